What follows belongs to an exercise in optimizing a design on an open flow for small area; a production flow would make more cautious choices. At most, simulation tests tie the RTL to the original design; equivalence was not proved. Runs are listed by start time; runs that overlapped did not see each other's results, and the first one shown may already differ from the original design. Not every run is shown, and edits may drop behaviour that the tests do not exercise. Function not checked in runs 1, 4 to 7 and 11: the RTL went through the layout flow alone. No driver is modelled on the clock port, so clocking that relies on it looks cheaper here than on a real chip.

**design/flow/design.v**
```verilog
module init_lites (
   input             clk8,
   input             reset8,
   input             frame_busy,
   input      [3:0]  cmd_inst,
   input      [27:0] cmd_data,
   input      [7:0]  sizeplus1,
   output reg        init_done,
   output reg [25:0] init_data,
   output reg        init_go
);
   localparam INITINIT  = 3'd0;
   localparam STARTINIT = 3'd1;
   localparam LOOPINIT  = 3'd2;
   localparam INCINIT   = 3'd3;
   localparam DONEINIT  = 3'd4;
   localparam ENDINIT   = 3'd5;
   reg [2:0] initsm;
   reg [5:0] low_addr;
   always @(posedge clk8) begin
      if (reset8) begin
         init_done <= 1'b0;
         init_data <= 26'd0;
         init_go   <= 1'b0;
         low_addr  <= 6'd0;
         initsm    <= INITINIT;
      end else begin
         case (initsm)
            INITINIT: begin
               init_done <= 1'b0;
               init_data <= 26'd0;
               init_go   <= 1'b0;
               low_addr  <= 6'd0;
               initsm    <= STARTINIT;  
            end
            STARTINIT: begin
               init_data <= {low_addr, 20'd0};
               init_go   <= 1'b1;
               if (frame_busy)
                  initsm <= LOOPINIT;
            end
            LOOPINIT: begin
               init_go <= 1'b0;
               if (!frame_busy && low_addr == sizeplus1[5:0])
                  initsm <= DONEINIT;
               else if (!frame_busy)  
                  initsm <= INCINIT;
            end
            INCINIT: begin
               low_addr <= low_addr + 6'd1;
               initsm   <= STARTINIT;
            end
            DONEINIT: begin
               init_done <= 1'b1;
               initsm    <= ENDINIT;
            end
            ENDINIT: begin  
               init_done <= 1'b0;
               init_data <= 26'd0;
               init_go   <= 1'b0;
               low_addr  <= 6'd0;
               if (cmd_inst == 4'h0)  
                  initsm <= INITINIT;
            end
            default:
               initsm <= INITINIT;
         endcase
      end
   end
endmodule
module pause (
   input             clk8,
   input             reset8,
   input             ce1,
   input      [3:0]  cmd_inst,
   input      [27:0] cmd_data,
   output reg        pause_done
);
   localparam INIT  = 2'd0;
   localparam DELAY = 2'd1;
   localparam START = 2'd2;
   localparam DONE  = 2'd3;
   reg [1:0]  pausesm;
   reg        cnt5en;
   reg        cnt5done;
   reg [8:0]  cnt5ms;
   reg [7:0]  cnt_main;
   reg        calc_randnum;
   reg [11:0] random;
   wire       feedback = ~(random[10] ^ random[9]);
   always @(posedge clk8) begin
      if (reset8) begin
         cnt_main     <= 8'h00;
         pause_done   <= 1'b0;
         cnt5en       <= 1'b0;
         calc_randnum <= 1'b0;
         pausesm      <= INIT;
      end else begin
         case (pausesm)
            INIT: begin
               pause_done <= 1'b0;
               if (cmd_inst == 4'h1) begin
                  pausesm <= DELAY;
                  if (cmd_data[27:20] == 8'h00) begin
                     cnt_main     <= {2'b00, random[5:0]};
                     calc_randnum <= 1'b1;
                  end else
                     cnt_main <= cmd_data[27:20];
               end
            end
            DELAY: begin
               calc_randnum <= 1'b0;
               if (cnt_main == 8'h00)
                  pausesm <= DONE;  
               else if (!cnt5done)
                  cnt5en <= 1'b1;
               else begin
                  cnt5en  <= 1'b0;
                  pausesm <= START;
               end
            end
            START: begin
               cnt_main <= cnt_main - 8'd1;
               pausesm  <= DELAY;  
            end
            DONE: begin
               pause_done <= 1'b1;
               pausesm    <= INIT;
            end
         endcase
      end
   end
   always @(posedge clk8) begin
      if (reset8) begin
         cnt5ms   <= 9'd0;
         cnt5done <= 1'b0;
      end else begin
         cnt5done <= 1'b0;
         if (ce1 && cnt5en) begin
            if (cnt5ms == 9'h1FF) begin
               cnt5ms   <= 9'd0;
               cnt5done <= 1'b1;
            end else
               cnt5ms <= cnt5ms + 9'd1;
         end
      end
   end
   always @(posedge clk8) begin
      if (reset8)
         random <= 12'h563;  
      else if (calc_randnum)
         random <= {random[10:0], feedback};
   end
endmodule
module star_sw (
   input            clk8,
   input            ce1,
   input            reset8,
   input            psh_butt,
   output     [1:0] disp_addr,
   output reg       chng_disp
);
   localparam INIT   = 2'd0;
   localparam S_HI   = 2'd1;
   localparam S_CHNG = 2'd2;
   localparam S_LO   = 2'd3;
   reg [1:0]  mainsm;
   reg        cnt_en;
   reg [1:0]  addr;
   reg        done_cnt;
   reg [14:0] low_cnt;
   assign disp_addr = addr;
   always @(posedge clk8) begin
      if (reset8) begin
         cnt_en    <= 1'b0;
         chng_disp <= 1'b0;
         addr      <= 2'b00;
         mainsm    <= INIT;
      end else begin
         case (mainsm)
            INIT: begin
               cnt_en    <= 1'b0;
               chng_disp <= 1'b0;
               if (psh_butt)
                  mainsm <= S_HI;
            end
            S_HI: begin
               if (psh_butt)
                  mainsm <= S_CHNG;
               else
                  mainsm <= INIT;
            end
            S_CHNG: begin
               addr      <= addr + 2'd1;
               chng_disp <= 1'b1;
               mainsm    <= S_LO;
            end
            S_LO: begin
               if (done_cnt)
                  mainsm <= INIT;
               cnt_en <= 1'b1;
            end
         endcase
      end
   end
   always @(posedge clk8) begin
      if (reset8) begin
         low_cnt  <= 15'd0;
         done_cnt <= 1'b0;
      end else begin
         if (cnt_en && !psh_butt) begin
            if (ce1)
               low_cnt <= low_cnt + 15'd1;
         end else
            low_cnt <= 15'd0;
         done_cnt <= low_cnt[14];
      end
   end
endmodule
module chase (
   input            clk8,
   input            reset8,
   input      [3:0] cmd_inst,
   input     [27:0] cmd_data,
   input            prog_busy,
   input            fading,
   output     [5:0] offset,
   output     [7:0] neo_size,
   output     [7:0] sizeplus1,
   output           chase_done
);
   localparam [7:0] TOTAL_LITES  = 8'd24;
   localparam [7:0] TOTAL_MINUS1 = 8'd23;
   localparam INIT  = 2'd0;
   localparam JUMP  = 2'd1;
   localparam START = 2'd2;
   localparam DONE  = 2'd3;
   reg [1:0] chasesm;
   reg       cnt_up;
   reg       cnt_clear;
   reg       cnt_en;
   reg       jump_en;
   reg       ch_done;
   reg [7:0] count;
   reg [7:0] step;
   reg [7:0] size;
   reg [7:0] leap;
   assign offset     = count[5:0];
   assign sizeplus1  = TOTAL_LITES;
   assign neo_size   = TOTAL_MINUS1;
   assign chase_done = ch_done;
   always @(posedge clk8) begin
      if (reset8) begin
         jump_en   <= 1'b0;
         cnt_en    <= 1'b0;
         ch_done   <= 1'b0;
         cnt_up    <= 1'b1;
         cnt_clear <= 1'b1;
         chasesm   <= INIT;
      end else begin
         case (chasesm)
            INIT: begin
               ch_done   <= 1'b0;
               cnt_up    <= cmd_data[12];
               cnt_clear <= cmd_data[13];
               if (cmd_inst == 4'h5)
                  chasesm <= JUMP;
            end
            JUMP: begin
               jump_en <= 1'b1;
               chasesm <= START;
            end
            START: begin
               jump_en <= 1'b0;
               cnt_en  <= 1'b1;
               chasesm <= DONE;
            end
            DONE: begin
               cnt_en  <= 1'b0;
               ch_done <= 1'b1;
               chasesm <= INIT;
            end
         endcase
      end
   end
   always @(posedge clk8) begin
      if (!reset8 && chasesm == INIT)
         step <= cmd_data[27:20];
   end
   always @(posedge clk8) begin
      if (reset8 || prog_busy) begin
         size <= 8'h00;
         leap <= 8'h00;
      end else if (jump_en) begin
         if (step == 8'h00) begin
            size <= 8'h01;
            leap <= count + 8'd1;
         end else begin
            size <= step;
            leap <= count + step;
         end
      end
   end
   always @(posedge clk8) begin
      if (reset8 || prog_busy)
         count <= 8'h00;
      else if (cnt_en) begin
         if (cnt_clear)
            count <= 8'h00;
         else if (fading)
            count <= count;
         else if (cnt_up) begin
            if (leap > TOTAL_MINUS1)
               count <= leap - TOTAL_LITES;
            else
               count <= leap;
         end else begin
            if (count >= size)
               count <= count - size;
            else
               count <= TOTAL_LITES - leap;
         end
      end
   end
endmodule
module rainbow (
   input             clk8,
   input             reset8,
   input      [3:0]  cmd_inst,
   input      [27:0] cmd_data,
   input             prog_busy,
   output            rbow_en,
   output     [11:0] rbow_data,
   output reg        rbow_done
);
   localparam INIT  = 2'd0;
   localparam START = 2'd1;
   localparam DONE  = 2'd2;
   localparam [3:0] cnt_max = 4'hE;
   localparam [3:0] cnt_min = 4'h1;
   reg [1:0] rbowsm;
   reg       cnt_on;
   reg       cnt_en;
   reg       main_en;
   reg       red_en, grn_en, blu_en;
   reg       red_en_lat, grn_en_lat, blu_en_lat;
   reg       red_cnt_up, grn_cnt_up, blu_cnt_up;
   reg [3:0] red_cnt, grn_cnt, blu_cnt;
   assign rbow_en   = main_en;
   assign rbow_data = {blu_cnt, grn_cnt, red_cnt};
   always @(posedge clk8 or posedge reset8) begin
      if (reset8) begin
         cnt_en    <= 1'b0;
         main_en   <= 1'b0;
         cnt_on    <= 1'b0;
         rbow_done <= 1'b0;
         rbowsm    <= INIT;
      end else begin
         case (rbowsm)
            INIT: begin
               rbow_done <= 1'b0;
               cnt_on    <= cmd_data[12];
               if (cmd_inst == 4'hB)
                  rbowsm <= START;
               if (prog_busy)
                  main_en <= 1'b0;
            end
            START: begin
               main_en <= cnt_on;
               cnt_en  <= 1'b1;
               rbowsm  <= DONE;
            end
            DONE: begin
               cnt_en    <= 1'b0;
               rbow_done <= 1'b1;
               rbowsm    <= INIT;
            end
            default:
               rbowsm <= INIT;
         endcase
      end
   end
   always @(posedge clk8 or posedge reset8) begin
      if (reset8) begin
         red_cnt    <= 4'hF;
         red_cnt_up <= 1'b0;
         red_en_lat <= 1'b1;
         grn_en     <= 1'b1;
      end else if (!main_en || prog_busy) begin
         red_cnt    <= 4'hF;
         red_cnt_up <= 1'b0;
         red_en_lat <= 1'b1;
         grn_en     <= 1'b1;
      end else if (cnt_en && (red_en || red_en_lat)) begin
         if (red_cnt >= cnt_max)
            red_cnt_up <= 1'b0;
         else if (red_cnt <= cnt_min)
            red_cnt_up <= 1'b1;
         if (red_cnt_up)
            red_cnt <= red_cnt + 4'd1;
         else
            red_cnt <= red_cnt - 4'd1;
         if (red_en)
            red_en_lat <= 1'b1;
         else if (red_cnt == 4'h1 && !red_cnt_up)
            red_en_lat <= 1'b0;
         grn_en <= (red_cnt == cnt_max && red_cnt_up);
      end
   end
   always @(posedge clk8 or posedge reset8) begin
      if (reset8) begin
         grn_cnt    <= 4'h0;
         grn_cnt_up <= 1'b1;
         grn_en_lat <= 1'b0;
         blu_en     <= 1'b0;
      end else if (!main_en || prog_busy) begin
         grn_cnt    <= 4'h0;
         grn_cnt_up <= 1'b1;
         grn_en_lat <= 1'b0;
         blu_en     <= 1'b0;
      end else if (cnt_en && (grn_en || grn_en_lat)) begin
         if (grn_cnt >= cnt_max)
            grn_cnt_up <= 1'b0;
         else if (grn_cnt <= cnt_min)
            grn_cnt_up <= 1'b1;
         if (grn_cnt_up)
            grn_cnt <= grn_cnt + 4'd1;
         else
            grn_cnt <= grn_cnt - 4'd1;
         if (grn_en)
            grn_en_lat <= 1'b1;
         else if (grn_cnt == 4'h1 && !grn_cnt_up)
            grn_en_lat <= 1'b0;
         blu_en <= (grn_cnt == cnt_max && grn_cnt_up);
      end
   end
   always @(posedge clk8 or posedge reset8) begin
      if (reset8) begin
         blu_cnt    <= 4'h0;
         blu_cnt_up <= 1'b1;
         blu_en_lat <= 1'b0;
         red_en     <= 1'b0;
      end else if (!main_en || prog_busy) begin
         blu_cnt    <= 4'h0;
         blu_cnt_up <= 1'b1;
         blu_en_lat <= 1'b0;
         red_en     <= 1'b0;
      end else if (cnt_en && (blu_en || blu_en_lat)) begin
         if (blu_cnt >= cnt_max)
            blu_cnt_up <= 1'b0;
         else if (blu_cnt <= cnt_min)
            blu_cnt_up <= 1'b1;
         if (blu_cnt_up)
            blu_cnt <= blu_cnt + 4'd1;
         else
            blu_cnt <= blu_cnt - 4'd1;
         if (blu_en)
            blu_en_lat <= 1'b1;
         else if (blu_cnt == 4'h1 && !blu_cnt_up)
            blu_en_lat <= 1'b0;
         red_en <= (blu_cnt == cnt_max && blu_cnt_up);
      end
   end
endmodule
module fade (
   input             clk8,
   input             reset8,
   input      [3:0]  cmd_inst,
   input      [27:0] cmd_data,
   input             prog_busy,
   output reg        fading,
   output            fade_en,
   output     [7:0]  fade_data,
   output reg        fade_done
);
   localparam INIT  = 2'd0;
   localparam START = 2'd1;
   localparam DONE  = 2'd2;
   reg [1:0] fadesm;
   reg       cnt_on;
   reg       cnt_up;
   reg       cnt_updly;
   reg       cnt_en;
   reg       cnt_dly;
   reg       main_en;
   reg [7:0] count;
   reg [1:0] cnt_by;
   reg [1:0] cnt_lolim;
   reg [1:0] cnt_uplim;
   reg [7:0] incr2;
   reg [7:0] loestlim;
   reg [7:0] lolim;
   reg [7:0] uplim;
   reg [7:0] cnt_max;
   reg [7:0] cnt_min;
   assign fade_en   = main_en;
   assign fade_data = count;
   always @(posedge clk8 or posedge reset8) begin
      if (reset8) begin
         cnt_en    <= 1'b0;
         main_en   <= 1'b0;
         cnt_on    <= 1'b0;
         fade_done <= 1'b0;
         fadesm    <= INIT;
         cnt_by    <= 2'b00;
         cnt_uplim <= 2'b00;
         cnt_lolim <= 2'b00;
      end else begin
         case (fadesm)
            INIT: begin
               fade_done <= 1'b0;
               cnt_on    <= cmd_data[12];
               cnt_by    <= cmd_data[21:20];
               cnt_uplim <= cmd_data[23:22];
               cnt_lolim <= cmd_data[25:24];
               if (cmd_inst == 4'h7)
                  fadesm <= START;
               if (prog_busy)
                  main_en <= 1'b0;
            end
            START: begin
               main_en <= cnt_on;
               cnt_en  <= 1'b1;
               fadesm  <= DONE;
            end
            DONE: begin
               cnt_en    <= 1'b0;
               fade_done <= 1'b1;
               fadesm    <= INIT;
            end
            default:
               fadesm <= INIT;
         endcase
      end
   end
   always @(posedge clk8 or posedge reset8) begin
      if (reset8) begin
         count     <= 8'h00;
         cnt_up    <= 1'b1;
         cnt_updly <= 1'b1;
      end else begin
         cnt_updly <= cnt_up;
         if (!main_en || prog_busy || (incr2 != cnt_min)) begin
            count  <= 8'h00;
            cnt_up <= 1'b1;
         end else if (cnt_en) begin
            if (count >= cnt_max)
               cnt_up <= 1'b0;
            else if (count <= cnt_min || count <= lolim)
               cnt_up <= 1'b1;
            if (cnt_up)
               count <= count + incr2;
            else
               count <= count - incr2;
         end
      end
   end
   always @(posedge clk8 or posedge reset8) begin
      if (reset8)
         fading <= 1'b0;
      else if (!main_en || prog_busy || count == loestlim || (!cnt_updly && cnt_up))
         fading <= 1'b0;
      else
         fading <= 1'b1;
   end
   always @(posedge clk8 or posedge reset8) begin
      if (reset8)
         uplim <= 8'hC0;
      else if (cnt_en) begin
         case (cnt_uplim)
            2'b00: uplim <= 8'hC0;
            2'b01: uplim <= 8'h80;
            2'b10: uplim <= 8'h60;
            2'b11: uplim <= 8'h40;
         endcase
      end
   end
   always @(posedge clk8 or posedge reset8) begin
      if (reset8) begin
         incr2   <= 8'h01;
         cnt_max <= 8'hBF;
         cnt_min <= 8'h01;
      end else if (cnt_en) begin
         case (cnt_by)
            2'b00: incr2 <= 8'h01;
            2'b01: incr2 <= 8'h02;
            2'b10: incr2 <= 8'h04;
            2'b11: incr2 <= 8'h08;
         endcase
         cnt_max <= uplim - incr2;
         cnt_min <= incr2;
      end
   end
   always @(posedge clk8 or posedge reset8) begin
      if (reset8) begin
         lolim    <= 8'h01;
         loestlim <= 8'h00;
      end else begin
         if (cnt_en) begin
            case (cnt_lolim)
               2'b00: lolim <= 8'h01;
               2'b01: lolim <= 8'h04;
               2'b10: lolim <= 8'h08;
               2'b11: lolim <= 8'h10;
            endcase
         end
         if (cnt_dly)
            loestlim <= lolim - incr2;
      end
   end
   always @(posedge clk8) begin
      if (!reset8)
         cnt_dly <= cnt_en;
   end
endmodule
module set_lites (
   input             clk8,
   input             reset8,
   input             frame_busy,
   input      [3:0]  cmd_inst,
   input      [27:0] cmd_data,
   input      [5:0]  offset,
   input      [7:0]  sizeplus1,
   input             fade_en,
   input      [7:0]  fade_data,
   input             fading,
   input             rbow_en,
   input      [11:0] rbow_data,
   output            set_done,
   output     [25:0] set_data,
   output reg        set_go
);
   localparam S_INIT    = 4'd0;
   localparam S_START   = 4'd1;
   localparam S_ADDRLIM = 4'd2;
   localparam S_NUM     = 4'd3;
   localparam S_DLY1    = 4'd4;
   localparam S_COLOR   = 4'd5;
   localparam S_DLY2    = 4'd6;
   localparam S_SEL     = 4'd7;
   localparam S_GO      = 4'd8;
   localparam S_WAIT    = 4'd9;
   localparam S_END     = 4'd10;
   localparam P_INIT  = 2'd0;
   localparam P_WE    = 2'd1;
   localparam P_PAUSE = 2'd2;
   localparam P_MEM   = 2'd3;
   reg [3:0]  setsm;
   reg [7:0]  address;
   reg [7:0]  addrsum;
   wire [7:0] offset_int = {2'b00, offset};
   reg [5:0]  rand_addr;
   reg [7:0]  briteness;
   reg [11:0] color_lat;
   reg        set_path;
   reg [11:0] color;
   reg        calc_randnum;
   reg        calc_color;
   reg        calc_sel;
   reg        calc_addr;
   reg        addr64;
   reg        col_done;
   reg        random_en;
   reg [11:0] random;
   reg [11:0] nx_color;
   wire       feedback = ~(random[10] ^ random[9]);
   reg [1:0]  palsm;
   reg [3:0]  pal_addr;
   reg [11:0] pal_out;
   reg [11:0] pal_color;
   reg        pal_done;
   reg        pal_we;
   reg [191:0] palette;
   assign set_data[25:20] = addr64 ? rand_addr : addrsum[5:0];
   assign set_data[19:12] = fade_en ? fade_data : briteness;
   assign set_data[11:0]  = rbow_en ? rbow_data : (set_path ? color_lat : color);
   assign set_done = col_done | pal_done;
   always @(posedge clk8 or posedge reset8) begin
      if (reset8) begin
         col_done     <= 1'b0;
         set_go       <= 1'b0;
         address      <= 8'd0;
         briteness    <= 8'd0;
         color_lat    <= 12'd0;
         set_path     <= 1'b0;
         addrsum      <= 8'd0;
         calc_randnum <= 1'b0;
         calc_color   <= 1'b0;
         calc_sel     <= 1'b0;
         calc_addr    <= 1'b0;
         addr64       <= 1'b0;
         setsm        <= S_INIT;
      end else begin
         case (setsm)
            S_INIT: begin
               col_done  <= 1'b0;
               set_go    <= 1'b0;
               addr64    <= cmd_data[26];
               address   <= {2'b00, cmd_data[25:20]};
               briteness <= cmd_data[19:12];
               color_lat <= cmd_data[11:0];
               if (cmd_inst == 4'h3) begin
                  set_path <= 1'b0;
                  setsm    <= S_START;
               end else if (cmd_inst == 4'h4) begin
                  set_path <= 1'b1;  
                  setsm    <= S_START;
               end
            end
            S_START: begin
               addrsum <= address + offset_int;  
               setsm   <= S_ADDRLIM;
            end
            S_ADDRLIM: begin
               if (!set_path && (color_lat[0] || addr64))
                  setsm <= S_NUM;  
               else if (!set_path && !color_lat[0])
                  setsm <= S_SEL;  
               else
                  setsm <= S_GO;   
               if (addrsum >= sizeplus1)
                  addrsum <= addrsum - sizeplus1;
            end
            S_NUM: begin
               if (random_en)
                  calc_randnum <= 1'b1;
               setsm <= S_DLY1;
            end
            S_DLY1: begin
               calc_randnum <= 1'b0;
               setsm        <= S_COLOR;
            end
            S_COLOR: begin
               calc_color <= 1'b1;
               setsm      <= S_DLY2;
            end
            S_DLY2: begin
               calc_color <= 1'b0;
               setsm      <= S_SEL;
            end
            S_SEL: begin
               if (color_lat[0])
                  calc_sel <= 1'b1;
               if (addr64)
                  calc_addr <= 1'b1;
               setsm <= S_GO;
            end
            S_GO: begin
               calc_sel  <= 1'b0;
               calc_addr <= 1'b0;
               set_go    <= 1'b1;
               if (frame_busy)
                  setsm <= S_WAIT;
            end
            S_WAIT: begin
               set_go <= 1'b0;
               if (!frame_busy)
                  setsm <= S_END;
            end
            S_END: begin
               col_done <= 1'b1;
               setsm    <= S_INIT;
            end
            default:
               setsm <= S_INIT;
         endcase
      end
   end
   always @(posedge clk8 or posedge reset8) begin
      if (reset8)
         random_en <= 1'b1;
      else if (!fade_en)
         random_en <= 1'b1;  
      else if (calc_randnum)
         random_en <= 1'b0;  
      else if (!fading)
         random_en <= 1'b1;
      else
         random_en <= 1'b0;
   end
   always @(posedge clk8 or posedge reset8) begin
      if (reset8)
         random <= 12'h563;  
      else if (calc_randnum)
         random <= {random[10:0], feedback};
   end
   always @(posedge clk8 or posedge reset8) begin
      if (reset8)
         nx_color <= 12'h37C;
      else if (calc_color)
         nx_color <= pal_out;
   end
   always @(posedge clk8 or posedge reset8) begin
      if (reset8)
         color <= 12'd0;
      else if (calc_sel)
         color <= nx_color;  
   end
   always @(posedge clk8 or posedge reset8) begin
      if (reset8)
         rand_addr <= 6'd0;
      else if (calc_addr) begin
         if (random[9:4] <= sizeplus1[5:0])
            rand_addr <= random[9:4];
         else if (!random[6])
            rand_addr <= {3'b000, random[11:9]};
         else if (!random[5])
            rand_addr <= {3'b010, random[11:9]};
         else
            rand_addr <= {3'b001, random[11:9]};
      end
   end
   always @(posedge clk8 or posedge reset8) begin
      if (reset8) begin
         pal_done  <= 1'b0;
         pal_addr  <= 4'd0;
         pal_color <= 12'd0;
         pal_we    <= 1'b0;
         palsm     <= P_INIT;
      end else begin
         case (palsm)
            P_INIT: begin
               pal_done  <= 1'b0;
               pal_addr  <= cmd_data[23:20];
               pal_color <= cmd_data[11:0];
               pal_we    <= 1'b0;
               if (cmd_inst == 4'h9)
                  palsm <= P_WE;
            end
            P_WE: begin
               pal_we <= 1'b1;
               palsm  <= P_PAUSE;
            end
            P_PAUSE: begin
               pal_we <= 1'b0;
               palsm  <= P_MEM;
            end
            P_MEM: begin
               pal_done <= 1'b1;
               palsm    <= P_INIT;
            end
         endcase
      end
   end
   localparam [191:0] PAL_INIT = {
      12'hF0C, 12'hF00, 12'h33F, 12'hCCC, 12'h0F0, 12'h0CF, 12'h03F, 12'h00F,
      12'hF0C, 12'hF00, 12'hCF0, 12'h3F0, 12'h0F0, 12'h0CF, 12'h03F, 12'h00F};
   always @(posedge clk8 or posedge reset8) begin
      if (reset8) begin
         pal_out <= 12'd0;
         palette <= PAL_INIT;
      end else begin
         pal_out <= palette[random[3:0]*12 +: 12];
         if (pal_we)
            palette[pal_addr*12 +: 12] <= pal_color;
      end
   end
endmodule
module L2RnR2L(clk8,reset8,frame_busy,cmd_inst,cmd_data,neo_size,sizeplus1,
   l2r_data,l2r_done,l2r_go);
   input clk8;
   input reset8;
   input frame_busy;
   input [3:0] cmd_inst;
   input [27:0] cmd_data;
   input [7:0] neo_size;
   input [7:0] sizeplus1;
   output l2r_done;
   output [25:0] l2r_data;
   output l2r_go;
   reg l2r_done;
   reg [25:0] l2r_data;
   reg l2r_go;
   reg [25:0] data_buf;
   reg [3:0] rite_blu;
   reg [3:0] rite_grn;
   reg [3:0] rite_red;
   reg [3:0] left_blu;
   reg [3:0] left_grn;
   reg [3:0] left_red;
   reg [4:0] mix_blu_int;
   reg [4:0] mix_grn_int;
   reg [4:0] mix_red_int;
   reg [3:0] nx_rite_blu;
   reg [3:0] nx_rite_grn;
   reg [3:0] nx_rite_red;
   reg [3:0] nx_left_blu;
   reg [3:0] nx_left_grn;
   reg [3:0] nx_left_red;
   reg [3:0] mix_blu;
   reg [3:0] mix_grn;
   reg [3:0] mix_red;
   wire [3:0] nx_mix_blu;
   wire [3:0] nx_mix_grn;
   wire [3:0] nx_mix_red;
   reg [2:0] num_lites;
   reg [4:0] address;
   reg [11:0] random;
   reg [3:0] mainsm;
   reg calc_start;
   reg calc_addr;
   reg calc_lim;
   reg do_compare;
   reg sel_color;
   reg [3:0] iteraysm;
   reg [4:0] num_lite_less1;
   reg [4:0] inner_rite_lite;
   reg [4:0] inner_rite_lim;
   reg [4:0] iteray;
   reg iteray_up;
   reg iteray_en;
   reg iteray_done;
   reg [2:0] colorsm;
   reg calc_randnum;
   reg calc_color;
   reg calc_mix;
   wire feedback = random[10] ~^ random[9];  
   reg [4:0] left_addr_lo;
   reg [4:0] left_addr_hi;
   reg [4:0] rite_addr_lo;
   reg [4:0] rite_addr_hi;
   reg left_cmp_lo;
   reg left_cmp_hi;
   reg rite_cmp_lo;
   reg rite_cmp_hi;
   reg [1:0] cmp;
   wire [1:0] cmp_int;
	reg [7:0] brite;	 
	reg [7:0] briter;	 
   localparam black = 4'h0;
   localparam s_init  = 4'b0000;
   localparam s_start = 4'b0001;
   localparam s_addr  = 4'b0011;
   localparam s_lim   = 4'b0010;
   localparam s_cmp   = 4'b0110;
   localparam s_color = 4'b0111;
   localparam s_go    = 4'b0101;
   localparam s_busy  = 4'b0100;
   localparam s_done  = 4'b1100;
   localparam s_cmd   = 4'b1001;
   localparam i_init  = 4'b0000;
   localparam i_start = 4'b0001;
   localparam i_addr  = 4'b0011;
   localparam i_loop  = 4'b0111;
   localparam i_iter  = 4'b1111;
   localparam i_next  = 4'b1011;
   localparam i_pause = 4'b0110;
   localparam c_init  = 3'b000;
   localparam c_num   = 3'b001;
   localparam c_color = 3'b011;
   localparam c_mix   = 3'b010;
   localparam c_wait  = 3'b110;
   localparam zero  = 2'b00;
   localparam seven = 2'b01;
   localparam eight = 2'b10;
   localparam fs    = 2'b11;
   localparam cmp_black = 2'b00;
   localparam cmp_rite  = 2'b01;
   localparam cmp_left  = 2'b10;
   localparam cmp_mix   = 2'b11;
   always @ (posedge clk8 or posedge reset8)
   begin
      if (reset8)
         begin
            l2r_done   <= 1'b0;
            l2r_go     <= 1'b0;
            num_lites  <= 3'b000;
				brite		  <= 8'h08;
            calc_start <= 1'b0;
            calc_addr  <= 1'b0;
            calc_lim   <= 1'b0;
            do_compare <= 1'b0;
            sel_color  <= 1'b0;
            mainsm     <= s_init;
         end
      else
         case (mainsm)
            s_init:
               begin
                  num_lites <= cmd_data[22:20];
						brite 	 <= cmd_data[19:12];
                  if (cmd_inst == 4'h6)
                     mainsm <= s_start;
               end
            s_start:
               begin
                  calc_start <= 1'b1;  
                  mainsm     <= s_addr;
               end
            s_addr:
               begin
                  calc_start <= 1'b0;
                  mainsm     <= s_lim;
               end
            s_lim:
               begin
                  calc_lim   <= 1'b1;
                  mainsm     <= s_cmp;
               end
            s_cmp:
               begin
                  calc_lim   <= 1'b0;
                  do_compare <= 1'b1;
                  mainsm     <= s_color;
               end
            s_color:
               begin
                  do_compare <= 1'b0;
                  sel_color  <= 1'b1;
                  mainsm     <= s_go;
               end
            s_go:
               begin
                  sel_color  <= 1'b0;
                  l2r_go     <= 1'b1;
                  if (frame_busy == 1)
                     mainsm <= s_busy;
               end
            s_busy:
               begin
                  l2r_go <= 1'b0;
                  if (frame_busy == 0)
                     mainsm <= s_done;
               end
            s_done:
               begin
                  calc_addr <= 1'b1;
                  l2r_done  <= 1'b1;
                  mainsm    <= s_cmd;
               end
            s_cmd:
               begin
                  calc_addr <= 1'b0;
                  l2r_done  <= 1'b0;
                  num_lites <= cmd_data[22:20];
						brite 	 <= cmd_data[19:12];
                  if (cmd_inst == 4'h6)
                     mainsm <= s_start;
               end
            default:
               begin
                  l2r_go <= 1'b0;
                  mainsm <= s_cmd;
               end
         endcase
   end
   always @ (posedge clk8 or posedge reset8)
   begin
      if (reset8)
         address <= 5'b00000;
      else
         if (calc_addr)
            begin
               if (address == neo_size[4:0])  
                  address <= 5'b00000;  
               else
                  address <= address + 1'b1;
            end
   end
   always @ (posedge clk8 or posedge reset8)
   begin
      if (reset8)
         begin
            left_addr_lo <= 5'b00000;
            left_addr_hi <= 5'b00000;
            rite_addr_lo <= 5'b00000;
            rite_addr_hi <= 5'b00000;
         end
      else
         if (calc_lim)
            begin
               left_addr_lo <= iteray;
               left_addr_hi <= num_lites + iteray;  
               rite_addr_lo <= inner_rite_lim - iteray;  
               rite_addr_hi <= neo_size[4:0] - iteray;  
            end
   end
   always @ (posedge clk8 or posedge reset8)
   begin
      if (reset8)
         begin
            left_cmp_lo <= 1'b0;
            left_cmp_hi <= 1'b0;
            rite_cmp_lo <= 1'b0;
            rite_cmp_hi <= 1'b0;
         end
      else
         if (do_compare)
            begin
               begin
                  if (address >= left_addr_lo)
                     left_cmp_lo <= 1'b1;
                  else
                     left_cmp_lo <= 1'b0;
               end
               begin
                  if (address <= left_addr_hi)
                     left_cmp_hi <= 1'b1;
                  else
                     left_cmp_hi <= 1'b0;
               end
               begin
                  if (address >= rite_addr_lo)
                     rite_cmp_lo <= 1'b1;
                  else
                     rite_cmp_lo <= 1'b0;
               end
               begin
                  if (address <= rite_addr_hi)
                     rite_cmp_hi <= 1'b1;
                  else
                     rite_cmp_hi <= 1'b0;
               end
            end
   end
   assign cmp_int = {left_cmp_lo & left_cmp_hi, rite_cmp_lo & rite_cmp_hi};
   always @ (cmp_int)
   begin
      cmp <= cmp_int;
   end
	always @ (posedge clk8 or posedge reset8)
   begin
      if (reset8)
         briter <= 8'h0C; 
		else
			begin
				if (calc_start)
					briter <= brite + {1'b0, brite[7:1]};
			end
	end
   always @ (posedge clk8 or posedge reset8)
   begin
      if (reset8)
         begin
            num_lite_less1  <= 5'b00000;
            inner_rite_lite <= 5'b00000;
            inner_rite_lim  <= 5'b00000;
            iteray_en       <= 1'b0;
            iteray_done     <= 1'b0;
            iteraysm        <= i_init;
         end
      else
         case (iteraysm)
            i_init:
               begin
                  iteray_en       <= 1'b0;
                  iteray_done     <= 1'b0;
                  if (sel_color)
                     iteraysm     <= i_start;
               end
            i_start:
               begin
                  num_lite_less1  <= num_lites - 3'b001;
                  inner_rite_lite <= sizeplus1[4:0] - num_lites; 
                  inner_rite_lim  <= neo_size[4:0] - num_lites; 
                  iteraysm        <= i_addr;
               end
            i_addr:
               begin
                  if (address[4:3] == 2'b01)
                     iteraysm <= i_loop;
               end
            i_loop:
               begin
                  if (iteray_up == 1'b0 && iteray == 5'b00000)
                     iteraysm <= i_pause;  
                  else
                     iteraysm <= i_iter;  
               end
            i_iter:
               begin
                  iteray_en <= 1'b1;
                  iteraysm  <= i_next;
               end
            i_next:
               begin
                  iteray_en <= 1'b0;
                  if (address[4] == 1'b1)
                     iteraysm <= i_addr;  
               end
            i_pause:
               begin
                  iteray_done <= 1'b1;
                  if (address == neo_size[4:0] && calc_addr == 1'b1)
                     iteraysm <= i_init;  
               end
            default:
               begin
                  iteraysm <= i_init;
               end
         endcase
   end
   always @ (posedge clk8 or posedge reset8)
   begin
      if (reset8)
         begin
            iteray    <= 5'b00000;
            iteray_up <= 1'b1;
         end
      else
         begin
            begin
               if (iteray_en == 1'b1 && iteray == inner_rite_lite)
                  iteray_up <= 1'b0;
               else if (iteray_done == 1'b1)
                  iteray_up <= 1'b1;
            end
            if (iteray_en)
               begin
                  if (iteray_up == 1'b1 && iteray < inner_rite_lite)
                     iteray <= iteray + 1'b1;
                  else
                     iteray <= iteray - 1'b1;
               end
         end
   end
   always @ (posedge clk8 or posedge reset8)
   begin
      if (reset8)
         begin
            calc_randnum <= 1'b0;
            calc_color   <= 1'b0;
            calc_mix     <= 1'b0;
            colorsm      <= c_init;
         end
      else
         case (colorsm)
            c_init:
               begin
                  calc_randnum <= 1'b0;
                  calc_color   <= 1'b0;
                  calc_mix     <= 1'b0;
                  if (address[4] == 1'b1)
                     colorsm <= c_num;
               end
            c_num:
               begin
                  calc_randnum <= 1'b1;
                  colorsm      <= c_color;
               end
            c_color:
               begin
                  calc_randnum <= 1'b0;
                  calc_color   <= 1'b1;
                  colorsm      <= c_mix;
               end
            c_mix:
               begin
                  calc_color   <= 1'b0;
                  calc_mix     <= 1'b1;
                  colorsm      <= c_wait;
               end
            c_wait:
               begin
                  calc_mix     <= 1'b0;
                  if (address[4] == 1'b0)
                     colorsm <= c_init;
               end
            default:
               colorsm <= c_init;
         endcase
   end
   always @ (posedge clk8 or posedge reset8)
   begin
      if (reset8)
         random <= 12'h563;  
      else
         begin
            if (calc_randnum)
               random <= {random[10:0], feedback};  
         end
   end
   always @ (posedge clk8 or posedge reset8)
   begin
      if (reset8)
         begin
            nx_rite_blu <= 4'h0;
            nx_rite_grn <= 4'h0;
            nx_rite_red <= 4'h0;
            nx_left_blu <= 4'h0;
            nx_left_grn <= 4'h0;
            nx_left_red <= 4'h0;
         end
      else
         begin
            if (calc_color)
               begin
                  case (random[11:10])
                     3'b00:
                        begin
                           nx_rite_blu <= 4'h0;
                           nx_rite_grn <= 4'h0;
                           nx_rite_red <= 4'hF;
                           nx_left_blu <= 4'h0;
                           nx_left_grn <= 4'h8;
                           nx_left_red <= 4'h0;
                        end
                     3'b01:
                        begin
                           nx_rite_blu <= 4'h0;
                           nx_rite_grn <= 4'h0;
                           nx_rite_red <= 4'hF;
                           nx_left_blu <= 4'h8; 
                           nx_left_grn <= 4'h0;
                           nx_left_red <= 4'h0;
                        end
                     3'b10:
                        begin
                           nx_rite_blu <= 4'h8;
                           nx_rite_grn <= 4'h0;
                           nx_rite_red <= 4'hF;
                           nx_left_blu <= 4'h0;
                           nx_left_grn <= 4'h8;
                           nx_left_red <= 4'hF;
                        end
                     3'b11:
                        begin
                           nx_rite_blu <= 4'h0;
                           nx_rite_grn <= 4'hF;
                           nx_rite_red <= 4'h0;
                           nx_left_blu <= 4'h8;
                           nx_left_grn <= 4'h0;
                           nx_left_red <= 4'h0;
                        end
                  endcase
               end
         end
   end
   always @ (posedge clk8 or posedge reset8)
   begin
      if (reset8)
         begin
            mix_blu_int <= 5'b00000;
            mix_grn_int <= 5'b00000;
            mix_red_int <= 5'b00000;
         end
      else
         if (calc_mix)
            begin
               mix_blu_int <= nx_rite_blu + nx_left_blu;
               mix_grn_int <= nx_rite_grn + nx_left_grn;
               mix_red_int <= nx_rite_red + nx_left_red;
            end
   end
   assign nx_mix_blu = mix_blu_int[4] ? 4'hF : mix_blu_int[3:0];
   assign nx_mix_grn = mix_grn_int[4] ? 4'hF : mix_grn_int[3:0];
   assign nx_mix_red = mix_red_int[4] ? 4'hF : mix_red_int[3:0];
   always @ (posedge clk8 or posedge reset8)
   begin
      if (reset8)
         begin
            rite_blu <= 4'h0;
            rite_grn <= 4'hF;
            rite_red <= 4'h0;
            left_blu <= 4'h0;
            left_grn <= 4'h0;
            left_red <= 4'hF;
            mix_blu  <= 4'h0;
            mix_grn  <= 4'hF;
            mix_red  <= 4'hF;
         end
      else
         begin
            if (iteray_done == 1'b1)
               begin
                  rite_blu <= nx_rite_blu;
                  rite_grn <= nx_rite_grn;
                  rite_red <= nx_rite_red;
                  left_blu <= nx_left_blu;
                  left_grn <= nx_left_grn;
                  left_red <= nx_left_red;
                  mix_blu  <= nx_mix_blu;
                  mix_grn  <= nx_mix_grn;
                  mix_red  <= nx_mix_red;
               end
         end
   end  
   always @ (posedge clk8 or posedge reset8)
   begin
      if (reset8)
         begin
            l2r_data <= 26'h0000000;
         end
      else
         begin
            if (sel_color)
               begin
                  case (cmp)
                     cmp_black:
                        begin
                           l2r_data <= {1'b0, address, brite, black, black, black};
                        end
                     cmp_rite:
                        begin
                           l2r_data <= {1'b0, address, brite, rite_blu, rite_grn, rite_red};
                        end
                     cmp_left:
                        begin
                           l2r_data <= {1'b0, address, brite, left_blu, left_grn, left_red};
                        end
                     cmp_mix:
                        begin
                           l2r_data <= {1'b0, address, briter, mix_blu, mix_grn, mix_red};
                        end
                  endcase
               end
         end
   end
endmodule            
module tasks2do (
   input             clk8,
   input             reset8,
   input             ce1,
   input      [3:0]  cmd_inst,
   input      [27:0] cmd_data,
   input             timeout_done,
   input             prog_busy,
   input             frame_busy,
   input             neo_busy,
   input             disp_sel_n,
   output reg        frame_start,
   output reg [25:0] frame_data,
   output reg        shared_done,
   output     [7:0]  neo_size,
   output     [1:0]  disp_addr,
   output            chng_disp
);
   wire        init_done, init_go;
   wire [25:0] init_data;
   wire        set_done, set_go;
   wire [25:0] set_data;
   wire [5:0]  offset;
   wire        chase_done;
   wire        pause_done;
   wire        l2r_done, l2r_go;
   wire [25:0] l2r_data;
   wire        fading, fade_en, fade_done;
   wire [7:0]  fade_data;
   wire        rbow_en, rbow_done;
   wire [11:0] rbow_data;
   wire [7:0]  neo_size_int;
   wire [7:0]  sizeplus1;
   reg         f_start_int;
   reg  [7:0]  latch_start;
   wire dual_busy = frame_busy | neo_busy;
   wire psh_butt  = ~disp_sel_n;
   assign neo_size = neo_size_int;
   init_lites init_0 (
      .clk8(clk8), .reset8(reset8), .frame_busy(dual_busy),
      .cmd_inst(cmd_inst), .cmd_data(cmd_data), .sizeplus1(sizeplus1),
      .init_done(init_done), .init_data(init_data), .init_go(init_go));
   set_lites set_lites_0 (
      .clk8(clk8), .reset8(reset8), .frame_busy(dual_busy),
      .cmd_inst(cmd_inst), .cmd_data(cmd_data), .offset(offset),
      .sizeplus1(sizeplus1), .fade_en(fade_en), .fade_data(fade_data),
      .fading(fading), .rbow_en(rbow_en), .rbow_data(rbow_data),
      .set_done(set_done), .set_data(set_data), .set_go(set_go));
   chase chase_0 (
      .clk8(clk8), .reset8(reset8), .cmd_inst(cmd_inst), .cmd_data(cmd_data),
      .prog_busy(prog_busy), .fading(fading), .offset(offset),
      .neo_size(neo_size_int), .sizeplus1(sizeplus1), .chase_done(chase_done));
   pause pause_0 (
      .clk8(clk8), .reset8(reset8), .ce1(ce1), .cmd_inst(cmd_inst),
      .cmd_data(cmd_data), .pause_done(pause_done));
   L2RnR2L l2r_0 (
      .clk8(clk8), .reset8(reset8), .frame_busy(dual_busy),
      .cmd_inst(cmd_inst), .cmd_data(cmd_data), .neo_size(neo_size_int),
      .sizeplus1(sizeplus1), .l2r_done(l2r_done), .l2r_data(l2r_data),
      .l2r_go(l2r_go));
   fade fade_0 (
      .clk8(clk8), .reset8(reset8), .cmd_inst(cmd_inst), .cmd_data(cmd_data),
      .prog_busy(prog_busy), .fading(fading), .fade_en(fade_en),
      .fade_data(fade_data), .fade_done(fade_done));
   rainbow rainbow_0 (
      .clk8(clk8), .reset8(reset8), .cmd_inst(cmd_inst), .cmd_data(cmd_data),
      .prog_busy(prog_busy), .rbow_en(rbow_en), .rbow_data(rbow_data),
      .rbow_done(rbow_done));
   star_sw neo_sw_0 (
      .clk8(clk8), .ce1(ce1), .reset8(reset8), .psh_butt(psh_butt),
      .disp_addr(disp_addr), .chng_disp(chng_disp));
   always @(posedge clk8) begin
      if (reset8) begin
         frame_start <= 1'b0;
         f_start_int <= 1'b0;
         shared_done <= 1'b0;
         latch_start <= 8'd0;
      end else begin
         frame_start <= f_start_int;
         if (init_go || set_go || l2r_go) begin
            f_start_int <= 1'b1;
            latch_start <= {5'b00000, l2r_go, set_go, init_go};
         end else if (init_done || set_done || chase_done || pause_done ||
                      l2r_done || fade_done || timeout_done || rbow_done) begin
            shared_done <= 1'b1;
            latch_start <= 8'd0;
         end else begin
            f_start_int <= 1'b0;
            shared_done <= 1'b0;
         end
      end
   end
   always @(posedge clk8) begin
      if (reset8)
         frame_data <= 26'd0;
      else begin
         case (latch_start)
            8'b00000001: frame_data <= init_data;
            8'b00000010: frame_data <= set_data;
            8'b00000100: frame_data <= l2r_data;
            default:     frame_data <= 26'd0;
         endcase
      end
   end
endmodule
```
**design/flow/run.sh**
```bash
#!/bin/bash
# synth_recipe.tcl (not shown) runs the flow's synth.tcl, then flattens the netlist and writes it again
# the make line also repeats each setting of config.mk as NAME=value (left out here)
make -C /OpenROAD-flow-scripts/flow DESIGN_CONFIG=/design/flow/config.mk WORK_HOME=/design/flow/orfs CLKGATE_MAP_FILE= SYNTH_SCRIPT=/design/flow/synth_recipe.tcl finish
```
**design/flow/config.mk**
```make
export PLATFORM = sky130hd
export DESIGN_NAME = tasks2do
export DESIGN_NICKNAME = tasks2do
export VERILOG_FILES = /design/flow/design.v
export SDC_FILE = /design/flow/constraint.sdc
export NUM_CORES = 4
export LEC_CHECK = 0
export CAP_MARGIN = 20
export CORE_MARGIN = 2
export CORE_UTILIZATION = 40
export SLEW_MARGIN = 20
```
**design/flow/constraint.sdc**
```tcl
create_clock -name core_clock -period 10.0 [get_ports {clk8}]
set_input_delay 2.0000 -clock core_clock [delete_from_list [all_inputs] [get_ports {clk8}]]
set_output_delay 2.0000 -clock core_clock [all_outputs]
set_load 0.01 [all_outputs]
```
==> metrics.yaml, run 1 <==
synthesis:
  synthTopCellsByCount: "396 x dfrtp_1, 288 x nor2_1, 264 x nand2_1, 191 x a21oi_1, 171 x inv_1"
  async_flop_share_pct: 78.6
  netlist_instances: 3250
  yosysMostFrequentCell: "dfrtp_1"
  synth_seq_area_share_pct: 48.1
  synth_top_area_cell: "dfrtp_1"
  synth_edf_count: 9
  synth_ff_type: "dfrtp_1"
  netlist_area_mm2: 0.0343
  synth_top_cell_area_share_pct: 28.9
  yosysWarnings: 9
  ys_types: 96
  syn_area_per_cell_um2: 10.6
  synth_top_cells_by_area: "dfrtp_1 29%, dfstp_2 10%, dfxtp_1 7.9%"
  ys_ff_latch: 678
routing:
  routed_wl_um: 93600
  routedWlPerCell_um: 21.0
  antenna_left: 0
  routed_via_density: 5.64
  first_pass_iters: 5
  first_iter_violations: 2106
  vias: 25200
  drc: 0
placed_design:
  placed_cells: 4316
  dp_slack_ns: 4.60
  io_buffer_count: 70
  dp.final_hpwl_um: 65900
  place_congestion: 0.957
  post_dp_cell_area_mm2: 0.0360
finish:
  layout.nets: 3449
  fillers: 7951
  area_delta_synth_final_pct: 12.8
  finish.instance_area_mm2: 0.0387
  drive_gt1_share_pct: 16.2
  fin_cells: 4458
grt:
  grt_first_pass_wirelength_um: 146000
  gr-total-overflow: 0
  use_met3_pct: 4.05
  grt_max_degree: 176
  grt_use_total_pct: 21.1
  grt.busiest_layer: "met2"
  use_met1_pct: 29.0
  grt_util_met2_pct: 33.0
  antenna_found_initial: 4
  first_global_vias: 24400
sta:
  final.setup.worst_slack_ns: 4.50
  period_needed_ns: 5.50
  final-setup-viol-count: 0
  slew_violations: 0
  setup_tns_ns: 0
  skew_ns: 0.0298
  slew-limit-headroom_pct: 22.2
  fmax_ghz: 0.182
  hold_violations: 0
  period_share_pct: 55.0
  grt_setup_unrepaired: "false"
  worstMarginPinSlew_ns: 1.16
clocking:
  cts_tree: "done"
  insertion_delay_ns: 0.63
  path_clk_slew_ns: 0.06
  cts_buffer_depth: 3
  cts.sinks: 678
  cts_hold_buf: 0
  cts_max_level: 3
  clockRootBuffer: "clkbuf_16"
  cts_buffers: 75
  post_cts_resized: 0
  cts_setup_buffers: 0
worst_setup_path:
  critical_path_class: "flip-flop to flip-flop"
  r2r-start: "set_lites_0.pal_addr[0]"
  crit_path_end_kind: "flip-flop"
  startpoint: "set_lites_0.pal_addr[0]"
  worst_ep_required_time_ns: 10.51
  critPathArrivalTime_ns: 6.02
  crit_fanout: 40
  worst_setup_path_start_kind: "flip-flop"
floorplanning:
  start_util_pct: 40.3
  die_area_mm2: 0.0881
  core_area_mm2: 0.0850
  num_rows: 107
  die_y_um: 297
  num_io_pins: 79
  die_x_um: 297
flow_run:
  maxCapViolations: 0
min_path:
  hp-start: "fade_0.cnt_up"
  hp-class: "flip-flop to flip-flop"
run_status:
  outcome: "finished clean"
[cell usage in the layout (no fill, tap or decap), types with 69 or more instances in the layout]
master and instances:
a21oi_1 191, inv_1 170, dfstp_2 136, a22o_1 114
o21ai_0 140, clkdlybuf4s50_1 69, clkbuf_16 77, ha_1 150
mux2_2 137, dfxtp_1 136, dfrtp_1 396, mux2i_1 97
nor2_1 287, nand2_1 264
[through the flow]
stage / hold WS (ns) / util [%]
finish: 0.432 / 45.5
detailed placement: 0.424 / 42.3
floorplan: 0.353 / -
global placement: 0.423 / 42.3
CTS: 0.432 / 45.5
global route: 0.444 / 45.5
[final cells by class]
| cell class | instances | area, um^2 | area share [%] |
|---|---|---|---|
| Antenna cell | 1 | 2.50 | 0.00647 |
| Tap cell | 1144 | 1430 | 3.70 |
| Multi-Input combinational cell | 2227 | 16500 | 42.7 |
| Timing Repair Buffer | 97 | 922 | 2.38 |
| Inverter | 171 | 649 | 1.68 |
| Clock inverter | 35 | 500 | 1.29 |
| Clock buffer | 105 | 2170 | 5.61 |
| Sequential cell | 678 | 16500 | 42.7 |
[flip-flops by register name (all words and copies together) (netlist names), 9 cells and up, named ones only]
register and count:
set_lites_0.palette 192, frame_data 26, l2r_0.l2r_data 20, neo_sw_0.low_cnt 15, l2r_0.random 12, set_lites_0.color 12, set_lites_0.color_lat 12, set_lites_0.nx_color 12
set_lites_0.pal_color 12, set_lites_0.pal_out 12, set_lites_0.random 12, pause_0.random 11, pause_0.cnt5ms 9
[metal layers]
layer	vias up	part of all wire, %
met1	12400	44
met5	-	0.029
met4	4	4.0
met2	808	45
li1	11700	-
met3	233	6.5
[final timing paths]
| path | to | depth (start not counted) | slack [ns] |
|---|---|---|---|
| min reg2reg | fade_0.cnt_updly | 0 | 0.43 |
| min in group asynchronous | fade_0.cnt_uplim[0] | 2 | 1.56 |
| max in group asynchronous | set_lites_0.palette[79] | 4 | 6.20 |
| min | fade_0.cnt_updly | 0 | 0.43 |
| max reg2reg | set_lites_0.palette[175] | 11 | 4.50 |
| max | set_lites_0.palette[175] | 11 | 4.50 |
[cell families after synthesis]
group                    synth area share [%]
XOR/XNOR                                 2.47
AND/OR/NAND/NOR                          12.1
multiplexers                             11.4
adder cells (fa/ha/maj)                  6.00
buffers and inverters                    4.03
other                                  0.0219
flip-flops                               48.1
AO/OA/AOI/OAI                            15.9
[critical path: stages, from the launching register on]
cell       delay (ns)
dfrtp_1          0.32
buf_4            0.40
inv_1            0.34
ha_1             0.75
nor3b_1          0.91
o211a_1          0.26
ha_1             0.39
nor2_1           0.25
o2111ai_1        0.40
nor2_1           0.84
nand2_1          0.25
a22o_1           0.24
Power of run 1 is not shown: the default activity estimate is doubtful for this run.
==> run 2, diff against run 1 <==
==> design/flow/design.v (replaced) <==
module init_lites (
   input             clk8,
   input             reset8,
   input             frame_busy,
   input      [3:0]  cmd_inst,
   input      [27:0] cmd_data,
   input      [7:0]  sizeplus1,
   output reg        init_done,
   output reg [25:0] init_data,
   output reg        init_go
);
   localparam INITINIT  = 3'd0;
   localparam STARTINIT = 3'd1;
   localparam LOOPINIT  = 3'd2;
   localparam INCINIT   = 3'd3;
   localparam DONEINIT  = 3'd4;
   localparam ENDINIT   = 3'd5;
   reg [2:0] initsm;
   reg [5:0] low_addr;
   always @(posedge clk8) begin
      if (reset8) begin
         init_done <= 1'b0;
         init_data <= 26'd0;
         init_go   <= 1'b0;
         low_addr  <= 6'd0;
         initsm    <= INITINIT;
      end else begin
         case (initsm)
            INITINIT: begin
               init_done <= 1'b0;
               init_data <= 26'd0;
               init_go   <= 1'b0;
               low_addr  <= 6'd0;
               initsm    <= STARTINIT;  
            end
            STARTINIT: begin
               init_data <= {low_addr, 20'd0};
               init_go   <= 1'b1;
               if (frame_busy)
                  initsm <= LOOPINIT;
            end
            LOOPINIT: begin
               init_go <= 1'b0;
               if (!frame_busy && low_addr == sizeplus1[5:0])
                  initsm <= DONEINIT;
               else if (!frame_busy)  
                  initsm <= INCINIT;
            end
            INCINIT: begin
               low_addr <= low_addr + 6'd1;
               initsm   <= STARTINIT;
            end
            DONEINIT: begin
               init_done <= 1'b1;
               initsm    <= ENDINIT;
            end
            ENDINIT: begin  
               init_done <= 1'b0;
               init_data <= 26'd0;
               init_go   <= 1'b0;
               low_addr  <= 6'd0;
               if (cmd_inst == 4'h0)  
                  initsm <= INITINIT;
            end
            default:
               initsm <= INITINIT;
         endcase
      end
   end
endmodule
module pause (
   input             clk8,
   input             reset8,
   input             ce1,
   input      [3:0]  cmd_inst,
   input      [27:0] cmd_data,
   output reg        pause_done
);
   localparam INIT  = 2'd0;
   localparam DELAY = 2'd1;
   localparam START = 2'd2;
   localparam DONE  = 2'd3;
   reg [1:0]  pausesm;
   reg        cnt5en;
   reg        cnt5done;
   reg [8:0]  cnt5ms;
   reg [7:0]  cnt_main;
   reg        calc_randnum;
   reg [11:0] random;
   wire       feedback = ~(random[10] ^ random[9]);
   always @(posedge clk8) begin
      if (reset8) begin
         cnt_main     <= 8'h00;
         pause_done   <= 1'b0;
         cnt5en       <= 1'b0;
         calc_randnum <= 1'b0;
         pausesm      <= INIT;
      end else begin
         case (pausesm)
            INIT: begin
               pause_done <= 1'b0;
               if (cmd_inst == 4'h1) begin
                  pausesm <= DELAY;
                  if (cmd_data[27:20] == 8'h00) begin
                     cnt_main     <= {2'b00, random[5:0]};
                     calc_randnum <= 1'b1;
                  end else
                     cnt_main <= cmd_data[27:20];
               end
            end
            DELAY: begin
               calc_randnum <= 1'b0;
               if (cnt_main == 8'h00)
                  pausesm <= DONE;  
               else if (!cnt5done)
                  cnt5en <= 1'b1;
               else begin
                  cnt5en  <= 1'b0;
                  pausesm <= START;
               end
            end
            START: begin
               cnt_main <= cnt_main - 8'd1;
               pausesm  <= DELAY;  
            end
            DONE: begin
               pause_done <= 1'b1;
               pausesm    <= INIT;
            end
         endcase
      end
   end
   always @(posedge clk8) begin
      if (reset8) begin
         cnt5ms   <= 9'd0;
         cnt5done <= 1'b0;
      end else begin
         cnt5done <= 1'b0;
         if (ce1 && cnt5en) begin
            if (cnt5ms == 9'h1FF) begin
               cnt5ms   <= 9'd0;
               cnt5done <= 1'b1;
            end else
               cnt5ms <= cnt5ms + 9'd1;
         end
      end
   end
   always @(posedge clk8) begin
      if (reset8)
         random <= 12'h563;  
      else if (calc_randnum)
         random <= {random[10:0], feedback};
   end
endmodule
module star_sw (
   input            clk8,
   input            ce1,
   input            reset8,
   input            psh_butt,
   output     [1:0] disp_addr,
   output reg       chng_disp
);
   localparam INIT   = 2'd0;
   localparam S_HI   = 2'd1;
   localparam S_CHNG = 2'd2;
   localparam S_LO   = 2'd3;
   reg [1:0]  mainsm;
   reg        cnt_en;
   reg [1:0]  addr;
   reg        done_cnt;
   reg [14:0] low_cnt;
   assign disp_addr = addr;
   always @(posedge clk8) begin
      if (reset8) begin
         cnt_en    <= 1'b0;
         chng_disp <= 1'b0;
         addr      <= 2'b00;
         mainsm    <= INIT;
      end else begin
         case (mainsm)
            INIT: begin
               cnt_en    <= 1'b0;
               chng_disp <= 1'b0;
               if (psh_butt)
                  mainsm <= S_HI;
            end
            S_HI: begin
               if (psh_butt)
                  mainsm <= S_CHNG;
               else
                  mainsm <= INIT;
            end
            S_CHNG: begin
               addr      <= addr + 2'd1;
               chng_disp <= 1'b1;
               mainsm    <= S_LO;
            end
            S_LO: begin
               if (done_cnt)
                  mainsm <= INIT;
               cnt_en <= 1'b1;
            end
         endcase
      end
   end
   always @(posedge clk8) begin
      if (reset8) begin
         low_cnt  <= 15'd0;
         done_cnt <= 1'b0;
      end else begin
         if (cnt_en && !psh_butt) begin
            if (ce1)
               low_cnt <= low_cnt + 15'd1;
         end else
            low_cnt <= 15'd0;
         done_cnt <= low_cnt[14];
      end
   end
endmodule
module chase (
   input            clk8,
   input            reset8,
   input      [3:0] cmd_inst,
   input     [27:0] cmd_data,
   input            prog_busy,
   input            fading,
   output     [5:0] offset,
   output     [7:0] neo_size,
   output     [7:0] sizeplus1,
   output           chase_done
);
   localparam [7:0] TOTAL_LITES  = 8'd24;
   localparam [7:0] TOTAL_MINUS1 = 8'd23;
   localparam INIT  = 3'd0;
   localparam JUMP  = 3'd1;
   localparam START = 3'd2;
   localparam DONE  = 3'd3;
   localparam INITD = 3'd4;   
   reg [2:0] chasesm;
   reg       cnt_up;
   reg       cnt_clear;
   reg       pb_dly;          
   reg [7:0] count;
   reg [7:0] step;
   wire cnt_en = (chasesm == DONE);
   assign offset     = count[5:0];
   assign sizeplus1  = TOTAL_LITES;
   assign neo_size   = TOTAL_MINUS1;
   assign chase_done = (chasesm == INITD);
   always @(posedge clk8) begin
      if (reset8) begin
         cnt_up    <= 1'b1;
         cnt_clear <= 1'b1;
         chasesm   <= INIT;
      end else begin
         case (chasesm)
            INIT, INITD: begin
               cnt_up    <= cmd_data[12];
               cnt_clear <= cmd_data[13];
               chasesm   <= (cmd_inst == 4'h5) ? JUMP : INIT;
            end
            JUMP:    chasesm <= START;
            START:   chasesm <= DONE;
            DONE:    chasesm <= INITD;
            default: chasesm <= INIT;
         endcase
      end
   end
   always @(posedge clk8) begin
      if (!reset8 && (chasesm == INIT || chasesm == INITD))
         step <= cmd_data[27:20];
   end
   always @(posedge clk8)
      pb_dly <= prog_busy;
   wire [7:0] size = (step == 8'h00) ? 8'h01 : step;
   wire [7:0] leap = count + size;
   always @(posedge clk8) begin
      if (reset8 || prog_busy)
         count <= 8'h00;
      else if (cnt_en) begin
         if (cnt_clear || pb_dly)
            count <= 8'h00;
         else if (fading)
            count <= count;
         else if (cnt_up) begin
            if (leap > TOTAL_MINUS1)
               count <= leap - TOTAL_LITES;
            else
               count <= leap;
         end else begin
            if (count >= size)
               count <= count - size;
            else
               count <= TOTAL_LITES - leap;
         end
      end
   end
endmodule
module rainbow (
   input             clk8,
   input             reset8,
   input      [3:0]  cmd_inst,
   input      [27:0] cmd_data,
   input             prog_busy,
   output            rbow_en,
   output     [11:0] rbow_data,
   output            rbow_done
);
   localparam INIT  = 2'd0;
   localparam START = 2'd1;
   localparam DONE  = 2'd2;
   localparam INITD = 2'd3;   
   localparam [3:0] cnt_max = 4'hE;
   localparam [3:0] cnt_min = 4'h1;
   reg [1:0] rbowsm;
   reg       cnt_on;
   reg       main_en;
   reg       red_en, grn_en, blu_en;
   reg       red_en_lat, grn_en_lat, blu_en_lat;
   reg       red_cnt_up, grn_cnt_up, blu_cnt_up;
   reg [3:0] red_cnt, grn_cnt, blu_cnt;
   wire cnt_en = (rbowsm == DONE);
   assign rbow_en   = main_en;
   assign rbow_data = {blu_cnt, grn_cnt, red_cnt};
   assign rbow_done = (rbowsm == INITD);
   always @(posedge clk8 or posedge reset8) begin
      if (reset8) begin
         main_en   <= 1'b0;
         cnt_on    <= 1'b0;
         rbowsm    <= INIT;
      end else begin
         case (rbowsm)
            INIT, INITD: begin
               cnt_on <= cmd_data[12];
               rbowsm <= (cmd_inst == 4'hB) ? START : INIT;
               if (prog_busy)
                  main_en <= 1'b0;
            end
            START: begin
               main_en <= cnt_on;
               rbowsm  <= DONE;
            end
            default:
               rbowsm <= INITD;
         endcase
      end
   end
   always @(posedge clk8 or posedge reset8) begin
      if (reset8) begin
         red_cnt    <= 4'hF;
         red_cnt_up <= 1'b0;
         red_en_lat <= 1'b1;
         grn_en     <= 1'b1;
      end else if (!main_en || prog_busy) begin
         red_cnt    <= 4'hF;
         red_cnt_up <= 1'b0;
         red_en_lat <= 1'b1;
         grn_en     <= 1'b1;
      end else if (cnt_en && (red_en || red_en_lat)) begin
         if (red_cnt >= cnt_max)
            red_cnt_up <= 1'b0;
         else if (red_cnt <= cnt_min)
            red_cnt_up <= 1'b1;
         if (red_cnt_up)
            red_cnt <= red_cnt + 4'd1;
         else
            red_cnt <= red_cnt - 4'd1;
         if (red_en)
            red_en_lat <= 1'b1;
         else if (red_cnt == 4'h1 && !red_cnt_up)
            red_en_lat <= 1'b0;
         grn_en <= (red_cnt == cnt_max && red_cnt_up);
      end
   end
   always @(posedge clk8 or posedge reset8) begin
      if (reset8) begin
         grn_cnt    <= 4'h0;
         grn_cnt_up <= 1'b1;
         grn_en_lat <= 1'b0;
         blu_en     <= 1'b0;
      end else if (!main_en || prog_busy) begin
         grn_cnt    <= 4'h0;
         grn_cnt_up <= 1'b1;
         grn_en_lat <= 1'b0;
         blu_en     <= 1'b0;
      end else if (cnt_en && (grn_en || grn_en_lat)) begin
         if (grn_cnt >= cnt_max)
            grn_cnt_up <= 1'b0;
         else if (grn_cnt <= cnt_min)
            grn_cnt_up <= 1'b1;
         if (grn_cnt_up)
            grn_cnt <= grn_cnt + 4'd1;
         else
            grn_cnt <= grn_cnt - 4'd1;
         if (grn_en)
            grn_en_lat <= 1'b1;
         else if (grn_cnt == 4'h1 && !grn_cnt_up)
            grn_en_lat <= 1'b0;
         blu_en <= (grn_cnt == cnt_max && grn_cnt_up);
      end
   end
   always @(posedge clk8 or posedge reset8) begin
      if (reset8) begin
         blu_cnt    <= 4'h0;
         blu_cnt_up <= 1'b1;
         blu_en_lat <= 1'b0;
         red_en     <= 1'b0;
      end else if (!main_en || prog_busy) begin
         blu_cnt    <= 4'h0;
         blu_cnt_up <= 1'b1;
         blu_en_lat <= 1'b0;
         red_en     <= 1'b0;
      end else if (cnt_en && (blu_en || blu_en_lat)) begin
         if (blu_cnt >= cnt_max)
            blu_cnt_up <= 1'b0;
         else if (blu_cnt <= cnt_min)
            blu_cnt_up <= 1'b1;
         if (blu_cnt_up)
            blu_cnt <= blu_cnt + 4'd1;
         else
            blu_cnt <= blu_cnt - 4'd1;
         if (blu_en)
            blu_en_lat <= 1'b1;
         else if (blu_cnt == 4'h1 && !blu_cnt_up)
            blu_en_lat <= 1'b0;
         red_en <= (blu_cnt == cnt_max && blu_cnt_up);
      end
   end
endmodule
module fade (
   input             clk8,
   input             reset8,
   input      [3:0]  cmd_inst,
   input      [27:0] cmd_data,
   input             prog_busy,
   output reg        fading,
   output            fade_en,
   output     [7:0]  fade_data,
   output            fade_done
);
   localparam INIT  = 2'd0;
   localparam START = 2'd1;
   localparam DONE  = 2'd2;
   localparam INITD = 2'd3;   
   reg [1:0] fadesm;
   reg       cnt_on;
   reg       cnt_up;
   reg       cnt_updly;
   reg       main_en;
   reg [7:0] count;
   reg [1:0] cnt_by;
   reg [1:0] cnt_lolim;
   reg [1:0] cnt_uplim;
   reg [1:0] incr_c;      
   reg [1:0] min_c;       
   reg [1:0] up_c;        
   reg [1:0] maxup_c;     
   reg [1:0] lo_c;        
   reg [1:0] lel_c;       
   reg [1:0] lei_c;
   wire cnt_en = (fadesm == DONE);
   assign fade_done = (fadesm == INITD);
   assign fade_en   = main_en;
   assign fade_data = count;
   function [7:0] pow2;
      input [1:0] c;
      pow2 = 8'h01 << c;
   endfunction
   function [7:0] uplim_of;
      input [1:0] c;
      case (c)
         2'b00: uplim_of = 8'hC0;
         2'b01: uplim_of = 8'h80;
         2'b10: uplim_of = 8'h60;
         default: uplim_of = 8'h40;
      endcase
   endfunction
   function [7:0] lolim_of;
      input [1:0] c;
      case (c)
         2'b00: lolim_of = 8'h01;
         2'b01: lolim_of = 8'h04;
         2'b10: lolim_of = 8'h08;
         default: lolim_of = 8'h10;
      endcase
   endfunction
   wire [7:0] incr2    = pow2(incr_c);
   wire [7:0] cnt_min  = pow2(min_c);
   wire [7:0] cnt_max  = uplim_of(maxup_c) - cnt_min;
   wire [7:0] lolim    = lolim_of(lo_c);
   wire [7:0] loestlim = lolim_of(lel_c) - pow2(lei_c);
   always @(posedge clk8 or posedge reset8) begin
      if (reset8) begin
         main_en   <= 1'b0;
         cnt_on    <= 1'b0;
         fadesm    <= INIT;
         cnt_by    <= 2'b00;
         cnt_uplim <= 2'b00;
         cnt_lolim <= 2'b00;
      end else begin
         case (fadesm)
            INIT, INITD: begin
               cnt_on    <= cmd_data[12];
               cnt_by    <= cmd_data[21:20];
               cnt_uplim <= cmd_data[23:22];
               cnt_lolim <= cmd_data[25:24];
               fadesm    <= (cmd_inst == 4'h7) ? START : INIT;
               if (prog_busy)
                  main_en <= 1'b0;
            end
            START: begin
               main_en <= cnt_on;
               fadesm  <= DONE;
            end
            default:
               fadesm <= INITD;
         endcase
      end
   end
   always @(posedge clk8 or posedge reset8) begin
      if (reset8) begin
         count     <= 8'h00;
         cnt_up    <= 1'b1;
         cnt_updly <= 1'b1;
      end else begin
         cnt_updly <= cnt_up;
         if (!main_en || prog_busy || (incr_c != min_c)) begin
            count  <= 8'h00;
            cnt_up <= 1'b1;
         end else if (cnt_en) begin
            if (count >= cnt_max)
               cnt_up <= 1'b0;
            else if (count <= cnt_min || count <= lolim)
               cnt_up <= 1'b1;
            if (cnt_up)
               count <= count + incr2;
            else
               count <= count - incr2;
         end
      end
   end
   always @(posedge clk8 or posedge reset8) begin
      if (reset8)
         fading <= 1'b0;
      else
         fading <= !(!main_en || prog_busy || count == loestlim || (!cnt_updly && cnt_up));
   end
   always @(posedge clk8 or posedge reset8) begin
      if (reset8) begin
         up_c    <= 2'b00;
         incr_c  <= 2'b00;
         maxup_c <= 2'b00;
         min_c   <= 2'b00;
         lo_c    <= 2'b00;
      end else if (cnt_en) begin
         up_c    <= cnt_uplim;
         incr_c  <= cnt_by;
         maxup_c <= up_c;
         min_c   <= incr_c;
         lo_c    <= cnt_lolim;
      end
   end
   always @(posedge clk8 or posedge reset8) begin
      if (reset8) begin
         lel_c <= 2'b00;
         lei_c <= 2'b00;
      end else if (fade_done) begin
         lel_c <= lo_c;
         lei_c <= incr_c;
      end
   end
endmodule
module set_lites (
   input             clk8,
   input             reset8,
   input             frame_busy,
   input      [3:0]  cmd_inst,
   input      [27:0] cmd_data,
   input      [5:0]  offset,
   input      [7:0]  sizeplus1,
   input             fade_en,
   input      [7:0]  fade_data,
   input             fading,
   input             rbow_en,
   input      [11:0] rbow_data,
   output            set_done,
   output     [25:0] set_data,
   output reg        set_go
);
   localparam S_INIT    = 4'd0;
   localparam S_START   = 4'd1;
   localparam S_ADDRLIM = 4'd2;
   localparam S_NUM     = 4'd3;
   localparam S_DLY1    = 4'd4;
   localparam S_COLOR   = 4'd5;
   localparam S_DLY2    = 4'd6;
   localparam S_SEL     = 4'd7;
   localparam S_GO1     = 4'd8;   
   localparam S_GO      = 4'd9;
   localparam S_WAIT    = 4'd10;
   localparam S_END     = 4'd11;
   localparam P_INIT  = 2'd0;
   localparam P_WE    = 2'd1;
   localparam P_PAUSE = 2'd2;
   localparam P_MEM   = 2'd3;
   reg [3:0]  setsm;
   reg [5:0]  address;
   reg [6:0]  addrsum;
   reg [5:0]  rand_addr;
   reg [7:0]  briteness;
   reg [11:0] color_lat;
   reg        set_path;
   reg [11:0] color;
   reg        calc_randnum;
   reg        addr64;
   reg        col_done;
   reg        random_en;
   reg [11:0] random;
   reg [11:0] nx_color;
   wire       feedback = ~(random[10] ^ random[9]);
   reg [1:0]  palsm;
   reg [3:0]  pal_addr;
   reg [11:0] pal_color;
   reg        pal_done;
   reg [191:0] palette;
   wire go1 = (setsm == S_GO1);
   assign set_data[25:20] = addr64 ? rand_addr : addrsum[5:0];
   assign set_data[19:12] = fade_en ? fade_data : briteness;
   assign set_data[11:0]  = rbow_en ? rbow_data : (set_path ? color_lat : color);
   assign set_done = col_done | pal_done;
   always @(posedge clk8 or posedge reset8) begin
      if (reset8) begin
         col_done     <= 1'b0;
         set_go       <= 1'b0;
         address      <= 6'd0;
         briteness    <= 8'd0;
         color_lat    <= 12'd0;
         set_path     <= 1'b0;
         addrsum      <= 7'd0;
         calc_randnum <= 1'b0;
         addr64       <= 1'b0;
         setsm        <= S_INIT;
      end else begin
         case (setsm)
            S_INIT: begin
               col_done  <= 1'b0;
               set_go    <= 1'b0;
               addr64    <= cmd_data[26];
               address   <= cmd_data[25:20];
               briteness <= cmd_data[19:12];
               color_lat <= cmd_data[11:0];
               if (cmd_inst == 4'h3) begin
                  set_path <= 1'b0;
                  setsm    <= S_START;
               end else if (cmd_inst == 4'h4) begin
                  set_path <= 1'b1;
                  setsm    <= S_START;
               end
            end
            S_START: begin
               addrsum <= {1'b0, address} + {1'b0, offset};
               setsm   <= S_ADDRLIM;
            end
            S_ADDRLIM: begin
               if (!set_path && (color_lat[0] || addr64))
                  setsm <= S_NUM;
               else if (!set_path)
                  setsm <= S_SEL;
               else
                  setsm <= S_GO;
               if (addrsum >= 7'd24)
                  addrsum <= addrsum - 7'd24;
            end
            S_NUM: begin
               calc_randnum <= random_en;
               setsm <= S_DLY1;
            end
            S_DLY1: begin
               calc_randnum <= 1'b0;
               setsm        <= S_COLOR;
            end
            S_COLOR: setsm <= S_DLY2;
            S_DLY2:  setsm <= S_SEL;
            S_SEL:   setsm <= S_GO1;
            S_GO1, S_GO: begin
               set_go <= 1'b1;
               setsm  <= frame_busy ? S_WAIT : S_GO;
            end
            S_WAIT: begin
               set_go <= 1'b0;
               if (!frame_busy)
                  setsm <= S_END;
            end
            S_END: begin
               col_done <= 1'b1;
               setsm    <= S_INIT;
            end
            default:
               setsm <= S_INIT;
         endcase
      end
   end
   always @(posedge clk8 or posedge reset8) begin
      if (reset8)
         random_en <= 1'b1;
      else if (!fade_en)
         random_en <= 1'b1;
      else if (calc_randnum)
         random_en <= 1'b0;
      else
         random_en <= !fading;
   end
   always @(posedge clk8 or posedge reset8) begin
      if (reset8)
         random <= 12'h563;
      else if (calc_randnum)
         random <= {random[10:0], feedback};
   end
   always @(posedge clk8 or posedge reset8) begin
      if (reset8)
         nx_color <= 12'h37C;
      else if (setsm == S_COLOR)
         nx_color <= palette[random[3:0]*12 +: 12];
   end
   always @(posedge clk8 or posedge reset8) begin
      if (reset8)
         color <= 12'd0;
      else if (go1 && color_lat[0])
         color <= nx_color;
   end
   always @(posedge clk8 or posedge reset8) begin
      if (reset8)
         rand_addr <= 6'd0;
      else if (go1 && addr64) begin
         if (random[9:4] <= 6'd24)
            rand_addr <= random[9:4];
         else if (!random[6])
            rand_addr <= {3'b000, random[11:9]};
         else if (!random[5])
            rand_addr <= {3'b010, random[11:9]};
         else
            rand_addr <= {3'b001, random[11:9]};
      end
   end
   always @(posedge clk8 or posedge reset8) begin
      if (reset8) begin
         pal_done  <= 1'b0;
         pal_addr  <= 4'd0;
         pal_color <= 12'd0;
         palsm     <= P_INIT;
      end else begin
         case (palsm)
            P_INIT: begin
               pal_done  <= 1'b0;
               pal_addr  <= cmd_data[23:20];
               pal_color <= cmd_data[11:0];
               if (cmd_inst == 4'h9)
                  palsm <= P_WE;
            end
            P_WE:    palsm <= P_PAUSE;
            P_PAUSE: palsm <= P_MEM;
            P_MEM: begin
               pal_done <= 1'b1;
               palsm    <= P_INIT;
            end
         endcase
      end
   end
   localparam [191:0] PAL_INIT = {
      12'hF0C, 12'hF00, 12'h33F, 12'hCCC, 12'h0F0, 12'h0CF, 12'h03F, 12'h00F,
      12'hF0C, 12'hF00, 12'hCF0, 12'h3F0, 12'h0F0, 12'h0CF, 12'h03F, 12'h00F};
   genvar e;
   generate
      for (e = 0; e < 16; e = e + 1) begin : pal_entry
         wire        pal_ld = reset8 | (palsm == P_PAUSE && pal_addr == e);
         wire [11:0] pal_d  = reset8 ? PAL_INIT[e*12 +: 12] : pal_color;
         always @(posedge clk8)
            if (pal_ld)
               palette[e*12 +: 12] <= pal_d;
      end
   endgenerate
endmodule
module L2RnR2L(clk8,reset8,frame_busy,cmd_inst,cmd_data,neo_size,sizeplus1,
   l2r_data,l2r_done,l2r_go);
   input clk8;
   input reset8;
   input frame_busy;
   input [3:0] cmd_inst;
   input [27:0] cmd_data;
   input [7:0] neo_size;
   input [7:0] sizeplus1;
   output l2r_done;
   output [25:0] l2r_data;
   output l2r_go;
   localparam s_cmd   = 4'd0;   
   localparam s_start = 4'd1;
   localparam s_addr  = 4'd2;
   localparam s_lim   = 4'd3;
   localparam s_cmp   = 4'd4;
   localparam s_color = 4'd5;
   localparam s_go1   = 4'd6;   
   localparam s_go    = 4'd7;
   localparam s_busy1 = 4'd8;   
   localparam s_busy  = 4'd9;
   localparam s_done  = 4'd10;
   localparam s_cmd1  = 4'd11;  
   localparam i_init  = 3'd0;
   localparam i_start = 3'd1;
   localparam i_addr  = 3'd2;
   localparam i_loop  = 3'd3;
   localparam i_iter  = 3'd4;
   localparam i_next  = 3'd5;
   localparam i_pause = 3'd6;
   localparam c_init  = 3'd0;
   localparam c_num   = 3'd1;
   localparam c_color = 3'd2;
   localparam c_mix   = 3'd3;
   localparam c_wait1 = 3'd4;   
   localparam c_wait  = 3'd5;
   reg [3:0] mainsm;
   reg [2:0] num_lites;
   reg [7:0] brite;
   reg [4:0] address;
   reg [1:0] cmp;
   reg [2:0] iteraysm;
   reg       iteray_en;
   reg       iteray_done;
   reg [2:0] snap_lites;
   reg       snap_valid;
   reg [4:0] iteray;
   reg       iteray_up;
   reg [2:0]  colorsm;
   reg [11:0] random;
   reg [2:0]  nx_code;
   reg [2:0]  mixi_code;
   reg [2:0]  rl_code;
   reg [2:0]  mix_code;
   reg [4:0] d_addr;
   reg [7:0] d_brite;
   reg [1:0] d_cmp;
   reg [2:0] d_code;
   wire calc_lim  = (mainsm == s_cmp);
   wire sel_color = (mainsm == s_go1);
   wire calc_addr = (mainsm == s_cmd1);
   assign l2r_go   = (mainsm == s_go) | (mainsm == s_busy1);
   assign l2r_done = calc_addr;
   wire feedback = random[10] ~^ random[9];
   wire [4:0] inner_rite_lite = 5'd24 - {2'b00, snap_lites};
   wire [4:0] inner_rite_lim  = snap_valid ? (5'd23 - {2'b00, snap_lites}) : 5'd0;
   always @(posedge clk8 or posedge reset8) begin
      if (reset8) begin
         num_lites <= 3'b000;
         brite     <= 8'h08;
         mainsm    <= s_cmd;
      end else
         case (mainsm)
            s_cmd, s_cmd1: begin
               num_lites <= cmd_data[22:20];
               brite     <= cmd_data[19:12];
               mainsm    <= (cmd_inst == 4'h6) ? s_start : s_cmd;
            end
            s_start: mainsm <= s_addr;
            s_addr:  mainsm <= s_lim;
            s_lim:   mainsm <= s_cmp;
            s_cmp:   mainsm <= s_color;
            s_color: mainsm <= s_go1;
            s_go1, s_go:
               mainsm <= frame_busy ? s_busy1 : s_go;
            s_busy1, s_busy:
               mainsm <= frame_busy ? s_busy : s_done;
            s_done:  mainsm <= s_cmd1;
            default: mainsm <= s_cmd;
         endcase
   end
   always @(posedge clk8 or posedge reset8) begin
      if (reset8)
         address <= 5'b00000;
      else if (calc_addr)
         address <= (address == 5'd23) ? 5'b00000 : address + 1'b1;
   end
   wire [4:0] left_addr_hi = {2'b00, num_lites} + iteray;
   wire [4:0] rite_addr_lo = inner_rite_lim - iteray;
   wire [4:0] rite_addr_hi = 5'd23 - iteray;
   always @(posedge clk8 or posedge reset8) begin
      if (reset8)
         cmp <= 2'b00;
      else if (calc_lim)
         cmp <= {(address >= iteray) & (address <= left_addr_hi),
                 (address >= rite_addr_lo) & (address <= rite_addr_hi)};
   end
   always @(posedge clk8 or posedge reset8) begin
      if (reset8) begin
         snap_lites  <= 3'd0;
         snap_valid  <= 1'b0;
         iteray_en   <= 1'b0;
         iteray_done <= 1'b0;
         iteraysm    <= i_init;
      end else
         case (iteraysm)
            i_init: begin
               iteray_en   <= 1'b0;
               iteray_done <= 1'b0;
               if (sel_color)
                  iteraysm <= i_start;
            end
            i_start: begin
               snap_lites <= num_lites;
               snap_valid <= 1'b1;
               iteraysm   <= i_addr;
            end
            i_addr:
               if (address[4:3] == 2'b01)
                  iteraysm <= i_loop;
            i_loop:
               if (iteray_up == 1'b0 && iteray == 5'b00000)
                  iteraysm <= i_pause;
               else
                  iteraysm <= i_iter;
            i_iter: begin
               iteray_en <= 1'b1;
               iteraysm  <= i_next;
            end
            i_next: begin
               iteray_en <= 1'b0;
               if (address[4])
                  iteraysm <= i_addr;
            end
            i_pause: begin
               iteray_done <= 1'b1;
               if (address == 5'd23 && calc_addr)
                  iteraysm <= i_init;
            end
            default:
               iteraysm <= i_init;
         endcase
   end
   always @(posedge clk8 or posedge reset8) begin
      if (reset8) begin
         iteray    <= 5'b00000;
         iteray_up <= 1'b1;
      end else begin
         if (iteray_en && iteray == inner_rite_lite)
            iteray_up <= 1'b0;
         else if (iteray_done)
            iteray_up <= 1'b1;
         if (iteray_en) begin
            if (iteray_up && iteray < inner_rite_lite)
               iteray <= iteray + 1'b1;
            else
               iteray <= iteray - 1'b1;
         end
      end
   end
   always @(posedge clk8 or posedge reset8) begin
      if (reset8)
         colorsm <= c_init;
      else
         case (colorsm)
            c_init:  if (address[4]) colorsm <= c_num;
            c_num:   colorsm <= c_color;
            c_color: colorsm <= c_mix;
            c_mix:   colorsm <= c_wait1;
            c_wait1, c_wait:
               colorsm <= address[4] ? c_wait : c_init;
            default: colorsm <= c_init;
         endcase
   end
   always @(posedge clk8 or posedge reset8) begin
      if (reset8)
         random <= 12'h563;
      else if (colorsm == c_color)
         random <= {random[10:0], feedback};
   end
   always @(posedge clk8 or posedge reset8) begin
      if (reset8) begin
         nx_code   <= 3'b000;
         mixi_code <= 3'b000;
         rl_code   <= 3'b001;
         mix_code  <= 3'b001;
      end else begin
         if (colorsm == c_mix)
            nx_code <= {1'b1, random[11:10]};
         if (colorsm == c_wait1)
            mixi_code <= nx_code;
         if (iteray_done) begin
            rl_code  <= nx_code;
            mix_code <= mixi_code;
         end
      end
   end
   always @(posedge clk8 or posedge reset8) begin
      if (reset8) begin
         d_addr  <= 5'd0;
         d_brite <= 8'd0;
         d_cmp   <= 2'b00;
         d_code  <= 3'b000;
      end else if (sel_color) begin
         d_addr  <= address;
         d_brite <= brite;
         d_cmp   <= cmp;
         d_code  <= (cmp == 2'b11) ? mix_code : rl_code;
      end
   end
   reg [11:0] d_color;
   always @(*) begin
      d_color = 12'h000;
      case (d_cmp)
         2'b01:  
            case (d_code)
               3'b001:  d_color = 12'h0F0;
               3'b100, 3'b101: d_color = 12'h00F;
               3'b110:  d_color = 12'h80F;
               3'b111:  d_color = 12'h0F0;
               default: d_color = 12'h000;
            endcase
         2'b10:  
            case (d_code)
               3'b001:  d_color = 12'h00F;
               3'b100:  d_color = 12'h080;
               3'b101, 3'b111: d_color = 12'h800;
               3'b110:  d_color = 12'h08F;
               default: d_color = 12'h000;
            endcase
         2'b11:  
            case (d_code)
               3'b001:  d_color = 12'h0FF;
               3'b100:  d_color = 12'h08F;
               3'b101:  d_color = 12'h80F;
               3'b110:  d_color = 12'h88F;
               3'b111:  d_color = 12'h8F0;
               default: d_color = 12'h000;
            endcase
         default: d_color = 12'h000;
      endcase
   end
   wire [7:0] d_briter = d_brite + {1'b0, d_brite[7:1]};
   assign l2r_data = {1'b0, d_addr, (d_cmp == 2'b11) ? d_briter : d_brite, d_color};
endmodule
module tasks2do (
   input             clk8,
   input             reset8,
   input             ce1,
   input      [3:0]  cmd_inst,
   input      [27:0] cmd_data,
   input             timeout_done,
   input             prog_busy,
   input             frame_busy,
   input             neo_busy,
   input             disp_sel_n,
   output reg        frame_start,
   output reg [25:0] frame_data,
   output reg        shared_done,
   output     [7:0]  neo_size,
   output     [1:0]  disp_addr,
   output            chng_disp
);
   wire        init_done, init_go;
   wire [25:0] init_data;
   wire        set_done, set_go;
   wire [25:0] set_data;
   wire [5:0]  offset;
   wire        chase_done;
   wire        pause_done;
   wire        l2r_done, l2r_go;
   wire [25:0] l2r_data;
   wire        fading, fade_en, fade_done;
   wire [7:0]  fade_data;
   wire        rbow_en, rbow_done;
   wire [11:0] rbow_data;
   wire [7:0]  neo_size_int;
   wire [7:0]  sizeplus1;
   reg         f_start_int;
   reg  [7:0]  latch_start;
   wire dual_busy = frame_busy | neo_busy;
   wire psh_butt  = ~disp_sel_n;
   assign neo_size = neo_size_int;
   init_lites init_0 (
      .clk8(clk8), .reset8(reset8), .frame_busy(dual_busy),
      .cmd_inst(cmd_inst), .cmd_data(cmd_data), .sizeplus1(sizeplus1),
      .init_done(init_done), .init_data(init_data), .init_go(init_go));
   set_lites set_lites_0 (
      .clk8(clk8), .reset8(reset8), .frame_busy(dual_busy),
      .cmd_inst(cmd_inst), .cmd_data(cmd_data), .offset(offset),
      .sizeplus1(sizeplus1), .fade_en(fade_en), .fade_data(fade_data),
      .fading(fading), .rbow_en(rbow_en), .rbow_data(rbow_data),
      .set_done(set_done), .set_data(set_data), .set_go(set_go));
   chase chase_0 (
      .clk8(clk8), .reset8(reset8), .cmd_inst(cmd_inst), .cmd_data(cmd_data),
      .prog_busy(prog_busy), .fading(fading), .offset(offset),
      .neo_size(neo_size_int), .sizeplus1(sizeplus1), .chase_done(chase_done));
   pause pause_0 (
      .clk8(clk8), .reset8(reset8), .ce1(ce1), .cmd_inst(cmd_inst),
      .cmd_data(cmd_data), .pause_done(pause_done));
   L2RnR2L l2r_0 (
      .clk8(clk8), .reset8(reset8), .frame_busy(dual_busy),
      .cmd_inst(cmd_inst), .cmd_data(cmd_data), .neo_size(neo_size_int),
      .sizeplus1(sizeplus1), .l2r_done(l2r_done), .l2r_data(l2r_data),
      .l2r_go(l2r_go));
   fade fade_0 (
      .clk8(clk8), .reset8(reset8), .cmd_inst(cmd_inst), .cmd_data(cmd_data),
      .prog_busy(prog_busy), .fading(fading), .fade_en(fade_en),
      .fade_data(fade_data), .fade_done(fade_done));
   rainbow rainbow_0 (
      .clk8(clk8), .reset8(reset8), .cmd_inst(cmd_inst), .cmd_data(cmd_data),
      .prog_busy(prog_busy), .rbow_en(rbow_en), .rbow_data(rbow_data),
      .rbow_done(rbow_done));
   star_sw neo_sw_0 (
      .clk8(clk8), .ce1(ce1), .reset8(reset8), .psh_butt(psh_butt),
      .disp_addr(disp_addr), .chng_disp(chng_disp));
   always @(posedge clk8) begin
      if (reset8) begin
         frame_start <= 1'b0;
         f_start_int <= 1'b0;
         shared_done <= 1'b0;
         latch_start <= 8'd0;
      end else begin
         frame_start <= f_start_int;
         if (init_go || set_go || l2r_go) begin
            f_start_int <= 1'b1;
            latch_start <= {5'b00000, l2r_go, set_go, init_go};
         end else if (init_done || set_done || chase_done || pause_done ||
                      l2r_done || fade_done || timeout_done || rbow_done) begin
            shared_done <= 1'b1;
            latch_start <= 8'd0;
         end else begin
            f_start_int <= 1'b0;
            shared_done <= 1'b0;
         end
      end
   end
   always @(posedge clk8) begin
      if (reset8)
         frame_data <= 26'd0;
      else begin
         case (latch_start)
            8'b00000001: frame_data <= init_data;
            8'b00000010: frame_data <= set_data;
            8'b00000100: frame_data <= l2r_data;
            default:     frame_data <= 26'd0;
         endcase
      end
   end
endmodule
==> run 2 against run 1 <==
Compared with the run above:
- clock skew is 0.026 ns higher
- register-to-register slack better by 1.6 ns
- via count down 27%
- highest routed layer unchanged
- first-iteration DRC count decreased by 34%
- final cell count shrank 25%
- non-clock buffer count is 5 lower
- fmax increased by 25%
==> metrics.yaml, run 2 <==
run_status:
  outcome: "finished clean"
synthesis:
  yosysMostFrequentCell: "dfrtp_1"
  synthTopCellsByCount: "212 x dfrtp_1, 200 x edfxtp_1, 165 x nor2_1, 154 x mux2_2, 151 x nand2_1"
  synth-simple-area-share_pct: 11.5  # -0.54 points
  netlist_instances: 2360  # -27%
  synth_seq_area_share_pct: 52.8  # +4.7 points
  synth_fa_ha_area_share_pct: 6.56  # +0.56 points
  ys_types: 85  # -11%
  synth_compound_area_share_pct: 9.97  # -5.9 points
  synth_edf_count: 200  # +191
  async_flop_share_pct: 43.5  # -35 points
  synth_xor_area_share_pct: 2.60  # +0.13 points
  ys_ff_latch: 565  # -17%
  netlist_area_mm2: 0.0276  # -19%
  synth_ff_type: "dfrtp_1"
  yosysWarnings: 9  # unchanged
  muxShareOfSynthArea_pct: 13.2  # +1.8 points
  synth_top_cells_by_area: "edfxtp_1 22%, dfrtp_1 19%, dfxtp_1 8.6%"
  synth_top_area_cell: "edfxtp_1"
  synth_top_family_by_area: "multiplexers"
  syn_area_per_cell_um2: 11.7  # +11%
  synth_top_cell_area_share_pct: 21.7  # -7.1 points
finish:
  final_common_cell: "dfrtp_1"
  area_delta_synth_final_pct: 12.7  # about the same
  layout.nets: 2574  # -25%
  final_cell_mix: "212 x dfrtp_1, 200 x edfxtp_1, 164 x nor2_1, 154 x mux2_2, 151 x nand2_1"
  largest_reg_flops: 192  # unchanged
  reg.largest.list: "set_lites_0.palette: 192 flops, frame_data: 26 flops, neo_sw_0.low_cnt: 15 flops"
  fillers: 6193  # -22%
  finalCoreUtilization_pct: 45.5  # -0.050 points
  drive_gt1_share_pct: 17.3  # +1.0 points
  top_register: "set_lites_0.palette"
sta:
  grt_setup_unrepaired: "false"
  setup_tns_ns: 0  # unchanged
  slew-limit-headroom_pct: 29.6  # +7.4 points
  period_share_pct: 44.1  # -11 points
  period_needed_ns: 4.41  # -1.10 ns
  worstMarginPinSlew_ns: 1.05  # -0.109 ns
  fmax_ghz: 0.227  # +25%
  slew_violations: 0  # unchanged
  hold_violations: 0  # unchanged
  skew_ns: 0.0561  # +0.0264 ns
  final-setup-viol-count: 0  # unchanged
  worst_hold_slack_ns: 0.401  # -0.0306 ns
clocking:
  path_clk_slew_ns: 0.07  # about the same
  post_cts_resized: 0  # unchanged
  cts_setup_buffers: 0  # unchanged
  cts_hold_buf: 0  # unchanged
  cts_max_level: 2  # -1
  insertion_delay_ns: 0.65  # +0.02 ns
  cts.sinks: 565  # -17%
  cts_buffer_depth: 3  # unchanged
  clockRootBuffer: "clkbuf_16"
  cts_tree: "done"
  cts_buffers: 60  # -20%
grt:
  grt_max_degree: 139  # -21%
  grt_use_total_pct: 18.3  # -2.8 points
  gr-total-overflow: 0  # unchanged
  grt_first_pass_wirelength_um: 102000  # -30%
  antenna_found_initial: 5  # +1
  first_global_vias: 18300  # -25%
routing:
  drc: 0  # unchanged
  routed_via_density: 5.50  # -2.6%
  routed_wl_um: 65200  # -30%
  first_pass_iters: 5  # unchanged
  routedWlPerCell_um: 19.6  # -6.8%
  antenna_left: 0  # unchanged
  first_iter_violations: 1400  # -34%
  vias: 18300  # -27%
worst_setup_path:
  worstReg2RegEnd: "chase_0.count[7]"
  reg2reg_slack_ns: 6.14  # +1.64 ns
  r2r_cells: 13  # +2
  critPathArrivalTime_ns: 4.63  # -1.39 ns
  worst_ep_required_time_ns: 10.23  # -0.28 ns
  worst_setup_path_start_kind: "input pin"
  r2r-start: "chase_0.step[5]"
  crit_fanout: 138  # +250%
  crit_path_end_kind: "flip-flop"
  critical_path_class: "input pin to flip-flop"
placed_design:
  dp.final_hpwl_um: 45800  # -31%
  place_congestion: 0.843  # -12%
  io_buffer_count: 70  # unchanged
min_path:
  hp-start: "fade_0.cnt_up"
  hp-class: "flip-flop to flip-flop"
  holdPathEnd: "fade_0.cnt_updly"
  whs_path_depth: 0  # unchanged
floorplanning:
  die_area_mm2: 0.0712  # -19%
  core_area_mm2: 0.0685  # -19%
  num_rows: 96  # -10%
  die_x_um: 267  # -10%
  num_io_pins: 79  # unchanged
  start_util_pct: 40.3  # about the same
  die_y_um: 267  # -10%
flow_run:
  maxCapViolations: 0  # unchanged
-- run 2: cell families after synthesis --
| logic type | Yosys count |
|---|---|
| buf+inv | 223 |
| mux | 271 |
| flops | 565 |
| other cells | 2 |
| simple gates | 638 |
| compound gates | 439 |
| fa+ha+maj | 140 |
| xor+xnor | 82 |
-- run 2: worst max-delay path: stages --
cell	delay, ns
buf_4	0.27
inv_8	0.72
buf_4	0.83
nand2_1	0.65
-- run 2: worst max-delay path by stage --
stage / cells past startpoint / slack (ns) / startpoint / end
after detailed placement: 4 / 4.78 / reset8 / set_lites_0.palette[46]
after global routing: 5 / 5.18 / reset8 / neo_sw_0.low_cnt[12]
final: 4 / 5.59 / reset8 / set_lites_0.palette[37]
after floorplan: 5 / 2.27 / reset8 / set_lites_0.palette[0]
after global placement: 4 / 4.91 / reset8 / set_lites_0.palette[41]
after CTS: 4 / 5.50 / reset8 / set_lites_0.palette[45]
-- run 2: per-layer routing --
layer,part of all wire (%),up-vias,GRT usage [%]
li1,-,8610,-
met5,0.064,-,0
met4,3.1,6,6.10
met3,6.1,115,3.91
met1,45,9139,24.7
met2,46,427,29.2
-- run 2: cell type report --
type / instances / area, um^2 / area share (%)
diodes: 1 / 2.50 / 0.00804
clock buffers: 76 / 1640 / 5.28
multi-input cells: 1578 / 12200 / 39.1
flip-flops and latches: 565 / 14600 / 46.9
inverters: 97 / 372 / 1.19
clock inverters: 38 / 378 / 1.21
repair buffers: 92 / 863 / 2.77
well taps: 882 / 1100 / 3.55
-- run 2: through the flow --
stage	worst slack, ns	cell area [um^2]	std cells
after floorplan	2.27	27600	2366
after global placement	4.91	29100	3214
after detailed placement	4.78	29100	3214
after CTS	5.50	31100	3328
after global routing	5.18	31100	3328
final	5.59	31100	3329
Power of run 2 is not shown: the default activity estimate is doubtful for this run.
==> run 3, diff against run 2 <==
--- a/design/flow/config.mk
+++ b/design/flow/config.mk
@@ -7,5 +7,7 @@
 export LEC_CHECK = 0
 export CAP_MARGIN = 20
 export CORE_MARGIN = 2
-export CORE_UTILIZATION = 40
+export CORE_UTILIZATION = 60
+export CTS_BUF_LIST = sky130_fd_sc_hd__clkbuf_4
+export CTS_CLUSTER_SIZE = 30
 export SLEW_MARGIN = 20
==> run 3 against run 2 <==
Compared with the run above:
- still clean
- design area decreased by 0.96%
- flip-flop and latch count unchanged
- global-route usage increased by 8.4 points
- final cell count decreased by 4.0%
- non-clock buffer count decreased by 2
- clock skew decreased by 0.0052 ns
- worst hold slack improved by 0.021 ns
- utilization increased by 22 points
- wire length decreased by 5.9%
- sequential share of layout area increased by 0.45 points
- critical endpoint is now shared_done
==> metrics.yaml, run 3 <==
run_status:
  outcome: "finished clean"
finish:
  area_delta_synth_final_pct: 11.6
  multi_input_area_mm2: 0.0122  # +0.26%
  final_cell_mix: "237 x clkbuf_4, 212 x dfrtp_1, 200 x edfxtp_1, 164 x nor2_1, 154 x mux2_2"
  drive_gt1_share_pct: 22.3  # +5.1 points
  reg.largest.list: "set_lites_0.palette: 192 flops, frame_data: 26 flops, neo_sw_0.low_cnt: 15 flops"
  layout.nets: 2659  # +3.3%
  regArea_mm2: 0.0146  # unchanged
  largest_reg_flops: 192  # unchanged
  fillers: 3461  # -44%
  final_common_cell: "clkbuf_4"
  finish.instance_area_mm2: 0.0308  # -0.96%
  top_register: "set_lites_0.palette"
sta:
  slew_violations: 0  # unchanged
  slew-limit-headroom_pct: 25.8  # -3.8 points
  setup_tns_ns: 0  # unchanged
  hold_violations: 0  # unchanged
  period_share_pct: 39.3  # -4.8 points
  worstMarginPinSlew_ns: 1.11  # +0.0569 ns
  period_needed_ns: 3.93  # -0.480 ns
  final.setup.worst_slack_ns: 6.07  # +0.480 ns
  fmax_ghz: 0.255  # +12%
  final-setup-viol-count: 0  # unchanged
  worst_hold_slack_ns: 0.422  # +0.0212 ns
  grt_setup_unrepaired: "false"
  skew_ns: 0.0510  # -0.00515 ns
min_path:
  whs_path_depth: 0  # unchanged
  hp-class: "flip-flop to flip-flop"
  hp-start: "fade_0.cnt_up"
  holdPathEnd: "fade_0.cnt_updly"
flow_run:
  maxCapViolations: 0  # unchanged
placed_design:
  io_buffer_count: 70  # unchanged
  dp.final_hpwl_um: 41400  # -9.5%
  place_congestion: 0.842  # -0.12%
  post_dp_cell_area_mm2: 0.0288  # -1.2%
  dp_slack_ns: 5.27  # +0.490 ns
worst_setup_path:
  reg2reg_slack_ns: 6.08  # -0.06 ns
  r2r_cells: 13  # unchanged
  critPathBufInv: 1  # -2
  crit_fanout: 2  # -99%
  worstReg2RegEnd: "chase_0.count[7]"
  crit_path_end_kind: "output port"
  critical_path_class: "flip-flop to output port"
  slowest_delay_ns: 0.62  # -0.21 ns
  cp_slowest_cell: "clkdlybuf4s50_1"
  worst_setup_path_start_kind: "flip-flop"
  r2r-start: "chase_0.step[5]"
  crit_family: "buffers and inverters"
  worst_ep_required_time_ns: 8.00  # -2.23 ns
  critPathArrivalTime_ns: 1.93  # -2.70 ns
  cp_cell_sequence: "clkdlybuf4s50_1"
synthesis:
  synth_ff_type: "dfrtp_1"
  synth_edf_count: 200  # unchanged
  netlist_area_mm2: 0.0276  # unchanged
  syn_area_per_cell_um2: 11.7  # unchanged
  synth_top_cells_by_area: "edfxtp_1 22%, dfrtp_1 19%, dfxtp_1 8.6%"
  synthTopCellsByCount: "212 x dfrtp_1, 200 x edfxtp_1, 165 x nor2_1, 154 x mux2_2, 151 x nand2_1"
  async_flop_share_pct: 43.5  # unchanged
  yosysWarnings: 9  # unchanged
  synth_top_area_cell: "edfxtp_1"
  yosysMostFrequentCell: "dfrtp_1"
  ys_ff_latch: 565  # unchanged
  synth_seq_area_share_pct: 52.8  # unchanged
  netlist_instances: 2360  # unchanged
  ys_types: 85  # unchanged
  synth_top_cell_area_share_pct: 21.7  # unchanged
floorplanning:
  num_rows: 78  # -19%
  start_util_pct: 60.9  # +21 points
  die_y_um: 219  # -18%
  core_area_mm2: 0.0454  # -34%
  die_area_mm2: 0.0478  # -33%
  num_io_pins: 79  # unchanged
  die_x_um: 219  # -18%
routing:
  vias: 18800  # +2.7%
  routedWlPerCell_um: 19.2  # -2.0%
  drc: 0  # unchanged
  antenna_left: 0  # unchanged
  routed_via_density: 5.88  # +7.0%
  first_pass_iters: 8  # +3
  first_iter_violations: 1542  # +10%
  routed_wl_um: 61300  # -5.9%
clocking:
  clockRootBuffer: "clkbuf_4"
  cts_hold_buf: 0  # unchanged
  cts_max_level: 4  # +2
  path_clk_slew_ns: 0.07  # about the same
  cts_tree: "done"
  cts_buffers: 147  # +150%
  insertion_delay_ns: 0.97  # +0.32 ns
  post_cts_resized: 0  # unchanged
  cts_setup_buffers: 0  # unchanged
  cts.sinks: 565  # unchanged
  cts_buffer_depth: 3  # unchanged
grt:
  grt_first_pass_wirelength_um: 98500  # -3.9%
  antenna_found_initial: 3  # -2
  gr-total-overflow: 0  # unchanged
  grt_use_total_pct: 26.7  # +8.4 points
  first_global_vias: 18400  # +0.50%
  grt_max_degree: 74  # -47%
==> run 3: cell count changes in the layout (fill, tap and decap cells not counted), moves of 3 or more <==
cell and change:
clkbuf_1 -9, clkbuf_16 -61, clkbuf_4 +237, clkbuf_8 -6, clkinv_1 +7, clkinv_2 -13, clkinvlp_4 -4, inv_2 +3
o21ai_1 -6, o21ai_2 +6
==> run 3: per-layer routing <==
| metal | routed length, um | share of wire, % | GRT usage [%] | vias up |
|---|---|---|---|---|
| li1 | - | - | - | 8902 |
| met1 | 27300 | 44 | 35.8 | 9289 |
| met2 | 29500 | 48 | 42.7 | 479 |
| met3 | 2890 | 4.7 | 5.46 | 119 |
| met4 | 1650 | 2.7 | 10.7 | 0 |
| met5 | 0 | 0 | 0 | - |
==> run 3: area by class of cell <==
type | instances | area share [%]
Antenna cell | 2 | 0.0162
Clock buffer | 237 | 5.77
Clock inverter | 27 | 0.901
Inverter | 97 | 1.21
Multi-Input combinational cell | 1578 | 39.6
Sequential cell | 565 | 47.3
Tap cell | 600 | 2.43
Timing Repair Buffer | 90 | 2.75
==> run 3: metrics by stage <==
stage / std cells / utilization [%]
after floorplan: 2366 / -
after global placement: 2929 / 63.4
after detailed placement: 2929 / 63.4
after CTS: 3193 / 67.9
after global routing: 3196 / 67.9
final: 3196 / 67.9
==> run 3: logic make-up (layout without fill, tap and decap cells) <==
kind of cell / after synthesis / count (layout) / share of synthesized area, %
XOR/XNOR: 82 / 82 / 2.60
AND/OR/NAND/NOR: 638 / 638 / 11.5
flip-flops: 565 / 565 / 52.8
buffers and inverters: 223 / 451 / 3.27
multiplexers: 271 / 271 / 13.2
adder cells (fa/ha/maj): 140 / 140 / 6.56
other: 2 / 10 / 0.0272
AO/OA/AOI/OAI: 439 / 439 / 9.97
==> run 3: worst max path at each step <==
| stage | startpoint | endpoint | slack, ns | cells after the start |
|---|---|---|---|---|
| 2_1_floorplan | reset8 | set_lites_0.palette[0] | 2.27 | 5 |
| 3_3_place_gp | cmd_data[22] | pause_0.cnt_main[0] | 5.31 | 7 |
| 3_5_place_dp | cmd_data[22] | pause_0.cnt_main[0] | 5.27 | 7 |
| 4_1_cts | shared_done | shared_done | 5.95 | 1 |
| 5_1_grt | chase_0.step[5] | chase_0.count[7] | 5.74 | 13 |
| 6_report | shared_done | shared_done | 6.07 | 1 |
Power of run 3 is not shown: the default activity estimate is doubtful for this run.
==> run 4, diff against run 3 <==
--- a/design/flow/design.v
+++ b/design/flow/design.v
@@ -6,7 +6,7 @@
    input      [27:0] cmd_data,
    input      [7:0]  sizeplus1,
    output reg        init_done,
-   output reg [25:0] init_data,
+   output     [25:0] init_data,
    output reg        init_go
 );
    localparam INITINIT  = 3'd0;
@@ -15,51 +15,43 @@
    localparam INCINIT   = 3'd3;
    localparam DONEINIT  = 3'd4;
    localparam ENDINIT   = 3'd5;
+   localparam STARTINC  = 3'd6;   
    reg [2:0] initsm;
-   reg [5:0] low_addr;
+   reg [5:0] addr;
+   assign init_data = {addr, 20'd0};
    always @(posedge clk8) begin
       if (reset8) begin
          init_done <= 1'b0;
-         init_data <= 26'd0;
          init_go   <= 1'b0;
-         low_addr  <= 6'd0;
          initsm    <= INITINIT;
       end else begin
          case (initsm)
             INITINIT: begin
                init_done <= 1'b0;
-               init_data <= 26'd0;
                init_go   <= 1'b0;
-               low_addr  <= 6'd0;
-               initsm    <= STARTINIT;  
+               initsm    <= STARTINIT;
             end
-            STARTINIT: begin
-               init_data <= {low_addr, 20'd0};
-               init_go   <= 1'b1;
-               if (frame_busy)
-                  initsm <= LOOPINIT;
+            STARTINIT, STARTINC: begin
+               init_go <= 1'b1;
+               initsm  <= frame_busy ? LOOPINIT : STARTINIT;
             end
             LOOPINIT: begin
                init_go <= 1'b0;
-               if (!frame_busy && low_addr == sizeplus1[5:0])
+               if (!frame_busy && addr == 6'd24)
                   initsm <= DONEINIT;
-               else if (!frame_busy)  
+               else if (!frame_busy)
                   initsm <= INCINIT;
             end
-            INCINIT: begin
-               low_addr <= low_addr + 6'd1;
-               initsm   <= STARTINIT;
-            end
+            INCINIT:
+               initsm <= STARTINC;
             DONEINIT: begin
                init_done <= 1'b1;
                initsm    <= ENDINIT;
             end
-            ENDINIT: begin  
+            ENDINIT: begin
                init_done <= 1'b0;
-               init_data <= 26'd0;
                init_go   <= 1'b0;
-               low_addr  <= 6'd0;
-               if (cmd_inst == 4'h0)  
+               if (cmd_inst == 4'h0)
                   initsm <= INITINIT;
             end
             default:
@@ -67,6 +59,12 @@
          endcase
       end
    end
+   always @(posedge clk8) begin
+      if (initsm == INITINIT)
+         addr <= 6'd0;
+      else if (initsm == STARTINC)
+         addr <= addr + 6'd1;
+   end
 endmodule
 module pause (
    input             clk8,
@@ -90,7 +88,6 @@
    wire       feedback = ~(random[10] ^ random[9]);
    always @(posedge clk8) begin
       if (reset8) begin
-         cnt_main     <= 8'h00;
          pause_done   <= 1'b0;
          cnt5en       <= 1'b0;
          calc_randnum <= 1'b0;
@@ -101,11 +98,8 @@
                pause_done <= 1'b0;
                if (cmd_inst == 4'h1) begin
                   pausesm <= DELAY;
-                  if (cmd_data[27:20] == 8'h00) begin
-                     cnt_main     <= {2'b00, random[5:0]};
+                  if (cmd_data[27:20] == 8'h00)
                      calc_randnum <= 1'b1;
-                  end else
-                     cnt_main <= cmd_data[27:20];
                end
             end
             DELAY: begin
@@ -119,10 +113,8 @@
                   pausesm <= START;
                end
             end
-            START: begin
-               cnt_main <= cnt_main - 8'd1;
+            START:
                pausesm  <= DELAY;  
-            end
             DONE: begin
                pause_done <= 1'b1;
                pausesm    <= INIT;
@@ -131,6 +123,12 @@
       end
    end
    always @(posedge clk8) begin
+      if (pausesm == INIT)
+         cnt_main <= (cmd_data[27:20] == 8'h00) ? {2'b00, random[5:0]} : cmd_data[27:20];
+      else if (pausesm == START)
+         cnt_main <= cnt_main - 8'd1;
+   end
+   always @(posedge clk8) begin
       if (reset8) begin
          cnt5ms   <= 9'd0;
          cnt5done <= 1'b0;
@@ -248,15 +246,11 @@
    assign neo_size   = TOTAL_MINUS1;
    assign chase_done = (chasesm == INITD);
    always @(posedge clk8) begin
-      if (reset8) begin
-         cnt_up    <= 1'b1;
-         cnt_clear <= 1'b1;
+      if (reset8)
          chasesm   <= INIT;
-      end else begin
+      else begin
          case (chasesm)
             INIT, INITD: begin
-               cnt_up    <= cmd_data[12];
-               cnt_clear <= cmd_data[13];
                chasesm   <= (cmd_inst == 4'h5) ? JUMP : INIT;
             end
             JUMP:    chasesm <= START;
@@ -267,8 +261,11 @@
       end
    end
    always @(posedge clk8) begin
-      if (!reset8 && (chasesm == INIT || chasesm == INITD))
-         step <= cmd_data[27:20];
+      if (chasesm == INIT || chasesm == INITD) begin
+         step      <= cmd_data[27:20];
+         cnt_up    <= cmd_data[12];
+         cnt_clear <= cmd_data[13];
+      end
    end
    always @(posedge clk8)
       pb_dly <= prog_busy;
@@ -326,12 +323,10 @@
    always @(posedge clk8 or posedge reset8) begin
       if (reset8) begin
          main_en   <= 1'b0;
-         cnt_on    <= 1'b0;
          rbowsm    <= INIT;
       end else begin
          case (rbowsm)
             INIT, INITD: begin
-               cnt_on <= cmd_data[12];
                rbowsm <= (cmd_inst == 4'hB) ? START : INIT;
                if (prog_busy)
                   main_en <= 1'b0;
@@ -345,6 +340,10 @@
          endcase
       end
    end
+   always @(posedge clk8) begin
+      if (rbowsm == INIT || rbowsm == INITD)
+         cnt_on <= cmd_data[12];
+   end
    always @(posedge clk8 or posedge reset8) begin
       if (reset8) begin
          red_cnt    <= 4'hF;
@@ -492,18 +491,10 @@
    always @(posedge clk8 or posedge reset8) begin
       if (reset8) begin
          main_en   <= 1'b0;
-         cnt_on    <= 1'b0;
          fadesm    <= INIT;
-         cnt_by    <= 2'b00;
-         cnt_uplim <= 2'b00;
-         cnt_lolim <= 2'b00;
       end else begin
          case (fadesm)
             INIT, INITD: begin
-               cnt_on    <= cmd_data[12];
-               cnt_by    <= cmd_data[21:20];
-               cnt_uplim <= cmd_data[23:22];
-               cnt_lolim <= cmd_data[25:24];
                fadesm    <= (cmd_inst == 4'h7) ? START : INIT;
                if (prog_busy)
                   main_en <= 1'b0;
@@ -517,6 +508,14 @@
          endcase
       end
    end
+   always @(posedge clk8) begin
+      if (fadesm == INIT || fadesm == INITD) begin
+         cnt_on    <= cmd_data[12];
+         cnt_by    <= cmd_data[21:20];
+         cnt_uplim <= cmd_data[23:22];
+         cnt_lolim <= cmd_data[25:24];
+      end
+   end
    always @(posedge clk8 or posedge reset8) begin
       if (reset8) begin
          count     <= 8'h00;
@@ -632,35 +631,18 @@
       if (reset8) begin
          col_done     <= 1'b0;
          set_go       <= 1'b0;
-         address      <= 6'd0;
-         briteness    <= 8'd0;
-         color_lat    <= 12'd0;
-         set_path     <= 1'b0;
-         addrsum      <= 7'd0;
          calc_randnum <= 1'b0;
-         addr64       <= 1'b0;
          setsm        <= S_INIT;
       end else begin
          case (setsm)
             S_INIT: begin
                col_done  <= 1'b0;
                set_go    <= 1'b0;
-               addr64    <= cmd_data[26];
-               address   <= cmd_data[25:20];
-               briteness <= cmd_data[19:12];
-               color_lat <= cmd_data[11:0];
-               if (cmd_inst == 4'h3) begin
-                  set_path <= 1'b0;
-                  setsm    <= S_START;
-               end else if (cmd_inst == 4'h4) begin
-                  set_path <= 1'b1;
-                  setsm    <= S_START;
-               end
-            end
-            S_START: begin
-               addrsum <= {1'b0, address} + {1'b0, offset};
-               setsm   <= S_ADDRLIM;
+               if (cmd_inst == 4'h3 || cmd_inst == 4'h4)
+                  setsm <= S_START;
             end
+            S_START:
+               setsm <= S_ADDRLIM;
             S_ADDRLIM: begin
                if (!set_path && (color_lat[0] || addr64))
                   setsm <= S_NUM;
@@ -668,8 +650,6 @@
                   setsm <= S_SEL;
                else
                   setsm <= S_GO;
-               if (addrsum >= 7'd24)
-                  addrsum <= addrsum - 7'd24;
             end
             S_NUM: begin
                calc_randnum <= random_en;
@@ -700,6 +680,19 @@
          endcase
       end
    end
+   always @(posedge clk8) begin
+      if (setsm == S_INIT) begin
+         addr64    <= cmd_data[26];
+         address   <= cmd_data[25:20];
+         briteness <= cmd_data[19:12];
+         color_lat <= cmd_data[11:0];
+         set_path  <= (cmd_inst == 4'h4);
+      end
+      if (setsm == S_START)
+         addrsum <= {1'b0, address} + {1'b0, offset};
+      else if (setsm == S_ADDRLIM && addrsum >= 7'd24)
+         addrsum <= addrsum - 7'd24;
+   end
    always @(posedge clk8 or posedge reset8) begin
       if (reset8)
          random_en <= 1'b1;
@@ -716,10 +709,8 @@
       else if (calc_randnum)
          random <= {random[10:0], feedback};
    end
-   always @(posedge clk8 or posedge reset8) begin
-      if (reset8)
-         nx_color <= 12'h37C;
-      else if (setsm == S_COLOR)
+   always @(posedge clk8) begin
+      if (setsm == S_COLOR)
          nx_color <= palette[random[3:0]*12 +: 12];
    end
    always @(posedge clk8 or posedge reset8) begin
@@ -745,15 +736,11 @@
    always @(posedge clk8 or posedge reset8) begin
       if (reset8) begin
          pal_done  <= 1'b0;
-         pal_addr  <= 4'd0;
-         pal_color <= 12'd0;
          palsm     <= P_INIT;
       end else begin
          case (palsm)
             P_INIT: begin
                pal_done  <= 1'b0;
-               pal_addr  <= cmd_data[23:20];
-               pal_color <= cmd_data[11:0];
                if (cmd_inst == 4'h9)
                   palsm <= P_WE;
             end
@@ -766,6 +753,12 @@
          endcase
       end
    end
+   always @(posedge clk8) begin
+      if (palsm == P_INIT) begin
+         pal_addr  <= cmd_data[23:20];
+         pal_color <= cmd_data[11:0];
+      end
+   end
    localparam [191:0] PAL_INIT = {
       12'hF0C, 12'hF00, 12'h33F, 12'hCCC, 12'h0F0, 12'h0CF, 12'h03F, 12'h00F,
       12'hF0C, 12'hF00, 12'hCF0, 12'h3F0, 12'h0F0, 12'h0CF, 12'h03F, 12'h00F};
@@ -831,10 +824,7 @@
    reg       iteray_up;
    reg [2:0]  colorsm;
    reg [11:0] random;
-   reg [2:0]  nx_code;
-   reg [2:0]  mixi_code;
-   reg [2:0]  rl_code;
-   reg [2:0]  mix_code;
+   reg [2:0]  col_code;
    reg [4:0] d_addr;
    reg [7:0] d_brite;
    reg [1:0] d_cmp;
@@ -848,17 +838,12 @@
    wire [4:0] inner_rite_lite = 5'd24 - {2'b00, snap_lites};
    wire [4:0] inner_rite_lim  = snap_valid ? (5'd23 - {2'b00, snap_lites}) : 5'd0;
    always @(posedge clk8 or posedge reset8) begin
-      if (reset8) begin
-         num_lites <= 3'b000;
-         brite     <= 8'h08;
-         mainsm    <= s_cmd;
-      end else
+      if (reset8)
+         mainsm <= s_cmd;
+      else
          case (mainsm)
-            s_cmd, s_cmd1: begin
-               num_lites <= cmd_data[22:20];
-               brite     <= cmd_data[19:12];
-               mainsm    <= (cmd_inst == 4'h6) ? s_start : s_cmd;
-            end
+            s_cmd, s_cmd1:
+               mainsm <= (cmd_inst == 4'h6) ? s_start : s_cmd;
             s_start: mainsm <= s_addr;
             s_addr:  mainsm <= s_lim;
             s_lim:   mainsm <= s_cmp;
@@ -872,6 +857,12 @@
             default: mainsm <= s_cmd;
          endcase
    end
+   always @(posedge clk8) begin
+      if (mainsm == s_cmd || mainsm == s_cmd1) begin
+         num_lites <= cmd_data[22:20];
+         brite     <= cmd_data[19:12];
+      end
+   end
    always @(posedge clk8 or posedge reset8) begin
       if (reset8)
          address <= 5'b00000;
@@ -881,16 +872,13 @@
    wire [4:0] left_addr_hi = {2'b00, num_lites} + iteray;
    wire [4:0] rite_addr_lo = inner_rite_lim - iteray;
    wire [4:0] rite_addr_hi = 5'd23 - iteray;
-   always @(posedge clk8 or posedge reset8) begin
-      if (reset8)
-         cmp <= 2'b00;
-      else if (calc_lim)
+   always @(posedge clk8) begin
+      if (calc_lim)
          cmp <= {(address >= iteray) & (address <= left_addr_hi),
                  (address >= rite_addr_lo) & (address <= rite_addr_hi)};
    end
    always @(posedge clk8 or posedge reset8) begin
       if (reset8) begin
-         snap_lites  <= 3'd0;
          snap_valid  <= 1'b0;
          iteray_en   <= 1'b0;
          iteray_done <= 1'b0;
@@ -904,7 +892,6 @@
                   iteraysm <= i_start;
             end
             i_start: begin
-               snap_lites <= num_lites;
                snap_valid <= 1'b1;
                iteraysm   <= i_addr;
             end
@@ -934,6 +921,10 @@
                iteraysm <= i_init;
          endcase
    end
+   always @(posedge clk8) begin
+      if (iteraysm == i_start)
+         snap_lites <= num_lites;
+   end
    always @(posedge clk8 or posedge reset8) begin
       if (reset8) begin
          iteray    <= 5'b00000;
@@ -972,33 +963,17 @@
          random <= {random[10:0], feedback};
    end
    always @(posedge clk8 or posedge reset8) begin
-      if (reset8) begin
-         nx_code   <= 3'b000;
-         mixi_code <= 3'b000;
-         rl_code   <= 3'b001;
-         mix_code  <= 3'b001;
-      end else begin
-         if (colorsm == c_mix)
-            nx_code <= {1'b1, random[11:10]};
-         if (colorsm == c_wait1)
-            mixi_code <= nx_code;
-         if (iteray_done) begin
-            rl_code  <= nx_code;
-            mix_code <= mixi_code;
-         end
-      end
+      if (reset8)
+         col_code <= 3'b001;
+      else if (iteray_done)
+         col_code <= {1'b1, random[11:10]};
    end
-   always @(posedge clk8 or posedge reset8) begin
-      if (reset8) begin
-         d_addr  <= 5'd0;
-         d_brite <= 8'd0;
-         d_cmp   <= 2'b00;
-         d_code  <= 3'b000;
-      end else if (sel_color) begin
+   always @(posedge clk8) begin
+      if (sel_color) begin
          d_addr  <= address;
          d_brite <= brite;
          d_cmp   <= cmp;
-         d_code  <= (cmp == 2'b11) ? mix_code : rl_code;
+         d_code  <= col_code;
       end
    end
    reg [11:0] d_color;
@@ -1070,7 +1045,7 @@
    wire [7:0]  neo_size_int;
    wire [7:0]  sizeplus1;
    reg         f_start_int;
-   reg  [7:0]  latch_start;
+   reg  [1:0]  latch_sel;    
    wire dual_busy = frame_busy | neo_busy;
    wire psh_butt  = ~disp_sel_n;
    assign neo_size = neo_size_int;
@@ -1112,16 +1087,18 @@
          frame_start <= 1'b0;
          f_start_int <= 1'b0;
          shared_done <= 1'b0;
-         latch_start <= 8'd0;
+         latch_sel   <= 2'd0;
       end else begin
          frame_start <= f_start_int;
          if (init_go || set_go || l2r_go) begin
             f_start_int <= 1'b1;
-            latch_start <= {5'b00000, l2r_go, set_go, init_go};
+            latch_sel   <= (init_go & ~set_go & ~l2r_go) ? 2'd1 :
+                           (set_go & ~init_go & ~l2r_go) ? 2'd2 :
+                           (l2r_go & ~init_go & ~set_go) ? 2'd3 : 2'd0;
          end else if (init_done || set_done || chase_done || pause_done ||
                       l2r_done || fade_done || timeout_done || rbow_done) begin
             shared_done <= 1'b1;
-            latch_start <= 8'd0;
+            latch_sel   <= 2'd0;
          end else begin
             f_start_int <= 1'b0;
             shared_done <= 1'b0;
@@ -1132,11 +1109,11 @@
       if (reset8)
          frame_data <= 26'd0;
       else begin
-         case (latch_start)
-            8'b00000001: frame_data <= init_data;
-            8'b00000010: frame_data <= set_data;
-            8'b00000100: frame_data <= l2r_data;
-            default:     frame_data <= 26'd0;
+         case (latch_sel)
+            2'd1:    frame_data <= init_data;
+            2'd2:    frame_data <= set_data;
+            2'd3:    frame_data <= l2r_data;
+            default: frame_data <= 26'd0;
          endcase
       end
    end
--- a/design/flow/config.mk
+++ b/design/flow/config.mk
@@ -8,6 +8,7 @@
 export CAP_MARGIN = 20
 export CORE_MARGIN = 2
 export CORE_UTILIZATION = 60
-export CTS_BUF_LIST = sky130_fd_sc_hd__clkbuf_4
-export CTS_CLUSTER_SIZE = 30
+export CTS_BUF_LIST = sky130_fd_sc_hd__clkbuf_16
+export CTS_CLUSTER_DIAMETER = 60
+export CTS_CLUSTER_SIZE = 18
 export SLEW_MARGIN = 20
==> run 4 against run 3 <==
Compared with the run above:
- still clean on timing, DRC and antenna
- clock skew shrank 0.029 ns
- non-clock buffer count shrank 4
- worst setup slack gained 0.20 ns
- global-route usage shrank 0.33 points
==> metrics.yaml, run 4 <==
synthesis:
  synth_edf_count: 315  # +57%
  ys_types: 93  # +9.4%
  synth_top_area_cell: "edfxtp_1"
  synth_top_cell_area_share_pct: 36.1  # +14 points
  yosysMostFrequentCell: "edfxtp_1"
  yosysWarnings: 9  # unchanged
  synthTopCellsByCount: "315 x edfxtp_1, 167 x nor2_1, 142 x nand2_1, 135 x a21oi_1, 132 x ha_1"
  synth_top_cells_by_area: "edfxtp_1 36%, dfrtp_1 10%, dfxtp_1 7.8%"
  synth_seq_area_share_pct: 56.6  # +3.8 points
  async_flop_share_pct: 24.0  # -19 points
  synth_ff_type: "edfxtp_1"
  syn_area_per_cell_um2: 12.2  # +4.6%
  netlist_instances: 2141  # -9.3%
  netlist_area_mm2: 0.0262  # -5.1%
  ys_ff_latch: 549  # -2.8%
sta:
  period_share_pct: 37.2  # -2.0 points
  period_needed_ns: 3.72  # -0.204 ns
  final-setup-viol-count: 0  # unchanged
  fmax_ghz: 0.269  # +5.5%
  final.setup.worst_slack_ns: 6.28  # +0.204 ns
  setup_tns_ns: 0  # unchanged
  slew-limit-headroom_pct: 26.3  # +0.55 points
  hold_violations: 0  # unchanged
  slew_violations: 0  # unchanged
  worstMarginPinSlew_ns: 1.11  # -0.00582 ns
  skew_ns: 0.0218  # -0.0292 ns
  grt_setup_unrepaired: "false"
clocking:
  cts_max_level: 2  # -2
  post_cts_resized: 0  # unchanged
  cts_tree: "done"
  cts_setup_buffers: 0  # unchanged
  path_clk_slew_ns: 0.07  # about the same
  cts_hold_buf: 0  # unchanged
  cts.sinks: 549  # -2.8%
  insertion_delay_ns: 0.60  # -0.37 ns
  clockRootBuffer: "clkbuf_16"
  cts_buffer_depth: 3  # unchanged
  cts_buffers: 41  # -72%
finish:
  multi_input_area_mm2: 0.0107  # -12%
  layout.nets: 2355  # -11%
  finish.instance_area_mm2: 0.0288  # -6.8%
  area_delta_synth_final_pct: 9.69
  final_cell_mix: "315 x edfxtp_1, 167 x nor2_1, 142 x nand2_1, 135 x a21oi_1, 132 x ha_1"
  final_common_cell: "edfxtp_1"
  top_register: "set_lites_0.palette"
  largest_reg_flops: 192  # unchanged
  reg.largest.list: "set_lites_0.palette: 192 flops, frame_data: 26 flops, neo_sw_0.low_cnt: 15 flops"
  fin_cells: 2794  # -13%
  regArea_mm2: 0.0148  # +1.7%
  fillers: 3184  # -8.0%
  drive_gt1_share_pct: 13.5  # -8.9 points
floorplanning:
  num_rows: 76  # -2.6%
  num_io_pins: 79  # unchanged
  start_util_pct: 60.8  # about the same
  die_x_um: 213  # -2.5%
  core_area_mm2: 0.0431  # -5.1%
  die_area_mm2: 0.0454  # -5.0%
  die_y_um: 213  # -2.5%
grt:
  grt_max_degree: 76  # +2.7%
  use_met3_pct: 3.35  # -2.1 points
  grt_use_total_pct: 26.4  # -0.33 points
  grt.busiest_layer: "met2"
  gr-total-overflow: 0  # unchanged
  use_met1_pct: 38.5  # +2.7 points
  grt_first_pass_wirelength_um: 91000  # -7.7%
  first_global_vias: 16200  # -12%
  antenna_found_initial: 1  # -2
  grt_util_met2_pct: 41.3  # -1.4 points
routing:
  first_iter_violations: 1525  # -1.1%
  routed_via_density: 5.95  # +1.2%
  vias: 16600  # -12%
  routedWlPerCell_um: 20.6  # +7.2%
  first_pass_iters: 5  # -3
  routed_wl_um: 57500  # -6.3%
  drc: 0  # unchanged
  antenna_left: 0  # unchanged
placed_design:
  dp_slack_ns: 5.75  # +0.486 ns
  dp.final_hpwl_um: 40700  # -1.7%
  io_buffer_count: 70  # unchanged
  place_congestion: 0.939  # +12%
  post_dp_cell_area_mm2: 0.0274  # -4.6%
  placed_cells: 2716  # -7.3%
worst_setup_path:
  crit_family: "compound AO/OA/AOI/OAI gates"
  startpoint: "chase_0.step[2]"
  reg2reg_slack_ns: 6.28  # +0.20 ns
  crit_path_end_kind: "flip-flop"
  crit_fanout: 7  # +5
  cp_slowest_cell: "edfxtp_1"
  cp_cell_sequence: "nor4_1, a41o_1, ha_1, fa_1, nand2b_1, a21oi_1, xnor2_1, ha_1, a21boi_0, nor4_2, xnor3_1, o221ai_2, a22oi_2"
  critPathBufInv: 0  # -1
  slowest_delay_ns: 0.43  # -0.19 ns
  r2r-start: "chase_0.step[2]"
  critPathArrivalTime_ns: 4.20  # +2.27 ns
  critical_path_class: "flip-flop to flip-flop"
  worst_path_most_repeated_cell: "ha_1"
  worst_setup_path_start_kind: "flip-flop"
  worst_ep_required_time_ns: 10.47  # +2.47 ns
run_status:
  outcome: "finished clean"
flow_run:
  maxCapViolations: 0  # unchanged
min_path:
  hp-start: "fade_0.cnt_up"
  hp-class: "flip-flop to flip-flop"
## run 4: cell count changes in the layout (fill, tap and decap cells not counted), sizes merged, moves of 9 or more
cell / change
edfxtp: +115
a22oi: -11
o21ai: -16
inv: +15
mux2: -95
clkbuf: -194
dfstp: -9
dfrtp: -105
dfxtp: -17
nand3: -9
nand2: -10
## run 4: per-layer routing
layer | part of all wire, % | routed length (um) | vias to the layer above
li1 | - | - | 7864
met1 | 45 | 25900 | 8185
met2 | 46 | 26600 | 501
met3 | 5.9 | 3370 | 77
met4 | 2.8 | 1610 | 0
met5 | 0 | 0 | -
## run 4: area by class of cell
type,instances,area share (%)
Clock inverter,33,0.753
Tap cell,585,2.55
Clock buffer,43,3.74
Antenna cell,1,0.00870
Timing Repair Buffer,86,2.85
Multi-Input combinational cell,1404,37.3
Sequential cell,549,51.6
Inverter,93,1.23
## run 4: final timing paths
path,to,cells past startpoint
worst max register to register,chase_0.count[7],13
worst min-delay path,fade_0.cnt_updly,0
min in group asynchronous,set_lites_0.color[6],2
worst max-delay path,chase_0.count[7],13
worst min register to register,fade_0.cnt_updly,0
max in group asynchronous,l2r_0.snap_valid,3
## run 4: through the flow
step | utilization [%] | hold slack (ns)
floorplan | - | 0.386
detailed placement | 63.7 | 0.407
finish | 66.7 | 0.418
global placement | 63.6 | 0.403
CTS | 66.7 | 0.418
global route | 66.7 | 0.430
## run 4: cell families (layout without fill, tap and decap cells)
family                     after synthesis  count (layout)  synth area share (%)
and+or+nand+nor                        609             609                  11.7
DFF                                    549             549                  56.6
AOI/OAI and AO/OA                      386             386                  9.07
buffers and inverters                  194             255                  2.96
muxes                                  172             172                  9.71
adders and majority gates              140             140                  6.91
xor gates and xnor gates                89              89                  3.03
other                                    2               9                0.0287
Power of run 4 is not shown: the default activity estimate is doubtful for this run.
==> run 5, diff against run 4 <==
--- a/design/flow/config.mk
+++ b/design/flow/config.mk
@@ -9,6 +9,6 @@
 export CORE_MARGIN = 2
 export CORE_UTILIZATION = 60
 export CTS_BUF_LIST = sky130_fd_sc_hd__clkbuf_16
-export CTS_CLUSTER_DIAMETER = 60
-export CTS_CLUSTER_SIZE = 18
+export CTS_CLUSTER_DIAMETER = 80
+export CTS_CLUSTER_SIZE = 25
 export SLEW_MARGIN = 20
==> run 5 against run 4 <==
Compared with the run above:
- synthesized area is the same
- final cell count decreased by 0.54%
- clock-buffer cell count fell by 8
- synthesized cell count unchanged
- critical endpoint is now chase_0.count[5]
- clock skew is 0.016 ns higher
- global-route usage barely moved
- still clean
- critical path depth unchanged
- fmax fell by 1.1%
- first-iteration DRC count rose by 2.4%
- highest routed layer unchanged
- non-clock buffer count did not move
==> metrics.yaml, run 5 <==
finish:
  drive_gt1_share_pct: 13.1  # -0.37 points
  largest_reg_flops: 192  # unchanged
  final_common_cell: "edfxtp_1"
  diodes: 0  # -1
  layout.nets: 2349  # -0.25%
  area_delta_synth_final_pct: 9.06
  top_register: "set_lites_0.palette"
  reg.largest.list: "set_lites_0.palette: 192 flops, frame_data: 26 flops, neo_sw_0.low_cnt: 15 flops"
  fillers: 3155  # -0.91%
  final_cell_mix: "315 x edfxtp_1, 167 x nor2_1, 142 x nand2_1, 135 x a21oi_1, 132 x ha_1"
worst_setup_path:
  r2r_cells: 13  # unchanged
  critPathBufInv: 1  # +1
  critPathArrivalTime_ns: 4.21  # about the same
  worst_ep_required_time_ns: 10.45  # -0.02 ns
  worstReg2RegEnd: "chase_0.count[5]"
  r2r-start: "chase_0.step[2]"
  worst_path_most_repeated_cell: "xnor2_1"
  crit_fanout: 6  # -1
  endpoint: "chase_0.count[5]"
  worst_setup_path_start_kind: "flip-flop"
  critical_path_class: "flip-flop to flip-flop"
  startpoint: "chase_0.step[2]"
  crit_family: "compound AO/OA/AOI/OAI gates"
  cp_cell_sequence: "nor4_1, a41o_1, ha_1, nor3b_2, nor3_2, xnor2_1, inv_2, ha_1, a21boi_0, xnor2_1, o21ai_2, xnor2_1, a221o_1"
  crit_path_end_kind: "flip-flop"
  slowest_delay_ns: 0.44  # about the same
  cp_slowest_cell: "edfxtp_1"
  worst-path-stages: 13  # unchanged
  reg2reg_slack_ns: 6.24  # -0.04 ns
sta:
  final-setup-viol-count: 0  # unchanged
  slew-limit-headroom_pct: 26.5  # +0.20 points
  period_needed_ns: 3.76  # +0.0401 ns
  period_share_pct: 37.6  # +0.40 points
  skew_ns: 0.0379  # +0.0162 ns
  hold_violations: 0  # unchanged
  worstMarginPinSlew_ns: 1.10  # -0.00302 ns
  slew_violations: 0  # unchanged
  fmax_ghz: 0.266  # -1.1%
  grt_setup_unrepaired: "false"
  setup_tns_ns: 0  # unchanged
floorplanning:
  die_y_um: 213  # unchanged
  die_x_um: 213  # unchanged
  num_io_pins: 79  # unchanged
  num_rows: 76  # unchanged
  core_area_mm2: 0.0431  # unchanged
  start_util_pct: 60.8  # unchanged
  die_area_mm2: 0.0454  # unchanged
synthesis:
  yosysMostFrequentCell: "edfxtp_1"
  synth_top_cells_by_area: "edfxtp_1 36%, dfrtp_1 10%, dfxtp_1 7.8%"
  synth_edf_count: 315  # unchanged
  async_flop_share_pct: 24.0  # unchanged
  yosysWarnings: 9  # unchanged
  synth_xor_area_share_pct: 3.03  # unchanged
  muxShareOfSynthArea_pct: 9.71  # unchanged
  synth_compound_area_share_pct: 9.07  # unchanged
  synthTopCellsByCount: "315 x edfxtp_1, 167 x nor2_1, 142 x nand2_1, 135 x a21oi_1, 132 x ha_1"
  ys_ff_latch: 549  # unchanged
  synth_fa_ha_area_share_pct: 6.91  # unchanged
  netlist_instances: 2141  # unchanged
  netlist_area_mm2: 0.0262  # unchanged
  synth_top_area_cell: "edfxtp_1"
  synth_seq_area_share_pct: 56.6  # unchanged
  syn_area_per_cell_um2: 12.2  # unchanged
  synth_ff_type: "edfxtp_1"
  synth_top_family_by_area: "simple AND/OR/NAND/NOR gates"
  synth-simple-area-share_pct: 11.7  # unchanged
  ys_types: 93  # unchanged
  synth_top_cell_area_share_pct: 36.1  # unchanged
grt:
  grt_max_degree: 76  # unchanged
  first_global_vias: 16100  # -0.54%
  antenna_found_initial: 1  # unchanged
  gr-total-overflow: 0  # unchanged
  grt_use_total_pct: 26.3  # -0.047 points
  grt_first_pass_wirelength_um: 90700  # -0.26%
clocking:
  cts_hold_buf: 0  # unchanged
  cts_max_level: 2  # unchanged
  cts_buffers: 35  # -15%
  clockRootBuffer: "clkbuf_16"
  path_clk_slew_ns: 0.09  # +0.02 ns
  cts_buffer_depth: 3  # unchanged
  cts_tree: "done"
  cts.sinks: 549  # unchanged
  insertion_delay_ns: 0.58  # -0.02 ns
  post_cts_resized: 0  # unchanged
  cts_setup_buffers: 0  # unchanged
routing:
  first_iter_violations: 1561  # +2.4%
  vias: 16500  # -0.94%
  drc: 0  # unchanged
  routed_wl_um: 57600  # +0.28%
  antenna_left: 0  # unchanged
  routed_via_density: 5.93  # -0.41%
  first_pass_iters: 6  # +1
  routedWlPerCell_um: 20.7  # +0.82%
placed_design:
  io_buffer_count: 70  # unchanged
  place_congestion: 0.939  # unchanged
  dp.final_hpwl_um: 40700  # unchanged
flow_run:
  maxCapViolations: 0  # unchanged
min_path:
  hp-class: "flip-flop to flip-flop"
run_status:
  outcome: "finished clean"
==> run 5: cell counts after synthesis <==
No cell type changed its count.
==> run 5: cell families after synthesis <==
group | after synthesis
multiplexers | 172
AO/OA/AOI/OAI | 386
XOR/XNOR | 89
other | 2
AND/OR/NAND/NOR | 609
adder cells (fa/ha/maj) | 140
flip-flops | 549
buffers and inverters | 194
==> run 5: cell type report <==
cell class	instances	area (um^2)	share of cell area, %
multi-input cells	1404	10700	37.5
repair buffers	86	818	2.86
well taps	585	732	2.56
flip-flops and latches	549	14800	51.9
clock buffers	35	876	3.06
clock inverters	27	253	0.884
inverters	93	354	1.24
==> run 5: through the flow <==
step                      cell area, um^2  hold slack (ns)  instances  setup slack [ns]  utilization [%]
final                               28600            0.422       2779              6.24             66.4
after global routing                28600            0.434       2779              6.00             66.4
after CTS                           28600            0.422       2778              6.24             66.3
after detailed placement            27400            0.407       2716              5.75             63.7
after global placement              27400            0.403       2716              5.73             63.6
after floorplan                     26200            0.386       2147              1.57                -
==> run 5: worst min path at each step <==
stage / end / cells after the start / startpoint
after floorplan: fade_0.cnt_updly / 0 / fade_0.cnt_up
after global placement: l2r_0.d_brite[7] / 0 / l2r_0.brite[7]
after detailed placement: fade_0.cnt_updly / 0 / fade_0.cnt_up
after CTS: fade_0.cnt_updly / 0 / fade_0.cnt_up
after global routing: fade_0.cnt_updly / 0 / fade_0.cnt_up
final: fade_0.cnt_updly / 0 / fade_0.cnt_up
==> run 5: worst register-to-register path, stage by stage, from the launching register on <==
cell and delay (ns):
edfxtp_1 0.44, nor4_1 0.43, a41o_1 0.26, ha_1 0.20, nor3b_2 0.30, nor3_2 0.11
xnor2_1 0.35, inv_2 0.12, ha_1 0.29, a21boi_0 0.40, xnor2_1 0.19, o21ai_2 0.07
xnor2_1 0.16, a221o_1 0.32
==> run 5: metal layers <==
layer	share of wire, %	global-route usage (%)	up-vias
met5	0	0	-
met1	45	38.4	8095
met4	2.8	7.74	0
li1	-	-	7837
met3	5.9	3.99	87
met2	46	41.2	451
Power of run 5 is not shown: the default activity estimate is doubtful for this run.
==> run 6, diff against run 5 <==
--- a/design/flow/design.v
+++ b/design/flow/design.v
@@ -156,7 +156,7 @@
    input            reset8,
    input            psh_butt,
    output     [1:0] disp_addr,
-   output reg       chng_disp
+   output           chng_disp
 );
    localparam INIT   = 2'd0;
    localparam S_HI   = 2'd1;
@@ -168,17 +168,16 @@
    reg        done_cnt;
    reg [14:0] low_cnt;
    assign disp_addr = addr;
+   assign chng_disp = (mainsm == S_LO) | (mainsm == INIT & cnt_en);
    always @(posedge clk8) begin
       if (reset8) begin
          cnt_en    <= 1'b0;
-         chng_disp <= 1'b0;
          addr      <= 2'b00;
          mainsm    <= INIT;
       end else begin
          case (mainsm)
             INIT: begin
                cnt_en    <= 1'b0;
-               chng_disp <= 1'b0;
                if (psh_butt)
                   mainsm <= S_HI;
             end
@@ -190,7 +189,6 @@
             end
             S_CHNG: begin
                addr      <= addr + 2'd1;
-               chng_disp <= 1'b1;
                mainsm    <= S_LO;
             end
             S_LO: begin
@@ -307,20 +305,21 @@
    localparam START = 2'd1;
    localparam DONE  = 2'd2;
    localparam INITD = 2'd3;   
-   localparam [3:0] cnt_max = 4'hE;
-   localparam [3:0] cnt_min = 4'h1;
    reg [1:0] rbowsm;
    reg       cnt_on;
    reg       main_en;
-   reg       red_en, grn_en, blu_en;
-   reg       red_en_lat, grn_en_lat, blu_en_lat;
-   reg       red_cnt_up, grn_cnt_up, blu_cnt_up;
-   reg [3:0] red_cnt, grn_cnt, blu_cnt;
+   reg [1:0] phase;
+   reg [3:0] stp;
    wire cnt_en = (rbowsm == DONE);
+   wire [3:0] up = stp;
+   wire [3:0] dn = ~stp;
+   wire [3:0] red_cnt = (phase == 2'd0) ? dn : (phase == 2'd2) ? up : 4'h0;
+   wire [3:0] grn_cnt = (phase == 2'd0) ? up : (phase == 2'd1) ? dn : 4'h0;
+   wire [3:0] blu_cnt = (phase == 2'd1) ? up : (phase == 2'd2) ? dn : 4'h0;
    assign rbow_en   = main_en;
    assign rbow_data = {blu_cnt, grn_cnt, red_cnt};
    assign rbow_done = (rbowsm == INITD);
-   always @(posedge clk8 or posedge reset8) begin
+   always @(posedge clk8) begin
       if (reset8) begin
          main_en   <= 1'b0;
          rbowsm    <= INIT;
@@ -344,85 +343,16 @@
       if (rbowsm == INIT || rbowsm == INITD)
          cnt_on <= cmd_data[12];
    end
-   always @(posedge clk8 or posedge reset8) begin
-      if (reset8) begin
-         red_cnt    <= 4'hF;
-         red_cnt_up <= 1'b0;
-         red_en_lat <= 1'b1;
-         grn_en     <= 1'b1;
-      end else if (!main_en || prog_busy) begin
-         red_cnt    <= 4'hF;
-         red_cnt_up <= 1'b0;
-         red_en_lat <= 1'b1;
-         grn_en     <= 1'b1;
-      end else if (cnt_en && (red_en || red_en_lat)) begin
-         if (red_cnt >= cnt_max)
-            red_cnt_up <= 1'b0;
-         else if (red_cnt <= cnt_min)
-            red_cnt_up <= 1'b1;
-         if (red_cnt_up)
-            red_cnt <= red_cnt + 4'd1;
-         else
-            red_cnt <= red_cnt - 4'd1;
-         if (red_en)
-            red_en_lat <= 1'b1;
-         else if (red_cnt == 4'h1 && !red_cnt_up)
-            red_en_lat <= 1'b0;
-         grn_en <= (red_cnt == cnt_max && red_cnt_up);
-      end
-   end
-   always @(posedge clk8 or posedge reset8) begin
-      if (reset8) begin
-         grn_cnt    <= 4'h0;
-         grn_cnt_up <= 1'b1;
-         grn_en_lat <= 1'b0;
-         blu_en     <= 1'b0;
-      end else if (!main_en || prog_busy) begin
-         grn_cnt    <= 4'h0;
-         grn_cnt_up <= 1'b1;
-         grn_en_lat <= 1'b0;
-         blu_en     <= 1'b0;
-      end else if (cnt_en && (grn_en || grn_en_lat)) begin
-         if (grn_cnt >= cnt_max)
-            grn_cnt_up <= 1'b0;
-         else if (grn_cnt <= cnt_min)
-            grn_cnt_up <= 1'b1;
-         if (grn_cnt_up)
-            grn_cnt <= grn_cnt + 4'd1;
-         else
-            grn_cnt <= grn_cnt - 4'd1;
-         if (grn_en)
-            grn_en_lat <= 1'b1;
-         else if (grn_cnt == 4'h1 && !grn_cnt_up)
-            grn_en_lat <= 1'b0;
-         blu_en <= (grn_cnt == cnt_max && grn_cnt_up);
-      end
-   end
-   always @(posedge clk8 or posedge reset8) begin
-      if (reset8) begin
-         blu_cnt    <= 4'h0;
-         blu_cnt_up <= 1'b1;
-         blu_en_lat <= 1'b0;
-         red_en     <= 1'b0;
-      end else if (!main_en || prog_busy) begin
-         blu_cnt    <= 4'h0;
-         blu_cnt_up <= 1'b1;
-         blu_en_lat <= 1'b0;
-         red_en     <= 1'b0;
-      end else if (cnt_en && (blu_en || blu_en_lat)) begin
-         if (blu_cnt >= cnt_max)
-            blu_cnt_up <= 1'b0;
-         else if (blu_cnt <= cnt_min)
-            blu_cnt_up <= 1'b1;
-         if (blu_cnt_up)
-            blu_cnt <= blu_cnt + 4'd1;
-         else
-            blu_cnt <= blu_cnt - 4'd1;
-         if (blu_en)
-            blu_en_lat <= 1'b1;
-         else if (blu_cnt == 4'h1 && !blu_cnt_up)
-            blu_en_lat <= 1'b0;
-         red_en <= (blu_cnt == cnt_max && blu_cnt_up);
+   always @(posedge clk8) begin
+      if (reset8 || !main_en || prog_busy) begin
+         phase <= 2'd0;
+         stp   <= 4'd0;
+      end else if (cnt_en) begin
+         if (stp == 4'd14) begin
+            stp   <= 4'd0;
+            phase <= (phase == 2'd2) ? 2'd0 : phase + 2'd1;
+         end else
+            stp <= stp + 4'd1;
       end
    end
 endmodule
@@ -488,7 +418,7 @@
    wire [7:0] cnt_max  = uplim_of(maxup_c) - cnt_min;
    wire [7:0] lolim    = lolim_of(lo_c);
    wire [7:0] loestlim = lolim_of(lel_c) - pow2(lei_c);
-   always @(posedge clk8 or posedge reset8) begin
+   always @(posedge clk8) begin
       if (reset8) begin
          main_en   <= 1'b0;
          fadesm    <= INIT;
@@ -516,7 +446,7 @@
          cnt_lolim <= cmd_data[25:24];
       end
    end
-   always @(posedge clk8 or posedge reset8) begin
+   always @(posedge clk8) begin
       if (reset8) begin
          count     <= 8'h00;
          cnt_up    <= 1'b1;
@@ -538,13 +468,13 @@
          end
       end
    end
-   always @(posedge clk8 or posedge reset8) begin
+   always @(posedge clk8) begin
       if (reset8)
          fading <= 1'b0;
       else
          fading <= !(!main_en || prog_busy || count == loestlim || (!cnt_updly && cnt_up));
    end
-   always @(posedge clk8 or posedge reset8) begin
+   always @(posedge clk8) begin
       if (reset8) begin
          up_c    <= 2'b00;
          incr_c  <= 2'b00;
@@ -559,7 +489,7 @@
          lo_c    <= cnt_lolim;
       end
    end
-   always @(posedge clk8 or posedge reset8) begin
+   always @(posedge clk8) begin
       if (reset8) begin
          lel_c <= 2'b00;
          lei_c <= 2'b00;
@@ -603,7 +533,6 @@
    localparam P_PAUSE = 2'd2;
    localparam P_MEM   = 2'd3;
    reg [3:0]  setsm;
-   reg [5:0]  address;
    reg [6:0]  addrsum;
    reg [5:0]  rand_addr;
    reg [7:0]  briteness;
@@ -627,7 +556,7 @@
    assign set_data[19:12] = fade_en ? fade_data : briteness;
    assign set_data[11:0]  = rbow_en ? rbow_data : (set_path ? color_lat : color);
    assign set_done = col_done | pal_done;
-   always @(posedge clk8 or posedge reset8) begin
+   always @(posedge clk8) begin
       if (reset8) begin
          col_done     <= 1'b0;
          set_go       <= 1'b0;
@@ -683,17 +612,18 @@
    always @(posedge clk8) begin
       if (setsm == S_INIT) begin
          addr64    <= cmd_data[26];
-         address   <= cmd_data[25:20];
          briteness <= cmd_data[19:12];
          color_lat <= cmd_data[11:0];
          set_path  <= (cmd_inst == 4'h4);
       end
-      if (setsm == S_START)
-         addrsum <= {1'b0, address} + {1'b0, offset};
+      if (setsm == S_INIT)
+         addrsum <= {1'b0, cmd_data[25:20]};
+      else if (setsm == S_START)
+         addrsum <= addrsum + {1'b0, offset};
       else if (setsm == S_ADDRLIM && addrsum >= 7'd24)
          addrsum <= addrsum - 7'd24;
    end
-   always @(posedge clk8 or posedge reset8) begin
+   always @(posedge clk8) begin
       if (reset8)
          random_en <= 1'b1;
       else if (!fade_en)
@@ -703,7 +633,7 @@
       else
          random_en <= !fading;
    end
-   always @(posedge clk8 or posedge reset8) begin
+   always @(posedge clk8) begin
       if (reset8)
          random <= 12'h563;
       else if (calc_randnum)
@@ -713,13 +643,13 @@
       if (setsm == S_COLOR)
          nx_color <= palette[random[3:0]*12 +: 12];
    end
-   always @(posedge clk8 or posedge reset8) begin
+   always @(posedge clk8) begin
       if (reset8)
          color <= 12'd0;
       else if (go1 && color_lat[0])
          color <= nx_color;
    end
-   always @(posedge clk8 or posedge reset8) begin
+   always @(posedge clk8) begin
       if (reset8)
          rand_addr <= 6'd0;
       else if (go1 && addr64) begin
@@ -733,7 +663,7 @@
             rand_addr <= {3'b001, random[11:9]};
       end
    end
-   always @(posedge clk8 or posedge reset8) begin
+   always @(posedge clk8) begin
       if (reset8) begin
          pal_done  <= 1'b0;
          palsm     <= P_INIT;
@@ -825,9 +755,6 @@
    reg [2:0]  colorsm;
    reg [11:0] random;
    reg [2:0]  col_code;
-   reg [4:0] d_addr;
-   reg [7:0] d_brite;
-   reg [1:0] d_cmp;
    reg [2:0] d_code;
    wire calc_lim  = (mainsm == s_cmp);
    wire sel_color = (mainsm == s_go1);
@@ -837,7 +764,7 @@
    wire feedback = random[10] ~^ random[9];
    wire [4:0] inner_rite_lite = 5'd24 - {2'b00, snap_lites};
    wire [4:0] inner_rite_lim  = snap_valid ? (5'd23 - {2'b00, snap_lites}) : 5'd0;
-   always @(posedge clk8 or posedge reset8) begin
+   always @(posedge clk8) begin
       if (reset8)
          mainsm <= s_cmd;
       else
@@ -863,7 +790,7 @@
          brite     <= cmd_data[19:12];
       end
    end
-   always @(posedge clk8 or posedge reset8) begin
+   always @(posedge clk8) begin
       if (reset8)
          address <= 5'b00000;
       else if (calc_addr)
@@ -877,7 +804,7 @@
          cmp <= {(address >= iteray) & (address <= left_addr_hi),
                  (address >= rite_addr_lo) & (address <= rite_addr_hi)};
    end
-   always @(posedge clk8 or posedge reset8) begin
+   always @(posedge clk8) begin
       if (reset8) begin
          snap_valid  <= 1'b0;
          iteray_en   <= 1'b0;
@@ -925,7 +852,7 @@
       if (iteraysm == i_start)
          snap_lites <= num_lites;
    end
-   always @(posedge clk8 or posedge reset8) begin
+   always @(posedge clk8) begin
       if (reset8) begin
          iteray    <= 5'b00000;
          iteray_up <= 1'b1;
@@ -942,7 +869,7 @@
          end
       end
    end
-   always @(posedge clk8 or posedge reset8) begin
+   always @(posedge clk8) begin
       if (reset8)
          colorsm <= c_init;
       else
@@ -956,60 +883,52 @@
             default: colorsm <= c_init;
          endcase
    end
-   always @(posedge clk8 or posedge reset8) begin
+   always @(posedge clk8) begin
       if (reset8)
          random <= 12'h563;
       else if (colorsm == c_color)
          random <= {random[10:0], feedback};
    end
-   always @(posedge clk8 or posedge reset8) begin
+   always @(posedge clk8) begin
       if (reset8)
-         col_code <= 3'b001;
+         col_code <= 3'b000;
       else if (iteray_done)
          col_code <= {1'b1, random[11:10]};
    end
    always @(posedge clk8) begin
-      if (sel_color) begin
-         d_addr  <= address;
-         d_brite <= brite;
-         d_cmp   <= cmp;
-         d_code  <= col_code;
-      end
+      if (sel_color)
+         d_code <= col_code;
    end
    reg [11:0] d_color;
    always @(*) begin
-      d_color = 12'h000;
-      case (d_cmp)
+      case (cmp)
          2'b01:  
-            case (d_code)
-               3'b001:  d_color = 12'h0F0;
+            casez (d_code)
+               3'b0??:  d_color = 12'h0F0;
                3'b100, 3'b101: d_color = 12'h00F;
                3'b110:  d_color = 12'h80F;
-               3'b111:  d_color = 12'h0F0;
-               default: d_color = 12'h000;
+               default: d_color = 12'h0F0;
             endcase
          2'b10:  
-            case (d_code)
-               3'b001:  d_color = 12'h00F;
+            casez (d_code)
+               3'b0??:  d_color = 12'h00F;
                3'b100:  d_color = 12'h080;
-               3'b101, 3'b111: d_color = 12'h800;
                3'b110:  d_color = 12'h08F;
-               default: d_color = 12'h000;
+               default: d_color = 12'h800;
             endcase
          2'b11:  
-            case (d_code)
-               3'b001:  d_color = 12'h0FF;
+            casez (d_code)
+               3'b0??:  d_color = 12'h0FF;
                3'b100:  d_color = 12'h08F;
                3'b101:  d_color = 12'h80F;
                3'b110:  d_color = 12'h88F;
-               3'b111:  d_color = 12'h8F0;
-               default: d_color = 12'h000;
+               default: d_color = 12'h8F0;
             endcase
          default: d_color = 12'h000;
       endcase
    end
-   wire [7:0] d_briter = d_brite + {1'b0, d_brite[7:1]};
-   assign l2r_data = {1'b0, d_addr, (d_cmp == 2'b11) ? d_briter : d_brite, d_color};
+   wire [7:0] briter = brite + {1'b0, brite[7:1]};
+   assign l2r_data = {1'b0, address, (cmp == 2'b11) ? briter : brite, d_color};
 endmodule
 module tasks2do (
    input             clk8,
--- a/design/flow/config.mk
+++ b/design/flow/config.mk
@@ -7,8 +7,8 @@
 export LEC_CHECK = 0
 export CAP_MARGIN = 20
 export CORE_MARGIN = 2
-export CORE_UTILIZATION = 60
+export CORE_UTILIZATION = 70
 export CTS_BUF_LIST = sky130_fd_sc_hd__clkbuf_16
-export CTS_CLUSTER_DIAMETER = 80
-export CTS_CLUSTER_SIZE = 25
+export CTS_CLUSTER_DIAMETER = 100
+export CTS_CLUSTER_SIZE = 28
 export SLEW_MARGIN = 20
==> run 6 against run 5 <==
Compared with the run above:
- still clean
- final cell count fell by 5.9%
- wire length is 6.2% lower
- worst hold slack better by 0.034 ns
- clock-buffer cell count fell by 13
- design area down 8.7%
- register-to-register slack about the same
- first-iteration DRC count fell by 4.0%
- critical path type is now flip-flop to output port
- critical endpoint is now chng_disp
==> metrics.yaml, run 6 <==
worst_setup_path:
  crit_path_end_kind: "output port"
  r2r-start: "chase_0.step[1]"
  crit_fanout: 6  # unchanged
  critPathArrivalTime_ns: 2.00  # -2.21 ns
  worst_ep_required_time_ns: 8.00  # -2.45 ns
  critical_path_class: "flip-flop to output port"
  startpoint: "neo_sw_0.mainsm[0]"
  worst_setup_path_start_kind: "flip-flop"
routing:
  vias: 16300  # -1.1%
  routed_via_density: 6.23  # +5.1%
  first_iter_violations: 1499  # -4.0%
  routed_wl_um: 54000  # -6.2%
  first_pass_iters: 7  # +1
  routedWlPerCell_um: 20.7  # -0.30%
  drc: 0  # unchanged
  antenna_left: 0  # unchanged
floorplanning:
  num_rows: 68  # -11%
  die_x_um: 191  # -10%
  die_y_um: 191  # -10%
  core_area_mm2: 0.0345  # -20%
  num_io_pins: 79  # unchanged
  start_util_pct: 70.9  # +10 points
  die_area_mm2: 0.0364  # -20%
synthesis:
  synth_top_area_cell: "edfxtp_1"
  yosysMostFrequentCell: "edfxtp_1"
  synth_top_cell_area_share_pct: 36.0  # -0.080 points
  synth_fa_ha_area_share_pct: 6.85  # -0.061 points
  synth-simple-area-share_pct: 13.3  # +1.6 points
  netlist_instances: 2137  # -0.19%
  ys_ff_latch: 512  # -6.7%
  async_flop_share_pct: 0  # -24 points
  synth_ff_type: "edfxtp_1"
  synth_top_family_by_area: "simple AND/OR/NAND/NOR gates"
  ys_types: 83  # -11%
  synth_edf_count: 293  # -7.0%
  yosysWarnings: 9  # unchanged
  synth_top_cells_by_area: "edfxtp_1 36%, dfxtp_1 18%, ha_1 6.2%"
  muxShareOfSynthArea_pct: 9.42  # -0.30 points
  synthTopCellsByCount: "293 x edfxtp_1, 219 x dfxtp_1, 207 x nor2_1, 167 x nand2_1, 145 x a21oi_1"
  netlist_area_mm2: 0.0244  # -6.8%
  synth_compound_area_share_pct: 9.98  # +0.91 points
  synth_seq_area_share_pct: 54.0  # -2.6 points
  syn_area_per_cell_um2: 11.4  # -6.6%
  synth_xor_area_share_pct: 3.19  # +0.16 points
sta:
  slew_violations: 0  # unchanged
  worst_hold_slack_ns: 0.456  # +0.0339 ns
  period_share_pct: 40.0  # +2.4 points
  final-setup-viol-count: 0  # unchanged
  setup_tns_ns: 0  # unchanged
  period_needed_ns: 4.00  # +0.236 ns
  fmax_ghz: 0.250  # -5.9%
  slew-limit-headroom_pct: 27.1  # +0.61 points
  worstMarginPinSlew_ns: 1.09  # -0.00915 ns
  grt_setup_unrepaired: "false"
  hold_violations: 0  # unchanged
  skew_ns: 0.0207  # -0.0172 ns
grt:
  gr-total-overflow: 0  # unchanged
  grt_max_degree: 84  # +11%
  grt_first_pass_wirelength_um: 85700  # -5.6%
  grt_use_total_pct: 30.2  # +3.9 points
  first_global_vias: 15700  # -2.6%
  antenna_found_initial: 0  # -1
finish:
  finalCoreUtilization_pct: 75.7  # +9.4 points
  drive_gt1_share_pct: 8.57  # -4.5 points
  final_cell_mix: "293 x edfxtp_1, 217 x dfxtp_1, 206 x nor2_1, 167 x nand2_1, 145 x a21oi_1"
  diodes: 0  # unchanged
  area_delta_synth_final_pct: 6.79
  layout.nets: 2312  # -1.6%
  reg.largest.list: "set_lites_0.palette: 192 flops, frame_data: 26 flops, neo_sw_0.low_cnt: 15 flops"
  final_common_cell: "edfxtp_1"
  largest_reg_flops: 192  # unchanged
  top_register: "set_lites_0.palette"
clocking:
  cts_hold_buf: 0  # unchanged
  cts.sinks: 512  # -6.7%
  path_clk_slew_ns: 0.10  # about the same
  clockRootBuffer: "clkbuf_16"
  cts_buffers: 22  # -37%
  post_cts_resized: 0  # unchanged
  cts_max_level: 1  # -1
  cts_setup_buffers: 0  # unchanged
  cts_tree: "done"
  cts_buffer_depth: 3  # unchanged
  insertion_delay_ns: 0.57  # about the same
min_path:
  hp-start: "set_lites_0.color[10]"
  hp-class: "flip-flop to flip-flop"
run_status:
  outcome: "finished clean"
placed_design:
  io_buffer_count: 70  # unchanged
  place_congestion: 0.885  # -5.7%
  dp.final_hpwl_um: 38100  # -6.4%
flow_run:
  maxCapViolations: 0  # unchanged
[run 6: cell types whose count changed in the layout (fill, tap and decap cells not counted), sizes merged, moves of 25 or more]
cell and delta:
nor2 +40, dfrtp -107, o21ai -35, dfstp -25, mux2 -52, mux2i +34
dfxtp +117, nand2 +26
[run 6: cell type report]
class	instances	area [um^2]
sequential	512	13200
multi-input combinational	1433	10500
fill	2254	8370
timing repair buffer	91	860
tap	455	569
clock buffer	22	551
inverter	83	312
clock inverter	18	97.6
[run 6: per-stage QoR]
stage | instance area, um^2 | std cells | setup slack [ns]
6_report | 26100 | 2614 | 6.00
2_1_floorplan | 24500 | 2143 | 6.47
3_3_place_gp | 25400 | 2574 | 5.62
4_1_cts | 26100 | 2614 | 5.98
3_5_place_dp | 25400 | 2574 | 5.65
5_1_grt | 26100 | 2614 | 5.88
[run 6: routing by layer]
layer	routed length, um	global-route usage, %	up-vias
li1	-	-	7699
met5	0	0	-
met2	25900	50.1	610
met4	1350	7.57	0
met3	3660	3.22	90
met1	23200	43.0	7890
[run 6: worst max-delay path, cell delays in order, from the launching register on]
cell and delay (ns):
dfxtp_1 0.44, inv_1 0.11, ha_1 0.22, a21o_1 0.17
clkdlybuf4s50_1 0.48
[run 6: final timing paths]
kind | endpoint | slack (ns) | depth (start not counted)
setup reg to reg | chase_0.count[5] | 6.25 | 14
hold reg to reg | set_lites_0.color[10] | 0.46 | 2
hold / removal | set_lites_0.color[10] | 0.46 | 2
setup / recovery | chng_disp | 6.00 | 4
[run 6: kinds of logic (layout without fill, tap and decap cells)]
| kind of cell | count (synthesis) | after routing |
|---|---|---|
| flops | 512 | 512 |
| simple gates | 675 | 675 |
| xor+xnor | 88 | 88 |
| compound gates | 379 | 379 |
| fa+ha+maj | 129 | 129 |
| other cells | 2 | 8 |
| buf+inv | 198 | 214 |
| mux | 154 | 154 |
Power of run 6 is not shown: the default activity estimate is doubtful for this run.
==> run 7, diff against run 6 <==
--- a/design/flow/config.mk
+++ b/design/flow/config.mk
@@ -10,5 +10,5 @@
 export CORE_UTILIZATION = 70
 export CTS_BUF_LIST = sky130_fd_sc_hd__clkbuf_16
 export CTS_CLUSTER_DIAMETER = 100
-export CTS_CLUSTER_SIZE = 28
+export CTS_CLUSTER_SIZE = 26
 export SLEW_MARGIN = 20
==> run 7 against run 6 <==
Compared with the run above:
- still clean on timing, DRC and antenna
- first-iteration DRC count shrank 0.80%
- non-clock buffer count unchanged
- worst hold slack worse by 0.0046 ns
- synthesized cell count unchanged
- utilization up 0.062 points
- clock-buffer cell count grew 1
- design area is essentially flat
- largest cell class unchanged
==> metrics.yaml, run 7 <==
synthesis:
  netlist_area_mm2: 0.0244  # unchanged
  synth_top_cells_by_area: "edfxtp_1 36%, dfxtp_1 18%, ha_1 6.2%"
  synth_seq_area_share_pct: 54.0  # unchanged
  synthTopCellsByCount: "293 x edfxtp_1, 219 x dfxtp_1, 207 x nor2_1, 167 x nand2_1, 145 x a21oi_1"
  syn_area_per_cell_um2: 11.4  # unchanged
  netlist_instances: 2137  # unchanged
  async_flop_share_pct: 0  # unchanged
  synth_ff_type: "edfxtp_1"
  synth_edf_count: 293  # unchanged
  ys_types: 83  # unchanged
  yosysWarnings: 9  # unchanged
  yosysMostFrequentCell: "edfxtp_1"
  synth_top_cell_area_share_pct: 36.0  # unchanged
  ys_ff_latch: 512  # unchanged
  synth_top_area_cell: "edfxtp_1"
grt:
  grt_max_degree: 84  # unchanged
  gr-total-overflow: 0  # unchanged
  antenna_found_initial: 2  # +2
  grt_first_pass_wirelength_um: 85900  # +0.23%
  first_global_vias: 15700  # +0.24%
  grt_use_total_pct: 30.4  # +0.24 points
clocking:
  cts_setup_buffers: 0  # unchanged
  cts_tree: "done"
  cts_buffer_depth: 3  # unchanged
  cts_hold_buf: 0  # unchanged
  post_cts_resized: 0  # unchanged
  cts.sinks: 512  # unchanged
  clockRootBuffer: "clkbuf_16"
  path_clk_slew_ns: 0.10  # about the same
  insertion_delay_ns: 0.56  # about the same
  cts_buffers: 23  # +4.5%
  cts_max_level: 1  # unchanged
finish:
  final_common_cell: "edfxtp_1"
  drive_gt1_share_pct: 8.61  # +0.042 points
  regArea_mm2: 0.0132  # unchanged
  final_cell_mix: "293 x edfxtp_1, 217 x dfxtp_1, 206 x nor2_1, 167 x nand2_1, 145 x a21oi_1"
  largest_reg_flops: 192  # unchanged
  top_register: "set_lites_0.palette"
  area_delta_synth_final_pct: 6.88  # about the same
  layout.nets: 2313  # +0.043%
  multi_input_area_mm2: 0.0105  # unchanged
  reg.largest.list: "set_lites_0.palette: 192 flops, frame_data: 26 flops, neo_sw_0.low_cnt: 15 flops"
  fillers: 2280  # +1.2%
run_status:
  outcome: "finished clean"
worst_setup_path:
  startpoint: "neo_sw_0.mainsm[0]"
  reg2reg_slack_ns: 6.25  # about the same
  r2r-start: "chase_0.step[1]"
  critical_path_class: "flip-flop to output port"
  worst_ep_required_time_ns: 8.00  # about the same
  critPathArrivalTime_ns: 2.00  # about the same
  crit_path_end_kind: "output port"
  crit_fanout: 6  # unchanged
  worst_setup_path_start_kind: "flip-flop"
min_path:
  hp-class: "flip-flop to flip-flop"
  hp-start: "l2r_0.col_code[2]"
sta:
  final-setup-viol-count: 0  # unchanged
  slew-limit-headroom_pct: 24.6  # -2.5 points
  grt_setup_unrepaired: "false"
  period_needed_ns: 4.00  # -0.00131 ns
  hold_violations: 0  # unchanged
  worstMarginPinSlew_ns: 1.13  # +0.0375 ns
  fmax_ghz: 0.250  # about the same
  slew_violations: 0  # unchanged
  period_share_pct: 40.0  # about the same
  skew_ns: 0.0143  # -0.00639 ns
  setup_tns_ns: 0  # unchanged
routing:
  routed_wl_um: 54700  # +1.2%
  routed_via_density: 6.25  # +0.25%
  vias: 16300  # +0.33%
  drc: 0  # unchanged
  first_pass_iters: 7  # unchanged
  first_iter_violations: 1487  # -0.80%
  antenna_left: 0  # unchanged
  routedWlPerCell_um: 20.9  # +1.1%
placed_design:
  place_congestion: 0.885  # unchanged
  io_buffer_count: 70  # unchanged
  dp.final_hpwl_um: 38100  # unchanged
floorplanning:
  die_area_mm2: 0.0364  # unchanged
  die_y_um: 191  # unchanged
  core_area_mm2: 0.0345  # unchanged
  die_x_um: 191  # unchanged
  num_rows: 68  # unchanged
  start_util_pct: 70.9  # unchanged
  num_io_pins: 79  # unchanged
flow_run:
  maxCapViolations: 0  # unchanged
[run 7: cell types whose count changed in the layout (fill, tap and decap cells not counted)]
| cell | delta |
|---|---|
| bufinv_8 | +1 |
| clkbuf_16 | +1 |
| clkinv_2 | -1 |
| clkinv_8 | -1 |
| diode_2 | +1 |
| inv_16 | -1 |
| inv_6 | +2 |
[run 7: worst paths after layout]
kind / to / cells past startpoint
max: chng_disp / 4
min: l2r_0.d_code[2] / 0
max reg2reg: chase_0.count[5] / 14
min reg2reg: l2r_0.d_code[2] / 0
[run 7: per-layer routing]
metal  track usage, %  routed length [um]  share of wire (%)
met4             9.69                1730                3.2
met2             50.2               26100                 48
met1             42.2               23000                 42
met5                0                  13              0.024
met3             4.05                3770                6.9
[run 7: logic make-up after synthesis]
kind of cell,count (synthesis),synth area share (%)
adders and majority gates,129,6.85
DFF,512,54.0
other,2,0.0307
and+or+nand+nor,675,13.3
muxes,154,9.42
buffers and inverters,198,3.26
xor gates and xnor gates,88,3.19
AOI/OAI and AO/OA,379,9.98
[run 7: area by class of cell]
cell class	count	area share [%]
flip-flops and latches	512	50.5
multi-input cells	1433	40.3
repair buffers	91	3.29
clock buffers	23	2.20
well taps	455	2.18
inverters	83	1.19
clock inverters	18	0.350
diodes	1	0.00958
[run 7: critical path: stages, from the launching register on]
cell and delay, ns:
dfxtp_1 0.44, inv_1 0.11, ha_1 0.22, a21o_1 0.17
clkdlybuf4s50_1 0.48
[run 7: stage by stage]
step / instance area [um^2] / util (%) / setup slack (ns) / std cells / hold WS [ns]
6_report: 26100 / 75.8 / 6.00 / 2616 / 0.451
2_1_floorplan: 24500 / - / 6.47 / 2143 / 0.408
4_1_cts: 26100 / 75.8 / 5.98 / 2615 / 0.454
5_1_grt: 26100 / 75.8 / 5.89 / 2615 / 0.474
3_3_place_gp: 25400 / 73.8 / 5.62 / 2574 / 0.421
3_5_place_dp: 25400 / 73.8 / 5.65 / 2574 / 0.429
Power of run 7 is not shown: the default activity estimate is doubtful for this run.
==> run 8, diff against run 7 <==
--- a/design/flow/design.v
+++ b/design/flow/design.v
@@ -269,6 +269,8 @@
       pb_dly <= prog_busy;
    wire [7:0] size = (step == 8'h00) ? 8'h01 : step;
    wire [7:0] leap = count + size;
+   wire [7:0] lm24 = leap - TOTAL_LITES;                   
+   wire [8:0] diff = {1'b0, count} - {1'b0, size};         
    always @(posedge clk8) begin
       if (reset8 || prog_busy)
          count <= 8'h00;
@@ -277,17 +279,10 @@
             count <= 8'h00;
          else if (fading)
             count <= count;
-         else if (cnt_up) begin
-            if (leap > TOTAL_MINUS1)
-               count <= leap - TOTAL_LITES;
-            else
-               count <= leap;
-         end else begin
-            if (count >= size)
-               count <= count - size;
-            else
-               count <= TOTAL_LITES - leap;
-         end
+         else if (cnt_up)
+            count <= (leap > TOTAL_MINUS1) ? lm24 : leap;
+         else
+            count <= diff[8] ? 8'h00 - lm24 : diff[7:0];    
       end
    end
 endmodule
@@ -386,7 +381,6 @@
    reg [1:0] maxup_c;     
    reg [1:0] lo_c;        
    reg [1:0] lel_c;       
-   reg [1:0] lei_c;
    wire cnt_en = (fadesm == DONE);
    assign fade_done = (fadesm == INITD);
    assign fade_en   = main_en;
@@ -417,7 +411,7 @@
    wire [7:0] cnt_min  = pow2(min_c);
    wire [7:0] cnt_max  = uplim_of(maxup_c) - cnt_min;
    wire [7:0] lolim    = lolim_of(lo_c);
-   wire [7:0] loestlim = lolim_of(lel_c) - pow2(lei_c);
+   wire [7:0] loestlim = lolim_of(lel_c) - (fade_done ? cnt_min : incr2);
    always @(posedge clk8) begin
       if (reset8) begin
          main_en   <= 1'b0;
@@ -490,13 +484,10 @@
       end
    end
    always @(posedge clk8) begin
-      if (reset8) begin
+      if (reset8)
          lel_c <= 2'b00;
-         lei_c <= 2'b00;
-      end else if (fade_done) begin
+      else if (fade_done)
          lel_c <= lo_c;
-         lei_c <= incr_c;
-      end
    end
 endmodule
 module set_lites (
@@ -734,12 +725,6 @@
    localparam i_iter  = 3'd4;
    localparam i_next  = 3'd5;
    localparam i_pause = 3'd6;
-   localparam c_init  = 3'd0;
-   localparam c_num   = 3'd1;
-   localparam c_color = 3'd2;
-   localparam c_mix   = 3'd3;
-   localparam c_wait1 = 3'd4;   
-   localparam c_wait  = 3'd5;
    reg [3:0] mainsm;
    reg [2:0] num_lites;
    reg [7:0] brite;
@@ -752,7 +737,6 @@
    reg       snap_valid;
    reg [4:0] iteray;
    reg       iteray_up;
-   reg [2:0]  colorsm;
    reg [11:0] random;
    reg [2:0]  col_code;
    reg [2:0] d_code;
@@ -871,22 +855,8 @@
    end
    always @(posedge clk8) begin
       if (reset8)
-         colorsm <= c_init;
-      else
-         case (colorsm)
-            c_init:  if (address[4]) colorsm <= c_num;
-            c_num:   colorsm <= c_color;
-            c_color: colorsm <= c_mix;
-            c_mix:   colorsm <= c_wait1;
-            c_wait1, c_wait:
-               colorsm <= address[4] ? c_wait : c_init;
-            default: colorsm <= c_init;
-         endcase
-   end
-   always @(posedge clk8) begin
-      if (reset8)
          random <= 12'h563;
-      else if (colorsm == c_color)
+      else if (calc_addr && address == 5'd15)
          random <= {random[10:0], feedback};
    end
    always @(posedge clk8) begin
--- a/design/flow/config.mk
+++ b/design/flow/config.mk
@@ -10,5 +10,5 @@
 export CORE_UTILIZATION = 70
 export CTS_BUF_LIST = sky130_fd_sc_hd__clkbuf_16
 export CTS_CLUSTER_DIAMETER = 100
-export CTS_CLUSTER_SIZE = 26
+export CTS_CLUSTER_SIZE = 28
 export SLEW_MARGIN = 20
==> run 8 against run 7 <==
Compared with the run above:
- largest cell class unchanged
- fmax increased by 0.20%
- wire length up 0.24%
- via count fell by 1.4%
- worst setup slack improved by 0.0078 ns
==> metrics.yaml, run 8 <==
worst_setup_path:
  critPathBufInv: 2  # unchanged
  cp_cell_sequence: "inv_1, ha_1, a21o_1, clkdlybuf4s50_1"
  crit_path_end_kind: "output port"
  worst_setup_path_start_kind: "flip-flop"
  cp_slowest_cell: "clkdlybuf4s50_1"
  slowest_delay_ns: 0.47  # about the same
  worst_ep_required_time_ns: 8.00  # about the same
  critPathArrivalTime_ns: 1.99  # about the same
  crit_fanout: 6  # unchanged
  critical_path_class: "flip-flop to output port"
  crit_family: "buffers and inverters"
run_status:
  outcome: "finished clean"
finish:
  finalCoreUtilization_pct: 75.4  # -0.36 points
  largest_reg_flops: 192  # unchanged
  area_delta_synth_final_pct: 6.79  # about the same
  final_common_cell: "edfxtp_1"
  drive_gt1_share_pct: 7.97  # -0.64 points
  reg.largest.list: "set_lites_0.palette: 192 flops, frame_data: 26 flops, neo_sw_0.low_cnt: 15 flops"
  fin_cells: 2588  # -1.1%
  final_cell_mix: "293 x edfxtp_1, 228 x nor2_1, 212 x dfxtp_1, 154 x nand2_1, 130 x a21oi_1"
  layout.nets: 2286  # -1.2%
  fillers: 2329  # +2.1%
  top_register: "set_lites_0.palette"
  finish.instance_area_mm2: 0.0259  # -0.72%
grt:
  antenna_found_initial: 0  # -2
  grt_use_total_pct: 30.4  # -0.058 points
  use_met3_pct: 3.31  # -0.74 points
  use_met1_pct: 42.9  # +0.62 points
  grt_first_pass_wirelength_um: 84600  # -1.5%
  grt_max_degree: 98  # +17%
  first_global_vias: 15300  # -2.8%
  grt.busiest_layer: "met2"
  gr-total-overflow: 0  # unchanged
  grt_util_met2_pct: 51.0  # +0.76 points
synthesis:
  synth_top_family_by_area: "simple AND/OR/NAND/NOR gates"
  netlist_area_mm2: 0.0243  # -0.63%
  synth_ff_type: "edfxtp_1"
  netlist_instances: 2118  # -0.89%
  synth_top_area_cell: "edfxtp_1"
  async_flop_share_pct: 0  # unchanged
  yosysWarnings: 9  # unchanged
  syn_area_per_cell_um2: 11.5  # +0.26%
  synth_edf_count: 293  # unchanged
  muxShareOfSynthArea_pct: 9.91  # +0.49 points
  yosysMostFrequentCell: "edfxtp_1"
  synthTopCellsByCount: "293 x edfxtp_1, 230 x nor2_1, 214 x dfxtp_1, 154 x nand2_1, 130 x a21oi_1"
  synth_compound_area_share_pct: 9.32  # -0.66 points
  synth-simple-area-share_pct: 13.3  # -0.023 points
  synth_seq_area_share_pct: 53.9  # -0.068 points
  synth_top_cells_by_area: "edfxtp_1 36%, dfxtp_1 18%, ha_1 6.3%"
  ys_ff_latch: 507  # -0.98%
  synth_xor_area_share_pct: 3.43  # +0.24 points
  synth_fa_ha_area_share_pct: 6.95  # +0.095 points
  synth_top_cell_area_share_pct: 36.2  # +0.23 points
  ys_types: 78  # -6.0%
floorplanning:
  die_area_mm2: 0.0362  # -0.62%
  num_io_pins: 79  # unchanged
  core_area_mm2: 0.0344  # -0.25%
  die_x_um: 190  # -0.31%
  num_rows: 68  # unchanged
  die_y_um: 190  # -0.31%
  start_util_pct: 70.6  # -0.28 points
sta:
  worstMarginPinSlew_ns: 1.02  # -0.113 ns
  setup_tns_ns: 0  # unchanged
  final-setup-viol-count: 0  # unchanged
  slew_violations: 0  # unchanged
  period_needed_ns: 3.99  # -0.00781 ns
  slew-limit-headroom_pct: 32.1  # +7.5 points
  skew_ns: 0.0295  # +0.0152 ns
  fmax_ghz: 0.251  # +0.20%
  hold_violations: 0  # unchanged
  grt_setup_unrepaired: "false"
  period_share_pct: 39.9  # -0.078 points
clocking:
  cts_max_level: 1  # unchanged
  cts_buffer_depth: 3  # unchanged
  insertion_delay_ns: 0.59  # +0.03 ns
  path_clk_slew_ns: 0.10  # about the same
  cts_hold_buf: 0  # unchanged
  cts_setup_buffers: 0  # unchanged
  cts_buffers: 22  # -4.3%
  cts.sinks: 507  # -0.98%
  clockRootBuffer: "clkbuf_16"
  post_cts_resized: 0  # unchanged
  cts_tree: "done"
placed_design:
  io_buffer_count: 70  # unchanged
  post_dp_cell_area_mm2: 0.0252  # -0.83%
  placed_cells: 2547  # -1.0%
  place_congestion: 0.861  # -2.7%
  dp.final_hpwl_um: 38800  # +1.8%
routing:
  routed_wl_um: 54800  # +0.24%
  vias: 16100  # -1.4%
  first_pass_iters: 5  # -2
  antenna_left: 0  # unchanged
  routedWlPerCell_um: 21.2  # +1.3%
  first_iter_violations: 1437  # -3.4%
  drc: 0  # unchanged
  routed_via_density: 6.23  # -0.32%
min_path:
  hp-class: "flip-flop to flip-flop"
flow_run:
  maxCapViolations: 0  # unchanged
-- run 8: stage by stage --
stage	setup WS, ns	hold slack [ns]
after floorplan	6.49	0.408
after global placement	5.75	0.422
after detailed placement	5.61	0.424
after CTS	5.99	0.436
after global routing	5.80	0.464
final	6.01	0.438
-- run 8: final timing paths --
path | depth (start not counted) | start | to | slack [ns]
max | 4 | neo_sw_0.mainsm[0] | chng_disp | 6.01
min | 2 | l2r_0.random[8] | l2r_0.random[9] | 0.44
max reg2reg | 14 | chase_0.step[3] | chase_0.count[4] | 6.14
min reg2reg | 2 | l2r_0.random[8] | l2r_0.random[9] | 0.44
-- run 8: worst reg2reg max path, stage by stage (launching register included) --
cell and delay [ns]:
edfxtp_1 0.45, nor4_1 0.33, a41o_1 0.25, ha_1 0.19, fa_1 0.30, nand2b_1 0.09
a21oi_1 0.32, xor2_1 0.37, inv_1 0.11, ha_1 0.34, nor3_1 0.32, nor2_1 0.12
a211o_1 0.29, a21boi_0 0.17, a311oi_1 0.07
-- run 8: cell type report --
cell class | count | area (um^2) | share of cell area (%)
Antenna cell | 1 | 2.50 | 0.00965
Sequential cell | 507 | 13100 | 50.5
Clock inverter | 18 | 120 | 0.463
Inverter | 72 | 270 | 1.04
Timing Repair Buffer | 85 | 815 | 3.14
Tap cell | 455 | 569 | 2.20
Clock buffer | 22 | 551 | 2.12
Multi-Input combinational cell | 1428 | 10500 | 40.5
-- run 8: cells by family (layout without fill, tap and decap cells) --
| family | Yosys count | after routing |
|---|---|---|
| AO/OA/AOI/OAI | 360 | 360 |
| adder cells (fa/ha/maj) | 130 | 130 |
| multiplexers | 164 | 164 |
| flip-flops | 507 | 507 |
| other | 2 | 9 |
| XOR/XNOR | 95 | 95 |
| buffers and inverters | 189 | 197 |
| AND/OR/NAND/NOR | 671 | 671 |
-- run 8: routing by layer --
layer / wire (um) / vias up
li1: - / 7602
met1: 23100 / 7876
met2: 26600 / 552
met3: 3870 / 86
met4: 1300 / 0
met5: 0 / -
Power of run 8 is not shown: the default activity estimate is doubtful for this run.
==> run 9, diff against run 8 <==
==> design/flow/flow/run.sh (new file) <==
#!/bin/bash
# Layout: the standard flow (standard.sh), with two changes passed to
# ORFS through its own variables: the port buffers are buf_1 cells, and the
# clock tree uses clkbuf_16 cells on clusters of up to 28 flip-flops without
# dummy loads.  The whole output goes to standard.log here; ORFS keeps each
# step's log under orfs/logs.
set -euo pipefail
export BUFFER_PORTS_ARGS="-buffer_cell sky130_fd_sc_hd__buf_1"
export CTS_ARGS="-sink_clustering_enable -repair_clock_nets -sink_clustering_size 28 -sink_clustering_max_diameter 100 -buf_list sky130_fd_sc_hd__clkbuf_16 -dont_use_dummy_load"
bash standard.sh > standard.log 2>&1
==> design/flow/standard.sh (new file) <==
#!/bin/bash
# synth_recipe.tcl (not shown) runs the flow's synth.tcl, then flattens the netlist and writes it again
# the make line also repeats each setting of config.mk as NAME=value (left out here)
make -C /OpenROAD-flow-scripts/flow DESIGN_CONFIG=/design/flow/config.mk WORK_HOME=/design/flow/orfs CLKGATE_MAP_FILE= SYNTH_SCRIPT=/design/flow/synth_recipe.tcl "${@:-finish}"
--- a/design/flow/config.mk
+++ b/design/flow/config.mk
@@ -8,7 +8,4 @@
 export CAP_MARGIN = 20
 export CORE_MARGIN = 2
 export CORE_UTILIZATION = 70
-export CTS_BUF_LIST = sky130_fd_sc_hd__clkbuf_16
-export CTS_CLUSTER_DIAMETER = 100
-export CTS_CLUSTER_SIZE = 28
 export SLEW_MARGIN = 20
removed: design/flow/run.sh
==> run 9 against run 8 <==
Compared with the run above:
- sequential share of layout area increased by 1.1 points
- synthesized area is the same
- global-route usage grew 0.059 points
- worst setup slack gained 0.27 ns
- clock skew grew 0.0041 ns
- flip-flop and latch count unchanged
- via count up 0.30%
- clock-buffer cell count is the same
- largest cell class unchanged
==> metrics.yaml, run 9 <==
synthesis:
  synthTopCellsByCount: "293 x edfxtp_1, 230 x nor2_1, 214 x dfxtp_1, 154 x nand2_1, 130 x a21oi_1"
  yosysWarnings: 9  # unchanged
  synth_top_area_cell: "edfxtp_1"
  netlist_instances: 2118  # unchanged
  synth_top_cells_by_area: "edfxtp_1 36%, dfxtp_1 18%, ha_1 6.3%"
  synth_ff_type: "edfxtp_1"
  synth_edf_count: 293  # unchanged
  synth_seq_area_share_pct: 53.9  # unchanged
  yosysMostFrequentCell: "edfxtp_1"
  async_flop_share_pct: 0  # unchanged
  synth_top_cell_area_share_pct: 36.2  # unchanged
  netlist_area_mm2: 0.0243  # unchanged
  ys_ff_latch: 507  # unchanged
  ys_types: 78  # unchanged
  syn_area_per_cell_um2: 11.5  # unchanged
clocking:
  post_cts_resized: 0  # unchanged
  clockRootBuffer: "clkbuf_16"
  cts.sinks: 507  # unchanged
  cts_setup_buffers: 0  # unchanged
  insertion_delay_ns: 0.55  # -0.04 ns
  cts_buffer_depth: 3  # unchanged
  cts_max_level: 1  # unchanged
  cts_hold_buf: 0  # unchanged
  cts_buffers: 22  # unchanged
  path_clk_slew_ns: 0.11  # about the same
  cts_tree: "done"
finish:
  drive_gt1_share_pct: 8.02  # +0.049 points
  fillers: 2367  # +1.6%
  final_cell_mix: "293 x edfxtp_1, 228 x nor2_1, 212 x dfxtp_1, 154 x nand2_1, 130 x a21oi_1"
  area_delta_synth_final_pct: 4.60
  final_common_cell: "edfxtp_1"
  multi_input_area_mm2: 0.0105  # -0.11%
  reg.largest.list: "set_lites_0.palette: 192 flops, frame_data: 26 flops, neo_sw_0.low_cnt: 15 flops"
  largest_reg_flops: 192  # unchanged
  top_register: "set_lites_0.palette"
  diodes: 0  # -1
  regArea_mm2: 0.0131  # unchanged
  layout.nets: 2291  # +0.22%
grt:
  first_global_vias: 15400  # +0.35%
  grt_use_total_pct: 30.4  # +0.059 points
  antenna_found_initial: 0  # unchanged
  gr-total-overflow: 0  # unchanged
  grt_first_pass_wirelength_um: 84800  # +0.15%
  grt_max_degree: 82  # -16%
routing:
  antenna_left: 0  # unchanged
  first_pass_iters: 5  # unchanged
  drc: 0  # unchanged
  vias: 16200  # +0.30%
  routed_wl_um: 55100  # +0.62%
  routedWlPerCell_um: 21.4  # +1.2%
  first_iter_violations: 1371  # -4.6%
  routed_via_density: 6.28  # +0.84%
sta:
  period_needed_ns: 3.72  # -0.272 ns
  slew-limit-headroom_pct: 30.3  # -1.8 points
  worstMarginPinSlew_ns: 1.04  # +0.0276 ns
  skew_ns: 0.0336  # +0.00408 ns
  slew_violations: 0  # unchanged
  fmax_ghz: 0.269  # +7.3%
  hold_violations: 0  # unchanged
  period_share_pct: 37.2  # -2.7 points
  setup_tns_ns: 0  # unchanged
  grt_setup_unrepaired: "false"
  final-setup-viol-count: 0  # unchanged
placed_design:
  io_buffer_count: 70  # unchanged
  dp.final_hpwl_um: 37700  # -2.7%
  place_congestion: 0.927  # +7.7%
run_status:
  outcome: "finished clean"
flow_run:
  maxCapViolations: 0  # unchanged
worst_setup_path:
  crit_path_end_kind: "flip-flop"
  worst_ep_required_time_ns: 10.43  # +2.43 ns
  worst_setup_path_start_kind: "flip-flop"
  crit_fanout: 5  # -1
  critPathArrivalTime_ns: 4.15  # +2.16 ns
  critical_path_class: "flip-flop to flip-flop"
floorplanning:
  die_area_mm2: 0.0362  # unchanged
  core_area_mm2: 0.0344  # unchanged
  num_io_pins: 79  # unchanged
  die_x_um: 190  # unchanged
  die_y_um: 190  # unchanged
  start_util_pct: 70.6  # unchanged
  num_rows: 68  # unchanged
min_path:
  hp-class: "flip-flop to flip-flop"
==> run 9: per-layer routing <==
metal  global-route usage, %  share of wire [%]
met5                       0                  0
met4                    9.09                2.8
met3                    3.26                7.4
met2                    50.1                 47
met1                    43.3                 42
==> run 9: layout make-up <==
cell class	instances	share of cell area [%]
Sequential cell	507	51.5
Inverter	72	1.06
Timing Repair Buffer	90	1.64
Clock buffer	22	2.17
Multi-Input combinational cell	1428	41.3
Tap cell	455	2.24
==> run 9: worst max-delay path, cell delays in order, from the launching register on <==
cell      delay [ns]
edfxtp_1        0.43
nor4_1          0.32
a41o_1          0.24
ha_1            0.19
fa_1            0.28
nand2b_1        0.08
a21oi_1         0.29
xor2_1          0.36
inv_1           0.13
ha_1            0.34
nor3_1          0.30
nor2_1          0.10
a211o_1         0.30
a21boi_0        0.17
a311oi_1        0.06
==> run 9: path summary, 6_finish.rpt <==
check             slack [ns]               end              start  depth (start not counted)
setup reg to reg        6.28  chase_0.count[4]    chase_0.step[3]                         14
hold reg to reg         0.45   l2r_0.d_code[0]  l2r_0.col_code[0]                          0
hold / removal          0.45   l2r_0.d_code[0]  l2r_0.col_code[0]                          0
setup / recovery        6.28  chase_0.count[4]    chase_0.step[3]                         14
==> run 9: stage by stage <==
stage / hold WS [ns] / instances / setup WS, ns / util, % / area [um^2]
after floorplan: 0.408 / 2124 / 6.49 / - / 24300
after global placement: 0.419 / 2552 / 6.01 / 72.2 / 24800
after detailed placement: 0.416 / 2552 / 5.93 / 72.2 / 24800
after CTS: 0.446 / 2574 / 6.27 / 73.8 / 25400
after global routing: 0.469 / 2574 / 5.98 / 73.9 / 25400
final: 0.446 / 2574 / 6.28 / 73.9 / 25400
==> run 9: kinds of logic (layout without fill, tap and decap cells) <==
| group | after synthesis | after routing | share of synthesized area, % |
|---|---|---|---|
| multiplexers | 164 | 164 | 9.91 |
| adder cells (fa/ha/maj) | 130 | 130 | 6.95 |
| other | 2 | 8 | 0.0309 |
| AND/OR/NAND/NOR | 671 | 671 | 13.3 |
| XOR/XNOR | 95 | 95 | 3.43 |
| flip-flops | 507 | 507 | 53.9 |
| AO/OA/AOI/OAI | 360 | 360 | 9.32 |
| buffers and inverters | 189 | 184 | 3.18 |
Power of run 9 is not shown: the default activity estimate is doubtful for this run.
==> run 10, diff against run 9 <==
--- a/design/flow/design.v
+++ b/design/flow/design.v
@@ -535,7 +535,6 @@
    reg        col_done;
    reg        random_en;
    reg [11:0] random;
-   reg [11:0] nx_color;
    wire       feedback = ~(random[10] ^ random[9]);
    reg [1:0]  palsm;
    reg [3:0]  pal_addr;
@@ -631,14 +630,10 @@
          random <= {random[10:0], feedback};
    end
    always @(posedge clk8) begin
-      if (setsm == S_COLOR)
-         nx_color <= palette[random[3:0]*12 +: 12];
-   end
-   always @(posedge clk8) begin
       if (reset8)
          color <= 12'd0;
-      else if (go1 && color_lat[0])
-         color <= nx_color;
+      else if (setsm == S_COLOR && color_lat[0])
+         color <= palette[random[3:0]*12 +: 12];
    end
    always @(posedge clk8) begin
       if (reset8)
@@ -739,7 +734,6 @@
    reg       iteray_up;
    reg [11:0] random;
    reg [2:0]  col_code;
-   reg [2:0] d_code;
    wire calc_lim  = (mainsm == s_cmp);
    wire sel_color = (mainsm == s_go1);
    wire calc_addr = (mainsm == s_cmd1);
@@ -859,35 +853,33 @@
       else if (calc_addr && address == 5'd15)
          random <= {random[10:0], feedback};
    end
+   wire hold_col = (mainsm == s_go) | (mainsm == s_busy1) | (mainsm == s_busy) |
+                   (mainsm == s_done) | (mainsm == s_cmd1);
    always @(posedge clk8) begin
       if (reset8)
          col_code <= 3'b000;
-      else if (iteray_done)
+      else if (iteray_done && !hold_col)
          col_code <= {1'b1, random[11:10]};
    end
-   always @(posedge clk8) begin
-      if (sel_color)
-         d_code <= col_code;
-   end
    reg [11:0] d_color;
    always @(*) begin
       case (cmp)
          2'b01:  
-            casez (d_code)
+            casez (col_code)
                3'b0??:  d_color = 12'h0F0;
                3'b100, 3'b101: d_color = 12'h00F;
                3'b110:  d_color = 12'h80F;
                default: d_color = 12'h0F0;
             endcase
          2'b10:  
-            casez (d_code)
+            casez (col_code)
                3'b0??:  d_color = 12'h00F;
                3'b100:  d_color = 12'h080;
                3'b110:  d_color = 12'h08F;
                default: d_color = 12'h800;
             endcase
          2'b11:  
-            casez (d_code)
+            casez (col_code)
                3'b0??:  d_color = 12'h0FF;
                3'b100:  d_color = 12'h08F;
                3'b101:  d_color = 12'h80F;
==> run 10 against run 9 <==
Compared with the run above:
- still clean on timing, DRC and antenna
- critical path depth is 1 higher
- die area is 0.81% lower
- synthesized area is 0.83% lower
- wire length is 5.1% lower
- final cell count is 0.54% lower
- worst setup slack worse by 0.39 ns
- worst hold slack better by 0.016 ns
- critical endpoint is now chase_0.count[6]
==> metrics.yaml, run 10 <==
worst_setup_path:
  slowest_delay_ns: 0.44  # about the same
  crit_fanout: 10  # +5
  worst_ep_required_time_ns: 10.48  # +0.05 ns
  crit_path_end_kind: "flip-flop"
  critPathArrivalTime_ns: 4.58  # +0.43 ns
  cp_slowest_cell: "edfxtp_1"
  cp_cell_sequence: "nor4_1, a41o_1, ha_1, fa_1, nand2b_1, a21oi_4, xnor2_1, ha_1, nor3b_1, a311oi_1, o211ai_2, nor4_1, xnor2_1, o221ai_1, a31oi_1"
  worst_setup_path_start_kind: "flip-flop"
  critical_path_class: "flip-flop to flip-flop"
finish:
  reg.largest.list: "set_lites_0.palette: 192 flops, frame_data: 26 flops, neo_sw_0.low_cnt: 15 flops"
  drive_gt1_share_pct: 7.82  # -0.21 points
  largest_reg_flops: 192  # unchanged
  final_cell_mix: "278 x edfxtp_1, 232 x nor2_1, 211 x dfxtp_1, 153 x nand2_1, 136 x a21oi_1"
  layout.nets: 2283  # -0.35%
  final_common_cell: "edfxtp_1"
  top_register: "set_lites_0.palette"
  finalCoreUtilization_pct: 74.2  # +0.32 points
  area_delta_synth_final_pct: 3.85
  fillers: 2382  # +0.63%
grt:
  grt_use_total_pct: 29.4  # -1.1 points
  gr-total-overflow: 0  # unchanged
  grt_first_pass_wirelength_um: 82500  # -2.6%
  use_met3_pct: 3.23  # -0.032 points
  grt.busiest_layer: "met2"
  first_global_vias: 15400  # +0.47%
  antenna_found_initial: 1  # +1
  grt_max_degree: 67  # -18%
  grt_util_met2_pct: 50.3  # +0.20 points
  use_met1_pct: 40.2  # -3.1 points
floorplanning:
  die_y_um: 189  # -0.41%
  core_area_mm2: 0.0337  # -2.0%
  die_x_um: 189  # -0.41%
  num_rows: 67  # -1.5%
  num_io_pins: 79  # unchanged
  die_area_mm2: 0.0359  # -0.81%
  start_util_pct: 71.4  # +0.81 points
synthesis:
  async_flop_share_pct: 0  # unchanged
  synthTopCellsByCount: "278 x edfxtp_1, 233 x nor2_1, 214 x dfxtp_1, 153 x nand2_1, 137 x a21oi_1"
  synth_top_area_cell: "edfxtp_1"
  synth_ff_type: "edfxtp_1"
  ys_types: 97  # +24%
  yosysMostFrequentCell: "edfxtp_1"
  syn_area_per_cell_um2: 11.3  # -1.1%
  synth_top_cell_area_share_pct: 34.7  # -1.6 points
  synth_edf_count: 278  # -5.1%
  netlist_area_mm2: 0.0241  # -0.83%
  yosysWarnings: 9  # unchanged
  synth_top_cells_by_area: "edfxtp_1 35%, dfxtp_1 18%, ha_1 6.3%"
  netlist_instances: 2124  # +0.28%
  ys_ff_latch: 492  # -3.0%
  synth_seq_area_share_pct: 52.5  # -1.4 points
clocking:
  post_cts_resized: 0  # unchanged
  cts_buffers: 21  # -4.5%
  clockRootBuffer: "clkbuf_16"
  insertion_delay_ns: 0.56  # about the same
  path_clk_slew_ns: 0.11  # about the same
  cts_max_level: 1  # unchanged
  cts_tree: "done"
  cts.sinks: 492  # -3.0%
  cts_hold_buf: 0  # unchanged
  cts_buffer_depth: 3  # unchanged
  cts_setup_buffers: 0  # unchanged
routing:
  routedWlPerCell_um: 20.4  # -4.6%
  routed_via_density: 6.23  # -0.81%
  first_pass_iters: 5  # unchanged
  vias: 15900  # -1.3%
  routed_wl_um: 52300  # -5.1%
  drc: 0  # unchanged
  first_iter_violations: 1279  # -6.7%
  antenna_left: 0  # unchanged
sta:
  fmax_ghz: 0.243  # -9.5%
  hold_violations: 0  # unchanged
  slew_violations: 0  # unchanged
  skew_ns: 0.0511  # +0.0175 ns
  period_share_pct: 41.1  # +3.9 points
  worstMarginPinSlew_ns: 1.13  # +0.0833 ns
  final-setup-viol-count: 0  # unchanged
  setup_tns_ns: 0  # unchanged
  period_needed_ns: 4.11  # +0.390 ns
  slew-limit-headroom_pct: 24.8  # -5.5 points
  grt_setup_unrepaired: "false"
min_path:
  hp-class: "flip-flop to flip-flop"
placed_design:
  io_buffer_count: 70  # unchanged
  dp.final_hpwl_um: 36400  # -3.6%
  place_congestion: 0.923  # -0.50%
run_status:
  outcome: "finished clean"
flow_run:
  maxCapViolations: 0  # unchanged
-- run 10: cell count changes after synthesis, sizes merged, moves of 5 or more --
| cell | before | now |
|---|---|---|
| o21ai | 83 | 67 |
| edfxtp | 293 | 278 |
| buf | 31 | 45 |
| clkbuf | 86 | 73 |
| nand3 | 29 | 41 |
| a21oi | 130 | 139 |
| nor3 | 41 | 32 |
| o211ai | 3 | 10 |
| a211oi | 23 | 17 |
| a21o | 21 | 27 |
| nand2b | 32 | 38 |
| nor2b | 60 | 65 |
-- run 10: through the flow --
stage | std cells | hold slack (ns) | setup slack, ns | instance area, um^2
2_1_floorplan | 2130 | 0.431 | 6.46 | 24100
3_3_place_gp | 2538 | 0.441 | 5.88 | 24500
3_5_place_dp | 2538 | 0.447 | 5.87 | 24500
4_1_cts | 2559 | 0.465 | 5.94 | 25000
5_1_grt | 2560 | 0.486 | 5.56 | 25000
6_report | 2560 | 0.461 | 5.89 | 25000
-- run 10: cell type report --
| type | count | area [um^2] | share of cell area, % |
|---|---|---|---|
| antenna | 1 | 2.50 | 0.0100 |
| inverter | 73 | 274 | 1.10 |
| sequential | 492 | 12600 | 50.5 |
| multi-input combinational | 1447 | 10700 | 42.7 |
| tap | 448 | 561 | 2.24 |
| clock buffer | 21 | 526 | 2.10 |
| timing repair buffer | 78 | 327 | 1.31 |
-- run 10: cell families (layout without fill, tap and decap cells) --
kind of cell	count (synthesis)	in the layout	synth area share, %
compound gates	358	358	9.60
simple gates	693	693	14.1
other cells	2	9	0.0312
mux	162	162	9.90
flops	492	492	52.5
xor+xnor	96	96	3.52
fa+ha+maj	130	130	7.01
buf+inv	191	172	3.34
-- run 10: critical path, delay by kind of cell, from the launching register on --
family / cells / cell delay, ns
AOI/OAI and AO/OA: 6 / 1.34
xor gates and xnor gates: 2 / 0.40
adders and majority gates: 3 / 0.91
DFF: 1 / 0.44
and+or+nand+nor: 4 / 0.93
-- run 10: final timing paths --
kind | from | to | slack [ns] | depth (start not counted)
setup / recovery | chase_0.step[2] | chase_0.count[6] | 5.89 | 15
hold / removal | l2r_0.random[1] | l2r_0.random[2] | 0.46 | 2
setup reg to reg | chase_0.step[2] | chase_0.count[6] | 5.89 | 15
hold reg to reg | l2r_0.random[1] | l2r_0.random[2] | 0.46 | 2
-- run 10: routing by layer --
layer  up-vias  share of wire, %
met3        87               6.8
li1       7594                 -
met4         0               2.7
met2       569                49
met1      7696                42
met5         -                 0
Power of run 10 is not shown: the default activity estimate is doubtful for this run.
==> run 11, diff against run 10 <==
--- a/design/flow/design.v
+++ b/design/flow/design.v
@@ -853,12 +853,10 @@
       else if (calc_addr && address == 5'd15)
          random <= {random[10:0], feedback};
    end
-   wire hold_col = (mainsm == s_go) | (mainsm == s_busy1) | (mainsm == s_busy) |
-                   (mainsm == s_done) | (mainsm == s_cmd1);
    always @(posedge clk8) begin
       if (reset8)
          col_code <= 3'b000;
-      else if (iteray_done && !hold_col)
+      else if (iteray_done)
          col_code <= {1'b1, random[11:10]};
    end
    reg [11:0] d_color;
@@ -965,12 +963,10 @@
       .disp_addr(disp_addr), .chng_disp(chng_disp));
    always @(posedge clk8) begin
       if (reset8) begin
-         frame_start <= 1'b0;
          f_start_int <= 1'b0;
          shared_done <= 1'b0;
          latch_sel   <= 2'd0;
       end else begin
-         frame_start <= f_start_int;
          if (init_go || set_go || l2r_go) begin
             f_start_int <= 1'b1;
             latch_sel   <= (init_go & ~set_go & ~l2r_go) ? 2'd1 :
@@ -987,15 +983,12 @@
       end
    end
    always @(posedge clk8) begin
-      if (reset8)
-         frame_data <= 26'd0;
-      else begin
-         case (latch_sel)
-            2'd1:    frame_data <= init_data;
-            2'd2:    frame_data <= set_data;
-            2'd3:    frame_data <= l2r_data;
-            default: frame_data <= 26'd0;
-         endcase
-      end
+      frame_start <= f_start_int;
+      case (latch_sel)
+         2'd1:    frame_data <= init_data;
+         2'd2:    frame_data <= set_data;
+         2'd3:    frame_data <= l2r_data;
+         default: frame_data <= 26'd0;
+      endcase
    end
 endmodule
--- a/design/flow/config.mk
+++ b/design/flow/config.mk
@@ -7,5 +7,5 @@
 export LEC_CHECK = 0
 export CAP_MARGIN = 20
 export CORE_MARGIN = 2
-export CORE_UTILIZATION = 70
+export CORE_UTILIZATION = 80
 export SLEW_MARGIN = 20
==> run 11 against run 10 <==
Compared with the run above:
- still clean
- worst hold slack worse by 0.090 ns
- register-to-register slack better by 0.36 ns
- sequential share of layout area is 0.67 points higher
- non-clock buffer count is 2 higher
- synthesized cell count is 2.3% lower
- synthesized area is 1.3% lower
- final cell count is 4.0% lower
==> metrics.yaml, run 11 <==
synthesis:
  synth_top_cell_area_share_pct: 35.1  # +0.45 points
  netlist_instances: 2076  # -2.3%
  yosysWarnings: 9  # unchanged
  synth_seq_area_share_pct: 53.1  # +0.68 points
  synth_top_cells_by_area: "edfxtp_1 35%, dfxtp_1 18%, ha_1 6.4%"
  ys_types: 81  # -16%
  ys_ff_latch: 492  # unchanged
  yosysMostFrequentCell: "edfxtp_1"
  synth_top_area_cell: "edfxtp_1"
  netlist_area_mm2: 0.0238  # -1.3%
  syn_area_per_cell_um2: 11.4  # +1.0%
  synthTopCellsByCount: "278 x edfxtp_1, 221 x nor2_1, 214 x dfxtp_1, 125 x a21oi_1, 123 x nand2_1"
  async_flop_share_pct: 0  # unchanged
  synth_edf_count: 278  # unchanged
  synth_ff_type: "edfxtp_1"
worst_setup_path:
  critPathArrivalTime_ns: 4.64  # +0.06 ns
  crit_fanout: 89  # +79
  worst-path-stages: 5  # -10
  cp_slowest_cell: "buf_4"
  crit_path_end_kind: "flip-flop"
  critical_path_class: "input pin to flip-flop"
  worst_path_most_repeated_cell: "buf_4"
  critPathBufInv: 3  # +3
  crit_family: "buffers and inverters"
  r2r_cells: 14  # -1
  slowest_delay_ns: 0.80  # +0.36 ns
  worst_setup_path_start_kind: "input pin"
  worst_ep_required_time_ns: 10.43  # -0.05 ns
  cp_cell_sequence: "clkbuf_4, buf_4, buf_4, nand3b_1, nor2_1"
grt:
  grt_first_pass_wirelength_um: 90900  # +10%
  gr-total-overflow: 0  # unchanged
  first_global_vias: 15900  # +3.2%
  grt_use_total_pct: 38.5  # +9.1 points
  antenna_found_initial: 3  # +2
  grt_max_degree: 90  # +34%
floorplanning:
  num_io_pins: 79  # unchanged
  die_y_um: 176  # -6.9%
  start_util_pct: 80.6  # +9.2 points
  core_area_mm2: 0.0295  # -13%
  die_x_um: 176  # -6.9%
  num_rows: 63  # -6.0%
  die_area_mm2: 0.0311  # -13%
finish:
  top_register: "set_lites_0.palette"
  drive_gt1_share_pct: 7.56  # -0.25 points
  finish.instance_area_mm2: 0.0247  # -1.3%
  fillers: 1584  # -34%
  largest_reg_flops: 192  # unchanged
  final_cell_mix: "278 x edfxtp_1, 220 x nor2_1, 212 x dfxtp_1, 125 x a21oi_1, 123 x nand2_1"
  reg.largest.list: "set_lites_0.palette: 192 flops, frame_data: 26 flops, neo_sw_0.low_cnt: 15 flops"
  layout.nets: 2235  # -2.1%
  final_common_cell: "edfxtp_1"
  area_delta_synth_final_pct: 3.82  # about the same
run_status:
  outcome: "finished clean"
min_path:
  whs_path_depth: 0  # -2
  hp-class: "flip-flop to flip-flop"
clocking:
  cts_tree: "done"
  cts_max_level: 1  # unchanged
  cts.sinks: 492  # unchanged
  cts_buffers: 21  # unchanged
  insertion_delay_ns: 0.57  # about the same
  cts_setup_buffers: 0  # unchanged
  post_cts_resized: 0  # unchanged
  clockRootBuffer: "clkbuf_16"
  cts_buffer_depth: 3  # unchanged
  cts_hold_buf: 0  # unchanged
  path_clk_slew_ns: 0.11  # about the same
routing:
  first_iter_violations: 1996  # +56%
  antenna_left: 0  # unchanged
  first_pass_iters: 5  # unchanged
  routedWlPerCell_um: 24.1  # +18%
  vias: 16600  # +3.9%
  routed_wl_um: 59200  # +13%
  routed_via_density: 6.74  # +8.2%
  drc: 0  # unchanged
sta:
  hold_violations: 0  # unchanged
  worstMarginPinSlew_ns: 1.01  # -0.116 ns
  slew-limit-headroom_pct: 32.4  # +7.6 points
  period_share_pct: 42.0  # +0.97 points
  period_needed_ns: 4.20  # +0.0966 ns
  fmax_ghz: 0.238  # -2.3%
  slew_violations: 0  # unchanged
  skew_ns: 0.0432  # -0.00791 ns
  final-setup-viol-count: 0  # unchanged
  setup_tns_ns: 0  # unchanged
  grt_setup_unrepaired: "false"
placed_design:
  io_buffer_count: 70  # unchanged
  dp.final_hpwl_um: 41400  # +14%
  post_dp_cell_area_mm2: 0.0241  # -1.4%
  place_congestion: 0.891  # -3.5%
flow_run:
  maxCapViolations: 0  # unchanged
==> run 11: cell count changes after synthesis, moves of 10 or more <==
cell      delta
buf_1       -10
nand3_1     -13
mux2i_1     -11
clkbuf_1    +18
a211o_1     +10
nand2_1     -30
a21oi_1     -12
nor2_1      -12
o21ai_0     +10
==> run 11: worst reg2reg max path, stage by stage, from the launching register on <==
cell      delay, ns
edfxtp_1       0.46
nor4_1         0.07
a41o_1         0.27
ha_1           0.25
fa_1           0.45
nor2b_1        0.19
o31ai_2        0.33
xor2_1         0.42
ha_1           0.22
inv_1          0.12
xnor2_1        0.24
xnor2_1        0.14
a21oi_1        0.09
xnor2_1        0.20
o32ai_1        0.23
==> run 11: final cells by class <==
cell class	instances	area, um^2	area share [%]
Sequential cell	492	12600	51.2
Multi-Input combinational cell	1394	10400	42.0
Clock buffer	21	526	2.13
Tap cell	390	488	1.98
Timing Repair Buffer	80	354	1.43
Inverter	76	285	1.16
Antenna cell	5	12.5	0.0507
==> run 11: logic make-up (layout without fill, tap and decap cells) <==
logic type      Yosys count  count (layout)  share of synthesized area, %
other cells               2              13                        0.0316
flops                   492             492                          53.1
simple gates            636             636                          13.1
fa+ha+maj               130             130                          7.10
xor+xnor                 97              97                          3.57
buf+inv                 196             177                          3.37
compound gates          374             374                          10.2
mux                     149             149                          9.46
==> run 11: worst paths after layout <==
check                           slack [ns]                    to            start
worst max-delay path                  5.80  neo_sw_0.low_cnt[12]           reset8
worst min-delay path                  0.37           frame_start      f_start_int
worst max register to register        6.25      chase_0.count[5]  chase_0.step[6]
worst min register to register        0.37           frame_start      f_start_int
==> run 11: per-stage QoR <==
step / hold WS, ns / util (%) / std cells / setup slack (ns)
global placement: 0.344 / 81.7 / 2430 / 5.36
detailed placement: 0.350 / 81.8 / 2432 / 5.31
CTS: 0.366 / 83.6 / 2453 / 5.87
finish: 0.372 / 83.7 / 2458 / 5.80
global route: 0.368 / 83.7 / 2453 / 5.61
floorplan: 0.331 / - / 2082 / 6.49
==> run 11: per-layer routing <==
metal  routed length [um]  GRT usage (%)  part of all wire (%)  vias up
li1                     -              -                     -     7441
met1                21700           49.5                    37     8002
met2                29000           65.5                    49      947
met3                 5470           5.68                   9.3      181
met4                 3080           16.8                   5.2        0
met5                    0              0                     0        -
Power of run 11 is not shown: the default activity estimate is doubtful for this run.
==> run 12, diff against run 11 <==
--- a/design/flow/design.v
+++ b/design/flow/design.v
@@ -83,27 +83,21 @@
    reg        cnt5done;
    reg [8:0]  cnt5ms;
    reg [7:0]  cnt_main;
-   reg        calc_randnum;
    reg [11:0] random;
    wire       feedback = ~(random[10] ^ random[9]);
    always @(posedge clk8) begin
       if (reset8) begin
          pause_done   <= 1'b0;
          cnt5en       <= 1'b0;
-         calc_randnum <= 1'b0;
          pausesm      <= INIT;
       end else begin
          case (pausesm)
             INIT: begin
                pause_done <= 1'b0;
-               if (cmd_inst == 4'h1) begin
+               if (cmd_inst == 4'h1)
                   pausesm <= DELAY;
-                  if (cmd_data[27:20] == 8'h00)
-                     calc_randnum <= 1'b1;
-               end
             end
             DELAY: begin
-               calc_randnum <= 1'b0;
                if (cnt_main == 8'h00)
                   pausesm <= DONE;  
                else if (!cnt5done)
@@ -133,20 +127,15 @@
          cnt5ms   <= 9'd0;
          cnt5done <= 1'b0;
       end else begin
-         cnt5done <= 1'b0;
-         if (ce1 && cnt5en) begin
-            if (cnt5ms == 9'h1FF) begin
-               cnt5ms   <= 9'd0;
-               cnt5done <= 1'b1;
-            end else
-               cnt5ms <= cnt5ms + 9'd1;
-         end
+         cnt5done <= ce1 && cnt5en && (cnt5ms == 9'h1FF);
+         if (ce1 && cnt5en)
+            cnt5ms <= cnt5ms + 9'd1;    
       end
    end
    always @(posedge clk8) begin
       if (reset8)
          random <= 12'h563;  
-      else if (calc_randnum)
+      else if (pausesm == INIT && cmd_inst == 4'h1 && cmd_data[27:20] == 8'h00)
          random <= {random[10:0], feedback};
    end
 endmodule
@@ -530,10 +519,8 @@
    reg [11:0] color_lat;
    reg        set_path;
    reg [11:0] color;
-   reg        calc_randnum;
    reg        addr64;
    reg        col_done;
-   reg        random_en;
    reg [11:0] random;
    wire       feedback = ~(random[10] ^ random[9]);
    reg [1:0]  palsm;
@@ -550,7 +537,6 @@
       if (reset8) begin
          col_done     <= 1'b0;
          set_go       <= 1'b0;
-         calc_randnum <= 1'b0;
          setsm        <= S_INIT;
       end else begin
          case (setsm)
@@ -570,14 +556,8 @@
                else
                   setsm <= S_GO;
             end
-            S_NUM: begin
-               calc_randnum <= random_en;
-               setsm <= S_DLY1;
-            end
-            S_DLY1: begin
-               calc_randnum <= 1'b0;
-               setsm        <= S_COLOR;
-            end
+            S_NUM:   setsm <= S_DLY1;
+            S_DLY1:  setsm <= S_COLOR;
             S_COLOR: setsm <= S_DLY2;
             S_DLY2:  setsm <= S_SEL;
             S_SEL:   setsm <= S_GO1;
@@ -615,18 +595,9 @@
    end
    always @(posedge clk8) begin
       if (reset8)
-         random_en <= 1'b1;
-      else if (!fade_en)
-         random_en <= 1'b1;
-      else if (calc_randnum)
-         random_en <= 1'b0;
-      else
-         random_en <= !fading;
-   end
-   always @(posedge clk8) begin
-      if (reset8)
          random <= 12'h563;
-      else if (calc_randnum)
+      else if (setsm == S_ADDRLIM && !set_path && (color_lat[0] || addr64) &&
+               !(fade_en && fading))
          random <= {random[10:0], feedback};
    end
    always @(posedge clk8) begin
--- a/design/flow/config.mk
+++ b/design/flow/config.mk
@@ -7,5 +7,5 @@
 export LEC_CHECK = 0
 export CAP_MARGIN = 20
 export CORE_MARGIN = 2
-export CORE_UTILIZATION = 80
+export CORE_UTILIZATION = 70
 export SLEW_MARGIN = 20
==> run 12 against run 11 <==
Compared with the run above:
- die area rose by 13%
- fmax rose by 4.2%
- worst setup slack improved by 0.17 ns
- global-route usage fell by 8.2 points
- highest routed layer is now met5
- via count fell by 6.5%
==> metrics.yaml, run 12 <==
floorplanning:
  die_y_um: 187  # +6.2%
  core_area_mm2: 0.0333  # +13%
  num_io_pins: 79  # unchanged
  start_util_pct: 70.6  # -10 points
  die_x_um: 187  # +6.2%
  die_area_mm2: 0.0351  # +13%
  num_rows: 67  # +6.3%
synthesis:
  synth_top_cells_by_area: "edfxtp_1 36%, dfxtp_1 18%, ha_1 6.5%"
  synth_seq_area_share_pct: 53.5  # +0.34 points
  synth_top_area_cell: "edfxtp_1"
  yosysMostFrequentCell: "edfxtp_1"
  synth_ff_type: "edfxtp_1"
  netlist_instances: 2039  # -1.8%
  syn_area_per_cell_um2: 11.5  # +0.68%
  synth_edf_count: 278  # unchanged
  ys_types: 82  # +1.2%
  ys_ff_latch: 489  # -0.61%
  async_flop_share_pct: 0  # unchanged
  yosysWarnings: 9  # unchanged
  synth_top_cell_area_share_pct: 35.5  # +0.40 points
  netlist_area_mm2: 0.0235  # -1.1%
  synthTopCellsByCount: "278 x edfxtp_1, 213 x nor2_1, 211 x dfxtp_1, 123 x nand2_1, 122 x ha_1"
placed_design:
  dp.final_hpwl_um: 36500  # -12%
  io_buffer_count: 70  # unchanged
  place_congestion: 0.893  # +0.28%
  dp_slack_ns: 5.43  # +0.125 ns
worst_setup_path:
  r2r_cells: 14  # unchanged
  r2r-start: "chase_0.step[1]"
  critPathArrivalTime_ns: 4.47  # -0.17 ns
  crit_fanout: 72  # -19%
  critical_path_class: "input pin to flip-flop"
  reg2reg_slack_ns: 6.26  # about the same
  crit_path_end_kind: "flip-flop"
  worstReg2RegEnd: "chase_0.count[6]"
  worst_ep_required_time_ns: 10.44  # about the same
  worst_setup_path_start_kind: "input pin"
clocking:
  cts.sinks: 489  # -0.61%
  cts_buffers: 21  # unchanged
  cts_tree: "done"
  clockRootBuffer: "clkbuf_16"
  cts_hold_buf: 0  # unchanged
  cts_max_level: 1  # unchanged
  insertion_delay_ns: 0.56  # about the same
  path_clk_slew_ns: 0.11  # about the same
  cts_setup_buffers: 0  # unchanged
  post_cts_resized: 0  # unchanged
  cts_buffer_depth: 3  # unchanged
run_status:
  outcome: "finished clean"
min_path:
  whs_path_depth: 0  # unchanged
  hp-class: "flip-flop to flip-flop"
  holdPathEnd: "frame_start"
  hp-start: "f_start_int"
finish:
  top_register: "set_lites_0.palette"
  reg.largest.list: "set_lites_0.palette: 192 flops, frame_data: 26 flops, neo_sw_0.low_cnt: 15 flops"
  drive_gt1_share_pct: 7.33  # -0.24 points
  final_common_cell: "edfxtp_1"
  area_delta_synth_final_pct: 4.29
  layout.nets: 2206  # -1.3%
  largest_reg_flops: 192  # unchanged
  final_cell_mix: "278 x edfxtp_1, 212 x nor2_1, 208 x dfxtp_1, 123 x nand2_1, 121 x ha_1"
grt:
  grt_use_total_pct: 30.2  # -8.2 points
  gr-total-overflow: 0  # unchanged
  grt_max_degree: 73  # -19%
  grt_first_pass_wirelength_um: 82300  # -9.5%
  antenna_found_initial: 3  # unchanged
  first_global_vias: 14800  # -7.0%
routing:
  first_iter_violations: 1391  # -30%
  vias: 15500  # -6.5%
  routed_wl_um: 52500  # -11%
  routed_via_density: 6.24  # -7.4%
  antenna_left: 0  # unchanged
  first_pass_iters: 5  # unchanged
  drc: 0  # unchanged
  routedWlPerCell_um: 21.2  # -12%
sta:
  grt_setup_unrepaired: "false"
  period_needed_ns: 4.04  # -0.168 ns
  period_share_pct: 40.4  # -1.7 points
  final.setup.worst_slack_ns: 5.96  # +0.168 ns
  worstMarginPinSlew_ns: 1.00  # -0.0119 ns
  skew_ns: 0.0415  # -0.00170 ns
  slew-limit-headroom_pct: 33.3  # +0.89 points
  fmax_ghz: 0.248  # +4.2%
  hold_violations: 0  # unchanged
  slew_violations: 0  # unchanged
  final-setup-viol-count: 0  # unchanged
  setup_tns_ns: 0  # unchanged
flow_run:
  maxCapViolations: 0  # unchanged
[run 12: cell count changes in the layout (fill, tap and decap cells not counted), sizes merged, moves of 5 or more]
cell   change
a21oi     -10
and2       -6
and3       -5
inv        +9
nand3      -7
nor2       -7
o21ai      -8
o22ai      +5
or3        +5
[run 12: cell families (layout without fill, tap and decap cells)]
logic type	Yosys count	in the layout	share of synthesized area, %
compound gates	366	366	10.1
flops	489	489	53.5
mux	151	151	9.65
fa+ha+maj	130	130	7.18
xor+xnor	96	96	3.61
other cells	2	10	0.0320
simple gates	611	611	12.6
buf+inv	194	183	3.30
[run 12: per-stage QoR]
| step | hold slack [ns] | area [um^2] | util, % | cells |
|---|---|---|---|---|
| global placement | 0.350 | 24000 | 72.0 | 2461 |
| CTS | 0.370 | 24500 | 73.6 | 2482 |
| global route | 0.382 | 24500 | 73.6 | 2484 |
| detailed placement | 0.355 | 24000 | 72.0 | 2461 |
| floorplan | 0.331 | 23500 | - | 2045 |
| finish | 0.366 | 24500 | 73.6 | 2484 |
[run 12: critical path: stages]
cell and delay (ns):
clkbuf_4 0.56, buf_4 0.73, nor2_1 0.30, nand4_1 0.44, a211oi_1 0.09, a31o_2 0.24
[run 12: worst max path at each step]
stage / from / slack, ns / end
floorplan: cmd_data[25] / 6.26 / pause_0.random[10]
global placement: reset8 / 5.47 / fade_0.count[7]
detailed placement: reset8 / 5.43 / fade_0.count[7]
CTS: reset8 / 5.99 / fade_0.count[7]
global route: reset8 / 5.83 / fade_0.count[7]
finish: reset8 / 5.96 / fade_0.count[7]
[run 12: final cells by class]
class | instances | area (um^2)
tap | 448 | 561
inverter | 85 | 319
sequential | 489 | 12600
timing repair buffer | 77 | 319
fill | 2299 | 8770
multi-input combinational | 1362 | 10200
antenna | 2 | 5.00
clock buffer | 21 | 526
[run 12: per-layer routing]
layer / GRT usage (%) / up-vias / part of all wire [%] / wire length [um]
li1: - / 7335 / - / -
met1: 41.2 / 7570 / 41 / 21600
met2: 50.8 / 506 / 49 / 25600
met3: 3.56 / 89 / 6.6 / 3470
met4: 10.5 / 2 / 3.6 / 1900
met5: 0 / - / 0.025 / 13
Power of run 12 is not shown: the default activity estimate is doubtful for this run.
==> run 13, diff against run 12 <==
==> design/flow/flow/run.sh (replaced) <==
#!/bin/bash
# Layout: the standard flow (standard.sh) with three changes:
#  - synthesis maps the logic with the ABC script flow/area.abc (area-oriented
#    mapping) instead of ORFS's speed script; everything else in the
#    synthesis script, and so every register, is unchanged;
#  - the port buffers are buf_1 cells;
#  - the clock tree uses clkbuf_16 cells on clusters of up to 28 flip-flops,
#    without dummy loads.
# The whole output goes to standard.log here; ORFS keeps each step's log
# under orfs/logs.
set -euo pipefail
here=$(pwd)
# the synthesis script: synth_recipe.tcl with ABC's script replaced
{
   head -n 1 synth_recipe.tcl
   echo "proc abc {args} { set i [lsearch \$args -script]; lset args [expr {\$i+1}] $here/flow/area.abc; yosys abc {*}\$args }"
   tail -n +2 synth_recipe.tcl
} > area_synth.tcl
sed "s|$here/synth_recipe.tcl|$here/area_synth.tcl|g" standard.sh > area_standard.sh
grep -q area_synth.tcl area_standard.sh
export BUFFER_PORTS_ARGS="-buffer_cell sky130_fd_sc_hd__buf_1"
export CTS_ARGS="-sink_clustering_enable -repair_clock_nets -sink_clustering_size 28 -sink_clustering_max_diameter 100 -buf_list sky130_fd_sc_hd__clkbuf_16 -dont_use_dummy_load"
bash area_standard.sh > standard.log 2>&1
==> design/flow/flow/area.abc (new file) <==
strash
dch
amap
strash
dch
amap
strash
dch
amap
topo
==> run 13 against run 12 <==
Compared with the run above:
- utilization up 1.5 points
- final cell count up 4.1%
- flip-flop and latch count unchanged
- clock-buffer cell count unchanged
- synthesized cell count up 2.8%
- die area down 5.4%
- largest cell class unchanged
- global-route usage up 2.1 points
- wire length up 3.5%
- fmax down 6.2%
==> metrics.yaml, run 13 <==
run_status:
  outcome: "finished clean"
worst_setup_path:
  r2r-start: "chase_0.step[6]"
  crit_path_end_kind: "flip-flop"
  critPathArrivalTime_ns: 4.72  # +0.25 ns
  worst_ep_required_time_ns: 10.42  # -0.02 ns
  critical_path_class: "flip-flop to flip-flop"
  reg2reg_slack_ns: 5.70  # -0.56 ns
  worst_setup_path_start_kind: "flip-flop"
  r2r_cells: 21  # +7
  worstReg2RegEnd: "chase_0.count[6]"
  crit_fanout: 8  # -89%
finish:
  finalCoreUtilization_pct: 75.2  # +1.5 points
  largest_reg_flops: 192  # unchanged
  fin_cells: 2587  # +4.1%
  layout.nets: 2356  # +6.8%
  top_register: "set_lites_0.palette"
  final_cell_mix: "295 x nor2_1, 278 x edfxtp_1, 216 x clkinv_1, 210 x dfxtp_1, 146 x a22oi_1"
  final_common_cell: "nor2_1"
  fillers: 2189  # -4.8%
  area_delta_synth_final_pct: 6.28
  reg.largest.list: "set_lites_0.palette: 192 flops, frame_data: 26 flops, neo_sw_0.low_cnt: 15 flops"
  drive_gt1_share_pct: 2.70  # -4.6 points
synthesis:
  syn_area_per_cell_um2: 10.6  # -8.1%
  synth_edf_count: 278  # unchanged
  netlist_instances: 2097  # +2.8%
  synth_ff_type: "edfxtp_1"
  synth_top_area_cell: "edfxtp_1"
  synth_top_cell_area_share_pct: 37.6  # +2.1 points
  yosysMostFrequentCell: "nor2_1"
  synth_seq_area_share_pct: 56.6  # +3.1 points
  ys_ff_latch: 489  # unchanged
  ys_types: 54  # -34%
  netlist_area_mm2: 0.0222  # -5.5%
  yosysWarnings: 9  # unchanged
  synth_top_cells_by_area: "edfxtp_1 38%, dfxtp_1 19%, ha_1 6.9%"
  synthTopCellsByCount: "296 x nor2_1, 278 x edfxtp_1, 217 x clkinv_1, 211 x dfxtp_1, 146 x a22oi_1"
  async_flop_share_pct: 0  # unchanged
grt:
  use_met1_pct: 47.1  # +5.9 points
  first_global_vias: 15700  # +6.1%
  use_met3_pct: 4.63  # +1.1 points
  grt_max_degree: 96  # +32%
  grt.busiest_layer: "met2"
  grt_util_met2_pct: 50.6  # -0.20 points
  antenna_found_initial: 2  # -1
  grt_first_pass_wirelength_um: 84100  # +2.2%
  gr-total-overflow: 0  # unchanged
  grt_use_total_pct: 32.4  # +2.1 points
sta:
  hold_violations: 0  # unchanged
  final-setup-viol-count: 0  # unchanged
  setup_tns_ns: 0  # unchanged
  slew-limit-headroom_pct: 25.0  # -8.3 points
  worstMarginPinSlew_ns: 1.12  # +0.117 ns
  fmax_ghz: 0.232  # -6.2%
  period_share_pct: 43.0  # +2.7 points
  period_needed_ns: 4.30  # +0.268 ns
  final.setup.worst_slack_ns: 5.70  # -0.268 ns
  slew_violations: 0  # unchanged
  skew_ns: 0.0464  # +0.00489 ns
  grt_setup_unrepaired: "false"
min_path:
  whs_path_depth: 0  # unchanged
  hp-start: "f_start_int"
  holdPathEnd: "frame_start"
  hp-class: "flip-flop to flip-flop"
routing:
  antenna_left: 0  # unchanged
  routed_wl_um: 54400  # +3.5%
  routedWlPerCell_um: 21.0  # -0.60%
  first_iter_violations: 2015  # +45%
  first_pass_iters: 5  # unchanged
  routed_via_density: 6.59  # +5.6%
  drc: 0  # unchanged
  vias: 17000  # +10%
placed_design:
  io_buffer_count: 70  # unchanged
  placed_cells: 2562  # +4.1%
  place_congestion: 0.895  # +0.19%
  dp_slack_ns: 5.44  # +0.000930 ns
  dp.final_hpwl_um: 38100  # +4.3%
floorplanning:
  die_area_mm2: 0.0332  # -5.4%
  die_x_um: 182  # -2.7%
  start_util_pct: 70.7  # +0.10 points
  die_y_um: 182  # -2.7%
  core_area_mm2: 0.0314  # -5.7%
  num_io_pins: 79  # unchanged
  num_rows: 65  # -3.0%
clocking:
  cts_buffers: 21  # unchanged
  insertion_delay_ns: 0.56  # about the same
  cts_tree: "done"
  cts_buffer_depth: 3  # unchanged
  cts_setup_buffers: 0  # unchanged
  clockRootBuffer: "clkbuf_16"
  path_clk_slew_ns: 0.10  # about the same
  post_cts_resized: 0  # unchanged
  cts_max_level: 1  # unchanged
  cts_hold_buf: 0  # unchanged
  cts.sinks: 489  # unchanged
flow_run:
  maxCapViolations: 0  # unchanged
## run 13: cell count changes in the layout (fill, tap and decap cells not counted), sizes merged, moves of 28 or more
cell and delta:
nand2 -28, xor2 -36, o22ai +75, xnor2 -59, nand2b -31, nor2b -51
a22oi +143, mux4 -60, inv -84, mux2i -86, nor2 +82, clkinv +216
## run 13: routing by layer
layer	share of wire, %	vias up
li1	-	8031
met1	43	8056
met2	45	848
met3	9.1	111
met4	3.4	2
met5	0.024	-
## run 13: per-stage QoR
| stage | hold slack [ns] | cell area (um^2) |
|---|---|---|
| after floorplan | 0.331 | 22200 |
| after global placement | 0.340 | 23000 |
| after detailed placement | 0.346 | 23000 |
| after CTS | 0.363 | 23500 |
| after global routing | 0.380 | 23600 |
| final | 0.363 | 23600 |
## run 13: critical path, cell delays in order (launching register included)
cell and delay, ns:
edfxtp_1 0.48, nor4_1 0.31, a41o_1 0.25, ha_1 0.16
clkinv_1 0.09, fa_1 0.41, a21oi_1 0.14, o21ai_0 0.10
nand2_1 0.09, nand2b_1 0.06, a21oi_1 0.21, clkinv_1 0.12
a21oi_1 0.16, nor2_1 0.05, nor2_1 0.43, clkinv_1 0.35
a211oi_1 0.29, nor3_1 0.08, a31oi_1 0.17, nor2_1 0.06
a21oi_1 0.12, nor2_1 0.05
## run 13: logic make-up after synthesis
family	Yosys count	synth area share (%)
buf+inv	253	4.41
xor+xnor	1	0.0395
compound gates	659	20.3
flops	489	56.6
simple gates	563	11.0
other cells	2	0.0338
fa+ha+maj	130	7.60
## run 13: area by class of cell
cell class | instances | area [um^2] | share of cell area, %
Antenna cell | 1 | 2.50 | 0.0106
Clock buffer | 21 | 526 | 2.23
Inverter | 217 | 815 | 3.45
Multi-Input combinational cell | 1361 | 8710 | 36.9
Sequential cell | 489 | 12600 | 53.3
Tap cell | 402 | 503 | 2.13
Timing Repair Buffer | 96 | 462 | 1.96
## run 13: worst max-delay path by stage
| stage | start | endpoint | slack (ns) | cells after the start |
|---|---|---|---|---|
| finish | chase_0.step[6] | chase_0.count[6] | 5.70 | 21 |
| detailed placement | reset8 | set_lites_0.palette[17] | 5.44 | 5 |
| global placement | reset8 | set_lites_0.palette[179] | 5.49 | 4 |
| CTS | chase_0.step[6] | chase_0.count[6] | 5.72 | 21 |
| global route | chase_0.step[6] | chase_0.count[6] | 5.32 | 21 |
| floorplan | set_lites_0.random[0] | set_lites_0.color[5] | 4.74 | 7 |
Power of run 13 is not shown: the default activity estimate is doubtful for this run.
==> run 14, diff against run 13 <==
--- a/design/flow/design.v
+++ b/design/flow/design.v
@@ -158,34 +158,28 @@
    reg [14:0] low_cnt;
    assign disp_addr = addr;
    assign chng_disp = (mainsm == S_LO) | (mainsm == INIT & cnt_en);
+   reg [1:0] mainsm_nx;
+   always @(*) begin
+      case (mainsm)
+         INIT:    mainsm_nx = psh_butt ? S_HI : INIT;
+         S_HI:    mainsm_nx = psh_butt ? S_CHNG : INIT;
+         S_CHNG:  mainsm_nx = S_LO;
+         default: mainsm_nx = done_cnt ? INIT : S_LO;
+      endcase
+   end
    always @(posedge clk8) begin
       if (reset8) begin
-         cnt_en    <= 1'b0;
-         addr      <= 2'b00;
-         mainsm    <= INIT;
+         cnt_en <= 1'b0;
+         addr   <= 2'b00;
+         mainsm <= INIT;
       end else begin
-         case (mainsm)
-            INIT: begin
-               cnt_en    <= 1'b0;
-               if (psh_butt)
-                  mainsm <= S_HI;
-            end
-            S_HI: begin
-               if (psh_butt)
-                  mainsm <= S_CHNG;
-               else
-                  mainsm <= INIT;
-            end
-            S_CHNG: begin
-               addr      <= addr + 2'd1;
-               mainsm    <= S_LO;
-            end
-            S_LO: begin
-               if (done_cnt)
-                  mainsm <= INIT;
-               cnt_en <= 1'b1;
-            end
-         endcase
+         mainsm <= mainsm_nx;
+         if (mainsm == INIT)
+            cnt_en <= 1'b0;
+         else if (mainsm == S_LO)
+            cnt_en <= 1'b1;
+         if (mainsm == S_CHNG)
+            addr <= addr + 2'd1;
       end
    end
    always @(posedge clk8) begin
@@ -513,7 +507,8 @@
    localparam P_PAUSE = 2'd2;
    localparam P_MEM   = 2'd3;
    reg [3:0]  setsm;
-   reg [6:0]  addrsum;
+   reg [5:0]  addrsum;
+   wire [6:0] addr_off = {1'b0, addrsum} + {1'b0, offset};
    reg [5:0]  rand_addr;
    reg [7:0]  briteness;
    reg [11:0] color_lat;
@@ -529,7 +524,7 @@
    reg        pal_done;
    reg [191:0] palette;
    wire go1 = (setsm == S_GO1);
-   assign set_data[25:20] = addr64 ? rand_addr : addrsum[5:0];
+   assign set_data[25:20] = addr64 ? rand_addr : addrsum;
    assign set_data[19:12] = fade_en ? fade_data : briteness;
    assign set_data[11:0]  = rbow_en ? rbow_data : (set_path ? color_lat : color);
    assign set_done = col_done | pal_done;
@@ -587,11 +582,9 @@
          set_path  <= (cmd_inst == 4'h4);
       end
       if (setsm == S_INIT)
-         addrsum <= {1'b0, cmd_data[25:20]};
+         addrsum <= cmd_data[25:20];
       else if (setsm == S_START)
-         addrsum <= addrsum + {1'b0, offset};
-      else if (setsm == S_ADDRLIM && addrsum >= 7'd24)
-         addrsum <= addrsum - 7'd24;
+         addrsum <= (addr_off >= 7'd24) ? addr_off[5:0] - 6'd24 : addr_off[5:0];
    end
    always @(posedge clk8) begin
       if (reset8)
==> design/flow/flow/run.sh (replaced) <==
#!/bin/bash
# Layout: the standard flow (standard.sh) with these changes:
#  - synthesis maps the logic with the ABC script flow/area.abc (area-only
#    standard-cell mapping, repeated) instead of ORFS's speed script, and
#    leaves adders to that mapping instead of ORFS's half/full-adder cell
#    map (ADDER_MAP_FILE empty); the rest of the synthesis script is
#    unchanged, and it gives the same registers, by name and cell type;
#  - the port buffers are buf_1 cells;
#  - the clock tree uses clkbuf_16 cells on clusters of up to 28 flip-flops,
#    without dummy loads.
# The whole output goes to standard.log here; ORFS keeps each step's log
# under orfs/logs.
set -euo pipefail
here=$(pwd)
# the synthesis script: synth_recipe.tcl with ABC's script replaced
{
   head -n 1 synth_recipe.tcl
   echo "proc abc {args} { set i [lsearch \$args -script]; lset args [expr {\$i+1}] $here/flow/area.abc; yosys abc {*}\$args }"
   tail -n +2 synth_recipe.tcl
} > area_synth.tcl
sed "s|$here/synth_recipe.tcl|$here/area_synth.tcl|g" standard.sh > area_standard.sh
grep -q area_synth.tcl area_standard.sh
export ADDER_MAP_FILE=
export BUFFER_PORTS_ARGS="-buffer_cell sky130_fd_sc_hd__buf_1"
export CTS_ARGS="-sink_clustering_enable -repair_clock_nets -sink_clustering_size 28 -sink_clustering_max_diameter 100 -buf_list sky130_fd_sc_hd__clkbuf_16 -dont_use_dummy_load"
bash area_standard.sh > standard.log 2>&1
==> design/flow/flow/area.abc (replaced) <==
strash
dch
amap -m -F 2 -A 8
strash
dch
amap -m -F 2 -A 8
strash
dch
amap -m -F 2 -A 8
strash
dch
amap -m -F 2 -A 8
strash
dch
amap -m -F 2 -A 8
topo
==> run 14 against run 13 <==
Compared with the run above:
- design area decreased by 8.6%
- still clean on timing, DRC and antenna
- non-clock buffer count decreased by 11
- first-iteration DRC count increased by 12%
==> metrics.yaml, run 14 <==
run_status:
  outcome: "finished clean"
worst_setup_path:
  critPathBufInv: 2  # -1
  crit_fanout: 6  # -2
  critical_path_class: "flip-flop to flip-flop"
  cp_slowest_cell: "nor3_1"
  slowest_delay_ns: 0.49  # about the same
  cp_cell_sequence: "nor4_1, a41oi_1, nor2_1, clkinv_1, o22ai_1, nand2_1, o21ai_0, o21ai_0, o21ai_0, o21ai_0, o21ai_0, o21ai_0, o21ai_0, o21ai_0, o21ai_0, a21oi_1, nor3_1, clkinv_1, o21ai_0, a21oi_1, a211oi_1, a21oi_1, nor2_1"
  crit_path_end_kind: "flip-flop"
  worst_path_most_repeated_cell: "o21ai_0"
  critPathArrivalTime_ns: 4.95  # +0.23 ns
  worst_ep_required_time_ns: 10.47  # +0.05 ns
  crit_family: "compound AO/OA/AOI/OAI gates"
  worst_setup_path_start_kind: "flip-flop"
sta:
  fmax_ghz: 0.224  # -3.8%
  grt_setup_unrepaired: "false"
  period_share_pct: 44.7  # +1.7 points
  slew-limit-headroom_pct: 19.4  # -5.5 points
  worstMarginPinSlew_ns: 1.20  # +0.0863 ns
  final-setup-viol-count: 0  # unchanged
  slew_violations: 0  # unchanged
  period_needed_ns: 4.47  # +0.168 ns
  hold_violations: 0  # unchanged
  skew_ns: 0.0458  # -0.000600 ns
  setup_tns_ns: 0  # unchanged
synthesis:
  yosysWarnings: 9  # unchanged
  synth_ff_type: "edfxtp_1"
  synth_fa_ha_area_share_pct: 0  # -7.6 points
  synth_top_area_cell: "edfxtp_1"
  synth_top_cell_area_share_pct: 41.2  # +3.6 points
  muxShareOfSynthArea_pct: 0  # unchanged
  netlist_instances: 1956  # -6.7%
  synth_xor_area_share_pct: 0.0432  # +0.0038 points
  synth_compound_area_share_pct: 23.0  # +2.7 points
  synth_top_cells_by_area: "edfxtp_1 41%, dfxtp_1 21%, o22ai_1 6.5%"
  synth_top_family_by_area: "compound AO/OA/AOI/OAI gates"
  synth-simple-area-share_pct: 10.5  # -0.47 points
  synth_edf_count: 278  # unchanged
  synth_seq_area_share_pct: 61.9  # +5.3 points
  ys_types: 49  # -9.3%
  synthTopCellsByCount: "288 x nor2_1, 278 x edfxtp_1, 211 x o22ai_1, 210 x dfxtp_1, 200 x clkinv_1"
  ys_ff_latch: 488  # -0.20%
  netlist_area_mm2: 0.0203  # -8.7%
  async_flop_share_pct: 0  # unchanged
  syn_area_per_cell_um2: 10.4  # -2.2%
  yosysMostFrequentCell: "nor2_1"
floorplanning:
  num_rows: 62  # -4.6%
  die_area_mm2: 0.0303  # -8.5%
  die_x_um: 174  # -4.4%
  num_io_pins: 79  # unchanged
  core_area_mm2: 0.0286  # -8.8%
  die_y_um: 174  # -4.4%
  start_util_pct: 70.8  # about the same
finish:
  diodes: 0  # -1
  final_common_cell: "nor2_1"
  top_register: "set_lites_0.palette"
  area_delta_synth_final_pct: 6.38
  drive_gt1_share_pct: 2.41  # -0.29 points
  fillers: 1995  # -8.9%
  largest_reg_flops: 192  # unchanged
  finalCoreUtilization_pct: 75.3  # +0.15 points
  layout.nets: 2078  # -12%
  final_cell_mix: "287 x nor2_1, 278 x edfxtp_1, 211 x o22ai_1, 209 x dfxtp_1, 199 x clkinv_1"
  fin_cells: 2420  # -6.5%
  reg.largest.list: "set_lites_0.palette: 192 flops, frame_data: 26 flops, neo_sw_0.low_cnt: 15 flops"
placed_design:
  dp.final_hpwl_um: 37200  # -2.4%
  io_buffer_count: 70  # unchanged
  placed_cells: 2397  # -6.4%
  place_congestion: 0.946  # +5.7%
grt:
  grt_max_degree: 99  # +3.1%
  grt_first_pass_wirelength_um: 81200  # -3.5%
  antenna_found_initial: 1  # -1
  gr-total-overflow: 0  # unchanged
  first_global_vias: 14600  # -6.9%
  grt_use_total_pct: 34.4  # +2.1 points
routing:
  vias: 16200  # -4.9%
  antenna_left: 0  # unchanged
  drc: 0  # unchanged
  routed_via_density: 6.70  # +1.7%
  routed_wl_um: 52800  # -2.9%
  routedWlPerCell_um: 21.8  # +3.8%
  first_pass_iters: 7  # +2
  first_iter_violations: 2258  # +12%
clocking:
  cts_max_level: 1  # unchanged
  clockRootBuffer: "clkbuf_16"
  cts_tree: "done"
  cts_setup_buffers: 0  # unchanged
  cts.sinks: 488  # -0.20%
  cts_buffers: 21  # unchanged
  path_clk_slew_ns: 0.11  # about the same
  insertion_delay_ns: 0.56  # about the same
  cts_buffer_depth: 3  # unchanged
  cts_hold_buf: 0  # unchanged
  post_cts_resized: 0  # unchanged
min_path:
  hp-class: "flip-flop to flip-flop"
flow_run:
  maxCapViolations: 0  # unchanged
-- run 14: cell families (layout without fill, tap and decap cells) --
family | count (synthesis) | count (layout)
buffers and inverters | 232 | 306
xor gates and xnor gates | 1 | 1
DFF | 488 | 488
AOI/OAI and AO/OA | 728 | 728
and+or+nand+nor | 505 | 505
other | 2 | 8
-- run 14: area by class of cell --
| class | count | area [um^2] | share of cell area [%] |
|---|---|---|---|
| repair buffers | 85 | 377 | 1.75 |
| flip-flops and latches | 488 | 12600 | 58.2 |
| inverters | 200 | 751 | 3.48 |
| well taps | 384 | 480 | 2.23 |
| clock buffers | 21 | 526 | 2.44 |
| multi-input cells | 1242 | 6870 | 31.9 |
-- run 14: routing by layer --
metal / part of all wire (%) / vias up / GRT usage, %
li1: - / 7601 / -
met1: 39 / 7662 / 47.1
met2: 49 / 847 / 57.9
met3: 8.9 / 110 / 4.42
met4: 3.6 / 0 / 11.0
met5: 0 / - / 0
-- run 14: worst paths after layout --
kind / startpoint / end / slack, ns / cells past startpoint
worst max-delay path: chase_0.step[4] / chase_0.count[3] / 5.53 / 23
worst min-delay path: f_start_int / frame_start / 0.37 / 0
worst max register to register: chase_0.step[4] / chase_0.count[3] / 5.53 / 23
worst min register to register: f_start_int / frame_start / 0.37 / 0
-- run 14: worst reg2reg max path, delay by kind of cell, from the launching register on --
| family | cells | cell delay, ns |
|---|---|---|
| DFF | 1 | 0.46 |
| and+or+nand+nor | 5 | 1.23 |
| buffers and inverters | 2 | 0.35 |
| AOI/OAI and AO/OA | 16 | 2.36 |
-- run 14: metrics by stage --
| step | hold slack, ns | setup WS [ns] | area [um^2] |
|---|---|---|---|
| 6_report | 0.366 | 5.53 | 21600 |
| 2_1_floorplan | 0.331 | 4.75 | 20300 |
| 3_3_place_gp | 0.354 | 5.20 | 21000 |
| 4_1_cts | 0.368 | 5.62 | 21500 |
| 3_5_place_dp | 0.349 | 5.11 | 21000 |
| 5_1_grt | 0.375 | 4.94 | 21600 |
Power of run 14 is not shown: the default activity estimate is doubtful for this run.
==> run 15, diff against run 14 <==
--- a/design/flow/design.v
+++ b/design/flow/design.v
@@ -488,7 +488,7 @@
    input      [11:0] rbow_data,
    output            set_done,
    output     [25:0] set_data,
-   output reg        set_go
+   output            set_go
 );
    localparam S_INIT    = 4'd0;
    localparam S_START   = 4'd1;
@@ -500,8 +500,10 @@
    localparam S_SEL     = 4'd7;
    localparam S_GO1     = 4'd8;   
    localparam S_GO      = 4'd9;
-   localparam S_WAIT    = 4'd10;
-   localparam S_END     = 4'd11;
+   localparam S_WAIT1   = 4'd10;  
+   localparam S_WAIT    = 4'd11;
+   localparam S_END     = 4'd12;
+   localparam S_INITD   = 4'd13;  
    localparam P_INIT  = 2'd0;
    localparam P_WE    = 2'd1;
    localparam P_PAUSE = 2'd2;
@@ -515,7 +517,6 @@
    reg        set_path;
    reg [11:0] color;
    reg        addr64;
-   reg        col_done;
    reg [11:0] random;
    wire       feedback = ~(random[10] ^ random[9]);
    reg [1:0]  palsm;
@@ -527,20 +528,17 @@
    assign set_data[25:20] = addr64 ? rand_addr : addrsum;
    assign set_data[19:12] = fade_en ? fade_data : briteness;
    assign set_data[11:0]  = rbow_en ? rbow_data : (set_path ? color_lat : color);
+   wire in_init = (setsm == S_INIT) | (setsm == S_INITD);
+   assign set_go   = (setsm == S_GO) | (setsm == S_WAIT1);
+   wire   col_done = (setsm == S_INITD);
    assign set_done = col_done | pal_done;
    always @(posedge clk8) begin
-      if (reset8) begin
-         col_done     <= 1'b0;
-         set_go       <= 1'b0;
-         setsm        <= S_INIT;
-      end else begin
+      if (reset8)
+         setsm <= S_INIT;
+      else begin
          case (setsm)
-            S_INIT: begin
-               col_done  <= 1'b0;
-               set_go    <= 1'b0;
-               if (cmd_inst == 4'h3 || cmd_inst == 4'h4)
-                  setsm <= S_START;
-            end
+            S_INIT, S_INITD:
+               setsm <= (cmd_inst == 4'h3 || cmd_inst == 4'h4) ? S_START : S_INIT;
             S_START:
                setsm <= S_ADDRLIM;
             S_ADDRLIM: begin
@@ -549,39 +547,30 @@
                else if (!set_path)
                   setsm <= S_SEL;
                else
-                  setsm <= S_GO;
+                  setsm <= S_GO1;
             end
             S_NUM:   setsm <= S_DLY1;
             S_DLY1:  setsm <= S_COLOR;
             S_COLOR: setsm <= S_DLY2;
             S_DLY2:  setsm <= S_SEL;
             S_SEL:   setsm <= S_GO1;
-            S_GO1, S_GO: begin
-               set_go <= 1'b1;
-               setsm  <= frame_busy ? S_WAIT : S_GO;
-            end
-            S_WAIT: begin
-               set_go <= 1'b0;
-               if (!frame_busy)
-                  setsm <= S_END;
-            end
-            S_END: begin
-               col_done <= 1'b1;
-               setsm    <= S_INIT;
-            end
-            default:
-               setsm <= S_INIT;
+            S_GO1, S_GO:
+               setsm <= frame_busy ? S_WAIT1 : S_GO;
+            S_WAIT1, S_WAIT:
+               setsm <= frame_busy ? S_WAIT : S_END;
+            S_END:   setsm <= S_INITD;
+            default: setsm <= S_INIT;
          endcase
       end
    end
    always @(posedge clk8) begin
-      if (setsm == S_INIT) begin
+      if (in_init) begin
          addr64    <= cmd_data[26];
          briteness <= cmd_data[19:12];
          color_lat <= cmd_data[11:0];
          set_path  <= (cmd_inst == 4'h4);
       end
-      if (setsm == S_INIT)
+      if (in_init)
          addrsum <= cmd_data[25:20];
       else if (setsm == S_START)
          addrsum <= (addr_off >= 7'd24) ? addr_off[5:0] - 6'd24 : addr_off[5:0];
@@ -602,7 +591,7 @@
    always @(posedge clk8) begin
       if (reset8)
          rand_addr <= 6'd0;
-      else if (go1 && addr64) begin
+      else if (go1 && addr64 && !set_path) begin
          if (random[9:4] <= 6'd24)
             rand_addr <= random[9:4];
          else if (!random[6])
@@ -677,21 +666,22 @@
    localparam s_busy  = 4'd9;
    localparam s_done  = 4'd10;
    localparam s_cmd1  = 4'd11;  
-   localparam i_init  = 3'd0;
-   localparam i_start = 3'd1;
-   localparam i_addr  = 3'd2;
-   localparam i_loop  = 3'd3;
-   localparam i_iter  = 3'd4;
-   localparam i_next  = 3'd5;
-   localparam i_pause = 3'd6;
+   localparam i_init   = 4'd0;
+   localparam i_start  = 4'd1;
+   localparam i_addr   = 4'd2;
+   localparam i_loop   = 4'd3;
+   localparam i_iter   = 4'd4;
+   localparam i_next1  = 4'd5;   
+   localparam i_next   = 4'd6;
+   localparam i_pause1 = 4'd7;   
+   localparam i_pause  = 4'd8;   
+   localparam i_init1  = 4'd9;   
    reg [3:0] mainsm;
    reg [2:0] num_lites;
    reg [7:0] brite;
    reg [4:0] address;
    reg [1:0] cmp;
-   reg [2:0] iteraysm;
-   reg       iteray_en;
-   reg       iteray_done;
+   reg [3:0] iteraysm;
    reg [2:0] snap_lites;
    reg       snap_valid;
    reg [4:0] iteray;
@@ -746,20 +736,16 @@
          cmp <= {(address >= iteray) & (address <= left_addr_hi),
                  (address >= rite_addr_lo) & (address <= rite_addr_hi)};
    end
+   wire iteray_en   = (iteraysm == i_next1);
+   wire iteray_done = (iteraysm == i_pause) | (iteraysm == i_init1);
    always @(posedge clk8) begin
       if (reset8) begin
-         snap_valid  <= 1'b0;
-         iteray_en   <= 1'b0;
-         iteray_done <= 1'b0;
-         iteraysm    <= i_init;
+         snap_valid <= 1'b0;
+         iteraysm   <= i_init;
       end else
          case (iteraysm)
-            i_init: begin
-               iteray_en   <= 1'b0;
-               iteray_done <= 1'b0;
-               if (sel_color)
-                  iteraysm <= i_start;
-            end
+            i_init, i_init1:
+               iteraysm <= sel_color ? i_start : i_init;
             i_start: begin
                snap_valid <= 1'b1;
                iteraysm   <= i_addr;
@@ -768,24 +754,13 @@
                if (address[4:3] == 2'b01)
                   iteraysm <= i_loop;
             i_loop:
-               if (iteray_up == 1'b0 && iteray == 5'b00000)
-                  iteraysm <= i_pause;
-               else
-                  iteraysm <= i_iter;
-            i_iter: begin
-               iteray_en <= 1'b1;
-               iteraysm  <= i_next;
-            end
-            i_next: begin
-               iteray_en <= 1'b0;
-               if (address[4])
-                  iteraysm <= i_addr;
-            end
-            i_pause: begin
-               iteray_done <= 1'b1;
-               if (address == 5'd23 && calc_addr)
-                  iteraysm <= i_init;
-            end
+               iteraysm <= (iteray_up == 1'b0 && iteray == 5'b00000) ? i_pause1 : i_iter;
+            i_iter:
+               iteraysm <= i_next1;
+            i_next1, i_next:
+               iteraysm <= address[4] ? i_addr : i_next;
+            i_pause1, i_pause:
+               iteraysm <= (address == 5'd23 && calc_addr) ? i_init1 : i_pause;
             default:
                iteraysm <= i_init;
          endcase
==> run 15 against run 14 <==
Compared with the run above:
- flip-flop and latch count down 3
- sequential share of layout area increased by 0.083 points
- worst setup slack improved by 0.36 ns
- clock-buffer cell count unchanged
- first-iteration DRC count down 11%
- fmax up 8.8%
- clock skew about the same
- non-clock buffer count rose by 3
- critical path type is now input pin to flip-flop
- critical endpoint is now set_lites_0.palette[142]
==> metrics.yaml, run 15 <==
run_status:
  outcome: "finished clean"
synthesis:
  synth_top_cell_area_share_pct: 41.5  # +0.34 points
  synth_ff_type: "edfxtp_1"
  yosysWarnings: 9  # unchanged
  synth_seq_area_share_pct: 62.2  # +0.21 points
  synth_top_cells_by_area: "edfxtp_1 42%, dfxtp_1 21%, o22ai_1 6.0%"
  netlist_instances: 1922  # -1.7%
  synthTopCellsByCount: "278 x edfxtp_1, 263 x nor2_1, 207 x clkinv_1, 207 x dfxtp_1, 194 x o22ai_1"
  ys_types: 47  # -4.1%
  syn_area_per_cell_um2: 10.5  # +0.93%
  netlist_area_mm2: 0.0201  # -0.82%
  ys_ff_latch: 485  # -0.61%
  synth_top_area_cell: "edfxtp_1"
  async_flop_share_pct: 0  # unchanged
  synth_edf_count: 278  # unchanged
  yosysMostFrequentCell: "edfxtp_1"
grt:
  grt_util_met2_pct: 56.5  # -1.4 points
  grt_first_pass_wirelength_um: 79700  # -1.8%
  first_global_vias: 14800  # +1.1%
  use_met1_pct: 44.8  # -2.3 points
  grt_max_degree: 86  # -13%
  grt.busiest_layer: "met2"
  antenna_found_initial: 1  # unchanged
  use_met3_pct: 4.93  # +0.52 points
  grt_use_total_pct: 34.0  # -0.44 points
  gr-total-overflow: 0  # unchanged
sta:
  skew_ns: 0.0455  # -0.000305 ns
  worstMarginPinSlew_ns: 1.11  # -0.0987 ns
  final-setup-viol-count: 0  # unchanged
  slew-limit-headroom_pct: 25.5  # +6.1 points
  period_needed_ns: 4.11  # -0.361 ns
  period_share_pct: 41.1  # -3.6 points
  grt_setup_unrepaired: "false"
  hold_violations: 0  # unchanged
  fmax_ghz: 0.243  # +8.8%
  setup_tns_ns: 0  # unchanged
  final.setup.worst_slack_ns: 5.89  # +0.361 ns
  slew_violations: 0  # unchanged
worst_setup_path:
  critPathArrivalTime_ns: 4.28  # -0.67 ns
  worst_setup_path_start_kind: "input pin"
  cp_slowest_cell: "o21ai_1"
  crit_fanout: 47  # +41
  worst_ep_required_time_ns: 10.17  # -0.30 ns
  r2r_cells: 21  # -8.7%
  crit_path_end_kind: "flip-flop"
  r2r-start: "chase_0.step[4]"
  critical_path_class: "input pin to flip-flop"
  endpoint: "set_lites_0.palette[142]"
  worstReg2RegEnd: "chase_0.count[4]"
  reg2reg_slack_ns: 6.10  # +0.57 ns
  cp_cell_sequence: "clkbuf_4, clkinv_1, buf_4, o21ai_1"
  slowest_delay_ns: 0.67  # +0.18 ns
  startpoint: "reset8"
clocking:
  post_cts_resized: 0  # unchanged
  cts_tree: "done"
  cts_buffers: 21  # unchanged
  cts_setup_buffers: 0  # unchanged
  insertion_delay_ns: 0.55  # about the same
  clockRootBuffer: "clkbuf_16"
  cts.sinks: 485  # -0.61%
  cts_buffer_depth: 3  # unchanged
  cts_hold_buf: 0  # unchanged
  path_clk_slew_ns: 0.10  # about the same
  cts_max_level: 1  # unchanged
routing:
  drc: 0  # unchanged
  first_pass_iters: 5  # -2
  antenna_left: 0  # unchanged
  routed_via_density: 6.69  # -0.20%
  routedWlPerCell_um: 21.8  # -0.23%
  routed_wl_um: 52000  # -1.5%
  first_iter_violations: 2004  # -11%
  vias: 16000  # -1.4%
finish:
  top_register: "set_lites_0.palette"
  layout.nets: 2047  # -1.5%
  area_delta_synth_final_pct: 6.60
  final_common_cell: "edfxtp_1"
  drive_gt1_share_pct: 2.59  # +0.19 points
  largest_reg_flops: 192  # unchanged
  final_cell_mix: "278 x edfxtp_1, 262 x nor2_1, 206 x clkinv_1, 206 x dfxtp_1, 194 x o22ai_1"
  reg.largest.list: "set_lites_0.palette: 192 flops, frame_data: 26 flops, neo_sw_0.low_cnt: 15 flops"
floorplanning:
  core_area_mm2: 0.0285  # -0.54%
  die_y_um: 173  # -0.40%
  die_area_mm2: 0.0301  # -0.80%
  die_x_um: 173  # -0.40%
  num_rows: 62  # unchanged
  num_io_pins: 79  # unchanged
  start_util_pct: 70.6  # -0.20 points
flow_run:
  maxCapViolations: 0  # unchanged
placed_design:
  place_congestion: 0.945  # -0.11%
  dp.final_hpwl_um: 36700  # -1.3%
  io_buffer_count: 70  # unchanged
  dp_slack_ns: 5.36  # +0.253 ns
min_path:
  hp-class: "flip-flop to flip-flop"
  whs_path_depth: 0  # unchanged
==> run 15: changes by cell type after synthesis, moves of 5 or more <==
cell,previous run,this run
nor2_1,288,263
o22ai_1,211,194
o221ai_1,30,45
a21oi_1,113,103
o21ai_0,163,155
clkinv_1,200,207
nor3_1,58,64
o32ai_1,4,9
==> run 15: critical path, delay by kind of cell <==
kind,cells,cell delay (ns)
buffers and inverters,3,1.56
AO/OA/AOI/OAI,1,0.67
==> run 15: how the worst min path moves through the flow <==
stage	from	end
global placement	f_start_int	frame_start
global route	f_start_int	frame_start
finish	f_start_int	frame_start
CTS	f_start_int	frame_start
detailed placement	f_start_int	frame_start
floorplan	f_start_int	frame_start
==> run 15: final cells by class <==
| type | count | area (um^2) |
|---|---|---|
| tap | 384 | 480 |
| timing repair buffer | 88 | 402 |
| clock buffer | 21 | 526 |
| multi-input combinational | 1204 | 6740 |
| sequential | 485 | 12500 |
| fill | 1987 | 7050 |
| antenna | 1 | 2.50 |
| inverter | 207 | 777 |
==> run 15: cell families (layout without fill, tap and decap cells) <==
kind of cell           Yosys count  after routing  share of synthesized area [%]
AO/OA/AOI/OAI                  705            705                           22.7
other                            2              9                         0.0374
flip-flops                     485            485                           62.2
buffers and inverters          239            316                           4.61
AND/OR/NAND/NOR                489            489                           10.4
XOR/XNOR                         2              2                         0.0872
==> run 15: metrics by stage <==
step,hold WS [ns],cell area (um^2),std cells,utilization (%)
after CTS,0.386,21400,2387,75.1
after global placement,0.386,20800,2366,73.2
after floorplan,0.333,20100,1928,-
final,0.392,21400,2390,75.2
after global routing,0.391,21400,2389,75.2
after detailed placement,0.373,20800,2366,73.2
==> run 15: per-layer routing <==
| metal | part of all wire, % | routed length, um | up-vias |
|---|---|---|---|
| met5 | 0 | 0 | - |
| met4 | 5.1 | 2650 | 0 |
| met3 | 8.7 | 4510 | 142 |
| met2 | 48 | 24800 | 809 |
| met1 | 39 | 20100 | 7557 |
| li1 | - | - | 7479 |
Power of run 15 is not shown: the default activity estimate is doubtful for this run.
==> run 16, diff against run 15 <==
--- a/design/flow/flow/run.sh
+++ b/design/flow/flow/run.sh
@@ -22,5 +22,5 @@
 grep -q area_synth.tcl area_standard.sh
 export ADDER_MAP_FILE=
 export BUFFER_PORTS_ARGS="-buffer_cell sky130_fd_sc_hd__buf_1"
-export CTS_ARGS="-sink_clustering_enable -repair_clock_nets -sink_clustering_size 28 -sink_clustering_max_diameter 100 -buf_list sky130_fd_sc_hd__clkbuf_16 -dont_use_dummy_load"
+export CTS_ARGS="-sink_clustering_enable -repair_clock_nets -sink_clustering_size 14 -sink_clustering_max_diameter 60 -buf_list sky130_fd_sc_hd__clkbuf_8 -dont_use_dummy_load"
 bash area_standard.sh > standard.log 2>&1
==> run 16 against run 15 <==
Compared with the run above:
- clock skew rose by 0.015 ns
- non-clock buffer count did not move
- worst setup slack got worse by 0.014 ns
- final cell count rose by 0.88%
- first-iteration DRC count fell by 6.4%
- synthesized cell count did not move
- still clean
- flip-flop and latch count did not move
- design area rose by 0.23%
- wire length rose by 1.1%
- via count rose by 0.66%
- synthesized area did not move
- critical path depth did not move
==> metrics.yaml, run 16 <==
sta:
  hold_violations: 0  # unchanged
  period_needed_ns: 4.13  # +0.0139 ns
  slew-limit-headroom_pct: 23.2  # -2.3 points
  period_share_pct: 41.3  # +0.14 points
  setup_tns_ns: 0  # unchanged
  final.setup.worst_slack_ns: 5.87  # -0.0139 ns
  final-setup-viol-count: 0  # unchanged
  fmax_ghz: 0.242  # -0.34%
  slew_violations: 0  # unchanged
  worstMarginPinSlew_ns: 1.14  # +0.0348 ns
  grt_setup_unrepaired: "false"
  skew_ns: 0.0609  # +0.0154 ns
worst_setup_path:
  crit_fanout: 47  # unchanged
  cp_cell_sequence: "clkbuf_4, clkinv_1, buf_4, o21ai_1"
  critical_path_class: "input pin to flip-flop"
  crit_family: "buffers and inverters"
  cp_slowest_cell: "o21ai_1"
  critPathBufInv: 3  # unchanged
  crit_path_end_kind: "flip-flop"
  worst_setup_path_start_kind: "input pin"
  critPathArrivalTime_ns: 4.30  # +0.02 ns
  reg2reg_slack_ns: 6.10  # about the same
  slowest_delay_ns: 0.68  # about the same
  worst_ep_required_time_ns: 10.18  # about the same
finish:
  final_common_cell: "edfxtp_1"
  reg.largest.list: "set_lites_0.palette: 192 flops, frame_data: 26 flops, neo_sw_0.low_cnt: 15 flops"
  layout.nets: 2068  # +1.0%
  largest_reg_flops: 192  # unchanged
  area_delta_synth_final_pct: 6.85
  final_cell_mix: "278 x edfxtp_1, 262 x nor2_1, 206 x clkinv_1, 206 x dfxtp_1, 194 x o22ai_1"
  fillers: 1983  # -0.20%
  top_register: "set_lites_0.palette"
  drive_gt1_share_pct: 3.60  # +1.0 points
  fin_cells: 2411  # +0.88%
floorplanning:
  die_area_mm2: 0.0301  # unchanged
  start_util_pct: 70.6  # unchanged
  num_rows: 62  # unchanged
  die_x_um: 173  # unchanged
  num_io_pins: 79  # unchanged
  die_y_um: 173  # unchanged
  core_area_mm2: 0.0285  # unchanged
synthesis:
  ys_ff_latch: 485  # unchanged
  netlist_instances: 1922  # unchanged
  syn_area_per_cell_um2: 10.5  # unchanged
  synth_seq_area_share_pct: 62.2  # unchanged
  netlist_area_mm2: 0.0201  # unchanged
  yosysMostFrequentCell: "edfxtp_1"
  async_flop_share_pct: 0  # unchanged
  synth_edf_count: 278  # unchanged
  synth_top_cells_by_area: "edfxtp_1 42%, dfxtp_1 21%, o22ai_1 6.0%"
  yosysWarnings: 9  # unchanged
  ys_types: 47  # unchanged
  synth_top_cell_area_share_pct: 41.5  # unchanged
  synthTopCellsByCount: "278 x edfxtp_1, 263 x nor2_1, 207 x clkinv_1, 207 x dfxtp_1, 194 x o22ai_1"
  synth_top_area_cell: "edfxtp_1"
  synth_ff_type: "edfxtp_1"
grt:
  grt_use_total_pct: 34.3  # +0.36 points
  first_global_vias: 14900  # +1.1%
  gr-total-overflow: 0  # unchanged
  antenna_found_initial: 1  # unchanged
  grt_first_pass_wirelength_um: 80400  # +0.79%
  grt_max_degree: 86  # unchanged
routing:
  routed_via_density: 6.67  # -0.22%
  first_pass_iters: 6  # +1
  first_iter_violations: 1876  # -6.4%
  routed_wl_um: 52600  # +1.1%
  drc: 0  # unchanged
  routedWlPerCell_um: 21.8  # +0.26%
  vias: 16100  # +0.66%
  antenna_left: 0  # unchanged
run_status:
  outcome: "finished clean"
clocking:
  cts_hold_buf: 0  # unchanged
  insertion_delay_ns: 0.59  # +0.04 ns
  cts_tree: "done"
  path_clk_slew_ns: 0.09  # about the same
  cts_buffer_depth: 3  # unchanged
  post_cts_resized: 0  # unchanged
  cts_buffers: 42  # +100%
  cts_setup_buffers: 0  # unchanged
  cts.sinks: 485  # unchanged
  cts_max_level: 2  # +1
  clockRootBuffer: "clkbuf_8"
min_path:
  hp-class: "flip-flop to flip-flop"
flow_run:
  maxCapViolations: 0  # unchanged
placed_design:
  place_congestion: 0.945  # unchanged
  placed_cells: 2366  # unchanged
  dp.final_hpwl_um: 36700  # unchanged
  io_buffer_count: 70  # unchanged
  dp_slack_ns: 5.36  # unchanged
## run 16: cell counts after synthesis
Identical to the previous run, type by type.
## run 16: worst register-to-register path: cells and delay by family, from the launching register on
kind	cells	cell delay, ns
simple gates	8	1.30
buf+inv	3	0.47
compound gates	10	1.52
flops	1	0.48
## run 16: path summary, 6_finish.rpt
kind,depth (start not counted),end,startpoint
max,4,set_lites_0.palette[140],reset8
min,0,frame_start,f_start_int
max reg2reg,21,chase_0.count[4],chase_0.step[4]
min reg2reg,0,frame_start,f_start_int
## run 16: cell type report
cell class	count	area (um^2)	share of cell area, %
inverter	207	777	3.62
timing repair buffer	88	399	1.86
clock buffer	42	578	2.69
sequential	485	12500	58.2
antenna	1	2.50	0.0117
tap	384	480	2.24
multi-input combinational	1204	6740	31.4
## run 16: through the flow
stage          cell area, um^2  hold slack [ns]  util, %
2_1_floorplan            20100            0.333        -
3_3_place_gp             20800            0.386     73.2
3_5_place_dp             20800            0.373     73.2
4_1_cts                  21400            0.378     75.2
5_1_grt                  21500            0.380     75.4
6_report                 21500            0.382     75.4
## run 16: per-layer routing
| metal | wire length, um | share of wire [%] | track usage (%) |
|---|---|---|---|
| met5 | 0 | 0 | 0 |
| met4 | 2740 | 5.2 | 15.9 |
| met2 | 24800 | 47 | 56.7 |
| met3 | 4480 | 8.5 | 5.31 |
| met1 | 20600 | 39 | 45.3 |
## run 16: kinds of logic after synthesis
family / Yosys count / share of synthesized area (%)
xor gates and xnor gates: 2 / 0.0872
and+or+nand+nor: 489 / 10.4
DFF: 485 / 62.2
AOI/OAI and AO/OA: 705 / 22.7
other: 2 / 0.0374
buffers and inverters: 239 / 4.61
Power of run 16 is not shown: the default activity estimate is doubtful for this run.
==> run 17, diff against run 16 <==
--- a/design/flow/flow/run.sh
+++ b/design/flow/flow/run.sh
@@ -22,5 +22,5 @@
 grep -q area_synth.tcl area_standard.sh
 export ADDER_MAP_FILE=
 export BUFFER_PORTS_ARGS="-buffer_cell sky130_fd_sc_hd__buf_1"
-export CTS_ARGS="-sink_clustering_enable -repair_clock_nets -sink_clustering_size 14 -sink_clustering_max_diameter 60 -buf_list sky130_fd_sc_hd__clkbuf_8 -dont_use_dummy_load"
+export CTS_ARGS="-sink_clustering_enable -repair_clock_nets -sink_clustering_size 28 -sink_clustering_max_diameter 100 -buf_list sky130_fd_sc_hd__clkbuf_16 -dont_use_dummy_load"
 bash area_standard.sh > standard.log 2>&1
--- a/design/flow/config.mk
+++ b/design/flow/config.mk
@@ -5,7 +5,7 @@
 export SDC_FILE = /design/flow/constraint.sdc
 export NUM_CORES = 4
 export LEC_CHECK = 0
-export CAP_MARGIN = 20
+export CAP_MARGIN = 10
 export CORE_MARGIN = 2
 export CORE_UTILIZATION = 70
-export SLEW_MARGIN = 20
+export SLEW_MARGIN = 10
==> run 17 against run 16 <==
Compared with the run above:
- final cell count fell by 0.95%
- non-clock buffer count is 2 lower
- critical path depth unchanged
- via count is 0.77% lower
- sequential share of layout area is 0.27 points higher
- worst hold slack gained 0.0092 ns
- flip-flop and latch count did not move
- largest cell class unchanged
- highest routed layer unchanged
==> metrics.yaml, run 17 <==
floorplanning:
  core_area_mm2: 0.0285  # unchanged
  num_rows: 62  # unchanged
  die_y_um: 173  # unchanged
  die_x_um: 173  # unchanged
  start_util_pct: 70.6  # unchanged
  num_io_pins: 79  # unchanged
  die_area_mm2: 0.0301  # unchanged
clocking:
  cts.sinks: 485  # unchanged
  cts_buffer_depth: 3  # unchanged
  cts_setup_buffers: 0  # unchanged
  post_cts_resized: 0  # unchanged
  cts_max_level: 1  # -1
  cts_buffers: 21  # -50%
  insertion_delay_ns: 0.54  # -0.05 ns
  cts_hold_buf: 0  # unchanged
  cts_tree: "done"
  clockRootBuffer: "clkbuf_16"
  path_clk_slew_ns: 0.10  # about the same
grt:
  grt_first_pass_wirelength_um: 79700  # -0.78%
  grt_use_total_pct: 34.0  # -0.36 points
  antenna_found_initial: 1  # unchanged
  gr-total-overflow: 0  # unchanged
  first_global_vias: 14800  # -1.1%
  grt_max_degree: 86  # unchanged
finish:
  finalCoreUtilization_pct: 75.1  # -0.35 points
  final_common_cell: "edfxtp_1"
  largest_reg_flops: 192  # unchanged
  drive_gt1_share_pct: 2.10  # -1.5 points
  top_register: "set_lites_0.palette"
  layout.nets: 2045  # -1.1%
  final_cell_mix: "278 x edfxtp_1, 262 x nor2_1, 206 x clkinv_1, 206 x dfxtp_1, 194 x o22ai_1"
  area_delta_synth_final_pct: 6.35
  fin_cells: 2388  # -0.95%
  reg.largest.list: "set_lites_0.palette: 192 flops, frame_data: 26 flops, neo_sw_0.low_cnt: 15 flops"
routing:
  routed_via_density: 6.69  # +0.19%
  routedWlPerCell_um: 21.8  # -0.26%
  first_iter_violations: 1946  # +3.7%
  routed_wl_um: 52000  # -1.2%
  antenna_left: 0  # unchanged
  vias: 16000  # -0.77%
  first_pass_iters: 5  # -1
  drc: 0  # unchanged
synthesis:
  async_flop_share_pct: 0  # unchanged
  yosysMostFrequentCell: "edfxtp_1"
  synth_ff_type: "edfxtp_1"
  ys_ff_latch: 485  # unchanged
  yosysWarnings: 9  # unchanged
  synth_top_cell_area_share_pct: 41.5  # unchanged
  ys_types: 47  # unchanged
  netlist_instances: 1922  # unchanged
  synth_edf_count: 278  # unchanged
  netlist_area_mm2: 0.0201  # unchanged
  synth_seq_area_share_pct: 62.2  # unchanged
  synth_top_area_cell: "edfxtp_1"
  synth_top_cells_by_area: "edfxtp_1 42%, dfxtp_1 21%, o22ai_1 6.0%"
  synthTopCellsByCount: "278 x edfxtp_1, 263 x nor2_1, 207 x clkinv_1, 207 x dfxtp_1, 194 x o22ai_1"
  syn_area_per_cell_um2: 10.5  # unchanged
worst_setup_path:
  r2r_cells: 21  # unchanged
  critical_path_class: "input pin to flip-flop"
  slowest_delay_ns: 0.75  # +0.07 ns
  crit_fanout: 47  # unchanged
  worst_setup_path_start_kind: "input pin"
  critPathBufInv: 3  # unchanged
  cp_slowest_cell: "o21ai_1"
  worstReg2RegEnd: "chase_0.count[4]"
  reg2reg_slack_ns: 6.09  # about the same
  critPathArrivalTime_ns: 4.35  # +0.05 ns
  cp_cell_sequence: "clkbuf_4, clkinv_1, buf_4, o21ai_1"
  crit_path_end_kind: "flip-flop"
  crit_family: "buffers and inverters"
  worst_ep_required_time_ns: 10.16  # -0.02 ns
  r2r-start: "chase_0.step[4]"
flow_run:
  maxCapViolations: 0  # unchanged
placed_design:
  place_congestion: 0.945  # unchanged
  placed_cells: 2366  # unchanged
  io_buffer_count: 70  # unchanged
  dp.final_hpwl_um: 36700  # unchanged
min_path:
  whs_path_depth: 0  # unchanged
  hp-start: "f_start_int"
  hp-class: "flip-flop to flip-flop"
  holdPathEnd: "frame_start"
sta:
  slew-limit-headroom_pct: 13.5  # -9.6 points
  slew_violations: 0  # unchanged
  period_share_pct: 41.9  # +0.59 points
  period_needed_ns: 4.19  # +0.0594 ns
  fmax_ghz: 0.239  # -1.4%
  grt_setup_unrepaired: "false"
  final-setup-viol-count: 0  # unchanged
  setup_tns_ns: 0  # unchanged
  hold_violations: 0  # unchanged
  worstMarginPinSlew_ns: 1.29  # +0.148 ns
  skew_ns: 0.0465  # -0.0144 ns
run_status:
  outcome: "finished clean"
run 17: worst max path at each step:
stage                              endpoint  cells after the start             startpoint  slack (ns)
floorplan              set_lites_0.color[0]                      7  set_lites_0.random[0]        4.75
global placement    set_lites_0.palette[95]                      4                 reset8        5.46
detailed placement  set_lites_0.palette[86]                      4                 reset8        5.36
CTS                 set_lites_0.palette[87]                      4                 reset8        5.96
global route               chase_0.count[6]                     22        chase_0.step[4]        5.63
finish              set_lites_0.palette[68]                      4                 reset8        5.81
run 17: metal layers:
| layer | vias up | track usage, % | part of all wire [%] |
|---|---|---|---|
| met5 | - | 0 | 0 |
| met1 | 7525 | 44.8 | 39 |
| met3 | 156 | 4.93 | 8.5 |
| met4 | 0 | 15.3 | 5.2 |
| met2 | 817 | 56.5 | 47 |
| li1 | 7470 | - | - |
run 17: per-stage QoR:
| step | cell area, um^2 | setup WS [ns] | hold WS, ns |
|---|---|---|---|
| CTS | 21400 | 5.96 | 0.386 |
| global route | 21400 | 5.63 | 0.391 |
| floorplan | 20100 | 4.75 | 0.333 |
| global placement | 20800 | 5.46 | 0.386 |
| finish | 21400 | 5.81 | 0.391 |
| detailed placement | 20800 | 5.36 | 0.373 |
run 17: area by class of cell:
| type | count | area [um^2] |
|---|---|---|
| tap | 384 | 480 |
| sequential | 485 | 12500 |
| timing repair buffer | 86 | 387 |
| antenna | 1 | 2.50 |
| multi-input combinational | 1204 | 6710 |
| fill | 1991 | 7100 |
| inverter | 207 | 777 |
| clock buffer | 21 | 526 |
run 17: worst reg2reg max path: stages (launching register included):
cell and delay, ns:
edfxtp_1 0.48, nor3_1 0.25, a31oi_1 0.17, nor2_1 0.19, clkinv_1 0.11, o22ai_1 0.19, nand2_1 0.10, o21ai_0 0.12
clkinv_1 0.13, nor2_1 0.17, o22ai_1 0.13, o22ai_1 0.21, nand2_1 0.10, o21ai_0 0.12, a21oi_1 0.11, nor3_1 0.40
clkinv_1 0.23, o21ai_0 0.19, o22a_1 0.15, nor2_1 0.03, a21oi_1 0.13, nor2_1 0.06
run 17: logic make-up (layout without fill, tap and decap cells):
group	Yosys count	in the layout	share of synthesized area, %
AND/OR/NAND/NOR	489	489	10.4
flip-flops	485	485	62.2
AO/OA/AOI/OAI	705	705	22.7
buffers and inverters	239	314	4.61
XOR/XNOR	2	2	0.0872
other	2	9	0.0374
Power of run 17 is not shown: the default activity estimate is doubtful for this run.
==> run 18, diff against run 17 <==
--- a/design/flow/flow/run.sh
+++ b/design/flow/flow/run.sh
@@ -22,5 +22,5 @@
 grep -q area_synth.tcl area_standard.sh
 export ADDER_MAP_FILE=
 export BUFFER_PORTS_ARGS="-buffer_cell sky130_fd_sc_hd__buf_1"
-export CTS_ARGS="-sink_clustering_enable -repair_clock_nets -sink_clustering_size 28 -sink_clustering_max_diameter 100 -buf_list sky130_fd_sc_hd__clkbuf_16 -dont_use_dummy_load"
+export CTS_ARGS="-sink_clustering_enable -repair_clock_nets -sink_clustering_size 32 -sink_clustering_max_diameter 100 -buf_list sky130_fd_sc_hd__clkbuf_16 -dont_use_dummy_load"
 bash area_standard.sh > standard.log 2>&1
--- a/design/flow/config.mk
+++ b/design/flow/config.mk
@@ -5,7 +5,7 @@
 export SDC_FILE = /design/flow/constraint.sdc
 export NUM_CORES = 4
 export LEC_CHECK = 0
-export CAP_MARGIN = 10
+export CAP_MARGIN = 20
 export CORE_MARGIN = 2
 export CORE_UTILIZATION = 70
-export SLEW_MARGIN = 10
+export SLEW_MARGIN = 20
==> run 18 against run 17 <==
Compared with the run above:
- still clean on timing, DRC and antenna
- flip-flop and latch count unchanged
- critical path depth stayed put
- via count decreased by 0.26%
- critical path type unchanged
- largest cell class unchanged
==> metrics.yaml, run 18 <==
sta:
  worstMarginPinSlew_ns: 1.14  # -0.150 ns
  grt_setup_unrepaired: "false"
  skew_ns: 0.0677  # +0.0212 ns
  period_needed_ns: 4.12  # -0.0669 ns
  hold_violations: 0  # unchanged
  period_share_pct: 41.2  # -0.67 points
  worst_hold_slack_ns: 0.421  # +0.0299 ns
  final.setup.worst_slack_ns: 5.88  # +0.0669 ns
  setup_tns_ns: 0  # unchanged
  final-setup-viol-count: 0  # unchanged
  fmax_ghz: 0.243  # +1.6%
  slew-limit-headroom_pct: 23.6  # +10 points
  slew_violations: 0  # unchanged
worst_setup_path:
  critPathArrivalTime_ns: 4.29  # -0.06 ns
  critical_path_class: "input pin to flip-flop"
  crit_path_end_kind: "flip-flop"
  reg2reg_slack_ns: 6.12  # +0.03 ns
  worst_setup_path_start_kind: "input pin"
  startpoint: "reset8"
  worst_ep_required_time_ns: 10.17  # about the same
  crit_fanout: 47  # unchanged
  r2r-start: "chase_0.step[4]"
synthesis:
  netlist_area_mm2: 0.0201  # unchanged
  synth_edf_count: 278  # unchanged
  synth_top_area_cell: "edfxtp_1"
  yosysWarnings: 9  # unchanged
  ys_ff_latch: 485  # unchanged
  synth_seq_area_share_pct: 62.2  # unchanged
  netlist_instances: 1922  # unchanged
  synth_top_cell_area_share_pct: 41.5  # unchanged
  synthTopCellsByCount: "278 x edfxtp_1, 263 x nor2_1, 207 x clkinv_1, 207 x dfxtp_1, 194 x o22ai_1"
  syn_area_per_cell_um2: 10.5  # unchanged
  yosysMostFrequentCell: "edfxtp_1"
  synth_ff_type: "edfxtp_1"
  synth_top_cells_by_area: "edfxtp_1 42%, dfxtp_1 21%, o22ai_1 6.0%"
  async_flop_share_pct: 0  # unchanged
  ys_types: 47  # unchanged
clocking:
  clockRootBuffer: "clkbuf_16"
  cts.sinks: 485  # unchanged
  insertion_delay_ns: 0.53  # about the same
  path_clk_slew_ns: 0.12  # +0.02 ns
  cts_tree: "done"
  cts_buffers: 19  # -9.5%
  cts_max_level: 1  # unchanged
  post_cts_resized: 0  # unchanged
  cts_hold_buf: 0  # unchanged
  cts_buffer_depth: 3  # unchanged
  cts_setup_buffers: 0  # unchanged
run_status:
  outcome: "finished clean"
grt:
  antenna_found_initial: 1  # unchanged
  first_global_vias: 14700  # -0.34%
  grt_max_degree: 86  # unchanged
  grt_use_total_pct: 33.9  # -0.12 points
  gr-total-overflow: 0  # unchanged
  grt_first_pass_wirelength_um: 79400  # -0.35%
floorplanning:
  die_y_um: 173  # unchanged
  start_util_pct: 70.6  # unchanged
  die_x_um: 173  # unchanged
  core_area_mm2: 0.0285  # unchanged
  num_io_pins: 79  # unchanged
  num_rows: 62  # unchanged
  die_area_mm2: 0.0301  # unchanged
finish:
  top_register: "set_lites_0.palette"
  largest_reg_flops: 192  # unchanged
  fillers: 2007  # +0.80%
  final_common_cell: "edfxtp_1"
  finalCoreUtilization_pct: 75.1  # about the same
  reg.largest.list: "set_lites_0.palette: 192 flops, frame_data: 26 flops, neo_sw_0.low_cnt: 15 flops"
  layout.nets: 2045  # unchanged
  drive_gt1_share_pct: 2.50  # +0.40 points
  multi_input_area_mm2: 0.00674  # +0.52%
  final_cell_mix: "278 x edfxtp_1, 262 x nor2_1, 206 x clkinv_1, 206 x dfxtp_1, 194 x o22ai_1"
  area_delta_synth_final_pct: 6.34  # about the same
  regArea_mm2: 0.0125  # unchanged
flow_run:
  maxCapViolations: 0  # unchanged
placed_design:
  dp.final_hpwl_um: 36700  # unchanged
  io_buffer_count: 70  # unchanged
  place_congestion: 0.945  # unchanged
  dp_slack_ns: 5.36  # unchanged
routing:
  routed_wl_um: 51800  # -0.38%
  routed_via_density: 6.67  # -0.26%
  antenna_left: 0  # unchanged
  first_pass_iters: 6  # +1
  first_iter_violations: 2041  # +4.9%
  drc: 0  # unchanged
  routedWlPerCell_um: 21.7  # -0.38%
  vias: 15900  # -0.26%
min_path:
  hp-class: "flip-flop to flip-flop"
  hp-start: "f_start_int"
-- run 18: cell count changes in the layout (fill, tap and decap cells not counted), sizes merged --
cell,before,now
buf,85,87
clkbuf,22,20
-- run 18: kinds of logic (layout without fill, tap and decap cells) --
group	after synthesis	count (layout)	share of synthesized area (%)
compound gates	705	705	22.7
simple gates	489	489	10.4
flops	485	485	62.2
buf+inv	239	314	4.61
other cells	2	9	0.0374
xor+xnor	2	2	0.0872
-- run 18: stage by stage --
step           area (um^2)  instances
5_1_grt              21400       2387
6_report             21400       2388
2_1_floorplan        20100       1928
3_3_place_gp         20800       2366
4_1_cts              21300       2385
3_5_place_dp         20800       2366
-- run 18: layout make-up --
cell class / count / area share, %
Multi-Input combinational cell: 1204 / 31.6
Sequential cell: 485 / 58.5
Tap cell: 384 / 2.25
Clock buffer: 19 / 2.22
Timing Repair Buffer: 88 / 1.87
Antenna cell: 1 / 0.0117
Inverter: 207 / 3.64
-- run 18: worst max-delay path, cell delays in order --
cell and delay [ns]:
clkbuf_4 0.46, clkinv_1 0.59, buf_4 0.49, o21ai_1 0.69
-- run 18: worst paths after layout --
path,endpoint,depth (start not counted)
min reg2reg,frame_start,0
min,frame_start,0
max,set_lites_0.palette[142],4
max reg2reg,chase_0.count[4],21
-- run 18: layer usage --
layer	track usage [%]	wire, um	share of wire, %
met2	56.2	24800	48
met1	44.9	20100	39
met3	4.98	4430	8.6
met4	15.0	2480	4.8
met5	0	0	0
Power of run 18 is not shown: the default activity estimate is doubtful for this run.
==> run 19, diff against run 18 <==
--- a/design/flow/flow/run.sh
+++ b/design/flow/flow/run.sh
@@ -6,7 +6,7 @@
 #    map (ADDER_MAP_FILE empty); the rest of the synthesis script is
 #    unchanged, and it gives the same registers, by name and cell type;
 #  - the port buffers are buf_1 cells;
-#  - the clock tree uses clkbuf_16 cells on clusters of up to 28 flip-flops,
+#  - the clock tree uses clkbuf_16 cells on clusters of up to 32 flip-flops,
 #    without dummy loads.
 # The whole output goes to standard.log here; ORFS keeps each step's log
 # under orfs/logs.
--- a/design/flow/config.mk
+++ b/design/flow/config.mk
@@ -5,7 +5,7 @@
 export SDC_FILE = /design/flow/constraint.sdc
 export NUM_CORES = 4
 export LEC_CHECK = 0
-export CAP_MARGIN = 20
+export CAP_MARGIN = 10
 export CORE_MARGIN = 2
 export CORE_UTILIZATION = 70
-export SLEW_MARGIN = 20
+export SLEW_MARGIN = 10
==> run 19 against run 18 <==
Compared with the run above:
- highest routed layer unchanged
- via count fell by 0.55%
- clock skew barely moved
- sequential share of layout area rose by 0.14 points
- worst hold slack got worse by 0.0054 ns
- critical path type unchanged
- die area did not move
- largest cell class unchanged
- design area fell by 0.23%
==> metrics.yaml, run 19 <==
sta:
  period_share_pct: 41.2  # about the same
  period_needed_ns: 4.12  # -0.000410 ns
  slew-limit-headroom_pct: 15.6  # -8.0 points
  worstMarginPinSlew_ns: 1.26  # +0.119 ns
  grt_setup_unrepaired: "false"
  hold_violations: 0  # unchanged
  slew_violations: 0  # unchanged
  setup_tns_ns: 0  # unchanged
  fmax_ghz: 0.243  # about the same
  final-setup-viol-count: 0  # unchanged
  skew_ns: 0.0674  # -0.000248 ns
finish:
  top_register: "set_lites_0.palette"
  diodes: 0  # -1
  final_common_cell: "edfxtp_1"
  largest_reg_flops: 192  # unchanged
  layout.nets: 2043  # -0.098%
  final_cell_mix: "278 x edfxtp_1, 262 x nor2_1, 206 x clkinv_1, 206 x dfxtp_1, 194 x o22ai_1"
  drive_gt1_share_pct: 2.00  # -0.50 points
  area_delta_synth_final_pct: 6.09
  reg.largest.list: "set_lites_0.palette: 192 flops, frame_data: 26 flops, neo_sw_0.low_cnt: 15 flops"
clocking:
  cts_buffer_depth: 3  # unchanged
  insertion_delay_ns: 0.53  # about the same
  post_cts_resized: 0  # unchanged
  cts_hold_buf: 0  # unchanged
  cts_tree: "done"
  cts.sinks: 485  # unchanged
  path_clk_slew_ns: 0.12  # about the same
  cts_buffers: 19  # unchanged
  cts_max_level: 1  # unchanged
  clockRootBuffer: "clkbuf_16"
  cts_setup_buffers: 0  # unchanged
floorplanning:
  num_io_pins: 79  # unchanged
  die_x_um: 173  # unchanged
  start_util_pct: 70.6  # unchanged
  core_area_mm2: 0.0285  # unchanged
  die_y_um: 173  # unchanged
  num_rows: 62  # unchanged
  die_area_mm2: 0.0301  # unchanged
min_path:
  hp-class: "flip-flop to flip-flop"
  hp-start: "f_start_int"
routing:
  antenna_left: 0  # unchanged
  vias: 15800  # -0.55%
  routed_via_density: 6.64  # -0.43%
  first_iter_violations: 2062  # +1.0%
  drc: 0  # unchanged
  first_pass_iters: 6  # unchanged
  routed_wl_um: 52000  # +0.40%
  routedWlPerCell_um: 21.8  # +0.53%
synthesis:
  synth_edf_count: 278  # unchanged
  synthTopCellsByCount: "278 x edfxtp_1, 263 x nor2_1, 207 x clkinv_1, 207 x dfxtp_1, 194 x o22ai_1"
  synth_top_cells_by_area: "edfxtp_1 42%, dfxtp_1 21%, o22ai_1 6.0%"
  netlist_area_mm2: 0.0201  # unchanged
  synth_top_cell_area_share_pct: 41.5  # unchanged
  yosysWarnings: 9  # unchanged
  synth_seq_area_share_pct: 62.2  # unchanged
  ys_types: 47  # unchanged
  async_flop_share_pct: 0  # unchanged
  ys_ff_latch: 485  # unchanged
  synth_ff_type: "edfxtp_1"
  synth_top_area_cell: "edfxtp_1"
  netlist_instances: 1922  # unchanged
  yosysMostFrequentCell: "edfxtp_1"
  syn_area_per_cell_um2: 10.5  # unchanged
worst_setup_path:
  worst_ep_required_time_ns: 10.17  # about the same
  startpoint: "reset8"
  crit_path_end_kind: "flip-flop"
  crit_family: "buffers and inverters"
  r2r-start: "chase_0.step[4]"
  critPathArrivalTime_ns: 4.29  # about the same
  cp_slowest_cell: "o21ai_1"
  cp_cell_sequence: "clkbuf_4, clkinv_1, buf_4, o21ai_1"
  crit_fanout: 47  # unchanged
  slowest_delay_ns: 0.74  # +0.05 ns
  critical_path_class: "input pin to flip-flop"
  critPathBufInv: 3  # unchanged
  worst_setup_path_start_kind: "input pin"
run_status:
  outcome: "finished clean"
placed_design:
  place_congestion: 0.945  # unchanged
  io_buffer_count: 70  # unchanged
  dp.final_hpwl_um: 36700  # unchanged
grt:
  antenna_found_initial: 1  # unchanged
  grt_first_pass_wirelength_um: 79400  # unchanged
  grt_max_degree: 86  # unchanged
  gr-total-overflow: 0  # unchanged
  first_global_vias: 14700  # unchanged
  grt_use_total_pct: 33.9  # unchanged
flow_run:
  maxCapViolations: 0  # unchanged
-- run 19: logic make-up (layout without fill, tap and decap cells) --
| logic type | Yosys count | count (layout) | synth area share, % |
|---|---|---|---|
| other | 2 | 8 | 0.0374 |
| AOI/OAI and AO/OA | 705 | 705 | 22.7 |
| DFF | 485 | 485 | 62.2 |
| and+or+nand+nor | 489 | 489 | 10.4 |
| buffers and inverters | 239 | 312 | 4.61 |
| xor gates and xnor gates | 2 | 2 | 0.0872 |
-- run 19: area by class of cell --
class                      instances  area, um^2
timing repair buffer              86         387
tap                              384         480
inverter                         207         777
clock buffer                      19         475
sequential                       485       12500
multi-input combinational       1204        6710
fill                            2014        7150
-- run 19: through the flow --
step,hold slack [ns],setup slack [ns],util (%),std cells,area (um^2)
finish,0.416,5.88,74.9,2385,21300
global route,0.405,5.62,74.9,2385,21300
CTS,0.407,5.95,74.9,2385,21300
detailed placement,0.373,5.36,73.2,2366,20800
global placement,0.386,5.46,73.2,2366,20800
floorplan,0.333,4.75,-,1928,20100
-- run 19: metal layers --
layer  part of all wire, %  routed length (um)  vias to the layer above  track usage, %
li1                      -                   -                     7463               -
met1                    39               20400                     7478            44.9
met2                    48               24700                      763            56.2
met3                   8.3                4320                      134            4.98
met4                   5.0                2590                        0            15.0
met5                     0                   0                        -               0
-- run 19: worst paths after layout --
check                                               end  slack [ns]  cells past startpoint
worst max-delay path            set_lites_0.palette[71]        5.88                      4
worst min register to register              frame_start        0.42                      0
worst min-delay path                        frame_start        0.42                      0
worst max register to register         chase_0.count[4]        6.10                     21
Power of run 19 is not shown: the default activity estimate is doubtful for this run.
==> run 20, diff against run 19 <==
--- a/design/flow/config.mk
+++ b/design/flow/config.mk
@@ -8,4 +8,5 @@
 export CAP_MARGIN = 10
 export CORE_MARGIN = 2
 export CORE_UTILIZATION = 70
+export GPL_TIMING_DRIVEN = 0
 export SLEW_MARGIN = 10
==> run 20 against run 19 <==
Compared with the run above:
- still clean
- flip-flop and latch count did not move
- worst hold slack got worse by 0.045 ns
- synthesized area unchanged
- die area unchanged
- fmax increased by 2.0%
- critical path depth rose by 18
- register-to-register slack worse by 0.14 ns
- critical path type is now flip-flop to flip-flop
- critical endpoint is now chase_0.count[6]
- highest routed layer unchanged
==> metrics.yaml, run 20 <==
routing:
  first_iter_violations: 2050  # -0.58%
  drc: 0  # unchanged
  vias: 16100  # +1.5%
  routed_via_density: 6.63  # -0.12%
  antenna_left: 0  # unchanged
  routedWlPerCell_um: 20.6  # -5.5%
  routed_wl_um: 49900  # -4.0%
  first_pass_iters: 6  # unchanged
worst_setup_path:
  critical_path_class: "flip-flop to flip-flop"
  crit_path_end_kind: "flip-flop"
  slowest_delay_ns: 0.46  # -0.28 ns
  worst_ep_required_time_ns: 10.48  # +0.31 ns
  critPathBufInv: 1  # -2
  worst_path_most_repeated_cell: "o21ai_0"
  critPathArrivalTime_ns: 4.51  # +0.22 ns
  worst_setup_path_start_kind: "flip-flop"
  crit_fanout: 8  # -83%
  reg2reg_slack_ns: 5.96  # -0.14 ns
  crit_family: "compound AO/OA/AOI/OAI gates"
  cp_slowest_cell: "edfxtp_1"
  cp_cell_sequence: "nor3_1, a31oi_1, nor2_1, o22ai_1, nand2_1, o21ai_0, nand2_1, o21ai_0, nand2_1, o21ai_0, a22oi_1, o21ai_0, o21ai_0, nand2_1, o21ai_0, clkinv_1, nor3_1, a21oi_1, o32a_1, nor2_1, a21oi_1, nor2_1"
synthesis:
  synth_top_cell_area_share_pct: 41.5  # unchanged
  synth_edf_count: 278  # unchanged
  netlist_area_mm2: 0.0201  # unchanged
  netlist_instances: 1922  # unchanged
  synth_ff_type: "edfxtp_1"
  async_flop_share_pct: 0  # unchanged
  synth_top_area_cell: "edfxtp_1"
  syn_area_per_cell_um2: 10.5  # unchanged
  yosysWarnings: 9  # unchanged
  synth_top_cells_by_area: "edfxtp_1 42%, dfxtp_1 21%, o22ai_1 6.0%"
  ys_ff_latch: 485  # unchanged
  ys_types: 47  # unchanged
  synth_seq_area_share_pct: 62.2  # unchanged
  yosysMostFrequentCell: "edfxtp_1"
  synthTopCellsByCount: "278 x edfxtp_1, 263 x nor2_1, 207 x clkinv_1, 207 x dfxtp_1, 194 x o22ai_1"
placed_design:
  dp.final_hpwl_um: 34700  # -5.4%
  io_buffer_count: 70  # unchanged
  placed_cells: 2404  # +1.6%
  place_congestion: 0.926  # -2.0%
finish:
  final_common_cell: "edfxtp_1"
  area_delta_synth_final_pct: 8.26
  layout.nets: 2081  # +1.9%
  fin_cells: 2423  # +1.6%
  final_cell_mix: "278 x edfxtp_1, 261 x nor2_1, 205 x dfxtp_1, 204 x clkinv_1, 194 x o22ai_1"
  reg.largest.list: "set_lites_0.palette: 192 flops, frame_data: 26 flops, neo_sw_0.low_cnt: 15 flops"
  top_register: "set_lites_0.palette"
  largest_reg_flops: 192  # unchanged
  diodes: 0  # unchanged
  drive_gt1_share_pct: 3.63  # +1.6 points
clocking:
  clockRootBuffer: "clkbuf_16"
  cts_buffers: 19  # unchanged
  path_clk_slew_ns: 0.12  # about the same
  cts_buffer_depth: 3  # unchanged
  cts_max_level: 1  # unchanged
  cts_setup_buffers: 0  # unchanged
  insertion_delay_ns: 0.54  # about the same
  cts_tree: "done"
  cts_hold_buf: 0  # unchanged
  post_cts_resized: 0  # unchanged
  cts.sinks: 485  # unchanged
run_status:
  outcome: "finished clean"
sta:
  period_share_pct: 40.4  # -0.81 points
  slew-limit-headroom_pct: 20.6  # +4.9 points
  hold_violations: 0  # unchanged
  period_needed_ns: 4.04  # -0.0810 ns
  grt_setup_unrepaired: "false"
  final-setup-viol-count: 0  # unchanged
  worstMarginPinSlew_ns: 1.19  # -0.0700 ns
  fmax_ghz: 0.248  # +2.0%
  skew_ns: 0.0649  # -0.00258 ns
  slew_violations: 0  # unchanged
grt:
  grt_first_pass_wirelength_um: 78300  # -1.4%
  grt_max_degree: 99  # +15%
  grt.busiest_layer: "met2"
  use_met1_pct: 44.5  # -0.37 points
  grt_use_total_pct: 32.8  # -1.1 points
  grt_util_met2_pct: 55.7  # -0.48 points
  use_met3_pct: 3.53  # -1.4 points
  gr-total-overflow: 0  # unchanged
  first_global_vias: 14800  # +0.50%
  antenna_found_initial: 0  # -1
floorplanning:
  die_y_um: 173  # unchanged
  num_rows: 62  # unchanged
  start_util_pct: 70.6  # unchanged
  die_x_um: 173  # unchanged
  num_io_pins: 79  # unchanged
  core_area_mm2: 0.0285  # unchanged
  die_area_mm2: 0.0301  # unchanged
min_path:
  hp-class: "flip-flop to flip-flop"
flow_run:
  maxCapViolations: 0  # unchanged
-- run 20: cell counts after synthesis --
No cell type changed its count.
-- run 20: worst register-to-register path: stages (launching register included) --
cell      delay, ns
edfxtp_1       0.46
nor3_1         0.24
a31oi_1        0.20
nor2_1         0.20
o22ai_1        0.13
nand2_1        0.11
o21ai_0        0.12
nand2_1        0.11
o21ai_0        0.10
nand2_1        0.09
o21ai_0        0.13
a22oi_1        0.27
o21ai_0        0.12
o21ai_0        0.14
nand2_1        0.08
o21ai_0        0.37
clkinv_1       0.37
nor3_1         0.25
a21oi_1        0.06
o32a_1         0.16
nor2_1         0.12
a21oi_1        0.05
nor2_1         0.08
-- run 20: metrics by stage --
step / area (um^2) / util [%] / worst slack, ns / TNS (ns) / hold slack [ns]
final: 21800 / 76.4 / 5.96 / 0 / 0.370
after global routing: 21800 / 76.4 / 5.48 / 0 / 0.381
after CTS: 21800 / 76.4 / 6.11 / 0 / 0.376
after detailed placement: 21300 / 74.7 / 5.73 / 0 / 0.360
after global placement: 20900 / 73.3 / -2.36 / -587.57 / 0.356
after floorplan: 20100 / - / 4.75 / 0 / 0.333
-- run 20: path summary, 6_finish.rpt --
path,from,endpoint,cells past startpoint
worst max-delay path,chase_0.step[4],chase_0.count[6],22
worst min-delay path,f_start_int,frame_start,0
worst max register to register,chase_0.step[4],chase_0.count[6],22
worst min register to register,f_start_int,frame_start,0
-- run 20: routing by layer --
metal  vias to the layer above  routed length, um
li1                       7546                  -
met1                      7571              19700
met2                       810              24200
met3                       144               4050
met4                         0               1940
met5                         -                  0
-- run 20: area by class of cell --
| type | count | area [um^2] |
|---|---|---|
| clock buffer | 19 | 475 |
| tap | 384 | 480 |
| inverter | 207 | 785 |
| multi-input combinational | 1204 | 6770 |
| sequential | 485 | 12500 |
| buffer | 32 | 150 |
| fill | 1917 | 6710 |
| timing repair buffer | 92 | 598 |
-- run 20: cells by family after synthesis --
group	count (synthesis)	share of synthesized area, %
flip-flops	485	62.2
other	2	0.0374
AND/OR/NAND/NOR	489	10.4
buffers and inverters	239	4.61
XOR/XNOR	2	0.0872
AO/OA/AOI/OAI	705	22.7
Power of run 20 is not shown: the default activity estimate is doubtful for this run.
==> run 21, diff against run 20 <==
--- a/design/flow/config.mk
+++ b/design/flow/config.mk
@@ -7,6 +7,5 @@
 export LEC_CHECK = 0
 export CAP_MARGIN = 10
 export CORE_MARGIN = 2
-export CORE_UTILIZATION = 70
-export GPL_TIMING_DRIVEN = 0
+export CORE_UTILIZATION = 60
 export SLEW_MARGIN = 10
==> run 21 against run 20 <==
Compared with the run above:
- still clean
- utilization is 12 points lower
- worst setup slack worse by 0.10 ns
- flip-flop and latch count stayed put
- global-route usage is 4.0 points lower
- sequential share of layout area is 0.62 points higher
- largest cell class unchanged
==> metrics.yaml, run 21 <==
grt:
  gr-total-overflow: 0  # unchanged
  use_met1_pct: 39.6  # -4.9 points
  grt_util_met2_pct: 48.6  # -7.1 points
  grt.busiest_layer: "met2"
  grt_first_pass_wirelength_um: 79300  # +1.3%
  antenna_found_initial: 1  # +1
  grt_use_total_pct: 28.9  # -4.0 points
  grt_max_degree: 65  # -34%
  use_met3_pct: 2.59  # -0.94 points
  first_global_vias: 14500  # -1.8%
sta:
  skew_ns: 0.0480  # -0.0168 ns
  final-setup-viol-count: 0  # unchanged
  worstMarginPinSlew_ns: 1.12  # -0.0625 ns
  period_share_pct: 41.4  # +1.0 points
  grt_setup_unrepaired: "false"
  hold_violations: 0  # unchanged
  slew_violations: 0  # unchanged
  period_needed_ns: 4.14  # +0.104 ns
  slew-limit-headroom_pct: 24.7  # +4.2 points
  final.setup.worst_slack_ns: 5.86  # -0.104 ns
  fmax_ghz: 0.241  # -2.5%
  setup_tns_ns: 0  # unchanged
synthesis:
  netlist_area_mm2: 0.0201  # unchanged
  ys_ff_latch: 485  # unchanged
  ys_types: 47  # unchanged
  syn_area_per_cell_um2: 10.5  # unchanged
  synth_compound_area_share_pct: 22.7  # unchanged
  synth_edf_count: 278  # unchanged
  yosysMostFrequentCell: "edfxtp_1"
  synth-simple-area-share_pct: 10.4  # unchanged
  synthTopCellsByCount: "278 x edfxtp_1, 263 x nor2_1, 207 x clkinv_1, 207 x dfxtp_1, 194 x o22ai_1"
  synth_top_cell_area_share_pct: 41.5  # unchanged
  synth_seq_area_share_pct: 62.2  # unchanged
  async_flop_share_pct: 0  # unchanged
  muxShareOfSynthArea_pct: 0  # unchanged
  synth_fa_ha_area_share_pct: 0  # unchanged
  netlist_instances: 1922  # unchanged
  synth_top_family_by_area: "compound AO/OA/AOI/OAI gates"
  synth_xor_area_share_pct: 0.0872  # unchanged
  synth_ff_type: "edfxtp_1"
  yosysWarnings: 9  # unchanged
  synth_top_cells_by_area: "edfxtp_1 42%, dfxtp_1 21%, o22ai_1 6.0%"
  synth_top_area_cell: "edfxtp_1"
worst_setup_path:
  critical_path_class: "input pin to flip-flop"
  critPathArrivalTime_ns: 4.58  # +0.07 ns
  crit_fanout: 56  # +48
  crit_path_end_kind: "flip-flop"
  worst_setup_path_start_kind: "input pin"
  worst_ep_required_time_ns: 10.44  # -0.04 ns
routing:
  routed_wl_um: 51000  # +2.2%
  vias: 15600  # -3.0%
  first_iter_violations: 1382  # -33%
  drc: 0  # unchanged
  first_pass_iters: 5  # -1
  antenna_left: 0  # unchanged
  routedWlPerCell_um: 20.7  # +0.54%
  routed_via_density: 6.33  # -4.6%
floorplanning:
  die_area_mm2: 0.0350  # +16%
  die_y_um: 187  # +7.8%
  num_rows: 67  # +8.1%
  start_util_pct: 60.4  # -10 points
  num_io_pins: 79  # unchanged
  core_area_mm2: 0.0333  # +17%
  die_x_um: 187  # +7.8%
finish:
  fin_cells: 2464  # +1.7%
  layout.nets: 2058  # -1.1%
  drive_gt1_share_pct: 2.83  # -0.80 points
  area_delta_synth_final_pct: 7.07
  fillers: 2716  # +42%
  reg.largest.list: "set_lites_0.palette: 192 flops, frame_data: 26 flops, neo_sw_0.low_cnt: 15 flops"
  top_register: "set_lites_0.palette"
  largest_reg_flops: 192  # unchanged
  diodes: 0  # unchanged
  final_common_cell: "edfxtp_1"
  final_cell_mix: "278 x edfxtp_1, 262 x nor2_1, 206 x dfxtp_1, 205 x clkinv_1, 194 x o22ai_1"
run_status:
  outcome: "finished clean"
clocking:
  cts_tree: "done"
  cts.sinks: 485  # unchanged
  cts_setup_buffers: 0  # unchanged
  cts_max_level: 1  # unchanged
  post_cts_resized: 0  # unchanged
  cts_buffer_depth: 3  # unchanged
  path_clk_slew_ns: 0.12  # about the same
  insertion_delay_ns: 0.54  # about the same
  cts_buffers: 19  # unchanged
  cts_hold_buf: 0  # unchanged
  clockRootBuffer: "clkbuf_16"
flow_run:
  maxCapViolations: 0  # unchanged
placed_design:
  io_buffer_count: 70  # unchanged
  dp.final_hpwl_um: 34200  # -1.5%
  dp_slack_ns: 5.32  # -0.417 ns
  placed_cells: 2445  # +1.7%
  place_congestion: 0.926  # about the same
min_path:
  hp-class: "flip-flop to flip-flop"
## run 21: cell counts after synthesis
No cell type changed its count.
## run 21: cell type report
| class | count | area (um^2) | share of cell area [%] |
|---|---|---|---|
| inverter | 207 | 777 | 3.61 |
| multi-input combinational | 1204 | 6710 | 31.2 |
| sequential | 485 | 12500 | 58.1 |
| clock buffer | 19 | 475 | 2.21 |
| tap | 448 | 561 | 2.61 |
| timing repair buffer | 101 | 499 | 2.32 |
## run 21: kinds of logic after synthesis
| family | Yosys count |
|---|---|
| AO/OA/AOI/OAI | 705 |
| XOR/XNOR | 2 |
| flip-flops | 485 |
| other | 2 |
| AND/OR/NAND/NOR | 489 |
| buffers and inverters | 239 |
## run 21: metrics by stage
stage	area, um^2	hold slack (ns)	utilization, %
after floorplan	20100	0.333	-
after global placement	21000	0.346	63.2
after detailed placement	21000	0.346	63.2
after CTS	21500	0.369	64.7
after global routing	21500	0.381	64.7
final	21500	0.366	64.7
## run 21: worst paths after layout
path,from,endpoint,slack [ns],cells past startpoint
setup / recovery,reset8,rainbow_0.stp[1],5.86,7
hold / removal,f_start_int,frame_start,0.37,0
setup reg to reg,chase_0.step[6],chase_0.count[4],6.15,21
hold reg to reg,f_start_int,frame_start,0.37,0
## run 21: critical path, stage by stage
cell and delay, ns:
clkbuf_4 0.32, buf_4 0.52, buf_4 0.63, or2_0 0.71, nor3_1 0.15, o21ai_0 0.13, nor2_1 0.06
## run 21: layer usage
metal | share of wire [%] | vias up
li1 | - | 7492
met1 | 42 | 7430
met2 | 48 | 564
met3 | 6.0 | 97
met4 | 3.6 | 2
met5 | 0.024 | -
Power of run 21 is not shown: the default activity estimate is doubtful for this run.
==> run 22, diff against run 21 <==
--- a/design/flow/config.mk
+++ b/design/flow/config.mk
@@ -7,5 +7,5 @@
 export LEC_CHECK = 0
 export CAP_MARGIN = 10
 export CORE_MARGIN = 2
-export CORE_UTILIZATION = 60
+export CORE_UTILIZATION = 78
 export SLEW_MARGIN = 10
==> run 22 against run 21 <==
Compared with the run above:
- die area decreased by 23%
- design area decreased by 1.4%
- flip-flop and latch count unchanged
- utilization increased by 19 points
- sequential share of layout area increased by 0.80 points
- clock-buffer cell count unchanged
- final cell count decreased by 5.6%
- synthesized area unchanged
- global-route usage increased by 12 points
- critical path depth decreased by 1
==> metrics.yaml, run 22 <==
run_status:
  outcome: "finished clean"
sta:
  hold_violations: 0  # unchanged
  setup_tns_ns: 0  # unchanged
  period_share_pct: 41.1  # -0.34 points
  grt_setup_unrepaired: "false"
  worstMarginPinSlew_ns: 1.30  # +0.171 ns
  period_needed_ns: 4.11  # -0.0344 ns
  fmax_ghz: 0.243  # +0.84%
  slew-limit-headroom_pct: 13.1  # -12 points
  slew_violations: 0  # unchanged
  skew_ns: 0.0725  # +0.0244 ns
  final-setup-viol-count: 0  # unchanged
  worst_hold_slack_ns: 0.396  # +0.0308 ns
worst_setup_path:
  crit_fanout: 100  # +79%
  crit_path_end_kind: "flip-flop"
  worst_ep_required_time_ns: 10.44  # about the same
  worst_setup_path_start_kind: "input pin"
  critPathArrivalTime_ns: 4.55  # -0.03 ns
  critical_path_class: "input pin to flip-flop"
clocking:
  insertion_delay_ns: 0.55  # about the same
  cts_tree: "done"
  post_cts_resized: 0  # unchanged
  cts_setup_buffers: 0  # unchanged
  cts_buffers: 19  # unchanged
  cts.sinks: 485  # unchanged
  cts_buffer_depth: 3  # unchanged
  cts_max_level: 1  # unchanged
  cts_hold_buf: 0  # unchanged
  clockRootBuffer: "clkbuf_16"
  path_clk_slew_ns: 0.12  # about the same
floorplanning:
  core_area_mm2: 0.0253  # -24%
  start_util_pct: 79.6  # +19 points
  num_io_pins: 79  # unchanged
  die_area_mm2: 0.0271  # -23%
  num_rows: 58  # -13%
  die_y_um: 165  # -12%
  die_x_um: 165  # -12%
synthesis:
  netlist_instances: 1922  # unchanged
  synth_top_cell_area_share_pct: 41.5  # unchanged
  synth_top_area_cell: "edfxtp_1"
  synth_top_cells_by_area: "edfxtp_1 42%, dfxtp_1 21%, o22ai_1 6.0%"
  yosysMostFrequentCell: "edfxtp_1"
  netlist_area_mm2: 0.0201  # unchanged
  synthTopCellsByCount: "278 x edfxtp_1, 263 x nor2_1, 207 x clkinv_1, 207 x dfxtp_1, 194 x o22ai_1"
  async_flop_share_pct: 0  # unchanged
  syn_area_per_cell_um2: 10.5  # unchanged
  synth_edf_count: 278  # unchanged
  ys_ff_latch: 485  # unchanged
  yosysWarnings: 9  # unchanged
  ys_types: 47  # unchanged
  synth_seq_area_share_pct: 62.2  # unchanged
  synth_ff_type: "edfxtp_1"
routing:
  routed_via_density: 7.20  # +14%
  antenna_left: 0  # unchanged
  vias: 16800  # +7.5%
  highest_layer: "met4"
  wl_met1_um: 19600  # -9.1%
  first_iter_violations: 3129  # +130%
  first_pass_iters: 12  # +7
  routed_wl_um: 55200  # +8.1%
  drc: 0  # unchanged
  wl_met2_um: 25400  # +3.4%
  wl_met3_um: 6960  # +130%
  routedWlPerCell_um: 23.7  # +15%
grt:
  grt_use_total_pct: 40.4  # +12 points
  grt_max_degree: 101  # +55%
  grt_first_pass_wirelength_um: 83300  # +5.0%
  first_global_vias: 15200  # +4.6%
  antenna_found_initial: 0  # -1
  gr-total-overflow: 0  # unchanged
finish:
  drive_gt1_share_pct: 1.80  # -1.0 points
  reg.largest.list: "set_lites_0.palette: 192 flops, frame_data: 26 flops, neo_sw_0.low_cnt: 15 flops"
  final_common_cell: "edfxtp_1"
  area_delta_synth_final_pct: 5.60
  layout.nets: 2039  # -0.92%
  final_cell_mix: "278 x edfxtp_1, 262 x nor2_1, 206 x clkinv_1, 206 x dfxtp_1, 194 x o22ai_1"
  diodes: 0  # unchanged
  largest_reg_flops: 192  # unchanged
  top_register: "set_lites_0.palette"
placed_design:
  place_congestion: 1.01  # +9.3%
  dp.final_hpwl_um: 38700  # +13%
  io_buffer_count: 70  # unchanged
flow_run:
  maxCapViolations: 0  # unchanged
min_path:
  hp-class: "flip-flop to flip-flop"
run 22: kinds of logic (layout without fill, tap and decap cells):
| group | after synthesis | after routing | synth area share, % |
|---|---|---|---|
| compound gates | 705 | 705 | 22.7 |
| other cells | 2 | 8 | 0.0374 |
| flops | 485 | 485 | 62.2 |
| xor+xnor | 2 | 2 | 0.0872 |
| simple gates | 489 | 489 | 10.4 |
| buf+inv | 239 | 308 | 4.61 |
run 22: path summary, 6_finish.rpt:
path                                       from                to  slack (ns)  depth (start not counted)
worst max-delay path                     reset8  rainbow_0.stp[0]        5.89                          6
worst min-delay path                f_start_int       frame_start        0.40                          0
worst max register to register  chase_0.step[1]  chase_0.count[6]        5.92                         22
worst min register to register      f_start_int       frame_start        0.40                          0
run 22: critical path, stage by stage:
cell,delay (ns)
clkbuf_4,0.34
buf_4,0.86
or2_0,0.87
nor3_1,0.19
o21ai_0,0.17
nor2_1,0.07
run 22: metal layers:
layer,vias up,GRT usage [%]
met2,1351,65.3
met4,0,19.3
met1,7677,53.7
met3,269,7.26
met5,-,0
li1,7459,-
run 22: metrics by stage:
stage | std cells | util, % | area (um^2) | setup WS [ns]
3_3_place_gp | 2308 | 82.2 | 20700 | 5.53
6_report | 2327 | 84.0 | 21200 | 5.89
3_5_place_dp | 2308 | 82.2 | 20700 | 5.40
2_1_floorplan | 1928 | - | 20100 | 4.75
5_1_grt | 2327 | 84.0 | 21200 | 5.46
4_1_cts | 2327 | 84.0 | 21200 | 5.96
run 22: area by class of cell:
cell class / instances / area, um^2
repair buffers: 82 / 357
inverters: 207 / 777
well taps: 330 / 413
fillers: 1358 / 4030
flip-flops and latches: 485 / 12500
clock buffers: 19 / 475
multi-input cells: 1204 / 6710
Power of run 22 is not shown: the default activity estimate is doubtful for this run.

-- re-timing with driven ports --
The flow's constraints put no driver on any port. The routed layouts listed below were extracted and timed again, unchanged, in two steps.
Step 1 assumes that a clkbuf_16 drives the clock port and a buf_2 every other input.
Step 2, shift: input delay + t, output delay - t, t = (earliest + latest rising clock arrival at the registers) / 2. This alone moves slack from input paths to output paths.
Slacks: no drivers / after step 1 / after step 2; pairs: no drivers / after step 1.
| run | t (ns) | setup WS [ns] | worst hold slack (ns) | worst data-port slew with drivers (ns) |
|---|---|---|---|---|
| run 1 | 0.688 | 4.495 / 4.495 / 4.495 | 0.432 / 0.432 / 0.432 | 0.11 |
| run 2 | 0.689 | 5.592 / 5.629 / 4.940 | 0.401 / 0.401 / 0.401 | 0.16 |
| run 3 | 1.006 | 6.073 / 6.016 / 5.254 | 0.422 / 0.422 / 0.422 | 0.09 |
| run 4 | 0.645 | 6.277 / 6.277 / 5.727 | 0.418 / 0.418 / 0.418 | 0.12 |
| run 5 | 0.627 | 6.237 / 6.237 / 5.699 | 0.422 / 0.422 / 0.422 | 0.11 |
| run 6 | 0.619 | 6.001 / 5.944 / 5.578 | 0.456 / 0.456 / 0.456 | 0.07 |
| run 7 | 0.614 | 6.003 / 5.947 / 5.618 | 0.451 / 0.451 / 0.451 | 0.06 |
| run 8 | 0.625 | 6.010 / 5.954 / 5.692 | 0.438 / 0.438 / 0.438 | 0.05 |
| run 9 | 0.599 | 6.282 / 6.282 / 5.911 | 0.446 / 0.446 / 0.446 | 0.07 |
| run 10 | 0.593 | 5.892 / 5.892 / 5.834 | 0.461 / 0.461 / 0.461 | 0.10 |
| run 11 | 0.600 | 5.795 / 5.734 / 5.134 | 0.372 / 0.372 / 0.372 | 0.11 |
| run 12 | 0.603 | 5.963 / 5.999 / 5.396 | 0.366 / 0.366 / 0.366 | 0.16 |
| run 13 | 0.587 | 5.696 / 5.696 / 5.352 | 0.363 / 0.363 / 0.363 | 0.07 |
| run 14 | 0.585 | 5.527 / 5.527 / 5.086 | 0.366 / 0.366 / 0.366 | 0.07 |
| run 15 | 0.578 | 5.888 / 5.881 / 5.303 | 0.392 / 0.392 / 0.392 | 0.07 |
| run 16 | 0.609 | 5.874 / 5.868 / 5.259 | 0.382 / 0.382 / 0.382 | 0.06 |
| run 17 | 0.576 | 5.815 / 5.808 / 5.232 | 0.391 / 0.391 / 0.391 | 0.07 |
| run 18 | 0.559 | 5.882 / 5.875 / 5.315 | 0.421 / 0.421 / 0.421 | 0.07 |
| run 19 | 0.562 | 5.882 / 5.878 / 5.316 | 0.416 / 0.416 / 0.416 | 0.06 |
| run 20 | 0.563 | 5.963 / 5.963 / 5.700 | 0.370 / 0.370 / 0.370 | 0.07 |
| run 21 | 0.572 | 5.859 / 5.887 / 5.316 | 0.366 / 0.366 / 0.366 | 0.07 |
| run 22 | 0.565 | 5.893 / 5.892 / 5.327 | 0.396 / 0.396 / 0.396 | 0.07 |
After both steps every run listed still meets setup and hold. For run 3, which loses most, drivers alone change the setup slack by -0.057 ns; drivers and shift together by -0.819 ns.
